What follows belongs to an exercise in optimizing a design on an open flow for small area; a production flow would make more cautious choices.
In this exercise RTL edits were held to simulation tests only and were not proved equivalent to the original.
The runs stand in the order in which they began. Some may have run side by side, so a run need not build on the results above it, and the first need not be the original design.
Some runs may be left out. An edit can pass the tests and still lose a function that they never use.

[config.mk]
export PLATFORM = sky130hd
export DESIGN_NAME = Posit_mult_N32_ES6_PIPE6
export DESIGN_NICKNAME = Posit_mult_N32_ES6_PIPE6
export VERILOG_FILES = /design/flow/design.v
export SDC_FILE = /design/flow/constraint.sdc
export NUM_CORES = 4
export LEC_CHECK = 0
export CAP_MARGIN = 20
export CORE_MARGIN = 2
export CORE_UTILIZATION = 40
export SLEW_MARGIN = 20
[constraint.sdc]
create_clock -name core_clock -period 9.0 [get_ports {clk}]
set_input_delay 1.8000 -clock core_clock [delete_from_list [all_inputs] [get_ports {clk}]]
set_output_delay 1.8000 -clock core_clock [all_outputs]
set_load 0.01 [all_outputs]
[design.v]
`timescale 1ns / 1ps
module Posit_mult_N32_ES6_PIPE6(clk, in1, in2, start, out, inf, zero, done);
function [31:0] log2;
input reg [31:0] value;
	begin
	value = value-1;
	for (log2=0; value>0; log2=log2+1)
        	value = value>>1;
      	end
endfunction
parameter N = 32;
parameter Bs = log2(N); 
parameter es = 6;
input clk;
input [N-1:0] in1, in2;
input start; 
output reg [N-1:0] out;
output reg inf, zero;
output reg done;
wire start0= start;
wire s1 = in1[N-1];
wire s2 = in2[N-1];
wire zero_tmp1 = |in1[N-2:0];
wire zero_tmp2 = |in2[N-2:0];
wire inf1 = in1[N-1] & (~zero_tmp1),
	inf2 = in2[N-1] & (~zero_tmp2);
wire zero1 = ~(in1[N-1] | zero_tmp1),
	zero2 = ~(in2[N-1] | zero_tmp2);
wire inf_t = inf1 | inf2,
	zero_t = zero1 & zero2;
wire rc1, rc2;
wire [Bs-1:0] regime1, regime2;
wire [es-1:0] e1, e2;
wire [N-es-1:0] mant1, mant2;
wire [N-1:0] xin1 = s1 ? -in1 : in1;
wire [N-1:0] xin2 = s2 ? -in2 : in2;
data_extract_N32_ES6 #(.N(N),.es(es)) uut_de1(.in(xin1), .rc(rc1), .regime(regime1), .exp(e1), .mant(mant1));
data_extract_N32_ES6 #(.N(N),.es(es)) uut_de2(.in(xin2), .rc(rc2), .regime(regime2), .exp(e2), .mant(mant2));
wire [N-es:0] m1 = {zero_tmp1,mant1}, 
	m2 = {zero_tmp2,mant2};
reg start_r00; 
reg s1_r00, s2_r00, inf_r00, zero_r00, rc1_r00, rc2_r00;
reg [Bs-1:0] regime1_r00, regime2_r00;
reg [es-1:0] e1_r00, e2_r00;
reg [N-es:0] m1_r00, m2_r00;
reg start_r0; 
reg s1_r0, s2_r0, inf_r0, zero_r0, rc1_r0, rc2_r0;
reg [Bs-1:0] regime1_r0, regime2_r0;
reg [es-1:0] e1_r0, e2_r0;
reg [N-es:0] m1_r0, m2_r0;
always @(posedge clk) begin
start_r0 <= start0; 
s1_r0 <= s1; 
s2_r0 <= s2; 
inf_r0 <= inf_t; 
zero_r0 <= zero_t; 
rc1_r0 <= rc1; 
rc2_r0 <= rc2;
regime1_r0 <= regime1; 
regime2_r0 <= regime2; 
e1_r0 <= e1; 
e2_r0 <= e2;
m1_r0 <= m1; 
m2_r0 <= m2;
end
wire [53:0] mult_m_r2;
wire [47:0] mult_P;
Mantissa_Multiplier_24x24 m24 (.clk(clk), .a(m1_r0[N-es:3]), .b(m2_r0[N-es:3]), .product(mult_P));
assign mult_m_r2 = {mult_P,6'b0};
reg start_r1; 
reg s1_r1, s2_r1, inf_r1, zero_r1, rc1_r1, rc2_r1;
reg [Bs-1:0] regime1_r1, regime2_r1;
reg [es-1:0] e1_r1, e2_r1;
reg [N-es:0] m1_r1, m2_r1;
reg start_r2; 
reg s1_r2, s2_r2, inf_r2, zero_r2, rc1_r2, rc2_r2;
reg [Bs-1:0] regime1_r2, regime2_r2;
reg [es-1:0] e1_r2, e2_r2;
reg [N-es:0] m1_r2, m2_r2;
always @(posedge clk) begin
start_r1 <= start_r0; 
s1_r1 <= s1_r0; 
s2_r1 <= s2_r0; 
inf_r1 <= inf_r0; 
zero_r1 <= zero_r0; 
rc1_r1 <= rc1_r0; 
rc2_r1 <= rc2_r0;
regime1_r1 <= regime1_r0; 
regime2_r1 <= regime2_r0; 
e1_r1 <= e1_r0; 
e2_r1 <= e2_r0;
m1_r1 <= m1_r0; 
m2_r1 <= m2_r0;
start_r2 <= start_r1; 
s1_r2 <= s1_r1; 
s2_r2 <= s2_r1; 
inf_r2 <= inf_r1; 
zero_r2 <= zero_r1; 
rc1_r2 <= rc1_r1; 
rc2_r2 <= rc2_r1;
regime1_r2 <= regime1_r1; 
regime2_r2 <= regime2_r1; 
e1_r2 <= e1_r1; 
e2_r2 <= e2_r1;
m1_r2 <= m1_r1; 
m2_r2 <= m2_r1;
end
wire mult_s = s1_r2 ^ s2_r2;
wire mult_m_ovf = mult_m_r2[2*(N-es)+1];
wire [2*(N-es)+1:0] mult_mN = ~mult_m_ovf ? mult_m_r2 << 1'b1 : mult_m_r2;
wire [Bs+1:0] r1 = rc1_r2 ? {2'b0,regime1_r2} : -regime1_r2;
wire [Bs+1:0] r2 = rc2_r2 ? {2'b0,regime2_r2} : -regime2_r2;
wire [Bs+es+1:0] mult_e  =  {r1, e1_r2} + {r2, e2_r2} + mult_m_ovf;
wire [es+Bs:0] mult_eN = mult_e[es+Bs+1] ? -mult_e : mult_e;
wire [es-1:0] e_o = mult_e[es-1:0];
wire [Bs:0] r_o = (~mult_e[es+Bs+1] || (|mult_e[es-1:0])) + mult_eN[es+Bs:es];
wire [2*N-1+3:0]tmp_o = {{N{~mult_e[es+Bs+1]}},mult_e[es+Bs+1],e_o,mult_mN[2*(N-es):2*(N-es)-(N-es-1)+1], mult_mN[2*(N-es)-(N-es-1):2*(N-es)-(N-es-1)-1], |mult_mN[2*(N-es)-(N-es-1)-2:0] }; 
reg start_r3, mult_s_r3, inf_r3, zero_r3;
reg [2*N-1+3:0] tmp_o_r3;
reg [Bs:0] r_o_r3;
reg [2*(N-es)+1:0] mult_mN_r3;
always @(posedge clk) begin
start_r3 <= start_r2; mult_s_r3 <= mult_s; inf_r3 <= inf_r2; zero_r3 <= zero_r2;
r_o_r3 <= r_o;
tmp_o_r3 <= tmp_o;
mult_mN_r3 <= mult_mN;
end
wire [3*N-1+3:0] tmp1_o;
DSR_right_N_S #(.N(3*N+3), .S(Bs+1)) dsr2 (.a({tmp_o_r3,{N{1'b0}}}), .b(r_o_r3[Bs] ? {Bs{1'b1}} : r_o_r3), .c(tmp1_o));
wire L = tmp1_o[N+4], G = tmp1_o[N+3], R = tmp1_o[N+2], St = |tmp1_o[N+1:0],
     ulp = ((G & (R | St)) | (L & G & ~(R | St)));
wire [N-1:0] rnd_ulp = {{N-1{1'b0}},ulp};
wire [N-1:0] tmp1_o_rnd = (r_o_r3 < N-es-2) ? tmp1_o[2*N-1+3:N+3] + rnd_ulp : tmp1_o[2*N-1+3:N+3];
wire [N-1:0] tmp1_oN = mult_s_r3 ? -tmp1_o_rnd : tmp1_o_rnd;
wire [N-1:0] out_tmp = inf_r3|zero_r3|(~mult_mN_r3[2*(N-es)+1]) ? {inf_r3,{N-1{1'b0}}} : {mult_s_r3, tmp1_oN[N-1:1]};
always @(posedge clk) begin
out <= out_tmp;
done <= start_r3;
inf <= inf_r3;
zero <= zero_r3;
end
endmodule
module data_extract_N32_ES6(in, rc, regime, exp, mant);
function [31:0] log2;
input reg [31:0] value;
	begin
	value = value-1;
	for (log2=0; value>0; log2=log2+1)
        value = value>>1;
    end
endfunction
parameter N=32;
parameter Bs=log2(N);
parameter es = 5;
input [N-1:0] in;
output rc;
output [Bs-1:0] regime;
output [es-1:0] exp;
output [N-es-1:0] mant;
wire [N-1:0] xin = in;
assign rc = xin[N-2];
wire [N-1:0] xin_r = rc ? ~xin : xin;
wire [Bs-1:0] k;
LOD_32 uut_lod32_5 (.in({xin_r[N-2:0],rc^1'b0}), .out(k));
assign regime = rc ? k-1 : k;
wire [N-1:0] xin_tmp;
DSR_left_N_S #(.N(N), .S(Bs)) ls (.a({xin[N-3:0],2'b0}),.b(k),.c(xin_tmp));
assign exp= xin_tmp[N-1:N-es];
assign mant= xin_tmp[N-es-1:0];
endmodule
module DSR_left_N_S(a,b,c);
        parameter N=16;
        parameter S=4;
        input [N-1:0] a;
        input [S-1:0] b;
        output [N-1:0] c;
wire [N-1:0] tmp [S-1:0];
assign tmp[0]  = b[0] ? a << 7'd1  : a; 
genvar i;
generate
	for (i=1; i<S; i=i+1)begin:loop_blk
		assign tmp[i] = b[i] ? tmp[i-1] << 2**i : tmp[i-1];
	end
endgenerate
assign c = tmp[S-1];
endmodule
module DSR_right_N_S(a,b,c);
        parameter N=16;
        parameter S=4;
        input [N-1:0] a;
        input [S-1:0] b;
        output [N-1:0] c;
wire [N-1:0] tmp [S-1:0];
assign tmp[0]  = b[0] ? a >> 7'd1  : a; 
genvar i;
generate
	for (i=1; i<S; i=i+1)begin:loop_blk
		assign tmp[i] = b[i] ? tmp[i-1] >> 2**i : tmp[i-1];
	end
endgenerate
assign c = tmp[S-1];
endmodule
module Mantissa_Multiplier_24x24
(
input clk,
input[ 24 - 1 : 0 ] a,
input[ 24 - 1 : 0 ] b,
output[ 48 - 1 : 0 ] product
);
wire [ 24 - 1 : 17 ] a_h = a [ 24 - 1 : 17 ];
wire [ 17 - 1 : 0 ] a_l = a [ 17 - 1 : 0 ];
reg [ 24 + 7 - 1 : 0 ] product_h;
reg [ 24 + 17 - 1 : 0 ] product_l;
always@( posedge clk ) begin
    product_h <= a_h * b;
    product_l <= a_l * b;
end
wire [ 48 - 1 : 0 ]  product_h_complete = { product_h, 17'd0 };
reg[ 48 - 1 : 0 ] product_reg;
always@( posedge clk ) begin
    product_reg <= product_h_complete + product_l;
end
assign product = product_reg;
endmodule
module LOD_32(in, out);
input [31:0] in;
output [4:0] out;
wire [3:0] out_l, out_h;
wire out_vl, out_vh;
LOD16_4 pl(.in(in[15:0]), .out(out_l), .out_v(out_vl));
LOD16_4 ph(.in(in[31:16]), .out(out_h), .out_v(out_vh));
assign out = out_vh ? {1'b0,out_h} : {out_vl,out_l};
endmodule
module LOD16_4(in, out, out_v);
input [15:0] in;
output [3:0] out;
output out_v;
wire [2:0] out_l, out_h;
wire out_vl, out_vh;
LOD8_3 pl(.in(in[7:0]), .out(out_l), .out_v(out_vl));
LOD8_3 ph(.in(in[15:8]), .out(out_h), .out_v(out_vh));
assign out = out_vh ? {1'b0,out_h} : {out_vl,out_l};
assign out_v = out_vl | out_vh;
endmodule
module LOD8_3(in, out, out_v);
input [7:0] in;
output [2:0] out;
output out_v;
wire [1:0] out_l, out_h;
wire out_vl, out_vh;
LOD4_2 pl(.in(in[3:0]), .out(out_l), .out_v(out_vl));
LOD4_2 ph(.in(in[7:4]), .out(out_h), .out_v(out_vh));
assign out = out_vh ? {1'b0,out_h} : {out_vl,out_l};
assign out_v = out_vl | out_vh;
endmodule
module LOD4_2(in, out, out_v);
input [3:0] in;
output [1:0] out;
output out_v;
wire out_l, out_h;
wire out_vl, out_vh;
LOD2_1 pl(.in(in[1:0]), .out(out_l), .out_v(out_vl));
LOD2_1 ph(.in(in[3:2]), .out(out_h), .out_v(out_vh));
assign out = out_vh ? {1'b0,out_h} : {out_vl,out_l};
assign out_v = out_vl | out_vh;
endmodule
module LOD2_1(in, out, out_v);
input [1:0] in;
output out;
output out_v;
assign out = ~in[1] & in[0];
assign out_v = |in;
endmodule
[run.sh]
#!/bin/bash
# synth_recipe.tcl (not shown) runs the flow's synth.tcl, then flattens the netlist and writes it again
# the make line also repeats each setting of config.mk as NAME=value (left out here)
make -C /OpenROAD-flow-scripts/flow DESIGN_CONFIG=/design/flow/config.mk WORK_HOME=/design/flow/orfs CLKGATE_MAP_FILE= SYNTH_SCRIPT=/design/flow/synth_recipe.tcl finish
==> impl_metrics.toml, run 1 <==
[routing]
drt-total-wl_um = 107000
vias = 31587
drc = 0
drtIter0Drc = 2147
ant_nets = 0
wl_per_cell_um = 18.6
via_per_inst = 5.50
drt_pre_antenna_iters = 5

[timing]
period_needed_ns = 7.63
hold_violations = 0
tns_ns = 0
maxSlewViolCount = 0
whs_ns = 0.318
grt_setup_unrepaired = "false"
max_freq_mhz = 131
worst_pin_slew_ns = 1.12
setup_viol = 0
relSlewSlack_pct = 25.5
finClkSkew_ns = 0.0462
period_share_pct = 84.8

[die]
die_area_um2 = 99300
die_h_um = 315
chipWidth_um = 315
core_area_um2 = 96300
start_util_pct = 40.2
rows = 114
ios = 101

[clocking]
cts_inserted_buffers = 39
hold_buffers = 0
cts.reportedPaths.clkPinSlew_ns = 0.07
cts_buffer_depth = 3
cts_root_buffer = "clkbuf_16"
postCtsSetupBuffers = 0
cts.sinks = 337
post_cts_resized = 0
cts_tree = "built"
clk_latency_ns = 0.59
htreeDepth = 2

[worst_setup_path]
ff2ff_path_depth = 25
cp.arrival_ns = 8.13
crit_path_start = "m1_r0[5]"
startpoint_type = "register"
crit_path_max_fanout = 15
worstSetupPathType = "register to register"
regToRegStartpoint = "m1_r0[5]"
worstReg2RegEnd = "m24.product_l[39]"
critPathCaptureType = "register"
regToRegSetupSlack_ns = 1.37
cp.required_ns = 9.50

[worst_hold_path]
min_to = "m24.product_reg[14]"
hold_class = "register to register"
min_path_cells = 0
hold_start = "m24.product_l[14]"

[synthesis]
synth_area_leaders = "fa_1 (23%), dfxtp_1 (17%), ha_1 (6.8%)"
synth-edff-count = 0
ys_ff_latch = 337
async_reset_ff_share_pct = 0
synth_area_um2 = 38700
syn_inst = 4447
synth_top_cell_by_area = "fa_1"
synth.top_cell.area_share_pct = 22.8
yosys.cell_types.count = 112
synth_warnings = 4
yosys_most_used_dff = "dfxtp_1"
seq_area_frac_synth_pct = 17.4
syn_area_per_cell_um2 = 8.71

[global_routing]
grt_pass1_wl_um = 176000
grt_use_total_pct = 21.8
antenna_found_initial = 2
grt_start_max_net_pins = 38
first_global_vias = 32279
gr-total-overflow = 0

[finish]
nFillCells = 9443
fin_util_pct = 44.0
layout-drive-gt1-share_pct = 7.58
syn_to_final_growth_pct = 9.34
final_nets = 5159
final_common_cell = "nand2_1"
largest_register_ff_count = 48
layout_common_cells = "nand2_1 (546), inv_1 (534), fa_1 (441), dfxtp_1 (332)"
diodes = 0

[run_status]
status = "no timing/DRC/antenna violations"

[job]
drv_cap = 0

[placement]
portBuffers = 100
place_congestion = 0.952
dpl.hpwl_um = 85300
## worst max-delay path, cell delays in order, from the launching register on
cell       delay (ns)
dfxtp_1          0.77
buf_4            0.31
nand2_1          0.10
fa_1             0.57
inv_1            0.05
fa_1             0.53
inv_1            0.05
fa_1             0.50
inv_1            0.05
fa_1             0.54
fa_1             0.43
fa_1             0.45
ha_1             0.37
a21o_1           0.20
a21o_1           0.16
a21o_1           0.19
a21o_1           0.17
a21oi_1          0.27
nor2b_1          0.18
a31o_2           0.17
a21oi_1          0.12
a221oi_1         0.38
a21oi_1          0.15
and4_1           0.22
a2111oi_0        0.46
xnor2_1          0.17
## synth_stat cells, types with 93 or more instances
library cell	n
nand2_1	546
inv_1	534
fa_1	441
dfxtp_1	337
nor2_1	241
and2_1	240
ha_1	209
o21ai_0	161
clkbuf_1	159
a21oi_1	158
xnor2_1	151
mux2i_1	141
xor2_1	93
## cell type report
class | count | area, µm² | area share [%]
sequential | 337 | 6750 | 16.0
inverter | 540 | 2040 | 4.82
clock buffer | 50 | 1080 | 2.54
multi-input combinational | 3344 | 28900 | 68.4
tap | 1276 | 1600 | 3.77
timing repair buffer | 181 | 1640 | 3.87
clock inverter | 20 | 283 | 0.668
## worst max path at each step
| stage | cells after the start | end | slack, ns |
|---|---|---|---|
| after floorplan | 25 | m24.product_l[39] | 2.24 |
| after global placement | 15 | e2_r0[5] | 1.40 |
| after detailed placement | 15 | e2_r0[5] | 1.26 |
| after CTS | 25 | m24.product_l[39] | 1.33 |
| after global routing | 25 | m24.product_l[39] | 0.88 |
| final | 25 | m24.product_l[39] | 1.37 |
## through the flow
stage / instance area [µm²] / setup WS (ns) / instances
floorplan: 38700 / 2.24 / 4447
global placement: 40900 / 1.40 / 5677
detailed placement: 40900 / 1.26 / 5677
CTS: 42300 / 1.33 / 5747
global route: 42300 / 0.881 / 5748
finish: 42300 / 1.37 / 5748
## logic make-up (layout without fill, tap and decap cells)
family                   Yosys count  in the layout  synth area share, %
adder cells (fa/ha/maj)          651            651                 29.6
AND/OR/NAND/NOR                 1462           1462                 18.7
XOR/XNOR                         246            246                 5.60
buffers and inverters            766            791                 7.85
flip-flops                       337            337                 17.4
multiplexers                     232            232                 7.25
AO/OA/AOI/OAI                    753            753                 13.6
## layer usage
layer | track usage (%) | vias to the layer above | routed length (µm) | share of wire (%)
met5 | 0 | - | 13 | 0.012
met4 | 6.80 | 2 | 3320 | 3.1
met3 | 2.48 | 217 | 5930 | 5.5
met2 | 36.7 | 993 | 50300 | 47
met1 | 29.2 | 15442 | 47300 | 44
li1 | - | 14933 | - | -
Power of run 1 is not shown: default switching activity piles up to over one toggle a cycle in this logic, so the estimate is an artifact.
--- run 2: outline of the changes from run 1 ---
design.v: 273 -> 1462 lines; modules unchanged: 0
  Posit_mult_N32_ES6_PIPE6: edited, 141 -> 63 lines
  posit_dec: new, 23 lines
  fa_cell: new, 6 lines
  fa1_cell: new, 6 lines
  ha_cell: new, 6 lines
  mul24: new, 1092 lines, shown in part
  cpa48: new, 265 lines
  removed: data_extract_N32_ES6, DSR_left_N_S, DSR_right_N_S, Mantissa_Multiplier_24x24, LOD_32, LOD16_4, LOD8_3, LOD4_2, LOD2_1
==> module Posit_mult_N32_ES6_PIPE6 as of run 2 <==
module Posit_mult_N32_ES6_PIPE6(clk, in1, in2, start, out, inf, zero, done);
input clk;
input [31:0] in1, in2;
input start;
output [31:0] out;
output inf, zero;
output done;
wire nz1, nz2, sg1, sg2;
wire [12:0] x1, x2;      
wire [22:0] f1, f2;      
posit_dec u_dec1 (.in(in1), .nz(nz1), .sgn(sg1), .sc(x1), .frac(f1));
posit_dec u_dec2 (.in(in2), .nz(nz2), .sgn(sg2), .sc(x2), .frac(f2));
wire kill_t = ~(nz1 & nz2);                  
wire inf_t  = (sg1 & ~nz1) | (sg2 & ~nz2);
wire zero_t = ~(sg1 | nz1) & ~(sg2 | nz2);
wire sgn_t  = kill_t ? inf_t : (sg1 ^ sg2);
reg        d1, k1, s1, z1;
reg [12:0] e1;
reg [22:0] fa1, fb1;
always @(posedge clk) begin
    d1  <= start;
    k1  <= kill_t;
    s1  <= sgn_t;
    z1  <= zero_t;
    e1  <= x1 + x2;
    fa1 <= f1;
    fb1 <= f2;
end
wire [28:0] ph;          
wire        pst;         
mul24 u_mul (.a(fa1), .b(fb1), .an(~fa1), .bn(~fb1), .ph(ph), .pst(pst));
reg        d2, k2, s2, z2, st2;
reg [12:0] e2;
reg [28:0] p2;
always @(posedge clk) begin
    d2  <= d1;
    k2  <= k1;
    s2  <= s1;
    z2  <= z1;
    e2  <= e1;
    p2  <= ph;
    st2 <= pst;
end
wire ovf = p2[28];
wire [26:0] mf  = ovf ? p2[27:1] : p2[26:0];
wire        st0 = ovf ? (p2[0] | st2) : st2;
wire [12:0] ee  = e2 + ovf;
wire        neg = ee[12];
wire [5:0]  ro  = (ee[11:6] ^ {6{neg}}) + 6'd1;    
wire [4:0]  sh  = ro[5] ? 5'd31 : ro[4:0];
wire [66:0] tv = {{32{~neg}}, neg, ee[5:0], mf, st0};
wire [66:0] tw = tv >> sh;
wire [30:0] y  = tw[34:4];
wire g  = tw[3], r = tw[2];
wire stk = |(tv & ~({67{1'b1}} << (sh + 2)));
wire ulp = g & (r | stk | y[0]) & (ro < 6'd24);
wire inc = s2 ? ~g : ulp;
wire [30:0] mag = (y ^ {31{s2}}) + inc;
assign out  = {s2, k2 ? 31'd0 : mag};
assign inf  = k2 & s2;
assign zero = z2;
assign done = d2;
endmodule
==> module posit_dec as of run 2 <==
module posit_dec(in, nz, sgn, sc, frac);
input  [31:0] in;
output nz, sgn;
output [12:0] sc;
output [22:0] frac;
assign sgn = in[31];
assign nz  = |in[30:0];
wire [31:0] xin = sgn ? -in : in;
wire rc = xin[30];
wire [31:0] xr = rc ? ~xin : xin;
wire [31:0] lz = {xr[30:0], rc};
reg [4:0] k;
integer i;
always @* begin
    k = 5'd0;
    for (i = 0; i < 32; i = i + 1)
        if (lz[i]) k = 31 - i;
end
wire [31:0] sft = {xin[29:0], 2'b0} << k;
wire [6:0] rg = rc ? {2'b0, k - 5'd1} : -{2'b0, k};
assign sc   = {rg, sft[31:26]};
assign frac = sft[25:3];
endmodule
==> module fa_cell as of run 2 <==
module fa_cell(a, b, c, s, co);
input a, b, c;
output s, co;
assign s  = a ^ b ^ c;
assign co = (a & b) | (a & c) | (b & c);
endmodule
==> module fa1_cell as of run 2 <==
module fa1_cell(a, b, s, co);
input a, b;
output s, co;
assign s  = ~(a ^ b);
assign co = a | b;
endmodule
==> module ha_cell as of run 2 <==
module ha_cell(a, b, s, co);
input a, b;
output s, co;
assign s  = a ^ b;
assign co = a & b;
endmodule
==> module mul24 as of run 2, first 60 of 1092 lines <==
module mul24(a, b, an, bn, ph, pst);
input [22:0] a, b, an, bn;
output [28:0] ph;
output pst;
wire pn0_0 = ~(a[0] & b[0]);
wire pn0_1 = ~(a[0] & b[1]);
wire pn0_2 = ~(a[0] & b[2]);
wire pn0_3 = ~(a[0] & b[3]);
wire pn0_4 = ~(a[0] & b[4]);
wire pn0_5 = ~(a[0] & b[5]);
wire pn0_6 = ~(a[0] & b[6]);
wire pn0_7 = ~(a[0] & b[7]);
wire pn0_8 = ~(a[0] & b[8]);
wire pn0_9 = ~(a[0] & b[9]);
wire pn0_10 = ~(a[0] & b[10]);
wire pn0_11 = ~(a[0] & b[11]);
wire pn0_12 = ~(a[0] & b[12]);
wire pn0_13 = ~(a[0] & b[13]);
wire pn0_14 = ~(a[0] & b[14]);
wire pn0_15 = ~(a[0] & b[15]);
wire pn0_16 = ~(a[0] & b[16]);
wire pn0_17 = ~(a[0] & b[17]);
wire pn0_18 = ~(a[0] & b[18]);
wire pn0_19 = ~(a[0] & b[19]);
wire pn0_20 = ~(a[0] & b[20]);
wire pn0_21 = ~(a[0] & b[21]);
wire pn0_22 = ~(a[0] & b[22]);
wire pn1_0 = ~(a[1] & b[0]);
wire pn1_1 = ~(a[1] & b[1]);
wire pn1_2 = ~(a[1] & b[2]);
wire pn1_3 = ~(a[1] & b[3]);
wire pn1_4 = ~(a[1] & b[4]);
wire pn1_5 = ~(a[1] & b[5]);
wire pn1_6 = ~(a[1] & b[6]);
wire pn1_7 = ~(a[1] & b[7]);
wire pn1_8 = ~(a[1] & b[8]);
wire pn1_9 = ~(a[1] & b[9]);
wire pn1_10 = ~(a[1] & b[10]);
wire pn1_11 = ~(a[1] & b[11]);
wire pn1_12 = ~(a[1] & b[12]);
wire pn1_13 = ~(a[1] & b[13]);
wire pn1_14 = ~(a[1] & b[14]);
wire pn1_15 = ~(a[1] & b[15]);
wire pn1_16 = ~(a[1] & b[16]);
wire pn1_17 = ~(a[1] & b[17]);
wire pn1_18 = ~(a[1] & b[18]);
wire pn1_19 = ~(a[1] & b[19]);
wire pn1_20 = ~(a[1] & b[20]);
wire pn1_21 = ~(a[1] & b[21]);
wire pn1_22 = ~(a[1] & b[22]);
wire pn2_0 = ~(a[2] & b[0]);
wire pn2_1 = ~(a[2] & b[1]);
wire pn2_2 = ~(a[2] & b[2]);
wire pn2_3 = ~(a[2] & b[3]);
wire pn2_4 = ~(a[2] & b[4]);
wire pn2_5 = ~(a[2] & b[5]);
wire pn2_6 = ~(a[2] & b[6]);
wire pn2_7 = ~(a[2] & b[7]);
wire pn2_8 = ~(a[2] & b[8]);
wire pn2_9 = ~(a[2] & b[9]);
==> module cpa48 as of run 2 <==
module cpa48(x, y, sh, allone);
input [47:0] x, y;
output [28:0] sh;
output allone;
wire g0_0 = x[0] & y[0];
wire p0_0 = x[0] ^ y[0];
wire g1_1 = x[1] & y[1];
wire p1_1 = x[1] ^ y[1];
wire g2_2 = x[2] & y[2];
wire p2_2 = x[2] ^ y[2];
wire g3_3 = x[3] & y[3];
wire p3_3 = x[3] ^ y[3];
wire g4_4 = x[4] & y[4];
wire p4_4 = x[4] ^ y[4];
wire g5_5 = x[5] & y[5];
wire p5_5 = x[5] ^ y[5];
wire g6_6 = x[6] & y[6];
wire p6_6 = x[6] ^ y[6];
wire g7_7 = x[7] & y[7];
wire p7_7 = x[7] ^ y[7];
wire g8_8 = x[8] & y[8];
wire p8_8 = x[8] ^ y[8];
wire g9_9 = x[9] & y[9];
wire p9_9 = x[9] ^ y[9];
wire g10_10 = x[10] & y[10];
wire p10_10 = x[10] ^ y[10];
wire g11_11 = x[11] & y[11];
wire p11_11 = x[11] ^ y[11];
wire g12_12 = x[12] & y[12];
wire p12_12 = x[12] ^ y[12];
wire g13_13 = x[13] & y[13];
wire p13_13 = x[13] ^ y[13];
wire g14_14 = x[14] & y[14];
wire p14_14 = x[14] ^ y[14];
wire g15_15 = x[15] & y[15];
wire p15_15 = x[15] ^ y[15];
wire g16_16 = x[16] & y[16];
wire p16_16 = x[16] ^ y[16];
wire g17_17 = x[17] & y[17];
wire p17_17 = x[17] ^ y[17];
wire g18_18 = x[18] & y[18];
wire p18_18 = x[18] ^ y[18];
wire g19_19 = x[19] & y[19];
wire p19_19 = x[19] ^ y[19];
wire g20_20 = x[20] & y[20];
wire p20_20 = x[20] ^ y[20];
wire g21_21 = x[21] & y[21];
wire p21_21 = x[21] ^ y[21];
wire g22_22 = x[22] & y[22];
wire p22_22 = x[22] ^ y[22];
wire g23_23 = x[23] & y[23];
wire p23_23 = x[23] ^ y[23];
wire g24_24 = x[24] & y[24];
wire p24_24 = x[24] ^ y[24];
wire g25_25 = x[25] & y[25];
wire p25_25 = x[25] ^ y[25];
wire g26_26 = x[26] & y[26];
wire p26_26 = x[26] ^ y[26];
wire g27_27 = x[27] & y[27];
wire p27_27 = x[27] ^ y[27];
wire g28_28 = x[28] & y[28];
wire p28_28 = x[28] ^ y[28];
wire g29_29 = x[29] & y[29];
wire p29_29 = x[29] ^ y[29];
wire g30_30 = x[30] & y[30];
wire p30_30 = x[30] ^ y[30];
wire g31_31 = x[31] & y[31];
wire p31_31 = x[31] ^ y[31];
wire g32_32 = x[32] & y[32];
wire p32_32 = x[32] ^ y[32];
wire g33_33 = x[33] & y[33];
wire p33_33 = x[33] ^ y[33];
wire g34_34 = x[34] & y[34];
wire p34_34 = x[34] ^ y[34];
wire g35_35 = x[35] & y[35];
wire p35_35 = x[35] ^ y[35];
wire g36_36 = x[36] & y[36];
wire p36_36 = x[36] ^ y[36];
wire g37_37 = x[37] & y[37];
wire p37_37 = x[37] ^ y[37];
wire g38_38 = x[38] & y[38];
wire p38_38 = x[38] ^ y[38];
wire g39_39 = x[39] & y[39];
wire p39_39 = x[39] ^ y[39];
wire g40_40 = x[40] & y[40];
wire p40_40 = x[40] ^ y[40];
wire g41_41 = x[41] & y[41];
wire p41_41 = x[41] ^ y[41];
wire g42_42 = x[42] & y[42];
wire p42_42 = x[42] ^ y[42];
wire g43_43 = x[43] & y[43];
wire p43_43 = x[43] ^ y[43];
wire g44_44 = x[44] & y[44];
wire p44_44 = x[44] ^ y[44];
wire g45_45 = x[45] & y[45];
wire p45_45 = x[45] ^ y[45];
wire g46_46 = x[46] & y[46];
wire p46_46 = x[46] ^ y[46];
wire g47_47 = x[47] & y[47];
wire p47_47 = x[47] ^ y[47];
wire g1_0 = g1_1 | (p1_1 & g0_0);
wire p1_0 = p1_1 & p0_0;
wire g3_2 = g3_3 | (p3_3 & g2_2);
wire p3_2 = p3_3 & p2_2;
wire g5_4 = g5_5 | (p5_5 & g4_4);
wire p5_4 = p5_5 & p4_4;
wire g7_6 = g7_7 | (p7_7 & g6_6);
wire p7_6 = p7_7 & p6_6;
wire g9_8 = g9_9 | (p9_9 & g8_8);
wire p9_8 = p9_9 & p8_8;
wire g11_10 = g11_11 | (p11_11 & g10_10);
wire p11_10 = p11_11 & p10_10;
wire g13_12 = g13_13 | (p13_13 & g12_12);
wire p13_12 = p13_13 & p12_12;
wire g15_14 = g15_15 | (p15_15 & g14_14);
wire p15_14 = p15_15 & p14_14;
wire g17_16 = g17_17 | (p17_17 & g16_16);
wire p17_16 = p17_17 & p16_16;
wire g19_18 = g19_19 | (p19_19 & g18_18);
wire p19_18 = p19_19 & p18_18;
wire g21_20 = g21_21 | (p21_21 & g20_20);
wire p21_20 = p21_21 & p20_20;
wire g23_22 = g23_23 | (p23_23 & g22_22);
wire p23_22 = p23_23 & p22_22;
wire g25_24 = g25_25 | (p25_25 & g24_24);
wire p25_24 = p25_25 & p24_24;
wire g27_26 = g27_27 | (p27_27 & g26_26);
wire p27_26 = p27_27 & p26_26;
wire g29_28 = g29_29 | (p29_29 & g28_28);
wire p29_28 = p29_29 & p28_28;
wire g31_30 = g31_31 | (p31_31 & g30_30);
wire p31_30 = p31_31 & p30_30;
wire g33_32 = g33_33 | (p33_33 & g32_32);
wire p33_32 = p33_33 & p32_32;
wire g35_34 = g35_35 | (p35_35 & g34_34);
wire p35_34 = p35_35 & p34_34;
wire g37_36 = g37_37 | (p37_37 & g36_36);
wire p37_36 = p37_37 & p36_36;
wire g39_38 = g39_39 | (p39_39 & g38_38);
wire p39_38 = p39_39 & p38_38;
wire g41_40 = g41_41 | (p41_41 & g40_40);
wire p41_40 = p41_41 & p40_40;
wire g43_42 = g43_43 | (p43_43 & g42_42);
wire p43_42 = p43_43 & p42_42;
wire g45_44 = g45_45 | (p45_45 & g44_44);
wire p45_44 = p45_45 & p44_44;
wire g47_46 = g47_47 | (p47_47 & g46_46);
wire p47_46 = p47_47 & p46_46;
wire g3_0 = g3_2 | (p3_2 & g1_0);
wire p3_0 = p3_2 & p1_0;
wire g7_4 = g7_6 | (p7_6 & g5_4);
wire p7_4 = p7_6 & p5_4;
wire g11_8 = g11_10 | (p11_10 & g9_8);
wire p11_8 = p11_10 & p9_8;
wire g15_12 = g15_14 | (p15_14 & g13_12);
wire p15_12 = p15_14 & p13_12;
wire g19_16 = g19_18 | (p19_18 & g17_16);
wire p19_16 = p19_18 & p17_16;
wire g23_20 = g23_22 | (p23_22 & g21_20);
wire p23_20 = p23_22 & p21_20;
wire g27_24 = g27_26 | (p27_26 & g25_24);
wire p27_24 = p27_26 & p25_24;
wire g31_28 = g31_30 | (p31_30 & g29_28);
wire p31_28 = p31_30 & p29_28;
wire g35_32 = g35_34 | (p35_34 & g33_32);
wire p35_32 = p35_34 & p33_32;
wire g39_36 = g39_38 | (p39_38 & g37_36);
wire p39_36 = p39_38 & p37_36;
wire g43_40 = g43_42 | (p43_42 & g41_40);
wire p43_40 = p43_42 & p41_40;
wire g47_44 = g47_46 | (p47_46 & g45_44);
wire p47_44 = p47_46 & p45_44;
wire g7_0 = g7_4 | (p7_4 & g3_0);
wire p7_0 = p7_4 & p3_0;
wire g15_8 = g15_12 | (p15_12 & g11_8);
wire p15_8 = p15_12 & p11_8;
wire g23_16 = g23_20 | (p23_20 & g19_16);
wire p23_16 = p23_20 & p19_16;
wire g31_24 = g31_28 | (p31_28 & g27_24);
wire p31_24 = p31_28 & p27_24;
wire g39_32 = g39_36 | (p39_36 & g35_32);
wire p39_32 = p39_36 & p35_32;
wire g47_40 = g47_44 | (p47_44 & g43_40);
wire p47_40 = p47_44 & p43_40;
wire g15_0 = g15_8 | (p15_8 & g7_0);
wire p15_0 = p15_8 & p7_0;
wire g31_16 = g31_24 | (p31_24 & g23_16);
wire p31_16 = p31_24 & p23_16;
wire g47_32 = g47_40 | (p47_40 & g39_32);
wire p47_32 = p47_40 & p39_32;
wire g31_0 = g31_16 | (p31_16 & g15_0);
wire p31_0 = p31_16 & p15_0;
wire g2_0 = g2_2 | (p2_2 & g1_0);
wire g4_0 = g4_4 | (p4_4 & g3_0);
wire g5_0 = g5_4 | (p5_4 & g3_0);
wire g6_0 = g6_6 | (p6_6 & g5_0);
wire g8_0 = g8_8 | (p8_8 & g7_0);
wire g9_0 = g9_8 | (p9_8 & g7_0);
wire g10_0 = g10_10 | (p10_10 & g9_0);
wire g11_0 = g11_8 | (p11_8 & g7_0);
wire g12_0 = g12_12 | (p12_12 & g11_0);
wire g13_0 = g13_12 | (p13_12 & g11_0);
wire g14_0 = g14_14 | (p14_14 & g13_0);
wire g16_0 = g16_16 | (p16_16 & g15_0);
wire g17_0 = g17_16 | (p17_16 & g15_0);
wire g18_0 = g18_18 | (p18_18 & g17_0);
wire g19_0 = g19_16 | (p19_16 & g15_0);
wire g20_0 = g20_20 | (p20_20 & g19_0);
wire g21_0 = g21_20 | (p21_20 & g19_0);
wire g22_0 = g22_22 | (p22_22 & g21_0);
wire g23_0 = g23_16 | (p23_16 & g15_0);
wire g24_0 = g24_24 | (p24_24 & g23_0);
wire g25_0 = g25_24 | (p25_24 & g23_0);
wire g26_0 = g26_26 | (p26_26 & g25_0);
wire g27_0 = g27_24 | (p27_24 & g23_0);
wire g28_0 = g28_28 | (p28_28 & g27_0);
wire g29_0 = g29_28 | (p29_28 & g27_0);
wire g30_0 = g30_30 | (p30_30 & g29_0);
wire g32_0 = g32_32 | (p32_32 & g31_0);
wire g33_0 = g33_32 | (p33_32 & g31_0);
wire g34_0 = g34_34 | (p34_34 & g33_0);
wire g35_0 = g35_32 | (p35_32 & g31_0);
wire g36_0 = g36_36 | (p36_36 & g35_0);
wire g37_0 = g37_36 | (p37_36 & g35_0);
wire g38_0 = g38_38 | (p38_38 & g37_0);
wire g39_0 = g39_32 | (p39_32 & g31_0);
wire g40_0 = g40_40 | (p40_40 & g39_0);
wire g41_0 = g41_40 | (p41_40 & g39_0);
wire g42_0 = g42_42 | (p42_42 & g41_0);
wire g43_0 = g43_40 | (p43_40 & g39_0);
wire g44_0 = g44_44 | (p44_44 & g43_0);
wire g45_0 = g45_44 | (p45_44 & g43_0);
wire g46_0 = g46_46 | (p46_46 & g45_0);
wire g47_0 = g47_32 | (p47_32 & g31_0);
assign sh[0] = p19_19 ^ g18_0;
assign sh[1] = p20_20 ^ g19_0;
assign sh[2] = p21_21 ^ g20_0;
assign sh[3] = p22_22 ^ g21_0;
assign sh[4] = p23_23 ^ g22_0;
assign sh[5] = p24_24 ^ g23_0;
assign sh[6] = p25_25 ^ g24_0;
assign sh[7] = p26_26 ^ g25_0;
assign sh[8] = p27_27 ^ g26_0;
assign sh[9] = p28_28 ^ g27_0;
assign sh[10] = p29_29 ^ g28_0;
assign sh[11] = p30_30 ^ g29_0;
assign sh[12] = p31_31 ^ g30_0;
assign sh[13] = p32_32 ^ g31_0;
assign sh[14] = p33_33 ^ g32_0;
assign sh[15] = p34_34 ^ g33_0;
assign sh[16] = p35_35 ^ g34_0;
assign sh[17] = p36_36 ^ g35_0;
assign sh[18] = p37_37 ^ g36_0;
assign sh[19] = p38_38 ^ g37_0;
assign sh[20] = p39_39 ^ g38_0;
assign sh[21] = p40_40 ^ g39_0;
assign sh[22] = p41_41 ^ g40_0;
assign sh[23] = p42_42 ^ g41_0;
assign sh[24] = p43_43 ^ g42_0;
assign sh[25] = p44_44 ^ g43_0;
assign sh[26] = p45_45 ^ g44_0;
assign sh[27] = p46_46 ^ g45_0;
assign sh[28] = p47_47 ^ g46_0;
assign allone = p0_0 & (p1_1 ^ g0_0) & (p2_2 ^ g1_1) & (p3_3 ^ g2_2) & (p4_4 ^ g3_3) & (p5_5 ^ g4_4) & (p6_6 ^ g5_5) & (p7_7 ^ g6_6) & (p8_8 ^ g7_7) & (p9_9 ^ g8_8) & (p10_10 ^ g9_9) & (p11_11 ^ g10_10) & (p12_12 ^ g11_11) & (p13_13 ^ g12_12) & (p14_14 ^ g13_13) & (p15_15 ^ g14_14) & (p16_16 ^ g15_15) & (p17_17 ^ g16_16) & (p18_18 ^ g17_17);
endmodule
--- a/config.mk
+++ b/config.mk
@@ -5,7 +5,10 @@
 export SDC_FILE = /design/flow/constraint.sdc
 export NUM_CORES = 4
 export LEC_CHECK = 0
+export ABC_AREA = 1
 export CAP_MARGIN = 20
 export CORE_MARGIN = 2
 export CORE_UTILIZATION = 40
 export SLEW_MARGIN = 20
+export SYNTH_HIERARCHICAL = 1
+export SYNTH_MINIMUM_KEEP_SIZE = 0
==> run 2 against run 1 <==
Critical path depth increased by 11. Die area decreased by 19%. Via count decreased by 7.1%. Core utilization decreased by 1.0 points. Area after synthesis decreased by 19%. Cell count decreased by 5.6%. Global-route usage increased by 3.3 points. Worst hold slack improved by 0.016 ns. First-iteration DRC count increased by 34%. Wire length decreased by 5.1%. Critical path type is now register to output pin. Highest routed layer is now met4.
==> impl_metrics.toml, run 2 <==
[run_status]
status = "no timing/DRC/antenna violations"

[worst_setup_path]
crit_path_max_fanout = 9
startpoint_type = "register"
critPathCaptureType = "output pin"
cpMaxStageDelayCell = "clkdlybuf4s50_1"
max_stage_delay_ns = 0.55
worstSetupEndpoint = "out[25]"
ff2ff_path_depth = 24
crit_path_start = "e2[0]"
cp.arrival_ns = 6.61
regToRegSetupSlack_ns = 2.06
worstReg2RegEnd = "p2[27]"
regToRegStartpoint = "fa1[11]"
cp.required_ns = 7.20
worstSetupPathType = "register to output pin"

[timing]
relSlewSlack_pct = 28.1
tns_ns = 0
finClkSkew_ns = 0.0190
period_needed_ns = 8.41
setup_viol = 0
grt_setup_unrepaired = "false"
period_share_pct = 93.4
worst_pin_slew_ns = 1.08
hold_violations = 0
maxSlewViolCount = 0
setup_ws_ns = 0.594
max_freq_mhz = 119

[finish]
layout.cells.non_filler = 5427
layout_common_cells = "nand2_1 (1421), nand3_1 (718), fa_1 (513), inv_1 (406), nor2_1 (224)"
largest_register_ff_count = 29
final_common_cell = "nand2_1"
syn_to_final_growth_pct = 6.14
fin_util_pct = 43.0
nFillCells = 8231
final_nets = 5090
layout-drive-gt1-share_pct = 6.79
diodes = 0

[die]
start_util_pct = 40.5
chipWidth_um = 284
die_h_um = 284
rows = 102
die_area_um2 = 80800
core_area_um2 = 77600
ios = 101

[global_routing]
grt_pass1_wl_um = 162000
antenna_found_initial = 0
grt_use_total_pct = 25.1
gr-total-overflow = 0
grt_start_max_net_pins = 54
first_global_vias = 29069

[clocking]
postCtsSetupBuffers = 0
cts_inserted_buffers = 9
cts.sinks = 110
cts_tree = "built"
cts.reportedPaths.clkPinSlew_ns = 0.09
htreeDepth = 3
cts_root_buffer = "clkbuf_16"
clk_latency_ns = 0.39
cts_buffer_depth = 2

[synthesis]
yosys.cell_types.count = 64
synth_warnings = 9
synth-edff-count = 0
synth.top_cell.area_share_pct = 32.7
synth_top_cell_by_area = "fa_1"
syn_area_per_cell_um2 = 7.10
seq_area_frac_synth_pct = 7.01
yosys_most_used_dff = "dfxtp_1"
synth_area_leaders = "fa_1 (33%), nand2_1 (17%), nand3_1 (11%)"
yosysMostFrequentCell = "nand2_1"
async_reset_ff_share_pct = 0
ys_ff_latch = 110
syn_inst = 4423
synth_area_um2 = 31400
ys_top_cells_by_count = "nand2_1 (1422), nand3_1 (718), fa_1 (513)"

[routing]
vias = 29350
drt-total-wl_um = 101000
wl_per_cell_um = 18.7
via_per_inst = 5.41
drc = 0
drtIter0Drc = 2871
ant_nets = 0
drt_pre_antenna_iters = 6

[placement]
portBuffers = 100
dpl.cell_count = 5411
dp_slack_ns = 0.265
place_congestion = 0.952
dpl.hpwl_um = 79000

[worst_hold_path]
hold_class = "register to register"

[job]
drv_cap = 0
[run 2: cell count changes after synthesis, sizes merged, moves of 80 or more]
cell,change
a21oi,-98
and2,-235
buf,+138
clkbuf,-134
dfxtp,-227
ha,-80
inv,-89
mux2i,-138
nand2,+920
nand3,+666
xnor2,-118
[run 2: worst min path at each step]
stage                 end  depth (start not counted)  slack (ns)  startpoint
floorplan              d2                          0        0.31          d1
global placement    e2[1]                          0        0.31       e1[1]
detailed placement  e2[1]                          0        0.31       e1[1]
CTS                 e2[1]                          0        0.33       e1[1]
global route        e2[1]                          0        0.34       e1[1]
finish              e2[1]                          0        0.33       e1[1]
[run 2: kinds of logic (layout without fill, tap and decap cells)]
| logic type | Yosys count | in the layout | share of synthesized area, % |
|---|---|---|---|
| buffers and inverters | 683 | 645 | 9.56 |
| AO/OA/AOI/OAI | 211 | 211 | 3.92 |
| XOR/XNOR | 157 | 157 | 4.38 |
| adder cells (fa/ha/maj) | 642 | 642 | 37.8 |
| flip-flops | 110 | 110 | 7.01 |
| AND/OR/NAND/NOR | 2616 | 2616 | 37.2 |
| other | 1 | 3 | 0.0119 |
| multiplexers | 3 | 3 | 0.0956 |
[run 2: routing by layer]
| metal | track usage, % | up-vias | part of all wire [%] |
|---|---|---|---|
| li1 | - | 13890 | - |
| met1 | 34.5 | 14102 | 43 |
| met2 | 41.5 | 1215 | 47 |
| met3 | 3.56 | 143 | 7.4 |
| met4 | 6.72 | 0 | 2.4 |
| met5 | 0 | - | 0 |
[run 2: what timing repair did]
item                                    4_1_cts  5_1_grt
endpoints found under the setup margin        0        1
resized for setup                             0        2
hold buffers                                  0        0
[run 2: final cells by class]
class	count	area, µm²	area share [%]
timing repair buffer	176	1570	4.72
clock buffer	9	225	0.676
sequential	110	2210	6.63
tap	1040	1300	3.90
multi-input combinational	3632	26200	78.7
inverter	453	1720	5.15
clock inverter	7	85.1	0.255
[run 2: through the flow]
stage          hold WS (ns)  area, µm²
2_1_floorplan         0.310      31400
3_3_place_gp          0.312      33000
3_5_place_dp          0.312      33000
4_1_cts               0.333      33300
5_1_grt               0.337      33300
6_report              0.334      33300
[run 2: Yosys stat by module, one instance, submodules excluded]
module / flip-flops and latches / area [µm²]
Posit_mult_N32_ES6_PIPE6: 110 / 8920
cpa48: 0 / 1990
fa1_cell: 0 / 27.5
fa_cell: 0 / 20.0
ha_cell: 0 / 12.5
mul24: 0 / 2620
posit_dec: 0 / 3570
[run 2: worst max-delay path, delay by kind of cell (launching register included)]
kind	cells	cell delay [ns]
simple gates	20	2.83
fa+ha+maj	6	1.59
flops	1	0.36
compound gates	4	0.54
buf+inv	6	0.89
Power of run 2 is left out for the same reason.
--- run 3: outline of the changes from run 2 ---
design.v: 1462 -> 2028 lines; modules unchanged: 2
  Posit_mult_N32_ES6_PIPE6: edited, 63 -> 76 lines
  pack_ctl: new, 8 lines
  inc31: new, 16 lines
  posit_dec: edited, 23 -> 325 lines, not shown
  lzc32: new, 9 lines
  lzc16: new, 11 lines
  lzc8: new, 8 lines
  mul24: edited, 1092 -> 1087 lines, shown in part
  pack: new, 205 lines, not shown
  muxi_cell: new, 5 lines
  cpa48: edited, 265 -> 265 lines
  removed: fa1_cell
==> module Posit_mult_N32_ES6_PIPE6 as of run 3 <==
module Posit_mult_N32_ES6_PIPE6(clk, in1, in2, start, out, inf, zero, done);
input clk;
input [31:0] in1, in2;
input start;
output [31:0] out;
output inf, zero;
output done;
wire nz1, nz2, sg1, sg2, rc1, rc2;
wire [4:0]  k1, k2;      
wire [28:0] g1n, g2n;    
posit_dec u_dec1 (.in(in1), .nz(nz1), .sgn(sg1), .rc(rc1), .k(k1), .fn(g1n));
posit_dec u_dec2 (.in(in2), .nz(nz2), .sgn(sg2), .rc(rc2), .k(k2), .fn(g2n));
wire [12:0] sc1 = {{2{~rc1}}, k1 ^ {5{~rc1}}, ~g1n[28:23]};
wire [12:0] sc2 = {{2{~rc2}}, k2 ^ {5{~rc2}}, ~g2n[28:23]};
wire kill_t = ~(nz1 & nz2);                  
wire inf_t  = (sg1 & ~nz1) | (sg2 & ~nz2);
wire zero_t = ~(sg1 | nz1) & ~(sg2 | nz2);
reg        d1, s1, n1, z1;
reg [12:0] e1;
reg [22:0] fa1n, fb1n;
always @(posedge clk) begin
    d1   <= start;
    s1   <= kill_t ? inf_t : (sg1 ^ sg2);
    n1   <= ~kill_t & (sg1 ^ sg2);
    z1   <= zero_t;
    e1   <= kill_t ? 13'h1000 : sc1 + sc2;
    fa1n <= g1n[22:0];
    fb1n <= g2n[22:0];
end
wire [47:0] px, py;
mul24 u_mul (.an(fa1n), .bn(fb1n), .x(px), .y(py));
wire [28:0] ph;          
wire        pz;          
cpa48 u_cpa (.x(px), .y(py), .sh(ph), .zlo(pz));
wire ovf = ph[28];
wire [12:0] ctl0, ctl1;
pack_ctl u_ctl0 (.e(e1),        .ctl(ctl0));
pack_ctl u_ctl1 (.e(e1 + 13'd1), .ctl(ctl1));
wire [12:0] ctl = ovf ? ctl1 : ctl0;
wire        neg = ctl[12];
wire [5:0]  eo  = ctl[11:6];
wire        rnd = ctl[5];
wire [4:0]  shm = ctl[4:0];
wire [26:0] mfn;
genvar gi;
generate for (gi = 0; gi < 27; gi = gi + 1) begin : g_norm
    muxi_cell u_m (.a0(ph[gi]), .a1(ph[gi+1]), .s(ovf), .y(mfn[gi]));
end endgenerate
wire st0n = pz & ~(ovf & ph[0]);
reg        d2, s2, n2, z2, r2;
reg [4:0]  sh2;
reg [34:0] v2n;          
always @(posedge clk) begin
    d2  <= d1;
    s2  <= s1;
    n2  <= n1;
    z2  <= z1;
    r2  <= rnd;
    sh2 <= shm;
    v2n <= {~neg, ~eo, mfn, st0n};
end
wire [33:2] w;
wire stk;
pack u_pack (.vn(v2n), .shm(sh2), .w(w), .stk(stk));
wire [30:0] y = {v2n[34], w[33:4]};          
wire g = w[3], r = w[2];
wire ulp = g & (r | stk | y[0]) & r2;
wire inc = n2 ? ~g : ulp;
wire [30:0] t = y ^ {31{n2}};
wire [30:0] mag;
inc31 u_inc (.a(t), .ci(inc), .s(mag));
assign out  = {s2, mag};
assign inf  = s2 & ~n2;
assign zero = z2;
assign done = d2;
endmodule
==> module pack_ctl as of run 3 <==
module pack_ctl(e, ctl);
input [12:0] e;
output [12:0] ctl;
wire       neg = e[12];
wire [5:0] q   = e[11:6] ^ {6{neg}};          
wire       sat = q[5] | (&q[4:1]);
assign ctl = {neg, e[5:0], q < 6'd23, sat ? 5'd30 : q[4:0]};
endmodule
==> module inc31 as of run 3 <==
module inc31(a, ci, s);
input [30:0] a;
input ci;
output [30:0] s;
wire [31:0] c;
assign c[0] = ci;
genvar i;
generate for (i = 0; i < 31; i = i + 1) begin : g_b
    if (i % 4 == 3 || i == 30) begin : g_skip
        ha_cell u_h (.a(a[i]), .b(c[i]), .s(s[i]), .co());
        assign c[i+1] = c[i - (i % 4)] & (&a[i:i - (i % 4)]);
    end else begin : g_rip
        ha_cell u_h (.a(a[i]), .b(c[i]), .s(s[i]), .co(c[i+1]));
    end
end endgenerate
endmodule
==> module lzc32 as of run 3 <==
module lzc32(in, k);
input [31:0] in;
output [4:0] k;
wire [3:0] kl, kh;
wire vl, vh;
lzc16 u_h (.in(in[31:16]), .k(kh), .v(vh));
lzc16 u_l (.in(in[15:0]),  .k(kl), .v(vl));
assign k = vh ? {1'b0, kh} : {1'b1, kl};
endmodule
==> module lzc16 as of run 3 <==
module lzc16(in, k, v);
input [15:0] in;
output [3:0] k;
output v;
wire [2:0] kl, kh;
wire vl, vh;
lzc8 u_h (.in(in[15:8]), .k(kh), .v(vh));
lzc8 u_l (.in(in[7:0]),  .k(kl), .v(vl));
assign k = vh ? {1'b0, kh} : {1'b1, kl};
assign v = vh | vl;
endmodule
==> module lzc8 as of run 3 <==
module lzc8(in, k, v);
input [7:0] in;
output [2:0] k;
output v;
assign v = |in;
assign k = in[7] ? 3'd0 : in[6] ? 3'd1 : in[5] ? 3'd2 : in[4] ? 3'd3 :
           in[3] ? 3'd4 : in[2] ? 3'd5 : in[1] ? 3'd6 : 3'd7;
endmodule
==> module mul24 as of run 3, first 57 of 1087 lines <==
module mul24(an, bn, x, y);
input [22:0] an, bn;
output [47:0] x, y;
wire pp0_0 = ~(an[0] | bn[0]);
wire pp0_1 = ~(an[0] | bn[1]);
wire pp0_2 = ~(an[0] | bn[2]);
wire pp0_3 = ~(an[0] | bn[3]);
wire pp0_4 = ~(an[0] | bn[4]);
wire pp0_5 = ~(an[0] | bn[5]);
wire pp0_6 = ~(an[0] | bn[6]);
wire pp0_7 = ~(an[0] | bn[7]);
wire pp0_8 = ~(an[0] | bn[8]);
wire pp0_9 = ~(an[0] | bn[9]);
wire pp0_10 = ~(an[0] | bn[10]);
wire pp0_11 = ~(an[0] | bn[11]);
wire pp0_12 = ~(an[0] | bn[12]);
wire pp0_13 = ~(an[0] | bn[13]);
wire pp0_14 = ~(an[0] | bn[14]);
wire pp0_15 = ~(an[0] | bn[15]);
wire pp0_16 = ~(an[0] | bn[16]);
wire pp0_17 = ~(an[0] | bn[17]);
wire pp0_18 = ~(an[0] | bn[18]);
wire pp0_19 = ~(an[0] | bn[19]);
wire pp0_20 = ~(an[0] | bn[20]);
wire pp0_21 = ~(an[0] | bn[21]);
wire pp0_22 = ~(an[0] | bn[22]);
wire pp1_0 = ~(an[1] | bn[0]);
wire pp1_1 = ~(an[1] | bn[1]);
wire pp1_2 = ~(an[1] | bn[2]);
wire pp1_3 = ~(an[1] | bn[3]);
wire pp1_4 = ~(an[1] | bn[4]);
wire pp1_5 = ~(an[1] | bn[5]);
wire pp1_6 = ~(an[1] | bn[6]);
wire pp1_7 = ~(an[1] | bn[7]);
wire pp1_8 = ~(an[1] | bn[8]);
wire pp1_9 = ~(an[1] | bn[9]);
wire pp1_10 = ~(an[1] | bn[10]);
wire pp1_11 = ~(an[1] | bn[11]);
wire pp1_12 = ~(an[1] | bn[12]);
wire pp1_13 = ~(an[1] | bn[13]);
wire pp1_14 = ~(an[1] | bn[14]);
wire pp1_15 = ~(an[1] | bn[15]);
wire pp1_16 = ~(an[1] | bn[16]);
wire pp1_17 = ~(an[1] | bn[17]);
wire pp1_18 = ~(an[1] | bn[18]);
wire pp1_19 = ~(an[1] | bn[19]);
wire pp1_20 = ~(an[1] | bn[20]);
wire pp1_21 = ~(an[1] | bn[21]);
wire pp1_22 = ~(an[1] | bn[22]);
wire pp2_0 = ~(an[2] | bn[0]);
wire pp2_1 = ~(an[2] | bn[1]);
wire pp2_2 = ~(an[2] | bn[2]);
wire pp2_3 = ~(an[2] | bn[3]);
wire pp2_4 = ~(an[2] | bn[4]);
wire pp2_5 = ~(an[2] | bn[5]);
wire pp2_6 = ~(an[2] | bn[6]);
wire pp2_7 = ~(an[2] | bn[7]);
==> module muxi_cell as of run 3 <==
module muxi_cell(a0, a1, s, y);
input a0, a1, s;
output y;
assign y = ~(s ? a1 : a0);
endmodule
==> module cpa48, changes in run 3 <==
@@ -1,7 +1,7 @@
-module cpa48(x, y, sh, allone);
+module cpa48(x, y, sh, zlo);
 input [47:0] x, y;
 output [28:0] sh;
-output allone;
+output zlo;
 wire g0_0 = x[0] & y[0];
 wire p0_0 = x[0] ^ y[0];
 wire g1_1 = x[1] & y[1];
@@ -261,5 +261,5 @@
 assign sh[26] = p45_45 ^ g44_0;
 assign sh[27] = p46_46 ^ g45_0;
 assign sh[28] = p47_47 ^ g46_0;
-assign allone = p0_0 & (p1_1 ^ g0_0) & (p2_2 ^ g1_1) & (p3_3 ^ g2_2) & (p4_4 ^ g3_3) & (p5_5 ^ g4_4) & (p6_6 ^ g5_5) & (p7_7 ^ g6_6) & (p8_8 ^ g7_7) & (p9_9 ^ g8_8) & (p10_10 ^ g9_9) & (p11_11 ^ g10_10) & (p12_12 ^ g11_11) & (p13_13 ^ g12_12) & (p14_14 ^ g13_13) & (p15_15 ^ g14_14) & (p16_16 ^ g15_15) & (p17_17 ^ g16_16) & (p18_18 ^ g17_17);
+assign zlo = ~p0_0 & ~(p1_1 ^ (x[0] | y[0])) & ~(p2_2 ^ (x[1] | y[1])) & ~(p3_3 ^ (x[2] | y[2])) & ~(p4_4 ^ (x[3] | y[3])) & ~(p5_5 ^ (x[4] | y[4])) & ~(p6_6 ^ (x[5] | y[5])) & ~(p7_7 ^ (x[6] | y[6])) & ~(p8_8 ^ (x[7] | y[7])) & ~(p9_9 ^ (x[8] | y[8])) & ~(p10_10 ^ (x[9] | y[9])) & ~(p11_11 ^ (x[10] | y[10])) & ~(p12_12 ^ (x[11] | y[11])) & ~(p13_13 ^ (x[12] | y[12])) & ~(p14_14 ^ (x[13] | y[13])) & ~(p15_15 ^ (x[14] | y[14])) & ~(p16_16 ^ (x[15] | y[15])) & ~(p17_17 ^ (x[16] | y[16])) & ~(p18_18 ^ (x[17] | y[17]));
 endmodule
--- a/config.mk
+++ b/config.mk
@@ -5,7 +5,6 @@
 export SDC_FILE = /design/flow/constraint.sdc
 export NUM_CORES = 4
 export LEC_CHECK = 0
-export ABC_AREA = 1
 export CAP_MARGIN = 20
 export CORE_MARGIN = 2
 export CORE_UTILIZATION = 40
==> run 3 against run 2 <==
First-iteration DRC count shrank 50%. Worst hold slack lost 0.0036 ns. Register-to-register slack lost 1.1 ns. Sequential share of layout area grew 0.70 points. Clock skew shrank 0.0028 ns. Global-route usage shrank 5.0 points. Area after synthesis shrank 6.9%. Core utilization shrank 2.2 points. Wire length shrank 26%. Final area shrank 11%. Synthesized cell count shrank 32%. Clock-buffer cell count is the same. Highest routed layer unchanged.
==> impl_metrics.toml, run 3 <==
[run_status]
status = "no timing/DRC/antenna violations"

[routing]
via_per_inst = 5.33
drt_pre_antenna_iters = 5
drtIter0Drc = 1448
ant_nets = 0
drt-total-wl_um = 75200
drc = 0
wl_per_cell_um = 19.6
vias = 20413

[finish]
final_common_cell = "nor2_1"
layout-drive-gt1-share_pct = 7.27
final_nets = 3564
largest_register_ff_count = 35
layout.cells.non_filler = 3833
fin_util_pct = 40.7
layout_common_cells = "nor2_1 (607), fa_1 (498), mux2i_1 (425), inv_1 (162), xnor2_1 (155)"
diodes = 0
syn_to_final_growth_pct = 1.26

[job]
drv_cap = 0

[timing]
relSlewSlack_pct = 28.5
finClkSkew_ns = 0.0162
tns_ns = 0
period_share_pct = 89.5
max_freq_mhz = 124
grt_setup_unrepaired = "false"
period_needed_ns = 8.06
hold_violations = 0
setup_viol = 0
whs_ns = 0.330
maxSlewViolCount = 0
worst_pin_slew_ns = 1.07

[global_routing]
grt_use_total_pct = 20.2
grt_pass1_wl_um = 119000
first_global_vias = 21344
antenna_found_initial = 0
grt_start_max_net_pins = 35
gr-total-overflow = 0

[die]
chipWidth_um = 274
ios = 101
start_util_pct = 40.2
die_area_um2 = 75300
rows = 99
core_area_um2 = 72700
die_h_um = 274

[worst_setup_path]
cp.required_ns = 9.28
crit_path_max_fanout = 26
cp.arrival_ns = 8.34
worstSetupPathType = "input port to register"
startpoint_type = "input port"
critPathCaptureType = "register"

[clocking]
cts.sinks = 108
hold_buffers = 0
cts_tree = "built"
cts_root_buffer = "clkbuf_16"
post_cts_resized = 0
htreeDepth = 3
clk_latency_ns = 0.38
cts.reportedPaths.clkPinSlew_ns = 0.09
cts_inserted_buffers = 9
postCtsSetupBuffers = 0
cts_buffer_depth = 2

[placement]
portBuffers = 100
place_congestion = 0.894
dpl.cell_count = 3817
dpl.hpwl_um = 60300

[synthesis]
synth_warnings = 7
synth_area_um2 = 29200
syn_inst = 3013
syn_area_per_cell_um2 = 9.70

[worst_hold_path]
hold_class = "register to register"
==> run 3: path summary, 6_finish.rpt <==
check | startpoint | end | slack (ns) | depth (start not counted)
setup reg to reg | fb1n[14] | v2n[5] | 0.96 | 21
hold / removal | n1 | n2 | 0.33 | 0
hold reg to reg | n1 | n2 | 0.33 | 0
setup / recovery | in2[16] | e1[10] | 0.94 | 23
==> run 3: per-stage QoR <==
stage,instance area [µm²],setup WS (ns)
2_1_floorplan,29200,1.21
3_3_place_gp,29300,0.691
3_5_place_dp,29300,0.575
4_1_cts,29600,0.977
5_1_grt,29600,0.195
6_report,29600,0.941
==> run 3: layout make-up <==
cell class                      instances  area, µm²
Clock buffer                            9        225
Clock inverter                          7       93.8
Fill cell                            7146      43100
Inverter                              164        616
Multi-Input combinational cell       2403      23700
Sequential cell                       108       2170
Tap cell                              959       1200
Timing Repair Buffer                  183       1640
==> run 3: routing by layer <==
layer / part of all wire, % / track usage, % / wire length (µm)
met1: 43 / 26.7 / 32300
met2: 48 / 33.8 / 35800
met3: 5.8 / 2.42 / 4340
met4: 3.7 / 7.67 / 2750
met5: 0 / 0 / 0
==> run 3: critical path, stage by stage <==
cell,delay (ns)
clkdlybuf4s50_1,0.59
nor4_1,0.60
nand4_1,0.36
or3b_1,0.49
nor2_1,0.09
xnor2_1,0.18
nor4_2,0.27
nand3_1,0.23
or2_2,0.40
inv_1,0.57
mux2i_1,0.32
mux2i_1,0.13
mux2i_1,0.23
mux2i_1,0.13
mux2i_1,0.15
inv_1,0.06
ha_1,0.20
fa_1,0.43
a21oi_2,0.19
o211ai_2,0.15
a221oi_4,0.33
o21bai_2,0.12
mux2_4,0.30
Power of run 3 is left out for the same reason.
## Run 4: large edit since run 3, in outline
design.v: 2028 -> 1947 lines; modules unchanged: 12
  mul24: edited, 1087 -> 986 lines, shown in part
  sel_cell: new, 5 lines
  xor_cell: new, 5 lines
  xnor_cell: new, 5 lines
  or_cell: new, 5 lines
==> module mul24 as of run 4, first 28 of 986 lines <==
module mul24(an, bn, x, y);
input [22:0] an, bn;
output [47:0] x, y;
wire one0 = ~bn[0] ^ 1'b0;
wire two0 = (~bn[1]) ? (~(~bn[0]) & ~(1'b0)) : ((~bn[0]) & (1'b0));
wire onen0 = ~one0;
wire twon0 = ~two0;
wire neg0 = ~bn[1];
wire sel0_0 = ~(onen0 | an[0]);
wire pp0_0 = sel0_0 ^ neg0;
wire sel0_1; sel_cell u_s0_1 (.onen(onen0), .an0(an[1]), .twon(twon0), .an1(an[0]), .y(sel0_1));
wire pp0_1; xor_cell u_x0_1 (.a(sel0_1), .b(neg0), .y(pp0_1));
wire sel0_2; sel_cell u_s0_2 (.onen(onen0), .an0(an[2]), .twon(twon0), .an1(an[1]), .y(sel0_2));
wire pp0_2; xor_cell u_x0_2 (.a(sel0_2), .b(neg0), .y(pp0_2));
wire sel0_3; sel_cell u_s0_3 (.onen(onen0), .an0(an[3]), .twon(twon0), .an1(an[2]), .y(sel0_3));
wire pp0_3; xor_cell u_x0_3 (.a(sel0_3), .b(neg0), .y(pp0_3));
wire sel0_4; sel_cell u_s0_4 (.onen(onen0), .an0(an[4]), .twon(twon0), .an1(an[3]), .y(sel0_4));
wire pp0_4; xor_cell u_x0_4 (.a(sel0_4), .b(neg0), .y(pp0_4));
wire sel0_5; sel_cell u_s0_5 (.onen(onen0), .an0(an[5]), .twon(twon0), .an1(an[4]), .y(sel0_5));
wire pp0_5; xor_cell u_x0_5 (.a(sel0_5), .b(neg0), .y(pp0_5));
wire sel0_6; sel_cell u_s0_6 (.onen(onen0), .an0(an[6]), .twon(twon0), .an1(an[5]), .y(sel0_6));
wire pp0_6; xor_cell u_x0_6 (.a(sel0_6), .b(neg0), .y(pp0_6));
wire sel0_7; sel_cell u_s0_7 (.onen(onen0), .an0(an[7]), .twon(twon0), .an1(an[6]), .y(sel0_7));
wire pp0_7; xor_cell u_x0_7 (.a(sel0_7), .b(neg0), .y(pp0_7));
wire sel0_8; sel_cell u_s0_8 (.onen(onen0), .an0(an[8]), .twon(twon0), .an1(an[7]), .y(sel0_8));
wire pp0_8; xor_cell u_x0_8 (.a(sel0_8), .b(neg0), .y(pp0_8));
wire sel0_9; sel_cell u_s0_9 (.onen(onen0), .an0(an[9]), .twon(twon0), .an1(an[8]), .y(sel0_9));
wire pp0_9; xor_cell u_x0_9 (.a(sel0_9), .b(neg0), .y(pp0_9));
==> module sel_cell as of run 4 <==
module sel_cell(onen, an0, twon, an1, y);
input onen, an0, twon, an1;
output y;
assign y = ~((onen | an0) & (twon | an1));
endmodule
==> module xor_cell as of run 4 <==
module xor_cell(a, b, y);
input a, b;
output y;
assign y = a ^ b;
endmodule
==> module xnor_cell as of run 4 <==
module xnor_cell(a, b, y);
input a, b;
output y;
assign y = ~(a ^ b);
endmodule
==> module or_cell as of run 4 <==
module or_cell(a, b, y);
input a, b;
output y;
assign y = a | b;
endmodule
==> run 4 against run 3 <==
Final area shrank 6.0%. Cell count is 5.0% lower. Fmax fell by 3.4%. Largest cell class unchanged.
==> impl_metrics.toml, run 4 <==
[run_status]
status = "no timing/DRC/antenna violations"

[finish]
layout_common_cells = "mux2i_1 (425), xor2_1 (326), fa_1 (271), o22ai_1 (242), inv_1 (179)"
regArea_um2 = 2170
largest_register_ff_count = 35
diodes = 0
nFillCells = 6334
final_common_cell = "mux2i_1"
layout-drive-gt1-share_pct = 7.81
final_nets = 3267
multi_input_area_um2 = 21900
design_area_um2 = 27800
syn_to_final_growth_pct = 4.82

[placement]
place_congestion = 0.946
dpl.hpwl_um = 61500
placed_area_um2 = 27500
portBuffers = 100

[worst_setup_path]
startpoint_type = "register"
critPathCaptureType = "register"
crit_chain = "inv_1, ha_1, nand2_1, a21boi_2, buf_4, o22ai_1, xor2_1, fa_1, fa_1, fa_1, fa_1, inv_1, ha_1, nand4_1, nor3_1, a2111oi_4, a211oi_1, or2_1, a21o_1, a221o_1, fa_1, xnor2_4, buf_4, mux2i_1"
path_common_cell = "fa_1"
worstSetupPathType = "register to register"
cp_num_buf_inv = 4
cp.arrival_ns = 8.61
cpMaxStageDelayCell = "fa_1"
crit_family = "adder cells"
cp.required_ns = 9.27
max_stage_delay_ns = 0.59
crit_path_max_fanout = 16

[global_routing]
grt_start_max_net_pins = 35
antenna_found_initial = 0
grt_pass1_wl_um = 119000
gr-total-overflow = 0
grt_use_total_pct = 21.9
first_global_vias = 21690

[timing]
hold_violations = 0
max_freq_mhz = 120
period_needed_ns = 8.34
whs_ns = 0.331
period_share_pct = 92.7
worst_pin_slew_ns = 1.07
relSlewSlack_pct = 28.3
setup_viol = 0
maxSlewViolCount = 0
finClkSkew_ns = 0.0226
grt_setup_unrepaired = "false"
tns_ns = 0

[clocking]
cts.sinks = 108
hold_buffers = 0
clk_latency_ns = 0.40
cts_root_buffer = "clkbuf_16"
post_cts_resized = 0
cts_inserted_buffers = 9
postCtsSetupBuffers = 0
cts_tree = "built"
cts_buffer_depth = 2
cts.reportedPaths.clkPinSlew_ns = 0.09
htreeDepth = 3

[die]
die_h_um = 262
ios = 101
die_area_um2 = 68500
rows = 94
core_area_um2 = 65700
chipWidth_um = 262
start_util_pct = 40.4

[synthesis]
synth_area_um2 = 26600
syn_area_per_cell_um2 = 9.37
synth_warnings = 7
syn_inst = 2834

[routing]
drc = 0
wl_per_cell_um = 20.7
drt_pre_antenna_iters = 7
drt-total-wl_um = 75500
via_per_inst = 5.70
ant_nets = 0
vias = 20774
drtIter0Drc = 1696

[worst_hold_path]
hold_class = "register to register"

[job]
drv_cap = 0
[run 4: changes by cell type in the layout (fill, tap and decap cells not counted), sizes merged, moves of 18 or more]
| cell | previous run | this run |
|---|---|---|
| nor2 | 607 | 90 |
| o22ai | 0 | 242 |
| xor2 | 87 | 329 |
| fa | 498 | 271 |
| a21oi | 39 | 72 |
| ha | 131 | 157 |
| a22oi | 2 | 23 |
| xnor2 | 158 | 176 |
[run 4: worst paths after layout]
kind,from,endpoint,slack [ns],depth (start not counted)
worst max-delay path,fb1n[9],v2n[3],0.66,24
worst min-delay path,n1,n2,0.33,0
worst max register to register,fb1n[9],v2n[3],0.66,24
worst min register to register,n1,n2,0.33,0
[run 4: layer usage]
layer / up-vias / GRT usage, % / wire length (µm)
li1: 9678 / - / -
met1: 10174 / 27.1 / 31500
met2: 776 / 38.5 / 36800
met3: 146 / 3.50 / 4850
met4: 0 / 7.75 / 2340
met5: - / 0 / 0
[run 4: metrics by stage]
stage	setup slack (ns)	util, %	instances
finish	0.656	42.3	3642
CTS	0.657	42.3	3642
global placement	0.601	41.8	3626
detailed placement	0.508	41.8	3626
floorplan	0.00347	-	2834
global route	0.220	42.3	3642
[run 4: final cells by class]
cell class                 count  area share (%)
clock buffer                  12           0.886
clock inverter                 4           0.279
inverter                     180            2.43
multi-input combinational   2288            78.8
sequential                   108            7.80
tap                          864            3.88
timing repair buffer         186            5.90
Power of run 4 is left out for the same reason.
--- run 5: outline of the changes from run 4 ---
design.v: 1947 -> 1911 lines; modules unchanged: 13
  Posit_mult_N32_ES6_PIPE6: edited, 76 -> 75 lines
  posit_dec: edited, 325 -> 302 lines, shown in part
  pack: edited, 205 -> 205 lines, not shown
  cpa48: edited, 265 -> 253 lines
==> module Posit_mult_N32_ES6_PIPE6, changes in run 5 <==
@@ -33,38 +33,37 @@
 wire        pz;          
 cpa48 u_cpa (.x(px), .y(py), .sh(ph), .zlo(pz));
 wire ovf = ph[28];
+genvar gi;
 wire [12:0] ctl0, ctl1;
 pack_ctl u_ctl0 (.e(e1),        .ctl(ctl0));
 pack_ctl u_ctl1 (.e(e1 + 13'd1), .ctl(ctl1));
-wire [12:0] ctl = ovf ? ctl1 : ctl0;
-wire        neg = ctl[12];
-wire [5:0]  eo  = ctl[11:6];
-wire        rnd = ctl[5];
-wire [4:0]  shm = ctl[4:0];
+wire [12:0] ctln;        
+generate for (gi = 0; gi < 13; gi = gi + 1) begin : g_ctl
+    muxi_cell u_m (.a0(ctl0[gi]), .a1(ctl1[gi]), .s(ovf), .y(ctln[gi]));
+end endgenerate
 wire [26:0] mfn;
-genvar gi;
 generate for (gi = 0; gi < 27; gi = gi + 1) begin : g_norm
     muxi_cell u_m (.a0(ph[gi]), .a1(ph[gi+1]), .s(ovf), .y(mfn[gi]));
 end endgenerate
 wire st0n = pz & ~(ovf & ph[0]);
-reg        d2, s2, n2, z2, r2;
-reg [4:0]  sh2;
+reg        d2, s2, n2, z2, r2n;
+reg [4:0]  sh2n;         
 reg [34:0] v2n;          
 always @(posedge clk) begin
     d2  <= d1;
     s2  <= s1;
     n2  <= n1;
     z2  <= z1;
-    r2  <= rnd;
-    sh2 <= shm;
-    v2n <= {~neg, ~eo, mfn, st0n};
+    r2n  <= ctln[5];
+    sh2n <= ctln[4:0];
+    v2n  <= {ctln[12:6], mfn, st0n};
 end
 wire [33:2] w;
 wire stk;
-pack u_pack (.vn(v2n), .shm(sh2), .w(w), .stk(stk));
+pack u_pack (.vn(v2n), .shmn(sh2n), .w(w), .stk(stk));
 wire [30:0] y = {v2n[34], w[33:4]};          
 wire g = w[3], r = w[2];
-wire ulp = g & (r | stk | y[0]) & r2;
+wire ulp = g & (r | stk | y[0]) & ~r2n;
 wire inc = n2 ? ~g : ulp;
 wire [30:0] t = y ^ {31{n2}};
 wire [30:0] mag;
==> module posit_dec, changes in run 5, first 69 of 514 lines <==
@@ -20,97 +20,74 @@
 wire po13 = in[25] | in[24];
 wire po14 = in[27] | in[26];
 wire po15 = in[29] | in[28];
-wire po16 = in[2] | po1;
-wire po17 = po2 | po1;
-wire po18 = in[6] | po3;
-wire po19 = po4 | po3;
-wire po20 = in[10] | po5;
-wire po21 = po6 | po5;
-wire po22 = in[14] | po7;
-wire po23 = po8 | po7;
-wire po24 = in[18] | po9;
-wire po25 = po10 | po9;
-wire po26 = in[22] | po11;
-wire po27 = po12 | po11;
-wire po28 = in[26] | po13;
-wire po29 = po14 | po13;
-wire po30 = in[30] | po15;
-wire po31 = in[4] | po17;
-wire po32 = po3 | po17;
-wire po33 = po18 | po17;
-wire po34 = po19 | po17;
-wire po35 = in[12] | po21;
-wire po36 = po7 | po21;
-wire po37 = po22 | po21;
-wire po38 = po23 | po21;
-wire po39 = in[20] | po25;
-wire po40 = po11 | po25;
-wire po41 = po26 | po25;
-wire po42 = po27 | po25;
-wire po43 = in[28] | po29;
-wire po44 = po15 | po29;
-wire po45 = po30 | po29;
-wire po46 = in[8] | po34;
-wire po47 = po5 | po34;
-wire po48 = po20 | po34;
-wire po49 = po21 | po34;
-wire po50 = po35 | po34;
-wire po51 = po36 | po34;
-wire po52 = po37 | po34;
-wire po53 = po38 | po34;
-wire po54 = in[24] | po42;
-wire po55 = po13 | po42;
-wire po56 = po28 | po42;
-wire po57 = po29 | po42;
-wire po58 = po43 | po42;
-wire po59 = po44 | po42;
-wire po60 = po45 | po42;
-wire po61 = in[16] | po53;
-wire po62 = po9 | po53;
-wire po63 = po24 | po53;
-wire po64 = po25 | po53;
-wire po65 = po39 | po53;
-wire po66 = po40 | po53;
-wire po67 = po41 | po53;
-wire po68 = po42 | po53;
-wire po69 = po54 | po53;
-wire po70 = po55 | po53;
-wire po71 = po56 | po53;
-wire po72 = po57 | po53;
-wire po73 = po58 | po53;
-wire po74 = po59 | po53;
-wire po75 = po60 | po53;
+wire po16 = po2 | po1;
+wire po17 = po4 | po3;
+wire po18 = po6 | po5;
+wire po19 = po8 | po7;
+wire po20 = po10 | po9;
==> module cpa48 as of run 5 <==
module cpa48(x, y, sh, zlo);
input [47:0] x, y;
output [28:0] sh;
output zlo;
wire g0_0, p0_0; ha_cell u_gp0 (.a(x[0]), .b(y[0]), .s(p0_0), .co(g0_0));
wire g1_1, p1_1; ha_cell u_gp1 (.a(x[1]), .b(y[1]), .s(p1_1), .co(g1_1));
wire g2_2, p2_2; ha_cell u_gp2 (.a(x[2]), .b(y[2]), .s(p2_2), .co(g2_2));
wire g3_3, p3_3; ha_cell u_gp3 (.a(x[3]), .b(y[3]), .s(p3_3), .co(g3_3));
wire g4_4, p4_4; ha_cell u_gp4 (.a(x[4]), .b(y[4]), .s(p4_4), .co(g4_4));
wire g5_5, p5_5; ha_cell u_gp5 (.a(x[5]), .b(y[5]), .s(p5_5), .co(g5_5));
wire g6_6, p6_6; ha_cell u_gp6 (.a(x[6]), .b(y[6]), .s(p6_6), .co(g6_6));
wire g7_7, p7_7; ha_cell u_gp7 (.a(x[7]), .b(y[7]), .s(p7_7), .co(g7_7));
wire g8_8, p8_8; ha_cell u_gp8 (.a(x[8]), .b(y[8]), .s(p8_8), .co(g8_8));
wire g9_9, p9_9; ha_cell u_gp9 (.a(x[9]), .b(y[9]), .s(p9_9), .co(g9_9));
wire g10_10, p10_10; ha_cell u_gp10 (.a(x[10]), .b(y[10]), .s(p10_10), .co(g10_10));
wire g11_11, p11_11; ha_cell u_gp11 (.a(x[11]), .b(y[11]), .s(p11_11), .co(g11_11));
wire g12_12, p12_12; ha_cell u_gp12 (.a(x[12]), .b(y[12]), .s(p12_12), .co(g12_12));
wire g13_13, p13_13; ha_cell u_gp13 (.a(x[13]), .b(y[13]), .s(p13_13), .co(g13_13));
wire g14_14, p14_14; ha_cell u_gp14 (.a(x[14]), .b(y[14]), .s(p14_14), .co(g14_14));
wire g15_15, p15_15; ha_cell u_gp15 (.a(x[15]), .b(y[15]), .s(p15_15), .co(g15_15));
wire g16_16, p16_16; ha_cell u_gp16 (.a(x[16]), .b(y[16]), .s(p16_16), .co(g16_16));
wire g17_17, p17_17; ha_cell u_gp17 (.a(x[17]), .b(y[17]), .s(p17_17), .co(g17_17));
wire g18_18, p18_18; ha_cell u_gp18 (.a(x[18]), .b(y[18]), .s(p18_18), .co(g18_18));
wire g19_19, p19_19; ha_cell u_gp19 (.a(x[19]), .b(y[19]), .s(p19_19), .co(g19_19));
wire g20_20, p20_20; ha_cell u_gp20 (.a(x[20]), .b(y[20]), .s(p20_20), .co(g20_20));
wire g21_21, p21_21; ha_cell u_gp21 (.a(x[21]), .b(y[21]), .s(p21_21), .co(g21_21));
wire g22_22, p22_22; ha_cell u_gp22 (.a(x[22]), .b(y[22]), .s(p22_22), .co(g22_22));
wire g23_23, p23_23; ha_cell u_gp23 (.a(x[23]), .b(y[23]), .s(p23_23), .co(g23_23));
wire g24_24, p24_24; ha_cell u_gp24 (.a(x[24]), .b(y[24]), .s(p24_24), .co(g24_24));
wire g25_25, p25_25; ha_cell u_gp25 (.a(x[25]), .b(y[25]), .s(p25_25), .co(g25_25));
wire g26_26, p26_26; ha_cell u_gp26 (.a(x[26]), .b(y[26]), .s(p26_26), .co(g26_26));
wire g27_27, p27_27; ha_cell u_gp27 (.a(x[27]), .b(y[27]), .s(p27_27), .co(g27_27));
wire g28_28, p28_28; ha_cell u_gp28 (.a(x[28]), .b(y[28]), .s(p28_28), .co(g28_28));
wire g29_29, p29_29; ha_cell u_gp29 (.a(x[29]), .b(y[29]), .s(p29_29), .co(g29_29));
wire g30_30, p30_30; ha_cell u_gp30 (.a(x[30]), .b(y[30]), .s(p30_30), .co(g30_30));
wire g31_31, p31_31; ha_cell u_gp31 (.a(x[31]), .b(y[31]), .s(p31_31), .co(g31_31));
wire g32_32, p32_32; ha_cell u_gp32 (.a(x[32]), .b(y[32]), .s(p32_32), .co(g32_32));
wire g33_33, p33_33; ha_cell u_gp33 (.a(x[33]), .b(y[33]), .s(p33_33), .co(g33_33));
wire g34_34, p34_34; ha_cell u_gp34 (.a(x[34]), .b(y[34]), .s(p34_34), .co(g34_34));
wire g35_35, p35_35; ha_cell u_gp35 (.a(x[35]), .b(y[35]), .s(p35_35), .co(g35_35));
wire g36_36, p36_36; ha_cell u_gp36 (.a(x[36]), .b(y[36]), .s(p36_36), .co(g36_36));
wire g37_37, p37_37; ha_cell u_gp37 (.a(x[37]), .b(y[37]), .s(p37_37), .co(g37_37));
wire g38_38, p38_38; ha_cell u_gp38 (.a(x[38]), .b(y[38]), .s(p38_38), .co(g38_38));
wire g39_39, p39_39; ha_cell u_gp39 (.a(x[39]), .b(y[39]), .s(p39_39), .co(g39_39));
wire g40_40, p40_40; ha_cell u_gp40 (.a(x[40]), .b(y[40]), .s(p40_40), .co(g40_40));
wire g41_41, p41_41; ha_cell u_gp41 (.a(x[41]), .b(y[41]), .s(p41_41), .co(g41_41));
wire g42_42, p42_42; ha_cell u_gp42 (.a(x[42]), .b(y[42]), .s(p42_42), .co(g42_42));
wire g43_43, p43_43; ha_cell u_gp43 (.a(x[43]), .b(y[43]), .s(p43_43), .co(g43_43));
wire g44_44, p44_44; ha_cell u_gp44 (.a(x[44]), .b(y[44]), .s(p44_44), .co(g44_44));
wire g45_45, p45_45; ha_cell u_gp45 (.a(x[45]), .b(y[45]), .s(p45_45), .co(g45_45));
wire g46_46, p46_46; ha_cell u_gp46 (.a(x[46]), .b(y[46]), .s(p46_46), .co(g46_46));
wire g47_47, p47_47; ha_cell u_gp47 (.a(x[47]), .b(y[47]), .s(p47_47), .co(g47_47));
wire g1_0 = g1_1 | (p1_1 & g0_0);
wire p1_0 = p1_1 & p0_0;
wire g3_2 = g3_3 | (p3_3 & g2_2);
wire p3_2 = p3_3 & p2_2;
wire g5_4 = g5_5 | (p5_5 & g4_4);
wire p5_4 = p5_5 & p4_4;
wire g7_6 = g7_7 | (p7_7 & g6_6);
wire p7_6 = p7_7 & p6_6;
wire g9_8 = g9_9 | (p9_9 & g8_8);
wire p9_8 = p9_9 & p8_8;
wire g11_10 = g11_11 | (p11_11 & g10_10);
wire p11_10 = p11_11 & p10_10;
wire g13_12 = g13_13 | (p13_13 & g12_12);
wire p13_12 = p13_13 & p12_12;
wire g15_14 = g15_15 | (p15_15 & g14_14);
wire p15_14 = p15_15 & p14_14;
wire g17_16 = g17_17 | (p17_17 & g16_16);
wire p17_16 = p17_17 & p16_16;
wire g19_18 = g19_19 | (p19_19 & g18_18);
wire p19_18 = p19_19 & p18_18;
wire g21_20 = g21_21 | (p21_21 & g20_20);
wire p21_20 = p21_21 & p20_20;
wire g23_22 = g23_23 | (p23_23 & g22_22);
wire p23_22 = p23_23 & p22_22;
wire g25_24 = g25_25 | (p25_25 & g24_24);
wire p25_24 = p25_25 & p24_24;
wire g27_26 = g27_27 | (p27_27 & g26_26);
wire p27_26 = p27_27 & p26_26;
wire g29_28 = g29_29 | (p29_29 & g28_28);
wire p29_28 = p29_29 & p28_28;
wire g31_30 = g31_31 | (p31_31 & g30_30);
wire p31_30 = p31_31 & p30_30;
wire g33_32 = g33_33 | (p33_33 & g32_32);
wire p33_32 = p33_33 & p32_32;
wire g35_34 = g35_35 | (p35_35 & g34_34);
wire p35_34 = p35_35 & p34_34;
wire g37_36 = g37_37 | (p37_37 & g36_36);
wire p37_36 = p37_37 & p36_36;
wire g39_38 = g39_39 | (p39_39 & g38_38);
wire p39_38 = p39_39 & p38_38;
wire g41_40 = g41_41 | (p41_41 & g40_40);
wire p41_40 = p41_41 & p40_40;
wire g43_42 = g43_43 | (p43_43 & g42_42);
wire p43_42 = p43_43 & p42_42;
wire g45_44 = g45_45 | (p45_45 & g44_44);
wire p45_44 = p45_45 & p44_44;
wire g47_46 = g47_47 | (p47_47 & g46_46);
wire p47_46 = p47_47 & p46_46;
wire g3_0 = g3_2 | (p3_2 & g1_0);
wire p3_0 = p3_2 & p1_0;
wire g7_4 = g7_6 | (p7_6 & g5_4);
wire p7_4 = p7_6 & p5_4;
wire g11_8 = g11_10 | (p11_10 & g9_8);
wire p11_8 = p11_10 & p9_8;
wire g15_12 = g15_14 | (p15_14 & g13_12);
wire p15_12 = p15_14 & p13_12;
wire g19_16 = g19_18 | (p19_18 & g17_16);
wire p19_16 = p19_18 & p17_16;
wire g23_20 = g23_22 | (p23_22 & g21_20);
wire p23_20 = p23_22 & p21_20;
wire g27_24 = g27_26 | (p27_26 & g25_24);
wire p27_24 = p27_26 & p25_24;
wire g31_28 = g31_30 | (p31_30 & g29_28);
wire p31_28 = p31_30 & p29_28;
wire g35_32 = g35_34 | (p35_34 & g33_32);
wire p35_32 = p35_34 & p33_32;
wire g39_36 = g39_38 | (p39_38 & g37_36);
wire p39_36 = p39_38 & p37_36;
wire g43_40 = g43_42 | (p43_42 & g41_40);
wire p43_40 = p43_42 & p41_40;
wire g47_44 = g47_46 | (p47_46 & g45_44);
wire p47_44 = p47_46 & p45_44;
wire g7_0 = g7_4 | (p7_4 & g3_0);
wire p7_0 = p7_4 & p3_0;
wire g15_8 = g15_12 | (p15_12 & g11_8);
wire p15_8 = p15_12 & p11_8;
wire g23_16 = g23_20 | (p23_20 & g19_16);
wire p23_16 = p23_20 & p19_16;
wire g31_24 = g31_28 | (p31_28 & g27_24);
wire p31_24 = p31_28 & p27_24;
wire g39_32 = g39_36 | (p39_36 & g35_32);
wire p39_32 = p39_36 & p35_32;
wire g47_40 = g47_44 | (p47_44 & g43_40);
wire p47_40 = p47_44 & p43_40;
wire g15_0 = g15_8 | (p15_8 & g7_0);
wire p15_0 = p15_8 & p7_0;
wire g31_16 = g31_24 | (p31_24 & g23_16);
wire p31_16 = p31_24 & p23_16;
wire g47_32 = g47_40 | (p47_40 & g39_32);
wire p47_32 = p47_40 & p39_32;
wire g31_0 = g31_16 | (p31_16 & g15_0);
wire p31_0 = p31_16 & p15_0;
wire g2_0 = g2_2 | (p2_2 & g1_0);
wire g4_0 = g4_4 | (p4_4 & g3_0);
wire g5_0 = g5_4 | (p5_4 & g3_0);
wire g6_0 = g6_6 | (p6_6 & g5_0);
wire g8_0 = g8_8 | (p8_8 & g7_0);
wire g9_0 = g9_8 | (p9_8 & g7_0);
wire g10_0 = g10_10 | (p10_10 & g9_0);
wire g11_0 = g11_8 | (p11_8 & g7_0);
wire g12_0 = g12_12 | (p12_12 & g11_0);
wire g13_0 = g13_12 | (p13_12 & g11_0);
wire g14_0 = g14_14 | (p14_14 & g13_0);
wire g16_0 = g16_16 | (p16_16 & g15_0);
wire g17_0 = g17_16 | (p17_16 & g15_0);
wire g18_0 = g18_18 | (p18_18 & g17_0);
wire g19_0 = g19_16 | (p19_16 & g15_0);
wire g20_0 = g20_20 | (p20_20 & g19_0);
wire g21_0 = g21_20 | (p21_20 & g19_0);
wire g22_0 = g22_22 | (p22_22 & g21_0);
wire g23_0 = g23_16 | (p23_16 & g15_0);
wire g24_0 = g24_24 | (p24_24 & g23_0);
wire g25_0 = g25_24 | (p25_24 & g23_0);
wire g26_0 = g26_26 | (p26_26 & g25_0);
wire g27_0 = g27_24 | (p27_24 & g23_0);
wire g28_0 = g28_28 | (p28_28 & g27_0);
wire g29_0 = g29_28 | (p29_28 & g27_0);
wire g30_0 = g30_30 | (p30_30 & g29_0);
wire g32_0 = g32_32 | (p32_32 & g31_0);
wire g33_0 = g33_32 | (p33_32 & g31_0);
wire g34_0 = g34_34 | (p34_34 & g33_0);
wire g35_0 = g35_32 | (p35_32 & g31_0);
wire g36_0 = g36_36 | (p36_36 & g35_0);
wire g37_0 = g37_36 | (p37_36 & g35_0);
wire g38_0 = g38_38 | (p38_38 & g37_0);
wire g39_0 = g39_32 | (p39_32 & g31_0);
wire g40_0 = g40_40 | (p40_40 & g39_0);
wire g41_0 = g41_40 | (p41_40 & g39_0);
wire g42_0 = g42_42 | (p42_42 & g41_0);
wire g43_0 = g43_40 | (p43_40 & g39_0);
wire g44_0 = g44_44 | (p44_44 & g43_0);
wire g45_0 = g45_44 | (p45_44 & g43_0);
wire g46_0 = g46_46 | (p46_46 & g45_0);
wire g47_0 = g47_32 | (p47_32 & g31_0);
xor_cell u_s19 (.a(p19_19), .b(g18_0), .y(sh[0]));
xor_cell u_s20 (.a(p20_20), .b(g19_0), .y(sh[1]));
xor_cell u_s21 (.a(p21_21), .b(g20_0), .y(sh[2]));
xor_cell u_s22 (.a(p22_22), .b(g21_0), .y(sh[3]));
xor_cell u_s23 (.a(p23_23), .b(g22_0), .y(sh[4]));
xor_cell u_s24 (.a(p24_24), .b(g23_0), .y(sh[5]));
xor_cell u_s25 (.a(p25_25), .b(g24_0), .y(sh[6]));
xor_cell u_s26 (.a(p26_26), .b(g25_0), .y(sh[7]));
xor_cell u_s27 (.a(p27_27), .b(g26_0), .y(sh[8]));
xor_cell u_s28 (.a(p28_28), .b(g27_0), .y(sh[9]));
xor_cell u_s29 (.a(p29_29), .b(g28_0), .y(sh[10]));
xor_cell u_s30 (.a(p30_30), .b(g29_0), .y(sh[11]));
xor_cell u_s31 (.a(p31_31), .b(g30_0), .y(sh[12]));
xor_cell u_s32 (.a(p32_32), .b(g31_0), .y(sh[13]));
xor_cell u_s33 (.a(p33_33), .b(g32_0), .y(sh[14]));
xor_cell u_s34 (.a(p34_34), .b(g33_0), .y(sh[15]));
xor_cell u_s35 (.a(p35_35), .b(g34_0), .y(sh[16]));
xor_cell u_s36 (.a(p36_36), .b(g35_0), .y(sh[17]));
xor_cell u_s37 (.a(p37_37), .b(g36_0), .y(sh[18]));
xor_cell u_s38 (.a(p38_38), .b(g37_0), .y(sh[19]));
xor_cell u_s39 (.a(p39_39), .b(g38_0), .y(sh[20]));
xor_cell u_s40 (.a(p40_40), .b(g39_0), .y(sh[21]));
xor_cell u_s41 (.a(p41_41), .b(g40_0), .y(sh[22]));
xor_cell u_s42 (.a(p42_42), .b(g41_0), .y(sh[23]));
xor_cell u_s43 (.a(p43_43), .b(g42_0), .y(sh[24]));
xor_cell u_s44 (.a(p44_44), .b(g43_0), .y(sh[25]));
xor_cell u_s45 (.a(p45_45), .b(g44_0), .y(sh[26]));
xor_cell u_s46 (.a(p46_46), .b(g45_0), .y(sh[27]));
xor_cell u_s47 (.a(p47_47), .b(g46_0), .y(sh[28]));
wire o0 = g0_0 | p0_0;
wire z1; xnor_cell u_z1 (.a(p1_1), .b(o0), .y(z1));
wire o1 = g1_1 | p1_1;
wire z2; xnor_cell u_z2 (.a(p2_2), .b(o1), .y(z2));
wire o2 = g2_2 | p2_2;
wire z3; xnor_cell u_z3 (.a(p3_3), .b(o2), .y(z3));
wire o3 = g3_3 | p3_3;
wire z4; xnor_cell u_z4 (.a(p4_4), .b(o3), .y(z4));
wire o4 = g4_4 | p4_4;
wire z5; xnor_cell u_z5 (.a(p5_5), .b(o4), .y(z5));
wire o5 = g5_5 | p5_5;
wire z6; xnor_cell u_z6 (.a(p6_6), .b(o5), .y(z6));
wire o6 = g6_6 | p6_6;
wire z7; xnor_cell u_z7 (.a(p7_7), .b(o6), .y(z7));
wire o7 = g7_7 | p7_7;
wire z8; xnor_cell u_z8 (.a(p8_8), .b(o7), .y(z8));
wire o8 = g8_8 | p8_8;
wire z9; xnor_cell u_z9 (.a(p9_9), .b(o8), .y(z9));
wire o9 = g9_9 | p9_9;
wire z10; xnor_cell u_z10 (.a(p10_10), .b(o9), .y(z10));
wire o10 = g10_10 | p10_10;
wire z11; xnor_cell u_z11 (.a(p11_11), .b(o10), .y(z11));
wire o11 = g11_11 | p11_11;
wire z12; xnor_cell u_z12 (.a(p12_12), .b(o11), .y(z12));
wire o12 = g12_12 | p12_12;
wire z13; xnor_cell u_z13 (.a(p13_13), .b(o12), .y(z13));
wire o13 = g13_13 | p13_13;
wire z14; xnor_cell u_z14 (.a(p14_14), .b(o13), .y(z14));
wire o14 = g14_14 | p14_14;
wire z15; xnor_cell u_z15 (.a(p15_15), .b(o14), .y(z15));
wire o15 = g15_15 | p15_15;
wire z16; xnor_cell u_z16 (.a(p16_16), .b(o15), .y(z16));
wire o16 = g16_16 | p16_16;
wire z17; xnor_cell u_z17 (.a(p17_17), .b(o16), .y(z17));
wire o17 = g17_17 | p17_17;
wire z18; xnor_cell u_z18 (.a(p18_18), .b(o17), .y(z18));
assign zlo = ~p0_0 & z1 & z2 & z3 & z4 & z5 & z6 & z7 & z8 & z9 & z10 & z11 & z12 & z13 & z14 & z15 & z16 & z17 & z18;
endmodule
--- a/config.mk
+++ b/config.mk
@@ -8,6 +8,7 @@
 export CAP_MARGIN = 20
 export CORE_MARGIN = 2
 export CORE_UTILIZATION = 40
+export CTS_BUF_LIST = sky130_fd_sc_hd__clkbuf_8
 export SLEW_MARGIN = 20
 export SYNTH_HIERARCHICAL = 1
 export SYNTH_MINIMUM_KEEP_SIZE = 0
==> run 5 against run 4 <==
Still clean. Wire length down 3.4%. Synthesized cell count is 4.1% lower. Sequential cell count unchanged. Final area shrank 2.8%. Register-to-register slack better by 0.82 ns. Area after synthesis shrank 3.0%. Clock-buffer cell count is 2 lower. Critical endpoint is now e1[12]. Largest cell class unchanged. Highest routed layer unchanged.
==> impl_metrics.toml, run 5 <==
[finish]
layout-drive-gt1-share_pct = 8.82
final_nets = 3146
syn_to_final_growth_pct = 4.99
final_common_cell = "mux2i_1"
diodes = 0
layout_common_cells = "mux2i_1 (431), xor2_1 (350), fa_1 (257), o22ai_1 (243), ha_1 (141)"
nFillCells = 6197
largest_register_ff_count = 35

[timing]
maxSlewViolCount = 0
finClkSkew_ns = 0.0274
hold_violations = 0
period_needed_ns = 8.43
setup_viol = 0
max_freq_mhz = 119
tns_ns = 0
period_share_pct = 93.6
relSlewSlack_pct = 23.1
grt_setup_unrepaired = "false"
worst_pin_slew_ns = 1.15

[routing]
via_per_inst = 5.76
drc = 0
ant_nets = 0
drtIter0Drc = 1661
drt_pre_antenna_iters = 8
drt-total-wl_um = 73000
wl_per_cell_um = 20.6
vias = 20408

[die]
ios = 101
start_util_pct = 40.2
chipWidth_um = 258
die_area_um2 = 66400
rows = 93
die_h_um = 258
core_area_um2 = 64100

[worst_setup_path]
cp.required_ns = 9.36
startpoint_type = "input port"
worstReg2RegEnd = "v2n[33]"
ff2ff_path_depth = 21
regToRegStartpoint = "fb1n[9]"
worstSetupPathType = "input port to register"
cp.arrival_ns = 8.79
regToRegSetupSlack_ns = 1.48
critPathCaptureType = "register"
crit_path_max_fanout = 23

[worst_hold_path]
min_path_cells = 0
min_to = "n2"
hold_start = "n1"
hold_class = "register to register"

[global_routing]
first_global_vias = 21000
grt_use_total_pct = 21.5
grt_pass1_wl_um = 115000
grt_start_max_net_pins = 42
gr-total-overflow = 0
antenna_found_initial = 0

[clocking]
post_cts_resized = 0
cts_inserted_buffers = 9
cts_tree = "built"
htreeDepth = 3
clk_latency_ns = 0.41
cts.reportedPaths.clkPinSlew_ns = 0.11
hold_buffers = 0
cts_root_buffer = "clkbuf_8"
cts.sinks = 108
cts_buffer_depth = 2
postCtsSetupBuffers = 0

[synthesis]
synth_area_um2 = 25800
synth_warnings = 7
syn_area_per_cell_um2 = 9.47
syn_inst = 2719

[placement]
dpl.hpwl_um = 57800
place_congestion = 0.959
portBuffers = 100

[job]
drv_cap = 0

[run_status]
status = "no timing/DRC/antenna violations"
==> run 5: layout make-up <==
class | instances | area [µm²] | area share [%]
well taps | 855 | 1070 | 3.96
flip-flops and latches | 108 | 2170 | 8.02
repair buffers | 198 | 1770 | 6.56
inverters | 135 | 507 | 1.87
multi-input cells | 2230 | 21300 | 78.9
clock inverters | 6 | 61.3 | 0.227
clock buffers | 10 | 138 | 0.509
==> run 5: worst max path at each step <==
stage,cells after the start,slack [ns],end,start
after floorplan,22,0.23,v2n[0],fb1n[7]
final,23,0.57,e1[12],in1[14]
after CTS,23,0.59,e1[12],in1[14]
after detailed placement,23,0.14,e1[12],in1[14]
after global routing,23,0.16,e1[12],in1[14]
after global placement,23,0.28,e1[12],in1[14]
==> run 5: metrics by stage <==
| step | worst slack [ns] | util (%) | instance area, µm² | hold WS (ns) | cells |
|---|---|---|---|---|---|
| 5_1_grt | 0.165 | 42.2 | 27000 | 0.345 | 3542 |
| 4_1_cts | 0.588 | 42.2 | 27000 | 0.345 | 3542 |
| 2_1_floorplan | 0.229 | - | 25800 | 0.310 | 2719 |
| 3_5_place_dp | 0.144 | 41.9 | 26800 | 0.315 | 3526 |
| 6_report | 0.572 | 42.2 | 27000 | 0.339 | 3542 |
| 3_3_place_gp | 0.277 | 41.9 | 26800 | 0.311 | 3526 |
==> run 5: worst max-delay path: stages <==
cell	delay (ns)
clkdlybuf4s50_1	0.46
or4_4	0.58
or3_1	0.51
o41a_1	0.53
xnor2_4	0.18
buf_4	0.27
xnor2_1	0.15
nor4_2	0.30
nand3_1	0.22
or2_2	0.40
mux2_2	0.69
mux2i_1	0.22
mux2i_1	0.25
mux2i_1	0.14
mux2i_1	0.15
inv_1	0.07
ha_1	0.23
fa_1	0.41
a21o_1	0.20
a221oi_2	0.36
o31ai_2	0.14
a2111oi_2	0.36
a211o_1	0.14
==> run 5: routing by layer <==
metal	global-route usage (%)	up-vias	share of wire (%)
met5	0	-	0
met4	9.22	0	4.5
met3	3.05	187	6.8
met2	34.9	855	45
met1	28.5	9910	44
li1	-	9456	-
Power of run 5 is left out for the same reason.
==> run 6, diff against run 5 <==
==> flow/run.sh (new file) <==
#!/bin/bash
# The standard layout (standard.sh: ORFS synthesis through finish),
# with the port buffers that global placement inserts made from the smallest
# buffer cell instead of the resizer's default choice.
set -euo pipefail
export BUFFER_PORTS_ARGS="-buffer_cell sky130_fd_sc_hd__buf_1"
bash standard.sh > standard.log 2>&1
==> standard.sh (new file) <==
#!/bin/bash
# synth_recipe.tcl (not shown) runs the flow's synth.tcl, then flattens the netlist and writes it again
# the make line also repeats each setting of config.mk as NAME=value (left out here)
make -C /OpenROAD-flow-scripts/flow DESIGN_CONFIG=/design/flow/config.mk WORK_HOME=/design/flow/orfs CLKGATE_MAP_FILE= SYNTH_SCRIPT=/design/flow/synth_recipe.tcl "${@:-finish}"
removed: run.sh
==> run 6 against run 5 <==
Still clean. Sequential cell count stayed put. Clock skew grew 0.0020 ns. Sequential share of layout area grew 0.20 points. Worst setup slack improved by 0.31 ns. Cell count is 0.20% lower. Core utilization fell by 1.0 points. Worst hold slack got worse by 0.0036 ns. Critical path depth rose by 2. Register-to-register slack is essentially flat. Die area unchanged. Critical endpoint unchanged. Largest cell class unchanged. Highest routed layer unchanged.
==> impl_metrics.toml, run 6 <==
[run_status]
status = "no timing/DRC/antenna violations"

[finish]
regArea_um2 = 2170
layout_common_cells = "mux2i_1 (431), xor2_1 (350), fa_1 (257), o22ai_1 (243), ha_1 (141)"
syn_to_final_growth_pct = 2.41
multi_input_area_um2 = 21300
design_area_um2 = 26400
layout-drive-gt1-share_pct = 8.62
largest_register_ff_count = 35
nFillCells = 6281
final_nets = 3139
final_common_cell = "mux2i_1"
diodes = 0

[routing]
via_per_inst = 5.74
drt-total-wl_um = 72800
drt_pre_antenna_iters = 6
vias = 20302
drc = 0
drtIter0Drc = 1813
wl_per_cell_um = 20.6
ant_nets = 0

[timing]
period_share_pct = 90.2
setup_ws_ns = 0.879
finClkSkew_ns = 0.0294
grt_setup_unrepaired = "false"
period_needed_ns = 8.12
worst_pin_slew_ns = 1.17
max_freq_mhz = 123
tns_ns = 0
hold_violations = 0
relSlewSlack_pct = 22.2
setup_viol = 0
maxSlewViolCount = 0

[clocking]
cts_buffer_depth = 2
hold_buffers = 0
cts_tree = "built"
cts_inserted_buffers = 9
cts.sinks = 108
postCtsSetupBuffers = 0
htreeDepth = 3
post_cts_resized = 0
cts_root_buffer = "clkbuf_8"
clk_latency_ns = 0.41
cts.reportedPaths.clkPinSlew_ns = 0.13

[worst_setup_path]
path_common_cell = "mux2i_1"
crit_family = "simple AND/OR/NAND/NOR gates"
regToRegSetupSlack_ns = 1.49
cp.arrival_ns = 8.48
regToRegStartpoint = "fb1n[1]"
critPathCaptureType = "register"
max_stage_delay_ns = 0.57
startpoint_type = "input port"
cp_num_buf_inv = 5
crit_path_max_fanout = 16
cp.required_ns = 9.36
worstSetupPathType = "input port to register"
ff2ff_path_depth = 25
cpMaxStageDelayCell = "or4_4"
worstReg2RegEnd = "sh2n[4]"

[worst_hold_path]
hold_class = "register to register"
min_to = "n2"
hold_start = "n1"
min_path_cells = 0

[global_routing]
gr-total-overflow = 0
antenna_found_initial = 0
grt_start_max_net_pins = 42
grt_pass1_wl_um = 115000
grt_use_total_pct = 21.5
first_global_vias = 20787

[placement]
dpl.hpwl_um = 57800
placed_area_um2 = 26200
dp_slack_ns = 0.475
portBuffers = 100
place_congestion = 0.945

[die]
rows = 93
ios = 101
core_area_um2 = 64100
die_h_um = 258
die_area_um2 = 66400
start_util_pct = 40.2
chipWidth_um = 258

[synthesis]
syn_inst = 2719
synth_warnings = 7
syn_area_per_cell_um2 = 9.47
synth_area_um2 = 25800

[job]
drv_cap = 0
run 6: how the worst max path moves through the flow:
stage / start / endpoint / slack (ns) / cells after the start
4_1_cts: in2[14] / e1[12] / 0.91 / 23
3_3_place_gp: in1[14] / e1[12] / 0.58 / 25
6_report: in1[14] / e1[12] / 0.88 / 25
5_1_grt: in1[14] / e1[12] / 0.41 / 25
2_1_floorplan: fb1n[7] / v2n[0] / 0.23 / 22
3_5_place_dp: in2[14] / e1[12] / 0.47 / 23
run 6: final cells by class:
type	count	share of cell area, %
Clock buffer	10	0.522
Clock inverter	6	0.337
Inverter	135	1.92
Multi-Input combinational cell	2230	80.8
Sequential cell	108	8.22
Tap cell	855	4.05
Timing Repair Buffer	191	4.11
run 6: per-stage QoR:
step | utilization (%) | std cells | hold slack, ns
floorplan | - | 2719 | 0.310
global placement | 40.8 | 3519 | 0.310
detailed placement | 40.8 | 3519 | 0.313
CTS | 41.1 | 3535 | 0.336
global route | 41.1 | 3535 | 0.344
finish | 41.1 | 3535 | 0.336
run 6: routing by layer:
metal  share of wire, %  wire length (µm)  up-vias  GRT usage, %
met5                  0                 0        -             0
met4                3.6              2650        0          7.95
met3                6.4              4690      144          2.94
met2                 46             33600      794          35.3
met1                 44             31900     9921          28.6
li1                   -                 -     9443             -
Power of run 6 is left out for the same reason.
==> run 7, diff against run 6 <==
==> run.sh (new file) <==
#!/bin/bash
# synth_recipe.tcl (not shown) runs the flow's synth.tcl, then flattens the netlist and writes it again
# the make line also repeats each setting of config.mk as NAME=value (left out here)
make -C /OpenROAD-flow-scripts/flow DESIGN_CONFIG=/design/flow/config.mk WORK_HOME=/design/flow/orfs CLKGATE_MAP_FILE= SYNTH_SCRIPT=/design/flow/synth_recipe.tcl finish
--- a/config.mk
+++ b/config.mk
@@ -5,10 +5,10 @@
 export SDC_FILE = /design/flow/constraint.sdc
 export NUM_CORES = 4
 export LEC_CHECK = 0
-export CAP_MARGIN = 20
+export CAP_MARGIN = 0
 export CORE_MARGIN = 2
 export CORE_UTILIZATION = 40
 export CTS_BUF_LIST = sky130_fd_sc_hd__clkbuf_8
-export SLEW_MARGIN = 20
+export SLEW_MARGIN = 0
 export SYNTH_HIERARCHICAL = 1
 export SYNTH_MINIMUM_KEEP_SIZE = 0
removed: flow/run.sh
removed: standard.sh
==> run 7 against run 6 <==
Area after synthesis did not move. Highest routed layer unchanged. Register-to-register slack barely moved. Global-route usage barely moved. Critical path depth fell by 2. Cell count rose by 0.20%. Still clean on timing, DRC and antenna. Synthesized cell count did not move.
==> impl_metrics.toml, run 7 <==
[clocking]
cts_inserted_buffers = 9
post_cts_resized = 0
cts_buffer_depth = 2
cts_root_buffer = "clkbuf_8"
htreeDepth = 3
cts_tree = "built"
cts.sinks = 108
clk_latency_ns = 0.41
cts.reportedPaths.clkPinSlew_ns = 0.11
hold_buffers = 0
postCtsSetupBuffers = 0

[global_routing]
first_global_vias = 21000
gr-usage-met2_pct = 34.9
grt_start_max_net_pins = 42
met1_usage_pct = 28.5
grt_use_total_pct = 21.5
antenna_found_initial = 0
met3_usage_pct = 3.05
grt_pass1_wl_um = 115000
top_usage_layer = "met2"
gr-total-overflow = 0

[worst_setup_path]
regToRegStartpoint = "fb1n[9]"
max_stage_delay_ns = 0.69
ff2ff_path_depth = 21
worstReg2RegEnd = "v2n[33]"
cpMaxStageDelayCell = "mux2_2"
crit_family = "simple AND/OR/NAND/NOR gates"
startpoint_type = "input port"
cp.required_ns = 9.36
path_common_cell = "mux2i_1"
cp.arrival_ns = 8.79
critPathCaptureType = "register"
worstSetupPathType = "input port to register"
regToRegSetupSlack_ns = 1.48
crit_chain = "clkdlybuf4s50_1, or4_4, or3_1, o41a_1, xnor2_4, buf_4, xnor2_1, nor4_2, nand3_1, or2_2, mux2_2, mux2i_1, mux2i_1, mux2i_1, mux2i_1, inv_1, ha_1, fa_1, a21o_1, a221oi_2, o31ai_2, a2111oi_2, a211o_1"
cp_num_buf_inv = 3
crit_path_max_fanout = 23

[routing]
wl_per_cell_um = 20.6
via_per_inst = 5.76
drc = 0
vias = 20408
drtIter0Drc = 1661
ant_nets = 0
drt-total-wl_um = 73000
drt_pre_antenna_iters = 8

[timing]
relSlewSlack_pct = 23.1
grt_setup_unrepaired = "false"
hold_violations = 0
period_needed_ns = 8.43
period_share_pct = 93.6
finClkSkew_ns = 0.0274
worst_pin_slew_ns = 1.15
maxSlewViolCount = 0
setup_viol = 0
max_freq_mhz = 119
tns_ns = 0

[finish]
final_common_cell = "mux2i_1"
diodes = 0
syn_to_final_growth_pct = 4.99
layout.cells.non_filler = 3542
largest_register_ff_count = 35
nFillCells = 6197
final_nets = 3146
layout_common_cells = "mux2i_1 (431), xor2_1 (350), fa_1 (257), o22ai_1 (243), ha_1 (141)"
layout-drive-gt1-share_pct = 8.82

[die]
start_util_pct = 40.2
die_area_um2 = 66400
core_area_um2 = 64100
ios = 101
die_h_um = 258
chipWidth_um = 258
rows = 93

[placement]
portBuffers = 100
dpl.hpwl_um = 57800
place_congestion = 0.959
dpl.cell_count = 3526

[synthesis]
syn_area_per_cell_um2 = 9.47
syn_inst = 2719
synth_area_um2 = 25800
synth_warnings = 7

[worst_hold_path]
hold_start = "n1"
hold_class = "register to register"
min_path_cells = 0
min_to = "n2"

[run_status]
status = "no timing/DRC/antenna violations"

[job]
drv_cap = 0
==> run 7: how the worst max path moves through the flow <==
stage	startpoint	to	cells past startpoint
after floorplan	fb1n[7]	v2n[0]	22
after global placement	in1[14]	e1[12]	23
after detailed placement	in1[14]	e1[12]	23
after CTS	in1[14]	e1[12]	23
after global routing	in1[14]	e1[12]	23
final	in1[14]	e1[12]	23
==> run 7: area by class of cell <==
class	count	area (µm²)	area share, %
timing repair buffer	198	1770	6.56
tap	855	1070	3.96
multi-input combinational	2230	21300	78.9
clock inverter	6	61.3	0.227
inverter	135	507	1.87
clock buffer	10	138	0.509
sequential	108	2170	8.02
==> run 7: layer usage <==
metal,vias to the layer above,share of wire [%]
met4,0,4.5
met2,855,45
met3,187,6.8
met1,9910,44
li1,9456,-
met5,-,0
==> run 7: per-stage QoR <==
stage | area, µm² | hold slack [ns] | setup WS [ns] | util, %
after floorplan | 25800 | 0.310 | 0.229 | -
after global placement | 26800 | 0.311 | 0.277 | 41.9
after detailed placement | 26800 | 0.315 | 0.144 | 41.9
after CTS | 27000 | 0.345 | 0.588 | 42.2
after global routing | 27000 | 0.345 | 0.165 | 42.2
final | 27000 | 0.339 | 0.572 | 42.2
Power of run 7 is left out for the same reason.
==> run 8, diff against run 7 <==
==> flow/run.sh (new file) <==
#!/bin/bash
set -euo pipefail
export BUFFER_PORTS_ARGS="-buffer_cell sky130_fd_sc_hd__buf_1"
export REMOVE_ABC_BUFFERS=1
bash standard.sh > standard.log 2>&1
==> standard.sh (new file) <==
#!/bin/bash
# synth_recipe.tcl (not shown) runs the flow's synth.tcl, then flattens the netlist and writes it again
# the make line also repeats each setting of config.mk as NAME=value (left out here)
make -C /OpenROAD-flow-scripts/flow DESIGN_CONFIG=/design/flow/config.mk WORK_HOME=/design/flow/orfs CLKGATE_MAP_FILE= SYNTH_SCRIPT=/design/flow/synth_recipe.tcl "${@:-finish}"
--- a/config.mk
+++ b/config.mk
@@ -5,10 +5,11 @@
 export SDC_FILE = /design/flow/constraint.sdc
 export NUM_CORES = 4
 export LEC_CHECK = 0
-export CAP_MARGIN = 0
+export CAP_MARGIN = 20
 export CORE_MARGIN = 2
 export CORE_UTILIZATION = 40
 export CTS_BUF_LIST = sky130_fd_sc_hd__clkbuf_8
-export SLEW_MARGIN = 0
+export GPL_TIMING_DRIVEN = 0
+export SLEW_MARGIN = 20
 export SYNTH_HIERARCHICAL = 1
 export SYNTH_MINIMUM_KEEP_SIZE = 0
removed: run.sh
==> run 8 against run 7 <==
Critical path depth is 2 lower. Sequential share of layout area is 0.30 points higher. Wire length is 0.25% higher. Cell count is 2.1% lower. First-iteration DRC count is 12% higher. Global-route usage is 0.094 points lower. Sequential cell count stayed put. Via count is 0.34% higher. Synthesized cell count stayed put. Register-to-register slack worse by 0.96 ns. Non-clock buffer count is 76 lower. Critical endpoint unchanged.
==> impl_metrics.toml, run 8 <==
[clocking]
hold_buffers = 0
clk_latency_ns = 0.41
cts.reportedPaths.clkPinSlew_ns = 0.10
cts_tree = "built"
cts_inserted_buffers = 9
cts.sinks = 108
cts_root_buffer = "clkbuf_8"
htreeDepth = 3
cts_buffer_depth = 2

[routing]
via_per_inst = 5.91
drt-total-wl_um = 73200
wl_per_cell_um = 21.1
vias = 20477
drc = 0
drtIter0Drc = 1865
ant_nets = 0
drt_pre_antenna_iters = 5

[finish]
largest_register_ff_count = 35
layout-drive-gt1-share_pct = 7.81
syn_to_final_growth_pct = 2.09
layout_common_cells = "mux2i_1 (431), xor2_1 (350), fa_1 (257), o22ai_1 (243), ha_1 (141)"
final_common_cell = "mux2i_1"
layout.cells.non_filler = 3467
design_area_um2 = 26300
final_nets = 3070

[worst_setup_path]
crit_path_max_fanout = 27
cp.arrival_ns = 8.88
critPathCaptureType = "register"
worstSetupPathType = "input port to register"
startpoint_type = "input port"
ff2ff_path_depth = 24
cp.required_ns = 9.35

[timing]
hold_violations = 0
max_freq_mhz = 117
period_needed_ns = 8.53
worst_pin_slew_ns = 1.22
setup_viol = 0
setup_ws_ns = 0.468
finClkSkew_ns = 0.0255
relSlewSlack_pct = 18.7
period_share_pct = 94.8
grt_setup_unrepaired = "false"
maxSlewViolCount = 0

[job]
drv_cap = 0

[synthesis]
syn_inst = 2719
synth_area_um2 = 25800
synth_warnings = 7
syn_area_per_cell_um2 = 9.47

[die]
die_area_um2 = 66400
start_util_pct = 40.2
die_h_um = 258
core_area_um2 = 64100
chipWidth_um = 258
ios = 101
rows = 93

[global_routing]
grt_pass1_wl_um = 115000
first_global_vias = 21083
grt_start_max_net_pins = 35
grt_use_total_pct = 21.4
gr-total-overflow = 0
antenna_found_initial = 1

[placement]
dpl.hpwl_um = 54100
dpl.cell_count = 3448
portBuffers = 100
dp_slack_ns = -0.442
placed_area_um2 = 26000
place_congestion = 0.867

[worst_hold_path]
hold_class = "register to register"
min_path_cells = 0

[run_status]
status = "no timing/DRC/antenna violations"
==> run 8: cell types whose count changed in the layout (fill, tap and decap cells not counted), moves of 16 or more <==
| cell | delta |
|---|---|
| dfxtp_1 | -16 |
| buf_4 | -93 |
| dfxtp_2 | +16 |
| clkdlybuf4s50_1 | -100 |
| buf_1 | +98 |
==> run 8: worst paths after layout <==
check | start | to | slack, ns
max | in1[14] | e1[12] | 0.47
min | z1 | z2 | 0.34
max reg2reg | fb1n[1] | v2n[4] | 0.52
min reg2reg | z1 | z2 | 0.34
==> run 8: final cells by class <==
type	count	area (µm²)
inverters	135	514
clock buffers	11	151
flip-flops and latches	108	2190
repair buffers	122	841
diodes	1	2.50
multi-input cells	2230	21400
clock inverters	5	88.8
fillers	6270	37800
well taps	855	1070
==> run 8: through the flow <==
stage	TNS [ns]	utilization, %	hold slack, ns
2_1_floorplan	-49.79	-	0.310
3_3_place_gp	-187.31	39.6	0.311
3_5_place_dp	-1.51	40.6	0.315
4_1_cts	0	40.9	0.340
5_1_grt	0	41.0	0.348
6_report	0	41.0	0.337
==> run 8: critical path, cell delays in order <==
cell and delay, ns:
buf_1 0.11, or4_4 0.57, or3_1 0.52, o41a_1 0.53, xnor2_4 0.49, xor3_1 0.48, nor4_2 0.31, nand3_1 0.26
or2_2 0.44, mux2_2 0.79, mux2i_1 0.35, mux2i_1 0.14, mux2i_1 0.19, inv_1 0.06, ha_1 0.22, fa_1 0.40
a21o_1 0.19, a221oi_2 0.35, o31ai_2 0.14, a2111oi_2 0.36, a211o_1 0.16
==> run 8: what timing repair did <==
| item | 4_1_cts | 5_1_grt |
|---|---|---|
| setup endpoints to repair | 0 | 8 |
| resized for setup | 0 | 6 |
| setup buffers | 0 | 2 |
==> run 8: layer usage <==
metal / GRT usage (%) / up-vias / wire length, µm
li1: - / 9302 / -
met5: 0 / - / 0
met3: 3.78 / 191 / 5900
met4: 8.01 / 0 / 2470
met1: 27.7 / 9998 / 30600
met2: 35.5 / 986 / 34200
Power of run 8 is left out for the same reason.
==> run 9, diff against run 8 <==
--- a/config.mk
+++ b/config.mk
@@ -8,7 +8,6 @@
 export CAP_MARGIN = 20
 export CORE_MARGIN = 2
 export CORE_UTILIZATION = 40
-export CTS_BUF_LIST = sky130_fd_sc_hd__clkbuf_8
 export GPL_TIMING_DRIVEN = 0
 export SLEW_MARGIN = 20
 export SYNTH_HIERARCHICAL = 1
==> run 9 against run 8 <==
Clock-buffer cell count unchanged. Synthesized cell count unchanged. Via count about the same. Critical endpoint is now v2n[11].
==> impl_metrics.toml, run 9 <==
[run_status]
status = "no timing/DRC/antenna violations"

[routing]
drtIter0Drc = 1902
vias = 20483
drt-total-wl_um = 73400
wl_per_cell_um = 21.2
via_per_inst = 5.91
ant_nets = 0
drt_pre_antenna_iters = 5
drc = 0

[finish]
nFillCells = 6248
final_nets = 3071
layout_common_cells = "mux2i_1 (431), xor2_1 (350), fa_1 (257), o22ai_1 (243), ha_1 (141)"
largest_register_ff_count = 35
final_common_cell = "mux2i_1"
diodes = 0
layout-drive-gt1-share_pct = 7.85
layout.cells.non_filler = 3467
syn_to_final_growth_pct = 2.51

[synthesis]
synth_area_um2 = 25800
syn_area_per_cell_um2 = 9.47
synth_warnings = 7
syn_inst = 2719

[timing]
max_freq_mhz = 118
maxSlewViolCount = 0
setup_viol = 0
whs_ns = 0.329
finClkSkew_ns = 0.0142
period_share_pct = 94.4
relSlewSlack_pct = 19.4
grt_setup_unrepaired = "false"
hold_violations = 0
worst_pin_slew_ns = 1.21
period_needed_ns = 8.50

[worst_setup_path]
critPathCaptureType = "register"
worstSetupPathType = "register to register"
path_common_cell = "fa_1"
max_stage_delay_ns = 0.69
cpMaxStageDelayCell = "dfxtp_1"
crit_chain = "inv_2, ha_1, nand2_1, a21boi_2, buf_6, o22ai_1, xor2_1, fa_1, fa_1, fa_1, fa_1, fa_1, ha_1, a21oi_2, o21ai_1, a221oi_2, nor4_1, nor3_2, o31ai_4, a31o_1, xor2_4, buf_16, buf_16, mux2i_1"
crit_path_max_fanout = 26
ff2ff_path_depth = 24
cp.required_ns = 9.28
cp.arrival_ns = 8.78
startpoint_type = "register"

[placement]
dpl.hpwl_um = 54100
dpl.cell_count = 3448
portBuffers = 100
place_congestion = 0.867

[global_routing]
first_global_vias = 21083
gr-total-overflow = 0
grt_pass1_wl_um = 115000
grt_use_total_pct = 21.4
antenna_found_initial = 0
grt_start_max_net_pins = 35

[clocking]
cts_root_buffer = "clkbuf_16"
cts.reportedPaths.clkPinSlew_ns = 0.07
cts_inserted_buffers = 9
cts.sinks = 108
cts_tree = "built"
cts_buffer_depth = 2
hold_buffers = 0
htreeDepth = 3
clk_latency_ns = 0.37

[die]
start_util_pct = 40.2
chipWidth_um = 258
core_area_um2 = 64100
die_area_um2 = 66400
rows = 93
die_h_um = 258
ios = 101

[worst_hold_path]
min_path_cells = 0
hold_class = "register to register"

[job]
drv_cap = 0
run 9: layer usage:
| metal | wire [µm] | track usage, % | vias up |
|---|---|---|---|
| met5 | 0 | 0 | - |
| met4 | 2500 | 8.49 | 0 |
| met3 | 5550 | 3.75 | 200 |
| met2 | 34400 | 35.7 | 945 |
| met1 | 30900 | 27.6 | 10017 |
| li1 | - | - | 9321 |
run 9: area by class of cell:
type	count	area [µm²]	area share, %
Clock buffer	11	253	0.957
Clock inverter	5	88.8	0.336
Inverter	135	514	1.95
Multi-Input combinational cell	2230	21400	81.2
Sequential cell	108	2190	8.29
Tap cell	855	1070	4.05
Timing Repair Buffer	122	841	3.18
Timing Repair inverter	1	5.00	0.0190
run 9: worst paths after layout:
path              startpoint  endpoint  slack [ns]
setup / recovery     fb1n[1]   v2n[11]        0.50
hold / removal            z1        z2        0.33
hold reg to reg           z1        z2        0.33
setup reg to reg     fb1n[1]   v2n[11]        0.50
run 9: repair_timing:
action	4_1_cts	5_1_grt
endpoints found under the hold margin	0	0
endpoints found under the setup margin	1	8
gates cloned	0	1
pin swaps	0	1
buffers inserted	0	2
gates resized for setup	1	6
run 9: critical path: cells and delay by family (launching register included):
family | cells | cell delay (ns)
flip-flops | 1 | 0.69
adder cells (fa/ha/maj) | 7 | 3.13
XOR/XNOR | 2 | 0.52
buffers and inverters | 4 | 1.17
multiplexers | 1 | 0.22
AND/OR/NAND/NOR | 3 | 0.68
AO/OA/AOI/OAI | 7 | 1.96
run 9: through the flow:
stage                     util [%]  setup TNS [ns]  area, µm²  worst slack [ns]
after floorplan                  -          -49.79      24000             -1.34
after detailed placement      40.6           -1.51      26000            -0.442
after global routing          41.2               0      26400             0.143
after global placement        39.6         -187.31      25400             -4.50
final                         41.2               0      26400             0.503
after CTS                     41.1               0      26400            0.0168
Power of run 9 is left out for the same reason.
==> run 10, diff against run 9 <==
--- a/design.v
+++ b/design.v
@@ -223,210 +223,269 @@
 assign xin[30] = in[30] ^ (sgn & po[29]);
 assign rc = xin[30];
 wire [29:0] xr = xin[29:0] ^ {30{rc}};
-wire [31:0] lz = {xr, 2'b11};
-lzc32 u_lzc (.in(lz), .k(k));
-wire zf53 = k[4] | ~xin[0];
-wire zf54 = k[4] | ~xin[1];
-wire zf55 = k[4] | ~xin[2];
-wire zf56 = k[4] | ~xin[3];
-wire zf57 = k[4] | ~xin[4];
-wire zf58 = k[4] | ~xin[5];
-wire zf59 = k[4] | ~xin[6];
-wire zf60 = k[4] | ~xin[7];
-wire zf61 = k[4] | ~xin[8];
-wire zf62 = k[4] | ~xin[9];
-wire zf63 = k[4] | ~xin[10];
-wire zf64 = k[4] | ~xin[11];
-wire zf65 = k[4] | ~xin[12];
-wire zf66 = k[4] | ~xin[13];
-wire zf67 = k[4] | ~xin[14];
-wire zf68 = k[4] | ~xin[15];
-wire mx69; muxi_cell u_mx69 (.a0(xin[16]), .a1(xin[0]), .s(k[4]), .y(mx69));
-wire mx70; muxi_cell u_mx70 (.a0(xin[17]), .a1(xin[1]), .s(k[4]), .y(mx70));
-wire mx71; muxi_cell u_mx71 (.a0(xin[18]), .a1(xin[2]), .s(k[4]), .y(mx71));
-wire mx72; muxi_cell u_mx72 (.a0(xin[19]), .a1(xin[3]), .s(k[4]), .y(mx72));
-wire mx73; muxi_cell u_mx73 (.a0(xin[20]), .a1(xin[4]), .s(k[4]), .y(mx73));
-wire mx74; muxi_cell u_mx74 (.a0(xin[21]), .a1(xin[5]), .s(k[4]), .y(mx74));
-wire mx75; muxi_cell u_mx75 (.a0(xin[22]), .a1(xin[6]), .s(k[4]), .y(mx75));
-wire mx76; muxi_cell u_mx76 (.a0(xin[23]), .a1(xin[7]), .s(k[4]), .y(mx76));
-wire mx77; muxi_cell u_mx77 (.a0(xin[24]), .a1(xin[8]), .s(k[4]), .y(mx77));
-wire mx78; muxi_cell u_mx78 (.a0(xin[25]), .a1(xin[9]), .s(k[4]), .y(mx78));
-wire mx79; muxi_cell u_mx79 (.a0(xin[26]), .a1(xin[10]), .s(k[4]), .y(mx79));
-wire mx80; muxi_cell u_mx80 (.a0(xin[27]), .a1(xin[11]), .s(k[4]), .y(mx80));
-wire mx81; muxi_cell u_mx81 (.a0(xin[28]), .a1(xin[12]), .s(k[4]), .y(mx81));
-wire zf82 = ~(k[3] | zf53);
-wire zf83 = ~(k[3] | zf54);
-wire zf84 = ~(k[3] | zf55);
-wire zf85 = ~(k[3] | zf56);
-wire zf86 = ~(k[3] | zf57);
-wire zf87 = ~(k[3] | zf58);
-wire zf88 = ~(k[3] | zf59);
-wire zf89 = ~(k[3] | zf60);
-wire mx90; muxi_cell u_mx90 (.a0(zf61), .a1(zf53), .s(k[3]), .y(mx90));
-wire mx91; muxi_cell u_mx91 (.a0(zf62), .a1(zf54), .s(k[3]), .y(mx91));
-wire mx92; muxi_cell u_mx92 (.a0(zf63), .a1(zf55), .s(k[3]), .y(mx92));
-wire mx93; muxi_cell u_mx93 (.a0(zf64), .a1(zf56), .s(k[3]), .y(mx93));
-wire mx94; muxi_cell u_mx94 (.a0(zf65), .a1(zf57), .s(k[3]), .y(mx94));
-wire mx95; muxi_cell u_mx95 (.a0(zf66), .a1(zf58), .s(k[3]), .y(mx95));
-wire mx96; muxi_cell u_mx96 (.a0(zf67), .a1(zf59), .s(k[3]), .y(mx96));
-wire mx97; muxi_cell u_mx97 (.a0(zf68), .a1(zf60), .s(k[3]), .y(mx97));
-wire mx98; muxi_cell u_mx98 (.a0(mx69), .a1(zf61), .s(k[3]), .y(mx98));
-wire mx99; muxi_cell u_mx99 (.a0(mx70), .a1(zf62), .s(k[3]), .y(mx99));
-wire mx100; muxi_cell u_mx100 (.a0(mx71), .a1(zf63), .s(k[3]), .y(mx100));
-wire mx101; muxi_cell u_mx101 (.a0(mx72), .a1(zf64), .s(k[3]), .y(mx101));
-wire mx102; muxi_cell u_mx102 (.a0(mx73), .a1(zf65), .s(k[3]), .y(mx102));
-wire mx103; muxi_cell u_mx103 (.a0(mx74), .a1(zf66), .s(k[3]), .y(mx103));
-wire mx104; muxi_cell u_mx104 (.a0(mx75), .a1(zf67), .s(k[3]), .y(mx104));
-wire mx105; muxi_cell u_mx105 (.a0(mx76), .a1(zf68), .s(k[3]), .y(mx105));
-wire mx106; muxi_cell u_mx106 (.a0(mx77), .a1(mx69), .s(k[3]), .y(mx106));
-wire mx107; muxi_cell u_mx107 (.a0(mx78), .a1(mx70), .s(k[3]), .y(mx107));
-wire mx108; muxi_cell u_mx108 (.a0(mx79), .a1(mx71), .s(k[3]), .y(mx108));
-wire mx109; muxi_cell u_mx109 (.a0(mx80), .a1(mx72), .s(k[3]), .y(mx109));
-wire mx110; muxi_cell u_mx110 (.a0(mx81), .a1(mx73), .s(k[3]), .y(mx110));
-wire zf111 = k[2] | ~zf82;
-wire zf112 = k[2] | ~zf83;
-wire zf113 = k[2] | ~zf84;
-wire zf114 = k[2] | ~zf85;
-wire mx115; muxi_cell u_mx115 (.a0(zf86), .a1(zf82), .s(k[2]), .y(mx115));
-wire mx116; muxi_cell u_mx116 (.a0(zf87), .a1(zf83), .s(k[2]), .y(mx116));
-wire mx117; muxi_cell u_mx117 (.a0(zf88), .a1(zf84), .s(k[2]), .y(mx117));
-wire mx118; muxi_cell u_mx118 (.a0(zf89), .a1(zf85), .s(k[2]), .y(mx118));
-wire mx119; muxi_cell u_mx119 (.a0(mx90), .a1(zf86), .s(k[2]), .y(mx119));
-wire mx120; muxi_cell u_mx120 (.a0(mx91), .a1(zf87), .s(k[2]), .y(mx120));
-wire mx121; muxi_cell u_mx121 (.a0(mx92), .a1(zf88), .s(k[2]), .y(mx121));
-wire mx122; muxi_cell u_mx122 (.a0(mx93), .a1(zf89), .s(k[2]), .y(mx122));
-wire mx123; muxi_cell u_mx123 (.a0(mx94), .a1(mx90), .s(k[2]), .y(mx123));
-wire mx124; muxi_cell u_mx124 (.a0(mx95), .a1(mx91), .s(k[2]), .y(mx124));
-wire mx125; muxi_cell u_mx125 (.a0(mx96), .a1(mx92), .s(k[2]), .y(mx125));
-wire mx126; muxi_cell u_mx126 (.a0(mx97), .a1(mx93), .s(k[2]), .y(mx126));
-wire mx127; muxi_cell u_mx127 (.a0(mx98), .a1(mx94), .s(k[2]), .y(mx127));
-wire mx128; muxi_cell u_mx128 (.a0(mx99), .a1(mx95), .s(k[2]), .y(mx128));
-wire mx129; muxi_cell u_mx129 (.a0(mx100), .a1(mx96), .s(k[2]), .y(mx129));
-wire mx130; muxi_cell u_mx130 (.a0(mx101), .a1(mx97), .s(k[2]), .y(mx130));
-wire mx131; muxi_cell u_mx131 (.a0(mx102), .a1(mx98), .s(k[2]), .y(mx131));
-wire mx132; muxi_cell u_mx132 (.a0(mx103), .a1(mx99), .s(k[2]), .y(mx132));
-wire mx133; muxi_cell u_mx133 (.a0(mx104), .a1(mx100), .s(k[2]), .y(mx133));
-wire mx134; muxi_cell u_mx134 (.a0(mx105), .a1(mx101), .s(k[2]), .y(mx134));
-wire mx135; muxi_cell u_mx135 (.a0(mx106), .a1(mx102), .s(k[2]), .y(mx135));
-wire mx136; muxi_cell u_mx136 (.a0(mx107), .a1(mx103), .s(k[2]), .y(mx136));
-wire mx137; muxi_cell u_mx137 (.a0(mx108), .a1(mx104), .s(k[2]), .y(mx137));
-wire mx138; muxi_cell u_mx138 (.a0(mx109), .a1(mx105), .s(k[2]), .y(mx138));
-wire mx139; muxi_cell u_mx139 (.a0(mx110), .a1(mx106), .s(k[2]), .y(mx139));
-wire zf140 = ~(k[1] | zf111);
-wire zf141 = ~(k[1] | zf112);
-wire mx142; muxi_cell u_mx142 (.a0(zf113), .a1(zf111), .s(k[1]), .y(mx142));
-wire mx143; muxi_cell u_mx143 (.a0(zf114), .a1(zf112), .s(k[1]), .y(mx143));
-wire mx144; muxi_cell u_mx144 (.a0(mx115), .a1(zf113), .s(k[1]), .y(mx144));
-wire mx145; muxi_cell u_mx145 (.a0(mx116), .a1(zf114), .s(k[1]), .y(mx145));
-wire mx146; muxi_cell u_mx146 (.a0(mx117), .a1(mx115), .s(k[1]), .y(mx146));
-wire mx147; muxi_cell u_mx147 (.a0(mx118), .a1(mx116), .s(k[1]), .y(mx147));
-wire mx148; muxi_cell u_mx148 (.a0(mx119), .a1(mx117), .s(k[1]), .y(mx148));
-wire mx149; muxi_cell u_mx149 (.a0(mx120), .a1(mx118), .s(k[1]), .y(mx149));
-wire mx150; muxi_cell u_mx150 (.a0(mx121), .a1(mx119), .s(k[1]), .y(mx150));
-wire mx151; muxi_cell u_mx151 (.a0(mx122), .a1(mx120), .s(k[1]), .y(mx151));
-wire mx152; muxi_cell u_mx152 (.a0(mx123), .a1(mx121), .s(k[1]), .y(mx152));
-wire mx153; muxi_cell u_mx153 (.a0(mx124), .a1(mx122), .s(k[1]), .y(mx153));
-wire mx154; muxi_cell u_mx154 (.a0(mx125), .a1(mx123), .s(k[1]), .y(mx154));
-wire mx155; muxi_cell u_mx155 (.a0(mx126), .a1(mx124), .s(k[1]), .y(mx155));
-wire mx156; muxi_cell u_mx156 (.a0(mx127), .a1(mx125), .s(k[1]), .y(mx156));
-wire mx157; muxi_cell u_mx157 (.a0(mx128), .a1(mx126), .s(k[1]), .y(mx157));
-wire mx158; muxi_cell u_mx158 (.a0(mx129), .a1(mx127), .s(k[1]), .y(mx158));
-wire mx159; muxi_cell u_mx159 (.a0(mx130), .a1(mx128), .s(k[1]), .y(mx159));
-wire mx160; muxi_cell u_mx160 (.a0(mx131), .a1(mx129), .s(k[1]), .y(mx160));
-wire mx161; muxi_cell u_mx161 (.a0(mx132), .a1(mx130), .s(k[1]), .y(mx161));
-wire mx162; muxi_cell u_mx162 (.a0(mx133), .a1(mx131), .s(k[1]), .y(mx162));
-wire mx163; muxi_cell u_mx163 (.a0(mx134), .a1(mx132), .s(k[1]), .y(mx163));
-wire mx164; muxi_cell u_mx164 (.a0(mx135), .a1(mx133), .s(k[1]), .y(mx164));
-wire mx165; muxi_cell u_mx165 (.a0(mx136), .a1(mx134), .s(k[1]), .y(mx165));
-wire mx166; muxi_cell u_mx166 (.a0(mx137), .a1(mx135), .s(k[1]), .y(mx166));
-wire mx167; muxi_cell u_mx167 (.a0(mx138), .a1(mx136), .s(k[1]), .y(mx167));
-wire mx168; muxi_cell u_mx168 (.a0(mx139), .a1(mx137), .s(k[1]), .y(mx168));
-wire zf169 = k[0] | ~zf140;
-wire mx170; muxi_cell u_mx170 (.a0(zf141), .a1(zf140), .s(k[0]), .y(mx170));
-wire mx171; muxi_cell u_mx171 (.a0(mx142), .a1(zf141), .s(k[0]), .y(mx171));
-wire mx172; muxi_cell u_mx172 (.a0(mx143), .a1(mx142), .s(k[0]), .y(mx172));
-wire mx173; muxi_cell u_mx173 (.a0(mx144), .a1(mx143), .s(k[0]), .y(mx173));
-wire mx174; muxi_cell u_mx174 (.a0(mx145), .a1(mx144), .s(k[0]), .y(mx174));
-wire mx175; muxi_cell u_mx175 (.a0(mx146), .a1(mx145), .s(k[0]), .y(mx175));
-wire mx176; muxi_cell u_mx176 (.a0(mx147), .a1(mx146), .s(k[0]), .y(mx176));
-wire mx177; muxi_cell u_mx177 (.a0(mx148), .a1(mx147), .s(k[0]), .y(mx177));
-wire mx178; muxi_cell u_mx178 (.a0(mx149), .a1(mx148), .s(k[0]), .y(mx178));
-wire mx179; muxi_cell u_mx179 (.a0(mx150), .a1(mx149), .s(k[0]), .y(mx179));
-wire mx180; muxi_cell u_mx180 (.a0(mx151), .a1(mx150), .s(k[0]), .y(mx180));
-wire mx181; muxi_cell u_mx181 (.a0(mx152), .a1(mx151), .s(k[0]), .y(mx181));
-wire mx182; muxi_cell u_mx182 (.a0(mx153), .a1(mx152), .s(k[0]), .y(mx182));
-wire mx183; muxi_cell u_mx183 (.a0(mx154), .a1(mx153), .s(k[0]), .y(mx183));
-wire mx184; muxi_cell u_mx184 (.a0(mx155), .a1(mx154), .s(k[0]), .y(mx184));
-wire mx185; muxi_cell u_mx185 (.a0(mx156), .a1(mx155), .s(k[0]), .y(mx185));
-wire mx186; muxi_cell u_mx186 (.a0(mx157), .a1(mx156), .s(k[0]), .y(mx186));
-wire mx187; muxi_cell u_mx187 (.a0(mx158), .a1(mx157), .s(k[0]), .y(mx187));
-wire mx188; muxi_cell u_mx188 (.a0(mx159), .a1(mx158), .s(k[0]), .y(mx188));
-wire mx189; muxi_cell u_mx189 (.a0(mx160), .a1(mx159), .s(k[0]), .y(mx189));
-wire mx190; muxi_cell u_mx190 (.a0(mx161), .a1(mx160), .s(k[0]), .y(mx190));
-wire mx191; muxi_cell u_mx191 (.a0(mx162), .a1(mx161), .s(k[0]), .y(mx191));
-wire mx192; muxi_cell u_mx192 (.a0(mx163), .a1(mx162), .s(k[0]), .y(mx192));
-wire mx193; muxi_cell u_mx193 (.a0(mx164), .a1(mx163), .s(k[0]), .y(mx193));
-wire mx194; muxi_cell u_mx194 (.a0(mx165), .a1(mx164), .s(k[0]), .y(mx194));
-wire mx195; muxi_cell u_mx195 (.a0(mx166), .a1(mx165), .s(k[0]), .y(mx195));
-wire mx196; muxi_cell u_mx196 (.a0(mx167), .a1(mx166), .s(k[0]), .y(mx196));
-wire mx197; muxi_cell u_mx197 (.a0(mx168), .a1(mx167), .s(k[0]), .y(mx197));
-assign fn[0] = zf169;
-assign fn[1] = mx170;
-assign fn[2] = mx171;
-assign fn[3] = mx172;
-assign fn[4] = mx173;
-assign fn[5] = mx174;
-assign fn[6] = mx175;
-assign fn[7] = mx176;
-assign fn[8] = mx177;
-assign fn[9] = mx178;
-assign fn[10] = mx179;
-assign fn[11] = mx180;
-assign fn[12] = mx181;
-assign fn[13] = mx182;
-assign fn[14] = mx183;
-assign fn[15] = mx184;
-assign fn[16] = mx185;
-assign fn[17] = mx186;
-assign fn[18] = mx187;
-assign fn[19] = mx188;
-assign fn[20] = mx189;
-assign fn[21] = mx190;
-assign fn[22] = mx191;
-assign fn[23] = mx192;
-assign fn[24] = mx193;
-assign fn[25] = mx194;
-assign fn[26] = mx195;
-assign fn[27] = mx196;
-assign fn[28] = mx197;
-endmodule
-module lzc32(in, k);
-input [31:0] in;
-output [4:0] k;
-wire [3:0] kl, kh;
-wire vl, vh;
-lzc16 u_h (.in(in[31:16]), .k(kh), .v(vh));
-lzc16 u_l (.in(in[15:0]),  .k(kl), .v(vl));
-assign k = vh ? {1'b0, kh} : {1'b1, kl};
-endmodule
-module lzc16(in, k, v);
-input [15:0] in;
-output [3:0] k;
-output v;
-wire [2:0] kl, kh;
-wire vl, vh;
-lzc8 u_h (.in(in[15:8]), .k(kh), .v(vh));
-lzc8 u_l (.in(in[7:0]),  .k(kl), .v(vl));
-assign k = vh ? {1'b0, kh} : {1'b1, kl};
-assign v = vh | vl;
-endmodule
-module lzc8(in, k, v);
-input [7:0] in;
-output [2:0] k;
-output v;
-assign v = |in;
-assign k = in[7] ? 3'd0 : in[6] ? 3'd1 : in[5] ? 3'd2 : in[4] ? 3'd3 :
-           in[3] ? 3'd4 : in[2] ? 3'd5 : in[1] ? 3'd6 : 3'd7;
+wire lv53 = xr[29] | xr[28];
+wire lk54 = ~xr[29];
+wire lv55 = xr[27] | xr[26];
+wire lk56 = ~xr[27];
+wire lv57 = lv53 | lv55;
+wire lk58 = ~lv53;
+wire lk59 = lv53 ? lk54 : lk56;
+wire lv60 = xr[25] | xr[24];
+wire lk61 = ~xr[25];
+wire lv62 = xr[23] | xr[22];
+wire lk63 = ~xr[23];
+wire lv64 = lv60 | lv62;
+wire lk65 = ~lv60;
+wire lk66 = lv60 ? lk61 : lk63;
+wire lv67 = lv57 | lv64;
+wire lk68 = ~lv57;
+wire lk69 = lv57 ? lk58 : lk65;
+wire lk70 = lv57 ? lk59 : lk66;
+wire lv71 = xr[21] | xr[20];
+wire lk72 = ~xr[21];
+wire lv73 = xr[19] | xr[18];
+wire lk74 = ~xr[19];
+wire lv75 = lv71 | lv73;
+wire lk76 = ~lv71;
+wire lk77 = lv71 ? lk72 : lk74;
+wire lv78 = xr[17] | xr[16];
+wire lk79 = ~xr[17];
+wire lv80 = xr[15] | xr[14];
+wire lk81 = ~xr[15];
+wire lv82 = lv78 | lv80;
+wire lk83 = ~lv78;
+wire lk84 = lv78 ? lk79 : lk81;
+wire lv85 = lv75 | lv82;
+wire lk86 = ~lv75;
+wire lk87 = lv75 ? lk76 : lk83;
+wire lk88 = lv75 ? lk77 : lk84;
+wire lv89 = lv67 | lv85;
+wire lk90 = ~lv67;
+wire lk91 = lv67 ? lk68 : lk86;
+wire lk92 = lv67 ? lk69 : lk87;
+wire lk93 = lv67 ? lk70 : lk88;
+wire lv94 = xr[13] | xr[12];
+wire lk95 = ~xr[13];
+wire lv96 = xr[11] | xr[10];
+wire lk97 = ~xr[11];
+wire lv98 = lv94 | lv96;
+wire lk99 = ~lv94;
+wire lk100 = lv94 ? lk95 : lk97;
+wire lv101 = xr[9] | xr[8];
+wire lk102 = ~xr[9];
+wire lv103 = xr[7] | xr[6];
+wire lk104 = ~xr[7];
+wire lv105 = lv101 | lv103;
+wire lk106 = ~lv101;
+wire lk107 = lv101 ? lk102 : lk104;
+wire lv108 = lv98 | lv105;
+wire lk109 = ~lv98;
+wire lk110 = lv98 ? lk99 : lk106;
+wire lk111 = lv98 ? lk100 : lk107;
+wire lv112 = xr[5] | xr[4];
+wire lk113 = ~xr[5];
+wire lv114 = xr[3] | xr[2];
+wire lk115 = ~xr[3];
+wire lv116 = lv112 | lv114;
+wire lk117 = ~lv112;
+wire lk118 = lv112 ? lk113 : lk115;
+wire lv119 = xr[1] | xr[0];
+wire lk120 = ~xr[1];
+wire lv121 = 1'b1 | 1'b1;
+wire lk122 = ~1'b1;
+wire lv123 = lv119 | lv121;
+wire lk124 = ~lv119;
+wire lk125 = lv119 ? lk120 : lk122;
+wire lv126 = lv116 | lv123;
+wire lk127 = ~lv116;
+wire lk128 = lv116 ? lk117 : lk124;
+wire lk129 = lv116 ? lk118 : lk125;
+wire lv130 = lv108 | lv126;
+wire lk131 = ~lv108;
+wire lk132 = lv108 ? lk109 : lk127;
+wire lk133 = lv108 ? lk110 : lk128;
+wire lk134 = lv108 ? lk111 : lk129;
+wire lv135 = lv89 | lv130;
+wire lk136 = ~lv89;
+wire lk137 = lv89 ? lk90 : lk131;
+wire lk138 = lv89 ? lk91 : lk132;
+wire lk139 = lv89 ? lk92 : lk133;
+wire lk140 = lv89 ? lk93 : lk134;
+assign k = {lk136, lk137, lk138, lk139, lk140};
+wire zf141 = k[4] | ~xin[0];
+wire zf142 = k[4] | ~xin[1];
+wire zf143 = k[4] | ~xin[2];
+wire zf144 = k[4] | ~xin[3];
+wire zf145 = k[4] | ~xin[4];
+wire zf146 = k[4] | ~xin[5];
+wire zf147 = k[4] | ~xin[6];
+wire zf148 = k[4] | ~xin[7];
+wire zf149 = k[4] | ~xin[8];
+wire zf150 = k[4] | ~xin[9];
+wire zf151 = k[4] | ~xin[10];
+wire zf152 = k[4] | ~xin[11];
+wire zf153 = k[4] | ~xin[12];
+wire zf154 = k[4] | ~xin[13];
+wire zf155 = k[4] | ~xin[14];
+wire zf156 = k[4] | ~xin[15];
+wire mx157; muxi_cell u_mx157 (.a0(xin[16]), .a1(xin[0]), .s(k[4]), .y(mx157));
+wire mx158; muxi_cell u_mx158 (.a0(xin[17]), .a1(xin[1]), .s(k[4]), .y(mx158));
+wire mx159; muxi_cell u_mx159 (.a0(xin[18]), .a1(xin[2]), .s(k[4]), .y(mx159));
+wire mx160; muxi_cell u_mx160 (.a0(xin[19]), .a1(xin[3]), .s(k[4]), .y(mx160));
+wire mx161; muxi_cell u_mx161 (.a0(xin[20]), .a1(xin[4]), .s(k[4]), .y(mx161));
+wire mx162; muxi_cell u_mx162 (.a0(xin[21]), .a1(xin[5]), .s(k[4]), .y(mx162));
+wire mx163; muxi_cell u_mx163 (.a0(xin[22]), .a1(xin[6]), .s(k[4]), .y(mx163));
+wire mx164; muxi_cell u_mx164 (.a0(xin[23]), .a1(xin[7]), .s(k[4]), .y(mx164));
+wire mx165; muxi_cell u_mx165 (.a0(xin[24]), .a1(xin[8]), .s(k[4]), .y(mx165));
+wire mx166; muxi_cell u_mx166 (.a0(xin[25]), .a1(xin[9]), .s(k[4]), .y(mx166));
+wire mx167; muxi_cell u_mx167 (.a0(xin[26]), .a1(xin[10]), .s(k[4]), .y(mx167));
+wire mx168; muxi_cell u_mx168 (.a0(xin[27]), .a1(xin[11]), .s(k[4]), .y(mx168));
+wire mx169; muxi_cell u_mx169 (.a0(xin[28]), .a1(xin[12]), .s(k[4]), .y(mx169));
+wire zf170 = ~(k[3] | zf141);
+wire zf171 = ~(k[3] | zf142);
+wire zf172 = ~(k[3] | zf143);
+wire zf173 = ~(k[3] | zf144);
+wire zf174 = ~(k[3] | zf145);
+wire zf175 = ~(k[3] | zf146);
+wire zf176 = ~(k[3] | zf147);
+wire zf177 = ~(k[3] | zf148);
+wire mx178; muxi_cell u_mx178 (.a0(zf149), .a1(zf141), .s(k[3]), .y(mx178));
+wire mx179; muxi_cell u_mx179 (.a0(zf150), .a1(zf142), .s(k[3]), .y(mx179));
+wire mx180; muxi_cell u_mx180 (.a0(zf151), .a1(zf143), .s(k[3]), .y(mx180));
+wire mx181; muxi_cell u_mx181 (.a0(zf152), .a1(zf144), .s(k[3]), .y(mx181));
+wire mx182; muxi_cell u_mx182 (.a0(zf153), .a1(zf145), .s(k[3]), .y(mx182));
+wire mx183; muxi_cell u_mx183 (.a0(zf154), .a1(zf146), .s(k[3]), .y(mx183));
+wire mx184; muxi_cell u_mx184 (.a0(zf155), .a1(zf147), .s(k[3]), .y(mx184));
+wire mx185; muxi_cell u_mx185 (.a0(zf156), .a1(zf148), .s(k[3]), .y(mx185));
+wire mx186; muxi_cell u_mx186 (.a0(mx157), .a1(zf149), .s(k[3]), .y(mx186));
+wire mx187; muxi_cell u_mx187 (.a0(mx158), .a1(zf150), .s(k[3]), .y(mx187));
+wire mx188; muxi_cell u_mx188 (.a0(mx159), .a1(zf151), .s(k[3]), .y(mx188));
+wire mx189; muxi_cell u_mx189 (.a0(mx160), .a1(zf152), .s(k[3]), .y(mx189));
+wire mx190; muxi_cell u_mx190 (.a0(mx161), .a1(zf153), .s(k[3]), .y(mx190));
+wire mx191; muxi_cell u_mx191 (.a0(mx162), .a1(zf154), .s(k[3]), .y(mx191));
+wire mx192; muxi_cell u_mx192 (.a0(mx163), .a1(zf155), .s(k[3]), .y(mx192));
+wire mx193; muxi_cell u_mx193 (.a0(mx164), .a1(zf156), .s(k[3]), .y(mx193));
+wire mx194; muxi_cell u_mx194 (.a0(mx165), .a1(mx157), .s(k[3]), .y(mx194));
+wire mx195; muxi_cell u_mx195 (.a0(mx166), .a1(mx158), .s(k[3]), .y(mx195));
+wire mx196; muxi_cell u_mx196 (.a0(mx167), .a1(mx159), .s(k[3]), .y(mx196));
+wire mx197; muxi_cell u_mx197 (.a0(mx168), .a1(mx160), .s(k[3]), .y(mx197));
+wire mx198; muxi_cell u_mx198 (.a0(mx169), .a1(mx161), .s(k[3]), .y(mx198));
+wire zf199 = k[2] | ~zf170;
+wire zf200 = k[2] | ~zf171;
+wire zf201 = k[2] | ~zf172;
+wire zf202 = k[2] | ~zf173;
+wire mx203; muxi_cell u_mx203 (.a0(zf174), .a1(zf170), .s(k[2]), .y(mx203));
+wire mx204; muxi_cell u_mx204 (.a0(zf175), .a1(zf171), .s(k[2]), .y(mx204));
+wire mx205; muxi_cell u_mx205 (.a0(zf176), .a1(zf172), .s(k[2]), .y(mx205));
+wire mx206; muxi_cell u_mx206 (.a0(zf177), .a1(zf173), .s(k[2]), .y(mx206));
+wire mx207; muxi_cell u_mx207 (.a0(mx178), .a1(zf174), .s(k[2]), .y(mx207));
+wire mx208; muxi_cell u_mx208 (.a0(mx179), .a1(zf175), .s(k[2]), .y(mx208));
+wire mx209; muxi_cell u_mx209 (.a0(mx180), .a1(zf176), .s(k[2]), .y(mx209));
+wire mx210; muxi_cell u_mx210 (.a0(mx181), .a1(zf177), .s(k[2]), .y(mx210));
+wire mx211; muxi_cell u_mx211 (.a0(mx182), .a1(mx178), .s(k[2]), .y(mx211));
+wire mx212; muxi_cell u_mx212 (.a0(mx183), .a1(mx179), .s(k[2]), .y(mx212));
+wire mx213; muxi_cell u_mx213 (.a0(mx184), .a1(mx180), .s(k[2]), .y(mx213));
+wire mx214; muxi_cell u_mx214 (.a0(mx185), .a1(mx181), .s(k[2]), .y(mx214));
+wire mx215; muxi_cell u_mx215 (.a0(mx186), .a1(mx182), .s(k[2]), .y(mx215));
+wire mx216; muxi_cell u_mx216 (.a0(mx187), .a1(mx183), .s(k[2]), .y(mx216));
+wire mx217; muxi_cell u_mx217 (.a0(mx188), .a1(mx184), .s(k[2]), .y(mx217));
+wire mx218; muxi_cell u_mx218 (.a0(mx189), .a1(mx185), .s(k[2]), .y(mx218));
+wire mx219; muxi_cell u_mx219 (.a0(mx190), .a1(mx186), .s(k[2]), .y(mx219));
+wire mx220; muxi_cell u_mx220 (.a0(mx191), .a1(mx187), .s(k[2]), .y(mx220));
+wire mx221; muxi_cell u_mx221 (.a0(mx192), .a1(mx188), .s(k[2]), .y(mx221));
+wire mx222; muxi_cell u_mx222 (.a0(mx193), .a1(mx189), .s(k[2]), .y(mx222));
+wire mx223; muxi_cell u_mx223 (.a0(mx194), .a1(mx190), .s(k[2]), .y(mx223));
+wire mx224; muxi_cell u_mx224 (.a0(mx195), .a1(mx191), .s(k[2]), .y(mx224));
+wire mx225; muxi_cell u_mx225 (.a0(mx196), .a1(mx192), .s(k[2]), .y(mx225));
+wire mx226; muxi_cell u_mx226 (.a0(mx197), .a1(mx193), .s(k[2]), .y(mx226));
+wire mx227; muxi_cell u_mx227 (.a0(mx198), .a1(mx194), .s(k[2]), .y(mx227));
+wire zf228 = ~(k[1] | zf199);
+wire zf229 = ~(k[1] | zf200);
+wire mx230; muxi_cell u_mx230 (.a0(zf201), .a1(zf199), .s(k[1]), .y(mx230));
+wire mx231; muxi_cell u_mx231 (.a0(zf202), .a1(zf200), .s(k[1]), .y(mx231));
+wire mx232; muxi_cell u_mx232 (.a0(mx203), .a1(zf201), .s(k[1]), .y(mx232));
+wire mx233; muxi_cell u_mx233 (.a0(mx204), .a1(zf202), .s(k[1]), .y(mx233));
+wire mx234; muxi_cell u_mx234 (.a0(mx205), .a1(mx203), .s(k[1]), .y(mx234));
+wire mx235; muxi_cell u_mx235 (.a0(mx206), .a1(mx204), .s(k[1]), .y(mx235));
+wire mx236; muxi_cell u_mx236 (.a0(mx207), .a1(mx205), .s(k[1]), .y(mx236));
+wire mx237; muxi_cell u_mx237 (.a0(mx208), .a1(mx206), .s(k[1]), .y(mx237));
+wire mx238; muxi_cell u_mx238 (.a0(mx209), .a1(mx207), .s(k[1]), .y(mx238));
+wire mx239; muxi_cell u_mx239 (.a0(mx210), .a1(mx208), .s(k[1]), .y(mx239));
+wire mx240; muxi_cell u_mx240 (.a0(mx211), .a1(mx209), .s(k[1]), .y(mx240));
+wire mx241; muxi_cell u_mx241 (.a0(mx212), .a1(mx210), .s(k[1]), .y(mx241));
+wire mx242; muxi_cell u_mx242 (.a0(mx213), .a1(mx211), .s(k[1]), .y(mx242));
+wire mx243; muxi_cell u_mx243 (.a0(mx214), .a1(mx212), .s(k[1]), .y(mx243));
+wire mx244; muxi_cell u_mx244 (.a0(mx215), .a1(mx213), .s(k[1]), .y(mx244));
+wire mx245; muxi_cell u_mx245 (.a0(mx216), .a1(mx214), .s(k[1]), .y(mx245));
+wire mx246; muxi_cell u_mx246 (.a0(mx217), .a1(mx215), .s(k[1]), .y(mx246));
+wire mx247; muxi_cell u_mx247 (.a0(mx218), .a1(mx216), .s(k[1]), .y(mx247));
+wire mx248; muxi_cell u_mx248 (.a0(mx219), .a1(mx217), .s(k[1]), .y(mx248));
+wire mx249; muxi_cell u_mx249 (.a0(mx220), .a1(mx218), .s(k[1]), .y(mx249));
+wire mx250; muxi_cell u_mx250 (.a0(mx221), .a1(mx219), .s(k[1]), .y(mx250));
+wire mx251; muxi_cell u_mx251 (.a0(mx222), .a1(mx220), .s(k[1]), .y(mx251));
+wire mx252; muxi_cell u_mx252 (.a0(mx223), .a1(mx221), .s(k[1]), .y(mx252));
+wire mx253; muxi_cell u_mx253 (.a0(mx224), .a1(mx222), .s(k[1]), .y(mx253));
+wire mx254; muxi_cell u_mx254 (.a0(mx225), .a1(mx223), .s(k[1]), .y(mx254));
+wire mx255; muxi_cell u_mx255 (.a0(mx226), .a1(mx224), .s(k[1]), .y(mx255));
+wire mx256; muxi_cell u_mx256 (.a0(mx227), .a1(mx225), .s(k[1]), .y(mx256));
+wire zf257 = k[0] | ~zf228;
+wire mx258; muxi_cell u_mx258 (.a0(zf229), .a1(zf228), .s(k[0]), .y(mx258));
+wire mx259; muxi_cell u_mx259 (.a0(mx230), .a1(zf229), .s(k[0]), .y(mx259));
+wire mx260; muxi_cell u_mx260 (.a0(mx231), .a1(mx230), .s(k[0]), .y(mx260));
+wire mx261; muxi_cell u_mx261 (.a0(mx232), .a1(mx231), .s(k[0]), .y(mx261));
+wire mx262; muxi_cell u_mx262 (.a0(mx233), .a1(mx232), .s(k[0]), .y(mx262));
+wire mx263; muxi_cell u_mx263 (.a0(mx234), .a1(mx233), .s(k[0]), .y(mx263));
+wire mx264; muxi_cell u_mx264 (.a0(mx235), .a1(mx234), .s(k[0]), .y(mx264));
+wire mx265; muxi_cell u_mx265 (.a0(mx236), .a1(mx235), .s(k[0]), .y(mx265));
+wire mx266; muxi_cell u_mx266 (.a0(mx237), .a1(mx236), .s(k[0]), .y(mx266));
+wire mx267; muxi_cell u_mx267 (.a0(mx238), .a1(mx237), .s(k[0]), .y(mx267));
+wire mx268; muxi_cell u_mx268 (.a0(mx239), .a1(mx238), .s(k[0]), .y(mx268));
+wire mx269; muxi_cell u_mx269 (.a0(mx240), .a1(mx239), .s(k[0]), .y(mx269));
+wire mx270; muxi_cell u_mx270 (.a0(mx241), .a1(mx240), .s(k[0]), .y(mx270));
+wire mx271; muxi_cell u_mx271 (.a0(mx242), .a1(mx241), .s(k[0]), .y(mx271));
+wire mx272; muxi_cell u_mx272 (.a0(mx243), .a1(mx242), .s(k[0]), .y(mx272));
+wire mx273; muxi_cell u_mx273 (.a0(mx244), .a1(mx243), .s(k[0]), .y(mx273));
+wire mx274; muxi_cell u_mx274 (.a0(mx245), .a1(mx244), .s(k[0]), .y(mx274));
+wire mx275; muxi_cell u_mx275 (.a0(mx246), .a1(mx245), .s(k[0]), .y(mx275));
+wire mx276; muxi_cell u_mx276 (.a0(mx247), .a1(mx246), .s(k[0]), .y(mx276));
+wire mx277; muxi_cell u_mx277 (.a0(mx248), .a1(mx247), .s(k[0]), .y(mx277));
+wire mx278; muxi_cell u_mx278 (.a0(mx249), .a1(mx248), .s(k[0]), .y(mx278));
+wire mx279; muxi_cell u_mx279 (.a0(mx250), .a1(mx249), .s(k[0]), .y(mx279));
+wire mx280; muxi_cell u_mx280 (.a0(mx251), .a1(mx250), .s(k[0]), .y(mx280));
+wire mx281; muxi_cell u_mx281 (.a0(mx252), .a1(mx251), .s(k[0]), .y(mx281));
+wire mx282; muxi_cell u_mx282 (.a0(mx253), .a1(mx252), .s(k[0]), .y(mx282));
+wire mx283; muxi_cell u_mx283 (.a0(mx254), .a1(mx253), .s(k[0]), .y(mx283));
+wire mx284; muxi_cell u_mx284 (.a0(mx255), .a1(mx254), .s(k[0]), .y(mx284));
+wire mx285; muxi_cell u_mx285 (.a0(mx256), .a1(mx255), .s(k[0]), .y(mx285));
+assign fn[0] = zf257;
+assign fn[1] = mx258;
+assign fn[2] = mx259;
+assign fn[3] = mx260;
+assign fn[4] = mx261;
+assign fn[5] = mx262;
+assign fn[6] = mx263;
+assign fn[7] = mx264;
+assign fn[8] = mx265;
+assign fn[9] = mx266;
+assign fn[10] = mx267;
+assign fn[11] = mx268;
+assign fn[12] = mx269;
+assign fn[13] = mx270;
+assign fn[14] = mx271;
+assign fn[15] = mx272;
+assign fn[16] = mx273;
+assign fn[17] = mx274;
+assign fn[18] = mx275;
+assign fn[19] = mx276;
+assign fn[20] = mx277;
+assign fn[21] = mx278;
+assign fn[22] = mx279;
+assign fn[23] = mx280;
+assign fn[24] = mx281;
+assign fn[25] = mx282;
+assign fn[26] = mx283;
+assign fn[27] = mx284;
+assign fn[28] = mx285;
 endmodule
 module mul24(an, bn, x, y);
 input [22:0] an, bn;
--- a/config.mk
+++ b/config.mk
@@ -8,6 +8,7 @@
 export CAP_MARGIN = 20
 export CORE_MARGIN = 2
 export CORE_UTILIZATION = 40
+export CTS_BUF_LIST = sky130_fd_sc_hd__clkbuf_8
 export GPL_TIMING_DRIVEN = 0
 export SLEW_MARGIN = 20
 export SYNTH_HIERARCHICAL = 1
==> run 10 against run 9 <==
Still clean. Clock-buffer cell count is 2 lower. Register-to-register slack worse by 0.12 ns. Worst setup slack worse by 0.17 ns. Fmax is 2.0% lower. Core utilization shrank 0.11 points. Synthesized cell count up 11%. First-iteration DRC count increased by 5.4%. Area after synthesis up 5.6%. Critical path type is now input port to register. Critical endpoint is now e1[12]. Highest routed layer unchanged.
==> impl_metrics.toml, run 10 <==
[global_routing]
gr-total-overflow = 0
grt_use_total_pct = 21.5
gr-usage-met2_pct = 35.8
grt_start_max_net_pins = 39
first_global_vias = 21731
met1_usage_pct = 27.4
antenna_found_initial = 2
met3_usage_pct = 4.69
top_usage_layer = "met2"
grt_pass1_wl_um = 121000

[routing]
vias = 22257
via_per_inst = 5.98
drt_pre_antenna_iters = 8
drt-total-wl_um = 77700
ant_nets = 0
drc = 0
drtIter0Drc = 2004
wl_per_cell_um = 20.9

[synthesis]
syn_inst = 3020
synth_warnings = 7
synth-edff-count = 0
synth_top_cell_by_area = "fa_1"
synth_area_leaders = "fa_1 (19%), mux2i_1 (16%), xor2_1 (11%)"
seq_area_frac_synth_pct = 7.95
synth_area_um2 = 27200
yosys_most_used_dff = "dfxtp_1"
async_reset_ff_share_pct = 0
synth.top_cell.area_share_pct = 18.9
syn_area_per_cell_um2 = 9.01
ys_ff_latch = 108
ys_top_cells_by_count = "mux2i_1 (445), xor2_1 (333), fa_1 (257), o22ai_1 (257), buf_4 (217)"
yosysMostFrequentCell = "mux2i_1"
yosys.cell_types.count = 85

[finish]
design_area_um2 = 27600
layout_common_cells = "mux2i_1 (445), xor2_1 (331), fa_1 (257), o22ai_1 (255), ha_1 (141)"
final_nets = 3306
layout-drive-gt1-share_pct = 7.10
largest_register_ff_count = 35
syn_to_final_growth_pct = 1.59
final_common_cell = "mux2i_1"
nFillCells = 6692

[worst_setup_path]
cp.arrival_ns = 9.00
max_stage_delay_ns = 0.77
crit_path_max_fanout = 21
crit_chain = "buf_1, or4_1, or4_1, o21ai_0, xnor2_2, bufinv_8, or4b_4, a21oi_4, nand2b_4, inv_4, mux2i_1, mux2i_1, mux2i_1, mux2i_1, mux2i_1, inv_1, ha_1, fa_1, a21o_1, a221oi_2, o31ai_2, a2111oi_2, a211o_1"
startpoint_type = "input port"
path_common_cell = "mux2i_1"
cpMaxStageDelayCell = "or4_1"
cp.required_ns = 9.34
worstSetupPathType = "input port to register"
critPathCaptureType = "register"

[die]
core_area_um2 = 67300
start_util_pct = 40.4
ios = 101
die_h_um = 265
chipWidth_um = 265
die_area_um2 = 70100
rows = 95

[worst_hold_path]
hold_class = "register to register"

[timing]
period_needed_ns = 8.67
setup_viol = 0
relSlewSlack_pct = 16.8
whs_ns = 0.335
grt_setup_unrepaired = "false"
worst_pin_slew_ns = 1.25
finClkSkew_ns = 0.0256
max_freq_mhz = 115
period_share_pct = 96.3
setup_ws_ns = 0.332
hold_violations = 0
maxSlewViolCount = 0

[placement]
dp_slack_ns = -2.27
portBuffers = 100
dpl.hpwl_um = 57500
place_congestion = 0.900
placed_area_um2 = 27300

[run_status]
status = "no timing/DRC/antenna violations"

[clocking]
clk_latency_ns = 0.44
cts_inserted_buffers = 9
cts_tree = "built"
cts_root_buffer = "clkbuf_8"
cts.sinks = 108
htreeDepth = 3
cts.reportedPaths.clkPinSlew_ns = 0.12
cts_buffer_depth = 2
hold_buffers = 0

[job]
drv_cap = 0
## run 10: cells by family (layout without fill, tap and decap cells)
logic type | count (synthesis) | after routing | synth area share [%]
AO/OA/AOI/OAI | 643 | 643 | 16.0
XOR/XNOR | 436 | 436 | 14.0
adder cells (fa/ha/maj) | 398 | 398 | 25.4
buffers and inverters | 436 | 263 | 9.37
flip-flops | 108 | 108 | 7.95
multiplexers | 447 | 447 | 16.5
other | 1 | 2 | 0.0138
AND/OR/NAND/NOR | 551 | 551 | 10.7
## run 10: timing repair
item                       CTS  global route
setup buffers                0             0
setup endpoints to repair   13             7
cloned                       0             0
resized for setup           16             5
## run 10: final cells by class
class,instances,area (µm²),area share [%]
clock inverters,7,62.6,0.226
well taps,873,1090,3.95
multi-input cells,2476,22800,82.4
clock buffers,9,124,0.448
repair buffers,122,888,3.21
flip-flops and latches,108,2180,7.91
diodes,1,2.50,0.00906
inverters,125,502,1.82
## run 10: per-layer routing
metal / vias up / wire, µm
met4: 0 / 2780
li1: 10385 / -
met3: 216 / 6690
met2: 1015 / 35500
met5: - / 0
met1: 10641 / 32700
## run 10: through the flow
step	setup TNS, ns	util [%]	cells
after floorplan	-61.53	-	2709
after global placement	-332.48	39.5	3682
after detailed placement	-24.89	40.6	3703
after CTS	0	41.0	3719
after global routing	0	41.1	3721
final	0	41.1	3721
## run 10: critical path, delay by kind of cell
kind                     cells  cell delay [ns]
AO/OA/AOI/OAI                7             2.01
XOR/XNOR                     1             0.31
adder cells (fa/ha/maj)      2             0.63
buffers and inverters        4             0.97
multiplexers                 5             0.98
AND/OR/NAND/NOR              4             2.28
## run 10: per-module statistics from Yosys (local to each module, per instance), a selection
module     cell area (µm²)  cells  times used  flops+latches
pack                   343     47           1              0
xnor_cell             8.76      1          25              0
posit_dec             2500    403           2              0
muxi_cell             10.0      1         428              0
xor_cell              8.76      1         271              0
cpa48                  962    147           1              0
mul24                 1970    304           1              0
sel_cell              6.26      1         242              0
ha_cell               12.5      1         107              0
pack_ctl               231     37           2              0
## run 10: path summary, 6_finish.rpt
| kind | from | end | slack (ns) | cells past startpoint |
|---|---|---|---|---|
| hold reg to reg | n1 | n2 | 0.33 | 0 |
| setup reg to reg | fb1n[5] | sh2n[4] | 0.38 | 21 |
| hold / removal | n1 | n2 | 0.33 | 0 |
| setup / recovery | in2[17] | e1[12] | 0.33 | 23 |
Power of run 10 is left out for the same reason.
==> run 11, diff against run 10 <==
==> flow/run.sh (replaced) <==
#!/bin/bash
# The standard layout (standard.sh: ORFS synthesis through finish),
# with the port buffers that global placement inserts made from the smallest
# buffer cell instead of the resizer's default choice.
set -euo pipefail
export BUFFER_PORTS_ARGS="-buffer_cell sky130_fd_sc_hd__buf_1"
bash standard.sh > standard.log 2>&1
--- a/config.mk
+++ b/config.mk
@@ -9,7 +9,6 @@
 export CORE_MARGIN = 2
 export CORE_UTILIZATION = 40
 export CTS_BUF_LIST = sky130_fd_sc_hd__clkbuf_8
-export GPL_TIMING_DRIVEN = 0
 export SLEW_MARGIN = 20
 export SYNTH_HIERARCHICAL = 1
 export SYNTH_MINIMUM_KEEP_SIZE = 0
==> run 11 against run 10 <==
Clock-buffer cell count is 1 higher. Critical path depth stayed put. Synthesized cell count stayed put. Fmax is 7.7% higher. Core utilization is 0.097 points lower. Register-to-register slack better by 0.87 ns. Cell count is 1.7% higher. Via count is 0.26% higher. Area after synthesis stayed put. Wire length is 0.90% higher. Worst hold slack worse by 0.0035 ns. Critical path type unchanged. Largest cell class unchanged.
==> impl_metrics.toml, run 11 <==
[worst_setup_path]
crit_chain = "buf_1, or4_4, or4_1, buf_4, o31ai_1, mux2i_1, or4b_4, a21oi_2, nand2b_1, inv_2, mux2i_1, mux2i_1, mux2i_1, mux2i_1, mux2i_1, inv_1, ha_1, fa_1, a21o_1, a221oi_2, o31ai_2, a2111oi_2, a211o_1"
cp_num_buf_inv = 4
critPathCaptureType = "register"
startpoint_type = "input port"
max_stage_delay_ns = 0.65
cp.arrival_ns = 8.43
cpMaxStageDelayCell = "or4_1"
worstSetupPathType = "input port to register"
cp.required_ns = 9.38
crit_path_max_fanout = 23
crit_family = "compound AO/OA/AOI/OAI gates"
path_common_cell = "mux2i_1"

[synthesis]
syn_area_per_cell_um2 = 9.01
syn_inst = 3020
yosys_most_used_dff = "dfxtp_1"
ys_top_cells_by_count = "mux2i_1 (445), xor2_1 (333), fa_1 (257), o22ai_1 (257), buf_4 (217)"
synth_top_cell_by_area = "fa_1"
synth_area_leaders = "fa_1 (19%), mux2i_1 (16%), xor2_1 (11%)"
yosysMostFrequentCell = "mux2i_1"
async_reset_ff_share_pct = 0
yosys.cell_types.count = 85
synth-edff-count = 0
seq_area_frac_synth_pct = 7.95
synth.top_cell.area_share_pct = 18.9
ys_ff_latch = 108
synth_area_um2 = 27200
synth_warnings = 7

[global_routing]
antenna_found_initial = 1
first_global_vias = 22240
grt_use_total_pct = 22.0
grt_pass1_wl_um = 124000
grt_start_max_net_pins = 48
gr-total-overflow = 0

[timing]
setup_viol = 0
finClkSkew_ns = 0.0344
period_share_pct = 89.4
maxSlewViolCount = 0
tns_ns = 0
hold_violations = 0
relSlewSlack_pct = 23.7
max_freq_mhz = 124
period_needed_ns = 8.05
worst_pin_slew_ns = 1.14
grt_setup_unrepaired = "false"

[routing]
drtIter0Drc = 1834
drt-total-wl_um = 78400
via_per_inst = 5.90
drt_pre_antenna_iters = 8
drc = 0
vias = 22314
wl_per_cell_um = 20.7
ant_nets = 0

[die]
start_util_pct = 40.4
rows = 95
ios = 101
die_area_um2 = 70100
core_area_um2 = 67300
chipWidth_um = 265
die_h_um = 265

[finish]
final_nets = 3372
syn_to_final_growth_pct = 1.35
largest_register_ff_count = 35
regArea_um2 = 2170
layout-drive-gt1-share_pct = 7.59
nFillCells = 6795
multi_input_area_um2 = 22600
final_common_cell = "mux2i_1"
layout_common_cells = "mux2i_1 (445), xor2_1 (332), fa_1 (257), o22ai_1 (255), ha_1 (141)"

[clocking]
cts.sinks = 108
cts_inserted_buffers = 9
cts_root_buffer = "clkbuf_8"
cts.reportedPaths.clkPinSlew_ns = 0.09
htreeDepth = 3
cts_tree = "built"
postCtsSetupBuffers = 0
hold_buffers = 0
cts_buffer_depth = 2
post_cts_resized = 0
clk_latency_ns = 0.45

[worst_hold_path]
hold_class = "register to register"

[placement]
place_congestion = 0.901
portBuffers = 100
dpl.hpwl_um = 60000

[run_status]
status = "no timing/DRC/antenna violations"

[job]
drv_cap = 0
==> run 11: changes by cell type in the layout (fill, tap and decap cells not counted), sizes merged <==
cell / previous run / this run
inv: 129 / 124
bufinv: 2 / 1
buf: 121 / 186
clkbuf: 10 / 12
clkinv: 1 / 3
==> run 11: Yosys stat by module, one instance, submodules excluded, a selection <==
module,area (µm²),flops+latches,cells,times used
or_cell,6.26,0,1,7
xor_cell,8.76,0,1,271
sel_cell,6.26,0,1,242
Posit_mult_N32_ES6_PIPE6,3450,108,289,1
ha_cell,12.5,0,1,107
posit_dec,2500,0,403,2
fa_cell,20.0,0,1,256
pack,343,0,47,1
mul24,1970,0,304,1
==> run 11: cell type report <==
type | count | area share (%)
Multi-Input combinational cell | 2476 | 82.0
Sequential cell | 108 | 7.87
Tap cell | 873 | 3.96
Timing Repair Buffer | 188 | 3.81
Inverter | 125 | 1.70
Clock buffer | 10 | 0.499
Clock inverter | 3 | 0.172
Antenna cell | 1 | 0.00908
==> run 11: layer usage <==
metal  share of wire, %  track usage [%]  vias up
li1                   -                -    10521
met2                 46             36.3      910
met3                8.5             5.03      155
met1                 43             28.5    10728
met5                  0                0        -
met4                3.0             7.28        0
==> run 11: stage by stage <==
step | area [µm²] | cells | setup WS, ns | util [%] | hold WS, ns
floorplan | 27200 | 3020 | 0.0557 | - | 0.310
global placement | 27400 | 3770 | 0.641 | 40.7 | 0.312
detailed placement | 27400 | 3770 | 0.499 | 40.7 | 0.315
CTS | 27600 | 3783 | 0.958 | 41.0 | 0.334
global route | 27600 | 3784 | 0.364 | 41.0 | 0.336
finish | 27600 | 3784 | 0.950 | 41.0 | 0.331
==> run 11: final timing paths <==
check	startpoint	to	slack, ns	depth (start not counted)
setup reg to reg	fb1n[5]	v2n[4]	1.25	22
hold / removal	n1	n2	0.33	0
hold reg to reg	n1	n2	0.33	0
setup / recovery	in2[12]	e1[12]	0.95	23
==> run 11: worst register-to-register path: cells and delay by family, from the launching register on <==
kind            cells  cell delay, ns
compound gates      4            1.01
xor+xnor            2            0.38
fa+ha+maj           7            3.18
buf+inv             5            1.49
flops               1            0.59
mux                 1            0.33
simple gates        3            0.69
==> run 11: kinds of logic after synthesis <==
family                     synth area share [%]
DFF                                        7.95
muxes                                      16.5
and+or+nand+nor                            10.7
xor gates and xnor gates                   14.0
other                                    0.0138
AOI/OAI and AO/OA                          16.0
buffers and inverters                      9.37
adders and majority gates                  25.4
Power of run 11 is left out for the same reason.
==> run 12, diff against run 11 <==
--- a/design.v
+++ b/design.v
@@ -16,14 +16,13 @@
 wire kill_t = ~(nz1 & nz2);                  
 wire inf_t  = (sg1 & ~nz1) | (sg2 & ~nz2);
 wire zero_t = ~(sg1 | nz1) & ~(sg2 | nz2);
-reg        d1, s1, n1, z1;
+reg        d1, p1, q1;
 reg [12:0] e1;
 reg [22:0] fa1n, fb1n;
 always @(posedge clk) begin
     d1   <= start;
-    s1   <= kill_t ? inf_t : (sg1 ^ sg2);
-    n1   <= ~kill_t & (sg1 ^ sg2);
-    z1   <= zero_t;
+    p1   <= kill_t ? inf_t  : (sg1 ^ sg2);
+    q1   <= kill_t ? zero_t : (sg1 ^ sg2);
     e1   <= kill_t ? 13'h1000 : sc1 + sc2;
     fa1n <= g1n[22:0];
     fb1n <= g2n[22:0];
@@ -34,44 +33,37 @@
 wire        pz;          
 cpa48 u_cpa (.x(px), .y(py), .sh(ph), .zlo(pz));
 wire ovf = ph[28];
-genvar gi;
 wire [12:0] ctl0, ctl1;
-pack_ctl u_ctl0 (.e(e1),        .ctl(ctl0));
+pack_ctl u_ctl0 (.e(e1),         .ctl(ctl0));
 pack_ctl u_ctl1 (.e(e1 + 13'd1), .ctl(ctl1));
-wire [12:0] ctln;        
-generate for (gi = 0; gi < 13; gi = gi + 1) begin : g_ctl
-    muxi_cell u_m (.a0(ctl0[gi]), .a1(ctl1[gi]), .s(ovf), .y(ctln[gi]));
-end endgenerate
-wire [26:0] mfn;
-generate for (gi = 0; gi < 27; gi = gi + 1) begin : g_norm
-    muxi_cell u_m (.a0(ph[gi]), .a1(ph[gi+1]), .s(ovf), .y(mfn[gi]));
-end endgenerate
-wire st0n = pz & ~(ovf & ph[0]);
-reg        d2, s2, n2, z2, r2n;
-reg [4:0]  sh2n;         
-reg [34:0] v2n;          
+wire [4:0] sh1 = ctl1[4:0] + 5'd1;
+wire [35:28] ztop = ovf ? {ctl1[12:6], ph[27]} : {~ctl0[12], ctl0[12:6]};
+reg        d2, p2, q2, r2, f2;
+reg [4:0]  sh2;          
+reg [35:0] z2;           
 always @(posedge clk) begin
     d2  <= d1;
-    s2  <= s1;
-    n2  <= n1;
-    z2  <= z1;
-    r2n  <= ctln[5];
-    sh2n <= ctln[4:0];
-    v2n  <= {ctln[12:6], mfn, st0n};
+    p2  <= p1;
+    q2  <= q1;
+    r2  <= ovf ? ctl1[5] : ctl0[5];
+    f2  <= ovf ? ~ctl1[12] : ~ctl0[12];
+    sh2 <= ovf ? sh1 : ctl0[4:0];
+    z2  <= {ztop, ph[26:0], ~pz};
 end
-wire [33:2] w;
+wire [33:2] wn;          
 wire stk;
-pack u_pack (.vn(v2n), .shmn(sh2n), .w(w), .stk(stk));
-wire [30:0] y = {v2n[34], w[33:4]};          
-wire g = w[3], r = w[2];
-wire ulp = g & (r | stk | y[0]) & ~r2n;
-wire inc = n2 ? ~g : ulp;
-wire [30:0] t = y ^ {31{n2}};
+pack u_pack (.z(z2), .fill(f2), .sh(sh2), .wn(wn), .stk(stk));
+wire [30:0] yn = {~f2, wn[33:4]};             
+wire gn = wn[3], rn = wn[2];
+wire n2 = p2 & q2;
+wire ulp = ~gn & (~rn | stk | ~yn[0]) & r2;
+wire inc = n2 ? gn : ulp;
+wire [30:0] t = yn ^ {31{~n2}};
 wire [30:0] mag;
 inc31 u_inc (.a(t), .ci(inc), .s(mag));
-assign out  = {s2, mag};
-assign inf  = s2 & ~n2;
-assign zero = z2;
+assign out  = {p2, mag};
+assign inf  = p2 & ~q2;
+assign zero = ~p2 & q2;
 assign done = d2;
 endmodule
 module pack_ctl(e, ctl);
@@ -223,269 +215,274 @@
 assign xin[30] = in[30] ^ (sgn & po[29]);
 assign rc = xin[30];
 wire [29:0] xr = xin[29:0] ^ {30{rc}};
-wire lv53 = xr[29] | xr[28];
-wire lk54 = ~xr[29];
-wire lv55 = xr[27] | xr[26];
-wire lk56 = ~xr[27];
-wire lv57 = lv53 | lv55;
-wire lk58 = ~lv53;
-wire lk59 = lv53 ? lk54 : lk56;
-wire lv60 = xr[25] | xr[24];
-wire lk61 = ~xr[25];
-wire lv62 = xr[23] | xr[22];
-wire lk63 = ~xr[23];
-wire lv64 = lv60 | lv62;
-wire lk65 = ~lv60;
-wire lk66 = lv60 ? lk61 : lk63;
-wire lv67 = lv57 | lv64;
-wire lk68 = ~lv57;
-wire lk69 = lv57 ? lk58 : lk65;
-wire lk70 = lv57 ? lk59 : lk66;
-wire lv71 = xr[21] | xr[20];
-wire lk72 = ~xr[21];
-wire lv73 = xr[19] | xr[18];
-wire lk74 = ~xr[19];
-wire lv75 = lv71 | lv73;
-wire lk76 = ~lv71;
-wire lk77 = lv71 ? lk72 : lk74;
-wire lv78 = xr[17] | xr[16];
-wire lk79 = ~xr[17];
-wire lv80 = xr[15] | xr[14];
-wire lk81 = ~xr[15];
-wire lv82 = lv78 | lv80;
-wire lk83 = ~lv78;
-wire lk84 = lv78 ? lk79 : lk81;
-wire lv85 = lv75 | lv82;
-wire lk86 = ~lv75;
-wire lk87 = lv75 ? lk76 : lk83;
-wire lk88 = lv75 ? lk77 : lk84;
-wire lv89 = lv67 | lv85;
-wire lk90 = ~lv67;
-wire lk91 = lv67 ? lk68 : lk86;
-wire lk92 = lv67 ? lk69 : lk87;
-wire lk93 = lv67 ? lk70 : lk88;
-wire lv94 = xr[13] | xr[12];
-wire lk95 = ~xr[13];
-wire lv96 = xr[11] | xr[10];
-wire lk97 = ~xr[11];
-wire lv98 = lv94 | lv96;
-wire lk99 = ~lv94;
-wire lk100 = lv94 ? lk95 : lk97;
-wire lv101 = xr[9] | xr[8];
-wire lk102 = ~xr[9];
-wire lv103 = xr[7] | xr[6];
-wire lk104 = ~xr[7];
-wire lv105 = lv101 | lv103;
-wire lk106 = ~lv101;
-wire lk107 = lv101 ? lk102 : lk104;
-wire lv108 = lv98 | lv105;
-wire lk109 = ~lv98;
-wire lk110 = lv98 ? lk99 : lk106;
-wire lk111 = lv98 ? lk100 : lk107;
-wire lv112 = xr[5] | xr[4];
-wire lk113 = ~xr[5];
-wire lv114 = xr[3] | xr[2];
-wire lk115 = ~xr[3];
-wire lv116 = lv112 | lv114;
-wire lk117 = ~lv112;
-wire lk118 = lv112 ? lk113 : lk115;
-wire lv119 = xr[1] | xr[0];
-wire lk120 = ~xr[1];
-wire lv121 = 1'b1 | 1'b1;
-wire lk122 = ~1'b1;
-wire lv123 = lv119 | lv121;
-wire lk124 = ~lv119;
-wire lk125 = lv119 ? lk120 : lk122;
-wire lv126 = lv116 | lv123;
-wire lk127 = ~lv116;
-wire lk128 = lv116 ? lk117 : lk124;
-wire lk129 = lv116 ? lk118 : lk125;
-wire lv130 = lv108 | lv126;
-wire lk131 = ~lv108;
-wire lk132 = lv108 ? lk109 : lk127;
-wire lk133 = lv108 ? lk110 : lk128;
-wire lk134 = lv108 ? lk111 : lk129;
-wire lv135 = lv89 | lv130;
-wire lk136 = ~lv89;
-wire lk137 = lv89 ? lk90 : lk131;
-wire lk138 = lv89 ? lk91 : lk132;
-wire lk139 = lv89 ? lk92 : lk133;
-wire lk140 = lv89 ? lk93 : lk134;
-assign k = {lk136, lk137, lk138, lk139, lk140};
-wire zf141 = k[4] | ~xin[0];
-wire zf142 = k[4] | ~xin[1];
-wire zf143 = k[4] | ~xin[2];
-wire zf144 = k[4] | ~xin[3];
-wire zf145 = k[4] | ~xin[4];
-wire zf146 = k[4] | ~xin[5];
-wire zf147 = k[4] | ~xin[6];
-wire zf148 = k[4] | ~xin[7];
-wire zf149 = k[4] | ~xin[8];
-wire zf150 = k[4] | ~xin[9];
-wire zf151 = k[4] | ~xin[10];
-wire zf152 = k[4] | ~xin[11];
-wire zf153 = k[4] | ~xin[12];
-wire zf154 = k[4] | ~xin[13];
-wire zf155 = k[4] | ~xin[14];
-wire zf156 = k[4] | ~xin[15];
-wire mx157; muxi_cell u_mx157 (.a0(xin[16]), .a1(xin[0]), .s(k[4]), .y(mx157));
-wire mx158; muxi_cell u_mx158 (.a0(xin[17]), .a1(xin[1]), .s(k[4]), .y(mx158));
-wire mx159; muxi_cell u_mx159 (.a0(xin[18]), .a1(xin[2]), .s(k[4]), .y(mx159));
-wire mx160; muxi_cell u_mx160 (.a0(xin[19]), .a1(xin[3]), .s(k[4]), .y(mx160));
-wire mx161; muxi_cell u_mx161 (.a0(xin[20]), .a1(xin[4]), .s(k[4]), .y(mx161));
-wire mx162; muxi_cell u_mx162 (.a0(xin[21]), .a1(xin[5]), .s(k[4]), .y(mx162));
-wire mx163; muxi_cell u_mx163 (.a0(xin[22]), .a1(xin[6]), .s(k[4]), .y(mx163));
-wire mx164; muxi_cell u_mx164 (.a0(xin[23]), .a1(xin[7]), .s(k[4]), .y(mx164));
-wire mx165; muxi_cell u_mx165 (.a0(xin[24]), .a1(xin[8]), .s(k[4]), .y(mx165));
-wire mx166; muxi_cell u_mx166 (.a0(xin[25]), .a1(xin[9]), .s(k[4]), .y(mx166));
-wire mx167; muxi_cell u_mx167 (.a0(xin[26]), .a1(xin[10]), .s(k[4]), .y(mx167));
-wire mx168; muxi_cell u_mx168 (.a0(xin[27]), .a1(xin[11]), .s(k[4]), .y(mx168));
-wire mx169; muxi_cell u_mx169 (.a0(xin[28]), .a1(xin[12]), .s(k[4]), .y(mx169));
-wire zf170 = ~(k[3] | zf141);
-wire zf171 = ~(k[3] | zf142);
-wire zf172 = ~(k[3] | zf143);
-wire zf173 = ~(k[3] | zf144);
-wire zf174 = ~(k[3] | zf145);
-wire zf175 = ~(k[3] | zf146);
-wire zf176 = ~(k[3] | zf147);
-wire zf177 = ~(k[3] | zf148);
-wire mx178; muxi_cell u_mx178 (.a0(zf149), .a1(zf141), .s(k[3]), .y(mx178));
-wire mx179; muxi_cell u_mx179 (.a0(zf150), .a1(zf142), .s(k[3]), .y(mx179));
-wire mx180; muxi_cell u_mx180 (.a0(zf151), .a1(zf143), .s(k[3]), .y(mx180));
-wire mx181; muxi_cell u_mx181 (.a0(zf152), .a1(zf144), .s(k[3]), .y(mx181));
-wire mx182; muxi_cell u_mx182 (.a0(zf153), .a1(zf145), .s(k[3]), .y(mx182));
-wire mx183; muxi_cell u_mx183 (.a0(zf154), .a1(zf146), .s(k[3]), .y(mx183));
-wire mx184; muxi_cell u_mx184 (.a0(zf155), .a1(zf147), .s(k[3]), .y(mx184));
-wire mx185; muxi_cell u_mx185 (.a0(zf156), .a1(zf148), .s(k[3]), .y(mx185));
-wire mx186; muxi_cell u_mx186 (.a0(mx157), .a1(zf149), .s(k[3]), .y(mx186));
-wire mx187; muxi_cell u_mx187 (.a0(mx158), .a1(zf150), .s(k[3]), .y(mx187));
-wire mx188; muxi_cell u_mx188 (.a0(mx159), .a1(zf151), .s(k[3]), .y(mx188));
-wire mx189; muxi_cell u_mx189 (.a0(mx160), .a1(zf152), .s(k[3]), .y(mx189));
-wire mx190; muxi_cell u_mx190 (.a0(mx161), .a1(zf153), .s(k[3]), .y(mx190));
-wire mx191; muxi_cell u_mx191 (.a0(mx162), .a1(zf154), .s(k[3]), .y(mx191));
-wire mx192; muxi_cell u_mx192 (.a0(mx163), .a1(zf155), .s(k[3]), .y(mx192));
-wire mx193; muxi_cell u_mx193 (.a0(mx164), .a1(zf156), .s(k[3]), .y(mx193));
-wire mx194; muxi_cell u_mx194 (.a0(mx165), .a1(mx157), .s(k[3]), .y(mx194));
-wire mx195; muxi_cell u_mx195 (.a0(mx166), .a1(mx158), .s(k[3]), .y(mx195));
-wire mx196; muxi_cell u_mx196 (.a0(mx167), .a1(mx159), .s(k[3]), .y(mx196));
-wire mx197; muxi_cell u_mx197 (.a0(mx168), .a1(mx160), .s(k[3]), .y(mx197));
-wire mx198; muxi_cell u_mx198 (.a0(mx169), .a1(mx161), .s(k[3]), .y(mx198));
-wire zf199 = k[2] | ~zf170;
-wire zf200 = k[2] | ~zf171;
-wire zf201 = k[2] | ~zf172;
-wire zf202 = k[2] | ~zf173;
-wire mx203; muxi_cell u_mx203 (.a0(zf174), .a1(zf170), .s(k[2]), .y(mx203));
-wire mx204; muxi_cell u_mx204 (.a0(zf175), .a1(zf171), .s(k[2]), .y(mx204));
-wire mx205; muxi_cell u_mx205 (.a0(zf176), .a1(zf172), .s(k[2]), .y(mx205));
-wire mx206; muxi_cell u_mx206 (.a0(zf177), .a1(zf173), .s(k[2]), .y(mx206));
-wire mx207; muxi_cell u_mx207 (.a0(mx178), .a1(zf174), .s(k[2]), .y(mx207));
-wire mx208; muxi_cell u_mx208 (.a0(mx179), .a1(zf175), .s(k[2]), .y(mx208));
-wire mx209; muxi_cell u_mx209 (.a0(mx180), .a1(zf176), .s(k[2]), .y(mx209));
-wire mx210; muxi_cell u_mx210 (.a0(mx181), .a1(zf177), .s(k[2]), .y(mx210));
-wire mx211; muxi_cell u_mx211 (.a0(mx182), .a1(mx178), .s(k[2]), .y(mx211));
-wire mx212; muxi_cell u_mx212 (.a0(mx183), .a1(mx179), .s(k[2]), .y(mx212));
-wire mx213; muxi_cell u_mx213 (.a0(mx184), .a1(mx180), .s(k[2]), .y(mx213));
-wire mx214; muxi_cell u_mx214 (.a0(mx185), .a1(mx181), .s(k[2]), .y(mx214));
-wire mx215; muxi_cell u_mx215 (.a0(mx186), .a1(mx182), .s(k[2]), .y(mx215));
-wire mx216; muxi_cell u_mx216 (.a0(mx187), .a1(mx183), .s(k[2]), .y(mx216));
-wire mx217; muxi_cell u_mx217 (.a0(mx188), .a1(mx184), .s(k[2]), .y(mx217));
-wire mx218; muxi_cell u_mx218 (.a0(mx189), .a1(mx185), .s(k[2]), .y(mx218));
-wire mx219; muxi_cell u_mx219 (.a0(mx190), .a1(mx186), .s(k[2]), .y(mx219));
-wire mx220; muxi_cell u_mx220 (.a0(mx191), .a1(mx187), .s(k[2]), .y(mx220));
-wire mx221; muxi_cell u_mx221 (.a0(mx192), .a1(mx188), .s(k[2]), .y(mx221));
-wire mx222; muxi_cell u_mx222 (.a0(mx193), .a1(mx189), .s(k[2]), .y(mx222));
-wire mx223; muxi_cell u_mx223 (.a0(mx194), .a1(mx190), .s(k[2]), .y(mx223));
-wire mx224; muxi_cell u_mx224 (.a0(mx195), .a1(mx191), .s(k[2]), .y(mx224));
-wire mx225; muxi_cell u_mx225 (.a0(mx196), .a1(mx192), .s(k[2]), .y(mx225));
-wire mx226; muxi_cell u_mx226 (.a0(mx197), .a1(mx193), .s(k[2]), .y(mx226));
-wire mx227; muxi_cell u_mx227 (.a0(mx198), .a1(mx194), .s(k[2]), .y(mx227));
-wire zf228 = ~(k[1] | zf199);
-wire zf229 = ~(k[1] | zf200);
-wire mx230; muxi_cell u_mx230 (.a0(zf201), .a1(zf199), .s(k[1]), .y(mx230));
-wire mx231; muxi_cell u_mx231 (.a0(zf202), .a1(zf200), .s(k[1]), .y(mx231));
-wire mx232; muxi_cell u_mx232 (.a0(mx203), .a1(zf201), .s(k[1]), .y(mx232));
-wire mx233; muxi_cell u_mx233 (.a0(mx204), .a1(zf202), .s(k[1]), .y(mx233));
-wire mx234; muxi_cell u_mx234 (.a0(mx205), .a1(mx203), .s(k[1]), .y(mx234));
-wire mx235; muxi_cell u_mx235 (.a0(mx206), .a1(mx204), .s(k[1]), .y(mx235));
-wire mx236; muxi_cell u_mx236 (.a0(mx207), .a1(mx205), .s(k[1]), .y(mx236));
-wire mx237; muxi_cell u_mx237 (.a0(mx208), .a1(mx206), .s(k[1]), .y(mx237));
-wire mx238; muxi_cell u_mx238 (.a0(mx209), .a1(mx207), .s(k[1]), .y(mx238));
-wire mx239; muxi_cell u_mx239 (.a0(mx210), .a1(mx208), .s(k[1]), .y(mx239));
-wire mx240; muxi_cell u_mx240 (.a0(mx211), .a1(mx209), .s(k[1]), .y(mx240));
-wire mx241; muxi_cell u_mx241 (.a0(mx212), .a1(mx210), .s(k[1]), .y(mx241));
-wire mx242; muxi_cell u_mx242 (.a0(mx213), .a1(mx211), .s(k[1]), .y(mx242));
-wire mx243; muxi_cell u_mx243 (.a0(mx214), .a1(mx212), .s(k[1]), .y(mx243));
-wire mx244; muxi_cell u_mx244 (.a0(mx215), .a1(mx213), .s(k[1]), .y(mx244));
-wire mx245; muxi_cell u_mx245 (.a0(mx216), .a1(mx214), .s(k[1]), .y(mx245));
-wire mx246; muxi_cell u_mx246 (.a0(mx217), .a1(mx215), .s(k[1]), .y(mx246));
-wire mx247; muxi_cell u_mx247 (.a0(mx218), .a1(mx216), .s(k[1]), .y(mx247));
-wire mx248; muxi_cell u_mx248 (.a0(mx219), .a1(mx217), .s(k[1]), .y(mx248));
-wire mx249; muxi_cell u_mx249 (.a0(mx220), .a1(mx218), .s(k[1]), .y(mx249));
-wire mx250; muxi_cell u_mx250 (.a0(mx221), .a1(mx219), .s(k[1]), .y(mx250));
-wire mx251; muxi_cell u_mx251 (.a0(mx222), .a1(mx220), .s(k[1]), .y(mx251));
-wire mx252; muxi_cell u_mx252 (.a0(mx223), .a1(mx221), .s(k[1]), .y(mx252));
-wire mx253; muxi_cell u_mx253 (.a0(mx224), .a1(mx222), .s(k[1]), .y(mx253));
-wire mx254; muxi_cell u_mx254 (.a0(mx225), .a1(mx223), .s(k[1]), .y(mx254));
-wire mx255; muxi_cell u_mx255 (.a0(mx226), .a1(mx224), .s(k[1]), .y(mx255));
-wire mx256; muxi_cell u_mx256 (.a0(mx227), .a1(mx225), .s(k[1]), .y(mx256));
-wire zf257 = k[0] | ~zf228;
-wire mx258; muxi_cell u_mx258 (.a0(zf229), .a1(zf228), .s(k[0]), .y(mx258));
-wire mx259; muxi_cell u_mx259 (.a0(mx230), .a1(zf229), .s(k[0]), .y(mx259));
-wire mx260; muxi_cell u_mx260 (.a0(mx231), .a1(mx230), .s(k[0]), .y(mx260));
-wire mx261; muxi_cell u_mx261 (.a0(mx232), .a1(mx231), .s(k[0]), .y(mx261));
-wire mx262; muxi_cell u_mx262 (.a0(mx233), .a1(mx232), .s(k[0]), .y(mx262));
-wire mx263; muxi_cell u_mx263 (.a0(mx234), .a1(mx233), .s(k[0]), .y(mx263));
-wire mx264; muxi_cell u_mx264 (.a0(mx235), .a1(mx234), .s(k[0]), .y(mx264));
-wire mx265; muxi_cell u_mx265 (.a0(mx236), .a1(mx235), .s(k[0]), .y(mx265));
-wire mx266; muxi_cell u_mx266 (.a0(mx237), .a1(mx236), .s(k[0]), .y(mx266));
-wire mx267; muxi_cell u_mx267 (.a0(mx238), .a1(mx237), .s(k[0]), .y(mx267));
-wire mx268; muxi_cell u_mx268 (.a0(mx239), .a1(mx238), .s(k[0]), .y(mx268));
-wire mx269; muxi_cell u_mx269 (.a0(mx240), .a1(mx239), .s(k[0]), .y(mx269));
-wire mx270; muxi_cell u_mx270 (.a0(mx241), .a1(mx240), .s(k[0]), .y(mx270));
-wire mx271; muxi_cell u_mx271 (.a0(mx242), .a1(mx241), .s(k[0]), .y(mx271));
-wire mx272; muxi_cell u_mx272 (.a0(mx243), .a1(mx242), .s(k[0]), .y(mx272));
-wire mx273; muxi_cell u_mx273 (.a0(mx244), .a1(mx243), .s(k[0]), .y(mx273));
-wire mx274; muxi_cell u_mx274 (.a0(mx245), .a1(mx244), .s(k[0]), .y(mx274));
-wire mx275; muxi_cell u_mx275 (.a0(mx246), .a1(mx245), .s(k[0]), .y(mx275));
-wire mx276; muxi_cell u_mx276 (.a0(mx247), .a1(mx246), .s(k[0]), .y(mx276));
-wire mx277; muxi_cell u_mx277 (.a0(mx248), .a1(mx247), .s(k[0]), .y(mx277));
-wire mx278; muxi_cell u_mx278 (.a0(mx249), .a1(mx248), .s(k[0]), .y(mx278));
-wire mx279; muxi_cell u_mx279 (.a0(mx250), .a1(mx249), .s(k[0]), .y(mx279));
-wire mx280; muxi_cell u_mx280 (.a0(mx251), .a1(mx250), .s(k[0]), .y(mx280));
-wire mx281; muxi_cell u_mx281 (.a0(mx252), .a1(mx251), .s(k[0]), .y(mx281));
-wire mx282; muxi_cell u_mx282 (.a0(mx253), .a1(mx252), .s(k[0]), .y(mx282));
-wire mx283; muxi_cell u_mx283 (.a0(mx254), .a1(mx253), .s(k[0]), .y(mx283));
-wire mx284; muxi_cell u_mx284 (.a0(mx255), .a1(mx254), .s(k[0]), .y(mx284));
-wire mx285; muxi_cell u_mx285 (.a0(mx256), .a1(mx255), .s(k[0]), .y(mx285));
-assign fn[0] = zf257;
-assign fn[1] = mx258;
-assign fn[2] = mx259;
-assign fn[3] = mx260;
-assign fn[4] = mx261;
-assign fn[5] = mx262;
-assign fn[6] = mx263;
-assign fn[7] = mx264;
-assign fn[8] = mx265;
-assign fn[9] = mx266;
-assign fn[10] = mx267;
-assign fn[11] = mx268;
-assign fn[12] = mx269;
-assign fn[13] = mx270;
-assign fn[14] = mx271;
-assign fn[15] = mx272;
-assign fn[16] = mx273;
-assign fn[17] = mx274;
-assign fn[18] = mx275;
-assign fn[19] = mx276;
-assign fn[20] = mx277;
-assign fn[21] = mx278;
-assign fn[22] = mx279;
-assign fn[23] = mx280;
-assign fn[24] = mx281;
-assign fn[25] = mx282;
-assign fn[26] = mx283;
-assign fn[27] = mx284;
-assign fn[28] = mx285;
+lzc30 u_lzc (.in(xr), .k(k));
+wire zf53 = k[4] | ~xin[0];
+wire zf54 = k[4] | ~xin[1];
+wire zf55 = k[4] | ~xin[2];
+wire zf56 = k[4] | ~xin[3];
+wire zf57 = k[4] | ~xin[4];
+wire zf58 = k[4] | ~xin[5];
+wire zf59 = k[4] | ~xin[6];
+wire zf60 = k[4] | ~xin[7];
+wire zf61 = k[4] | ~xin[8];
+wire zf62 = k[4] | ~xin[9];
+wire zf63 = k[4] | ~xin[10];
+wire zf64 = k[4] | ~xin[11];
+wire zf65 = k[4] | ~xin[12];
+wire zf66 = k[4] | ~xin[13];
+wire zf67 = k[4] | ~xin[14];
+wire zf68 = k[4] | ~xin[15];
+wire mx69; muxi_cell u_mx69 (.a0(xin[16]), .a1(xin[0]), .s(k[4]), .y(mx69));
+wire mx70; muxi_cell u_mx70 (.a0(xin[17]), .a1(xin[1]), .s(k[4]), .y(mx70));
+wire mx71; muxi_cell u_mx71 (.a0(xin[18]), .a1(xin[2]), .s(k[4]), .y(mx71));
+wire mx72; muxi_cell u_mx72 (.a0(xin[19]), .a1(xin[3]), .s(k[4]), .y(mx72));
+wire mx73; muxi_cell u_mx73 (.a0(xin[20]), .a1(xin[4]), .s(k[4]), .y(mx73));
+wire mx74; muxi_cell u_mx74 (.a0(xin[21]), .a1(xin[5]), .s(k[4]), .y(mx74));
+wire mx75; muxi_cell u_mx75 (.a0(xin[22]), .a1(xin[6]), .s(k[4]), .y(mx75));
+wire mx76; muxi_cell u_mx76 (.a0(xin[23]), .a1(xin[7]), .s(k[4]), .y(mx76));
+wire mx77; muxi_cell u_mx77 (.a0(xin[24]), .a1(xin[8]), .s(k[4]), .y(mx77));
+wire mx78; muxi_cell u_mx78 (.a0(xin[25]), .a1(xin[9]), .s(k[4]), .y(mx78));
+wire mx79; muxi_cell u_mx79 (.a0(xin[26]), .a1(xin[10]), .s(k[4]), .y(mx79));
+wire mx80; muxi_cell u_mx80 (.a0(xin[27]), .a1(xin[11]), .s(k[4]), .y(mx80));
+wire mx81; muxi_cell u_mx81 (.a0(xin[28]), .a1(xin[12]), .s(k[4]), .y(mx81));
+wire zf82 = ~(k[3] | zf53);
+wire zf83 = ~(k[3] | zf54);
+wire zf84 = ~(k[3] | zf55);
+wire zf85 = ~(k[3] | zf56);
+wire zf86 = ~(k[3] | zf57);
+wire zf87 = ~(k[3] | zf58);
+wire zf88 = ~(k[3] | zf59);
+wire zf89 = ~(k[3] | zf60);
+wire mx90; muxi_cell u_mx90 (.a0(zf61), .a1(zf53), .s(k[3]), .y(mx90));
+wire mx91; muxi_cell u_mx91 (.a0(zf62), .a1(zf54), .s(k[3]), .y(mx91));
+wire mx92; muxi_cell u_mx92 (.a0(zf63), .a1(zf55), .s(k[3]), .y(mx92));
+wire mx93; muxi_cell u_mx93 (.a0(zf64), .a1(zf56), .s(k[3]), .y(mx93));
+wire mx94; muxi_cell u_mx94 (.a0(zf65), .a1(zf57), .s(k[3]), .y(mx94));
+wire mx95; muxi_cell u_mx95 (.a0(zf66), .a1(zf58), .s(k[3]), .y(mx95));
+wire mx96; muxi_cell u_mx96 (.a0(zf67), .a1(zf59), .s(k[3]), .y(mx96));
+wire mx97; muxi_cell u_mx97 (.a0(zf68), .a1(zf60), .s(k[3]), .y(mx97));
+wire mx98; muxi_cell u_mx98 (.a0(mx69), .a1(zf61), .s(k[3]), .y(mx98));
+wire mx99; muxi_cell u_mx99 (.a0(mx70), .a1(zf62), .s(k[3]), .y(mx99));
+wire mx100; muxi_cell u_mx100 (.a0(mx71), .a1(zf63), .s(k[3]), .y(mx100));
+wire mx101; muxi_cell u_mx101 (.a0(mx72), .a1(zf64), .s(k[3]), .y(mx101));
+wire mx102; muxi_cell u_mx102 (.a0(mx73), .a1(zf65), .s(k[3]), .y(mx102));
+wire mx103; muxi_cell u_mx103 (.a0(mx74), .a1(zf66), .s(k[3]), .y(mx103));
+wire mx104; muxi_cell u_mx104 (.a0(mx75), .a1(zf67), .s(k[3]), .y(mx104));
+wire mx105; muxi_cell u_mx105 (.a0(mx76), .a1(zf68), .s(k[3]), .y(mx105));
+wire mx106; muxi_cell u_mx106 (.a0(mx77), .a1(mx69), .s(k[3]), .y(mx106));
+wire mx107; muxi_cell u_mx107 (.a0(mx78), .a1(mx70), .s(k[3]), .y(mx107));
+wire mx108; muxi_cell u_mx108 (.a0(mx79), .a1(mx71), .s(k[3]), .y(mx108));
+wire mx109; muxi_cell u_mx109 (.a0(mx80), .a1(mx72), .s(k[3]), .y(mx109));
+wire mx110; muxi_cell u_mx110 (.a0(mx81), .a1(mx73), .s(k[3]), .y(mx110));
+wire zf111 = k[2] | ~zf82;
+wire zf112 = k[2] | ~zf83;
+wire zf113 = k[2] | ~zf84;
+wire zf114 = k[2] | ~zf85;
+wire mx115; muxi_cell u_mx115 (.a0(zf86), .a1(zf82), .s(k[2]), .y(mx115));
+wire mx116; muxi_cell u_mx116 (.a0(zf87), .a1(zf83), .s(k[2]), .y(mx116));
+wire mx117; muxi_cell u_mx117 (.a0(zf88), .a1(zf84), .s(k[2]), .y(mx117));
+wire mx118; muxi_cell u_mx118 (.a0(zf89), .a1(zf85), .s(k[2]), .y(mx118));
+wire mx119; muxi_cell u_mx119 (.a0(mx90), .a1(zf86), .s(k[2]), .y(mx119));
+wire mx120; muxi_cell u_mx120 (.a0(mx91), .a1(zf87), .s(k[2]), .y(mx120));
+wire mx121; muxi_cell u_mx121 (.a0(mx92), .a1(zf88), .s(k[2]), .y(mx121));
+wire mx122; muxi_cell u_mx122 (.a0(mx93), .a1(zf89), .s(k[2]), .y(mx122));
+wire mx123; muxi_cell u_mx123 (.a0(mx94), .a1(mx90), .s(k[2]), .y(mx123));
+wire mx124; muxi_cell u_mx124 (.a0(mx95), .a1(mx91), .s(k[2]), .y(mx124));
+wire mx125; muxi_cell u_mx125 (.a0(mx96), .a1(mx92), .s(k[2]), .y(mx125));
+wire mx126; muxi_cell u_mx126 (.a0(mx97), .a1(mx93), .s(k[2]), .y(mx126));
+wire mx127; muxi_cell u_mx127 (.a0(mx98), .a1(mx94), .s(k[2]), .y(mx127));
+wire mx128; muxi_cell u_mx128 (.a0(mx99), .a1(mx95), .s(k[2]), .y(mx128));
+wire mx129; muxi_cell u_mx129 (.a0(mx100), .a1(mx96), .s(k[2]), .y(mx129));
+wire mx130; muxi_cell u_mx130 (.a0(mx101), .a1(mx97), .s(k[2]), .y(mx130));
+wire mx131; muxi_cell u_mx131 (.a0(mx102), .a1(mx98), .s(k[2]), .y(mx131));
+wire mx132; muxi_cell u_mx132 (.a0(mx103), .a1(mx99), .s(k[2]), .y(mx132));
+wire mx133; muxi_cell u_mx133 (.a0(mx104), .a1(mx100), .s(k[2]), .y(mx133));
+wire mx134; muxi_cell u_mx134 (.a0(mx105), .a1(mx101), .s(k[2]), .y(mx134));
+wire mx135; muxi_cell u_mx135 (.a0(mx106), .a1(mx102), .s(k[2]), .y(mx135));
+wire mx136; muxi_cell u_mx136 (.a0(mx107), .a1(mx103), .s(k[2]), .y(mx136));
+wire mx137; muxi_cell u_mx137 (.a0(mx108), .a1(mx104), .s(k[2]), .y(mx137));
+wire mx138; muxi_cell u_mx138 (.a0(mx109), .a1(mx105), .s(k[2]), .y(mx138));
+wire mx139; muxi_cell u_mx139 (.a0(mx110), .a1(mx106), .s(k[2]), .y(mx139));
+wire zf140 = ~(k[1] | zf111);
+wire zf141 = ~(k[1] | zf112);
+wire mx142; muxi_cell u_mx142 (.a0(zf113), .a1(zf111), .s(k[1]), .y(mx142));
+wire mx143; muxi_cell u_mx143 (.a0(zf114), .a1(zf112), .s(k[1]), .y(mx143));
+wire mx144; muxi_cell u_mx144 (.a0(mx115), .a1(zf113), .s(k[1]), .y(mx144));
+wire mx145; muxi_cell u_mx145 (.a0(mx116), .a1(zf114), .s(k[1]), .y(mx145));
+wire mx146; muxi_cell u_mx146 (.a0(mx117), .a1(mx115), .s(k[1]), .y(mx146));
+wire mx147; muxi_cell u_mx147 (.a0(mx118), .a1(mx116), .s(k[1]), .y(mx147));
+wire mx148; muxi_cell u_mx148 (.a0(mx119), .a1(mx117), .s(k[1]), .y(mx148));
+wire mx149; muxi_cell u_mx149 (.a0(mx120), .a1(mx118), .s(k[1]), .y(mx149));
+wire mx150; muxi_cell u_mx150 (.a0(mx121), .a1(mx119), .s(k[1]), .y(mx150));
+wire mx151; muxi_cell u_mx151 (.a0(mx122), .a1(mx120), .s(k[1]), .y(mx151));
+wire mx152; muxi_cell u_mx152 (.a0(mx123), .a1(mx121), .s(k[1]), .y(mx152));
+wire mx153; muxi_cell u_mx153 (.a0(mx124), .a1(mx122), .s(k[1]), .y(mx153));
+wire mx154; muxi_cell u_mx154 (.a0(mx125), .a1(mx123), .s(k[1]), .y(mx154));
+wire mx155; muxi_cell u_mx155 (.a0(mx126), .a1(mx124), .s(k[1]), .y(mx155));
+wire mx156; muxi_cell u_mx156 (.a0(mx127), .a1(mx125), .s(k[1]), .y(mx156));
+wire mx157; muxi_cell u_mx157 (.a0(mx128), .a1(mx126), .s(k[1]), .y(mx157));
+wire mx158; muxi_cell u_mx158 (.a0(mx129), .a1(mx127), .s(k[1]), .y(mx158));
+wire mx159; muxi_cell u_mx159 (.a0(mx130), .a1(mx128), .s(k[1]), .y(mx159));
+wire mx160; muxi_cell u_mx160 (.a0(mx131), .a1(mx129), .s(k[1]), .y(mx160));
+wire mx161; muxi_cell u_mx161 (.a0(mx132), .a1(mx130), .s(k[1]), .y(mx161));
+wire mx162; muxi_cell u_mx162 (.a0(mx133), .a1(mx131), .s(k[1]), .y(mx162));
+wire mx163; muxi_cell u_mx163 (.a0(mx134), .a1(mx132), .s(k[1]), .y(mx163));
+wire mx164; muxi_cell u_mx164 (.a0(mx135), .a1(mx133), .s(k[1]), .y(mx164));
+wire mx165; muxi_cell u_mx165 (.a0(mx136), .a1(mx134), .s(k[1]), .y(mx165));
+wire mx166; muxi_cell u_mx166 (.a0(mx137), .a1(mx135), .s(k[1]), .y(mx166));
+wire mx167; muxi_cell u_mx167 (.a0(mx138), .a1(mx136), .s(k[1]), .y(mx167));
+wire mx168; muxi_cell u_mx168 (.a0(mx139), .a1(mx137), .s(k[1]), .y(mx168));
+wire zf169 = k[0] | ~zf140;
+wire mx170; muxi_cell u_mx170 (.a0(zf141), .a1(zf140), .s(k[0]), .y(mx170));
+wire mx171; muxi_cell u_mx171 (.a0(mx142), .a1(zf141), .s(k[0]), .y(mx171));
+wire mx172; muxi_cell u_mx172 (.a0(mx143), .a1(mx142), .s(k[0]), .y(mx172));
+wire mx173; muxi_cell u_mx173 (.a0(mx144), .a1(mx143), .s(k[0]), .y(mx173));
+wire mx174; muxi_cell u_mx174 (.a0(mx145), .a1(mx144), .s(k[0]), .y(mx174));
+wire mx175; muxi_cell u_mx175 (.a0(mx146), .a1(mx145), .s(k[0]), .y(mx175));
+wire mx176; muxi_cell u_mx176 (.a0(mx147), .a1(mx146), .s(k[0]), .y(mx176));
+wire mx177; muxi_cell u_mx177 (.a0(mx148), .a1(mx147), .s(k[0]), .y(mx177));
+wire mx178; muxi_cell u_mx178 (.a0(mx149), .a1(mx148), .s(k[0]), .y(mx178));
+wire mx179; muxi_cell u_mx179 (.a0(mx150), .a1(mx149), .s(k[0]), .y(mx179));
+wire mx180; muxi_cell u_mx180 (.a0(mx151), .a1(mx150), .s(k[0]), .y(mx180));
+wire mx181; muxi_cell u_mx181 (.a0(mx152), .a1(mx151), .s(k[0]), .y(mx181));
+wire mx182; muxi_cell u_mx182 (.a0(mx153), .a1(mx152), .s(k[0]), .y(mx182));
+wire mx183; muxi_cell u_mx183 (.a0(mx154), .a1(mx153), .s(k[0]), .y(mx183));
+wire mx184; muxi_cell u_mx184 (.a0(mx155), .a1(mx154), .s(k[0]), .y(mx184));
+wire mx185; muxi_cell u_mx185 (.a0(mx156), .a1(mx155), .s(k[0]), .y(mx185));
+wire mx186; muxi_cell u_mx186 (.a0(mx157), .a1(mx156), .s(k[0]), .y(mx186));
+wire mx187; muxi_cell u_mx187 (.a0(mx158), .a1(mx157), .s(k[0]), .y(mx187));
+wire mx188; muxi_cell u_mx188 (.a0(mx159), .a1(mx158), .s(k[0]), .y(mx188));
+wire mx189; muxi_cell u_mx189 (.a0(mx160), .a1(mx159), .s(k[0]), .y(mx189));
+wire mx190; muxi_cell u_mx190 (.a0(mx161), .a1(mx160), .s(k[0]), .y(mx190));
+wire mx191; muxi_cell u_mx191 (.a0(mx162), .a1(mx161), .s(k[0]), .y(mx191));
+wire mx192; muxi_cell u_mx192 (.a0(mx163), .a1(mx162), .s(k[0]), .y(mx192));
+wire mx193; muxi_cell u_mx193 (.a0(mx164), .a1(mx163), .s(k[0]), .y(mx193));
+wire mx194; muxi_cell u_mx194 (.a0(mx165), .a1(mx164), .s(k[0]), .y(mx194));
+wire mx195; muxi_cell u_mx195 (.a0(mx166), .a1(mx165), .s(k[0]), .y(mx195));
+wire mx196; muxi_cell u_mx196 (.a0(mx167), .a1(mx166), .s(k[0]), .y(mx196));
+wire mx197; muxi_cell u_mx197 (.a0(mx168), .a1(mx167), .s(k[0]), .y(mx197));
+assign fn[0] = zf169;
+assign fn[1] = mx170;
+assign fn[2] = mx171;
+assign fn[3] = mx172;
+assign fn[4] = mx173;
+assign fn[5] = mx174;
+assign fn[6] = mx175;
+assign fn[7] = mx176;
+assign fn[8] = mx177;
+assign fn[9] = mx178;
+assign fn[10] = mx179;
+assign fn[11] = mx180;
+assign fn[12] = mx181;
+assign fn[13] = mx182;
+assign fn[14] = mx183;
+assign fn[15] = mx184;
+assign fn[16] = mx185;
+assign fn[17] = mx186;
+assign fn[18] = mx187;
+assign fn[19] = mx188;
+assign fn[20] = mx189;
+assign fn[21] = mx190;
+assign fn[22] = mx191;
+assign fn[23] = mx192;
+assign fn[24] = mx193;
+assign fn[25] = mx194;
+assign fn[26] = mx195;
+assign fn[27] = mx196;
+assign fn[28] = mx197;
+endmodule
+module lzc30(in, k);
+input [29:0] in;
+output [4:0] k;
+wire w1 = in[29] | in[28];
+wire w2 = ~in[29];
+wire w3 = in[27] | in[26];
+wire w4 = ~in[27];
+wire w5 = w1 | w3;
+wire w6 = ~w1;
+wire w7 = w1 ? w2 : w4;
+wire w8 = in[25] | in[24];
+wire w9 = ~in[25];
+wire w10 = in[23] | in[22];
+wire w11 = ~in[23];
+wire w12 = w8 | w10;
+wire w13 = ~w8;
+wire w14 = w8 ? w9 : w11;
+wire w15 = w5 | w12;
+wire w16 = ~w5;
+wire w17 = w5 ? w6 : w13;
+wire w18 = w5 ? w7 : w14;
+wire w19 = in[21] | in[20];
+wire w20 = ~in[21];
+wire w21 = in[19] | in[18];
+wire w22 = ~in[19];
+wire w23 = w19 | w21;
+wire w24 = ~w19;
+wire w25 = w19 ? w20 : w22;
+wire w26 = in[17] | in[16];
+wire w27 = ~in[17];
+wire w28 = in[15] | in[14];
+wire w29 = ~in[15];
+wire w30 = w26 | w28;
+wire w31 = ~w26;
+wire w32 = w26 ? w27 : w29;
+wire w33 = w23 | w30;
+wire w34 = ~w23;
+wire w35 = w23 ? w24 : w31;
+wire w36 = w23 ? w25 : w32;
+wire w37 = w15 | w33;
+wire w38 = ~w15;
+wire w39 = w15 ? w16 : w34;
+wire w40 = w15 ? w17 : w35;
+wire w41 = w15 ? w18 : w36;
+wire w42 = in[13] | in[12];
+wire w43 = ~in[13];
+wire w44 = in[11] | in[10];
+wire w45 = ~in[11];
+wire w46 = w42 | w44;
+wire w47 = ~w42;
+wire w48 = w42 ? w43 : w45;
+wire w49 = in[9] | in[8];
+wire w50 = ~in[9];
+wire w51 = in[7] | in[6];
+wire w52 = ~in[7];
+wire w53 = w49 | w51;
+wire w54 = ~w49;
+wire w55 = w49 ? w50 : w52;
+wire w56 = w46 | w53;
+wire w57 = ~w46;
+wire w58 = w46 ? w47 : w54;
+wire w59 = w46 ? w48 : w55;
+wire w60 = in[5] | in[4];
+wire w61 = ~in[5];
+wire w62 = in[3] | in[2];
+wire w63 = ~in[3];
+wire w64 = w60 | w62;
+wire w65 = ~w60;
+wire w66 = w60 ? w61 : w63;
+wire w67 = in[1] | in[0];
+wire w68 = ~in[1];
+wire w69 = 1'b1 | 1'b1;
+wire w70 = ~1'b1;
+wire w71 = w67 | w69;
+wire w72 = ~w67;
+wire w73 = w67 ? w68 : w70;
+wire w74 = w64 | w71;
+wire w75 = ~w64;
+wire w76 = w64 ? w65 : w72;
+wire w77 = w64 ? w66 : w73;
+wire w78 = w56 | w74;
+wire w79 = ~w56;
+wire w80 = w56 ? w57 : w75;
+wire w81 = w56 ? w58 : w76;
+wire w82 = w56 ? w59 : w77;
+wire w83 = w37 | w78;
+wire w84 = ~w37;
+wire w85 = w37 ? w38 : w79;
+wire w86 = w37 ? w39 : w80;
+wire w87 = w37 ? w40 : w81;
+wire w88 = w37 ? w41 : w82;
+assign k = {w84, w85, w86, w87, w88};
 endmodule
 module mul24(an, bn, x, y);
 input [22:0] an, bn;
@@ -1473,210 +1470,214 @@
 assign x = {fc588, fc586, fc584, fc582, fc580, fc578, fc576, fc574, fc572, fc570, fc568, fc566, fc564, fc562, fc560, fc558, fc556, fc554, fc552, fc550, fc548, fc546, fc544, fc542, fc540, fc538, fc536, fc534, fc532, fc530, fc528, fc526, fc524, fc522, fc520, fc518, fc516, fc514, fc512, fc510, fc508, fc506, fc504, hc502, hc500, neg1, pp0_1, pp0_0};
 assign y = {kh589, fs587, fs585, fs583, fs581, fs579, fs577, fs575, fs573, fs571, fs569, fs567, fs565, fs563, fs561, fs559, fs557, fs555, fs553, fs551, fs549, fs547, fs545, fs543, fs541, fs539, fs537, fs535, fs533, fs531, fs529, fs527, fs525, fs523, fs521, fs519, fs517, fs515, fs513, fs511, fs509, fs507, fs505, fs503, hs501, hs499, 1'b0, neg0};
 endmodule
-module pack(vn, shmn, w, stk);
-input [34:0] vn;       
-input [4:0] shmn;      
-output [33:2] w;       
+module pack(z, fill, sh, wn, stk);
+input [35:0] z;
+input fill;
+input [4:0] sh;        
+output [33:2] wn;      
 output stk;            
-wire neg = ~vn[34];
-wire so1 = ~shmn[4] & ~(vn[3] & vn[4] & vn[5] & vn[6] & vn[7] & vn[8] & vn[9] & vn[10] & vn[11] & vn[12] & vn[13] & vn[14] & vn[15] & vn[16] & vn[17] & vn[18]);
-wire mx2; muxi_cell u_mx2 (.a0(vn[19]), .a1(vn[3]), .s(shmn[4]), .y(mx2));
-wire mx3; muxi_cell u_mx3 (.a0(vn[20]), .a1(vn[4]), .s(shmn[4]), .y(mx3));
-wire mx4; muxi_cell u_mx4 (.a0(vn[21]), .a1(vn[5]), .s(shmn[4]), .y(mx4));
-wire mx5; muxi_cell u_mx5 (.a0(vn[22]), .a1(vn[6]), .s(shmn[4]), .y(mx5));
-wire mx6; muxi_cell u_mx6 (.a0(vn[23]), .a1(vn[7]), .s(shmn[4]), .y(mx6));
-wire mx7; muxi_cell u_mx7 (.a0(vn[24]), .a1(vn[8]), .s(shmn[4]), .y(mx7));
-wire mx8; muxi_cell u_mx8 (.a0(vn[25]), .a1(vn[9]), .s(shmn[4]), .y(mx8));
-wire mx9; muxi_cell u_mx9 (.a0(vn[26]), .a1(vn[10]), .s(shmn[4]), .y(mx9));
-wire mx10; muxi_cell u_mx10 (.a0(vn[27]), .a1(vn[11]), .s(shmn[4]), .y(mx10));
-wire mx11; muxi_cell u_mx11 (.a0(vn[28]), .a1(vn[12]), .s(shmn[4]), .y(mx11));
-wire mx12; muxi_cell u_mx12 (.a0(vn[29]), .a1(vn[13]), .s(shmn[4]), .y(mx12));
-wire mx13; muxi_cell u_mx13 (.a0(vn[30]), .a1(vn[14]), .s(shmn[4]), .y(mx13));
-wire mx14; muxi_cell u_mx14 (.a0(vn[31]), .a1(vn[15]), .s(shmn[4]), .y(mx14));
-wire mx15; muxi_cell u_mx15 (.a0(vn[32]), .a1(vn[16]), .s(shmn[4]), .y(mx15));
-wire mx16; muxi_cell u_mx16 (.a0(vn[33]), .a1(vn[17]), .s(shmn[4]), .y(mx16));
-wire mx17; muxi_cell u_mx17 (.a0(vn[34]), .a1(vn[18]), .s(shmn[4]), .y(mx17));
-wire mx18; muxi_cell u_mx18 (.a0(neg), .a1(vn[19]), .s(shmn[4]), .y(mx18));
-wire mx19; muxi_cell u_mx19 (.a0(neg), .a1(vn[20]), .s(shmn[4]), .y(mx19));
-wire mx20; muxi_cell u_mx20 (.a0(neg), .a1(vn[21]), .s(shmn[4]), .y(mx20));
-wire mx21; muxi_cell u_mx21 (.a0(neg), .a1(vn[22]), .s(shmn[4]), .y(mx21));
-wire mx22; muxi_cell u_mx22 (.a0(neg), .a1(vn[23]), .s(shmn[4]), .y(mx22));
-wire mx23; muxi_cell u_mx23 (.a0(neg), .a1(vn[24]), .s(shmn[4]), .y(mx23));
-wire mx24; muxi_cell u_mx24 (.a0(neg), .a1(vn[25]), .s(shmn[4]), .y(mx24));
-wire mx25; muxi_cell u_mx25 (.a0(neg), .a1(vn[26]), .s(shmn[4]), .y(mx25));
-wire mx26; muxi_cell u_mx26 (.a0(neg), .a1(vn[27]), .s(shmn[4]), .y(mx26));
-wire mx27; muxi_cell u_mx27 (.a0(neg), .a1(vn[28]), .s(shmn[4]), .y(mx27));
-wire mx28; muxi_cell u_mx28 (.a0(neg), .a1(vn[29]), .s(shmn[4]), .y(mx28));
-wire mx29; muxi_cell u_mx29 (.a0(neg), .a1(vn[30]), .s(shmn[4]), .y(mx29));
-wire mx30; muxi_cell u_mx30 (.a0(neg), .a1(vn[31]), .s(shmn[4]), .y(mx30));
-wire mx31; muxi_cell u_mx31 (.a0(neg), .a1(vn[32]), .s(shmn[4]), .y(mx31));
-wire mx32; muxi_cell u_mx32 (.a0(neg), .a1(vn[33]), .s(shmn[4]), .y(mx32));
-wire mx33; muxi_cell u_mx33 (.a0(neg), .a1(vn[34]), .s(shmn[4]), .y(mx33));
-wire so34 = ~shmn[3] & (mx2 | mx3 | mx4 | mx5 | mx6 | mx7 | mx8 | mx9);
-wire mx35; muxi_cell u_mx35 (.a0(mx10), .a1(mx2), .s(shmn[3]), .y(mx35));
-wire mx36; muxi_cell u_mx36 (.a0(mx11), .a1(mx3), .s(shmn[3]), .y(mx36));
-wire mx37; muxi_cell u_mx37 (.a0(mx12), .a1(mx4), .s(shmn[3]), .y(mx37));
-wire mx38; muxi_cell u_mx38 (.a0(mx13), .a1(mx5), .s(shmn[3]), .y(mx38));
-wire mx39; muxi_cell u_mx39 (.a0(mx14), .a1(mx6), .s(shmn[3]), .y(mx39));
-wire mx40; muxi_cell u_mx40 (.a0(mx15), .a1(mx7), .s(shmn[3]), .y(mx40));
-wire mx41; muxi_cell u_mx41 (.a0(mx16), .a1(mx8), .s(shmn[3]), .y(mx41));
-wire mx42; muxi_cell u_mx42 (.a0(mx17), .a1(mx9), .s(shmn[3]), .y(mx42));
-wire mx43; muxi_cell u_mx43 (.a0(mx18), .a1(mx10), .s(shmn[3]), .y(mx43));
-wire mx44; muxi_cell u_mx44 (.a0(mx19), .a1(mx11), .s(shmn[3]), .y(mx44));
-wire mx45; muxi_cell u_mx45 (.a0(mx20), .a1(mx12), .s(shmn[3]), .y(mx45));
-wire mx46; muxi_cell u_mx46 (.a0(mx21), .a1(mx13), .s(shmn[3]), .y(mx46));
-wire mx47; muxi_cell u_mx47 (.a0(mx22), .a1(mx14), .s(shmn[3]), .y(mx47));
-wire mx48; muxi_cell u_mx48 (.a0(mx23), .a1(mx15), .s(shmn[3]), .y(mx48));
-wire mx49; muxi_cell u_mx49 (.a0(mx24), .a1(mx16), .s(shmn[3]), .y(mx49));
-wire mx50; muxi_cell u_mx50 (.a0(mx25), .a1(mx17), .s(shmn[3]), .y(mx50));
-wire mx51; muxi_cell u_mx51 (.a0(mx26), .a1(mx18), .s(shmn[3]), .y(mx51));
-wire mx52; muxi_cell u_mx52 (.a0(mx27), .a1(mx19), .s(shmn[3]), .y(mx52));
-wire mx53; muxi_cell u_mx53 (.a0(mx28), .a1(mx20), .s(shmn[3]), .y(mx53));
-wire mx54; muxi_cell u_mx54 (.a0(mx29), .a1(mx21), .s(shmn[3]), .y(mx54));
-wire mx55; muxi_cell u_mx55 (.a0(mx30), .a1(mx22), .s(shmn[3]), .y(mx55));
-wire mx56; muxi_cell u_mx56 (.a0(mx31), .a1(mx23), .s(shmn[3]), .y(mx56));
-wire mx57; muxi_cell u_mx57 (.a0(mx32), .a1(mx24), .s(shmn[3]), .y(mx57));
-wire mx58; muxi_cell u_mx58 (.a0(mx33), .a1(mx25), .s(shmn[3]), .y(mx58));
-wire mx59; muxi_cell u_mx59 (.a0(vn[34]), .a1(mx26), .s(shmn[3]), .y(mx59));
-wire mx60; muxi_cell u_mx60 (.a0(vn[34]), .a1(mx27), .s(shmn[3]), .y(mx60));
-wire mx61; muxi_cell u_mx61 (.a0(vn[34]), .a1(mx28), .s(shmn[3]), .y(mx61));
-wire mx62; muxi_cell u_mx62 (.a0(vn[34]), .a1(mx29), .s(shmn[3]), .y(mx62));
-wire mx63; muxi_cell u_mx63 (.a0(vn[34]), .a1(mx30), .s(shmn[3]), .y(mx63));
-wire mx64; muxi_cell u_mx64 (.a0(vn[34]), .a1(mx31), .s(shmn[3]), .y(mx64));
-wire mx65; muxi_cell u_mx65 (.a0(vn[34]), .a1(mx32), .s(shmn[3]), .y(mx65));
-wire mx66; muxi_cell u_mx66 (.a0(vn[34]), .a1(mx33), .s(shmn[3]), .y(mx66));
-wire so67 = ~shmn[2] & ~(mx35 & mx36 & mx37 & mx38);
-wire mx68; muxi_cell u_mx68 (.a0(mx39), .a1(mx35), .s(shmn[2]), .y(mx68));
-wire mx69; muxi_cell u_mx69 (.a0(mx40), .a1(mx36), .s(shmn[2]), .y(mx69));
-wire mx70; muxi_cell u_mx70 (.a0(mx41), .a1(mx37), .s(shmn[2]), .y(mx70));
-wire mx71; muxi_cell u_mx71 (.a0(mx42), .a1(mx38), .s(shmn[2]), .y(mx71));
-wire mx72; muxi_cell u_mx72 (.a0(mx43), .a1(mx39), .s(shmn[2]), .y(mx72));
-wire mx73; muxi_cell u_mx73 (.a0(mx44), .a1(mx40), .s(shmn[2]), .y(mx73));
-wire mx74; muxi_cell u_mx74 (.a0(mx45), .a1(mx41), .s(shmn[2]), .y(mx74));
-wire mx75; muxi_cell u_mx75 (.a0(mx46), .a1(mx42), .s(shmn[2]), .y(mx75));
-wire mx76; muxi_cell u_mx76 (.a0(mx47), .a1(mx43), .s(shmn[2]), .y(mx76));
-wire mx77; muxi_cell u_mx77 (.a0(mx48), .a1(mx44), .s(shmn[2]), .y(mx77));
-wire mx78; muxi_cell u_mx78 (.a0(mx49), .a1(mx45), .s(shmn[2]), .y(mx78));
-wire mx79; muxi_cell u_mx79 (.a0(mx50), .a1(mx46), .s(shmn[2]), .y(mx79));
-wire mx80; muxi_cell u_mx80 (.a0(mx51), .a1(mx47), .s(shmn[2]), .y(mx80));
-wire mx81; muxi_cell u_mx81 (.a0(mx52), .a1(mx48), .s(shmn[2]), .y(mx81));
-wire mx82; muxi_cell u_mx82 (.a0(mx53), .a1(mx49), .s(shmn[2]), .y(mx82));
-wire mx83; muxi_cell u_mx83 (.a0(mx54), .a1(mx50), .s(shmn[2]), .y(mx83));
-wire mx84; muxi_cell u_mx84 (.a0(mx55), .a1(mx51), .s(shmn[2]), .y(mx84));
-wire mx85; muxi_cell u_mx85 (.a0(mx56), .a1(mx52), .s(shmn[2]), .y(mx85));
-wire mx86; muxi_cell u_mx86 (.a0(mx57), .a1(mx53), .s(shmn[2]), .y(mx86));
-wire mx87; muxi_cell u_mx87 (.a0(mx58), .a1(mx54), .s(shmn[2]), .y(mx87));
-wire mx88; muxi_cell u_mx88 (.a0(mx59), .a1(mx55), .s(shmn[2]), .y(mx88));
-wire mx89; muxi_cell u_mx89 (.a0(mx60), .a1(mx56), .s(shmn[2]), .y(mx89));
-wire mx90; muxi_cell u_mx90 (.a0(mx61), .a1(mx57), .s(shmn[2]), .y(mx90));
-wire mx91; muxi_cell u_mx91 (.a0(mx62), .a1(mx58), .s(shmn[2]), .y(mx91));
-wire mx92; muxi_cell u_mx92 (.a0(mx63), .a1(mx59), .s(shmn[2]), .y(mx92));
-wire mx93; muxi_cell u_mx93 (.a0(mx64), .a1(mx60), .s(shmn[2]), .y(mx93));
-wire mx94; muxi_cell u_mx94 (.a0(mx65), .a1(mx61), .s(shmn[2]), .y(mx94));
-wire mx95; muxi_cell u_mx95 (.a0(mx66), .a1(mx62), .s(shmn[2]), .y(mx95));
-wire mx96; muxi_cell u_mx96 (.a0(neg), .a1(mx63), .s(shmn[2]), .y(mx96));
-wire mx97; muxi_cell u_mx97 (.a0(neg), .a1(mx64), .s(shmn[2]), .y(mx97));
-wire mx98; muxi_cell u_mx98 (.a0(neg), .a1(mx65), .s(shmn[2]), .y(mx98));
-wire mx99; muxi_cell u_mx99 (.a0(neg), .a1(mx66), .s(shmn[2]), .y(mx99));
-wire so100 = ~shmn[1] & (mx68 | mx69);
-wire mx101; muxi_cell u_mx101 (.a0(mx70), .a1(mx68), .s(shmn[1]), .y(mx101));
-wire mx102; muxi_cell u_mx102 (.a0(mx71), .a1(mx69), .s(shmn[1]), .y(mx102));
-wire mx103; muxi_cell u_mx103 (.a0(mx72), .a1(mx70), .s(shmn[1]), .y(mx103));
-wire mx104; muxi_cell u_mx104 (.a0(mx73), .a1(mx71), .s(shmn[1]), .y(mx104));
-wire mx105; muxi_cell u_mx105 (.a0(mx74), .a1(mx72), .s(shmn[1]), .y(mx105));
-wire mx106; muxi_cell u_mx106 (.a0(mx75), .a1(mx73), .s(shmn[1]), .y(mx106));
-wire mx107; muxi_cell u_mx107 (.a0(mx76), .a1(mx74), .s(shmn[1]), .y(mx107));
-wire mx108; muxi_cell u_mx108 (.a0(mx77), .a1(mx75), .s(shmn[1]), .y(mx108));
-wire mx109; muxi_cell u_mx109 (.a0(mx78), .a1(mx76), .s(shmn[1]), .y(mx109));
-wire mx110; muxi_cell u_mx110 (.a0(mx79), .a1(mx77), .s(shmn[1]), .y(mx110));
-wire mx111; muxi_cell u_mx111 (.a0(mx80), .a1(mx78), .s(shmn[1]), .y(mx111));
-wire mx112; muxi_cell u_mx112 (.a0(mx81), .a1(mx79), .s(shmn[1]), .y(mx112));
-wire mx113; muxi_cell u_mx113 (.a0(mx82), .a1(mx80), .s(shmn[1]), .y(mx113));
-wire mx114; muxi_cell u_mx114 (.a0(mx83), .a1(mx81), .s(shmn[1]), .y(mx114));
-wire mx115; muxi_cell u_mx115 (.a0(mx84), .a1(mx82), .s(shmn[1]), .y(mx115));
-wire mx116; muxi_cell u_mx116 (.a0(mx85), .a1(mx83), .s(shmn[1]), .y(mx116));
-wire mx117; muxi_cell u_mx117 (.a0(mx86), .a1(mx84), .s(shmn[1]), .y(mx117));
-wire mx118; muxi_cell u_mx118 (.a0(mx87), .a1(mx85), .s(shmn[1]), .y(mx118));
-wire mx119; muxi_cell u_mx119 (.a0(mx88), .a1(mx86), .s(shmn[1]), .y(mx119));
-wire mx120; muxi_cell u_mx120 (.a0(mx89), .a1(mx87), .s(shmn[1]), .y(mx120));
-wire mx121; muxi_cell u_mx121 (.a0(mx90), .a1(mx88), .s(shmn[1]), .y(mx121));
-wire mx122; muxi_cell u_mx122 (.a0(mx91), .a1(mx89), .s(shmn[1]), .y(mx122));
-wire mx123; muxi_cell u_mx123 (.a0(mx92), .a1(mx90), .s(shmn[1]), .y(mx123));
-wire mx124; muxi_cell u_mx124 (.a0(mx93), .a1(mx91), .s(shmn[1]), .y(mx124));
-wire mx125; muxi_cell u_mx125 (.a0(mx94), .a1(mx92), .s(shmn[1]), .y(mx125));
-wire mx126; muxi_cell u_mx126 (.a0(mx95), .a1(mx93), .s(shmn[1]), .y(mx126));
-wire mx127; muxi_cell u_mx127 (.a0(mx96), .a1(mx94), .s(shmn[1]), .y(mx127));
-wire mx128; muxi_cell u_mx128 (.a0(mx97), .a1(mx95), .s(shmn[1]), .y(mx128));
-wire mx129; muxi_cell u_mx129 (.a0(mx98), .a1(mx96), .s(shmn[1]), .y(mx129));
-wire mx130; muxi_cell u_mx130 (.a0(mx99), .a1(mx97), .s(shmn[1]), .y(mx130));
-wire mx131; muxi_cell u_mx131 (.a0(vn[34]), .a1(mx98), .s(shmn[1]), .y(mx131));
-wire mx132; muxi_cell u_mx132 (.a0(vn[34]), .a1(mx99), .s(shmn[1]), .y(mx132));
-wire so133 = ~shmn[0] & ~(mx101);
-wire mx134; muxi_cell u_mx134 (.a0(mx102), .a1(mx101), .s(shmn[0]), .y(mx134));
-wire mx135; muxi_cell u_mx135 (.a0(mx103), .a1(mx102), .s(shmn[0]), .y(mx135));
-wire mx136; muxi_cell u_mx136 (.a0(mx104), .a1(mx103), .s(shmn[0]), .y(mx136));
-wire mx137; muxi_cell u_mx137 (.a0(mx105), .a1(mx104), .s(shmn[0]), .y(mx137));
-wire mx138; muxi_cell u_mx138 (.a0(mx106), .a1(mx105), .s(shmn[0]), .y(mx138));
-wire mx139; muxi_cell u_mx139 (.a0(mx107), .a1(mx106), .s(shmn[0]), .y(mx139));
-wire mx140; muxi_cell u_mx140 (.a0(mx108), .a1(mx107), .s(shmn[0]), .y(mx140));
-wire mx141; muxi_cell u_mx141 (.a0(mx109), .a1(mx108), .s(shmn[0]), .y(mx141));
-wire mx142; muxi_cell u_mx142 (.a0(mx110), .a1(mx109), .s(shmn[0]), .y(mx142));
-wire mx143; muxi_cell u_mx143 (.a0(mx111), .a1(mx110), .s(shmn[0]), .y(mx143));
-wire mx144; muxi_cell u_mx144 (.a0(mx112), .a1(mx111), .s(shmn[0]), .y(mx144));
-wire mx145; muxi_cell u_mx145 (.a0(mx113), .a1(mx112), .s(shmn[0]), .y(mx145));
-wire mx146; muxi_cell u_mx146 (.a0(mx114), .a1(mx113), .s(shmn[0]), .y(mx146));
-wire mx147; muxi_cell u_mx147 (.a0(mx115), .a1(mx114), .s(shmn[0]), .y(mx147));
-wire mx148; muxi_cell u_mx148 (.a0(mx116), .a1(mx115), .s(shmn[0]), .y(mx148));
-wire mx149; muxi_cell u_mx149 (.a0(mx117), .a1(mx116), .s(shmn[0]), .y(mx149));
-wire mx150; muxi_cell u_mx150 (.a0(mx118), .a1(mx117), .s(shmn[0]), .y(mx150));
-wire mx151; muxi_cell u_mx151 (.a0(mx119), .a1(mx118), .s(shmn[0]), .y(mx151));
-wire mx152; muxi_cell u_mx152 (.a0(mx120), .a1(mx119), .s(shmn[0]), .y(mx152));
-wire mx153; muxi_cell u_mx153 (.a0(mx121), .a1(mx120), .s(shmn[0]), .y(mx153));
-wire mx154; muxi_cell u_mx154 (.a0(mx122), .a1(mx121), .s(shmn[0]), .y(mx154));
-wire mx155; muxi_cell u_mx155 (.a0(mx123), .a1(mx122), .s(shmn[0]), .y(mx155));
-wire mx156; muxi_cell u_mx156 (.a0(mx124), .a1(mx123), .s(shmn[0]), .y(mx156));
-wire mx157; muxi_cell u_mx157 (.a0(mx125), .a1(mx124), .s(shmn[0]), .y(mx157));
-wire mx158; muxi_cell u_mx158 (.a0(mx126), .a1(mx125), .s(shmn[0]), .y(mx158));
-wire mx159; muxi_cell u_mx159 (.a0(mx127), .a1(mx126), .s(shmn[0]), .y(mx159));
-wire mx160; muxi_cell u_mx160 (.a0(mx128), .a1(mx127), .s(shmn[0]), .y(mx160));
-wire mx161; muxi_cell u_mx161 (.a0(mx129), .a1(mx128), .s(shmn[0]), .y(mx161));
-wire mx162; muxi_cell u_mx162 (.a0(mx130), .a1(mx129), .s(shmn[0]), .y(mx162));
-wire mx163; muxi_cell u_mx163 (.a0(mx131), .a1(mx130), .s(shmn[0]), .y(mx163));
-wire mx164; muxi_cell u_mx164 (.a0(mx132), .a1(mx131), .s(shmn[0]), .y(mx164));
-wire mx165; muxi_cell u_mx165 (.a0(neg), .a1(mx132), .s(shmn[0]), .y(mx165));
-assign w[2] = mx134;
-assign w[3] = mx135;
-assign w[4] = mx136;
-assign w[5] = mx137;
-assign w[6] = mx138;
-assign w[7] = mx139;
-assign w[8] = mx140;
-assign w[9] = mx141;
-assign w[10] = mx142;
-assign w[11] = mx143;
-assign w[12] = mx144;
-assign w[13] = mx145;
-assign w[14] = mx146;
-assign w[15] = mx147;
-assign w[16] = mx148;
-assign w[17] = mx149;
-assign w[18] = mx150;
-assign w[19] = mx151;
-assign w[20] = mx152;
-assign w[21] = mx153;
-assign w[22] = mx154;
-assign w[23] = mx155;
-assign w[24] = mx156;
-assign w[25] = mx157;
-assign w[26] = mx158;
-assign w[27] = mx159;
-assign w[28] = mx160;
-assign w[29] = mx161;
-assign w[30] = mx162;
-assign w[31] = mx163;
-assign w[32] = mx164;
-assign w[33] = mx165;
-assign stk = ~vn[0] | ~vn[1] | ~vn[2] | so1 | so34 | so67 | so100 | so133;
+wire so1 = sh[4] & (z[3] | z[4] | z[5] | z[6] | z[7] | z[8] | z[9] | z[10] | z[11] | z[12] | z[13] | z[14] | z[15] | z[16] | z[17] | z[18]);
+wire mx2; muxi_cell u_mx2 (.a0(z[3]), .a1(z[19]), .s(sh[4]), .y(mx2));
+wire mx3; muxi_cell u_mx3 (.a0(z[4]), .a1(z[20]), .s(sh[4]), .y(mx3));
+wire mx4; muxi_cell u_mx4 (.a0(z[5]), .a1(z[21]), .s(sh[4]), .y(mx4));
+wire mx5; muxi_cell u_mx5 (.a0(z[6]), .a1(z[22]), .s(sh[4]), .y(mx5));
+wire mx6; muxi_cell u_mx6 (.a0(z[7]), .a1(z[23]), .s(sh[4]), .y(mx6));
+wire mx7; muxi_cell u_mx7 (.a0(z[8]), .a1(z[24]), .s(sh[4]), .y(mx7));
+wire mx8; muxi_cell u_mx8 (.a0(z[9]), .a1(z[25]), .s(sh[4]), .y(mx8));
+wire mx9; muxi_cell u_mx9 (.a0(z[10]), .a1(z[26]), .s(sh[4]), .y(mx9));
+wire mx10; muxi_cell u_mx10 (.a0(z[11]), .a1(z[27]), .s(sh[4]), .y(mx10));
+wire mx11; muxi_cell u_mx11 (.a0(z[12]), .a1(z[28]), .s(sh[4]), .y(mx11));
+wire mx12; muxi_cell u_mx12 (.a0(z[13]), .a1(z[29]), .s(sh[4]), .y(mx12));
+wire mx13; muxi_cell u_mx13 (.a0(z[14]), .a1(z[30]), .s(sh[4]), .y(mx13));
+wire mx14; muxi_cell u_mx14 (.a0(z[15]), .a1(z[31]), .s(sh[4]), .y(mx14));
+wire mx15; muxi_cell u_mx15 (.a0(z[16]), .a1(z[32]), .s(sh[4]), .y(mx15));
+wire mx16; muxi_cell u_mx16 (.a0(z[17]), .a1(z[33]), .s(sh[4]), .y(mx16));
+wire mx17; muxi_cell u_mx17 (.a0(z[18]), .a1(z[34]), .s(sh[4]), .y(mx17));
+wire mx18; muxi_cell u_mx18 (.a0(z[19]), .a1(z[35]), .s(sh[4]), .y(mx18));
+wire mx19; muxi_cell u_mx19 (.a0(z[20]), .a1(fill), .s(sh[4]), .y(mx19));
+wire mx20; muxi_cell u_mx20 (.a0(z[21]), .a1(fill), .s(sh[4]), .y(mx20));
+wire mx21; muxi_cell u_mx21 (.a0(z[22]), .a1(fill), .s(sh[4]), .y(mx21));
+wire mx22; muxi_cell u_mx22 (.a0(z[23]), .a1(fill), .s(sh[4]), .y(mx22));
+wire mx23; muxi_cell u_mx23 (.a0(z[24]), .a1(fill), .s(sh[4]), .y(mx23));
+wire mx24; muxi_cell u_mx24 (.a0(z[25]), .a1(fill), .s(sh[4]), .y(mx24));
+wire mx25; muxi_cell u_mx25 (.a0(z[26]), .a1(fill), .s(sh[4]), .y(mx25));
+wire mx26; muxi_cell u_mx26 (.a0(z[27]), .a1(fill), .s(sh[4]), .y(mx26));
+wire mx27; muxi_cell u_mx27 (.a0(z[28]), .a1(fill), .s(sh[4]), .y(mx27));
+wire mx28; muxi_cell u_mx28 (.a0(z[29]), .a1(fill), .s(sh[4]), .y(mx28));
+wire mx29; muxi_cell u_mx29 (.a0(z[30]), .a1(fill), .s(sh[4]), .y(mx29));
+wire mx30; muxi_cell u_mx30 (.a0(z[31]), .a1(fill), .s(sh[4]), .y(mx30));
+wire mx31; muxi_cell u_mx31 (.a0(z[32]), .a1(fill), .s(sh[4]), .y(mx31));
+wire mx32; muxi_cell u_mx32 (.a0(z[33]), .a1(fill), .s(sh[4]), .y(mx32));
+wire mx33; muxi_cell u_mx33 (.a0(z[34]), .a1(fill), .s(sh[4]), .y(mx33));
+wire mx34; muxi_cell u_mx34 (.a0(z[35]), .a1(fill), .s(sh[4]), .y(mx34));
+wire so35 = sh[3] & ~(mx2 & mx3 & mx4 & mx5 & mx6 & mx7 & mx8 & mx9);
+wire mx36; muxi_cell u_mx36 (.a0(mx2), .a1(mx10), .s(sh[3]), .y(mx36));
+wire mx37; muxi_cell u_mx37 (.a0(mx3), .a1(mx11), .s(sh[3]), .y(mx37));
+wire mx38; muxi_cell u_mx38 (.a0(mx4), .a1(mx12), .s(sh[3]), .y(mx38));
+wire mx39; muxi_cell u_mx39 (.a0(mx5), .a1(mx13), .s(sh[3]), .y(mx39));
+wire mx40; muxi_cell u_mx40 (.a0(mx6), .a1(mx14), .s(sh[3]), .y(mx40));
+wire mx41; muxi_cell u_mx41 (.a0(mx7), .a1(mx15), .s(sh[3]), .y(mx41));
+wire mx42; muxi_cell u_mx42 (.a0(mx8), .a1(mx16), .s(sh[3]), .y(mx42));
+wire mx43; muxi_cell u_mx43 (.a0(mx9), .a1(mx17), .s(sh[3]), .y(mx43));
+wire mx44; muxi_cell u_mx44 (.a0(mx10), .a1(mx18), .s(sh[3]), .y(mx44));
+wire mx45; muxi_cell u_mx45 (.a0(mx11), .a1(mx19), .s(sh[3]), .y(mx45));
+wire mx46; muxi_cell u_mx46 (.a0(mx12), .a1(mx20), .s(sh[3]), .y(mx46));
+wire mx47; muxi_cell u_mx47 (.a0(mx13), .a1(mx21), .s(sh[3]), .y(mx47));
+wire mx48; muxi_cell u_mx48 (.a0(mx14), .a1(mx22), .s(sh[3]), .y(mx48));
+wire mx49; muxi_cell u_mx49 (.a0(mx15), .a1(mx23), .s(sh[3]), .y(mx49));
+wire mx50; muxi_cell u_mx50 (.a0(mx16), .a1(mx24), .s(sh[3]), .y(mx50));
+wire mx51; muxi_cell u_mx51 (.a0(mx17), .a1(mx25), .s(sh[3]), .y(mx51));
+wire mx52; muxi_cell u_mx52 (.a0(mx18), .a1(mx26), .s(sh[3]), .y(mx52));
+wire mx53; muxi_cell u_mx53 (.a0(mx19), .a1(mx27), .s(sh[3]), .y(mx53));
+wire mx54; muxi_cell u_mx54 (.a0(mx20), .a1(mx28), .s(sh[3]), .y(mx54));
+wire mx55; muxi_cell u_mx55 (.a0(mx21), .a1(mx29), .s(sh[3]), .y(mx55));
+wire mx56; muxi_cell u_mx56 (.a0(mx22), .a1(mx30), .s(sh[3]), .y(mx56));
+wire mx57; muxi_cell u_mx57 (.a0(mx23), .a1(mx31), .s(sh[3]), .y(mx57));
+wire mx58; muxi_cell u_mx58 (.a0(mx24), .a1(mx32), .s(sh[3]), .y(mx58));
+wire mx59; muxi_cell u_mx59 (.a0(mx25), .a1(mx33), .s(sh[3]), .y(mx59));
+wire mx60; muxi_cell u_mx60 (.a0(mx26), .a1(mx34), .s(sh[3]), .y(mx60));
+wire mx61; muxi_cell u_mx61 (.a0(mx27), .a1(~fill), .s(sh[3]), .y(mx61));
+wire mx62; muxi_cell u_mx62 (.a0(mx28), .a1(~fill), .s(sh[3]), .y(mx62));
+wire mx63; muxi_cell u_mx63 (.a0(mx29), .a1(~fill), .s(sh[3]), .y(mx63));
+wire mx64; muxi_cell u_mx64 (.a0(mx30), .a1(~fill), .s(sh[3]), .y(mx64));
+wire mx65; muxi_cell u_mx65 (.a0(mx31), .a1(~fill), .s(sh[3]), .y(mx65));
+wire mx66; muxi_cell u_mx66 (.a0(mx32), .a1(~fill), .s(sh[3]), .y(mx66));
+wire mx67; muxi_cell u_mx67 (.a0(mx33), .a1(~fill), .s(sh[3]), .y(mx67));
+wire mx68; muxi_cell u_mx68 (.a0(mx34), .a1(~fill), .s(sh[3]), .y(mx68));
+wire so69 = sh[2] & (mx36 | mx37 | mx38 | mx39);
+wire mx70; muxi_cell u_mx70 (.a0(mx36), .a1(mx40), .s(sh[2]), .y(mx70));
+wire mx71; muxi_cell u_mx71 (.a0(mx37), .a1(mx41), .s(sh[2]), .y(mx71));
+wire mx72; muxi_cell u_mx72 (.a0(mx38), .a1(mx42), .s(sh[2]), .y(mx72));
+wire mx73; muxi_cell u_mx73 (.a0(mx39), .a1(mx43), .s(sh[2]), .y(mx73));
+wire mx74; muxi_cell u_mx74 (.a0(mx40), .a1(mx44), .s(sh[2]), .y(mx74));
+wire mx75; muxi_cell u_mx75 (.a0(mx41), .a1(mx45), .s(sh[2]), .y(mx75));
+wire mx76; muxi_cell u_mx76 (.a0(mx42), .a1(mx46), .s(sh[2]), .y(mx76));
+wire mx77; muxi_cell u_mx77 (.a0(mx43), .a1(mx47), .s(sh[2]), .y(mx77));
+wire mx78; muxi_cell u_mx78 (.a0(mx44), .a1(mx48), .s(sh[2]), .y(mx78));
+wire mx79; muxi_cell u_mx79 (.a0(mx45), .a1(mx49), .s(sh[2]), .y(mx79));
+wire mx80; muxi_cell u_mx80 (.a0(mx46), .a1(mx50), .s(sh[2]), .y(mx80));
+wire mx81; muxi_cell u_mx81 (.a0(mx47), .a1(mx51), .s(sh[2]), .y(mx81));
+wire mx82; muxi_cell u_mx82 (.a0(mx48), .a1(mx52), .s(sh[2]), .y(mx82));
+wire mx83; muxi_cell u_mx83 (.a0(mx49), .a1(mx53), .s(sh[2]), .y(mx83));
+wire mx84; muxi_cell u_mx84 (.a0(mx50), .a1(mx54), .s(sh[2]), .y(mx84));
+wire mx85; muxi_cell u_mx85 (.a0(mx51), .a1(mx55), .s(sh[2]), .y(mx85));
+wire mx86; muxi_cell u_mx86 (.a0(mx52), .a1(mx56), .s(sh[2]), .y(mx86));
+wire mx87; muxi_cell u_mx87 (.a0(mx53), .a1(mx57), .s(sh[2]), .y(mx87));
+wire mx88; muxi_cell u_mx88 (.a0(mx54), .a1(mx58), .s(sh[2]), .y(mx88));
+wire mx89; muxi_cell u_mx89 (.a0(mx55), .a1(mx59), .s(sh[2]), .y(mx89));
+wire mx90; muxi_cell u_mx90 (.a0(mx56), .a1(mx60), .s(sh[2]), .y(mx90));
+wire mx91; muxi_cell u_mx91 (.a0(mx57), .a1(mx61), .s(sh[2]), .y(mx91));
+wire mx92; muxi_cell u_mx92 (.a0(mx58), .a1(mx62), .s(sh[2]), .y(mx92));
+wire mx93; muxi_cell u_mx93 (.a0(mx59), .a1(mx63), .s(sh[2]), .y(mx93));
+wire mx94; muxi_cell u_mx94 (.a0(mx60), .a1(mx64), .s(sh[2]), .y(mx94));
+wire mx95; muxi_cell u_mx95 (.a0(mx61), .a1(mx65), .s(sh[2]), .y(mx95));
+wire mx96; muxi_cell u_mx96 (.a0(mx62), .a1(mx66), .s(sh[2]), .y(mx96));
+wire mx97; muxi_cell u_mx97 (.a0(mx63), .a1(mx67), .s(sh[2]), .y(mx97));
+wire mx98; muxi_cell u_mx98 (.a0(mx64), .a1(mx68), .s(sh[2]), .y(mx98));
+wire mx99; muxi_cell u_mx99 (.a0(mx65), .a1(fill), .s(sh[2]), .y(mx99));
+wire mx100; muxi_cell u_mx100 (.a0(mx66), .a1(fill), .s(sh[2]), .y(mx100));
+wire mx101; muxi_cell u_mx101 (.a0(mx67), .a1(fill), .s(sh[2]), .y(mx101));
+wire mx102; muxi_cell u_mx102 (.a0(mx68), .a1(fill), .s(sh[2]), .y(mx102));
+wire so103 = sh[1] & ~(mx70 & mx71);
+wire mx104; muxi_cell u_mx104 (.a0(mx70), .a1(mx72), .s(sh[1]), .y(mx104));
+wire mx105; muxi_cell u_mx105 (.a0(mx71), .a1(mx73), .s(sh[1]), .y(mx105));
+wire mx106; muxi_cell u_mx106 (.a0(mx72), .a1(mx74), .s(sh[1]), .y(mx106));
+wire mx107; muxi_cell u_mx107 (.a0(mx73), .a1(mx75), .s(sh[1]), .y(mx107));
+wire mx108; muxi_cell u_mx108 (.a0(mx74), .a1(mx76), .s(sh[1]), .y(mx108));
+wire mx109; muxi_cell u_mx109 (.a0(mx75), .a1(mx77), .s(sh[1]), .y(mx109));
+wire mx110; muxi_cell u_mx110 (.a0(mx76), .a1(mx78), .s(sh[1]), .y(mx110));
+wire mx111; muxi_cell u_mx111 (.a0(mx77), .a1(mx79), .s(sh[1]), .y(mx111));
+wire mx112; muxi_cell u_mx112 (.a0(mx78), .a1(mx80), .s(sh[1]), .y(mx112));
+wire mx113; muxi_cell u_mx113 (.a0(mx79), .a1(mx81), .s(sh[1]), .y(mx113));
+wire mx114; muxi_cell u_mx114 (.a0(mx80), .a1(mx82), .s(sh[1]), .y(mx114));
+wire mx115; muxi_cell u_mx115 (.a0(mx81), .a1(mx83), .s(sh[1]), .y(mx115));
+wire mx116; muxi_cell u_mx116 (.a0(mx82), .a1(mx84), .s(sh[1]), .y(mx116));
+wire mx117; muxi_cell u_mx117 (.a0(mx83), .a1(mx85), .s(sh[1]), .y(mx117));
+wire mx118; muxi_cell u_mx118 (.a0(mx84), .a1(mx86), .s(sh[1]), .y(mx118));
+wire mx119; muxi_cell u_mx119 (.a0(mx85), .a1(mx87), .s(sh[1]), .y(mx119));
+wire mx120; muxi_cell u_mx120 (.a0(mx86), .a1(mx88), .s(sh[1]), .y(mx120));
+wire mx121; muxi_cell u_mx121 (.a0(mx87), .a1(mx89), .s(sh[1]), .y(mx121));
+wire mx122; muxi_cell u_mx122 (.a0(mx88), .a1(mx90), .s(sh[1]), .y(mx122));
+wire mx123; muxi_cell u_mx123 (.a0(mx89), .a1(mx91), .s(sh[1]), .y(mx123));
+wire mx124; muxi_cell u_mx124 (.a0(mx90), .a1(mx92), .s(sh[1]), .y(mx124));
+wire mx125; muxi_cell u_mx125 (.a0(mx91), .a1(mx93), .s(sh[1]), .y(mx125));
+wire mx126; muxi_cell u_mx126 (.a0(mx92), .a1(mx94), .s(sh[1]), .y(mx126));
+wire mx127; muxi_cell u_mx127 (.a0(mx93), .a1(mx95), .s(sh[1]), .y(mx127));
+wire mx128; muxi_cell u_mx128 (.a0(mx94), .a1(mx96), .s(sh[1]), .y(mx128));
+wire mx129; muxi_cell u_mx129 (.a0(mx95), .a1(mx97), .s(sh[1]), .y(mx129));
+wire mx130; muxi_cell u_mx130 (.a0(mx96), .a1(mx98), .s(sh[1]), .y(mx130));
+wire mx131; muxi_cell u_mx131 (.a0(mx97), .a1(mx99), .s(sh[1]), .y(mx131));
+wire mx132; muxi_cell u_mx132 (.a0(mx98), .a1(mx100), .s(sh[1]), .y(mx132));
+wire mx133; muxi_cell u_mx133 (.a0(mx99), .a1(mx101), .s(sh[1]), .y(mx133));
+wire mx134; muxi_cell u_mx134 (.a0(mx100), .a1(mx102), .s(sh[1]), .y(mx134));
+wire mx135; muxi_cell u_mx135 (.a0(mx101), .a1(~fill), .s(sh[1]), .y(mx135));
+wire mx136; muxi_cell u_mx136 (.a0(mx102), .a1(~fill), .s(sh[1]), .y(mx136));
+wire so137 = sh[0] & (mx104);
+wire mx138; muxi_cell u_mx138 (.a0(mx104), .a1(mx105), .s(sh[0]), .y(mx138));
+wire mx139; muxi_cell u_mx139 (.a0(mx105), .a1(mx106), .s(sh[0]), .y(mx139));
+wire mx140; muxi_cell u_mx140 (.a0(mx106), .a1(mx107), .s(sh[0]), .y(mx140));
+wire mx141; muxi_cell u_mx141 (.a0(mx107), .a1(mx108), .s(sh[0]), .y(mx141));
+wire mx142; muxi_cell u_mx142 (.a0(mx108), .a1(mx109), .s(sh[0]), .y(mx142));
+wire mx143; muxi_cell u_mx143 (.a0(mx109), .a1(mx110), .s(sh[0]), .y(mx143));
+wire mx144; muxi_cell u_mx144 (.a0(mx110), .a1(mx111), .s(sh[0]), .y(mx144));
+wire mx145; muxi_cell u_mx145 (.a0(mx111), .a1(mx112), .s(sh[0]), .y(mx145));
+wire mx146; muxi_cell u_mx146 (.a0(mx112), .a1(mx113), .s(sh[0]), .y(mx146));
+wire mx147; muxi_cell u_mx147 (.a0(mx113), .a1(mx114), .s(sh[0]), .y(mx147));
+wire mx148; muxi_cell u_mx148 (.a0(mx114), .a1(mx115), .s(sh[0]), .y(mx148));
+wire mx149; muxi_cell u_mx149 (.a0(mx115), .a1(mx116), .s(sh[0]), .y(mx149));
+wire mx150; muxi_cell u_mx150 (.a0(mx116), .a1(mx117), .s(sh[0]), .y(mx150));
+wire mx151; muxi_cell u_mx151 (.a0(mx117), .a1(mx118), .s(sh[0]), .y(mx151));
+wire mx152; muxi_cell u_mx152 (.a0(mx118), .a1(mx119), .s(sh[0]), .y(mx152));
+wire mx153; muxi_cell u_mx153 (.a0(mx119), .a1(mx120), .s(sh[0]), .y(mx153));
+wire mx154; muxi_cell u_mx154 (.a0(mx120), .a1(mx121), .s(sh[0]), .y(mx154));
+wire mx155; muxi_cell u_mx155 (.a0(mx121), .a1(mx122), .s(sh[0]), .y(mx155));
+wire mx156; muxi_cell u_mx156 (.a0(mx122), .a1(mx123), .s(sh[0]), .y(mx156));
+wire mx157; muxi_cell u_mx157 (.a0(mx123), .a1(mx124), .s(sh[0]), .y(mx157));
+wire mx158; muxi_cell u_mx158 (.a0(mx124), .a1(mx125), .s(sh[0]), .y(mx158));
+wire mx159; muxi_cell u_mx159 (.a0(mx125), .a1(mx126), .s(sh[0]), .y(mx159));
+wire mx160; muxi_cell u_mx160 (.a0(mx126), .a1(mx127), .s(sh[0]), .y(mx160));
+wire mx161; muxi_cell u_mx161 (.a0(mx127), .a1(mx128), .s(sh[0]), .y(mx161));
+wire mx162; muxi_cell u_mx162 (.a0(mx128), .a1(mx129), .s(sh[0]), .y(mx162));
+wire mx163; muxi_cell u_mx163 (.a0(mx129), .a1(mx130), .s(sh[0]), .y(mx163));
+wire mx164; muxi_cell u_mx164 (.a0(mx130), .a1(mx131), .s(sh[0]), .y(mx164));
+wire mx165; muxi_cell u_mx165 (.a0(mx131), .a1(mx132), .s(sh[0]), .y(mx165));
+wire mx166; muxi_cell u_mx166 (.a0(mx132), .a1(mx133), .s(sh[0]), .y(mx166));
+wire mx167; muxi_cell u_mx167 (.a0(mx133), .a1(mx134), .s(sh[0]), .y(mx167));
+wire mx168; muxi_cell u_mx168 (.a0(mx134), .a1(mx135), .s(sh[0]), .y(mx168));
+wire mx169; muxi_cell u_mx169 (.a0(mx135), .a1(mx136), .s(sh[0]), .y(mx169));
+assign wn[2] = mx138;
+assign wn[3] = mx139;
+assign wn[4] = mx140;
+assign wn[5] = mx141;
+assign wn[6] = mx142;
+assign wn[7] = mx143;
+assign wn[8] = mx144;
+assign wn[9] = mx145;
+assign wn[10] = mx146;
+assign wn[11] = mx147;
+assign wn[12] = mx148;
+assign wn[13] = mx149;
+assign wn[14] = mx150;
+assign wn[15] = mx151;
+assign wn[16] = mx152;
+assign wn[17] = mx153;
+assign wn[18] = mx154;
+assign wn[19] = mx155;
+assign wn[20] = mx156;
+assign wn[21] = mx157;
+assign wn[22] = mx158;
+assign wn[23] = mx159;
+assign wn[24] = mx160;
+assign wn[25] = mx161;
+assign wn[26] = mx162;
+assign wn[27] = mx163;
+assign wn[28] = mx164;
+assign wn[29] = mx165;
+assign wn[30] = mx166;
+assign wn[31] = mx167;
+assign wn[32] = mx168;
+assign wn[33] = mx169;
+assign stk = z[0] | z[1] | z[2] | so1 | so35 | so69 | so103 | so137;
 endmodule
 module fa_cell(a, b, c, s, co);
 input a, b, c;
==> flow/run.sh (replaced) <==
#!/bin/bash
set -euo pipefail
export BUFFER_PORTS_ARGS="-buffer_cell sky130_fd_sc_hd__buf_1"
export REMOVE_ABC_BUFFERS=1
bash standard.sh > standard.log 2>&1
--- a/config.mk
+++ b/config.mk
@@ -9,6 +9,7 @@
 export CORE_MARGIN = 2
 export CORE_UTILIZATION = 40
 export CTS_BUF_LIST = sky130_fd_sc_hd__clkbuf_8
+export GPL_TIMING_DRIVEN = 0
 export SLEW_MARGIN = 20
 export SYNTH_HIERARCHICAL = 1
 export SYNTH_MINIMUM_KEEP_SIZE = 0
==> run 12 against run 11 <==
Core utilization rose by 0.73 points. Worst hold slack improved by 0.0089 ns. Non-clock buffer count fell by 50. Largest cell class unchanged. Still clean on timing, DRC and antenna. Highest routed layer unchanged. Synthesized cell count fell by 10%. Critical path depth fell by 2. Via count fell by 9.2%.
==> impl_metrics.toml, run 12 <==
[die]
die_area_um2 = 66000
chipWidth_um = 257
rows = 92
start_util_pct = 40.5
ios = 101
die_h_um = 257
core_area_um2 = 63100

[worst_setup_path]
startpoint_type = "register"
worstReg2RegEnd = "r2"
crit_path_start = "fb1n[1]"
critPathCaptureType = "register"
ff2ff_path_depth = 21
worstSetupEndpoint = "r2"
regToRegStartpoint = "fb1n[1]"
regToRegSetupSlack_ns = 0.44
cp.required_ns = 9.30
crit_path_max_fanout = 26
cp.arrival_ns = 8.87
worstSetupPathType = "register to register"

[timing]
period_share_pct = 95.1
hold_violations = 0
relSlewSlack_pct = 19.2
period_needed_ns = 8.56
maxSlewViolCount = 0
setup_viol = 0
tns_ns = 0
max_freq_mhz = 117
finClkSkew_ns = 0.0320
grt_setup_unrepaired = "false"
worst_pin_slew_ns = 1.21
whs_ns = 0.340

[synthesis]
synthSimpleGateAreaFrac_pct = 8.66
syn_area_per_cell_um2 = 9.42
synth_top_cell_by_area = "fa_1"
seq_area_frac_synth_pct = 8.46
synth_top_family_by_area = "adder cells"
syn_inst = 2714
ys_top_cells_by_count = "mux2i_1 (396), xor2_1 (352), fa_1 (257)"
synth.top_cell.area_share_pct = 20.1
synth_compound_area_share_pct = 13.6
synth_mux_area_share_pct = 15.9
synth_area_leaders = "fa_1 (20%), mux2i_1 (16%), xor2_1 (12%)"
ys_ff_latch = 108
yosysMostFrequentCell = "mux2i_1"
async_reset_ff_share_pct = 0
yosys_most_used_dff = "dfxtp_1"
synth_area_um2 = 25600
synth_fa_ha_area_share_pct = 27.1
synth-edff-count = 0
synth_xor_area_share_pct = 17.1
synth_warnings = 7
yosys.cell_types.count = 79

[job]
drv_cap = 0

[finish]
nFillCells = 6256
regArea_um2 = 2180
multi_input_area_um2 = 21300
syn_to_final_growth_pct = 2.91
final_common_cell = "mux2i_1"
final_nets = 3072
fin_util_pct = 41.7
largest_register_ff_count = 36
layout-drive-gt1-share_pct = 7.35
layout_common_cells = "mux2i_1 (396), xor2_1 (350), fa_1 (257), o22ai_1 (243), ha_1 (142)"

[clocking]
clk_latency_ns = 0.44
htreeDepth = 3
hold_buffers = 0
cts.sinks = 108
cts_root_buffer = "clkbuf_8"
cts_buffer_depth = 2
cts_tree = "built"
cts_inserted_buffers = 9
cts.reportedPaths.clkPinSlew_ns = 0.12

[placement]
dpl.hpwl_um = 55000
portBuffers = 100
place_congestion = 0.894

[routing]
via_per_inst = 5.86
drt_pre_antenna_iters = 6
vias = 20268
ant_nets = 0
drt-total-wl_um = 72500
drtIter0Drc = 1611
drc = 0
wl_per_cell_um = 21.0

[worst_hold_path]
hold_start = "q1"
hold_class = "register to register"

[global_routing]
grt_start_max_net_pins = 35
grt_use_total_pct = 21.6
gr-total-overflow = 0
antenna_found_initial = 1
grt_pass1_wl_um = 115000
first_global_vias = 20858

[run_status]
status = "no timing/DRC/antenna violations"
[run 12: final cells by class]
class / count / area share (%)
Antenna cell: 1 / 0.00951
Clock buffer: 9 / 0.471
Clock inverter: 7 / 0.228
Inverter: 123 / 1.75
Multi-Input combinational cell: 2227 / 81.1
Sequential cell: 108 / 8.29
Tap cell: 846 / 4.02
Timing Repair Buffer: 138 / 4.15
[run 12: metrics by stage]
step	instances	setup WS (ns)	instance area, µm²
2_1_floorplan	2458	-1.55	23700
3_3_place_gp	3404	-3.18	25100
3_5_place_dp	3435	-0.427	26000
4_1_cts	3451	0.00745	26200
5_1_grt	3459	0.227	26300
6_report	3459	0.438	26300
[run 12: how the worst min path moves through the flow]
stage | to | slack, ns | cells after the start
after floorplan | d2 | 0.31 | 0
after global placement | d2 | 0.31 | 0
final | q2 | 0.34 | 0
after global routing | q2 | 0.34 | 0
after detailed placement | q2 | 0.31 | 0
after CTS | q2 | 0.34 | 0
[run 12: routing by layer]
| layer | vias up | wire [µm] | GRT usage, % |
|---|---|---|---|
| li1 | 9308 | - | - |
| met1 | 9895 | 31600 | 28.7 |
| met2 | 896 | 33600 | 35.9 |
| met3 | 169 | 5060 | 3.09 |
| met4 | 0 | 2280 | 7.45 |
| met5 | - | 0 | 0 |
[run 12: cells by family after synthesis]
| family | Yosys count |
|---|---|
| DFF | 108 |
| AOI/OAI and AO/OA | 525 |
| other | 1 |
| adders and majority gates | 399 |
| xor gates and xnor gates | 492 |
| muxes | 405 |
| and+or+nand+nor | 405 |
| buffers and inverters | 379 |
[run 12: worst max-delay path: stages (launching register included)]
cell and delay, ns:
dfxtp_1 0.78, inv_2 0.52, ha_1 0.47, inv_1 0.66, o22ai_1 0.18, xor2_1 0.22
fa_1 0.56, fa_1 0.44, fa_1 0.40, fa_1 0.56, fa_1 0.43, ha_1 0.36
a21oi_2 0.23, o21ai_1 0.13, a221oi_2 0.52, nor4_1 0.14, nor3_2 0.47, o31ai_4 0.17
a31o_1 0.28, xor2_2 0.27, buf_6 0.22, mux2_1 0.37
[run 12: repair_timing]
item	in CTS	in global routing
setup endpoints to repair	0	9
buffers inserted	0	6
resized for setup	0	3
[run 12: modules after synthesis, one instance, submodules excluded, a selection]
| module | cell area (µm²) | times used |
|---|---|---|
| Posit_mult_N32_ES6_PIPE6 | 3680 | 1 |
| mul24 | 1970 | 1 |
| posit_dec | 1410 | 2 |
| cpa48 | 962 | 1 |
| lzc30 | 344 | 2 |
| pack | 334 | 1 |
| pack_ctl | 231 | 2 |
| inc31 | 114 | 1 |
| fa_cell | 20.0 | 256 |
| ha_cell | 12.5 | 107 |
| muxi_cell | 10.0 | 392 |
| xnor_cell | 8.76 | 25 |
| xor_cell | 8.76 | 271 |
| sel_cell | 6.26 | 242 |
Power of run 12 is left out for the same reason.
==> run 13, diff against run 12 <==
==> flow/run.sh (replaced) <==
#!/bin/bash
# The standard layout (standard.sh: ORFS synthesis through finish),
# with the port buffers that global placement inserts made from the smallest
# buffer cell instead of the resizer's default choice.
set -euo pipefail
export BUFFER_PORTS_ARGS="-buffer_cell sky130_fd_sc_hd__buf_1"
bash standard.sh > standard.log 2>&1
--- a/config.mk
+++ b/config.mk
@@ -9,7 +9,6 @@
 export CORE_MARGIN = 2
 export CORE_UTILIZATION = 40
 export CTS_BUF_LIST = sky130_fd_sc_hd__clkbuf_8
-export GPL_TIMING_DRIVEN = 0
 export SLEW_MARGIN = 20
 export SYNTH_HIERARCHICAL = 1
 export SYNTH_MINIMUM_KEEP_SIZE = 0
==> run 13 against run 12 <==
Critical endpoint is now e1[12]. Critical path depth grew 2. Sequential share of layout area grew 0.069 points. Non-clock buffer count grew 29. Global-route usage grew 0.49 points. Worst hold slack lost 0.0067 ns. Wire length grew 2.6%.
==> impl_metrics.toml, run 13 <==
[run_status]
status = "no timing/DRC/antenna violations"

[synthesis]
syn_inst = 2714
synth_area_leaders = "fa_1 (20%), mux2i_1 (16%), xor2_1 (12%)"
synth_area_um2 = 25600
syn_area_per_cell_um2 = 9.42
yosys_most_used_dff = "dfxtp_1"
yosysMostFrequentCell = "mux2i_1"
ys_top_cells_by_count = "mux2i_1 (396), xor2_1 (352), fa_1 (257)"
synth_top_cell_by_area = "fa_1"
async_reset_ff_share_pct = 0
synth.top_cell.area_share_pct = 20.1
synth_warnings = 7
seq_area_frac_synth_pct = 8.46
synth-edff-count = 0
yosys.cell_types.count = 79
ys_ff_latch = 108

[global_routing]
gr-usage-met2_pct = 37.7
antenna_found_initial = 0
grt_start_max_net_pins = 35
grt_pass1_wl_um = 116000
grt_use_total_pct = 22.1
first_global_vias = 20885
met3_usage_pct = 3.89
gr-total-overflow = 0
met1_usage_pct = 27.5
top_usage_layer = "met2"

[worst_hold_path]
min_to = "d2"
hold_class = "register to register"
hold_start = "d1"
min_path_cells = 0

[clocking]
cts_root_buffer = "clkbuf_8"
clk_latency_ns = 0.44
cts_tree = "built"
postCtsSetupBuffers = 0
cts_buffer_depth = 2
cts_inserted_buffers = 9
htreeDepth = 3
hold_buffers = 0
post_cts_resized = 0
cts.reportedPaths.clkPinSlew_ns = 0.10
cts.sinks = 108

[routing]
drt_pre_antenna_iters = 6
wl_per_cell_um = 21.3
via_per_inst = 5.85
drc = 0
vias = 20397
ant_nets = 0
drt-total-wl_um = 74400
drtIter0Drc = 1677

[die]
die_area_um2 = 66000
start_util_pct = 40.5
ios = 101
core_area_um2 = 63100
die_h_um = 257
chipWidth_um = 257
rows = 92

[placement]
place_congestion = 0.924
portBuffers = 100
dpl.hpwl_um = 57300
dp_slack_ns = 0.469

[timing]
setup_viol = 0
finClkSkew_ns = 0.0153
setup_ws_ns = 0.925
max_freq_mhz = 124
tns_ns = 0
whs_ns = 0.334
grt_setup_unrepaired = "false"
relSlewSlack_pct = 20.5
period_needed_ns = 8.08
hold_violations = 0
maxSlewViolCount = 0
period_share_pct = 89.7
worst_pin_slew_ns = 1.19

[worst_setup_path]
max_stage_delay_ns = 0.58
cp.arrival_ns = 8.47
regToRegStartpoint = "fb1n[9]"
cpMaxStageDelayCell = "or4_1"
worstSetupPathType = "input port to register"
critPathCaptureType = "register"
ff2ff_path_depth = 22
regToRegSetupSlack_ns = 1.15
crit_chain = "buf_1, or4_4, or3_1, o41a_1, xnor2_4, xor3_1, or4_1, or2_1, nor3_2, buf_4, mux2i_1, mux2i_1, mux2i_1, mux2i_1, mux2i_1, inv_1, ha_1, fa_1, a21o_1, a22o_1, a2bb2oi_1, a2111oi_2, a211o_1"
cp.required_ns = 9.39
crit_path_max_fanout = 31
startpoint_type = "input port"
worstReg2RegEnd = "z2[32]"
path_common_cell = "mux2i_1"

[finish]
final_nets = 3101
syn_to_final_growth_pct = 1.53
largest_register_ff_count = 36
fin_util_pct = 41.2
layout-drive-gt1-share_pct = 7.08
final_common_cell = "mux2i_1"
layout_common_cells = "mux2i_1 (396), xor2_1 (350), fa_1 (257), o22ai_1 (243), ha_1 (142)"

[job]
drv_cap = 0
-- run 13: changes by cell type in the layout (fill, tap and decap cells not counted), moves of 6 or more --
cell | previous run | this run
a21boi_1 | 0 | 6
buf_16 | 17 | 0
buf_4 | 8 | 66
buf_8 | 6 | 0
dfxtp_1 | 93 | 102
dfxtp_2 | 15 | 6
inv_1 | 111 | 121
inv_2 | 13 | 2
-- run 13: how the worst max path moves through the flow --
stage	from	to	slack, ns	cells past startpoint
floorplan	fb1n[5]	f2	0.65	24
global placement	in2[14]	e1[12]	0.67	23
detailed placement	in2[14]	e1[12]	0.47	23
CTS	in2[14]	e1[12]	0.97	23
global route	in2[14]	e1[12]	0.57	23
finish	in2[14]	e1[12]	0.92	23
-- run 13: worst max-delay path, delay by kind of cell --
family                   cells  cell delay [ns]
AND/OR/NAND/NOR              5             2.12
AO/OA/AOI/OAI                6             1.59
multiplexers                 5             1.02
XOR/XNOR                     2             0.75
adder cells (fa/ha/maj)      2             0.62
buffers and inverters        3             0.54
-- run 13: per-stage QoR --
stage	cells	cell area, µm²
2_1_floorplan	2714	25600
3_3_place_gp	3471	25800
3_5_place_dp	3471	25800
4_1_cts	3486	25900
5_1_grt	3486	26000
6_report	3487	26000
-- run 13: final cells by class --
type / count / area (µm²)
fillers: 6339 / 37100
multi-input cells: 2227 / 21200
flip-flops and latches: 108 / 2170
well taps: 846 / 1060
repair buffers: 167 / 891
inverters: 123 / 462
clock buffers: 9 / 124
clock inverters: 6 / 53.8
diodes: 1 / 2.50
-- run 13: cells by family after synthesis --
family,synth area share (%)
xor+xnor,17.1
buf+inv,9.16
mux,15.9
simple gates,8.66
other cells,0.0147
fa+ha+maj,27.1
compound gates,13.6
flops,8.46
-- run 13: routing by layer --
metal / vias to the layer above / wire length (µm)
li1: 9341 / -
met1: 9965 / 30600
met2: 903 / 35300
met3: 188 / 5830
met4: 0 / 2750
met5: - / 0
-- run 13: Yosys stat by module (local to each module, per instance), excerpt --
module | cells inside | times used
sel_cell | 1 | 242
xnor_cell | 1 | 25
posit_dec | 195 | 2
lzc30 | 58 | 2
pack | 46 | 1
muxi_cell | 1 | 392
or_cell | 1 | 7
Power of run 13 is left out for the same reason.
==> run 14, diff against run 13 <==
--- a/design.v
+++ b/design.v
@@ -27,11 +27,20 @@
     fa1n <= g1n[22:0];
     fb1n <= g2n[22:0];
 end
+genvar gi;
 wire [47:0] px, py;
 mul24 u_mul (.an(fa1n), .bn(fb1n), .x(px), .y(py));
 wire [28:0] ph;          
-wire        pz;          
-cpa48 u_cpa (.x(px), .y(py), .sh(ph), .zlo(pz));
+cpa48 u_cpa (.x(px), .y(py), .sh(ph));
+wire [19:0] za, zb;
+assign za[0] = 1'b1;
+assign zb[0] = 1'b1;
+generate for (gi = 1; gi < 20; gi = gi + 1) begin : g_tz
+    assign za[gi] = za[gi-1] & fa1n[gi-1];
+    assign zb[gi] = zb[gi-1] & fb1n[gi-1];
+end endgenerate
+wire pz = |(za & {zb[0], zb[1], zb[2], zb[3], zb[4], zb[5], zb[6], zb[7], zb[8], zb[9],
+                  zb[10], zb[11], zb[12], zb[13], zb[14], zb[15], zb[16], zb[17], zb[18], zb[19]});
 wire ovf = ph[28];
 wire [12:0] ctl0, ctl1;
 pack_ctl u_ctl0 (.e(e1),         .ctl(ctl0));
@@ -1716,10 +1725,9 @@
 output y;
 assign y = ~(s ? a1 : a0);
 endmodule
-module cpa48(x, y, sh, zlo);
+module cpa48(x, y, sh);
 input [47:0] x, y;
 output [28:0] sh;
-output zlo;
 wire g0_0, p0_0; ha_cell u_gp0 (.a(x[0]), .b(y[0]), .s(p0_0), .co(g0_0));
 wire g1_1, p1_1; ha_cell u_gp1 (.a(x[1]), .b(y[1]), .s(p1_1), .co(g1_1));
 wire g2_2, p2_2; ha_cell u_gp2 (.a(x[2]), .b(y[2]), .s(p2_2), .co(g2_2));
@@ -1931,41 +1939,4 @@
 xor_cell u_s45 (.a(p45_45), .b(g44_0), .y(sh[26]));
 xor_cell u_s46 (.a(p46_46), .b(g45_0), .y(sh[27]));
 xor_cell u_s47 (.a(p47_47), .b(g46_0), .y(sh[28]));
-wire o0 = g0_0 | p0_0;
-wire z1; xnor_cell u_z1 (.a(p1_1), .b(o0), .y(z1));
-wire o1 = g1_1 | p1_1;
-wire z2; xnor_cell u_z2 (.a(p2_2), .b(o1), .y(z2));
-wire o2 = g2_2 | p2_2;
-wire z3; xnor_cell u_z3 (.a(p3_3), .b(o2), .y(z3));
-wire o3 = g3_3 | p3_3;
-wire z4; xnor_cell u_z4 (.a(p4_4), .b(o3), .y(z4));
-wire o4 = g4_4 | p4_4;
-wire z5; xnor_cell u_z5 (.a(p5_5), .b(o4), .y(z5));
-wire o5 = g5_5 | p5_5;
-wire z6; xnor_cell u_z6 (.a(p6_6), .b(o5), .y(z6));
-wire o6 = g6_6 | p6_6;
-wire z7; xnor_cell u_z7 (.a(p7_7), .b(o6), .y(z7));
-wire o7 = g7_7 | p7_7;
-wire z8; xnor_cell u_z8 (.a(p8_8), .b(o7), .y(z8));
-wire o8 = g8_8 | p8_8;
-wire z9; xnor_cell u_z9 (.a(p9_9), .b(o8), .y(z9));
-wire o9 = g9_9 | p9_9;
-wire z10; xnor_cell u_z10 (.a(p10_10), .b(o9), .y(z10));
-wire o10 = g10_10 | p10_10;
-wire z11; xnor_cell u_z11 (.a(p11_11), .b(o10), .y(z11));
-wire o11 = g11_11 | p11_11;
-wire z12; xnor_cell u_z12 (.a(p12_12), .b(o11), .y(z12));
-wire o12 = g12_12 | p12_12;
-wire z13; xnor_cell u_z13 (.a(p13_13), .b(o12), .y(z13));
-wire o13 = g13_13 | p13_13;
-wire z14; xnor_cell u_z14 (.a(p14_14), .b(o13), .y(z14));
-wire o14 = g14_14 | p14_14;
-wire z15; xnor_cell u_z15 (.a(p15_15), .b(o14), .y(z15));
-wire o15 = g15_15 | p15_15;
-wire z16; xnor_cell u_z16 (.a(p16_16), .b(o15), .y(z16));
-wire o16 = g16_16 | p16_16;
-wire z17; xnor_cell u_z17 (.a(p17_17), .b(o16), .y(z17));
-wire o17 = g17_17 | p17_17;
-wire z18; xnor_cell u_z18 (.a(p18_18), .b(o17), .y(z18));
-assign zlo = ~p0_0 & z1 & z2 & z3 & z4 & z5 & z6 & z7 & z8 & z9 & z10 & z11 & z12 & z13 & z14 & z15 & z16 & z17 & z18;
 endmodule
==> run 14 against run 13 <==
Still clean on timing, DRC and antenna. Cell count grew 0.11%. Global-route usage rose by 0.23 points. Final area about the same. Fmax shrank 0.49%. Area after synthesis down 0.80%. Via count fell by 0.18%. Clock skew rose by 0.0094 ns. Synthesized cell count shrank 0.70%. Sequential share of layout area barely moved. Register-to-register slack got worse by 0.27 ns. Core utilization rose by 0.16 points. First-iteration DRC count down 5.1%. Largest cell class unchanged. Highest routed layer unchanged.
==> impl_metrics.toml, run 14 <==
[placement]
place_congestion = 0.937
portBuffers = 100
dpl.hpwl_um = 59400

[worst_setup_path]
critPathCaptureType = "register"
crit_family = "adder cells"
worstSetupPathType = "register to register"
startpoint_type = "register"
path_common_cell = "fa_1"
cp.required_ns = 9.34
max_stage_delay_ns = 0.63
cp.arrival_ns = 8.45
crit_path_max_fanout = 19
cp_num_buf_inv = 4
crit_chain = "inv_1, ha_1, inv_1, buf_4, o22ai_1, xor2_1, fa_1, fa_1, fa_1, fa_1, fa_1, ha_1, nor2b_1, o21ai_0, o211ai_1, or3b_1, a221o_1, a31o_1, a31o_1, xor2_1, buf_4, mux2_2"
cpMaxStageDelayCell = "dfxtp_1"

[clocking]
htreeDepth = 3
post_cts_resized = 0
clk_latency_ns = 0.44
hold_buffers = 0
cts.sinks = 108
postCtsSetupBuffers = 0
cts.reportedPaths.clkPinSlew_ns = 0.11
cts_inserted_buffers = 9
cts_root_buffer = "clkbuf_8"
cts_buffer_depth = 2
cts_tree = "built"

[die]
die_h_um = 256
core_area_um2 = 62900
chipWidth_um = 256
die_area_um2 = 65400
start_util_pct = 40.4
ios = 101
rows = 92

[synthesis]
synth_top_family_by_area = "adder cells"
synth_area_um2 = 25400
synth_fa_ha_area_share_pct = 27.3
synth_compound_area_share_pct = 13.8
async_reset_ff_share_pct = 0
syn_inst = 2695
synth_xor_area_share_pct = 16.5
synthSimpleGateAreaFrac_pct = 8.57
yosys.cell_types.count = 82
synth_mux_area_share_pct = 16.1
synth_area_leaders = "fa_1 (20%), mux2i_1 (16%), xor2_1 (12%)"
syn_area_per_cell_um2 = 9.41
ys_top_cells_by_count = "mux2i_1 (397), xor2_1 (354), fa_1 (257)"
seq_area_frac_synth_pct = 8.52
synth.top_cell.area_share_pct = 20.3
yosys_most_used_dff = "dfxtp_1"
synth-edff-count = 0
synth_top_cell_by_area = "fa_1"
ys_ff_latch = 108
yosysMostFrequentCell = "mux2i_1"
synth_warnings = 7

[routing]
drtIter0Drc = 1591
wl_per_cell_um = 21.6
drt_pre_antenna_iters = 7
drt-total-wl_um = 75300
via_per_inst = 5.83
ant_nets = 0
drc = 0
vias = 20360

[job]
drv_cap = 0

[timing]
maxSlewViolCount = 0
grt_setup_unrepaired = "false"
max_freq_mhz = 123
worst_pin_slew_ns = 1.01
tns_ns = 0
hold_violations = 0
period_share_pct = 90.2
setup_viol = 0
finClkSkew_ns = 0.0247
relSlewSlack_pct = 32.5
period_needed_ns = 8.12

[global_routing]
top_usage_layer = "met2"
grt_pass1_wl_um = 117000
met1_usage_pct = 27.8
met3_usage_pct = 3.79
grt_use_total_pct = 22.3
gr-usage-met2_pct = 38.4
grt_start_max_net_pins = 35
antenna_found_initial = 1
gr-total-overflow = 0
first_global_vias = 20840

[finish]
final_nets = 3104
largest_register_ff_count = 36
nFillCells = 6295
syn_to_final_growth_pct = 2.37
layout_common_cells = "mux2i_1 (397), xor2_1 (353), fa_1 (257), o22ai_1 (243), ha_1 (142)"
final_common_cell = "mux2i_1"
layout-drive-gt1-share_pct = 7.49

[run_status]
status = "no timing/DRC/antenna violations"

[worst_hold_path]
hold_class = "register to register"
## run 14: changes by cell type in the layout (fill, tap and decap cells not counted), moves of 4 or more
| cell | change |
|---|---|
| mux2_1 | -9 |
| a21o_1 | +5 |
| and4_1 | +4 |
| nor3_1 | +8 |
| xnor2_1 | -24 |
| buf_4 | +25 |
| nand4_1 | -8 |
| mux2_2 | +9 |
| o21ai_0 | +8 |
| o21ai_1 | -8 |
| or2_2 | -18 |
| nand3_1 | +7 |
## run 14: worst paths after layout
path,cells past startpoint,slack (ns),startpoint,end
worst max-delay path,22,0.88,fb1n[9],z2[34]
worst min-delay path,0,0.34,d1,d2
worst max register to register,22,0.88,fb1n[9],z2[34]
worst min register to register,0,0.34,d1,d2
## run 14: routing by layer
| layer | wire, µm | share of wire, % | vias up |
|---|---|---|---|
| li1 | - | - | 9374 |
| met1 | 31500 | 42 | 9969 |
| met2 | 36000 | 48 | 828 |
| met3 | 5220 | 6.9 | 189 |
| met4 | 2680 | 3.6 | 0 |
| met5 | 0 | 0 | - |
## run 14: cell type report
class,count,area [µm²],area share [%]
tap,846,1060,4.08
clock buffer,10,138,0.530
sequential,108,2170,8.35
clock inverter,6,93.8,0.361
multi-input combinational,2209,21000,80.9
inverter,120,450,1.73
antenna,1,2.50,0.00964
timing repair buffer,191,1060,4.08
## run 14: logic make-up after synthesis
kind of cell	Yosys count
compound gates	530
fa+ha+maj	399
buf+inv	378
xor+xnor	470
simple gates	403
other cells	1
mux	406
flops	108
## run 14: through the flow
step	area [µm²]	cells	utilization, %	worst slack, ns	hold slack (ns)
2_1_floorplan	25400	2695	-	0.152	0.310
3_3_place_gp	25700	3474	40.9	0.726	0.312
3_5_place_dp	25700	3474	40.9	0.561	0.312
4_1_cts	26000	3490	41.3	0.918	0.336
5_1_grt	26000	3491	41.3	0.560	0.352
6_report	26000	3491	41.3	0.885	0.337
## run 14: per-module statistics from Yosys (local to each module, per instance)
module	cells	times used	flops+latches
pack_ctl	37	2	0
lzc30	58	2	0
inc31	17	1	0
sel_cell	1	242	0
xor_cell	1	271	0
fa_cell	1	256	0
muxi_cell	1	392	0
pack	46	1	0
Posit_mult_N32_ES6_PIPE6	358	1	108
posit_dec	195	2	0
xnor_cell	1	7	0
or_cell	1	7	0
mul24	306	1	0
cpa48	106	1	0
ha_cell	1	107	0
Power of run 14 is left out for the same reason.
==> run 15, diff against run 14 <==
--- a/config.mk
+++ b/config.mk
@@ -7,8 +7,8 @@
 export LEC_CHECK = 0
 export CAP_MARGIN = 20
 export CORE_MARGIN = 2
-export CORE_UTILIZATION = 40
-export CTS_BUF_LIST = sky130_fd_sc_hd__clkbuf_8
+export CORE_UTILIZATION = 60
+export PLACE_DENSITY = 0.7
 export SLEW_MARGIN = 20
 export SYNTH_HIERARCHICAL = 1
 export SYNTH_MINIMUM_KEEP_SIZE = 0
==> run 15 against run 14 <==
Still clean. First-iteration DRC count grew 33%. Cell count decreased by 9.1%. Core utilization increased by 20 points. Synthesized cell count did not move. Register-to-register slack got worse by 0.21 ns. Sequential share of layout area up 0.13 points. Sequential cell count stayed put. Area after synthesis unchanged. Critical path type unchanged.
==> impl_metrics.toml, run 15 <==
[run_status]
status = "no timing/DRC/antenna violations"

[finish]
layout-drive-gt1-share_pct = 7.18
final_common_cell = "mux2i_1"
largest_register_ff_count = 36
final_nets = 3094
layout_common_cells = "mux2i_1 (397), xor2_1 (353), fa_1 (257), o22ai_1 (243), ha_1 (142)"
syn_to_final_growth_pct = 0.898
diodes = 0

[synthesis]
yosys_most_used_dff = "dfxtp_1"
synth_top_cell_by_area = "fa_1"
yosysMostFrequentCell = "mux2i_1"
synth_fa_ha_area_share_pct = 27.3
synth_area_leaders = "fa_1 (20%), mux2i_1 (16%), xor2_1 (12%)"
synth_compound_area_share_pct = 13.8
syn_area_per_cell_um2 = 9.41
yosys.cell_types.count = 82
seq_area_frac_synth_pct = 8.52
synth-edff-count = 0
synth_mux_area_share_pct = 16.1
ys_top_cells_by_count = "mux2i_1 (397), xor2_1 (354), fa_1 (257)"
synthSimpleGateAreaFrac_pct = 8.57
synth_area_um2 = 25400
async_reset_ff_share_pct = 0
synth_warnings = 7
synth_xor_area_share_pct = 16.5
synth_top_family_by_area = "adder cells"
syn_inst = 2695
ys_ff_latch = 108
synth.top_cell.area_share_pct = 20.3

[timing]
period_share_pct = 92.5
hold_violations = 0
finClkSkew_ns = 0.0288
worst_pin_slew_ns = 1.07
grt_setup_unrepaired = "false"
max_freq_mhz = 120
period_needed_ns = 8.32
tns_ns = 0
setup_viol = 0
maxSlewViolCount = 0
relSlewSlack_pct = 28.4

[global_routing]
gr-total-overflow = 0
grt_use_total_pct = 31.7
grt_start_max_net_pins = 35
grt_pass1_wl_um = 111000
first_global_vias = 20603
antenna_found_initial = 1

[worst_setup_path]
worstSetupPathType = "register to register"
crit_family = "adder cells"
crit_chain = "inv_1, ha_1, inv_1, o22ai_1, xor2_1, fa_1, fa_1, fa_1, fa_1, fa_1, ha_1, a21o_1, a21o_1, a221oi_2, nand2b_1, or3b_1, a221o_1, a31o_1, a31o_1, xor2_1, buf_4, mux2_2"
cpMaxStageDelayCell = "inv_1"
max_stage_delay_ns = 0.67
path_common_cell = "fa_1"
cp.arrival_ns = 8.60
startpoint_type = "register"
cp.required_ns = 9.27
cp_num_buf_inv = 3
crit_path_max_fanout = 23
critPathCaptureType = "register"

[clocking]
cts.reportedPaths.clkPinSlew_ns = 0.07
postCtsSetupBuffers = 0
post_cts_resized = 0
cts_buffer_depth = 2
htreeDepth = 3
cts_tree = "built"
cts_inserted_buffers = 9
cts.sinks = 108
cts_root_buffer = "clkbuf_16"
clk_latency_ns = 0.40
hold_buffers = 0

[routing]
drt_pre_antenna_iters = 6
ant_nets = 0
drtIter0Drc = 2120
drt-total-wl_um = 69300
drc = 0
wl_per_cell_um = 21.8
via_per_inst = 6.41
vias = 20334

[placement]
dpl.hpwl_um = 54100
place_congestion = 0.936
portBuffers = 100

[die]
core_area_um2 = 41900
chipWidth_um = 210
start_util_pct = 60.6
die_area_um2 = 43900
ios = 101
rows = 75
die_h_um = 210

[job]
drv_cap = 0

[worst_hold_path]
hold_class = "register to register"
[run 15: cell counts after synthesis]
No cell type changed its count.
[run 15: cell families after synthesis]
logic type,count (synthesis)
AOI/OAI and AO/OA,530
muxes,406
DFF,108
xor gates and xnor gates,470
and+or+nand+nor,403
other,1
adders and majority gates,399
buffers and inverters,378
[run 15: layer usage]
layer | up-vias | track usage, % | wire [µm]
met5 | - | 0 | 13
li1 | 9345 | - | -
met3 | 183 | 6.78 | 5380
met1 | 9931 | 40.9 | 28700
met4 | 2 | 11.3 | 2500
met2 | 873 | 52.8 | 32700
[run 15: worst register-to-register path, stage by stage, from the launching register on]
cell	delay, ns
dfxtp_1	0.64
inv_1	0.14
ha_1	0.35
inv_1	0.67
o22ai_1	0.19
xor2_1	0.21
fa_1	0.48
fa_1	0.52
fa_1	0.46
fa_1	0.55
fa_1	0.43
ha_1	0.36
a21o_1	0.21
a21o_1	0.18
a221oi_2	0.48
nand2b_1	0.17
or3b_1	0.47
a221o_1	0.42
a31o_1	0.27
a31o_1	0.24
xor2_1	0.14
buf_4	0.25
mux2_2	0.38
[run 15: final cells by class]
type,instances,area [µm²]
well taps,539,674
clock inverters,7,92.6
clock buffers,9,225
flip-flops and latches,108,2170
fillers,3590,16300
inverters,120,450
multi-input cells,2209,21000
repair buffers,181,983
[run 15: per-stage QoR]
step | hold slack (ns) | worst slack [ns] | utilization [%] | instances | cell area (µm²)
finish | 0.334 | 0.675 | 61.1 | 3173 | 25600
global route | 0.343 | 0.414 | 61.1 | 3173 | 25600
CTS | 0.336 | 0.852 | 61.1 | 3173 | 25600
detailed placement | 0.313 | 0.507 | 60.4 | 3157 | 25300
global placement | 0.316 | 0.700 | 60.4 | 3157 | 25300
floorplan | 0.310 | 0.152 | - | 2695 | 25400
[run 15: final timing paths]
kind / startpoint / end / slack (ns) / cells after the start
worst max-delay path: fb1n[1] / z2[34] / 0.68 / 22
worst min-delay path: p1 / p2 / 0.33 / 0
worst max register to register: fb1n[1] / z2[34] / 0.68 / 22
worst min register to register: p1 / p2 / 0.33 / 0
[run 15: modules after synthesis, one instance, submodules excluded, a selection]
module / cells / flops+latches / area, µm²
muxi_cell: 1 / 0 / 10.0
fa_cell: 1 / 0 / 20.0
pack: 46 / 0 / 334
or_cell: 1 / 0 / 6.26
lzc30: 58 / 0 / 344
cpa48: 106 / 0 / 684
pack_ctl: 37 / 0 / 231
xnor_cell: 1 / 0 / 8.76
Posit_mult_N32_ES6_PIPE6: 358 / 108 / 3900
Power of run 15 is left out for the same reason.
==> run 16, diff against run 15 <==
--- a/design.v
+++ b/design.v
@@ -241,164 +241,169 @@
 wire zf66 = k[4] | ~xin[13];
 wire zf67 = k[4] | ~xin[14];
 wire zf68 = k[4] | ~xin[15];
-wire mx69; muxi_cell u_mx69 (.a0(xin[16]), .a1(xin[0]), .s(k[4]), .y(mx69));
-wire mx70; muxi_cell u_mx70 (.a0(xin[17]), .a1(xin[1]), .s(k[4]), .y(mx70));
-wire mx71; muxi_cell u_mx71 (.a0(xin[18]), .a1(xin[2]), .s(k[4]), .y(mx71));
-wire mx72; muxi_cell u_mx72 (.a0(xin[19]), .a1(xin[3]), .s(k[4]), .y(mx72));
-wire mx73; muxi_cell u_mx73 (.a0(xin[20]), .a1(xin[4]), .s(k[4]), .y(mx73));
-wire mx74; muxi_cell u_mx74 (.a0(xin[21]), .a1(xin[5]), .s(k[4]), .y(mx74));
-wire mx75; muxi_cell u_mx75 (.a0(xin[22]), .a1(xin[6]), .s(k[4]), .y(mx75));
-wire mx76; muxi_cell u_mx76 (.a0(xin[23]), .a1(xin[7]), .s(k[4]), .y(mx76));
-wire mx77; muxi_cell u_mx77 (.a0(xin[24]), .a1(xin[8]), .s(k[4]), .y(mx77));
-wire mx78; muxi_cell u_mx78 (.a0(xin[25]), .a1(xin[9]), .s(k[4]), .y(mx78));
-wire mx79; muxi_cell u_mx79 (.a0(xin[26]), .a1(xin[10]), .s(k[4]), .y(mx79));
-wire mx80; muxi_cell u_mx80 (.a0(xin[27]), .a1(xin[11]), .s(k[4]), .y(mx80));
-wire mx81; muxi_cell u_mx81 (.a0(xin[28]), .a1(xin[12]), .s(k[4]), .y(mx81));
-wire zf82 = ~(k[3] | zf53);
-wire zf83 = ~(k[3] | zf54);
-wire zf84 = ~(k[3] | zf55);
-wire zf85 = ~(k[3] | zf56);
-wire zf86 = ~(k[3] | zf57);
-wire zf87 = ~(k[3] | zf58);
-wire zf88 = ~(k[3] | zf59);
-wire zf89 = ~(k[3] | zf60);
-wire mx90; muxi_cell u_mx90 (.a0(zf61), .a1(zf53), .s(k[3]), .y(mx90));
-wire mx91; muxi_cell u_mx91 (.a0(zf62), .a1(zf54), .s(k[3]), .y(mx91));
-wire mx92; muxi_cell u_mx92 (.a0(zf63), .a1(zf55), .s(k[3]), .y(mx92));
-wire mx93; muxi_cell u_mx93 (.a0(zf64), .a1(zf56), .s(k[3]), .y(mx93));
-wire mx94; muxi_cell u_mx94 (.a0(zf65), .a1(zf57), .s(k[3]), .y(mx94));
-wire mx95; muxi_cell u_mx95 (.a0(zf66), .a1(zf58), .s(k[3]), .y(mx95));
-wire mx96; muxi_cell u_mx96 (.a0(zf67), .a1(zf59), .s(k[3]), .y(mx96));
-wire mx97; muxi_cell u_mx97 (.a0(zf68), .a1(zf60), .s(k[3]), .y(mx97));
-wire mx98; muxi_cell u_mx98 (.a0(mx69), .a1(zf61), .s(k[3]), .y(mx98));
-wire mx99; muxi_cell u_mx99 (.a0(mx70), .a1(zf62), .s(k[3]), .y(mx99));
-wire mx100; muxi_cell u_mx100 (.a0(mx71), .a1(zf63), .s(k[3]), .y(mx100));
-wire mx101; muxi_cell u_mx101 (.a0(mx72), .a1(zf64), .s(k[3]), .y(mx101));
-wire mx102; muxi_cell u_mx102 (.a0(mx73), .a1(zf65), .s(k[3]), .y(mx102));
-wire mx103; muxi_cell u_mx103 (.a0(mx74), .a1(zf66), .s(k[3]), .y(mx103));
-wire mx104; muxi_cell u_mx104 (.a0(mx75), .a1(zf67), .s(k[3]), .y(mx104));
-wire mx105; muxi_cell u_mx105 (.a0(mx76), .a1(zf68), .s(k[3]), .y(mx105));
-wire mx106; muxi_cell u_mx106 (.a0(mx77), .a1(mx69), .s(k[3]), .y(mx106));
-wire mx107; muxi_cell u_mx107 (.a0(mx78), .a1(mx70), .s(k[3]), .y(mx107));
-wire mx108; muxi_cell u_mx108 (.a0(mx79), .a1(mx71), .s(k[3]), .y(mx108));
-wire mx109; muxi_cell u_mx109 (.a0(mx80), .a1(mx72), .s(k[3]), .y(mx109));
-wire mx110; muxi_cell u_mx110 (.a0(mx81), .a1(mx73), .s(k[3]), .y(mx110));
-wire zf111 = k[2] | ~zf82;
-wire zf112 = k[2] | ~zf83;
-wire zf113 = k[2] | ~zf84;
-wire zf114 = k[2] | ~zf85;
-wire mx115; muxi_cell u_mx115 (.a0(zf86), .a1(zf82), .s(k[2]), .y(mx115));
-wire mx116; muxi_cell u_mx116 (.a0(zf87), .a1(zf83), .s(k[2]), .y(mx116));
-wire mx117; muxi_cell u_mx117 (.a0(zf88), .a1(zf84), .s(k[2]), .y(mx117));
-wire mx118; muxi_cell u_mx118 (.a0(zf89), .a1(zf85), .s(k[2]), .y(mx118));
-wire mx119; muxi_cell u_mx119 (.a0(mx90), .a1(zf86), .s(k[2]), .y(mx119));
-wire mx120; muxi_cell u_mx120 (.a0(mx91), .a1(zf87), .s(k[2]), .y(mx120));
-wire mx121; muxi_cell u_mx121 (.a0(mx92), .a1(zf88), .s(k[2]), .y(mx121));
-wire mx122; muxi_cell u_mx122 (.a0(mx93), .a1(zf89), .s(k[2]), .y(mx122));
-wire mx123; muxi_cell u_mx123 (.a0(mx94), .a1(mx90), .s(k[2]), .y(mx123));
-wire mx124; muxi_cell u_mx124 (.a0(mx95), .a1(mx91), .s(k[2]), .y(mx124));
-wire mx125; muxi_cell u_mx125 (.a0(mx96), .a1(mx92), .s(k[2]), .y(mx125));
-wire mx126; muxi_cell u_mx126 (.a0(mx97), .a1(mx93), .s(k[2]), .y(mx126));
-wire mx127; muxi_cell u_mx127 (.a0(mx98), .a1(mx94), .s(k[2]), .y(mx127));
-wire mx128; muxi_cell u_mx128 (.a0(mx99), .a1(mx95), .s(k[2]), .y(mx128));
-wire mx129; muxi_cell u_mx129 (.a0(mx100), .a1(mx96), .s(k[2]), .y(mx129));
-wire mx130; muxi_cell u_mx130 (.a0(mx101), .a1(mx97), .s(k[2]), .y(mx130));
-wire mx131; muxi_cell u_mx131 (.a0(mx102), .a1(mx98), .s(k[2]), .y(mx131));
-wire mx132; muxi_cell u_mx132 (.a0(mx103), .a1(mx99), .s(k[2]), .y(mx132));
-wire mx133; muxi_cell u_mx133 (.a0(mx104), .a1(mx100), .s(k[2]), .y(mx133));
-wire mx134; muxi_cell u_mx134 (.a0(mx105), .a1(mx101), .s(k[2]), .y(mx134));
-wire mx135; muxi_cell u_mx135 (.a0(mx106), .a1(mx102), .s(k[2]), .y(mx135));
-wire mx136; muxi_cell u_mx136 (.a0(mx107), .a1(mx103), .s(k[2]), .y(mx136));
-wire mx137; muxi_cell u_mx137 (.a0(mx108), .a1(mx104), .s(k[2]), .y(mx137));
-wire mx138; muxi_cell u_mx138 (.a0(mx109), .a1(mx105), .s(k[2]), .y(mx138));
-wire mx139; muxi_cell u_mx139 (.a0(mx110), .a1(mx106), .s(k[2]), .y(mx139));
-wire zf140 = ~(k[1] | zf111);
-wire zf141 = ~(k[1] | zf112);
-wire mx142; muxi_cell u_mx142 (.a0(zf113), .a1(zf111), .s(k[1]), .y(mx142));
-wire mx143; muxi_cell u_mx143 (.a0(zf114), .a1(zf112), .s(k[1]), .y(mx143));
-wire mx144; muxi_cell u_mx144 (.a0(mx115), .a1(zf113), .s(k[1]), .y(mx144));
-wire mx145; muxi_cell u_mx145 (.a0(mx116), .a1(zf114), .s(k[1]), .y(mx145));
-wire mx146; muxi_cell u_mx146 (.a0(mx117), .a1(mx115), .s(k[1]), .y(mx146));
-wire mx147; muxi_cell u_mx147 (.a0(mx118), .a1(mx116), .s(k[1]), .y(mx147));
-wire mx148; muxi_cell u_mx148 (.a0(mx119), .a1(mx117), .s(k[1]), .y(mx148));
-wire mx149; muxi_cell u_mx149 (.a0(mx120), .a1(mx118), .s(k[1]), .y(mx149));
-wire mx150; muxi_cell u_mx150 (.a0(mx121), .a1(mx119), .s(k[1]), .y(mx150));
-wire mx151; muxi_cell u_mx151 (.a0(mx122), .a1(mx120), .s(k[1]), .y(mx151));
-wire mx152; muxi_cell u_mx152 (.a0(mx123), .a1(mx121), .s(k[1]), .y(mx152));
-wire mx153; muxi_cell u_mx153 (.a0(mx124), .a1(mx122), .s(k[1]), .y(mx153));
-wire mx154; muxi_cell u_mx154 (.a0(mx125), .a1(mx123), .s(k[1]), .y(mx154));
-wire mx155; muxi_cell u_mx155 (.a0(mx126), .a1(mx124), .s(k[1]), .y(mx155));
-wire mx156; muxi_cell u_mx156 (.a0(mx127), .a1(mx125), .s(k[1]), .y(mx156));
-wire mx157; muxi_cell u_mx157 (.a0(mx128), .a1(mx126), .s(k[1]), .y(mx157));
-wire mx158; muxi_cell u_mx158 (.a0(mx129), .a1(mx127), .s(k[1]), .y(mx158));
-wire mx159; muxi_cell u_mx159 (.a0(mx130), .a1(mx128), .s(k[1]), .y(mx159));
-wire mx160; muxi_cell u_mx160 (.a0(mx131), .a1(mx129), .s(k[1]), .y(mx160));
-wire mx161; muxi_cell u_mx161 (.a0(mx132), .a1(mx130), .s(k[1]), .y(mx161));
-wire mx162; muxi_cell u_mx162 (.a0(mx133), .a1(mx131), .s(k[1]), .y(mx162));
-wire mx163; muxi_cell u_mx163 (.a0(mx134), .a1(mx132), .s(k[1]), .y(mx163));
-wire mx164; muxi_cell u_mx164 (.a0(mx135), .a1(mx133), .s(k[1]), .y(mx164));
-wire mx165; muxi_cell u_mx165 (.a0(mx136), .a1(mx134), .s(k[1]), .y(mx165));
-wire mx166; muxi_cell u_mx166 (.a0(mx137), .a1(mx135), .s(k[1]), .y(mx166));
-wire mx167; muxi_cell u_mx167 (.a0(mx138), .a1(mx136), .s(k[1]), .y(mx167));
-wire mx168; muxi_cell u_mx168 (.a0(mx139), .a1(mx137), .s(k[1]), .y(mx168));
-wire zf169 = k[0] | ~zf140;
-wire mx170; muxi_cell u_mx170 (.a0(zf141), .a1(zf140), .s(k[0]), .y(mx170));
-wire mx171; muxi_cell u_mx171 (.a0(mx142), .a1(zf141), .s(k[0]), .y(mx171));
-wire mx172; muxi_cell u_mx172 (.a0(mx143), .a1(mx142), .s(k[0]), .y(mx172));
-wire mx173; muxi_cell u_mx173 (.a0(mx144), .a1(mx143), .s(k[0]), .y(mx173));
-wire mx174; muxi_cell u_mx174 (.a0(mx145), .a1(mx144), .s(k[0]), .y(mx174));
-wire mx175; muxi_cell u_mx175 (.a0(mx146), .a1(mx145), .s(k[0]), .y(mx175));
-wire mx176; muxi_cell u_mx176 (.a0(mx147), .a1(mx146), .s(k[0]), .y(mx176));
-wire mx177; muxi_cell u_mx177 (.a0(mx148), .a1(mx147), .s(k[0]), .y(mx177));
-wire mx178; muxi_cell u_mx178 (.a0(mx149), .a1(mx148), .s(k[0]), .y(mx178));
-wire mx179; muxi_cell u_mx179 (.a0(mx150), .a1(mx149), .s(k[0]), .y(mx179));
-wire mx180; muxi_cell u_mx180 (.a0(mx151), .a1(mx150), .s(k[0]), .y(mx180));
-wire mx181; muxi_cell u_mx181 (.a0(mx152), .a1(mx151), .s(k[0]), .y(mx181));
-wire mx182; muxi_cell u_mx182 (.a0(mx153), .a1(mx152), .s(k[0]), .y(mx182));
-wire mx183; muxi_cell u_mx183 (.a0(mx154), .a1(mx153), .s(k[0]), .y(mx183));
-wire mx184; muxi_cell u_mx184 (.a0(mx155), .a1(mx154), .s(k[0]), .y(mx184));
-wire mx185; muxi_cell u_mx185 (.a0(mx156), .a1(mx155), .s(k[0]), .y(mx185));
-wire mx186; muxi_cell u_mx186 (.a0(mx157), .a1(mx156), .s(k[0]), .y(mx186));
-wire mx187; muxi_cell u_mx187 (.a0(mx158), .a1(mx157), .s(k[0]), .y(mx187));
-wire mx188; muxi_cell u_mx188 (.a0(mx159), .a1(mx158), .s(k[0]), .y(mx188));
-wire mx189; muxi_cell u_mx189 (.a0(mx160), .a1(mx159), .s(k[0]), .y(mx189));
-wire mx190; muxi_cell u_mx190 (.a0(mx161), .a1(mx160), .s(k[0]), .y(mx190));
-wire mx191; muxi_cell u_mx191 (.a0(mx162), .a1(mx161), .s(k[0]), .y(mx191));
-wire mx192; muxi_cell u_mx192 (.a0(mx163), .a1(mx162), .s(k[0]), .y(mx192));
-wire mx193; muxi_cell u_mx193 (.a0(mx164), .a1(mx163), .s(k[0]), .y(mx193));
-wire mx194; muxi_cell u_mx194 (.a0(mx165), .a1(mx164), .s(k[0]), .y(mx194));
-wire mx195; muxi_cell u_mx195 (.a0(mx166), .a1(mx165), .s(k[0]), .y(mx195));
-wire mx196; muxi_cell u_mx196 (.a0(mx167), .a1(mx166), .s(k[0]), .y(mx196));
-wire mx197; muxi_cell u_mx197 (.a0(mx168), .a1(mx167), .s(k[0]), .y(mx197));
-assign fn[0] = zf169;
-assign fn[1] = mx170;
-assign fn[2] = mx171;
-assign fn[3] = mx172;
-assign fn[4] = mx173;
-assign fn[5] = mx174;
-assign fn[6] = mx175;
-assign fn[7] = mx176;
-assign fn[8] = mx177;
-assign fn[9] = mx178;
-assign fn[10] = mx179;
-assign fn[11] = mx180;
-assign fn[12] = mx181;
-assign fn[13] = mx182;
-assign fn[14] = mx183;
-assign fn[15] = mx184;
-assign fn[16] = mx185;
-assign fn[17] = mx186;
-assign fn[18] = mx187;
-assign fn[19] = mx188;
-assign fn[20] = mx189;
-assign fn[21] = mx190;
-assign fn[22] = mx191;
-assign fn[23] = mx192;
-assign fn[24] = mx193;
-assign fn[25] = mx194;
-assign fn[26] = mx195;
-assign fn[27] = mx196;
-assign fn[28] = mx197;
+wire sn69 = ~k[4];
+wire mx70; muxi_cell u_mx70 (.a0(xin[16]), .a1(xin[0]), .s(k[4]), .sn(sn69), .y(mx70));
+wire mx71; muxi_cell u_mx71 (.a0(xin[17]), .a1(xin[1]), .s(k[4]), .sn(sn69), .y(mx71));
+wire mx72; muxi_cell u_mx72 (.a0(xin[18]), .a1(xin[2]), .s(k[4]), .sn(sn69), .y(mx72));
+wire mx73; muxi_cell u_mx73 (.a0(xin[19]), .a1(xin[3]), .s(k[4]), .sn(sn69), .y(mx73));
+wire mx74; muxi_cell u_mx74 (.a0(xin[20]), .a1(xin[4]), .s(k[4]), .sn(sn69), .y(mx74));
+wire mx75; muxi_cell u_mx75 (.a0(xin[21]), .a1(xin[5]), .s(k[4]), .sn(sn69), .y(mx75));
+wire mx76; muxi_cell u_mx76 (.a0(xin[22]), .a1(xin[6]), .s(k[4]), .sn(sn69), .y(mx76));
+wire mx77; muxi_cell u_mx77 (.a0(xin[23]), .a1(xin[7]), .s(k[4]), .sn(sn69), .y(mx77));
+wire mx78; muxi_cell u_mx78 (.a0(xin[24]), .a1(xin[8]), .s(k[4]), .sn(sn69), .y(mx78));
+wire mx79; muxi_cell u_mx79 (.a0(xin[25]), .a1(xin[9]), .s(k[4]), .sn(sn69), .y(mx79));
+wire mx80; muxi_cell u_mx80 (.a0(xin[26]), .a1(xin[10]), .s(k[4]), .sn(sn69), .y(mx80));
+wire mx81; muxi_cell u_mx81 (.a0(xin[27]), .a1(xin[11]), .s(k[4]), .sn(sn69), .y(mx81));
+wire mx82; muxi_cell u_mx82 (.a0(xin[28]), .a1(xin[12]), .s(k[4]), .sn(sn69), .y(mx82));
+wire zf83 = ~(k[3] | zf53);
+wire zf84 = ~(k[3] | zf54);
+wire zf85 = ~(k[3] | zf55);
+wire zf86 = ~(k[3] | zf56);
+wire zf87 = ~(k[3] | zf57);
+wire zf88 = ~(k[3] | zf58);
+wire zf89 = ~(k[3] | zf59);
+wire zf90 = ~(k[3] | zf60);
+wire sn91 = ~k[3];
+wire mx92; muxi_cell u_mx92 (.a0(zf61), .a1(zf53), .s(k[3]), .sn(sn91), .y(mx92));
+wire mx93; muxi_cell u_mx93 (.a0(zf62), .a1(zf54), .s(k[3]), .sn(sn91), .y(mx93));
+wire mx94; muxi_cell u_mx94 (.a0(zf63), .a1(zf55), .s(k[3]), .sn(sn91), .y(mx94));
+wire mx95; muxi_cell u_mx95 (.a0(zf64), .a1(zf56), .s(k[3]), .sn(sn91), .y(mx95));
+wire mx96; muxi_cell u_mx96 (.a0(zf65), .a1(zf57), .s(k[3]), .sn(sn91), .y(mx96));
+wire mx97; muxi_cell u_mx97 (.a0(zf66), .a1(zf58), .s(k[3]), .sn(sn91), .y(mx97));
+wire mx98; muxi_cell u_mx98 (.a0(zf67), .a1(zf59), .s(k[3]), .sn(sn91), .y(mx98));
+wire mx99; muxi_cell u_mx99 (.a0(zf68), .a1(zf60), .s(k[3]), .sn(sn91), .y(mx99));
+wire mx100; muxi_cell u_mx100 (.a0(mx70), .a1(zf61), .s(k[3]), .sn(sn91), .y(mx100));
+wire mx101; muxi_cell u_mx101 (.a0(mx71), .a1(zf62), .s(k[3]), .sn(sn91), .y(mx101));
+wire mx102; muxi_cell u_mx102 (.a0(mx72), .a1(zf63), .s(k[3]), .sn(sn91), .y(mx102));
+wire mx103; muxi_cell u_mx103 (.a0(mx73), .a1(zf64), .s(k[3]), .sn(sn91), .y(mx103));
+wire mx104; muxi_cell u_mx104 (.a0(mx74), .a1(zf65), .s(k[3]), .sn(sn91), .y(mx104));
+wire mx105; muxi_cell u_mx105 (.a0(mx75), .a1(zf66), .s(k[3]), .sn(sn91), .y(mx105));
+wire mx106; muxi_cell u_mx106 (.a0(mx76), .a1(zf67), .s(k[3]), .sn(sn91), .y(mx106));
+wire mx107; muxi_cell u_mx107 (.a0(mx77), .a1(zf68), .s(k[3]), .sn(sn91), .y(mx107));
+wire mx108; muxi_cell u_mx108 (.a0(mx78), .a1(mx70), .s(k[3]), .sn(sn91), .y(mx108));
+wire mx109; muxi_cell u_mx109 (.a0(mx79), .a1(mx71), .s(k[3]), .sn(sn91), .y(mx109));
+wire mx110; muxi_cell u_mx110 (.a0(mx80), .a1(mx72), .s(k[3]), .sn(sn91), .y(mx110));
+wire mx111; muxi_cell u_mx111 (.a0(mx81), .a1(mx73), .s(k[3]), .sn(sn91), .y(mx111));
+wire mx112; muxi_cell u_mx112 (.a0(mx82), .a1(mx74), .s(k[3]), .sn(sn91), .y(mx112));
+wire zf113 = k[2] | ~zf83;
+wire zf114 = k[2] | ~zf84;
+wire zf115 = k[2] | ~zf85;
+wire zf116 = k[2] | ~zf86;
+wire sn117 = ~k[2];
+wire mx118; muxi_cell u_mx118 (.a0(zf87), .a1(zf83), .s(k[2]), .sn(sn117), .y(mx118));
+wire mx119; muxi_cell u_mx119 (.a0(zf88), .a1(zf84), .s(k[2]), .sn(sn117), .y(mx119));
+wire mx120; muxi_cell u_mx120 (.a0(zf89), .a1(zf85), .s(k[2]), .sn(sn117), .y(mx120));
+wire mx121; muxi_cell u_mx121 (.a0(zf90), .a1(zf86), .s(k[2]), .sn(sn117), .y(mx121));
+wire mx122; muxi_cell u_mx122 (.a0(mx92), .a1(zf87), .s(k[2]), .sn(sn117), .y(mx122));
+wire mx123; muxi_cell u_mx123 (.a0(mx93), .a1(zf88), .s(k[2]), .sn(sn117), .y(mx123));
+wire mx124; muxi_cell u_mx124 (.a0(mx94), .a1(zf89), .s(k[2]), .sn(sn117), .y(mx124));
+wire mx125; muxi_cell u_mx125 (.a0(mx95), .a1(zf90), .s(k[2]), .sn(sn117), .y(mx125));
+wire mx126; muxi_cell u_mx126 (.a0(mx96), .a1(mx92), .s(k[2]), .sn(sn117), .y(mx126));
+wire mx127; muxi_cell u_mx127 (.a0(mx97), .a1(mx93), .s(k[2]), .sn(sn117), .y(mx127));
+wire mx128; muxi_cell u_mx128 (.a0(mx98), .a1(mx94), .s(k[2]), .sn(sn117), .y(mx128));
+wire mx129; muxi_cell u_mx129 (.a0(mx99), .a1(mx95), .s(k[2]), .sn(sn117), .y(mx129));
+wire mx130; muxi_cell u_mx130 (.a0(mx100), .a1(mx96), .s(k[2]), .sn(sn117), .y(mx130));
+wire mx131; muxi_cell u_mx131 (.a0(mx101), .a1(mx97), .s(k[2]), .sn(sn117), .y(mx131));
+wire mx132; muxi_cell u_mx132 (.a0(mx102), .a1(mx98), .s(k[2]), .sn(sn117), .y(mx132));
+wire mx133; muxi_cell u_mx133 (.a0(mx103), .a1(mx99), .s(k[2]), .sn(sn117), .y(mx133));
+wire mx134; muxi_cell u_mx134 (.a0(mx104), .a1(mx100), .s(k[2]), .sn(sn117), .y(mx134));
+wire mx135; muxi_cell u_mx135 (.a0(mx105), .a1(mx101), .s(k[2]), .sn(sn117), .y(mx135));
+wire mx136; muxi_cell u_mx136 (.a0(mx106), .a1(mx102), .s(k[2]), .sn(sn117), .y(mx136));
+wire mx137; muxi_cell u_mx137 (.a0(mx107), .a1(mx103), .s(k[2]), .sn(sn117), .y(mx137));
+wire mx138; muxi_cell u_mx138 (.a0(mx108), .a1(mx104), .s(k[2]), .sn(sn117), .y(mx138));
+wire mx139; muxi_cell u_mx139 (.a0(mx109), .a1(mx105), .s(k[2]), .sn(sn117), .y(mx139));
+wire mx140; muxi_cell u_mx140 (.a0(mx110), .a1(mx106), .s(k[2]), .sn(sn117), .y(mx140));
+wire mx141; muxi_cell u_mx141 (.a0(mx111), .a1(mx107), .s(k[2]), .sn(sn117), .y(mx141));
+wire mx142; muxi_cell u_mx142 (.a0(mx112), .a1(mx108), .s(k[2]), .sn(sn117), .y(mx142));
+wire zf143 = ~(k[1] | zf113);
+wire zf144 = ~(k[1] | zf114);
+wire sn145 = ~k[1];
+wire mx146; muxi_cell u_mx146 (.a0(zf115), .a1(zf113), .s(k[1]), .sn(sn145), .y(mx146));
+wire mx147; muxi_cell u_mx147 (.a0(zf116), .a1(zf114), .s(k[1]), .sn(sn145), .y(mx147));
+wire mx148; muxi_cell u_mx148 (.a0(mx118), .a1(zf115), .s(k[1]), .sn(sn145), .y(mx148));
+wire mx149; muxi_cell u_mx149 (.a0(mx119), .a1(zf116), .s(k[1]), .sn(sn145), .y(mx149));
+wire mx150; muxi_cell u_mx150 (.a0(mx120), .a1(mx118), .s(k[1]), .sn(sn145), .y(mx150));
+wire mx151; muxi_cell u_mx151 (.a0(mx121), .a1(mx119), .s(k[1]), .sn(sn145), .y(mx151));
+wire mx152; muxi_cell u_mx152 (.a0(mx122), .a1(mx120), .s(k[1]), .sn(sn145), .y(mx152));
+wire mx153; muxi_cell u_mx153 (.a0(mx123), .a1(mx121), .s(k[1]), .sn(sn145), .y(mx153));
+wire mx154; muxi_cell u_mx154 (.a0(mx124), .a1(mx122), .s(k[1]), .sn(sn145), .y(mx154));
+wire mx155; muxi_cell u_mx155 (.a0(mx125), .a1(mx123), .s(k[1]), .sn(sn145), .y(mx155));
+wire mx156; muxi_cell u_mx156 (.a0(mx126), .a1(mx124), .s(k[1]), .sn(sn145), .y(mx156));
+wire mx157; muxi_cell u_mx157 (.a0(mx127), .a1(mx125), .s(k[1]), .sn(sn145), .y(mx157));
+wire mx158; muxi_cell u_mx158 (.a0(mx128), .a1(mx126), .s(k[1]), .sn(sn145), .y(mx158));
+wire mx159; muxi_cell u_mx159 (.a0(mx129), .a1(mx127), .s(k[1]), .sn(sn145), .y(mx159));
+wire mx160; muxi_cell u_mx160 (.a0(mx130), .a1(mx128), .s(k[1]), .sn(sn145), .y(mx160));
+wire mx161; muxi_cell u_mx161 (.a0(mx131), .a1(mx129), .s(k[1]), .sn(sn145), .y(mx161));
+wire mx162; muxi_cell u_mx162 (.a0(mx132), .a1(mx130), .s(k[1]), .sn(sn145), .y(mx162));
+wire mx163; muxi_cell u_mx163 (.a0(mx133), .a1(mx131), .s(k[1]), .sn(sn145), .y(mx163));
+wire mx164; muxi_cell u_mx164 (.a0(mx134), .a1(mx132), .s(k[1]), .sn(sn145), .y(mx164));
+wire mx165; muxi_cell u_mx165 (.a0(mx135), .a1(mx133), .s(k[1]), .sn(sn145), .y(mx165));
+wire mx166; muxi_cell u_mx166 (.a0(mx136), .a1(mx134), .s(k[1]), .sn(sn145), .y(mx166));
+wire mx167; muxi_cell u_mx167 (.a0(mx137), .a1(mx135), .s(k[1]), .sn(sn145), .y(mx167));
+wire mx168; muxi_cell u_mx168 (.a0(mx138), .a1(mx136), .s(k[1]), .sn(sn145), .y(mx168));
+wire mx169; muxi_cell u_mx169 (.a0(mx139), .a1(mx137), .s(k[1]), .sn(sn145), .y(mx169));
+wire mx170; muxi_cell u_mx170 (.a0(mx140), .a1(mx138), .s(k[1]), .sn(sn145), .y(mx170));
+wire mx171; muxi_cell u_mx171 (.a0(mx141), .a1(mx139), .s(k[1]), .sn(sn145), .y(mx171));
+wire mx172; muxi_cell u_mx172 (.a0(mx142), .a1(mx140), .s(k[1]), .sn(sn145), .y(mx172));
+wire zf173 = k[0] | ~zf143;
+wire sn174 = ~k[0];
+wire mx175; muxi_cell u_mx175 (.a0(zf144), .a1(zf143), .s(k[0]), .sn(sn174), .y(mx175));
+wire mx176; muxi_cell u_mx176 (.a0(mx146), .a1(zf144), .s(k[0]), .sn(sn174), .y(mx176));
+wire mx177; muxi_cell u_mx177 (.a0(mx147), .a1(mx146), .s(k[0]), .sn(sn174), .y(mx177));
+wire mx178; muxi_cell u_mx178 (.a0(mx148), .a1(mx147), .s(k[0]), .sn(sn174), .y(mx178));
+wire mx179; muxi_cell u_mx179 (.a0(mx149), .a1(mx148), .s(k[0]), .sn(sn174), .y(mx179));
+wire mx180; muxi_cell u_mx180 (.a0(mx150), .a1(mx149), .s(k[0]), .sn(sn174), .y(mx180));
+wire mx181; muxi_cell u_mx181 (.a0(mx151), .a1(mx150), .s(k[0]), .sn(sn174), .y(mx181));
+wire mx182; muxi_cell u_mx182 (.a0(mx152), .a1(mx151), .s(k[0]), .sn(sn174), .y(mx182));
+wire mx183; muxi_cell u_mx183 (.a0(mx153), .a1(mx152), .s(k[0]), .sn(sn174), .y(mx183));
+wire mx184; muxi_cell u_mx184 (.a0(mx154), .a1(mx153), .s(k[0]), .sn(sn174), .y(mx184));
+wire mx185; muxi_cell u_mx185 (.a0(mx155), .a1(mx154), .s(k[0]), .sn(sn174), .y(mx185));
+wire mx186; muxi_cell u_mx186 (.a0(mx156), .a1(mx155), .s(k[0]), .sn(sn174), .y(mx186));
+wire mx187; muxi_cell u_mx187 (.a0(mx157), .a1(mx156), .s(k[0]), .sn(sn174), .y(mx187));
+wire mx188; muxi_cell u_mx188 (.a0(mx158), .a1(mx157), .s(k[0]), .sn(sn174), .y(mx188));
+wire mx189; muxi_cell u_mx189 (.a0(mx159), .a1(mx158), .s(k[0]), .sn(sn174), .y(mx189));
+wire mx190; muxi_cell u_mx190 (.a0(mx160), .a1(mx159), .s(k[0]), .sn(sn174), .y(mx190));
+wire mx191; muxi_cell u_mx191 (.a0(mx161), .a1(mx160), .s(k[0]), .sn(sn174), .y(mx191));
+wire mx192; muxi_cell u_mx192 (.a0(mx162), .a1(mx161), .s(k[0]), .sn(sn174), .y(mx192));
+wire mx193; muxi_cell u_mx193 (.a0(mx163), .a1(mx162), .s(k[0]), .sn(sn174), .y(mx193));
+wire mx194; muxi_cell u_mx194 (.a0(mx164), .a1(mx163), .s(k[0]), .sn(sn174), .y(mx194));
+wire mx195; muxi_cell u_mx195 (.a0(mx165), .a1(mx164), .s(k[0]), .sn(sn174), .y(mx195));
+wire mx196; muxi_cell u_mx196 (.a0(mx166), .a1(mx165), .s(k[0]), .sn(sn174), .y(mx196));
+wire mx197; muxi_cell u_mx197 (.a0(mx167), .a1(mx166), .s(k[0]), .sn(sn174), .y(mx197));
+wire mx198; muxi_cell u_mx198 (.a0(mx168), .a1(mx167), .s(k[0]), .sn(sn174), .y(mx198));
+wire mx199; muxi_cell u_mx199 (.a0(mx169), .a1(mx168), .s(k[0]), .sn(sn174), .y(mx199));
+wire mx200; muxi_cell u_mx200 (.a0(mx170), .a1(mx169), .s(k[0]), .sn(sn174), .y(mx200));
+wire mx201; muxi_cell u_mx201 (.a0(mx171), .a1(mx170), .s(k[0]), .sn(sn174), .y(mx201));
+wire mx202; muxi_cell u_mx202 (.a0(mx172), .a1(mx171), .s(k[0]), .sn(sn174), .y(mx202));
+assign fn[0] = zf173;
+assign fn[1] = mx175;
+assign fn[2] = mx176;
+assign fn[3] = mx177;
+assign fn[4] = mx178;
+assign fn[5] = mx179;
+assign fn[6] = mx180;
+assign fn[7] = mx181;
+assign fn[8] = mx182;
+assign fn[9] = mx183;
+assign fn[10] = mx184;
+assign fn[11] = mx185;
+assign fn[12] = mx186;
+assign fn[13] = mx187;
+assign fn[14] = mx188;
+assign fn[15] = mx189;
+assign fn[16] = mx190;
+assign fn[17] = mx191;
+assign fn[18] = mx192;
+assign fn[19] = mx193;
+assign fn[20] = mx194;
+assign fn[21] = mx195;
+assign fn[22] = mx196;
+assign fn[23] = mx197;
+assign fn[24] = mx198;
+assign fn[25] = mx199;
+assign fn[26] = mx200;
+assign fn[27] = mx201;
+assign fn[28] = mx202;
 endmodule
 module lzc30(in, k);
 input [29:0] in;
@@ -1486,207 +1491,212 @@
 output [33:2] wn;      
 output stk;            
 wire so1 = sh[4] & (z[3] | z[4] | z[5] | z[6] | z[7] | z[8] | z[9] | z[10] | z[11] | z[12] | z[13] | z[14] | z[15] | z[16] | z[17] | z[18]);
-wire mx2; muxi_cell u_mx2 (.a0(z[3]), .a1(z[19]), .s(sh[4]), .y(mx2));
-wire mx3; muxi_cell u_mx3 (.a0(z[4]), .a1(z[20]), .s(sh[4]), .y(mx3));
-wire mx4; muxi_cell u_mx4 (.a0(z[5]), .a1(z[21]), .s(sh[4]), .y(mx4));
-wire mx5; muxi_cell u_mx5 (.a0(z[6]), .a1(z[22]), .s(sh[4]), .y(mx5));
-wire mx6; muxi_cell u_mx6 (.a0(z[7]), .a1(z[23]), .s(sh[4]), .y(mx6));
-wire mx7; muxi_cell u_mx7 (.a0(z[8]), .a1(z[24]), .s(sh[4]), .y(mx7));
-wire mx8; muxi_cell u_mx8 (.a0(z[9]), .a1(z[25]), .s(sh[4]), .y(mx8));
-wire mx9; muxi_cell u_mx9 (.a0(z[10]), .a1(z[26]), .s(sh[4]), .y(mx9));
-wire mx10; muxi_cell u_mx10 (.a0(z[11]), .a1(z[27]), .s(sh[4]), .y(mx10));
-wire mx11; muxi_cell u_mx11 (.a0(z[12]), .a1(z[28]), .s(sh[4]), .y(mx11));
-wire mx12; muxi_cell u_mx12 (.a0(z[13]), .a1(z[29]), .s(sh[4]), .y(mx12));
-wire mx13; muxi_cell u_mx13 (.a0(z[14]), .a1(z[30]), .s(sh[4]), .y(mx13));
-wire mx14; muxi_cell u_mx14 (.a0(z[15]), .a1(z[31]), .s(sh[4]), .y(mx14));
-wire mx15; muxi_cell u_mx15 (.a0(z[16]), .a1(z[32]), .s(sh[4]), .y(mx15));
-wire mx16; muxi_cell u_mx16 (.a0(z[17]), .a1(z[33]), .s(sh[4]), .y(mx16));
-wire mx17; muxi_cell u_mx17 (.a0(z[18]), .a1(z[34]), .s(sh[4]), .y(mx17));
-wire mx18; muxi_cell u_mx18 (.a0(z[19]), .a1(z[35]), .s(sh[4]), .y(mx18));
-wire mx19; muxi_cell u_mx19 (.a0(z[20]), .a1(fill), .s(sh[4]), .y(mx19));
-wire mx20; muxi_cell u_mx20 (.a0(z[21]), .a1(fill), .s(sh[4]), .y(mx20));
-wire mx21; muxi_cell u_mx21 (.a0(z[22]), .a1(fill), .s(sh[4]), .y(mx21));
-wire mx22; muxi_cell u_mx22 (.a0(z[23]), .a1(fill), .s(sh[4]), .y(mx22));
-wire mx23; muxi_cell u_mx23 (.a0(z[24]), .a1(fill), .s(sh[4]), .y(mx23));
-wire mx24; muxi_cell u_mx24 (.a0(z[25]), .a1(fill), .s(sh[4]), .y(mx24));
-wire mx25; muxi_cell u_mx25 (.a0(z[26]), .a1(fill), .s(sh[4]), .y(mx25));
-wire mx26; muxi_cell u_mx26 (.a0(z[27]), .a1(fill), .s(sh[4]), .y(mx26));
-wire mx27; muxi_cell u_mx27 (.a0(z[28]), .a1(fill), .s(sh[4]), .y(mx27));
-wire mx28; muxi_cell u_mx28 (.a0(z[29]), .a1(fill), .s(sh[4]), .y(mx28));
-wire mx29; muxi_cell u_mx29 (.a0(z[30]), .a1(fill), .s(sh[4]), .y(mx29));
-wire mx30; muxi_cell u_mx30 (.a0(z[31]), .a1(fill), .s(sh[4]), .y(mx30));
-wire mx31; muxi_cell u_mx31 (.a0(z[32]), .a1(fill), .s(sh[4]), .y(mx31));
-wire mx32; muxi_cell u_mx32 (.a0(z[33]), .a1(fill), .s(sh[4]), .y(mx32));
-wire mx33; muxi_cell u_mx33 (.a0(z[34]), .a1(fill), .s(sh[4]), .y(mx33));
-wire mx34; muxi_cell u_mx34 (.a0(z[35]), .a1(fill), .s(sh[4]), .y(mx34));
-wire so35 = sh[3] & ~(mx2 & mx3 & mx4 & mx5 & mx6 & mx7 & mx8 & mx9);
-wire mx36; muxi_cell u_mx36 (.a0(mx2), .a1(mx10), .s(sh[3]), .y(mx36));
-wire mx37; muxi_cell u_mx37 (.a0(mx3), .a1(mx11), .s(sh[3]), .y(mx37));
-wire mx38; muxi_cell u_mx38 (.a0(mx4), .a1(mx12), .s(sh[3]), .y(mx38));
-wire mx39; muxi_cell u_mx39 (.a0(mx5), .a1(mx13), .s(sh[3]), .y(mx39));
-wire mx40; muxi_cell u_mx40 (.a0(mx6), .a1(mx14), .s(sh[3]), .y(mx40));
-wire mx41; muxi_cell u_mx41 (.a0(mx7), .a1(mx15), .s(sh[3]), .y(mx41));
-wire mx42; muxi_cell u_mx42 (.a0(mx8), .a1(mx16), .s(sh[3]), .y(mx42));
-wire mx43; muxi_cell u_mx43 (.a0(mx9), .a1(mx17), .s(sh[3]), .y(mx43));
-wire mx44; muxi_cell u_mx44 (.a0(mx10), .a1(mx18), .s(sh[3]), .y(mx44));
-wire mx45; muxi_cell u_mx45 (.a0(mx11), .a1(mx19), .s(sh[3]), .y(mx45));
-wire mx46; muxi_cell u_mx46 (.a0(mx12), .a1(mx20), .s(sh[3]), .y(mx46));
-wire mx47; muxi_cell u_mx47 (.a0(mx13), .a1(mx21), .s(sh[3]), .y(mx47));
-wire mx48; muxi_cell u_mx48 (.a0(mx14), .a1(mx22), .s(sh[3]), .y(mx48));
-wire mx49; muxi_cell u_mx49 (.a0(mx15), .a1(mx23), .s(sh[3]), .y(mx49));
-wire mx50; muxi_cell u_mx50 (.a0(mx16), .a1(mx24), .s(sh[3]), .y(mx50));
-wire mx51; muxi_cell u_mx51 (.a0(mx17), .a1(mx25), .s(sh[3]), .y(mx51));
-wire mx52; muxi_cell u_mx52 (.a0(mx18), .a1(mx26), .s(sh[3]), .y(mx52));
-wire mx53; muxi_cell u_mx53 (.a0(mx19), .a1(mx27), .s(sh[3]), .y(mx53));
-wire mx54; muxi_cell u_mx54 (.a0(mx20), .a1(mx28), .s(sh[3]), .y(mx54));
-wire mx55; muxi_cell u_mx55 (.a0(mx21), .a1(mx29), .s(sh[3]), .y(mx55));
-wire mx56; muxi_cell u_mx56 (.a0(mx22), .a1(mx30), .s(sh[3]), .y(mx56));
-wire mx57; muxi_cell u_mx57 (.a0(mx23), .a1(mx31), .s(sh[3]), .y(mx57));
-wire mx58; muxi_cell u_mx58 (.a0(mx24), .a1(mx32), .s(sh[3]), .y(mx58));
-wire mx59; muxi_cell u_mx59 (.a0(mx25), .a1(mx33), .s(sh[3]), .y(mx59));
-wire mx60; muxi_cell u_mx60 (.a0(mx26), .a1(mx34), .s(sh[3]), .y(mx60));
-wire mx61; muxi_cell u_mx61 (.a0(mx27), .a1(~fill), .s(sh[3]), .y(mx61));
-wire mx62; muxi_cell u_mx62 (.a0(mx28), .a1(~fill), .s(sh[3]), .y(mx62));
-wire mx63; muxi_cell u_mx63 (.a0(mx29), .a1(~fill), .s(sh[3]), .y(mx63));
-wire mx64; muxi_cell u_mx64 (.a0(mx30), .a1(~fill), .s(sh[3]), .y(mx64));
-wire mx65; muxi_cell u_mx65 (.a0(mx31), .a1(~fill), .s(sh[3]), .y(mx65));
-wire mx66; muxi_cell u_mx66 (.a0(mx32), .a1(~fill), .s(sh[3]), .y(mx66));
-wire mx67; muxi_cell u_mx67 (.a0(mx33), .a1(~fill), .s(sh[3]), .y(mx67));
-wire mx68; muxi_cell u_mx68 (.a0(mx34), .a1(~fill), .s(sh[3]), .y(mx68));
-wire so69 = sh[2] & (mx36 | mx37 | mx38 | mx39);
-wire mx70; muxi_cell u_mx70 (.a0(mx36), .a1(mx40), .s(sh[2]), .y(mx70));
-wire mx71; muxi_cell u_mx71 (.a0(mx37), .a1(mx41), .s(sh[2]), .y(mx71));
-wire mx72; muxi_cell u_mx72 (.a0(mx38), .a1(mx42), .s(sh[2]), .y(mx72));
-wire mx73; muxi_cell u_mx73 (.a0(mx39), .a1(mx43), .s(sh[2]), .y(mx73));
-wire mx74; muxi_cell u_mx74 (.a0(mx40), .a1(mx44), .s(sh[2]), .y(mx74));
-wire mx75; muxi_cell u_mx75 (.a0(mx41), .a1(mx45), .s(sh[2]), .y(mx75));
-wire mx76; muxi_cell u_mx76 (.a0(mx42), .a1(mx46), .s(sh[2]), .y(mx76));
-wire mx77; muxi_cell u_mx77 (.a0(mx43), .a1(mx47), .s(sh[2]), .y(mx77));
-wire mx78; muxi_cell u_mx78 (.a0(mx44), .a1(mx48), .s(sh[2]), .y(mx78));
-wire mx79; muxi_cell u_mx79 (.a0(mx45), .a1(mx49), .s(sh[2]), .y(mx79));
-wire mx80; muxi_cell u_mx80 (.a0(mx46), .a1(mx50), .s(sh[2]), .y(mx80));
-wire mx81; muxi_cell u_mx81 (.a0(mx47), .a1(mx51), .s(sh[2]), .y(mx81));
-wire mx82; muxi_cell u_mx82 (.a0(mx48), .a1(mx52), .s(sh[2]), .y(mx82));
-wire mx83; muxi_cell u_mx83 (.a0(mx49), .a1(mx53), .s(sh[2]), .y(mx83));
-wire mx84; muxi_cell u_mx84 (.a0(mx50), .a1(mx54), .s(sh[2]), .y(mx84));
-wire mx85; muxi_cell u_mx85 (.a0(mx51), .a1(mx55), .s(sh[2]), .y(mx85));
-wire mx86; muxi_cell u_mx86 (.a0(mx52), .a1(mx56), .s(sh[2]), .y(mx86));
-wire mx87; muxi_cell u_mx87 (.a0(mx53), .a1(mx57), .s(sh[2]), .y(mx87));
-wire mx88; muxi_cell u_mx88 (.a0(mx54), .a1(mx58), .s(sh[2]), .y(mx88));
-wire mx89; muxi_cell u_mx89 (.a0(mx55), .a1(mx59), .s(sh[2]), .y(mx89));
-wire mx90; muxi_cell u_mx90 (.a0(mx56), .a1(mx60), .s(sh[2]), .y(mx90));
-wire mx91; muxi_cell u_mx91 (.a0(mx57), .a1(mx61), .s(sh[2]), .y(mx91));
-wire mx92; muxi_cell u_mx92 (.a0(mx58), .a1(mx62), .s(sh[2]), .y(mx92));
-wire mx93; muxi_cell u_mx93 (.a0(mx59), .a1(mx63), .s(sh[2]), .y(mx93));
-wire mx94; muxi_cell u_mx94 (.a0(mx60), .a1(mx64), .s(sh[2]), .y(mx94));
-wire mx95; muxi_cell u_mx95 (.a0(mx61), .a1(mx65), .s(sh[2]), .y(mx95));
-wire mx96; muxi_cell u_mx96 (.a0(mx62), .a1(mx66), .s(sh[2]), .y(mx96));
-wire mx97; muxi_cell u_mx97 (.a0(mx63), .a1(mx67), .s(sh[2]), .y(mx97));
-wire mx98; muxi_cell u_mx98 (.a0(mx64), .a1(mx68), .s(sh[2]), .y(mx98));
-wire mx99; muxi_cell u_mx99 (.a0(mx65), .a1(fill), .s(sh[2]), .y(mx99));
-wire mx100; muxi_cell u_mx100 (.a0(mx66), .a1(fill), .s(sh[2]), .y(mx100));
-wire mx101; muxi_cell u_mx101 (.a0(mx67), .a1(fill), .s(sh[2]), .y(mx101));
-wire mx102; muxi_cell u_mx102 (.a0(mx68), .a1(fill), .s(sh[2]), .y(mx102));
-wire so103 = sh[1] & ~(mx70 & mx71);
-wire mx104; muxi_cell u_mx104 (.a0(mx70), .a1(mx72), .s(sh[1]), .y(mx104));
-wire mx105; muxi_cell u_mx105 (.a0(mx71), .a1(mx73), .s(sh[1]), .y(mx105));
-wire mx106; muxi_cell u_mx106 (.a0(mx72), .a1(mx74), .s(sh[1]), .y(mx106));
-wire mx107; muxi_cell u_mx107 (.a0(mx73), .a1(mx75), .s(sh[1]), .y(mx107));
-wire mx108; muxi_cell u_mx108 (.a0(mx74), .a1(mx76), .s(sh[1]), .y(mx108));
-wire mx109; muxi_cell u_mx109 (.a0(mx75), .a1(mx77), .s(sh[1]), .y(mx109));
-wire mx110; muxi_cell u_mx110 (.a0(mx76), .a1(mx78), .s(sh[1]), .y(mx110));
-wire mx111; muxi_cell u_mx111 (.a0(mx77), .a1(mx79), .s(sh[1]), .y(mx111));
-wire mx112; muxi_cell u_mx112 (.a0(mx78), .a1(mx80), .s(sh[1]), .y(mx112));
-wire mx113; muxi_cell u_mx113 (.a0(mx79), .a1(mx81), .s(sh[1]), .y(mx113));
-wire mx114; muxi_cell u_mx114 (.a0(mx80), .a1(mx82), .s(sh[1]), .y(mx114));
-wire mx115; muxi_cell u_mx115 (.a0(mx81), .a1(mx83), .s(sh[1]), .y(mx115));
-wire mx116; muxi_cell u_mx116 (.a0(mx82), .a1(mx84), .s(sh[1]), .y(mx116));
-wire mx117; muxi_cell u_mx117 (.a0(mx83), .a1(mx85), .s(sh[1]), .y(mx117));
-wire mx118; muxi_cell u_mx118 (.a0(mx84), .a1(mx86), .s(sh[1]), .y(mx118));
-wire mx119; muxi_cell u_mx119 (.a0(mx85), .a1(mx87), .s(sh[1]), .y(mx119));
-wire mx120; muxi_cell u_mx120 (.a0(mx86), .a1(mx88), .s(sh[1]), .y(mx120));
-wire mx121; muxi_cell u_mx121 (.a0(mx87), .a1(mx89), .s(sh[1]), .y(mx121));
-wire mx122; muxi_cell u_mx122 (.a0(mx88), .a1(mx90), .s(sh[1]), .y(mx122));
-wire mx123; muxi_cell u_mx123 (.a0(mx89), .a1(mx91), .s(sh[1]), .y(mx123));
-wire mx124; muxi_cell u_mx124 (.a0(mx90), .a1(mx92), .s(sh[1]), .y(mx124));
-wire mx125; muxi_cell u_mx125 (.a0(mx91), .a1(mx93), .s(sh[1]), .y(mx125));
-wire mx126; muxi_cell u_mx126 (.a0(mx92), .a1(mx94), .s(sh[1]), .y(mx126));
-wire mx127; muxi_cell u_mx127 (.a0(mx93), .a1(mx95), .s(sh[1]), .y(mx127));
-wire mx128; muxi_cell u_mx128 (.a0(mx94), .a1(mx96), .s(sh[1]), .y(mx128));
-wire mx129; muxi_cell u_mx129 (.a0(mx95), .a1(mx97), .s(sh[1]), .y(mx129));
-wire mx130; muxi_cell u_mx130 (.a0(mx96), .a1(mx98), .s(sh[1]), .y(mx130));
-wire mx131; muxi_cell u_mx131 (.a0(mx97), .a1(mx99), .s(sh[1]), .y(mx131));
-wire mx132; muxi_cell u_mx132 (.a0(mx98), .a1(mx100), .s(sh[1]), .y(mx132));
-wire mx133; muxi_cell u_mx133 (.a0(mx99), .a1(mx101), .s(sh[1]), .y(mx133));
-wire mx134; muxi_cell u_mx134 (.a0(mx100), .a1(mx102), .s(sh[1]), .y(mx134));
-wire mx135; muxi_cell u_mx135 (.a0(mx101), .a1(~fill), .s(sh[1]), .y(mx135));
-wire mx136; muxi_cell u_mx136 (.a0(mx102), .a1(~fill), .s(sh[1]), .y(mx136));
-wire so137 = sh[0] & (mx104);
-wire mx138; muxi_cell u_mx138 (.a0(mx104), .a1(mx105), .s(sh[0]), .y(mx138));
-wire mx139; muxi_cell u_mx139 (.a0(mx105), .a1(mx106), .s(sh[0]), .y(mx139));
-wire mx140; muxi_cell u_mx140 (.a0(mx106), .a1(mx107), .s(sh[0]), .y(mx140));
-wire mx141; muxi_cell u_mx141 (.a0(mx107), .a1(mx108), .s(sh[0]), .y(mx141));
-wire mx142; muxi_cell u_mx142 (.a0(mx108), .a1(mx109), .s(sh[0]), .y(mx142));
-wire mx143; muxi_cell u_mx143 (.a0(mx109), .a1(mx110), .s(sh[0]), .y(mx143));
-wire mx144; muxi_cell u_mx144 (.a0(mx110), .a1(mx111), .s(sh[0]), .y(mx144));
-wire mx145; muxi_cell u_mx145 (.a0(mx111), .a1(mx112), .s(sh[0]), .y(mx145));
-wire mx146; muxi_cell u_mx146 (.a0(mx112), .a1(mx113), .s(sh[0]), .y(mx146));
-wire mx147; muxi_cell u_mx147 (.a0(mx113), .a1(mx114), .s(sh[0]), .y(mx147));
-wire mx148; muxi_cell u_mx148 (.a0(mx114), .a1(mx115), .s(sh[0]), .y(mx148));
-wire mx149; muxi_cell u_mx149 (.a0(mx115), .a1(mx116), .s(sh[0]), .y(mx149));
-wire mx150; muxi_cell u_mx150 (.a0(mx116), .a1(mx117), .s(sh[0]), .y(mx150));
-wire mx151; muxi_cell u_mx151 (.a0(mx117), .a1(mx118), .s(sh[0]), .y(mx151));
-wire mx152; muxi_cell u_mx152 (.a0(mx118), .a1(mx119), .s(sh[0]), .y(mx152));
-wire mx153; muxi_cell u_mx153 (.a0(mx119), .a1(mx120), .s(sh[0]), .y(mx153));
-wire mx154; muxi_cell u_mx154 (.a0(mx120), .a1(mx121), .s(sh[0]), .y(mx154));
-wire mx155; muxi_cell u_mx155 (.a0(mx121), .a1(mx122), .s(sh[0]), .y(mx155));
-wire mx156; muxi_cell u_mx156 (.a0(mx122), .a1(mx123), .s(sh[0]), .y(mx156));
-wire mx157; muxi_cell u_mx157 (.a0(mx123), .a1(mx124), .s(sh[0]), .y(mx157));
-wire mx158; muxi_cell u_mx158 (.a0(mx124), .a1(mx125), .s(sh[0]), .y(mx158));
-wire mx159; muxi_cell u_mx159 (.a0(mx125), .a1(mx126), .s(sh[0]), .y(mx159));
-wire mx160; muxi_cell u_mx160 (.a0(mx126), .a1(mx127), .s(sh[0]), .y(mx160));
-wire mx161; muxi_cell u_mx161 (.a0(mx127), .a1(mx128), .s(sh[0]), .y(mx161));
-wire mx162; muxi_cell u_mx162 (.a0(mx128), .a1(mx129), .s(sh[0]), .y(mx162));
-wire mx163; muxi_cell u_mx163 (.a0(mx129), .a1(mx130), .s(sh[0]), .y(mx163));
-wire mx164; muxi_cell u_mx164 (.a0(mx130), .a1(mx131), .s(sh[0]), .y(mx164));
-wire mx165; muxi_cell u_mx165 (.a0(mx131), .a1(mx132), .s(sh[0]), .y(mx165));
-wire mx166; muxi_cell u_mx166 (.a0(mx132), .a1(mx133), .s(sh[0]), .y(mx166));
-wire mx167; muxi_cell u_mx167 (.a0(mx133), .a1(mx134), .s(sh[0]), .y(mx167));
-wire mx168; muxi_cell u_mx168 (.a0(mx134), .a1(mx135), .s(sh[0]), .y(mx168));
-wire mx169; muxi_cell u_mx169 (.a0(mx135), .a1(mx136), .s(sh[0]), .y(mx169));
-assign wn[2] = mx138;
-assign wn[3] = mx139;
-assign wn[4] = mx140;
-assign wn[5] = mx141;
-assign wn[6] = mx142;
-assign wn[7] = mx143;
-assign wn[8] = mx144;
-assign wn[9] = mx145;
-assign wn[10] = mx146;
-assign wn[11] = mx147;
-assign wn[12] = mx148;
-assign wn[13] = mx149;
-assign wn[14] = mx150;
-assign wn[15] = mx151;
-assign wn[16] = mx152;
-assign wn[17] = mx153;
-assign wn[18] = mx154;
-assign wn[19] = mx155;
-assign wn[20] = mx156;
-assign wn[21] = mx157;
-assign wn[22] = mx158;
-assign wn[23] = mx159;
-assign wn[24] = mx160;
-assign wn[25] = mx161;
-assign wn[26] = mx162;
-assign wn[27] = mx163;
-assign wn[28] = mx164;
-assign wn[29] = mx165;
-assign wn[30] = mx166;
-assign wn[31] = mx167;
-assign wn[32] = mx168;
-assign wn[33] = mx169;
-assign stk = z[0] | z[1] | z[2] | so1 | so35 | so69 | so103 | so137;
+wire sn2 = ~sh[4];
+wire mx3; muxi_cell u_mx3 (.a0(z[3]), .a1(z[19]), .s(sh[4]), .sn(sn2), .y(mx3));
+wire mx4; muxi_cell u_mx4 (.a0(z[4]), .a1(z[20]), .s(sh[4]), .sn(sn2), .y(mx4));
+wire mx5; muxi_cell u_mx5 (.a0(z[5]), .a1(z[21]), .s(sh[4]), .sn(sn2), .y(mx5));
+wire mx6; muxi_cell u_mx6 (.a0(z[6]), .a1(z[22]), .s(sh[4]), .sn(sn2), .y(mx6));
+wire mx7; muxi_cell u_mx7 (.a0(z[7]), .a1(z[23]), .s(sh[4]), .sn(sn2), .y(mx7));
+wire mx8; muxi_cell u_mx8 (.a0(z[8]), .a1(z[24]), .s(sh[4]), .sn(sn2), .y(mx8));
+wire mx9; muxi_cell u_mx9 (.a0(z[9]), .a1(z[25]), .s(sh[4]), .sn(sn2), .y(mx9));
+wire mx10; muxi_cell u_mx10 (.a0(z[10]), .a1(z[26]), .s(sh[4]), .sn(sn2), .y(mx10));
+wire mx11; muxi_cell u_mx11 (.a0(z[11]), .a1(z[27]), .s(sh[4]), .sn(sn2), .y(mx11));
+wire mx12; muxi_cell u_mx12 (.a0(z[12]), .a1(z[28]), .s(sh[4]), .sn(sn2), .y(mx12));
+wire mx13; muxi_cell u_mx13 (.a0(z[13]), .a1(z[29]), .s(sh[4]), .sn(sn2), .y(mx13));
+wire mx14; muxi_cell u_mx14 (.a0(z[14]), .a1(z[30]), .s(sh[4]), .sn(sn2), .y(mx14));
+wire mx15; muxi_cell u_mx15 (.a0(z[15]), .a1(z[31]), .s(sh[4]), .sn(sn2), .y(mx15));
+wire mx16; muxi_cell u_mx16 (.a0(z[16]), .a1(z[32]), .s(sh[4]), .sn(sn2), .y(mx16));
+wire mx17; muxi_cell u_mx17 (.a0(z[17]), .a1(z[33]), .s(sh[4]), .sn(sn2), .y(mx17));
+wire mx18; muxi_cell u_mx18 (.a0(z[18]), .a1(z[34]), .s(sh[4]), .sn(sn2), .y(mx18));
+wire mx19; muxi_cell u_mx19 (.a0(z[19]), .a1(z[35]), .s(sh[4]), .sn(sn2), .y(mx19));
+wire mx20; muxi_cell u_mx20 (.a0(z[20]), .a1(fill), .s(sh[4]), .sn(sn2), .y(mx20));
+wire mx21; muxi_cell u_mx21 (.a0(z[21]), .a1(fill), .s(sh[4]), .sn(sn2), .y(mx21));
+wire mx22; muxi_cell u_mx22 (.a0(z[22]), .a1(fill), .s(sh[4]), .sn(sn2), .y(mx22));
+wire mx23; muxi_cell u_mx23 (.a0(z[23]), .a1(fill), .s(sh[4]), .sn(sn2), .y(mx23));
+wire mx24; muxi_cell u_mx24 (.a0(z[24]), .a1(fill), .s(sh[4]), .sn(sn2), .y(mx24));
+wire mx25; muxi_cell u_mx25 (.a0(z[25]), .a1(fill), .s(sh[4]), .sn(sn2), .y(mx25));
+wire mx26; muxi_cell u_mx26 (.a0(z[26]), .a1(fill), .s(sh[4]), .sn(sn2), .y(mx26));
+wire mx27; muxi_cell u_mx27 (.a0(z[27]), .a1(fill), .s(sh[4]), .sn(sn2), .y(mx27));
+wire mx28; muxi_cell u_mx28 (.a0(z[28]), .a1(fill), .s(sh[4]), .sn(sn2), .y(mx28));
+wire mx29; muxi_cell u_mx29 (.a0(z[29]), .a1(fill), .s(sh[4]), .sn(sn2), .y(mx29));
+wire mx30; muxi_cell u_mx30 (.a0(z[30]), .a1(fill), .s(sh[4]), .sn(sn2), .y(mx30));
+wire mx31; muxi_cell u_mx31 (.a0(z[31]), .a1(fill), .s(sh[4]), .sn(sn2), .y(mx31));
+wire mx32; muxi_cell u_mx32 (.a0(z[32]), .a1(fill), .s(sh[4]), .sn(sn2), .y(mx32));
+wire mx33; muxi_cell u_mx33 (.a0(z[33]), .a1(fill), .s(sh[4]), .sn(sn2), .y(mx33));
+wire mx34; muxi_cell u_mx34 (.a0(z[34]), .a1(fill), .s(sh[4]), .sn(sn2), .y(mx34));
+wire mx35; muxi_cell u_mx35 (.a0(z[35]), .a1(fill), .s(sh[4]), .sn(sn2), .y(mx35));
+wire so36 = sh[3] & ~(mx3 & mx4 & mx5 & mx6 & mx7 & mx8 & mx9 & mx10);
+wire sn37 = ~sh[3];
+wire mx38; muxi_cell u_mx38 (.a0(mx3), .a1(mx11), .s(sh[3]), .sn(sn37), .y(mx38));
+wire mx39; muxi_cell u_mx39 (.a0(mx4), .a1(mx12), .s(sh[3]), .sn(sn37), .y(mx39));
+wire mx40; muxi_cell u_mx40 (.a0(mx5), .a1(mx13), .s(sh[3]), .sn(sn37), .y(mx40));
+wire mx41; muxi_cell u_mx41 (.a0(mx6), .a1(mx14), .s(sh[3]), .sn(sn37), .y(mx41));
+wire mx42; muxi_cell u_mx42 (.a0(mx7), .a1(mx15), .s(sh[3]), .sn(sn37), .y(mx42));
+wire mx43; muxi_cell u_mx43 (.a0(mx8), .a1(mx16), .s(sh[3]), .sn(sn37), .y(mx43));
+wire mx44; muxi_cell u_mx44 (.a0(mx9), .a1(mx17), .s(sh[3]), .sn(sn37), .y(mx44));
+wire mx45; muxi_cell u_mx45 (.a0(mx10), .a1(mx18), .s(sh[3]), .sn(sn37), .y(mx45));
+wire mx46; muxi_cell u_mx46 (.a0(mx11), .a1(mx19), .s(sh[3]), .sn(sn37), .y(mx46));
+wire mx47; muxi_cell u_mx47 (.a0(mx12), .a1(mx20), .s(sh[3]), .sn(sn37), .y(mx47));
+wire mx48; muxi_cell u_mx48 (.a0(mx13), .a1(mx21), .s(sh[3]), .sn(sn37), .y(mx48));
+wire mx49; muxi_cell u_mx49 (.a0(mx14), .a1(mx22), .s(sh[3]), .sn(sn37), .y(mx49));
+wire mx50; muxi_cell u_mx50 (.a0(mx15), .a1(mx23), .s(sh[3]), .sn(sn37), .y(mx50));
+wire mx51; muxi_cell u_mx51 (.a0(mx16), .a1(mx24), .s(sh[3]), .sn(sn37), .y(mx51));
+wire mx52; muxi_cell u_mx52 (.a0(mx17), .a1(mx25), .s(sh[3]), .sn(sn37), .y(mx52));
+wire mx53; muxi_cell u_mx53 (.a0(mx18), .a1(mx26), .s(sh[3]), .sn(sn37), .y(mx53));
+wire mx54; muxi_cell u_mx54 (.a0(mx19), .a1(mx27), .s(sh[3]), .sn(sn37), .y(mx54));
+wire mx55; muxi_cell u_mx55 (.a0(mx20), .a1(mx28), .s(sh[3]), .sn(sn37), .y(mx55));
+wire mx56; muxi_cell u_mx56 (.a0(mx21), .a1(mx29), .s(sh[3]), .sn(sn37), .y(mx56));
+wire mx57; muxi_cell u_mx57 (.a0(mx22), .a1(mx30), .s(sh[3]), .sn(sn37), .y(mx57));
+wire mx58; muxi_cell u_mx58 (.a0(mx23), .a1(mx31), .s(sh[3]), .sn(sn37), .y(mx58));
+wire mx59; muxi_cell u_mx59 (.a0(mx24), .a1(mx32), .s(sh[3]), .sn(sn37), .y(mx59));
+wire mx60; muxi_cell u_mx60 (.a0(mx25), .a1(mx33), .s(sh[3]), .sn(sn37), .y(mx60));
+wire mx61; muxi_cell u_mx61 (.a0(mx26), .a1(mx34), .s(sh[3]), .sn(sn37), .y(mx61));
+wire mx62; muxi_cell u_mx62 (.a0(mx27), .a1(mx35), .s(sh[3]), .sn(sn37), .y(mx62));
+wire mx63; muxi_cell u_mx63 (.a0(mx28), .a1(~fill), .s(sh[3]), .sn(sn37), .y(mx63));
+wire mx64; muxi_cell u_mx64 (.a0(mx29), .a1(~fill), .s(sh[3]), .sn(sn37), .y(mx64));
+wire mx65; muxi_cell u_mx65 (.a0(mx30), .a1(~fill), .s(sh[3]), .sn(sn37), .y(mx65));
+wire mx66; muxi_cell u_mx66 (.a0(mx31), .a1(~fill), .s(sh[3]), .sn(sn37), .y(mx66));
+wire mx67; muxi_cell u_mx67 (.a0(mx32), .a1(~fill), .s(sh[3]), .sn(sn37), .y(mx67));
+wire mx68; muxi_cell u_mx68 (.a0(mx33), .a1(~fill), .s(sh[3]), .sn(sn37), .y(mx68));
+wire mx69; muxi_cell u_mx69 (.a0(mx34), .a1(~fill), .s(sh[3]), .sn(sn37), .y(mx69));
+wire mx70; muxi_cell u_mx70 (.a0(mx35), .a1(~fill), .s(sh[3]), .sn(sn37), .y(mx70));
+wire so71 = sh[2] & (mx38 | mx39 | mx40 | mx41);
+wire sn72 = ~sh[2];
+wire mx73; muxi_cell u_mx73 (.a0(mx38), .a1(mx42), .s(sh[2]), .sn(sn72), .y(mx73));
+wire mx74; muxi_cell u_mx74 (.a0(mx39), .a1(mx43), .s(sh[2]), .sn(sn72), .y(mx74));
+wire mx75; muxi_cell u_mx75 (.a0(mx40), .a1(mx44), .s(sh[2]), .sn(sn72), .y(mx75));
+wire mx76; muxi_cell u_mx76 (.a0(mx41), .a1(mx45), .s(sh[2]), .sn(sn72), .y(mx76));
+wire mx77; muxi_cell u_mx77 (.a0(mx42), .a1(mx46), .s(sh[2]), .sn(sn72), .y(mx77));
+wire mx78; muxi_cell u_mx78 (.a0(mx43), .a1(mx47), .s(sh[2]), .sn(sn72), .y(mx78));
+wire mx79; muxi_cell u_mx79 (.a0(mx44), .a1(mx48), .s(sh[2]), .sn(sn72), .y(mx79));
+wire mx80; muxi_cell u_mx80 (.a0(mx45), .a1(mx49), .s(sh[2]), .sn(sn72), .y(mx80));
+wire mx81; muxi_cell u_mx81 (.a0(mx46), .a1(mx50), .s(sh[2]), .sn(sn72), .y(mx81));
+wire mx82; muxi_cell u_mx82 (.a0(mx47), .a1(mx51), .s(sh[2]), .sn(sn72), .y(mx82));
+wire mx83; muxi_cell u_mx83 (.a0(mx48), .a1(mx52), .s(sh[2]), .sn(sn72), .y(mx83));
+wire mx84; muxi_cell u_mx84 (.a0(mx49), .a1(mx53), .s(sh[2]), .sn(sn72), .y(mx84));
+wire mx85; muxi_cell u_mx85 (.a0(mx50), .a1(mx54), .s(sh[2]), .sn(sn72), .y(mx85));
+wire mx86; muxi_cell u_mx86 (.a0(mx51), .a1(mx55), .s(sh[2]), .sn(sn72), .y(mx86));
+wire mx87; muxi_cell u_mx87 (.a0(mx52), .a1(mx56), .s(sh[2]), .sn(sn72), .y(mx87));
+wire mx88; muxi_cell u_mx88 (.a0(mx53), .a1(mx57), .s(sh[2]), .sn(sn72), .y(mx88));
+wire mx89; muxi_cell u_mx89 (.a0(mx54), .a1(mx58), .s(sh[2]), .sn(sn72), .y(mx89));
+wire mx90; muxi_cell u_mx90 (.a0(mx55), .a1(mx59), .s(sh[2]), .sn(sn72), .y(mx90));
+wire mx91; muxi_cell u_mx91 (.a0(mx56), .a1(mx60), .s(sh[2]), .sn(sn72), .y(mx91));
+wire mx92; muxi_cell u_mx92 (.a0(mx57), .a1(mx61), .s(sh[2]), .sn(sn72), .y(mx92));
+wire mx93; muxi_cell u_mx93 (.a0(mx58), .a1(mx62), .s(sh[2]), .sn(sn72), .y(mx93));
+wire mx94; muxi_cell u_mx94 (.a0(mx59), .a1(mx63), .s(sh[2]), .sn(sn72), .y(mx94));
+wire mx95; muxi_cell u_mx95 (.a0(mx60), .a1(mx64), .s(sh[2]), .sn(sn72), .y(mx95));
+wire mx96; muxi_cell u_mx96 (.a0(mx61), .a1(mx65), .s(sh[2]), .sn(sn72), .y(mx96));
+wire mx97; muxi_cell u_mx97 (.a0(mx62), .a1(mx66), .s(sh[2]), .sn(sn72), .y(mx97));
+wire mx98; muxi_cell u_mx98 (.a0(mx63), .a1(mx67), .s(sh[2]), .sn(sn72), .y(mx98));
+wire mx99; muxi_cell u_mx99 (.a0(mx64), .a1(mx68), .s(sh[2]), .sn(sn72), .y(mx99));
+wire mx100; muxi_cell u_mx100 (.a0(mx65), .a1(mx69), .s(sh[2]), .sn(sn72), .y(mx100));
+wire mx101; muxi_cell u_mx101 (.a0(mx66), .a1(mx70), .s(sh[2]), .sn(sn72), .y(mx101));
+wire mx102; muxi_cell u_mx102 (.a0(mx67), .a1(fill), .s(sh[2]), .sn(sn72), .y(mx102));
+wire mx103; muxi_cell u_mx103 (.a0(mx68), .a1(fill), .s(sh[2]), .sn(sn72), .y(mx103));
+wire mx104; muxi_cell u_mx104 (.a0(mx69), .a1(fill), .s(sh[2]), .sn(sn72), .y(mx104));
+wire mx105; muxi_cell u_mx105 (.a0(mx70), .a1(fill), .s(sh[2]), .sn(sn72), .y(mx105));
+wire so106 = sh[1] & ~(mx73 & mx74);
+wire sn107 = ~sh[1];
+wire mx108; muxi_cell u_mx108 (.a0(mx73), .a1(mx75), .s(sh[1]), .sn(sn107), .y(mx108));
+wire mx109; muxi_cell u_mx109 (.a0(mx74), .a1(mx76), .s(sh[1]), .sn(sn107), .y(mx109));
+wire mx110; muxi_cell u_mx110 (.a0(mx75), .a1(mx77), .s(sh[1]), .sn(sn107), .y(mx110));
+wire mx111; muxi_cell u_mx111 (.a0(mx76), .a1(mx78), .s(sh[1]), .sn(sn107), .y(mx111));
+wire mx112; muxi_cell u_mx112 (.a0(mx77), .a1(mx79), .s(sh[1]), .sn(sn107), .y(mx112));
+wire mx113; muxi_cell u_mx113 (.a0(mx78), .a1(mx80), .s(sh[1]), .sn(sn107), .y(mx113));
+wire mx114; muxi_cell u_mx114 (.a0(mx79), .a1(mx81), .s(sh[1]), .sn(sn107), .y(mx114));
+wire mx115; muxi_cell u_mx115 (.a0(mx80), .a1(mx82), .s(sh[1]), .sn(sn107), .y(mx115));
+wire mx116; muxi_cell u_mx116 (.a0(mx81), .a1(mx83), .s(sh[1]), .sn(sn107), .y(mx116));
+wire mx117; muxi_cell u_mx117 (.a0(mx82), .a1(mx84), .s(sh[1]), .sn(sn107), .y(mx117));
+wire mx118; muxi_cell u_mx118 (.a0(mx83), .a1(mx85), .s(sh[1]), .sn(sn107), .y(mx118));
+wire mx119; muxi_cell u_mx119 (.a0(mx84), .a1(mx86), .s(sh[1]), .sn(sn107), .y(mx119));
+wire mx120; muxi_cell u_mx120 (.a0(mx85), .a1(mx87), .s(sh[1]), .sn(sn107), .y(mx120));
+wire mx121; muxi_cell u_mx121 (.a0(mx86), .a1(mx88), .s(sh[1]), .sn(sn107), .y(mx121));
+wire mx122; muxi_cell u_mx122 (.a0(mx87), .a1(mx89), .s(sh[1]), .sn(sn107), .y(mx122));
+wire mx123; muxi_cell u_mx123 (.a0(mx88), .a1(mx90), .s(sh[1]), .sn(sn107), .y(mx123));
+wire mx124; muxi_cell u_mx124 (.a0(mx89), .a1(mx91), .s(sh[1]), .sn(sn107), .y(mx124));
+wire mx125; muxi_cell u_mx125 (.a0(mx90), .a1(mx92), .s(sh[1]), .sn(sn107), .y(mx125));
+wire mx126; muxi_cell u_mx126 (.a0(mx91), .a1(mx93), .s(sh[1]), .sn(sn107), .y(mx126));
+wire mx127; muxi_cell u_mx127 (.a0(mx92), .a1(mx94), .s(sh[1]), .sn(sn107), .y(mx127));
+wire mx128; muxi_cell u_mx128 (.a0(mx93), .a1(mx95), .s(sh[1]), .sn(sn107), .y(mx128));
+wire mx129; muxi_cell u_mx129 (.a0(mx94), .a1(mx96), .s(sh[1]), .sn(sn107), .y(mx129));
+wire mx130; muxi_cell u_mx130 (.a0(mx95), .a1(mx97), .s(sh[1]), .sn(sn107), .y(mx130));
+wire mx131; muxi_cell u_mx131 (.a0(mx96), .a1(mx98), .s(sh[1]), .sn(sn107), .y(mx131));
+wire mx132; muxi_cell u_mx132 (.a0(mx97), .a1(mx99), .s(sh[1]), .sn(sn107), .y(mx132));
+wire mx133; muxi_cell u_mx133 (.a0(mx98), .a1(mx100), .s(sh[1]), .sn(sn107), .y(mx133));
+wire mx134; muxi_cell u_mx134 (.a0(mx99), .a1(mx101), .s(sh[1]), .sn(sn107), .y(mx134));
+wire mx135; muxi_cell u_mx135 (.a0(mx100), .a1(mx102), .s(sh[1]), .sn(sn107), .y(mx135));
+wire mx136; muxi_cell u_mx136 (.a0(mx101), .a1(mx103), .s(sh[1]), .sn(sn107), .y(mx136));
+wire mx137; muxi_cell u_mx137 (.a0(mx102), .a1(mx104), .s(sh[1]), .sn(sn107), .y(mx137));
+wire mx138; muxi_cell u_mx138 (.a0(mx103), .a1(mx105), .s(sh[1]), .sn(sn107), .y(mx138));
+wire mx139; muxi_cell u_mx139 (.a0(mx104), .a1(~fill), .s(sh[1]), .sn(sn107), .y(mx139));
+wire mx140; muxi_cell u_mx140 (.a0(mx105), .a1(~fill), .s(sh[1]), .sn(sn107), .y(mx140));
+wire so141 = sh[0] & (mx108);
+wire sn142 = ~sh[0];
+wire mx143; muxi_cell u_mx143 (.a0(mx108), .a1(mx109), .s(sh[0]), .sn(sn142), .y(mx143));
+wire mx144; muxi_cell u_mx144 (.a0(mx109), .a1(mx110), .s(sh[0]), .sn(sn142), .y(mx144));
+wire mx145; muxi_cell u_mx145 (.a0(mx110), .a1(mx111), .s(sh[0]), .sn(sn142), .y(mx145));
+wire mx146; muxi_cell u_mx146 (.a0(mx111), .a1(mx112), .s(sh[0]), .sn(sn142), .y(mx146));
+wire mx147; muxi_cell u_mx147 (.a0(mx112), .a1(mx113), .s(sh[0]), .sn(sn142), .y(mx147));
+wire mx148; muxi_cell u_mx148 (.a0(mx113), .a1(mx114), .s(sh[0]), .sn(sn142), .y(mx148));
+wire mx149; muxi_cell u_mx149 (.a0(mx114), .a1(mx115), .s(sh[0]), .sn(sn142), .y(mx149));
+wire mx150; muxi_cell u_mx150 (.a0(mx115), .a1(mx116), .s(sh[0]), .sn(sn142), .y(mx150));
+wire mx151; muxi_cell u_mx151 (.a0(mx116), .a1(mx117), .s(sh[0]), .sn(sn142), .y(mx151));
+wire mx152; muxi_cell u_mx152 (.a0(mx117), .a1(mx118), .s(sh[0]), .sn(sn142), .y(mx152));
+wire mx153; muxi_cell u_mx153 (.a0(mx118), .a1(mx119), .s(sh[0]), .sn(sn142), .y(mx153));
+wire mx154; muxi_cell u_mx154 (.a0(mx119), .a1(mx120), .s(sh[0]), .sn(sn142), .y(mx154));
+wire mx155; muxi_cell u_mx155 (.a0(mx120), .a1(mx121), .s(sh[0]), .sn(sn142), .y(mx155));
+wire mx156; muxi_cell u_mx156 (.a0(mx121), .a1(mx122), .s(sh[0]), .sn(sn142), .y(mx156));
+wire mx157; muxi_cell u_mx157 (.a0(mx122), .a1(mx123), .s(sh[0]), .sn(sn142), .y(mx157));
+wire mx158; muxi_cell u_mx158 (.a0(mx123), .a1(mx124), .s(sh[0]), .sn(sn142), .y(mx158));
+wire mx159; muxi_cell u_mx159 (.a0(mx124), .a1(mx125), .s(sh[0]), .sn(sn142), .y(mx159));
+wire mx160; muxi_cell u_mx160 (.a0(mx125), .a1(mx126), .s(sh[0]), .sn(sn142), .y(mx160));
+wire mx161; muxi_cell u_mx161 (.a0(mx126), .a1(mx127), .s(sh[0]), .sn(sn142), .y(mx161));
+wire mx162; muxi_cell u_mx162 (.a0(mx127), .a1(mx128), .s(sh[0]), .sn(sn142), .y(mx162));
+wire mx163; muxi_cell u_mx163 (.a0(mx128), .a1(mx129), .s(sh[0]), .sn(sn142), .y(mx163));
+wire mx164; muxi_cell u_mx164 (.a0(mx129), .a1(mx130), .s(sh[0]), .sn(sn142), .y(mx164));
+wire mx165; muxi_cell u_mx165 (.a0(mx130), .a1(mx131), .s(sh[0]), .sn(sn142), .y(mx165));
+wire mx166; muxi_cell u_mx166 (.a0(mx131), .a1(mx132), .s(sh[0]), .sn(sn142), .y(mx166));
+wire mx167; muxi_cell u_mx167 (.a0(mx132), .a1(mx133), .s(sh[0]), .sn(sn142), .y(mx167));
+wire mx168; muxi_cell u_mx168 (.a0(mx133), .a1(mx134), .s(sh[0]), .sn(sn142), .y(mx168));
+wire mx169; muxi_cell u_mx169 (.a0(mx134), .a1(mx135), .s(sh[0]), .sn(sn142), .y(mx169));
+wire mx170; muxi_cell u_mx170 (.a0(mx135), .a1(mx136), .s(sh[0]), .sn(sn142), .y(mx170));
+wire mx171; muxi_cell u_mx171 (.a0(mx136), .a1(mx137), .s(sh[0]), .sn(sn142), .y(mx171));
+wire mx172; muxi_cell u_mx172 (.a0(mx137), .a1(mx138), .s(sh[0]), .sn(sn142), .y(mx172));
+wire mx173; muxi_cell u_mx173 (.a0(mx138), .a1(mx139), .s(sh[0]), .sn(sn142), .y(mx173));
+wire mx174; muxi_cell u_mx174 (.a0(mx139), .a1(mx140), .s(sh[0]), .sn(sn142), .y(mx174));
+assign wn[2] = mx143;
+assign wn[3] = mx144;
+assign wn[4] = mx145;
+assign wn[5] = mx146;
+assign wn[6] = mx147;
+assign wn[7] = mx148;
+assign wn[8] = mx149;
+assign wn[9] = mx150;
+assign wn[10] = mx151;
+assign wn[11] = mx152;
+assign wn[12] = mx153;
+assign wn[13] = mx154;
+assign wn[14] = mx155;
+assign wn[15] = mx156;
+assign wn[16] = mx157;
+assign wn[17] = mx158;
+assign wn[18] = mx159;
+assign wn[19] = mx160;
+assign wn[20] = mx161;
+assign wn[21] = mx162;
+assign wn[22] = mx163;
+assign wn[23] = mx164;
+assign wn[24] = mx165;
+assign wn[25] = mx166;
+assign wn[26] = mx167;
+assign wn[27] = mx168;
+assign wn[28] = mx169;
+assign wn[29] = mx170;
+assign wn[30] = mx171;
+assign wn[31] = mx172;
+assign wn[32] = mx173;
+assign wn[33] = mx174;
+assign stk = z[0] | z[1] | z[2] | so1 | so36 | so71 | so106 | so141;
 endmodule
 module fa_cell(a, b, c, s, co);
 input a, b, c;
@@ -1720,10 +1730,10 @@
 output y;
 assign y = a | b;
 endmodule
-module muxi_cell(a0, a1, s, y);
-input a0, a1, s;
+module muxi_cell(a0, a1, s, sn, y);
+input a0, a1, s, sn;
 output y;
-assign y = ~(s ? a1 : a0);
+assign y = ~((a1 | sn) & (a0 | s));
 endmodule
 module cpa48(x, y, sh);
 input [47:0] x, y;
==> run 16 against run 15 <==
Via count increased by 7.2%. Die area down 3.5%. Global-route usage rose by 2.4 points. Register-to-register slack better by 0.02 ns. Fmax up 0.22%. First-iteration DRC count increased by 3.0%. Synthesized cell count is 4.5% higher. Core utilization up 0.27 points. Wire length is 4.1% higher. Clock skew fell by 0.0086 ns. Critical path depth grew 1. Final area fell by 4.0%. Still clean on timing, DRC and antenna.
==> impl_metrics.toml, run 16 <==
[timing]
finClkSkew_ns = 0.0202
maxSlewViolCount = 0
grt_setup_unrepaired = "false"
tns_ns = 0
period_needed_ns = 8.31
hold_violations = 0
period_share_pct = 92.3
setup_viol = 0
worst_pin_slew_ns = 1.02
relSlewSlack_pct = 31.7
max_freq_mhz = 120

[synthesis]
ys_ff_latch = 108
synth_fa_ha_area_share_pct = 28.3
synth.top_cell.area_share_pct = 21.0
synth_top_family_by_area = "adder cells"
synth_compound_area_share_pct = 24.1
yosys_most_used_dff = "dfxtp_1"
yosys.cell_types.count = 88
synth_warnings = 7
ys_top_cells_by_count = "o22ai_1 (637), xor2_1 (344), fa_1 (257)"
syn_area_per_cell_um2 = 8.69
synth_xor_area_share_pct = 18.0
syn_inst = 2815
synth_area_um2 = 24500
seq_area_frac_synth_pct = 8.84
synth_top_cell_by_area = "fa_1"
async_reset_ff_share_pct = 0
synth_mux_area_share_pct = 0.701
synth-edff-count = 0
yosysMostFrequentCell = "o22ai_1"
synthSimpleGateAreaFrac_pct = 10.2
synth_area_leaders = "fa_1 (21%), o22ai_1 (16%), xor2_1 (12%)"

[routing]
drt_pre_antenna_iters = 5
drt-total-wl_um = 72100
via_per_inst = 6.67
ant_nets = 0
drtIter0Drc = 2183
wl_per_cell_um = 22.1
vias = 21799
drc = 0

[die]
core_area_um2 = 40000
chipWidth_um = 206
start_util_pct = 61.2
die_h_um = 206
ios = 101
die_area_um2 = 42400
rows = 73

[worst_setup_path]
cp.arrival_ns = 8.57
critPathCaptureType = "register"
cpMaxStageDelayCell = "a21boi_1"
crit_chain = "inv_1, ha_1, nand2_1, a21boi_1, o22ai_1, xor2_1, fa_1, fa_1, fa_1, fa_1, fa_1, ha_1, a21o_1, a21o_1, a221oi_2, nand2b_1, or3b_1, a221o_1, a31o_1, a31o_1, xor2_1, buf_4, mux2_2"
worstSetupPathType = "register to register"
max_stage_delay_ns = 0.68
crit_path_max_fanout = 19
startpoint_type = "register"
regToRegStartpoint = "fb1n[3]"
crit_path_start = "fb1n[3]"
cp_num_buf_inv = 2
crit_family = "adder cells"
path_common_cell = "fa_1"
cp.required_ns = 9.27

[global_routing]
antenna_found_initial = 0
grt_use_total_pct = 34.2
grt_pass1_wl_um = 115000
first_global_vias = 21391
gr-total-overflow = 0
grt_start_max_net_pins = 38

[clocking]
clk_latency_ns = 0.38
post_cts_resized = 0
htreeDepth = 3
cts.reportedPaths.clkPinSlew_ns = 0.08
cts_inserted_buffers = 9
cts_buffer_depth = 2
cts_tree = "built"
cts.sinks = 108
cts_root_buffer = "clkbuf_16"
postCtsSetupBuffers = 0
hold_buffers = 0

[run_status]
status = "no timing/DRC/antenna violations"

[finish]
nFillCells = 3590
layout-drive-gt1-share_pct = 6.71
diodes = 0
final_nets = 3201
largest_register_ff_count = 36
layout_common_cells = "o22ai_1 (635), xor2_1 (343), fa_1 (257), xnor2_1 (152), ha_1 (142)"
syn_to_final_growth_pct = 0.419
multi_input_area_um2 = 20000
regArea_um2 = 2160
final_common_cell = "o22ai_1"

[placement]
dpl.hpwl_um = 56800
portBuffers = 100
place_congestion = 0.981

[job]
drv_cap = 0

[worst_hold_path]
hold_class = "register to register"
hold_start = "p1"
run 16: changes by cell type after synthesis, moves of 10 or more:
cell,change
o22ai_1,+392
mux2i_1,-390
xnor2_1,+44
nand2_1,+36
nor2_1,+20
or3_1,-18
nand2b_1,-17
nor3_1,+16
inv_1,+13
xor2_1,-10
run 16: final timing paths:
check             endpoint  slack, ns  depth (start not counted)
hold / removal          p2       0.33                          0
setup reg to reg        r2       0.69                         23
setup / recovery        r2       0.69                         23
hold reg to reg         p2       0.33                          0
run 16: final cells by class:
type / count / share of cell area [%]
clock inverter: 7 / 0.326
multi-input combinational: 2302 / 81.2
tap: 525 / 2.67
sequential: 108 / 8.80
clock buffer: 9 / 0.917
timing repair buffer: 182 / 4.03
inverter: 133 / 2.03
run 16: metal layers:
layer / part of all wire, % / track usage, %
met2: 45 / 54.8
met3: 8.6 / 7.21
met5: 0 / 0
met1: 41 / 44.4
met4: 4.5 / 15.0
run 16: logic make-up (layout without fill, tap and decap cells):
| group | Yosys count | in the layout |
|---|---|---|
| AO/OA/AOI/OAI | 918 | 918 |
| XOR/XNOR | 498 | 498 |
| AND/OR/NAND/NOR | 470 | 470 |
| buffers and inverters | 405 | 331 |
| adder cells (fa/ha/maj) | 399 | 399 |
| flip-flops | 108 | 108 |
| multiplexers | 16 | 16 |
| other | 1 | 1 |
run 16: modules after synthesis, one instance, submodules excluded, a selection:
module     flops+latches  cells inside
lzc30                  0            58
muxi_cell              0             1
posit_dec              0           252
ha_cell                0             1
sel_cell               0             1
inc31                  0            17
pack_ctl               0            37
xnor_cell              0             1
xor_cell               0             1
fa_cell                0             1
run 16: through the flow:
step | instance area [µm²] | hold slack [ns] | setup WS [ns] | std cells | utilization [%]
global route | 24600 | 0.337 | 0.404 | 3266 | 61.4
global placement | 24300 | 0.314 | 1.15 | 3250 | 60.6
floorplan | 24500 | 0.310 | 0.201 | 2815 | -
detailed placement | 24300 | 0.316 | 1.01 | 3250 | 60.6
finish | 24600 | 0.333 | 0.694 | 3266 | 61.4
CTS | 24600 | 0.334 | 1.02 | 3266 | 61.4
run 16: worst register-to-register path, stage by stage (launching register included):
cell,delay (ns)
dfxtp_1,0.61
inv_1,0.12
ha_1,0.23
nand2_1,0.08
a21boi_1,0.68
o22ai_1,0.17
xor2_1,0.22
fa_1,0.49
fa_1,0.46
fa_1,0.48
fa_1,0.52
fa_1,0.42
ha_1,0.36
a21o_1,0.20
a21o_1,0.18
a221oi_2,0.60
nand2b_1,0.19
or3b_1,0.51
a221o_1,0.43
a31o_1,0.27
a31o_1,0.23
xor2_1,0.15
buf_4,0.25
mux2_2,0.38
Power of run 16 is left out for the same reason.
## Run 17: large edit since run 16, in outline
design.v: 1952 -> 1916 lines; modules unchanged: 14
  mul24: edited, 986 -> 950 lines, shown in part
==> module mul24, changes in run 17, first 46 of 1343 lines <==
@@ -1,689 +1,653 @@
 module mul24(an, bn, x, y);
 input [22:0] an, bn;
 output [47:0] x, y;
+wire ra0 = ~an[0];
+wire ra1 = ~an[1];
+wire ra2 = ~an[2];
+wire ra3 = ~an[3];
+wire ra4 = ~an[4];
+wire ra5 = ~an[5];
+wire ra6 = ~an[6];
+wire ra7 = ~an[7];
+wire ra8 = ~an[8];
+wire ra9 = ~an[9];
+wire ra10 = ~an[10];
+wire ra11 = ~an[11];
+wire ra12 = ~an[12];
+wire ra13 = ~an[13];
+wire ra14 = ~an[14];
+wire ra15 = ~an[15];
+wire ra16 = ~an[16];
+wire ra17 = ~an[17];
+wire ra18 = ~an[18];
+wire ra19 = ~an[19];
+wire ra20 = ~an[20];
+wire ra21 = ~an[21];
+wire ra22 = ~an[22];
 wire one0 = ~bn[0] ^ 1'b0;
 wire two0 = (~bn[1]) ? (~(~bn[0]) & ~(1'b0)) : ((~bn[0]) & (1'b0));
 wire onen0 = ~one0;
 wire twon0 = ~two0;
-wire neg0 = ~bn[1];
-wire sel0_0 = ~(onen0 | an[0]);
-wire pp0_0 = sel0_0 ^ neg0;
-wire sel0_1; sel_cell u_s0_1 (.onen(onen0), .an0(an[1]), .twon(twon0), .an1(an[0]), .y(sel0_1));
-wire pp0_1; xor_cell u_x0_1 (.a(sel0_1), .b(neg0), .y(pp0_1));
-wire sel0_2; sel_cell u_s0_2 (.onen(onen0), .an0(an[2]), .twon(twon0), .an1(an[1]), .y(sel0_2));
-wire pp0_2; xor_cell u_x0_2 (.a(sel0_2), .b(neg0), .y(pp0_2));
-wire sel0_3; sel_cell u_s0_3 (.onen(onen0), .an0(an[3]), .twon(twon0), .an1(an[2]), .y(sel0_3));
-wire pp0_3; xor_cell u_x0_3 (.a(sel0_3), .b(neg0), .y(pp0_3));
-wire sel0_4; sel_cell u_s0_4 (.onen(onen0), .an0(an[4]), .twon(twon0), .an1(an[3]), .y(sel0_4));
-wire pp0_4; xor_cell u_x0_4 (.a(sel0_4), .b(neg0), .y(pp0_4));
-wire sel0_5; sel_cell u_s0_5 (.onen(onen0), .an0(an[5]), .twon(twon0), .an1(an[4]), .y(sel0_5));
-wire pp0_5; xor_cell u_x0_5 (.a(sel0_5), .b(neg0), .y(pp0_5));
-wire sel0_6; sel_cell u_s0_6 (.onen(onen0), .an0(an[6]), .twon(twon0), .an1(an[5]), .y(sel0_6));
-wire pp0_6; xor_cell u_x0_6 (.a(sel0_6), .b(neg0), .y(pp0_6));
--- a/config.mk
+++ b/config.mk
@@ -7,8 +7,7 @@
 export LEC_CHECK = 0
 export CAP_MARGIN = 20
 export CORE_MARGIN = 2
-export CORE_UTILIZATION = 60
-export PLACE_DENSITY = 0.7
+export CORE_UTILIZATION = 45
 export SLEW_MARGIN = 20
 export SYNTH_HIERARCHICAL = 1
 export SYNTH_MINIMUM_KEEP_SIZE = 0
==> run 17 against run 16 <==
Sequential share of layout area up 0.12 points. Highest routed layer unchanged. Via count increased by 7.1%. First-iteration DRC count grew 43%. Fmax fell by 0.58%. Worst hold slack got worse by 0.0019 ns. Critical path depth decreased by 1. Die area up 29%. Worst setup slack lost 0.048 ns. Area after synthesis shrank 2.8%. Clock-buffer cell count stayed put. Sequential cell count did not move.
==> impl_metrics.toml, run 17 <==
[placement]
portBuffers = 100
place_congestion = 0.984
dpl.hpwl_um = 62700

[worst_hold_path]
min_to = "d2"
hold_class = "register to register"
min_path_cells = 0
hold_start = "d1"

[finish]
regArea_um2 = 2160
diodes = 0
nFillCells = 5223
largest_register_ff_count = 36
multi_input_area_um2 = 19300
layout-drive-gt1-share_pct = 7.40
final_common_cell = "o22ai_1"
final_nets = 3189
syn_to_final_growth_pct = 1.93
layout_common_cells = "o22ai_1 (921), fa_1 (257), ha_1 (142), xnor2_1 (141), inv_1 (138)"

[synthesis]
syn_area_per_cell_um2 = 8.53
synth_warnings = 7
yosys_most_used_dff = "dfxtp_1"
synth-edff-count = 0
ys_top_cells_by_count = "o22ai_1 (923), fa_1 (257), buf_4 (215)"
synth.top_cell.area_share_pct = 24.3
synth_area_um2 = 23800
async_reset_ff_share_pct = 0
syn_inst = 2786
synth_area_leaders = "o22ai_1 (24%), fa_1 (22%), dfxtp_1 (9.1%)"
yosysMostFrequentCell = "o22ai_1"
seq_area_frac_synth_pct = 9.10
synth_top_cell_by_area = "o22ai_1"
ys_ff_latch = 108
yosys.cell_types.count = 85

[die]
die_h_um = 234
rows = 84
ios = 101
die_area_um2 = 54700
core_area_um2 = 52400
start_util_pct = 45.3
chipWidth_um = 234

[global_routing]
grt_start_max_net_pins = 37
grt_pass1_wl_um = 127000
grt_use_total_pct = 29.6
antenna_found_initial = 1
gr-total-overflow = 0
first_global_vias = 22564

[routing]
drt-total-wl_um = 82100
wl_per_cell_um = 24.0
dr_wl_met3_um = 8290
ant_nets = 0
drt_pre_antenna_iters = 10
drc = 0
drtIter0Drc = 3117
topRoutingLayerUsed = "met4"
met2_length_um = 36300
via_per_inst = 6.83
vias = 23349
m1WireLength_um = 33800

[timing]
maxSlewViolCount = 0
hold_violations = 0
period_share_pct = 92.8
max_freq_mhz = 120
tns_ns = 0
period_needed_ns = 8.35
grt_setup_unrepaired = "false"
relSlewSlack_pct = 26.6
finClkSkew_ns = 0.0115
setup_viol = 0
worst_pin_slew_ns = 1.08

[worst_setup_path]
crit_path_max_fanout = 27
regToRegStartpoint = "fb1n[13]"
startpoint_type = "register"
critPathCaptureType = "register"
regToRegSetupSlack_ns = 0.65
worstReg2RegEnd = "z2[29]"
worstSetupPathType = "register to register"
cp.required_ns = 9.27
ff2ff_path_depth = 22
cp.arrival_ns = 8.62

[job]
drv_cap = 0

[run_status]
status = "no timing/DRC/antenna violations"

[clocking]
cts_tree = "built"
cts.sinks = 108
cts_buffer_depth = 2
cts_root_buffer = "clkbuf_16"
post_cts_resized = 0
postCtsSetupBuffers = 0
cts_inserted_buffers = 9
htreeDepth = 3
hold_buffers = 0
clk_latency_ns = 0.38
cts.reportedPaths.clkPinSlew_ns = 0.07
## run 17: cell types whose count changed in the layout (fill, tap and decap cells not counted), moves of 7 or more
cell | before | now
a21oi_1 | 73 | 42
buf_4 | 82 | 93
mux2i_2 | 0 | 7
nor2_1 | 113 | 102
o22ai_1 | 635 | 921
xnor2_1 | 152 | 141
xor2_1 | 343 | 101
## run 17: worst max-delay path by stage
stage                        start  endpoint  slack, ns  cells past startpoint
after global routing      fb1n[13]    z2[29]       0.39                     22
after floorplan            fb1n[1]    sh2[0]       0.27                     26
after global placement      in2[0]    e1[11]       0.86                     23
final                     fb1n[13]    z2[29]       0.65                     22
after CTS                 fb1n[13]    z2[29]       0.76                     22
after detailed placement    in2[0]    e1[11]       0.74                     23
## run 17: cell type report
| cell class | count | share of cell area [%] |
|---|---|---|
| repair buffers | 193 | 4.43 |
| multi-input cells | 2274 | 79.7 |
| clock inverters | 7 | 0.325 |
| flip-flops and latches | 108 | 8.92 |
| clock buffers | 9 | 0.929 |
| inverters | 138 | 2.14 |
| well taps | 688 | 3.55 |
## run 17: kinds of logic after synthesis
logic type,synth area share (%)
AO/OA/AOI/OAI,31.2
XOR/XNOR,9.18
adder cells (fa/ha/maj),29.1
buffers and inverters,10.2
flip-flops,9.10
multiplexers,1.14
other,0.0158
AND/OR/NAND/NOR,10.1
## run 17: worst max-delay path: stages (launching register included)
cell,delay (ns)
dfxtp_1,0.46
inv_1,0.08
ha_1,0.24
or2_2,0.55
inv_1,0.52
o22ai_1,0.22
o22ai_1,0.35
fa_1,0.50
fa_1,0.48
fa_1,0.40
fa_1,0.53
fa_1,0.44
ha_1,0.34
and4_1,0.23
a221oi_2,0.40
nand2b_1,0.15
or3b_1,0.49
a221o_1,0.42
a31o_1,0.27
a31o_1,0.23
xor2_1,0.23
buf_4,0.29
mux2_2,0.37
## run 17: layer usage
metal / vias to the layer above / GRT usage (%)
li1: 10549 / -
met1: 11115 / 38.6
met2: 1391 / 46.5
met3: 294 / 8.09
met4: 0 / 11.7
met5: - / 0
## run 17: metrics by stage
stage	instances	setup slack, ns	utilization, %	instance area (µm²)	hold slack (ns)
floorplan	2786	0.269	-	23800	0.310
global placement	3401	0.865	45.6	23900	0.316
detailed placement	3401	0.744	45.6	23900	0.321
CTS	3417	0.762	46.2	24200	0.334
global route	3417	0.392	46.2	24200	0.335
finish	3417	0.646	46.2	24200	0.331
## run 17: modules after synthesis (local to each module, per instance), a selection
module     cells inside  flip-flops and latches
cpa48               106                       0
lzc30                58                       0
pack                 51                       0
sel_cell              1                       0
xnor_cell             1                       0
xor_cell              1                       0
Power of run 17 is left out for the same reason.
==> run 18, diff against run 17 <==
--- a/config.mk
+++ b/config.mk
@@ -6,8 +6,10 @@
 export NUM_CORES = 4
 export LEC_CHECK = 0
 export CAP_MARGIN = 20
+export CELL_PAD_IN_SITES_DETAIL_PLACEMENT = 1
+export CELL_PAD_IN_SITES_GLOBAL_PLACEMENT = 1
 export CORE_MARGIN = 2
-export CORE_UTILIZATION = 45
+export CORE_UTILIZATION = 40
 export SLEW_MARGIN = 20
 export SYNTH_HIERARCHICAL = 1
 export SYNTH_MINIMUM_KEEP_SIZE = 0
==> run 18 against run 17 <==
Final area rose by 0.99%. Critical endpoint is now e1[11]. Fmax rose by 4.6%. Register-to-register slack better by 0.39 ns. Largest cell class unchanged. Worst setup slack improved by 0.36 ns. Non-clock buffer count grew 17. Critical path depth up 1. Die area up 12%. Worst hold slack improved by 0.0084 ns. Sequential share of layout area down 0.083 points. Clock skew grew 0.013 ns. Area after synthesis is the same.
==> impl_metrics.toml, run 18 <==
[synthesis]
yosysMostFrequentCell = "o22ai_1"
syn_area_per_cell_um2 = 8.53
synth.top_cell.area_share_pct = 24.3
synth-edff-count = 0
async_reset_ff_share_pct = 0
yosys.cell_types.count = 85
synth_warnings = 7
seq_area_frac_synth_pct = 9.10
syn_inst = 2786
synth_top_cell_by_area = "o22ai_1"
synth_area_leaders = "o22ai_1 (24%), fa_1 (22%), dfxtp_1 (9.1%)"
ys_ff_latch = 108
synth_area_um2 = 23800
yosys_most_used_dff = "dfxtp_1"
ys_top_cells_by_count = "o22ai_1 (923), fa_1 (257), buf_4 (215)"

[worst_setup_path]
regToRegSetupSlack_ns = 1.04
worstSetupPathDepth = 23
critPathCaptureType = "register"
worstReg2RegEnd = "z2[32]"
cp.arrival_ns = 8.29
cp.required_ns = 9.30
cp_num_buf_inv = 4
cpMaxStageDelayCell = "nor4_1"
ff2ff_path_depth = 24
worstSetupEndpoint = "e1[11]"
crit_chain = "buf_1, nor4_1, nand4_2, or2_0, o41a_1, xnor2_1, or4_1, or2_1, nor3_2, buf_4, inv_1, o22ai_1, o22ai_1, o22ai_1, o22ai_1, o22ai_1, inv_1, ha_1, a21oi_1, o211ai_4, o221ai_2, nor4_1, a311o_1"
max_stage_delay_ns = 0.48
worstSetupPathType = "input port to register"
startpoint_type = "input port"
path_common_cell = "o22ai_1"
regToRegStartpoint = "fb1n[5]"
crit_family = "compound AO/OA/AOI/OAI gates"
crit_path_max_fanout = 24
crit_path_start = "in2[10]"

[die]
die_area_um2 = 61400
core_area_um2 = 58900
ios = 101
die_h_um = 248
rows = 89
start_util_pct = 40.4
chipWidth_um = 248

[finish]
layout_common_cells = "o22ai_1 (921), fa_1 (257), ha_1 (142), xnor2_1 (141), inv_1 (138)"
layout-drive-gt1-share_pct = 8.05
largest_register_ff_count = 36
syn_to_final_growth_pct = 2.94
multi_input_area_um2 = 19300
nFillCells = 7046
regArea_um2 = 2160
final_nets = 3206
final_common_cell = "o22ai_1"

[worst_hold_path]
hold_class = "register to register"
min_path_cells = 0

[timing]
finClkSkew_ns = 0.0244
grt_setup_unrepaired = "false"
hold_violations = 0
max_freq_mhz = 125
maxSlewViolCount = 0
period_share_pct = 88.8
setup_viol = 0
period_needed_ns = 7.99
worst_pin_slew_ns = 1.17
tns_ns = 0
relSlewSlack_pct = 20.3

[global_routing]
met3_usage_pct = 6.03
grt_pass1_wl_um = 141000
top_usage_layer = "met2"
gr-total-overflow = 0
grt_use_total_pct = 29.5
gr-usage-met2_pct = 47.6
antenna_found_initial = 0
grt_start_max_net_pins = 36
first_global_vias = 23536
met1_usage_pct = 39.9

[clocking]
cts.reportedPaths.clkPinSlew_ns = 0.09
hold_buffers = 0
postCtsSetupBuffers = 0
cts_buffer_depth = 2
clk_latency_ns = 0.41
cts.sinks = 108
cts_tree = "built"
cts_inserted_buffers = 9
htreeDepth = 3
post_cts_resized = 0
cts_root_buffer = "clkbuf_16"

[job]
drv_cap = 0

[routing]
via_per_inst = 6.70
wl_per_cell_um = 26.3
drc = 0
ant_nets = 0
drt-total-wl_um = 92700
drt_pre_antenna_iters = 8
vias = 23600
drtIter0Drc = 2410

[placement]
dpl.hpwl_um = 72100
portBuffers = 100
place_congestion = 0.949

[run_status]
status = "no timing/DRC/antenna violations"
==> run 18: changes by cell type in the layout (fill, tap and decap cells not counted) <==
cell      before  now
mux2i_4        3    1
dfxtp_1      108  107
diode_2        0    1
mux2i_2        7    9
nor2_1       102  101
nor2_2         0    1
inv_12         0    1
inv_6          2    1
inv_8          1    2
dfxtp_2        0    1
clkinv_8       2    3
buf_4         93  110
clkinv_4       2    0
==> run 18: final cells by class <==
cell class,instances,share of cell area [%]
clock buffer,9,0.920
antenna,1,0.0102
sequential,108,8.84
tap,773,3.95
timing repair buffer,210,4.91
multi-input combinational,2274,78.9
clock inverter,7,0.394
inverter,138,2.12
==> run 18: modules after synthesis (local to each module, per instance), a selection <==
module	area, µm²	copies in the design	flops+latches
Posit_mult_N32_ES6_PIPE6	3900	1	108
ha_cell	12.5	107	0
inc31	114	1	0
pack	357	1	0
pack_ctl	231	2	0
sel_cell	6.26	528	0
xnor_cell	8.76	7	0
==> run 18: routing by layer <==
| layer | share of wire, % | wire length (µm) | up-vias |
|---|---|---|---|
| met3 | 8.2 | 7590 | 152 |
| met5 | 0 | 0 | - |
| met2 | 45 | 42000 | 1076 |
| li1 | - | - | 10582 |
| met4 | 2.6 | 2420 | 0 |
| met1 | 44 | 40700 | 11790 |
==> run 18: cells by family (layout without fill, tap and decap cells) <==
| kind of cell | after synthesis | count (layout) | synth area share [%] |
|---|---|---|---|
| flops | 108 | 108 | 9.10 |
| compound gates | 1153 | 1153 | 31.2 |
| xor+xnor | 245 | 245 | 9.18 |
| other cells | 1 | 2 | 0.0158 |
| fa+ha+maj | 399 | 399 | 29.1 |
| mux | 26 | 26 | 1.14 |
| buf+inv | 404 | 364 | 10.2 |
| simple gates | 450 | 450 | 10.1 |
==> run 18: how the worst min path moves through the flow <==
stage | startpoint | endpoint | slack (ns)
floorplan | d1 | d2 | 0.31
global placement | d1 | d2 | 0.31
detailed placement | d1 | d2 | 0.31
CTS | d1 | d2 | 0.34
global route | d1 | d2 | 0.35
finish | p1 | p2 | 0.34
==> run 18: stage by stage <==
stage / hold WS, ns / utilization [%] / instance area, µm² / worst slack, ns / std cells
floorplan: 0.310 / - / 23800 / 0.269 / 2786
finish: 0.339 / 41.5 / 24500 / 1.01 / 3520
CTS: 0.339 / 41.5 / 24500 / 1.00 / 3519
global placement: 0.311 / 41.0 / 24100 / 0.933 / 3503
detailed placement: 0.315 / 41.0 / 24100 / 0.712 / 3503
global route: 0.347 / 41.5 / 24500 / 0.700 / 3519
Power of run 18 is left out for the same reason.
==> run 19, diff against run 18 <==
==> flow/run.sh (replaced) <==
#!/bin/bash
# The standard layout (standard.sh: ORFS synthesis through finish)
# with two changes to how the layout is made:
#  - the port buffers that global placement inserts use the smallest buffer
#    cell instead of the resizer's default choice;
#  - after the standard synthesis, the layout steps may not use the larger
#    buffer cells, so repair_design buffers high-fanout nets with buf_1/buf_2.
set -euo pipefail
export BUFFER_PORTS_ARGS="-buffer_cell sky130_fd_sc_hd__buf_1"
bash standard.sh synth > standard_synth.log 2>&1
export DONT_USE_CELLS="sky130_fd_sc_hd__buf_4 sky130_fd_sc_hd__buf_6 sky130_fd_sc_hd__buf_8 sky130_fd_sc_hd__buf_12 sky130_fd_sc_hd__buf_16"
bash standard.sh > standard.log 2>&1
--- a/config.mk
+++ b/config.mk
@@ -6,10 +6,8 @@
 export NUM_CORES = 4
 export LEC_CHECK = 0
 export CAP_MARGIN = 20
-export CELL_PAD_IN_SITES_DETAIL_PLACEMENT = 1
-export CELL_PAD_IN_SITES_GLOBAL_PLACEMENT = 1
 export CORE_MARGIN = 2
-export CORE_UTILIZATION = 40
+export CORE_UTILIZATION = 45
 export SLEW_MARGIN = 20
 export SYNTH_HIERARCHICAL = 1
 export SYNTH_MINIMUM_KEEP_SIZE = 0
==> run 19 against run 18 <==
Still clean. Final area fell by 0.98%. Wire length fell by 11%. Global-route usage rose by 0.079 points. Clock skew fell by 0.013 ns. Cell count fell by 2.9%. Clock-buffer cell count did not move. Via count fell by 1.1%. Core utilization rose by 4.7 points.
==> impl_metrics.toml, run 19 <==
[routing]
drtIter0Drc = 3117
ant_nets = 0
wl_per_cell_um = 24.0
vias = 23349
via_per_inst = 6.83
drt-total-wl_um = 82100
drt_pre_antenna_iters = 10
drc = 0

[worst_setup_path]
worstSetupPathDepth = 22
crit_family = "adder cells"
ff2ff_path_depth = 22
cp.arrival_ns = 8.62
cpMaxStageDelayCell = "or2_2"
regToRegStartpoint = "fb1n[13]"
path_common_cell = "fa_1"
worstSetupPathType = "register to register"
crit_chain = "inv_1, ha_1, or2_2, inv_1, o22ai_1, o22ai_1, fa_1, fa_1, fa_1, fa_1, fa_1, ha_1, and4_1, a221oi_2, nand2b_1, or3b_1, a221o_1, a31o_1, a31o_1, xor2_1, buf_4, mux2_2"
worstReg2RegEnd = "z2[29]"
cp_num_buf_inv = 3
max_stage_delay_ns = 0.55
critPathCaptureType = "register"
crit_path_max_fanout = 27
startpoint_type = "register"
cp.required_ns = 9.27
regToRegSetupSlack_ns = 0.65

[synthesis]
yosys_most_used_dff = "dfxtp_1"
synth_warnings = 7
ys_top_cells_by_count = "o22ai_1 (923), fa_1 (257), buf_4 (215)"
synth_top_cell_by_area = "o22ai_1"
synth_area_um2 = 23800
async_reset_ff_share_pct = 0
syn_area_per_cell_um2 = 8.53
syn_inst = 2786
ys_ff_latch = 108
yosys.cell_types.count = 85
synth-edff-count = 0
seq_area_frac_synth_pct = 9.10
synth.top_cell.area_share_pct = 24.3
yosysMostFrequentCell = "o22ai_1"
synth_area_leaders = "o22ai_1 (24%), fa_1 (22%), dfxtp_1 (9.1%)"

[worst_hold_path]
min_to = "d2"
min_path_cells = 0
hold_start = "d1"
hold_class = "register to register"

[finish]
syn_to_final_growth_pct = 1.93
layout_common_cells = "o22ai_1 (921), fa_1 (257), ha_1 (142), xnor2_1 (141), inv_1 (138)"
final_nets = 3189
design_area_um2 = 24200
diodes = 0
largest_register_ff_count = 36
layout-drive-gt1-share_pct = 7.40
final_common_cell = "o22ai_1"

[job]
drv_cap = 0

[die]
rows = 84
start_util_pct = 45.3
die_h_um = 234
die_area_um2 = 54700
chipWidth_um = 234
core_area_um2 = 52400
ios = 101

[global_routing]
top_usage_layer = "met2"
grt_start_max_net_pins = 37
met1_usage_pct = 38.6
gr-total-overflow = 0
first_global_vias = 22564
gr-usage-met2_pct = 46.5
antenna_found_initial = 1
grt_use_total_pct = 29.6
met3_usage_pct = 8.09
grt_pass1_wl_um = 127000

[clocking]
post_cts_resized = 0
cts_tree = "built"
cts_inserted_buffers = 9
htreeDepth = 3
hold_buffers = 0
cts_root_buffer = "clkbuf_16"
cts.reportedPaths.clkPinSlew_ns = 0.07
cts_buffer_depth = 2
clk_latency_ns = 0.38
postCtsSetupBuffers = 0
cts.sinks = 108

[placement]
placed_area_um2 = 23900
place_congestion = 0.984
portBuffers = 100
dpl.hpwl_um = 62700
dp_slack_ns = 0.744

[timing]
maxSlewViolCount = 0
setup_viol = 0
hold_violations = 0
finClkSkew_ns = 0.0115
period_share_pct = 92.8
period_needed_ns = 8.35
tns_ns = 0
grt_setup_unrepaired = "false"
relSlewSlack_pct = 26.6
max_freq_mhz = 120
whs_ns = 0.331
setup_ws_ns = 0.646
worst_pin_slew_ns = 1.08

[run_status]
status = "no timing/DRC/antenna violations"
-- run 19: modules after synthesis (local to each module, per instance) --
module,flops+latches,copies in the design
posit_dec,0,2
inc31,0,1
xor_cell,0,29
Posit_mult_N32_ES6_PIPE6,108,1
or_cell,0,7
lzc30,0,2
pack,0,1
cpa48,0,1
mul24,0,1
ha_cell,0,107
pack_ctl,0,2
muxi_cell,0,392
sel_cell,0,528
xnor_cell,0,7
fa_cell,0,256
-- run 19: worst max path at each step --
stage | start | end | slack [ns]
finish | fb1n[13] | z2[29] | 0.65
global route | fb1n[13] | z2[29] | 0.39
CTS | fb1n[13] | z2[29] | 0.76
detailed placement | in2[0] | e1[11] | 0.74
global placement | in2[0] | e1[11] | 0.86
floorplan | fb1n[1] | sh2[0] | 0.27
-- run 19: metal layers --
layer	wire length [µm]	share of wire (%)
met5	0	0
met4	3610	4.4
met3	8290	10
met2	36300	44
met1	33800	41
-- run 19: logic make-up after synthesis --
logic type,synth area share [%]
AOI/OAI and AO/OA,31.2
xor gates and xnor gates,9.18
adders and majority gates,29.1
buffers and inverters,10.2
DFF,9.10
muxes,1.14
other,0.0158
and+or+nand+nor,10.1
-- run 19: stage by stage --
step	cells	utilization, %
2_1_floorplan	2786	-
3_3_place_gp	3401	45.6
3_5_place_dp	3401	45.6
4_1_cts	3417	46.2
5_1_grt	3417	46.2
6_report	3417	46.2
-- run 19: cell type report --
| cell class | instances | area (µm²) |
|---|---|---|
| fill | 5223 | 28200 |
| multi-input combinational | 2274 | 19300 |
| sequential | 108 | 2160 |
| timing repair buffer | 193 | 1070 |
| tap | 688 | 861 |
| inverter | 138 | 518 |
| clock buffer | 9 | 225 |
| clock inverter | 7 | 78.8 |
Power of run 19 is left out for the same reason.
==> run 20, diff against run 19 <==
==> flow/run.sh (replaced) <==
#!/bin/bash
# The standard layout (standard.sh: ORFS synthesis through finish),
# with the port buffers that global placement inserts made from the smallest
# buffer cell instead of the resizer's default choice.
set -euo pipefail
export BUFFER_PORTS_ARGS="-buffer_cell sky130_fd_sc_hd__buf_1"
bash standard.sh > standard.log 2>&1
--- a/config.mk
+++ b/config.mk
@@ -6,8 +6,9 @@
 export NUM_CORES = 4
 export LEC_CHECK = 0
 export CAP_MARGIN = 20
+export CELL_PAD_IN_SITES_DETAIL_PLACEMENT = 1
 export CORE_MARGIN = 2
-export CORE_UTILIZATION = 45
+export CORE_UTILIZATION = 50
 export SLEW_MARGIN = 20
 export SYNTH_HIERARCHICAL = 1
 export SYNTH_MINIMUM_KEEP_SIZE = 0
==> run 20 against run 19 <==
Die area shrank 9.8%. Sequential share of layout area about the same. Non-clock buffer count is 6 higher. Critical path depth increased by 2. Synthesized cell count is the same. Clock skew grew 0.015 ns. Register-to-register slack improved by 0.21 ns. Critical path type unchanged.
==> impl_metrics.toml, run 20 <==
[routing]
ant_nets = 0
drc = 0
vias = 24360
drtIter0Drc = 2856
wl_per_cell_um = 27.3
drt-total-wl_um = 91400
drt_pre_antenna_iters = 6
via_per_inst = 7.29

[worst_setup_path]
crit_path_max_fanout = 27
startpoint_type = "register"
cp.required_ns = 9.29
cp.arrival_ns = 8.44
worstSetupPathType = "register to register"
critPathCaptureType = "register"

[die]
chipWidth_um = 222
die_area_um2 = 49300
core_area_um2 = 46800
start_util_pct = 50.8
rows = 79
ios = 101
die_h_um = 222

[synthesis]
yosys.cell_types.count = 85
yosysMostFrequentCell = "o22ai_1"
seq_area_frac_synth_pct = 9.10
synth-edff-count = 0
ys_ff_latch = 108
yosys_most_used_dff = "dfxtp_1"
synth_top_cell_by_area = "o22ai_1"
synth_area_um2 = 23800
syn_inst = 2786
ys_top_cells_by_count = "o22ai_1 (923), fa_1 (257), buf_4 (215)"
synth.top_cell.area_share_pct = 24.3
syn_area_per_cell_um2 = 8.53
synth_warnings = 7
synth_area_leaders = "o22ai_1 (24%), fa_1 (22%), dfxtp_1 (9.1%)"
async_reset_ff_share_pct = 0

[finish]
largest_register_ff_count = 36
final_common_cell = "o22ai_1"
final_nets = 3195
nFillCells = 5599
multi_input_area_um2 = 19300
diodes = 0
syn_to_final_growth_pct = 1.76
regArea_um2 = 2170
layout-drive-gt1-share_pct = 7.79
layout_common_cells = "o22ai_1 (921), fa_1 (257), ha_1 (142), xnor2_1 (141), inv_1 (138)"

[global_routing]
gr-total-overflow = 0
grt_pass1_wl_um = 140000
grt_start_max_net_pins = 38
first_global_vias = 24552
grt_use_total_pct = 36.0
antenna_found_initial = 0

[clocking]
cts.sinks = 108
hold_buffers = 0
htreeDepth = 3
cts_root_buffer = "clkbuf_16"
cts_buffer_depth = 2
clk_latency_ns = 0.41
postCtsSetupBuffers = 0
cts.reportedPaths.clkPinSlew_ns = 0.09
post_cts_resized = 0
cts_inserted_buffers = 9
cts_tree = "built"

[job]
drv_cap = 0

[timing]
tns_ns = 0
setup_viol = 0
grt_setup_unrepaired = "false"
finClkSkew_ns = 0.0264
worst_pin_slew_ns = 1.19
maxSlewViolCount = 0
period_share_pct = 90.5
relSlewSlack_pct = 19.0
period_needed_ns = 8.14
max_freq_mhz = 123
hold_violations = 0

[placement]
place_congestion = 0.990
portBuffers = 100
dpl.hpwl_um = 69800

[run_status]
status = "no timing/DRC/antenna violations"

[worst_hold_path]
hold_class = "register to register"
## run 20: through the flow
| step | hold WS, ns | std cells | worst slack (ns) | instance area, µm² | utilization [%] |
|---|---|---|---|---|---|
| 6_report | 0.334 | 3342 | 0.859 | 24200 | 51.7 |
| 5_1_grt | 0.342 | 3342 | 0.529 | 24200 | 51.7 |
| 4_1_cts | 0.334 | 3341 | 0.944 | 24100 | 51.7 |
| 3_5_place_dp | 0.313 | 3325 | 0.745 | 23900 | 51.0 |
| 3_3_place_gp | 0.310 | 3325 | 0.862 | 23900 | 51.0 |
| 2_1_floorplan | 0.310 | 2786 | 0.269 | 23800 | - |
## run 20: final timing paths
| check | slack, ns | start | endpoint | depth (start not counted) |
|---|---|---|---|---|
| max | 0.86 | fb1n[3] | z2[34] | 24 |
| min | 0.33 | q1 | q2 | 0 |
| max reg2reg | 0.86 | fb1n[3] | z2[34] | 24 |
| min reg2reg | 0.33 | q1 | q2 | 0 |
## run 20: cells by family (layout without fill, tap and decap cells)
group	after synthesis	count (layout)	share of synthesized area, %
AO/OA/AOI/OAI	1153	1153	31.2
flip-flops	108	108	9.10
XOR/XNOR	245	245	9.18
adder cells (fa/ha/maj)	399	399	29.1
AND/OR/NAND/NOR	450	450	10.1
buffers and inverters	404	353	10.2
other	1	1	0.0158
multiplexers	26	26	1.14
## run 20: Yosys stat by module (local to each module, per instance), a selection
module | times used | flip-flops and latches | cell area, µm²
Posit_mult_N32_ES6_PIPE6 | 1 | 108 | 3900
cpa48 | 1 | 0 | 684
fa_cell | 256 | 0 | 20.0
ha_cell | 107 | 0 | 12.5
inc31 | 1 | 0 | 114
lzc30 | 2 | 0 | 344
mul24 | 1 | 0 | 1630
muxi_cell | 392 | 0 | 6.26
or_cell | 7 | 0 | 6.26
pack | 1 | 0 | 357
pack_ctl | 2 | 0 | 231
sel_cell | 528 | 0 | 6.26
xnor_cell | 7 | 0 | 8.76
xor_cell | 29 | 0 | 8.76
## run 20: critical path, cell delays in order (launching register included)
cell and delay (ns):
dfxtp_1 0.48, inv_1 0.09, ha_1 0.22, or2_1 0.21, buf_4 0.23, inv_1 0.37, o22ai_1 0.19, o22ai_1 0.36
fa_1 0.51, fa_1 0.42, fa_1 0.42, fa_1 0.56, fa_1 0.41, ha_1 0.37, a21o_1 0.22, a21o_1 0.19
a221oi_2 0.31, nand2b_1 0.16, or3b_1 0.51, a221o_1 0.43, a31o_1 0.27, a31o_1 0.24, xor2_1 0.16, buf_4 0.27
mux2_2 0.38
## run 20: metal layers
metal | part of all wire [%] | GRT usage, % | vias up | routed length (µm)
met2 | 45 | 58.0 | 1483 | 41500
li1 | - | - | 10581 | -
met3 | 10 | 9.26 | 383 | 9180
met5 | 0 | 0 | - | 0
met4 | 5.7 | 18.1 | 0 | 5170
met1 | 39 | 44.5 | 11913 | 35600
## run 20: final cells by class
type,count,share of cell area [%]
Clock buffer,9,0.931
Clock inverter,7,0.274
Timing Repair Buffer,199,4.71
Tap cell,607,3.14
Sequential cell,108,8.96
Inverter,138,2.14
Multi-Input combinational cell,2274,79.8
Power of run 20 is left out for the same reason.
==> run 21, diff against run 20 <==
--- a/design.v
+++ b/design.v
@@ -49,7 +49,7 @@
 wire [35:28] ztop = ovf ? {ctl1[12:6], ph[27]} : {~ctl0[12], ctl0[12:6]};
 reg        d2, p2, q2, r2, f2;
 reg [4:0]  sh2;          
-reg [35:0] z2;           
+reg [35:2] z2;           
 always @(posedge clk) begin
     d2  <= d1;
     p2  <= p1;
@@ -57,7 +57,7 @@
     r2  <= ovf ? ctl1[5] : ctl0[5];
     f2  <= ovf ? ~ctl1[12] : ~ctl0[12];
     sh2 <= ovf ? sh1 : ctl0[4:0];
-    z2  <= {ztop, ph[26:0], ~pz};
+    z2  <= {ztop, ph[26:2], ph[1] | ph[0] | ~pz};   
 end
 wire [33:2] wn;          
 wire stk;
@@ -1449,7 +1449,7 @@
 assign y = {kh589, fs587, fs585, fs583, fs581, fs579, fs577, fs575, fs573, fs571, fs569, fs567, fs565, fs563, fs561, fs559, fs557, fs555, fs553, fs551, fs549, fs547, fs545, fs543, fs541, fs539, fs537, fs535, fs533, fs531, fs529, fs527, fs525, fs523, fs521, fs519, fs517, fs515, fs513, fs511, fs509, fs507, fs505, fs503, hs501, hs499, 1'b0, neg0};
 endmodule
 module pack(z, fill, sh, wn, stk);
-input [35:0] z;
+input [35:2] z;        
 input fill;
 input [4:0] sh;        
 output [33:2] wn;      
@@ -1660,7 +1660,7 @@
 assign wn[31] = mx172;
 assign wn[32] = mx173;
 assign wn[33] = mx174;
-assign stk = z[0] | z[1] | z[2] | so1 | so36 | so71 | so106 | so141;
+assign stk = z[2] | so1 | so36 | so71 | so106 | so141;
 endmodule
 module fa_cell(a, b, c, s, co);
 input a, b, c;
--- a/config.mk
+++ b/config.mk
@@ -6,9 +6,8 @@
 export NUM_CORES = 4
 export LEC_CHECK = 0
 export CAP_MARGIN = 20
-export CELL_PAD_IN_SITES_DETAIL_PLACEMENT = 1
 export CORE_MARGIN = 2
-export CORE_UTILIZATION = 50
+export CORE_UTILIZATION = 45
 export SLEW_MARGIN = 20
 export SYNTH_HIERARCHICAL = 1
 export SYNTH_MINIMUM_KEEP_SIZE = 0
==> run 21 against run 20 <==
Area after synthesis shrank 0.19%. Register-to-register slack gained 0.10 ns. Die area grew 11%. Via count shrank 4.2%. Worst setup slack gained 0.10 ns. Cell count grew 2.2%. Synthesized cell count shrank 0.29%. Fmax grew 1.3%. Clock skew shrank 0.015 ns. Final area grew 0.12%.
==> impl_metrics.toml, run 21 <==
[timing]
period_needed_ns = 8.04
relSlewSlack_pct = 30.8
setup_viol = 0
worst_pin_slew_ns = 1.02
maxSlewViolCount = 0
max_freq_mhz = 124
whs_ns = 0.330
period_share_pct = 89.3
tns_ns = 0
hold_violations = 0
finClkSkew_ns = 0.0116
grt_setup_unrepaired = "false"

[clocking]
post_cts_resized = 0
cts.sinks = 106
postCtsSetupBuffers = 0
cts_buffer_depth = 2
cts_inserted_buffers = 9
clk_latency_ns = 0.35
hold_buffers = 0
cts_tree = "built"
htreeDepth = 3
cts.reportedPaths.clkPinSlew_ns = 0.08
cts_root_buffer = "clkbuf_16"

[die]
ios = 101
chipWidth_um = 234
rows = 84
start_util_pct = 45.3
die_area_um2 = 54600
core_area_um2 = 52300
die_h_um = 234

[synthesis]
syn_area_per_cell_um2 = 8.54
yosysMostFrequentCell = "o22ai_1"
synth_area_leaders = "o22ai_1 (24%), fa_1 (22%), dfxtp_1 (8.9%)"
synth_warnings = 7
seq_area_frac_synth_pct = 8.94
ys_ff_latch = 106
yosys.cell_types.count = 87
synth-edff-count = 0
yosys_most_used_dff = "dfxtp_1"
ys_top_cells_by_count = "o22ai_1 (924), fa_1 (257), buf_4 (215)"
synth.top_cell.area_share_pct = 24.4
synth_top_cell_by_area = "o22ai_1"
synth_area_um2 = 23700
syn_inst = 2778
async_reset_ff_share_pct = 0

[worst_setup_path]
worstReg2RegEnd = "r2"
startpoint_type = "register"
max_stage_delay_ns = 0.61
cp_num_buf_inv = 3
crit_chain = "inv_1, ha_1, or2_2, inv_1, o22ai_1, o22ai_1, fa_1, fa_1, fa_1, fa_1, fa_1, ha_1, and4_1, a221oi_2, nand2b_1, or3b_1, a221o_1, a31o_1, a31o_1, xor2_1, buf_4, mux2_2"
cp.required_ns = 9.24
path_common_cell = "fa_1"
crit_family = "adder cells"
crit_path_max_fanout = 19
cpMaxStageDelayCell = "inv_1"
crit_path_start = "fb1n[13]"
ff2ff_path_depth = 22
cp.arrival_ns = 8.29
critPathCaptureType = "register"
worstSetupPathType = "register to register"
regToRegSetupSlack_ns = 0.96
regToRegStartpoint = "fb1n[13]"

[finish]
nFillCells = 5305
syn_to_final_growth_pct = 2.07
final_nets = 3188
multi_input_area_um2 = 19300
largest_register_ff_count = 34
diodes = 0
final_common_cell = "o22ai_1"
regArea_um2 = 2120
layout_common_cells = "o22ai_1 (922), fa_1 (257), inv_1 (142), ha_1 (142), xnor2_1 (139)"
layout-drive-gt1-share_pct = 7.77

[global_routing]
first_global_vias = 22147
gr-total-overflow = 0
antenna_found_initial = 1
grt_use_total_pct = 28.9
grt_start_max_net_pins = 39
grt_pass1_wl_um = 125000

[routing]
drc = 0
drtIter0Drc = 2755
wl_per_cell_um = 23.6
vias = 23327
via_per_inst = 6.83
ant_nets = 0
drt-total-wl_um = 80800
drt_pre_antenna_iters = 13

[job]
drv_cap = 0

[run_status]
status = "no timing/DRC/antenna violations"

[placement]
dpl.hpwl_um = 63300
place_congestion = 1.02
portBuffers = 100

[worst_hold_path]
hold_class = "register to register"
hold_start = "d1"
min_to = "d2"
min_path_cells = 0
[run 21: cell count changes in the layout (fill, tap and decap cells not counted), sizes merged, moves of 4 or more]
cell | previous run | this run
inv | 143 | 147
nand2 | 102 | 95
nor2 | 102 | 96
o21ai | 52 | 48
[run 21: layout make-up]
class,instances,share of cell area [%]
clock buffers,10,0.945
inverters,142,2.20
clock inverters,6,0.222
multi-input cells,2264,79.7
flip-flops and latches,106,8.76
well taps,688,3.55
repair buffers,200,4.65
[run 21: worst max path at each step]
stage | to | depth (start not counted)
after global placement | e1[12] | 25
after floorplan | f2 | 26
after global routing | z2[29] | 24
after CTS | z2[33] | 24
after detailed placement | e1[12] | 25
final | r2 | 22
[run 21: Yosys stat by module (local to each module, per instance), excerpt]
module | copies in the design | cells inside
inc31 | 1 | 17
xnor_cell | 7 | 1
mul24 | 1 | 234
fa_cell | 256 | 1
muxi_cell | 392 | 1
pack_ctl | 2 | 37
posit_dec | 2 | 252
Posit_mult_N32_ES6_PIPE6 | 1 | 351
cpa48 | 1 | 106
pack | 1 | 50
or_cell | 7 | 1
sel_cell | 528 | 1
[run 21: cells by family (layout without fill, tap and decap cells)]
| group | count (synthesis) | after routing | share of synthesized area (%) |
|---|---|---|---|
| AO/OA/AOI/OAI | 1156 | 1156 | 31.4 |
| XOR/XNOR | 244 | 244 | 9.17 |
| adder cells (fa/ha/maj) | 399 | 399 | 29.2 |
| buffers and inverters | 408 | 358 | 10.2 |
| flip-flops | 106 | 106 | 8.94 |
| multiplexers | 25 | 25 | 1.10 |
| other | 1 | 1 | 0.0158 |
| AND/OR/NAND/NOR | 439 | 439 | 10.0 |
[run 21: worst register-to-register path: stages (launching register included)]
cell,delay (ns)
dfxtp_1,0.45
inv_1,0.07
ha_1,0.24
or2_2,0.33
inv_1,0.61
o22ai_1,0.25
o22ai_1,0.30
fa_1,0.52
fa_1,0.49
fa_1,0.40
fa_1,0.53
fa_1,0.42
ha_1,0.34
and4_1,0.23
a221oi_2,0.37
nand2b_1,0.15
or3b_1,0.48
a221o_1,0.42
a31o_1,0.27
a31o_1,0.24
xor2_1,0.15
buf_4,0.27
mux2_2,0.39
[run 21: metrics by stage]
| step | std cells | utilization [%] | worst slack [ns] | instance area [µm²] |
|---|---|---|---|---|
| global placement | 3400 | 45.7 | 1.19 | 23900 |
| floorplan | 2778 | - | 0.316 | 23700 |
| detailed placement | 3400 | 45.7 | 1.04 | 23900 |
| finish | 3416 | 46.3 | 0.959 | 24200 |
| global route | 3416 | 46.3 | 0.689 | 24200 |
| CTS | 3416 | 46.3 | 1.04 | 24200 |
[run 21: per-layer routing]
| layer | share of wire (%) | global-route usage [%] | vias up |
|---|---|---|---|
| li1 | - | - | 10570 |
| met1 | 41 | 37.6 | 11106 |
| met2 | 45 | 47.0 | 1394 |
| met4 | 3.3 | 8.37 | 0 |
| met3 | 10 | 7.65 | 257 |
| met5 | 0 | 0 | - |
Power of run 21 is left out for the same reason.

re-timing with driven ports:
No port has a modelled driver above. Below, the same layouts with a new extraction and two added sets of constraints.
Step 1 (the two cells are an assumption about what drives the block):
set clk [get_ports {clk}]
set_driving_cell -lib_cell sky130_fd_sc_hd__clkbuf_16 $clk
set_driving_cell -lib_cell sky130_fd_sc_hd__buf_2 [delete_from_list [all_inputs] $clk]
Step 2 times the ports against the registers' clock, not the clock port: input delays grow and output delays shrink by t, the midpoint of the rising clock arrivals with the driver on.
Three values: no drivers, after step 1, after step 2; two values: the first two.
run	t (ns)	slack for setup (ns)	latest minus earliest clock arrival (ns)	cell pins on the clock port's net
run 1	0.629	1.366 / 1.366 / 1.061	0.047 / 0.047	1
run 2	0.454	0.594 / 0.524 / 0.298	0.023 / 0.023	1
run 3	0.427	0.941 / 0.960 / 0.544	0.017 / 0.016	1
run 4	0.438	0.656 / 0.656 / 0.518	0.024 / 0.024	1
run 5	0.442	0.572 / 0.595 / 0.153	0.029 / 0.029	1
run 6	0.438	0.879 / 0.902 / 0.465	0.032 / 0.031	1
run 7	0.442	0.572 / 0.595 / 0.153	0.029 / 0.029	1
run 8	0.452	0.468 / 0.487 / 0.035	0.025 / 0.025	1
run 9	0.418	0.503 / 0.503 / 0.188	0.014 / 0.015	1
run 10	0.480	0.332 / 0.368 / -0.112	0.026 / 0.026	1
run 11	0.480	0.950 / 0.947 / 0.467	0.035 / 0.034	1
run 12	0.479	0.438 / 0.438 / 0.262	0.032 / 0.032	1
run 13	0.485	0.925 / 0.951 / 0.466	0.018 / 0.018	1
run 14	0.480	0.885 / 0.885 / 0.598	0.025 / 0.024	1
run 15	0.451	0.675 / 0.675 / 0.479	0.029 / 0.030	1
run 16	0.429	0.694 / 0.694 / 0.694	0.021 / 0.021	1
run 17	0.432	0.646 / 0.646 / 0.646	0.014 / 0.014	1
run 18	0.452	1.010 / 1.035 / 0.589	0.025 / 0.025	1
run 19	0.432	0.646 / 0.646 / 0.646	0.014 / 0.014	1
run 20	0.453	0.859 / 0.859 / 0.760	0.027 / 0.027	1
run 21	0.402	0.959 / 0.959 / 0.917	0.013 / 0.013	1
With both steps, setup timing fails in run 10, where it was met with ideal ports. The setup slack of run 11, which loses most, moves by -0.003 ns with the drivers and by -0.483 ns with both steps.
